This design comes from an exercise in tuning for small area and a short achievable clock period on the open sky130 flow, not from production work. Where RTL was checked, it was by simulation tests only, not by an equivalence proof against the original. Order is by start time. A run may have started before the one above it ended, and the first run may already hold edits. Some runs may be left out. An edit can pass the tests and still lose a function that they never use. No functional check of the RTL was part of runs 19 and 24. No activity file was given, so power comes from the tool's default toggle rates.

[flow/design.v]
module DSP(A, B, C, D, clk, rst_n, P);
parameter OPERATION = "ADD";
input  [17:0] A, B, D;
input  [47:0] C;
input clk, rst_n;
output reg  [47:0] P;
reg  [17:0] A_reg_stg1, A_reg_stg2, B_reg, D_reg, adder_out_stg1, adder_out_stg2;
reg  [47:0] C_reg, mult_out;
always @(posedge clk or negedge rst_n) begin
	if (!rst_n) begin
		 A_reg_stg1 <= 0;
		 A_reg_stg2 <= 0;
		 B_reg <= 0;
		 C_reg <= 0;
		 D_reg <= 0;
		 adder_out_stg1 <= 0; 
		 adder_out_stg2 <= 0; 
		 mult_out <= 0;
		 P <= 0;
	end
	else begin
		A_reg_stg1 <= A;
		A_reg_stg2 <= A_reg_stg1;
		B_reg <= B;
		C_reg <= C;
		D_reg <= D; 
		adder_out_stg2 <= adder_out_stg1; 
		if (OPERATION == "ADD") begin
			adder_out_stg1 <= D_reg + B_reg;
			P <= mult_out + C_reg;
		end
		else if (OPERATION == "SUBTRACT") begin
			adder_out_stg1 <= D_reg - B_reg;
			P <= mult_out - C_reg;
		end
		mult_out <= A_reg_stg2 * adder_out_stg2;
	end
end
endmodule
[flow/run.sh]
#!/bin/bash
# synth_recipe.tcl (not shown) runs the flow's synth.tcl, then flattens the netlist and writes it again
# the make line also repeats each setting of config.mk as NAME=value (left out here)
make -C /OpenROAD-flow-scripts/flow DESIGN_CONFIG=/design/flow/config.mk WORK_HOME=/design/flow/orfs CLKGATE_MAP_FILE= SYNTH_SCRIPT=/design/flow/synth_recipe.tcl finish
[flow/config.mk]
export PLATFORM = sky130hd
export DESIGN_NAME = DSP
export DESIGN_NICKNAME = DSP
export VERILOG_FILES = /design/flow/design.v
export SDC_FILE = /design/flow/constraint.sdc
export NUM_CORES = 4
export LEC_CHECK = 0
export CAP_MARGIN = 20
export CORE_MARGIN = 2
export CORE_UTILIZATION = 40
export SLEW_MARGIN = 20
[flow/constraint.sdc]
create_clock -name core_clock -period 7.0 [get_ports {clk}]
set_input_delay 1.4000 -clock core_clock [delete_from_list [all_inputs] [get_ports {clk}]]
set_output_delay 1.4000 -clock core_clock [all_outputs]
set_load 0.01 [all_outputs]
==> results.txt, run 1 <==
The run finished with no timing, DRC or antenna violations. Static timing analysis puts the maximum clock frequency at 0.1583 GHz. The diode insertion count for antenna repair was 0; the global routing usage summed across all routing layers was 18.48%. The number of top-level pins was 152; the count of port buffers added during placement was 151.

The number of flops mapped to enable cells by yosys is 0. The H-tree depth was 1; the number of buffers between clock root and the deepest sink was 3. For this design, the sink count on the clock tree is 240. The maximum net fanout on the critical path was 18. The measured slew at the worst slew-check pin is 0.9940 ns.

The proportion of netlist area held by the largest area contributor was 30.89%; the width of the die was 224.5 um. The global-route wire length before repair is 73900 um. The cell area after synthesis is 19440 sq um.

Entering global routing, the biggest net connects 122 pins. The tools report the setup TNS as 0 ns. Counting both buffers and inverters, the worst setup path holds a total of 5. The floorplan step defined a die boundary enclosing 50390 sq um. The clock latency on the worst-skew pair is 0.57 ns. In this run the post-CTS setup repair buffer count came out at 0. The signal on the critical path passes through nand2_1 > fa_1 > inv_1 > fa_1 > inv_1 > fa_1 > inv_1 > fa_1 > fa_1 > inv_1 > fa_1 > inv_1 > ha_1 > nand2_1 > nor2_1 > nand3_1 > o32a_1 > a211o_1 > o21ai_1 > a21oi_1 > xnor2_1.

Dividing the synthesized area by the synthesized cell count gives 10.38 sq um. In the post-synthesis netlist, the biggest area contributors are dfrtp_1, fa_1, ha_1. The area growth from synthesis to layout is 15.37%. The number of endpoints with negative hold slack in the final report is 0. The dominant delay contributor by cell family on the critical path is adder cells. The clock period minus final worst setup slack is 6.319 ns, and the via density per instance is 4.937.

Setup repair after global routing left no endpoint under its margin. The initial antenna violation count was 0. The number of synthesis warnings was 1. The congestion estimate from routability-driven global placement came to 0.8958.

Total wire length: 44870 um. In this run the worst hold path is classified as register to register. In this run the number of cells on the critical path is 21. The worst relative slew slack was 33.74%. Of all cell types, the one taking the most synthesized area is dfrtp_1. The half-perimeter wire length after placement is 34580 um, and the core area is 47850 sq um. The via count of the first global-routing pass is 14090, and the height of the die is 224.5 um. The final critical path takes up 90.27% of the cycle.

The worst setup path category was register to register. The master of the slowest instance on the critical path was dfrtp_1. The tools report the total count of max-transition violations in the final report as 0. Cell at the root of the clock tree: clkbuf_16. The register clock-pin slew on the reported worst setup and hold paths works out to 0.06 ns. At the worst endpoint, the required time is 7.45 ns. The post-synthesis sequential element count was 240; the fraction of final layout cells sized beyond drive strength 1 was 3.182%.

Once detail routing completed, the nets flagged for antenna violations numbered 0. The number of DRC violations after detailed routing was 0. After clock tree synthesis, the flow added hold-fix buffers numbering 0. The post-synth net total is 2398, and the worst hold path stage count is 0. The floorplan has 80 rows.

Across all layers, the routed design uses 12970 vias. For this block, the initial DRC count from the detailed router was 790. The worst register-to-register path has a depth of 21.

In this run the register-to-register setup slack is 0.68 ns. In this design, the stage delay of the slowest critical-path cell is 0.84 ns. TritonCTS built the clock tree. Setup violations remaining at the end of the flow were counted as 0.

The tools report the post-CTS resize count as 0. The average wire length per cell after detail routing came out at 17.09 um. The cell that appears most often on the critical path is fa_1. Once the floorplan was initialized, standard cells occupied 40.64% of the core.

Buffers inserted during clock tree synthesis total 28. For this run, the post-layout net count is 2518. In this run, distinct cell masters in the synthesized netlist total 58. For this run, asynchronously set or reset flops after synthesis account for 100.0%.

The logs give 30.89% for the register area share after synthesis and 0.01564 ns for the final clock skew. The number of instances in the synthesized netlist is 1873, and the arrival time at the worst endpoint is 6.76 ns. The detailed-routing iteration count for the pre-antenna-repair pass was 7. The worst setup path is launched from a register. The worst setup path is captured at a register. The most used flip-flop cell after synthesis is dfrtp_1. The number of max-cap violations came out at 0. The total overflow left after global routing is 0.
cell usage after synthesis, types with 4 or more instances:
cell / n
inv_1: 312
fa_1: 258
dfrtp_1: 240
nand2_1: 237
ha_1: 163
and2_1: 137
a21oi_1: 68
xnor2_1: 63
clkbuf_1: 53
o21ai_0: 43
nor2_1: 40
a21o_1: 38
xor2_1: 27
nand3_1: 19
nor3_1: 19
o21a_1: 15
nand4_1: 13
a211oi_1: 11
and3_1: 11
o211ai_1: 10
buf_2: 8
o21bai_1: 8
o21ai_1: 7
or3_1: 7
nand2b_1: 6
nor2b_1: 6
a31oi_1: 5
or2_2: 4
kinds of logic (layout without fill, tap and decap cells):
group,Yosys count,after routing,synth area share (%)
compound gates,241,241,8.166
buf+inv,376,514,7.355
xor+xnor,90,90,4.054
flops,240,240,30.89
simple gates,505,505,12.48
fa+ha+maj,421,421,37.05
layout by cell type (no fill, tap or decap), types with 7 or more instances in the layout:
cell and instances:
clkbuf_16 28, o21bai_1 8, o21ai_0 43, o211ai_1 10, a21oi_1 68, fa_1 258
clkdlybuf4s50_1 150, nand2_1 237, o21ai_1 7, inv_1 312, ha_1 163, nand3_1 19
and2_1 137, a211oi_1 11, xnor2_1 63, nand4_1 13, xor2_1 27, o21a_1 15
nor2_1 40, and3_1 11, or3_1 7, dfrtp_1 240, a21o_1 38, nor3_1 19
final timing paths:
kind                                        start              to
min in group asynchronous                   rst_n  A_reg_stg1[12]
worst min-delay path                A_reg_stg1[1]   A_reg_stg2[1]
worst max register to register  adder_out_stg2[9]    mult_out[29]
worst min register to register      A_reg_stg1[1]   A_reg_stg2[1]
max in group asynchronous                   rst_n       D_reg[15]
worst max-delay path            adder_out_stg2[9]    mult_out[29]
through the flow:
step | hold WS (ns) | setup WS, ns | cell area, sq um | utilization (%) | cells
after floorplan | 0.3312 | 1.164 | 19440 | - | 1873
after global placement | 0.3315 | 0.7221 | 21510 | 44.95 | 2578
after detailed placement | 0.3347 | 0.7026 | 21510 | 44.95 | 2578
after CTS | 0.3464 | 0.7158 | 22430 | 46.89 | 2626
after global routing | 0.3506 | 0.3416 | 22430 | 46.89 | 2626
final | 0.3446 | 0.6811 | 22430 | 46.89 | 2626
layout make-up:
class                      count  area [sq um]
timing repair buffer         154          1551
fill                        4495         25410
sequential                   240          6006
inverter                     312          1171
clock inverter                 9         125.1
tap                          615         769.5
multi-input combinational   1257         12010
clock buffer                  39         802.0
metal layers:
layer | global-route usage, % | wire length, um | vias to the layer above
li1 | - | - | 6115
met1 | 25.31 | 20560 | 6415
met2 | 30.46 | 20460 | 361
met3 | 3.396 | 2749 | 74
met4 | 4.614 | 1095 | 0
met5 | 0 | 0 | -
worst register-to-register path, cell delays in order (launching register included):
cell,delay (ns)
dfrtp_1,0.84
nand2_1,0.18
fa_1,0.56
inv_1,0.05
fa_1,0.51
inv_1,0.06
fa_1,0.52
inv_1,0.05
fa_1,0.45
fa_1,0.49
inv_1,0.05
fa_1,0.47
inv_1,0.04
ha_1,0.38
nand2_1,0.12
nor2_1,0.19
nand3_1,0.14
o32a_1,0.40
a211o_1,0.31
o21ai_1,0.16
a21oi_1,0.10
xnor2_1,0.14
Power of run 1 is not shown: default switching activity piles up to over one toggle a cycle in this logic, so the estimate is an artifact.
==> run 2: changes to the inputs <==
==> flow/design.v (replaced) <==
module DSP(A, B, C, D, clk, rst_n, P);
input  [17:0] A, B, D;
input  [47:0] C;
input clk, rst_n;
output reg [47:0] P;
reg  [17:0] s1, s2, a1;
reg  [35:0] r0, r1;
reg  [47:0] sum;
wire pp1;
wire pp2;
wire pp3;
wire pp4;
wire pp5;
wire pp6;
wire pp7;
wire pp8;
wire pp9;
wire pp10;
wire pp11;
wire pp12;
wire pp13;
wire pp14;
wire pp15;
wire pp16;
wire pp17;
wire pp18;
wire pp19;
wire pp20;
wire pp21;
wire pp22;
wire pp23;
wire pp24;
wire pp25;
wire pp26;
wire pp27;
wire pp28;
wire pp29;
wire pp30;
wire pp31;
wire pp32;
wire pp33;
wire pp34;
wire pp35;
wire pp36;
wire pp37;
wire pp38;
wire pp39;
wire pp40;
wire pp41;
wire pp42;
wire pp43;
wire pp44;
wire pp45;
wire pp46;
wire pp47;
wire pp48;
wire pp49;
wire pp50;
wire pp51;
wire pp52;
wire pp53;
wire pp54;
wire pp55;
wire pp56;
wire pp57;
wire pp58;
wire pp59;
wire pp60;
wire pp61;
wire pp62;
wire pp63;
wire pp64;
wire pp65;
wire pp66;
wire pp67;
wire pp68;
wire pp69;
wire pp70;
wire pp71;
wire pp72;
wire pp73;
wire pp74;
wire pp75;
wire pp76;
wire pp77;
wire pp78;
wire pp79;
wire pp80;
wire pp81;
wire pp82;
wire pp83;
wire pp84;
wire pp85;
wire pp86;
wire pp87;
wire pp88;
wire pp89;
wire pp90;
wire pp91;
wire pp92;
wire pp93;
wire pp94;
wire pp95;
wire pp96;
wire pp97;
wire pp98;
wire pp99;
wire pp100;
wire pp101;
wire pp102;
wire pp103;
wire pp104;
wire pp105;
wire pp106;
wire pp107;
wire pp108;
wire pp109;
wire pp110;
wire pp111;
wire pp112;
wire pp113;
wire pp114;
wire pp115;
wire pp116;
wire pp117;
wire pp118;
wire pp119;
wire pp120;
wire pp121;
wire pp122;
wire pp123;
wire pp124;
wire pp125;
wire pp126;
wire pp127;
wire pp128;
wire pp129;
wire pp130;
wire pp131;
wire pp132;
wire pp133;
wire pp134;
wire pp135;
wire pp136;
wire pp137;
wire pp138;
wire pp139;
wire pp140;
wire pp141;
wire pp142;
wire pp143;
wire pp144;
wire pp145;
wire pp146;
wire pp147;
wire pp148;
wire pp149;
wire pp150;
wire pp151;
wire pp152;
wire pp153;
wire pp154;
wire pp155;
wire pp156;
wire pp157;
wire pp158;
wire pp159;
wire pp160;
wire pp161;
wire pp162;
wire pp163;
wire pp164;
wire pp165;
wire pp166;
wire pp167;
wire pp168;
wire pp169;
wire pp170;
wire pp171;
wire pp172;
wire pp173;
wire pp174;
wire pp175;
wire pp176;
wire pp177;
wire pp178;
wire pp179;
wire pp180;
wire pp181;
wire pp182;
wire pp183;
wire pp184;
wire pp185;
wire pp186;
wire pp187;
wire pp188;
wire pp189;
wire pp190;
wire pp191;
wire pp192;
wire pp193;
wire pp194;
wire pp195;
wire pp196;
wire pp197;
wire pp198;
wire pp199;
wire pp200;
wire pp201;
wire pp202;
wire pp203;
wire pp204;
wire pp205;
wire pp206;
wire pp207;
wire pp208;
wire pp209;
wire pp210;
wire pp211;
wire pp212;
wire pp213;
wire pp214;
wire pp215;
wire pp216;
wire pp217;
wire pp218;
wire pp219;
wire pp220;
wire pp221;
wire pp222;
wire pp223;
wire pp224;
wire pp225;
wire pp226;
wire pp227;
wire pp228;
wire pp229;
wire pp230;
wire pp231;
wire pp232;
wire pp233;
wire pp234;
wire pp235;
wire pp236;
wire pp237;
wire pp238;
wire pp239;
wire pp240;
wire pp241;
wire pp242;
wire pp243;
wire pp244;
wire pp245;
wire pp246;
wire pp247;
wire pp248;
wire pp249;
wire pp250;
wire pp251;
wire pp252;
wire pp253;
wire pp254;
wire pp255;
wire pp256;
wire pp257;
wire pp258;
wire pp259;
wire pp260;
wire pp261;
wire pp262;
wire pp263;
wire pp264;
wire pp265;
wire pp266;
wire pp267;
wire pp268;
wire pp269;
wire pp270;
wire pp271;
wire pp272;
wire pp273;
wire pp274;
wire pp275;
wire pp276;
wire pp277;
wire pp278;
wire pp279;
wire pp280;
wire pp281;
wire pp282;
wire pp283;
wire pp284;
wire pp285;
wire pp286;
wire pp287;
wire pp288;
wire pp289;
wire pp290;
wire pp291;
wire pp292;
wire pp293;
wire pp294;
wire pp295;
wire pp296;
wire pp297;
wire pp298;
wire pp299;
wire pp300;
wire pp301;
wire pp302;
wire pp303;
wire pp304;
wire pp305;
wire pp306;
wire pp307;
wire pp308;
wire pp309;
wire pp310;
wire pp311;
wire pp312;
wire pp313;
wire pp314;
wire pp315;
wire pp316;
wire pp317;
wire pp318;
wire pp319;
wire pp320;
wire pp321;
wire pp322;
wire pp323;
wire pp324;
wire hs325;
wire hc326;
wire fs327;
wire fc328;
wire hs329;
wire hc330;
wire fs331;
wire fc332;
wire fs333;
wire fc334;
wire hs335;
wire hc336;
wire fs337;
wire fc338;
wire fs339;
wire fc340;
wire fs341;
wire fc342;
wire hs343;
wire hc344;
wire fs345;
wire fc346;
wire fs347;
wire fc348;
wire fs349;
wire fc350;
wire fs351;
wire fc352;
wire hs353;
wire hc354;
wire fs355;
wire fc356;
wire fs357;
wire fc358;
wire fs359;
wire fc360;
wire fs361;
wire fc362;
wire hs363;
wire hc364;
wire fs365;
wire fc366;
wire fs367;
wire fc368;
wire fs369;
wire fc370;
wire fs371;
wire fc372;
wire fs373;
wire fc374;
wire fs375;
wire fc376;
wire fs377;
wire fc378;
wire fs379;
wire fc380;
wire fs381;
wire fc382;
wire fs383;
wire fc384;
wire hs385;
wire hc386;
wire fs387;
wire fc388;
wire hs389;
wire hc390;
wire fs391;
wire fc392;
wire fs393;
wire fc394;
wire hs395;
wire hc396;
wire fs397;
wire fc398;
wire fs399;
wire fc400;
wire fs401;
wire fc402;
wire hs403;
wire hc404;
wire fs405;
wire fc406;
wire fs407;
wire fc408;
wire fs409;
wire fc410;
wire fs411;
wire fc412;
wire fs413;
wire fc414;
wire fs415;
wire fc416;
wire fs417;
wire fc418;
wire fs419;
wire fc420;
wire fs421;
wire fc422;
wire fs423;
wire fc424;
wire fs425;
wire fc426;
wire fs427;
wire fc428;
wire fs429;
wire fc430;
wire fs431;
wire fc432;
wire fs433;
wire fc434;
wire fs435;
wire fc436;
wire fs437;
wire fc438;
wire fs439;
wire fc440;
wire fs441;
wire fc442;
wire fs443;
wire fc444;
wire fs445;
wire fc446;
wire fs447;
wire fc448;
wire fs449;
wire fc450;
wire fs451;
wire fc452;
wire fs453;
wire fc454;
wire fs455;
wire fc456;
wire fs457;
wire fc458;
wire fs459;
wire fc460;
wire fs461;
wire fc462;
wire fs463;
wire fc464;
wire fs465;
wire fc466;
wire fs467;
wire fc468;
wire fs469;
wire fc470;
wire fs471;
wire fc472;
wire fs473;
wire fc474;
wire fs475;
wire fc476;
wire fs477;
wire fc478;
wire fs479;
wire fc480;
wire fs481;
wire fc482;
wire fs483;
wire fc484;
wire fs485;
wire fc486;
wire fs487;
wire fc488;
wire fs489;
wire fc490;
wire fs491;
wire fc492;
wire fs493;
wire fc494;
wire fs495;
wire fc496;
wire fs497;
wire fc498;
wire fs499;
wire fc500;
wire fs501;
wire fc502;
wire fs503;
wire fc504;
wire hs505;
wire hc506;
wire fs507;
wire fc508;
wire hs509;
wire hc510;
wire fs511;
wire fc512;
wire fs513;
wire fc514;
wire hs515;
wire hc516;
wire fs517;
wire fc518;
wire fs519;
wire fc520;
wire fs521;
wire fc522;
wire fs523;
wire fc524;
wire fs525;
wire fc526;
wire fs527;
wire fc528;
wire fs529;
wire fc530;
wire fs531;
wire fc532;
wire fs533;
wire fc534;
wire fs535;
wire fc536;
wire fs537;
wire fc538;
wire fs539;
wire fc540;
wire fs541;
wire fc542;
wire fs543;
wire fc544;
wire fs545;
wire fc546;
wire fs547;
wire fc548;
wire fs549;
wire fc550;
wire fs551;
wire fc552;
wire fs553;
wire fc554;
wire fs555;
wire fc556;
wire fs557;
wire fc558;
wire fs559;
wire fc560;
wire fs561;
wire fc562;
wire fs563;
wire fc564;
wire fs565;
wire fc566;
wire fs567;
wire fc568;
wire fs569;
wire fc570;
wire fs571;
wire fc572;
wire fs573;
wire fc574;
wire fs575;
wire fc576;
wire fs577;
wire fc578;
wire fs579;
wire fc580;
wire fs581;
wire fc582;
wire fs583;
wire fc584;
wire fs585;
wire fc586;
wire fs587;
wire fc588;
wire fs589;
wire fc590;
wire fs591;
wire fc592;
wire fs593;
wire fc594;
wire fs595;
wire fc596;
wire fs597;
wire fc598;
wire fs599;
wire fc600;
wire fs601;
wire fc602;
wire fs603;
wire fc604;
wire fs605;
wire fc606;
wire fs607;
wire fc608;
wire fs609;
wire fc610;
wire fs611;
wire fc612;
wire fs613;
wire fc614;
wire fs615;
wire fc616;
wire fs617;
wire fc618;
wire fs619;
wire fc620;
wire fs621;
wire fc622;
wire fs623;
wire fc624;
wire fs625;
wire fc626;
wire fs627;
wire fc628;
wire fs629;
wire fc630;
wire fs631;
wire fc632;
wire fs633;
wire fc634;
wire fs635;
wire fc636;
wire hs637;
wire hc638;
wire fs639;
wire fc640;
wire hs641;
wire hc642;
wire fs643;
wire fc644;
wire fs645;
wire fc646;
wire fs647;
wire fc648;
wire fs649;
wire fc650;
wire fs651;
wire fc652;
wire fs653;
wire fc654;
wire fs655;
wire fc656;
wire fs657;
wire fc658;
wire fs659;
wire fc660;
wire fs661;
wire fc662;
wire fs663;
wire fc664;
wire fs665;
wire fc666;
wire fs667;
wire fc668;
wire fs669;
wire fc670;
wire fs671;
wire fc672;
wire fs673;
wire fc674;
wire fs675;
wire fc676;
wire fs677;
wire fc678;
wire fs679;
wire fc680;
wire fs681;
wire fc682;
wire fs683;
wire fc684;
wire fs685;
wire fc686;
wire fs687;
wire fc688;
wire fs689;
wire fc690;
wire fs691;
wire fc692;
wire fs693;
wire fc694;
wire fs695;
wire fc696;
wire fs697;
wire fc698;
wire fs699;
wire fc700;
wire fs701;
wire fc702;
wire fs703;
wire fc704;
wire fs705;
wire fc706;
wire fs707;
wire fc708;
wire fs709;
wire fc710;
wire fs711;
wire fc712;
wire fs713;
wire fc714;
wire fs715;
wire fc716;
wire fs717;
wire fc718;
wire fs719;
wire fc720;
wire fs721;
wire fc722;
wire fs723;
wire fc724;
wire fs725;
wire fc726;
wire fs727;
wire fc728;
wire fs729;
wire fc730;
wire fs731;
wire fc732;
wire fs733;
wire fc734;
wire fs735;
wire fc736;
wire fs737;
wire fc738;
wire fs739;
wire fc740;
wire fs741;
wire fc742;
wire fs743;
wire fc744;
wire hs745;
wire hc746;
wire fs747;
wire fc748;
wire fs749;
wire fc750;
wire fs751;
wire fc752;
wire fs753;
wire fc754;
wire fs755;
wire fc756;
wire fs757;
wire fc758;
wire fs759;
wire fc760;
wire fs761;
wire fc762;
wire fs763;
wire fc764;
wire fs765;
wire fc766;
wire fs767;
wire fc768;
wire fs769;
wire fc770;
wire fs771;
wire fc772;
wire fs773;
wire fc774;
wire fs775;
wire fc776;
wire fs777;
wire fc778;
wire fs779;
wire fc780;
wire fs781;
wire fc782;
wire fs783;
wire fc784;
wire fs785;
wire fc786;
wire fs787;
wire fc788;
wire fs789;
wire fc790;
wire fs791;
wire fc792;
wire fs793;
wire fc794;
wire fs795;
wire fc796;
wire fs797;
wire fc798;
wire fs799;
wire fc800;
wire fs801;
wire fc802;
wire fs803;
wire fc804;
wire hs805;
wire hc806;
wire fs807;
wire fc808;
wire fs809;
wire fc810;
wire fs811;
wire fc812;
wire fs813;
wire fc814;
wire fs815;
wire fc816;
wire fs817;
wire fc818;
wire fs819;
wire fc820;
wire fs821;
wire fc822;
wire fs823;
wire fc824;
wire fs825;
wire fc826;
wire fs827;
wire fc828;
wire fs829;
wire fc830;
wire fs831;
wire fc832;
wire fs833;
wire fc834;
wire fs835;
wire fc836;
wire fs837;
wire fc838;
wire fs839;
wire fc840;
wire fs841;
wire fc842;
wire fs843;
wire fc844;
wire fs845;
wire fc846;
wire fs847;
wire fc848;
wire fs849;
wire fc850;
wire fs851;
wire fc852;
wire fs853;
wire fc854;
wire fs855;
wire fc856;
wire fs857;
wire fc858;
wire fs859;
wire fc860;
wire fs861;
wire fc862;
wire fs863;
wire fc864;
wire fs865;
wire fc866;
wire fs867;
wire fc868;
assign pp1 = a1[0] & s2[0];
assign pp2 = a1[0] & s2[1];
assign pp3 = a1[0] & s2[2];
assign pp4 = a1[0] & s2[3];
assign pp5 = a1[0] & s2[4];
assign pp6 = a1[0] & s2[5];
assign pp7 = a1[0] & s2[6];
assign pp8 = a1[0] & s2[7];
assign pp9 = a1[0] & s2[8];
assign pp10 = a1[0] & s2[9];
assign pp11 = a1[0] & s2[10];
assign pp12 = a1[0] & s2[11];
assign pp13 = a1[0] & s2[12];
assign pp14 = a1[0] & s2[13];
assign pp15 = a1[0] & s2[14];
assign pp16 = a1[0] & s2[15];
assign pp17 = a1[0] & s2[16];
assign pp18 = a1[0] & s2[17];
assign pp19 = a1[1] & s2[0];
assign pp20 = a1[1] & s2[1];
assign pp21 = a1[1] & s2[2];
assign pp22 = a1[1] & s2[3];
assign pp23 = a1[1] & s2[4];
assign pp24 = a1[1] & s2[5];
assign pp25 = a1[1] & s2[6];
assign pp26 = a1[1] & s2[7];
assign pp27 = a1[1] & s2[8];
assign pp28 = a1[1] & s2[9];
assign pp29 = a1[1] & s2[10];
assign pp30 = a1[1] & s2[11];
assign pp31 = a1[1] & s2[12];
assign pp32 = a1[1] & s2[13];
assign pp33 = a1[1] & s2[14];
assign pp34 = a1[1] & s2[15];
assign pp35 = a1[1] & s2[16];
assign pp36 = a1[1] & s2[17];
assign pp37 = a1[2] & s2[0];
assign pp38 = a1[2] & s2[1];
assign pp39 = a1[2] & s2[2];
assign pp40 = a1[2] & s2[3];
assign pp41 = a1[2] & s2[4];
assign pp42 = a1[2] & s2[5];
assign pp43 = a1[2] & s2[6];
assign pp44 = a1[2] & s2[7];
assign pp45 = a1[2] & s2[8];
assign pp46 = a1[2] & s2[9];
assign pp47 = a1[2] & s2[10];
assign pp48 = a1[2] & s2[11];
assign pp49 = a1[2] & s2[12];
assign pp50 = a1[2] & s2[13];
assign pp51 = a1[2] & s2[14];
assign pp52 = a1[2] & s2[15];
assign pp53 = a1[2] & s2[16];
assign pp54 = a1[2] & s2[17];
assign pp55 = a1[3] & s2[0];
assign pp56 = a1[3] & s2[1];
assign pp57 = a1[3] & s2[2];
assign pp58 = a1[3] & s2[3];
assign pp59 = a1[3] & s2[4];
assign pp60 = a1[3] & s2[5];
assign pp61 = a1[3] & s2[6];
assign pp62 = a1[3] & s2[7];
assign pp63 = a1[3] & s2[8];
assign pp64 = a1[3] & s2[9];
assign pp65 = a1[3] & s2[10];
assign pp66 = a1[3] & s2[11];
assign pp67 = a1[3] & s2[12];
assign pp68 = a1[3] & s2[13];
assign pp69 = a1[3] & s2[14];
assign pp70 = a1[3] & s2[15];
assign pp71 = a1[3] & s2[16];
assign pp72 = a1[3] & s2[17];
assign pp73 = a1[4] & s2[0];
assign pp74 = a1[4] & s2[1];
assign pp75 = a1[4] & s2[2];
assign pp76 = a1[4] & s2[3];
assign pp77 = a1[4] & s2[4];
assign pp78 = a1[4] & s2[5];
assign pp79 = a1[4] & s2[6];
assign pp80 = a1[4] & s2[7];
assign pp81 = a1[4] & s2[8];
assign pp82 = a1[4] & s2[9];
assign pp83 = a1[4] & s2[10];
assign pp84 = a1[4] & s2[11];
assign pp85 = a1[4] & s2[12];
assign pp86 = a1[4] & s2[13];
assign pp87 = a1[4] & s2[14];
assign pp88 = a1[4] & s2[15];
assign pp89 = a1[4] & s2[16];
assign pp90 = a1[4] & s2[17];
assign pp91 = a1[5] & s2[0];
assign pp92 = a1[5] & s2[1];
assign pp93 = a1[5] & s2[2];
assign pp94 = a1[5] & s2[3];
assign pp95 = a1[5] & s2[4];
assign pp96 = a1[5] & s2[5];
assign pp97 = a1[5] & s2[6];
assign pp98 = a1[5] & s2[7];
assign pp99 = a1[5] & s2[8];
assign pp100 = a1[5] & s2[9];
assign pp101 = a1[5] & s2[10];
assign pp102 = a1[5] & s2[11];
assign pp103 = a1[5] & s2[12];
assign pp104 = a1[5] & s2[13];
assign pp105 = a1[5] & s2[14];
assign pp106 = a1[5] & s2[15];
assign pp107 = a1[5] & s2[16];
assign pp108 = a1[5] & s2[17];
assign pp109 = a1[6] & s2[0];
assign pp110 = a1[6] & s2[1];
assign pp111 = a1[6] & s2[2];
assign pp112 = a1[6] & s2[3];
assign pp113 = a1[6] & s2[4];
assign pp114 = a1[6] & s2[5];
assign pp115 = a1[6] & s2[6];
assign pp116 = a1[6] & s2[7];
assign pp117 = a1[6] & s2[8];
assign pp118 = a1[6] & s2[9];
assign pp119 = a1[6] & s2[10];
assign pp120 = a1[6] & s2[11];
assign pp121 = a1[6] & s2[12];
assign pp122 = a1[6] & s2[13];
assign pp123 = a1[6] & s2[14];
assign pp124 = a1[6] & s2[15];
assign pp125 = a1[6] & s2[16];
assign pp126 = a1[6] & s2[17];
assign pp127 = a1[7] & s2[0];
assign pp128 = a1[7] & s2[1];
assign pp129 = a1[7] & s2[2];
assign pp130 = a1[7] & s2[3];
assign pp131 = a1[7] & s2[4];
assign pp132 = a1[7] & s2[5];
assign pp133 = a1[7] & s2[6];
assign pp134 = a1[7] & s2[7];
assign pp135 = a1[7] & s2[8];
assign pp136 = a1[7] & s2[9];
assign pp137 = a1[7] & s2[10];
assign pp138 = a1[7] & s2[11];
assign pp139 = a1[7] & s2[12];
assign pp140 = a1[7] & s2[13];
assign pp141 = a1[7] & s2[14];
assign pp142 = a1[7] & s2[15];
assign pp143 = a1[7] & s2[16];
assign pp144 = a1[7] & s2[17];
assign pp145 = a1[8] & s2[0];
assign pp146 = a1[8] & s2[1];
assign pp147 = a1[8] & s2[2];
assign pp148 = a1[8] & s2[3];
assign pp149 = a1[8] & s2[4];
assign pp150 = a1[8] & s2[5];
assign pp151 = a1[8] & s2[6];
assign pp152 = a1[8] & s2[7];
assign pp153 = a1[8] & s2[8];
assign pp154 = a1[8] & s2[9];
assign pp155 = a1[8] & s2[10];
assign pp156 = a1[8] & s2[11];
assign pp157 = a1[8] & s2[12];
assign pp158 = a1[8] & s2[13];
assign pp159 = a1[8] & s2[14];
assign pp160 = a1[8] & s2[15];
assign pp161 = a1[8] & s2[16];
assign pp162 = a1[8] & s2[17];
assign pp163 = a1[9] & s2[0];
assign pp164 = a1[9] & s2[1];
assign pp165 = a1[9] & s2[2];
assign pp166 = a1[9] & s2[3];
assign pp167 = a1[9] & s2[4];
assign pp168 = a1[9] & s2[5];
assign pp169 = a1[9] & s2[6];
assign pp170 = a1[9] & s2[7];
assign pp171 = a1[9] & s2[8];
assign pp172 = a1[9] & s2[9];
assign pp173 = a1[9] & s2[10];
assign pp174 = a1[9] & s2[11];
assign pp175 = a1[9] & s2[12];
assign pp176 = a1[9] & s2[13];
assign pp177 = a1[9] & s2[14];
assign pp178 = a1[9] & s2[15];
assign pp179 = a1[9] & s2[16];
assign pp180 = a1[9] & s2[17];
assign pp181 = a1[10] & s2[0];
assign pp182 = a1[10] & s2[1];
assign pp183 = a1[10] & s2[2];
assign pp184 = a1[10] & s2[3];
assign pp185 = a1[10] & s2[4];
assign pp186 = a1[10] & s2[5];
assign pp187 = a1[10] & s2[6];
assign pp188 = a1[10] & s2[7];
assign pp189 = a1[10] & s2[8];
assign pp190 = a1[10] & s2[9];
assign pp191 = a1[10] & s2[10];
assign pp192 = a1[10] & s2[11];
assign pp193 = a1[10] & s2[12];
assign pp194 = a1[10] & s2[13];
assign pp195 = a1[10] & s2[14];
assign pp196 = a1[10] & s2[15];
assign pp197 = a1[10] & s2[16];
assign pp198 = a1[10] & s2[17];
assign pp199 = a1[11] & s2[0];
assign pp200 = a1[11] & s2[1];
assign pp201 = a1[11] & s2[2];
assign pp202 = a1[11] & s2[3];
assign pp203 = a1[11] & s2[4];
assign pp204 = a1[11] & s2[5];
assign pp205 = a1[11] & s2[6];
assign pp206 = a1[11] & s2[7];
assign pp207 = a1[11] & s2[8];
assign pp208 = a1[11] & s2[9];
assign pp209 = a1[11] & s2[10];
assign pp210 = a1[11] & s2[11];
assign pp211 = a1[11] & s2[12];
assign pp212 = a1[11] & s2[13];
assign pp213 = a1[11] & s2[14];
assign pp214 = a1[11] & s2[15];
assign pp215 = a1[11] & s2[16];
assign pp216 = a1[11] & s2[17];
assign pp217 = a1[12] & s2[0];
assign pp218 = a1[12] & s2[1];
assign pp219 = a1[12] & s2[2];
assign pp220 = a1[12] & s2[3];
assign pp221 = a1[12] & s2[4];
assign pp222 = a1[12] & s2[5];
assign pp223 = a1[12] & s2[6];
assign pp224 = a1[12] & s2[7];
assign pp225 = a1[12] & s2[8];
assign pp226 = a1[12] & s2[9];
assign pp227 = a1[12] & s2[10];
assign pp228 = a1[12] & s2[11];
assign pp229 = a1[12] & s2[12];
assign pp230 = a1[12] & s2[13];
assign pp231 = a1[12] & s2[14];
assign pp232 = a1[12] & s2[15];
assign pp233 = a1[12] & s2[16];
assign pp234 = a1[12] & s2[17];
assign pp235 = a1[13] & s2[0];
assign pp236 = a1[13] & s2[1];
assign pp237 = a1[13] & s2[2];
assign pp238 = a1[13] & s2[3];
assign pp239 = a1[13] & s2[4];
assign pp240 = a1[13] & s2[5];
assign pp241 = a1[13] & s2[6];
assign pp242 = a1[13] & s2[7];
assign pp243 = a1[13] & s2[8];
assign pp244 = a1[13] & s2[9];
assign pp245 = a1[13] & s2[10];
assign pp246 = a1[13] & s2[11];
assign pp247 = a1[13] & s2[12];
assign pp248 = a1[13] & s2[13];
assign pp249 = a1[13] & s2[14];
assign pp250 = a1[13] & s2[15];
assign pp251 = a1[13] & s2[16];
assign pp252 = a1[13] & s2[17];
assign pp253 = a1[14] & s2[0];
assign pp254 = a1[14] & s2[1];
assign pp255 = a1[14] & s2[2];
assign pp256 = a1[14] & s2[3];
assign pp257 = a1[14] & s2[4];
assign pp258 = a1[14] & s2[5];
assign pp259 = a1[14] & s2[6];
assign pp260 = a1[14] & s2[7];
assign pp261 = a1[14] & s2[8];
assign pp262 = a1[14] & s2[9];
assign pp263 = a1[14] & s2[10];
assign pp264 = a1[14] & s2[11];
assign pp265 = a1[14] & s2[12];
assign pp266 = a1[14] & s2[13];
assign pp267 = a1[14] & s2[14];
assign pp268 = a1[14] & s2[15];
assign pp269 = a1[14] & s2[16];
assign pp270 = a1[14] & s2[17];
assign pp271 = a1[15] & s2[0];
assign pp272 = a1[15] & s2[1];
assign pp273 = a1[15] & s2[2];
assign pp274 = a1[15] & s2[3];
assign pp275 = a1[15] & s2[4];
assign pp276 = a1[15] & s2[5];
assign pp277 = a1[15] & s2[6];
assign pp278 = a1[15] & s2[7];
assign pp279 = a1[15] & s2[8];
assign pp280 = a1[15] & s2[9];
assign pp281 = a1[15] & s2[10];
assign pp282 = a1[15] & s2[11];
assign pp283 = a1[15] & s2[12];
assign pp284 = a1[15] & s2[13];
assign pp285 = a1[15] & s2[14];
assign pp286 = a1[15] & s2[15];
assign pp287 = a1[15] & s2[16];
assign pp288 = a1[15] & s2[17];
assign pp289 = a1[16] & s2[0];
assign pp290 = a1[16] & s2[1];
assign pp291 = a1[16] & s2[2];
assign pp292 = a1[16] & s2[3];
assign pp293 = a1[16] & s2[4];
assign pp294 = a1[16] & s2[5];
assign pp295 = a1[16] & s2[6];
assign pp296 = a1[16] & s2[7];
assign pp297 = a1[16] & s2[8];
assign pp298 = a1[16] & s2[9];
assign pp299 = a1[16] & s2[10];
assign pp300 = a1[16] & s2[11];
assign pp301 = a1[16] & s2[12];
assign pp302 = a1[16] & s2[13];
assign pp303 = a1[16] & s2[14];
assign pp304 = a1[16] & s2[15];
assign pp305 = a1[16] & s2[16];
assign pp306 = a1[16] & s2[17];
assign pp307 = a1[17] & s2[0];
assign pp308 = a1[17] & s2[1];
assign pp309 = a1[17] & s2[2];
assign pp310 = a1[17] & s2[3];
assign pp311 = a1[17] & s2[4];
assign pp312 = a1[17] & s2[5];
assign pp313 = a1[17] & s2[6];
assign pp314 = a1[17] & s2[7];
assign pp315 = a1[17] & s2[8];
assign pp316 = a1[17] & s2[9];
assign pp317 = a1[17] & s2[10];
assign pp318 = a1[17] & s2[11];
assign pp319 = a1[17] & s2[12];
assign pp320 = a1[17] & s2[13];
assign pp321 = a1[17] & s2[14];
assign pp322 = a1[17] & s2[15];
assign pp323 = a1[17] & s2[16];
assign pp324 = a1[17] & s2[17];
assign hs325 = pp116 ^ pp133;
assign hc326 = pp116 & pp133;
assign fs327 = pp100 ^ pp117 ^ pp134;
assign fc328 = (pp100 & pp117) | (pp100 & pp134) | (pp117 & pp134);
assign hs329 = pp15 ^ pp151;
assign hc330 = pp15 & pp151;
assign fs331 = pp101 ^ pp118 ^ pp135;
assign fc332 = (pp101 & pp118) | (pp101 & pp135) | (pp118 & pp135);
assign fs333 = pp152 ^ pp16 ^ pp169;
assign fc334 = (pp152 & pp16) | (pp152 & pp169) | (pp16 & pp169);
assign hs335 = pp186 ^ pp203;
assign hc336 = pp186 & pp203;
assign fs337 = pp102 ^ pp119 ^ pp136;
assign fc338 = (pp102 & pp119) | (pp102 & pp136) | (pp119 & pp136);
assign fs339 = pp153 ^ pp17 ^ pp170;
assign fc340 = (pp153 & pp17) | (pp153 & pp170) | (pp17 & pp170);
assign fs341 = pp187 ^ pp204 ^ pp221;
assign fc342 = (pp187 & pp204) | (pp187 & pp221) | (pp204 & pp221);
assign hs343 = pp238 ^ pp255;
assign hc344 = pp238 & pp255;
assign fs345 = pp103 ^ pp120 ^ pp137;
assign fc346 = (pp103 & pp120) | (pp103 & pp137) | (pp120 & pp137);
assign fs347 = pp154 ^ pp171 ^ pp18;
assign fc348 = (pp154 & pp171) | (pp154 & pp18) | (pp171 & pp18);
assign fs349 = pp188 ^ pp205 ^ pp222;
assign fc350 = (pp188 & pp205) | (pp188 & pp222) | (pp205 & pp222);
assign fs351 = pp239 ^ pp256 ^ pp273;
assign fc352 = (pp239 & pp256) | (pp239 & pp273) | (pp256 & pp273);
assign hs353 = pp290 ^ pp307;
assign hc354 = pp290 & pp307;
assign fs355 = pp104 ^ pp121 ^ pp138;
assign fc356 = (pp104 & pp121) | (pp104 & pp138) | (pp121 & pp138);
assign fs357 = pp155 ^ pp172 ^ pp189;
assign fc358 = (pp155 & pp172) | (pp155 & pp189) | (pp172 & pp189);
assign fs359 = pp206 ^ pp223 ^ pp240;
assign fc360 = (pp206 & pp223) | (pp206 & pp240) | (pp223 & pp240);
assign fs361 = pp257 ^ pp274 ^ pp291;
assign fc362 = (pp257 & pp274) | (pp257 & pp291) | (pp274 & pp291);
assign hs363 = pp308 ^ pp36;
assign hc364 = pp308 & pp36;
assign fs365 = pp105 ^ pp122 ^ pp139;
assign fc366 = (pp105 & pp122) | (pp105 & pp139) | (pp122 & pp139);
assign fs367 = pp156 ^ pp173 ^ pp190;
assign fc368 = (pp156 & pp173) | (pp156 & pp190) | (pp173 & pp190);
assign fs369 = pp207 ^ pp224 ^ pp241;
assign fc370 = (pp207 & pp224) | (pp207 & pp241) | (pp224 & pp241);
assign fs371 = pp258 ^ pp275 ^ pp292;
assign fc372 = (pp258 & pp275) | (pp258 & pp292) | (pp275 & pp292);
assign fs373 = pp106 ^ pp123 ^ pp140;
assign fc374 = (pp106 & pp123) | (pp106 & pp140) | (pp123 & pp140);
assign fs375 = pp157 ^ pp174 ^ pp191;
assign fc376 = (pp157 & pp174) | (pp157 & pp191) | (pp174 & pp191);
assign fs377 = pp208 ^ pp225 ^ pp242;
assign fc378 = (pp208 & pp225) | (pp208 & pp242) | (pp225 & pp242);
assign fs379 = pp107 ^ pp124 ^ pp141;
assign fc380 = (pp107 & pp124) | (pp107 & pp141) | (pp124 & pp141);
assign fs381 = pp158 ^ pp175 ^ pp192;
assign fc382 = (pp158 & pp175) | (pp158 & pp192) | (pp175 & pp192);
assign fs383 = pp108 ^ pp125 ^ pp142;
assign fc384 = (pp108 & pp125) | (pp108 & pp142) | (pp125 & pp142);
assign hs385 = pp10 ^ pp112;
assign hc386 = pp10 & pp112;
assign fs387 = pp11 ^ pp113 ^ pp130;
assign fc388 = (pp11 & pp113) | (pp11 & pp130) | (pp113 & pp130);
assign hs389 = pp147 ^ pp164;
assign hc390 = pp147 & pp164;
assign fs391 = pp114 ^ pp12 ^ pp131;
assign fc392 = (pp114 & pp12) | (pp114 & pp131) | (pp12 & pp131);
assign fs393 = pp148 ^ pp165 ^ pp182;
assign fc394 = (pp148 & pp165) | (pp148 & pp182) | (pp165 & pp182);
assign hs395 = pp199 ^ pp29;
assign hc396 = pp199 & pp29;
assign fs397 = pp115 ^ pp13 ^ pp132;
assign fc398 = (pp115 & pp13) | (pp115 & pp132) | (pp13 & pp132);
assign fs399 = pp149 ^ pp166 ^ pp183;
assign fc400 = (pp149 & pp166) | (pp149 & pp183) | (pp166 & pp183);
assign fs401 = pp200 ^ pp217 ^ pp30;
assign fc402 = (pp200 & pp217) | (pp200 & pp30) | (pp217 & pp30);
assign hs403 = pp47 ^ pp64;
assign hc404 = pp47 & pp64;
assign fs405 = pp14 ^ pp150 ^ pp167;
assign fc406 = (pp14 & pp150) | (pp14 & pp167) | (pp150 & pp167);
assign fs407 = pp184 ^ pp201 ^ pp218;
assign fc408 = (pp184 & pp201) | (pp184 & pp218) | (pp201 & pp218);
assign fs409 = pp235 ^ pp31 ^ pp48;
assign fc410 = (pp235 & pp31) | (pp235 & pp48) | (pp31 & pp48);
assign fs411 = pp65 ^ pp82 ^ pp99;
assign fc412 = (pp65 & pp82) | (pp65 & pp99) | (pp82 & pp99);
assign fs413 = pp168 ^ pp185 ^ pp202;
assign fc414 = (pp168 & pp185) | (pp168 & pp202) | (pp185 & pp202);
assign fs415 = pp219 ^ pp236 ^ pp253;
assign fc416 = (pp219 & pp236) | (pp219 & pp253) | (pp236 & pp253);
assign fs417 = pp32 ^ pp49 ^ pp66;
assign fc418 = (pp32 & pp49) | (pp32 & pp66) | (pp49 & pp66);
assign fs419 = pp83 ^ hc326 ^ hs329;
assign fc420 = (pp83 & hc326) | (pp83 & hs329) | (hc326 & hs329);
assign fs421 = pp220 ^ pp237 ^ pp254;
assign fc422 = (pp220 & pp237) | (pp220 & pp254) | (pp237 & pp254);
assign fs423 = pp271 ^ pp33 ^ pp50;
assign fc424 = (pp271 & pp33) | (pp271 & pp50) | (pp33 & pp50);
assign fs425 = pp67 ^ pp84 ^ hc330;
assign fc426 = (pp67 & pp84) | (pp67 & hc330) | (pp84 & hc330);
assign fs427 = hs335 ^ fc328 ^ fc414;
assign fc428 = (hs335 & fc328) | (hs335 & fc414) | (fc328 & fc414);
assign fs429 = pp272 ^ pp289 ^ pp34;
assign fc430 = (pp272 & pp289) | (pp272 & pp34) | (pp289 & pp34);
assign fs431 = pp51 ^ pp68 ^ pp85;
assign fc432 = (pp51 & pp68) | (pp51 & pp85) | (pp68 & pp85);
assign fs433 = hc336 ^ hs343 ^ fc332;
assign fc434 = (hc336 & hs343) | (hc336 & fc332) | (hs343 & fc332);
assign fs435 = fc334 ^ fc422 ^ fc424;
assign fc436 = (fc334 & fc422) | (fc334 & fc424) | (fc422 & fc424);
assign fs437 = pp35 ^ pp52 ^ pp69;
assign fc438 = (pp35 & pp52) | (pp35 & pp69) | (pp52 & pp69);
assign fs439 = pp86 ^ hc344 ^ hs353;
assign fc440 = (pp86 & hc344) | (pp86 & hs353) | (hc344 & hs353);
assign fs441 = fc338 ^ fc340 ^ fc342;
assign fc442 = (fc338 & fc340) | (fc338 & fc342) | (fc340 & fc342);
assign fs443 = fc430 ^ fc432 ^ fs345;
assign fc444 = (fc430 & fc432) | (fc430 & fs345) | (fc432 & fs345);
assign fs445 = pp53 ^ pp70 ^ pp87;
assign fc446 = (pp53 & pp70) | (pp53 & pp87) | (pp70 & pp87);
assign fs447 = hc354 ^ hs363 ^ fc346;
assign fc448 = (hc354 & hs363) | (hc354 & fc346) | (hs363 & fc346);
assign fs449 = fc348 ^ fc350 ^ fc352;
assign fc450 = (fc348 & fc350) | (fc348 & fc352) | (fc350 & fc352);
assign fs451 = fc438 ^ fs355 ^ fs357;
assign fc452 = (fc438 & fs355) | (fc438 & fs357) | (fs355 & fs357);
assign fs453 = pp309 ^ pp54 ^ pp71;
assign fc454 = (pp309 & pp54) | (pp309 & pp71) | (pp54 & pp71);
assign fs455 = pp88 ^ hc364 ^ fc356;
assign fc456 = (pp88 & hc364) | (pp88 & fc356) | (hc364 & fc356);
assign fs457 = fc358 ^ fc360 ^ fc362;
assign fc458 = (fc358 & fc360) | (fc358 & fc362) | (fc360 & fc362);
assign fs459 = fc446 ^ fs365 ^ fs367;
assign fc460 = (fc446 & fs365) | (fc446 & fs367) | (fs365 & fs367);
assign fs461 = pp259 ^ pp276 ^ pp293;
assign fc462 = (pp259 & pp276) | (pp259 & pp293) | (pp276 & pp293);
assign fs463 = pp310 ^ pp72 ^ pp89;
assign fc464 = (pp310 & pp72) | (pp310 & pp89) | (pp72 & pp89);
assign fs465 = fc366 ^ fc368 ^ fc370;
assign fc466 = (fc366 & fc368) | (fc366 & fc370) | (fc368 & fc370);
assign fs467 = fc372 ^ fc454 ^ fs373;
assign fc468 = (fc372 & fc454) | (fc372 & fs373) | (fc454 & fs373);
assign fs469 = pp209 ^ pp226 ^ pp243;
assign fc470 = (pp209 & pp226) | (pp209 & pp243) | (pp226 & pp243);
assign fs471 = pp260 ^ pp277 ^ pp294;
assign fc472 = (pp260 & pp277) | (pp260 & pp294) | (pp277 & pp294);
assign fs473 = pp311 ^ pp90 ^ fc374;
assign fc474 = (pp311 & pp90) | (pp311 & fc374) | (pp90 & fc374);
assign fs475 = fc376 ^ fc378 ^ fc462;
assign fc476 = (fc376 & fc378) | (fc376 & fc462) | (fc378 & fc462);
assign fs477 = pp159 ^ pp176 ^ pp193;
assign fc478 = (pp159 & pp176) | (pp159 & pp193) | (pp176 & pp193);
assign fs479 = pp210 ^ pp227 ^ pp244;
assign fc480 = (pp210 & pp227) | (pp210 & pp244) | (pp227 & pp244);
assign fs481 = pp261 ^ pp278 ^ pp295;
assign fc482 = (pp261 & pp278) | (pp261 & pp295) | (pp278 & pp295);
assign fs483 = pp312 ^ fc380 ^ fc382;
assign fc484 = (pp312 & fc380) | (pp312 & fc382) | (fc380 & fc382);
assign fs485 = pp126 ^ pp143 ^ pp160;
assign fc486 = (pp126 & pp143) | (pp126 & pp160) | (pp143 & pp160);
assign fs487 = pp177 ^ pp194 ^ pp211;
assign fc488 = (pp177 & pp194) | (pp177 & pp211) | (pp194 & pp211);
assign fs489 = pp228 ^ pp245 ^ pp262;
assign fc490 = (pp228 & pp245) | (pp228 & pp262) | (pp245 & pp262);
assign fs491 = pp279 ^ pp296 ^ pp313;
assign fc492 = (pp279 & pp296) | (pp279 & pp313) | (pp296 & pp313);
assign fs493 = pp144 ^ pp161 ^ pp178;
assign fc494 = (pp144 & pp161) | (pp144 & pp178) | (pp161 & pp178);
assign fs495 = pp195 ^ pp212 ^ pp229;
assign fc496 = (pp195 & pp212) | (pp195 & pp229) | (pp212 & pp229);
assign fs497 = pp246 ^ pp263 ^ pp280;
assign fc498 = (pp246 & pp263) | (pp246 & pp280) | (pp263 & pp280);
assign fs499 = pp162 ^ pp179 ^ pp196;
assign fc500 = (pp162 & pp179) | (pp162 & pp196) | (pp179 & pp196);
assign fs501 = pp213 ^ pp230 ^ pp247;
assign fc502 = (pp213 & pp230) | (pp213 & pp247) | (pp230 & pp247);
assign fs503 = pp180 ^ pp197 ^ pp214;
assign fc504 = (pp180 & pp197) | (pp180 & pp214) | (pp197 & pp214);
assign hs505 = pp109 ^ pp24;
assign hc506 = pp109 & pp24;
assign fs507 = pp110 ^ pp127 ^ pp25;
assign fc508 = (pp110 & pp127) | (pp110 & pp25) | (pp127 & pp25);
assign hs509 = pp42 ^ pp59;
assign hc510 = pp42 & pp59;
assign fs511 = pp111 ^ pp128 ^ pp145;
assign fc512 = (pp111 & pp128) | (pp111 & pp145) | (pp128 & pp145);
assign fs513 = pp26 ^ pp43 ^ pp60;
assign fc514 = (pp26 & pp43) | (pp26 & pp60) | (pp43 & pp60);
assign hs515 = pp77 ^ pp9;
assign hc516 = pp77 & pp9;
assign fs517 = pp129 ^ pp146 ^ pp163;
assign fc518 = (pp129 & pp146) | (pp129 & pp163) | (pp146 & pp163);
assign fs519 = pp27 ^ pp44 ^ pp61;
assign fc520 = (pp27 & pp44) | (pp27 & pp61) | (pp44 & pp61);
assign fs521 = pp78 ^ pp95 ^ hc516;
assign fc522 = (pp78 & pp95) | (pp78 & hc516) | (pp95 & hc516);
assign fs523 = pp181 ^ pp28 ^ pp45;
assign fc524 = (pp181 & pp28) | (pp181 & pp45) | (pp28 & pp45);
assign fs525 = pp62 ^ pp79 ^ pp96;
assign fc526 = (pp62 & pp79) | (pp62 & pp96) | (pp79 & pp96);
assign fs527 = hc386 ^ hs389 ^ fc518;
assign fc528 = (hc386 & hs389) | (hc386 & fc518) | (hs389 & fc518);
assign fs529 = pp46 ^ pp63 ^ pp80;
assign fc530 = (pp46 & pp63) | (pp46 & pp80) | (pp63 & pp80);
assign fs531 = pp97 ^ hc390 ^ hs395;
assign fc532 = (pp97 & hc390) | (pp97 & hs395) | (hc390 & hs395);
assign fs533 = fc388 ^ fc524 ^ fc526;
assign fc534 = (fc388 & fc524) | (fc388 & fc526) | (fc524 & fc526);
assign fs535 = pp81 ^ pp98 ^ hc396;
assign fc536 = (pp81 & pp98) | (pp81 & hc396) | (pp98 & hc396);
assign fs537 = hs403 ^ fc392 ^ fc394;
assign fc538 = (hs403 & fc392) | (hs403 & fc394) | (fc392 & fc394);
assign fs539 = fc530 ^ fs397 ^ fs399;
assign fc540 = (fc530 & fs397) | (fc530 & fs399) | (fs397 & fs399);
assign fs541 = hc404 ^ hs325 ^ fc398;
assign fc542 = (hc404 & hs325) | (hc404 & fc398) | (hs325 & fc398);
assign fs543 = fc400 ^ fc402 ^ fs405;
assign fc544 = (fc400 & fc402) | (fc400 & fs405) | (fc402 & fs405);
assign fs545 = fs407 ^ fs409 ^ fs411;
assign fc546 = (fs407 & fs409) | (fs407 & fs411) | (fs409 & fs411);
assign fs547 = fc406 ^ fc408 ^ fc410;
assign fc548 = (fc406 & fc408) | (fc406 & fc410) | (fc408 & fc410);
assign fs549 = fc412 ^ fs327 ^ fs413;
assign fc550 = (fc412 & fs327) | (fc412 & fs413) | (fs327 & fs413);
assign fs551 = fs415 ^ fs417 ^ fc542;
assign fc552 = (fs415 & fs417) | (fs415 & fc542) | (fs417 & fc542);
assign fs553 = fc416 ^ fc418 ^ fs331;
assign fc554 = (fc416 & fc418) | (fc416 & fs331) | (fc418 & fs331);
assign fs555 = fs333 ^ fs421 ^ fs423;
assign fc556 = (fs333 & fs421) | (fs333 & fs423) | (fs421 & fs423);
assign fs557 = fc420 ^ fs425 ^ fc548;
assign fc558 = (fc420 & fs425) | (fc420 & fc548) | (fs425 & fc548);
assign fs559 = fs337 ^ fs339 ^ fs341;
assign fc560 = (fs337 & fs339) | (fs337 & fs341) | (fs339 & fs341);
assign fs561 = fs429 ^ fs431 ^ fc426;
assign fc562 = (fs429 & fs431) | (fs429 & fc426) | (fs431 & fc426);
assign fs563 = fc428 ^ fc554 ^ fc556;
assign fc564 = (fc428 & fc554) | (fc428 & fc556) | (fc554 & fc556);
assign fs565 = fs347 ^ fs349 ^ fs351;
assign fc566 = (fs347 & fs349) | (fs347 & fs351) | (fs349 & fs351);
assign fs567 = fs437 ^ fc434 ^ fc436;
assign fc568 = (fs437 & fc434) | (fs437 & fc436) | (fc434 & fc436);
assign fs569 = fs439 ^ fc560 ^ fs441;
assign fc570 = (fs439 & fc560) | (fs439 & fs441) | (fc560 & fs441);
assign fs571 = fs359 ^ fs361 ^ fs445;
assign fc572 = (fs359 & fs361) | (fs359 & fs445) | (fs361 & fs445);
assign fs573 = fc440 ^ fc442 ^ fc444;
assign fc574 = (fc440 & fc442) | (fc440 & fc444) | (fc442 & fc444);
assign fs575 = fc566 ^ fs447 ^ fs449;
assign fc576 = (fc566 & fs447) | (fc566 & fs449) | (fs447 & fs449);
assign fs577 = fs369 ^ fs371 ^ fs453;
assign fc578 = (fs369 & fs371) | (fs369 & fs453) | (fs371 & fs453);
assign fs579 = fc448 ^ fc450 ^ fc452;
assign fc580 = (fc448 & fc450) | (fc448 & fc452) | (fc450 & fc452);
assign fs581 = fc572 ^ fs455 ^ fs457;
assign fc582 = (fc572 & fs455) | (fc572 & fs457) | (fs455 & fs457);
assign fs583 = fs375 ^ fs377 ^ fs461;
assign fc584 = (fs375 & fs377) | (fs375 & fs461) | (fs377 & fs461);
assign fs585 = fs463 ^ fc456 ^ fc458;
assign fc586 = (fs463 & fc456) | (fs463 & fc458) | (fc456 & fc458);
assign fs587 = fc460 ^ fc578 ^ fs465;
assign fc588 = (fc460 & fc578) | (fc460 & fs465) | (fc578 & fs465);
assign fs589 = fc464 ^ fs379 ^ fs381;
assign fc590 = (fc464 & fs379) | (fc464 & fs381) | (fs379 & fs381);
assign fs591 = fs469 ^ fs471 ^ fc466;
assign fc592 = (fs469 & fs471) | (fs469 & fc466) | (fs471 & fc466);
assign fs593 = fc468 ^ fc584 ^ fs473;
assign fc594 = (fc468 & fc584) | (fc468 & fs473) | (fc584 & fs473);
assign fs595 = fc470 ^ fc472 ^ fs383;
assign fc596 = (fc470 & fc472) | (fc470 & fs383) | (fc472 & fs383);
assign fs597 = fs477 ^ fs479 ^ fs481;
assign fc598 = (fs477 & fs479) | (fs477 & fs481) | (fs479 & fs481);
assign fs599 = fc474 ^ fc476 ^ fc590;
assign fc600 = (fc474 & fc476) | (fc474 & fc590) | (fc476 & fc590);
assign fs601 = fc384 ^ fc478 ^ fc480;
assign fc602 = (fc384 & fc478) | (fc384 & fc480) | (fc478 & fc480);
assign fs603 = fc482 ^ fs485 ^ fs487;
assign fc604 = (fc482 & fs485) | (fc482 & fs487) | (fs485 & fs487);
assign fs605 = fs489 ^ fs491 ^ fc484;
assign fc606 = (fs489 & fs491) | (fs489 & fc484) | (fs491 & fc484);
assign fs607 = pp297 ^ pp314 ^ fc486;
assign fc608 = (pp297 & pp314) | (pp297 & fc486) | (pp314 & fc486);
assign fs609 = fc488 ^ fc490 ^ fc492;
assign fc610 = (fc488 & fc490) | (fc488 & fc492) | (fc490 & fc492);
assign fs611 = fs493 ^ fs495 ^ fs497;
assign fc612 = (fs493 & fs495) | (fs493 & fs497) | (fs495 & fs497);
assign fs613 = pp264 ^ pp281 ^ pp298;
assign fc614 = (pp264 & pp281) | (pp264 & pp298) | (pp281 & pp298);
assign fs615 = pp315 ^ fc494 ^ fc496;
assign fc616 = (pp315 & fc494) | (pp315 & fc496) | (fc494 & fc496);
assign fs617 = fc498 ^ fs499 ^ fs501;
assign fc618 = (fc498 & fs499) | (fc498 & fs501) | (fs499 & fs501);
assign fs619 = pp231 ^ pp248 ^ pp265;
assign fc620 = (pp231 & pp248) | (pp231 & pp265) | (pp248 & pp265);
assign fs621 = pp282 ^ pp299 ^ pp316;
assign fc622 = (pp282 & pp299) | (pp282 & pp316) | (pp299 & pp316);
assign fs623 = fc500 ^ fc502 ^ fc614;
assign fc624 = (fc500 & fc502) | (fc500 & fc614) | (fc502 & fc614);
assign fs625 = pp198 ^ pp215 ^ pp232;
assign fc626 = (pp198 & pp215) | (pp198 & pp232) | (pp215 & pp232);
assign fs627 = pp249 ^ pp266 ^ pp283;
assign fc628 = (pp249 & pp266) | (pp249 & pp283) | (pp266 & pp283);
assign fs629 = pp300 ^ pp317 ^ fc504;
assign fc630 = (pp300 & pp317) | (pp300 & fc504) | (pp317 & fc504);
assign fs631 = pp216 ^ pp233 ^ pp250;
assign fc632 = (pp216 & pp233) | (pp216 & pp250) | (pp233 & pp250);
assign fs633 = pp267 ^ pp284 ^ pp301;
assign fc634 = (pp267 & pp284) | (pp267 & pp301) | (pp284 & pp301);
assign fs635 = pp234 ^ pp251 ^ pp268;
assign fc636 = (pp234 & pp251) | (pp234 & pp268) | (pp251 & pp268);
assign hs637 = pp22 ^ pp39;
assign hc638 = pp22 & pp39;
assign fs639 = pp23 ^ pp40 ^ pp57;
assign fc640 = (pp23 & pp40) | (pp23 & pp57) | (pp40 & pp57);
assign hs641 = pp6 ^ pp74;
assign hc642 = pp6 & pp74;
assign fs643 = pp41 ^ pp58 ^ pp7;
assign fc644 = (pp41 & pp58) | (pp41 & pp7) | (pp58 & pp7);
assign fs645 = pp75 ^ pp92 ^ hc642;
assign fc646 = (pp75 & pp92) | (pp75 & hc642) | (pp92 & hc642);
assign fs647 = pp76 ^ pp8 ^ pp93;
assign fc648 = (pp76 & pp8) | (pp76 & pp93) | (pp8 & pp93);
assign fs649 = hc506 ^ hs509 ^ fc644;
assign fc650 = (hc506 & hs509) | (hc506 & fc644) | (hs509 & fc644);
assign fs651 = pp94 ^ hc510 ^ hs515;
assign fc652 = (pp94 & hc510) | (pp94 & hs515) | (hc510 & hs515);
assign fs653 = fc508 ^ fc648 ^ fs511;
assign fc654 = (fc508 & fc648) | (fc508 & fs511) | (fc648 & fs511);
assign fs655 = hs385 ^ fc512 ^ fc514;
assign fc656 = (hs385 & fc512) | (hs385 & fc514) | (fc512 & fc514);
assign fs657 = fs517 ^ fs519 ^ fc652;
assign fc658 = (fs517 & fs519) | (fs517 & fc652) | (fs519 & fc652);
assign fs659 = fc520 ^ fs387 ^ fs523;
assign fc660 = (fc520 & fs387) | (fc520 & fs523) | (fs387 & fs523);
assign fs661 = fs525 ^ fc522 ^ fc656;
assign fc662 = (fs525 & fc522) | (fs525 & fc656) | (fc522 & fc656);
assign fs663 = fs391 ^ fs393 ^ fs529;
assign fc664 = (fs391 & fs393) | (fs391 & fs529) | (fs393 & fs529);
assign fs665 = fc528 ^ fs531 ^ fc660;
assign fc666 = (fc528 & fs531) | (fc528 & fc660) | (fs531 & fc660);
assign fs667 = fs401 ^ fc532 ^ fs535;
assign fc668 = (fs401 & fc532) | (fs401 & fs535) | (fc532 & fs535);
assign fs669 = fc534 ^ fc664 ^ fs537;
assign fc670 = (fc534 & fc664) | (fc534 & fs537) | (fc664 & fs537);
assign fs671 = fc536 ^ fc538 ^ fc540;
assign fc672 = (fc536 & fc538) | (fc536 & fc540) | (fc538 & fc540);
assign fs673 = fs541 ^ fs543 ^ fs545;
assign fc674 = (fs541 & fs543) | (fs541 & fs545) | (fs543 & fs545);
assign fs675 = fs419 ^ fc544 ^ fc546;
assign fc676 = (fs419 & fc544) | (fs419 & fc546) | (fc544 & fc546);
assign fs677 = fs547 ^ fs549 ^ fc672;
assign fc678 = (fs547 & fs549) | (fs547 & fc672) | (fs549 & fc672);
assign fs679 = fc550 ^ fs427 ^ fs553;
assign fc680 = (fc550 & fs427) | (fc550 & fs553) | (fs427 & fs553);
assign fs681 = fs555 ^ fc552 ^ fc676;
assign fc682 = (fs555 & fc552) | (fs555 & fc676) | (fc552 & fc676);
assign fs683 = fs433 ^ fs435 ^ fs559;
assign fc684 = (fs433 & fs435) | (fs433 & fs559) | (fs435 & fs559);
assign fs685 = fc558 ^ fs561 ^ fc680;
assign fc686 = (fc558 & fs561) | (fc558 & fc680) | (fs561 & fc680);
assign fs687 = fs443 ^ fs565 ^ fc562;
assign fc688 = (fs443 & fs565) | (fs443 & fc562) | (fs565 & fc562);
assign fs689 = fc564 ^ fs567 ^ fc684;
assign fc690 = (fc564 & fs567) | (fc564 & fc684) | (fs567 & fc684);
assign fs691 = fs451 ^ fs571 ^ fc568;
assign fc692 = (fs451 & fs571) | (fs451 & fc568) | (fs571 & fc568);
assign fs693 = fc570 ^ fs573 ^ fs575;
assign fc694 = (fc570 & fs573) | (fc570 & fs575) | (fs573 & fs575);
assign fs695 = fs459 ^ fs577 ^ fc574;
assign fc696 = (fs459 & fs577) | (fs459 & fc574) | (fs577 & fc574);
assign fs697 = fc576 ^ fs579 ^ fs581;
assign fc698 = (fc576 & fs579) | (fc576 & fs581) | (fs579 & fs581);
assign fs699 = fs467 ^ fs583 ^ fc580;
assign fc700 = (fs467 & fs583) | (fs467 & fc580) | (fs583 & fc580);
assign fs701 = fc582 ^ fs585 ^ fs587;
assign fc702 = (fc582 & fs585) | (fc582 & fs587) | (fs585 & fs587);
assign fs703 = fs475 ^ fs589 ^ fc586;
assign fc704 = (fs475 & fs589) | (fs475 & fc586) | (fs589 & fc586);
assign fs705 = fc588 ^ fs591 ^ fs593;
assign fc706 = (fc588 & fs591) | (fc588 & fs593) | (fs591 & fs593);
assign fs707 = fs483 ^ fs595 ^ fs597;
assign fc708 = (fs483 & fs595) | (fs483 & fs597) | (fs595 & fs597);
assign fs709 = fc592 ^ fc594 ^ fs599;
assign fc710 = (fc592 & fc594) | (fc592 & fs599) | (fc594 & fs599);
assign fs711 = fc596 ^ fc598 ^ fs601;
assign fc712 = (fc596 & fc598) | (fc596 & fs601) | (fc598 & fs601);
assign fs713 = fs603 ^ fc600 ^ fs605;
assign fc714 = (fs603 & fc600) | (fs603 & fs605) | (fc600 & fs605);
assign fs715 = fc602 ^ fc604 ^ fs607;
assign fc716 = (fc602 & fc604) | (fc602 & fs607) | (fc604 & fs607);
assign fs717 = fs609 ^ fs611 ^ fc606;
assign fc718 = (fs609 & fs611) | (fs609 & fc606) | (fs611 & fc606);
assign fs719 = fs613 ^ fc608 ^ fc610;
assign fc720 = (fs613 & fc608) | (fs613 & fc610) | (fc608 & fc610);
assign fs721 = fc612 ^ fs615 ^ fs617;
assign fc722 = (fc612 & fs615) | (fc612 & fs617) | (fs615 & fs617);
assign fs723 = fs503 ^ fs619 ^ fs621;
assign fc724 = (fs503 & fs619) | (fs503 & fs621) | (fs619 & fs621);
assign fs725 = fc616 ^ fc618 ^ fs623;
assign fc726 = (fc616 & fc618) | (fc616 & fs623) | (fc618 & fs623);
assign fs727 = fc620 ^ fc622 ^ fs625;
assign fc728 = (fc620 & fc622) | (fc620 & fs625) | (fc622 & fs625);
assign fs729 = fs627 ^ fc624 ^ fc724;
assign fc730 = (fs627 & fc624) | (fs627 & fc724) | (fc624 & fc724);
assign fs731 = pp318 ^ fc626 ^ fc628;
assign fc732 = (pp318 & fc626) | (pp318 & fc628) | (fc626 & fc628);
assign fs733 = fs631 ^ fs633 ^ fc630;
assign fc734 = (fs631 & fs633) | (fs631 & fc630) | (fs633 & fc630);
assign fs735 = pp285 ^ pp302 ^ pp319;
assign fc736 = (pp285 & pp302) | (pp285 & pp319) | (pp302 & pp319);
assign fs737 = fc632 ^ fc634 ^ fs635;
assign fc738 = (fc632 & fc634) | (fc632 & fs635) | (fc634 & fs635);
assign fs739 = pp252 ^ pp269 ^ pp286;
assign fc740 = (pp252 & pp269) | (pp252 & pp286) | (pp269 & pp286);
assign fs741 = pp303 ^ pp320 ^ fc636;
assign fc742 = (pp303 & pp320) | (pp303 & fc636) | (pp320 & fc636);
assign fs743 = pp270 ^ pp287 ^ pp304;
assign fc744 = (pp270 & pp287) | (pp270 & pp304) | (pp287 & pp304);
assign hs745 = pp21 ^ pp38;
assign hc746 = pp21 & pp38;
assign fs747 = pp5 ^ pp56 ^ pp73;
assign fc748 = (pp5 & pp56) | (pp5 & pp73) | (pp56 & pp73);
assign fs749 = pp91 ^ hc638 ^ hs641;
assign fc750 = (pp91 & hc638) | (pp91 & hs641) | (hc638 & hs641);
assign fs751 = hs505 ^ fc640 ^ fs643;
assign fc752 = (hs505 & fc640) | (hs505 & fs643) | (fc640 & fs643);
assign fs753 = fs507 ^ fs647 ^ fc646;
assign fc754 = (fs507 & fs647) | (fs507 & fc646) | (fs647 & fc646);
assign fs755 = fs513 ^ fc650 ^ fs651;
assign fc756 = (fs513 & fc650) | (fs513 & fs651) | (fc650 & fs651);
assign fs757 = fs521 ^ fc654 ^ fs655;
assign fc758 = (fs521 & fc654) | (fs521 & fs655) | (fc654 & fs655);
assign fs759 = fs527 ^ fs659 ^ fc658;
assign fc760 = (fs527 & fs659) | (fs527 & fc658) | (fs659 & fc658);
assign fs761 = fs533 ^ fs663 ^ fc662;
assign fc762 = (fs533 & fs663) | (fs533 & fc662) | (fs663 & fc662);
assign fs763 = fs539 ^ fs667 ^ fc666;
assign fc764 = (fs539 & fs667) | (fs539 & fc666) | (fs667 & fc666);
assign fs765 = fc668 ^ fc670 ^ fs671;
assign fc766 = (fc668 & fc670) | (fc668 & fs671) | (fc670 & fs671);
assign fs767 = fs551 ^ fc674 ^ fs675;
assign fc768 = (fs551 & fc674) | (fs551 & fs675) | (fc674 & fs675);
assign fs769 = fs557 ^ fs679 ^ fc678;
assign fc770 = (fs557 & fs679) | (fs557 & fc678) | (fs679 & fc678);
assign fs771 = fs563 ^ fs683 ^ fc682;
assign fc772 = (fs563 & fs683) | (fs563 & fc682) | (fs683 & fc682);
assign fs773 = fs569 ^ fs687 ^ fc686;
assign fc774 = (fs569 & fs687) | (fs569 & fc686) | (fs687 & fc686);
assign fs775 = fc688 ^ fs691 ^ fc690;
assign fc776 = (fc688 & fs691) | (fc688 & fc690) | (fs691 & fc690);
assign fs777 = fc692 ^ fc694 ^ fs695;
assign fc778 = (fc692 & fc694) | (fc692 & fs695) | (fc694 & fs695);
assign fs779 = fc696 ^ fc698 ^ fs699;
assign fc780 = (fc696 & fc698) | (fc696 & fs699) | (fc698 & fs699);
assign fs781 = fc700 ^ fs703 ^ fc702;
assign fc782 = (fc700 & fs703) | (fc700 & fc702) | (fs703 & fc702);
assign fs783 = fs707 ^ fc704 ^ fc706;
assign fc784 = (fs707 & fc704) | (fs707 & fc706) | (fc704 & fc706);
assign fs785 = fc708 ^ fs711 ^ fc710;
assign fc786 = (fc708 & fs711) | (fc708 & fc710) | (fs711 & fc710);
assign fs787 = fc712 ^ fs715 ^ fc714;
assign fc788 = (fc712 & fs715) | (fc712 & fc714) | (fs715 & fc714);
assign fs789 = fc716 ^ fs719 ^ fs721;
assign fc790 = (fc716 & fs719) | (fc716 & fs721) | (fs719 & fs721);
assign fs791 = fs723 ^ fc720 ^ fc722;
assign fc792 = (fs723 & fc720) | (fs723 & fc722) | (fc720 & fc722);
assign fs793 = fs629 ^ fs727 ^ fc726;
assign fc794 = (fs629 & fs727) | (fs629 & fc726) | (fs727 & fc726);
assign fs795 = fc728 ^ fs731 ^ fc730;
assign fc796 = (fc728 & fs731) | (fc728 & fc730) | (fs731 & fc730);
assign fs797 = fs735 ^ fc732 ^ fs737;
assign fc798 = (fs735 & fc732) | (fs735 & fs737) | (fc732 & fs737);
assign fs799 = fc736 ^ fs739 ^ fc738;
assign fc800 = (fc736 & fs739) | (fc736 & fc738) | (fs739 & fc738);
assign fs801 = pp321 ^ fc740 ^ fs743;
assign fc802 = (pp321 & fc740) | (pp321 & fs743) | (fc740 & fs743);
assign fs803 = pp288 ^ pp305 ^ pp322;
assign fc804 = (pp288 & pp305) | (pp288 & pp322) | (pp305 & pp322);
assign hs805 = pp20 ^ pp3;
assign hc806 = pp20 & pp3;
assign fs807 = pp4 ^ pp55 ^ hc806;
assign fc808 = (pp4 & pp55) | (pp4 & hc806) | (pp55 & hc806);
assign fs809 = hc746 ^ hs637 ^ fs747;
assign fc810 = (hc746 & hs637) | (hc746 & fs747) | (hs637 & fs747);
assign fs811 = fc748 ^ fs639 ^ fs749;
assign fc812 = (fc748 & fs639) | (fc748 & fs749) | (fs639 & fs749);
assign fs813 = fc750 ^ fs645 ^ fs751;
assign fc814 = (fc750 & fs645) | (fc750 & fs751) | (fs645 & fs751);
assign fs815 = fc752 ^ fs649 ^ fs753;
assign fc816 = (fc752 & fs649) | (fc752 & fs753) | (fs649 & fs753);
assign fs817 = fs653 ^ fc754 ^ fs755;
assign fc818 = (fs653 & fc754) | (fs653 & fs755) | (fc754 & fs755);
assign fs819 = fc756 ^ fs657 ^ fs757;
assign fc820 = (fc756 & fs657) | (fc756 & fs757) | (fs657 & fs757);
assign fs821 = fc758 ^ fs661 ^ fs759;
assign fc822 = (fc758 & fs661) | (fc758 & fs759) | (fs661 & fs759);
assign fs823 = fs665 ^ fc760 ^ fs761;
assign fc824 = (fs665 & fc760) | (fs665 & fs761) | (fc760 & fs761);
assign fs825 = fs669 ^ fc762 ^ fs763;
assign fc826 = (fs669 & fc762) | (fs669 & fs763) | (fc762 & fs763);
assign fs827 = fs673 ^ fc764 ^ fs765;
assign fc828 = (fs673 & fc764) | (fs673 & fs765) | (fc764 & fs765);
assign fs829 = fc766 ^ fs677 ^ fs767;
assign fc830 = (fc766 & fs677) | (fc766 & fs767) | (fs677 & fs767);
assign fs831 = fc768 ^ fs681 ^ fs769;
assign fc832 = (fc768 & fs681) | (fc768 & fs769) | (fs681 & fs769);
assign fs833 = fs685 ^ fc770 ^ fs771;
assign fc834 = (fs685 & fc770) | (fs685 & fs771) | (fc770 & fs771);
assign fs835 = fs689 ^ fc772 ^ fs773;
assign fc836 = (fs689 & fc772) | (fs689 & fs773) | (fc772 & fs773);
assign fs837 = fs693 ^ fc774 ^ fs775;
assign fc838 = (fs693 & fc774) | (fs693 & fs775) | (fc774 & fs775);
assign fs839 = fs697 ^ fc776 ^ fs777;
assign fc840 = (fs697 & fc776) | (fs697 & fs777) | (fc776 & fs777);
assign fs841 = fs701 ^ fc778 ^ fs779;
assign fc842 = (fs701 & fc778) | (fs701 & fs779) | (fc778 & fs779);
assign fs843 = fs705 ^ fc780 ^ fs781;
assign fc844 = (fs705 & fc780) | (fs705 & fs781) | (fc780 & fs781);
assign fs845 = fs709 ^ fc782 ^ fs783;
assign fc846 = (fs709 & fc782) | (fs709 & fs783) | (fc782 & fs783);
assign fs847 = fs713 ^ fc784 ^ fs785;
assign fc848 = (fs713 & fc784) | (fs713 & fs785) | (fc784 & fs785);
assign fs849 = fs717 ^ fc786 ^ fs787;
assign fc850 = (fs717 & fc786) | (fs717 & fs787) | (fc786 & fs787);
assign fs851 = fc718 ^ fs789 ^ fc788;
assign fc852 = (fc718 & fs789) | (fc718 & fc788) | (fs789 & fc788);
assign fs853 = fs725 ^ fc790 ^ fs791;
assign fc854 = (fs725 & fc790) | (fs725 & fs791) | (fc790 & fs791);
assign fs855 = fs729 ^ fc792 ^ fs793;
assign fc856 = (fs729 & fc792) | (fs729 & fs793) | (fc792 & fs793);
assign fs857 = fs733 ^ fc794 ^ fs795;
assign fc858 = (fs733 & fc794) | (fs733 & fs795) | (fc794 & fs795);
assign fs859 = fc734 ^ fs797 ^ fc796;
assign fc860 = (fc734 & fs797) | (fc734 & fc796) | (fs797 & fc796);
assign fs861 = fs741 ^ fc798 ^ fs799;
assign fc862 = (fs741 & fc798) | (fs741 & fs799) | (fc798 & fs799);
assign fs863 = fc742 ^ fs801 ^ fc800;
assign fc864 = (fc742 & fs801) | (fc742 & fc800) | (fs801 & fc800);
assign fs865 = fc744 ^ fs803 ^ fc802;
assign fc866 = (fc744 & fs803) | (fc744 & fc802) | (fs803 & fc802);
assign fs867 = pp306 ^ pp323 ^ fc804;
assign fc868 = (pp306 & pp323) | (pp306 & fc804) | (pp323 & fc804);
wire [35:0] row0 = {1'b0, pp324, fs867, fs865, fc862, fs861, fc858, fc856, fc854, fs853, fc850, fc848, fc846, fc844, fc842, fc840, fc838, fc836, fc834, fc832, fc830, fc828, fc826, fc824, fc822, fc820, fc818, fc816, fc814, fc812, fc810, fc808, hs745, pp37, pp19, pp1};
wire [35:0] row1 = {1'b0, fc868, fc866, fc864, fs863, fc860, fs859, fs857, fs855, fc852, fs851, fs849, fs847, fs845, fs843, fs841, fs839, fs837, fs835, fs833, fs831, fs829, fs827, fs825, fs823, fs821, fs819, fs817, fs815, fs813, fs811, fs809, fs807, hs805, pp2, 1'b0};
always @(posedge clk or negedge rst_n) begin
  if (!rst_n) begin
    s1 <= 18'd0; s2 <= 18'd0; a1 <= 18'd0;
    r0 <= 0; r1 <= 0; sum <= 48'd0; P <= 48'd0;
  end else begin
    s1 <= B + D;
    s2 <= s1;
    a1 <= A;
    r0 <= row0;
    r1 <= row1;
    sum <= r0 + r1 + C;
    P <= sum;
  end
end
endmodule
==> run 2 against run 1 <==
Highest routed layer unchanged. Cell count decreased by 14%. Critical endpoint is now sum[45]. Die area decreased by 11%. Synthesized cell count fell by 17%. Worst hold slack got worse by 0.010 ns. Sequential share of layout area rose by 0.50 points. Global-route usage grew 0.52 points. Largest cell class unchanged. Critical path type is now input port to register.
==> results.txt, run 2 <==
The flow ran to the end and the layout has no timing, DRC or antenna violations. The run gives 76 as the number of core rows. The adder and majority gate portion of the synthesized area works out to 38.93%. For this design, the slowest cell found on the critical path is fa_1. Counting every instance in the synthesized netlist gives 1552. Global routing finished with a remaining overflow of 0. The number of buffers and inverters on the critical path is 2. Summed over all nets, the half-perimeter wirelength after detailed placement is 28800 um.

The smallest clock period supported by the final layout is computed as 4.803 ns. Measured slew at the worst slew-check pin: 0.9568 ns. The cell family contributing the most delay on the critical path is compound AO/OA/AOI/OAI gates. The startpoint identified for the worst register-to-register timing path is a1[9]. Summing the areas of all and, or, nand and nor instances in the mapped netlist gives 13.23% of the synthesized area. Number of CTS-inserted buffers: 25. The tools report the setup TNS as 0 ns.

The element type at the critical path start is an input port. The worst setup path startpoint is C[1]. The number of endpoints with negative hold slack in the final report came out at 0. By area, the combinational part of the netlist is dominated by adder cells.

The die covers 44710 sq um. The share of synthesized area in the top cell type comes to 33.84%. The clock latency on the worst-skew pair is 0.55 ns. Of the cells placed in the final design, the portion with a size suffix greater than 1 is 3.643%. The buffers inserted during post-CTS setup optimization is 0.

The initial antenna violation count is 0. The run gives 0.01359 ns as the final clock skew. The number of nets handed over by synthesis was 2017. The fraction of the mapped netlist area in compound gates is 6.157%. After clock tree synthesis, the clock-pin slew on the worst setup and hold paths is 0.06 ns. In the synthesized netlist the async set-or-reset flop fraction comes to 100.0%. Leaving out fill and tap cells, the most frequent cell in the layout is fa_1. Once the clock tree was built, the resizer swapped 0 gates to a different size. During placement, the flow inserted port buffers numbering 151. Data on the critical path is required at its endpoint by 7.43 ns. Global routing used 19.00% of the available tracks across all layers.

For this run, design rule violations remaining after detail routing come to 0. The tools report the total via count in the routed design as 11070. The tools report the number of synthesis warnings as 1.

The cell accounting for the most synthesized area is fa_1. 0 antenna diodes ended up in the layout. The highest achievable clock rate is 0.2082 GHz, and the average wire length per cell after detail routing is 17.69 um.

Worst setup path category: input port to register. The start point of the worst min-delay path is sum[1]. The total count of max-transition violations in the final report was 0. Routability-driven placement finished with a final weighted congestion of 0.8955. After floorplanning, the core was sized to cover 42790 sq um.

Clock tree synthesis selected as its root buffer the cell clkbuf_16. The portion of synthesized area spent on multiplexers is 0.05815%. The height of the die came out at 211.4 um.

Dividing the synthesized area by the synthesized cell count gives 11.09 sq um. For the setup-violating endpoint count in the final report, the log shows 0. STA puts the critical path data arrival time at 5.23 ns. The via count of the first global-routing pass came out at 12090. The synthesized design contains 0 enable-type register cells.

In this run the worst path has a maximum fanout of 7. Setup repair after global routing left no endpoint under its margin. Once detail routing completed, the nets flagged for antenna violations numbered 0. The largest net degree at the start of global routing was 158. The H-tree depth is 1, and the number of buffers between clock root and the deepest sink is 3. The share of the cycle needed by the critical path after routing was 68.61%.

TritonCTS built the clock tree. The post-synthesis sequential element count is 219. In the synthesized netlist the dominant register cell turns out to be dfrtp_1. The width of the die was 211.4 um. After the first detailed-routing iteration, the DRC count stood at 637. Among the stages of the critical path, the cell type that occurs most often is fa_1.

The cell area after synthesis is 17210 sq um. In the routed layout, each cell is associated on average with a via count of 4.924. The initial core utilization is 40.23%, and the area overhead of the layout relative to synthesis is 16.73%. Headroom to the max-slew limit came out at 36.21%.

After filler insertion, the fill cell instance count of the layout stands at 3950. Counting instances in the post-synthesis netlist gives the leading cell types as fa_1, inv_1, dfrtp_1. The tools report the count of cell types in the netlist as 56. fa_1 is the most common cell in the netlist. The first detailed-routing pass took 5 iterations.

The critical path goes through clkdlybuf4s50_1 > fa_1 > ha_1 > inv_1 > fa_1 > nor2b_1 > o21ai_0 > a21oi_1 > o2111ai_1 > a31oi_1 > o211ai_2 > a211oi_4 > o211ai_1 > xnor2_1. For this run, the register share of the synthesized area comes to 31.84%. The path class of the tightest hold or removal check is register to register.

Wires add up to 39760 um. Yosys attributes the largest share of cell area to fa_1, dfrtp_1, and2_1. The tools report the endpoint kind of the worst setup timing path as a register. On the worst path, the slowest cell contributes a delay of 0.55 ns. The logs give 65630 um for the global-route wire length before repair and 2148 for the final layout net count. The library cells used most frequently in the layout, excluding fill and tap cells, are fa_1, inv_1, dfrtp_1. The number of max-cap violations is 0, and the cell area after placement is 19260 sq um.

The tools report the final cell area excluding filler cells as 20090 sq um. The number of sinks on the clock net came out at 219. Hold repair after CTS inserted 0 buffers. The xor and xnor fraction of the mapped netlist area was 2.849%; the number of top-level pins was 152.
## run 2: cell count changes after synthesis, sizes merged, moves of 20 or more
cell,change
a21oi,-25
nand2,-60
xnor2,-20
fa,+33
and2,+49
ha,-93
o21ai,-25
dfrtp,-21
inv,-47
## run 2: worst reg2reg max path, delay by kind of cell (launching register included)
kind	cells	cell delay, ns
adders and majority gates	6	2.89
buffers and inverters	3	0.16
DFF	1	0.96
and+or+nand+nor	1	0.18
## run 2: final timing paths
kind / end / slack (ns) / cells after the start
worst max-delay path: sum[45] / 2.20 / 14
worst max register to register: r1[19] / 2.66 / 10
worst min-delay path: P[1] / 0.33 / 0
max in group asynchronous: P[20] / 4.95 / 2
min in group asynchronous: s1[0] / 0.78 / 1
worst min register to register: P[1] / 0.33 / 0
## run 2: cell type report
class	count	area (sq um)	area share, %
inverters	265	994.7	4.951
clock buffers	33	715.7	3.562
well taps	546	683.2	3.400
clock inverters	13	121.4	0.6040
repair buffers	155	1559	7.759
multi-input cells	1017	10540	52.45
flip-flops and latches	219	5480	27.27
## run 2: cell families after synthesis
logic type	after synthesis
AOI/OAI and AO/OA	152
xor gates and xnor gates	56
adders and majority gates	361
buffers and inverters	316
DFF	219
muxes	1
and+or+nand+nor	447
## run 2: stage by stage
stage | hold slack (ns) | worst slack (ns) | cells | util, %
floorplan | 0.3312 | 2.756 | 1552 | -
finish | 0.3346 | 2.197 | 2248 | 46.96
CTS | 0.3381 | 2.183 | 2248 | 46.96
global route | 0.3422 | 1.992 | 2248 | 46.96
detailed placement | 0.3347 | 1.616 | 2202 | 45.00
global placement | 0.3312 | 1.638 | 2202 | 45.00
## run 2: layer usage
layer  track usage, %  share of wire (%)
met1            26.59                 45
met2            30.67                 46
met3            3.264                6.8
met4            5.221                2.3
met5                0                  0
Power of run 2 is not shown: the default activity estimate is doubtful for this run.
--- run 3: outline of the changes from run 2 ---
flow/design.v: 1761 -> 2055 lines; modules unchanged: 0
  DSP: edited, 1761 -> 2055 lines, shown in part
==> module DSP, changes in run 3, first 131 of 3163 lines <==
@@ -4,7 +4,10 @@
 input clk, rst_n;
 output reg [47:0] P;
-reg  [17:0] s1, s2, a1;
-reg  [35:0] r0, r1;
-reg  [47:0] sum;
+reg  [17:0] s1, s2, s3, a1;
+reg  [8:0] ah;
+reg  [26:0] y0;
+reg  [47:0] z0;
+reg  [26:0] y1;
+reg  [47:0] z1;
 wire pp1;
 wire pp2;
@@ -169,710 +172,778 @@
 wire pp161;
 wire pp162;
-wire pp163;
-wire pp164;
-wire pp165;
-wire pp166;
-wire pp167;
-wire pp168;
-wire pp169;
-wire pp170;
-wire pp171;
-wire pp172;
-wire pp173;
-wire pp174;
-wire pp175;
-wire pp176;
-wire pp177;
-wire pp178;
-wire pp179;
-wire pp180;
-wire pp181;
-wire pp182;
-wire pp183;
-wire pp184;
-wire pp185;
-wire pp186;
-wire pp187;
-wire pp188;
-wire pp189;
-wire pp190;
-wire pp191;
-wire pp192;
-wire pp193;
-wire pp194;
-wire pp195;
-wire pp196;
-wire pp197;
-wire pp198;
-wire pp199;
-wire pp200;
-wire pp201;
-wire pp202;
-wire pp203;
-wire pp204;
-wire pp205;
-wire pp206;
-wire pp207;
-wire pp208;
-wire pp209;
-wire pp210;
-wire pp211;
-wire pp212;
-wire pp213;
-wire pp214;
-wire pp215;
-wire pp216;
-wire pp217;
-wire pp218;
-wire pp219;
-wire pp220;
-wire pp221;
-wire pp222;
-wire pp223;
-wire pp224;
-wire pp225;
-wire pp226;
-wire pp227;
-wire pp228;
-wire pp229;
-wire pp230;
-wire pp231;
-wire pp232;
-wire pp233;
-wire pp234;
-wire pp235;
-wire pp236;
-wire pp237;
-wire pp238;
-wire pp239;
-wire pp240;
-wire pp241;
-wire pp242;
-wire pp243;
-wire pp244;
-wire pp245;
-wire pp246;
-wire pp247;
-wire pp248;
-wire pp249;
-wire pp250;
-wire pp251;
-wire pp252;
-wire pp253;
-wire pp254;
-wire pp255;
-wire pp256;
-wire pp257;
-wire pp258;
-wire pp259;
-wire pp260;
-wire pp261;
-wire pp262;
-wire pp263;
-wire pp264;
-wire pp265;
-wire pp266;
-wire pp267;
-wire pp268;
-wire pp269;
-wire pp270;
-wire pp271;
-wire pp272;
-wire pp273;
-wire pp274;
-wire pp275;
-wire pp276;
==> run 3 against run 2 <==
Clock skew is 0.0019 ns higher. First-iteration DRC count is 11% lower. Synthesized area is 8.3% higher. Worst hold slack better by 0.0033 ns. Register-to-register slack better by 0.55 ns. Sequential cell count is 45 higher.
==> results.txt, run 3 <==
Worst setup path category: register to register. Once the clock tree was built, the setup fixing pass inserted 0 buffers. In this run, post-CTS repair resized a total of 0 instances. Tracing the worst setup path back leads to its startpoint at ah[0].

The measured slew at the worst slew-check pin works out to 0.8683 ns. The first global-routing pass estimated 65340 um of wire. The height of the die is 219.9 um.

TritonCTS built the clock tree. Most used flip-flop cell after synthesis: dfrtp_1. Of the post-synthesis cell area, the part taken by muxes is 0.1811%. The run gives 0.8635 as the final weighted congestion in routability-driven placement.

The diode insertion count for antenna repair was 0. The reg-to-reg critical path endpoint is z1[26]. The post-synthesis sequential element count works out to 264. Sorting the synthesized cells by how often they occur yields inv_1, fa_1, dfrtp_1. The run gives 0.3379 ns as the worst hold slack. The tools report the element type at the critical path start as a register. Data on the critical path arrives at its endpoint at 4.21 ns. The xor and xnor fraction of the mapped netlist area came out at 2.442%.

The biggest area contributor in the post-synthesis netlist is fa_1. Yosys attributes the largest share of cell area to fa_1, dfrtp_1, and2_1. In this run the remaining antenna-violating nets after routing total 0. Across all register-to-register paths, the minimum setup slack is 3.21 ns. Leaving out fill and tap cells, the most frequent cells in the layout are inv_1, fa_1, dfrtp_1. The via density per instance was 4.671; the mean post-synth cell area was 11.06 sq um. The H-tree depth is 1, and the share of the cycle needed by the critical path after routing is 54.07%. The run gives 0 as the initial antenna violation count. The width of the die works out to 219.9 um. For the cell leakage power, the log shows 10.07 nW. Power spread over the standard cell area amounts to 453.1 nW/um^2. For the number of synthesis warnings, the log shows 1. The launch instance of the worst register-to-register path is ah[0]. The final layout net count was 2292; the number of cell instances on the worst register-to-register path was 10. Clock period minus final worst setup slack: 3.785 ns. Between clock sinks in the finished design, the worst skew comes to 0.01549 ns.

No sink is reached through more buffers than the 3 on the longest clock path. The power consumption came out at 9.845 mW. Following the worst setup path forward leads to its endpoint at z1[26]. The share of synthesized area in the top cell type comes to 31.13%. The total grt overflow was 0; the cell area after synthesis was 18650 sq um.

Fill cells in the final layout number 4280. For the worst setup path, the data required time is 7.43 ns. The later pin in the worst-skew pair is clocked with a latency of 0.57 ns. During placement, the flow inserted port buffers numbering 151. After the first detailed-routing iteration, the DRC count stood at 565. Synthesis produced a netlist whose cell count is 1686.

The synthesized netlist devotes 5.964% of its cell area to compound gates. The final cell count without fillers is 2456. Endpoint kind of the worst setup timing path: a register.

The area growth from synthesis to layout is 16.51%. The async set-or-reset flop fraction in the synthesized netlist came out at 86.36%. Summing the areas of all fa, ha and maj instances in the mapped netlist gives 35.89% of the synthesized area. Static timing analysis puts the maximum clock frequency at 0.2642 GHz.

The tools report the worst relative slew slack as 42.12%. Setup repair after global routing left no endpoint under its margin. The total count of max-transition violations in the final report is 0, and the setup TNS is 0 ns.

Across the run, the number of max-cap violations was 0. The worst-case IR drop observed on VDD is 0.1991 mV. The average wire length per cell after detail routing was 15.78 um. The flow ran to the end and the layout has no timing, DRC or antenna violations. The run gives 0 as the cts-stage hold buffer count. The most common cell after layout, fill and taps aside was inv_1. The post-synth net total was 2151. The dominant cell by count in the synthesized netlist was inv_1. The number of DRC violations after detailed routing came out at 0. The run gives 38760 um as the total wire length. The tools report the setup-violating endpoint count in the final report as 0. The half-perimeter wire length after placement was 29550 um; the maximum net fanout on the critical path was 18. Counting flops with a built-in enable in the synthesized netlist gives 0. The tools report the number of top-level pins as 152.

Entering global routing, the biggest net connects 113 pins. The logs give 40.31% for the initial core utilization and 11470 for the total via count in the routed design. The register clock-pin slew on the reported worst setup and hold paths works out to 0.06 ns. The die covers 48370 sq um.

For this design, the sink count on the clock tree is 264. Yosys mapped the design onto 65 distinct sky130hd cell types. Before antenna repair, the detailed router went through 4 iterations. Of the synthesized area, sequential elements account for 34.46%. The number of placed instances, taps included, is 2403. The cell at the root of the clock tree is clkbuf_16. The type of the worst min-delay path is register to register. The tools report the via count of the first global-routing pass as 12530. Largest family of logic cells by synthesized area: adder cells. The logs give 0 for the number of endpoints with negative hold slack in the final report and 29 for the number of CTS-inserted buffers.

The worst hold path begins at s1[12]. The fraction of final layout cells sized beyond drive strength 1 is 3.894%, and the post-synthesis simple-gate area fraction is 13.43%. The number of core rows came out at 79. The region available for standard cell placement spans 46260 sq um.

The global routing usage summed across all routing layers was 16.97%.
[run 3: cell types whose count changed after synthesis, moves of 7 or more]
cell / before / now
inv_1: 265 / 330
nand2_1: 177 / 137
and2_1: 185 / 222
dfxtp_1: 0 / 36
a21oi_1: 42 / 55
a21o_1: 25 / 13
clkbuf_1: 45 / 34
dfrtp_1: 219 / 228
nor3_1: 7 / 14
[run 3: worst max-delay path: stages (launching register included)]
cell and delay, ns:
dfrtp_1 0.79, nand2_1 0.14, fa_1 0.42, fa_1 0.39, fa_1 0.49, inv_1 0.05
fa_1 0.35, inv_1 0.07, fa_1 0.44, inv_1 0.09, fa_1 0.40
[run 3: kinds of logic after synthesis]
kind of cell    after synthesis
compound gates              167
xor+xnor                     52
fa+ha+maj                   361
buf+inv                     373
flops                       264
mux                           3
simple gates                466
[run 3: worst min path at each step]
| stage | cells past startpoint | slack [ns] | to |
|---|---|---|---|
| floorplan | 0 | 0.32 | s2[0] |
| global route | 0 | 0.35 | s2[12] |
| detailed placement | 0 | 0.33 | s2[4] |
| finish | 0 | 0.34 | s2[12] |
| global placement | 0 | 0.33 | s2[12] |
| CTS | 0 | 0.34 | s2[12] |
[run 3: metrics by stage]
stage	utilization [%]	cell area (sq um)	setup WS, ns
6_report	46.97	21730	3.215
2_1_floorplan	-	18650	3.437
3_5_place_dp	44.87	20750	2.841
3_3_place_gp	44.87	20750	2.885
5_1_grt	46.97	21730	2.992
4_1_cts	46.97	21730	3.174
[run 3: cell type report]
cell class	count	area (sq um)	share of cell area, %
Multi-Input combinational cell	1049	10800	49.70
Tap cell	607	759.5	3.495
Sequential cell	264	6426	29.58
Clock buffer	39	845.8	3.893
Timing Repair Buffer	153	1531	7.048
Inverter	330	1239	5.701
Clock inverter	14	127.6	0.5874
[run 3: report_power, final]
group / internal, mW / switching, mW / total (mW)
Clock: 0.892 / 0.626 / 1.52
Combinational: 2.57 / 3.26 / 5.83
Sequential: 2.18 / 0.320 / 2.50
Total: 5.64 / 4.20 / 9.85
[run 3: routing by layer]
metal  vias to the layer above  wire, um  GRT usage [%]
met5                         -         0              0
met4                         0       971          5.101
met3                        63      1856          2.250
met2                       271     18410          28.30
met1                      5715     17530          23.19
li1                       5422         -              -
==> run 4: changes to the inputs <==
--- a/flow/config.mk
+++ b/flow/config.mk
@@ -9,3 +9,4 @@
 export CORE_MARGIN = 2
 export CORE_UTILIZATION = 40
+export SETUP_SLACK_MARGIN = 4.0
 export SLEW_MARGIN = 20
==> run 4 against run 3 <==
Still clean on timing, DRC and antenna. Design area rose by 6.8%. Register-to-register slack gained 0.49 ns. Via count is 4.4% higher. Sequential power is essentially flat. Global-route usage rose by 0.73 points. Count of clock-buffer cells in the layout increased by 3. Fmax grew 15%. Clock skew up 0.0098 ns. First-iteration DRC count is 8.0% higher.
==> results.txt, run 4 <==
The worst hold path stage count was 0; the number of buffer and inverter stages on the critical path was 3. The library cell used most frequently in the layout, excluding fill and tap cells, is inv_1. For the number of endpoints with negative hold slack in the final report, the log shows 0. Number of buffers between clock root and the deepest sink: 3. At the later pin of the worst-skew pair, clock insertion delay measures 0.57 ns.

Between clock sinks in the finished design, the worst skew comes to 0.02527 ns. The initial antenna violation count is 0. Before CTS, the worst setup slack after placement is 2.959 ns. For this configuration, the core starts out at a cell density of 40.31%. The post-route netlist has 20.56% of its cells at a drive strength greater than 1. The reg-to-reg critical path endpoint is z1[23]. Measured on the finished design, the core utilization comes to 50.14%. Count of cell types in the netlist: 65. Cell accounting for the most synthesized area: fa_1.

After layout, the worst setup slack is 3.701 ns. The synthesized netlist occupies a cell area of 18650 sq um. Global routing consumed, on the met1 layer, 23.55% of the routing resources. In this run the most used layer during global routing was met2. The tools report the H-tree depth as 1.

Traced cell by cell, the critical path runs through buf_6 > and2_4 > fa_2 > fa_1 > fa_2 > inv_2 > fa_1 > inv_1 > fa_2. The final layout net count is 2364. The number of CTS-inserted buffers is 28. Detailed placement finished with a half-perimeter wire length of 30310 um.

The synthesized design devotes to its leading area cell type 31.13% of total area. Global-route wire length before repair: 67790 um. The width of the die works out to 219.9 um. Leaving out fill and tap cells, the most frequent cells in the layout are inv_1, dfrtp_1, fa_1. After floorplanning, the core was divided into 79 placement rows. The logs give 17.70% for the global routing usage summed across all routing layers and 0.2319 mV for the worst-case vdd ir drop. Counting instances in the post-synthesis netlist gives the leading cell types as inv_1, fa_1, dfrtp_1.

The cell family contributing the most delay on the critical path is adder cells. The count of port buffers added during placement was 151. The run gives 1 as the number of synthesis warnings. The setup TNS was 0 ns; the height of the die was 219.9 um. Registers take 6506 sq um.

The cts-stage hold buffer count came out at 0. For this design the static power due to leakage is 10.48 nW. The detail route stage leaves a number of antenna-violating nets equal to 0. The async set-or-reset flop fraction in the synthesized netlist was 86.36%; the total wire length was 41620 um. Worst setup path category: register to register. Number of DRC violations after detailed routing: 0. For this run the aggregate overflow at the end of global routing stands at 0. Cell at the root of the clock tree: clkbuf_16. The startpoint identified for the worst register-to-register timing path is ah[6]. The run gives 3.72 ns as the arrival time at the worst endpoint.

The area overhead of the layout relative to synthesis is 24.38%. The number of flops mapped to enable cells by yosys was 0. Total count of max-transition violations in the final report: 0. After layout, the worst path uses 47.13% of the clock period. Core area: 46260 sq um. The cell depth of the worst setup path was 9; the clock period minus final worst setup slack was 3.299 ns. STA classifies the critical path endpoint as a register. The path with the worst hold slack has its endpoint at s2[16]. After detailed routing, the average wire length per cell comes to 16.46 um. The largest stage delay on the critical path came out at 0.57 ns.

The logs give 3.70 ns for the worst-case register-to-register setup slack and 7.42 ns for the data required time at the worst endpoint. Once placement completed, the tool counted placed cells totaling 2403. STA classifies the critical path startpoint as a register. In this run the worst path has a maximum fanout of 6. Counting every net in the synthesized netlist gives 2151.

Headroom to the max-slew limit came out at 45.33%. Global routing used 30.21% of the available met2 tracks. The cell count after synthesis came out at 1686.

The detailed router finished its first iteration with 610 violations. The run gives 13140 as the via count of the first global-routing pass. The most used flip-flop cell after synthesis is dfrtp_1. The start point of the worst min-delay path was s1[16]. Setup violations remaining at the end of the flow were counted as 0.

The final cell count without fillers was 2528; the register area share after synthesis was 34.46%. For this design the ratio of total power to cell area is 447.3 nW/um^2. The number of top-level pins was 152; the largest net degree at the start of global routing was 111. The detailed-routing iteration count for the pre-antenna-repair pass is 4. The worst hold slack was 0.3396 ns; the highest achievable clock rate was 0.3031 GHz. The tools report the area of the die as 48370 sq um.

In the global route stage, met3 resource usage came out at 2.181%. CTS saw 264 sinks. In the final layout, the multi-input gates occupy 11510 sq um.

TritonCTS built the clock tree. The measured slew at the worst slew-check pin was 0.8201 ns; the number of max-cap violations was 0. The via density per instance is 4.738, and the register clock-pin slew on the reported worst setup and hold paths is 0.06 ns. At the end of routability-driven placement, the weighted congestion stood at 0.8617. The post-synthesis sequential element count was 264; the number of cell instances on the worst register-to-register path was 9. The min-delay analysis places its worst path in the category register to register. The mean post-synth cell area is 11.06 sq um. The run finished with no timing, DRC or antenna violations. The largest individual stage delay along the critical path comes from the cell fa_2.

Setup repair after global routing could not meet its margin everywhere. The most numerous cell on the critical path is fa_2. By area the synthesized netlist is led by fa_1, dfrtp_1, and2_1. Number of inserted filler cells in the final layout: 4120. Among all cell types in the netlist, the one instantiated most often is inv_1. The final route contains 11980 vias. The run gives 0 as the diode insertion count for antenna repair.
run 4: changes by cell type in the layout (fill, tap and decap cells not counted), moves of 19 or more:
cell	delta
fa_2	+86
inv_2	+54
and2_4	+19
and2_1	-19
inv_1	-54
buf_4	+44
fa_1	-86
run 4: area by class of cell:
cell class | instances | area share (%)
Clock inverter | 10 | 0.4369
Inverter | 330 | 5.340
Clock buffer | 42 | 3.506
Timing Repair Buffer | 226 | 9.774
Tap cell | 607 | 3.274
Multi-Input combinational cell | 1049 | 49.62
Sequential cell | 264 | 28.05
run 4: cells by family (layout without fill, tap and decap cells):
| group | after synthesis | count (layout) | synth area share (%) |
|---|---|---|---|
| and+or+nand+nor | 466 | 466 | 13.43 |
| AOI/OAI and AO/OA | 167 | 167 | 5.965 |
| xor gates and xnor gates | 52 | 52 | 2.442 |
| DFF | 264 | 264 | 34.46 |
| muxes | 3 | 3 | 0.1811 |
| buffers and inverters | 373 | 608 | 7.635 |
| adders and majority gates | 361 | 361 | 35.89 |
run 4: per-layer routing:
metal / wire [um] / vias up
met5: 0 / -
li1: - / 5562
met2: 20200 / 313
met4: 1302 / 0
met1: 18070 / 6026
met3: 2048 / 76
run 4: worst max path at each step:
stage,from,endpoint,slack [ns]
final,ah[6],z1[23],3.70
after global routing,ah[0],z1[22],3.62
after CTS,ah[6],z1[26],3.70
after detailed placement,B[0],s1[16],2.96
after global placement,B[0],s1[16],3.00
after floorplan,ah[0],z1[26],3.76
run 4: stage by stage:
step / total power [mW] / cell area, sq um
final: 10.38 / 23200
after global placement: 8.331 / 20910
after CTS: 10.28 / 22660
after detailed placement: 8.536 / 20910
after floorplan: 6.715 / 18880
after global routing: 11.55 / 23200
run 4: what timing repair did:
item / 4_1_cts / 5_1_grt
buffers inserted: 56 / 17
pin swaps: 53 / 64
gates resized for setup: 146 / 144
endpoints found under the setup margin: 73 / 60
run 4: where the power goes:
part / internal (mW) / switching, mW / total (mW)
sequential: 2.19 / 0.314 / 2.50
combinational: 2.89 / 3.54 / 6.43
clock: 0.843 / 0.601 / 1.44
==> run 5: too many edits to list; what changed since run 4 <==
flow/design.v: 2055 -> 1757 lines; modules unchanged: 0
  DSP: edited, 2055 -> 1749 lines, shown in part
  dsp_fa: new, 4 lines
  dsp_ha: new, 4 lines
==> module DSP, changes in run 5, first 127 of 2795 lines <==
@@ -173,241 +173,360 @@
 wire pp162;
 wire yhs163;
-wire yhc164;
-wire yfs165;
+wire yhc163;
+wire yfs164;
+wire yfc164;
+wire yhs165;
+wire yhc165;
+wire yfs166;
 wire yfc166;
-wire yhs167;
+wire yfs167;
+wire yfc167;
+wire yhs168;
 wire yhc168;
 wire yfs169;
+wire yfc169;
+wire yfs170;
 wire yfc170;
 wire yfs171;
+wire yfc171;
+wire yfs172;
 wire yfc172;
-wire yhs173;
-wire yhc174;
+wire yfs173;
+wire yfc173;
+wire yfs174;
+wire yfc174;
 wire yfs175;
+wire yfc175;
+wire yfs176;
 wire yfc176;
 wire yfs177;
+wire yfc177;
+wire yfs178;
 wire yfc178;
 wire yfs179;
+wire yfc179;
+wire yfs180;
 wire yfc180;
 wire yfs181;
+wire yfc181;
+wire yfs182;
 wire yfc182;
 wire yfs183;
+wire yfc183;
+wire yfs184;
 wire yfc184;
 wire yfs185;
+wire yfc185;
+wire yfs186;
 wire yfc186;
 wire yfs187;
+wire yfc187;
+wire yfs188;
 wire yfc188;
 wire yfs189;
+wire yfc189;
+wire yfs190;
 wire yfc190;
 wire yfs191;
+wire yfc191;
+wire yfs192;
 wire yfc192;
 wire yfs193;
+wire yfc193;
+wire yfs194;
 wire yfc194;
 wire yfs195;
+wire yfc195;
+wire yfs196;
 wire yfc196;
 wire yfs197;
-wire yfc198;
+wire yfc197;
+wire yhs198;
+wire yhc198;
 wire yfs199;
+wire yfc199;
+wire yfs200;
 wire yfc200;
 wire yfs201;
-wire yfc202;
+wire yfc201;
+wire yhs202;
+wire yhc202;
 wire yfs203;
-wire yfc204;
+wire yfc203;
+wire yhs204;
+wire yhc204;
 wire yfs205;
+wire yfc205;
+wire yfs206;
 wire yfc206;
 wire yfs207;
+wire yfc207;
+wire yfs208;
 wire yfc208;
 wire yfs209;
+wire yfc209;
+wire yfs210;
 wire yfc210;
 wire yfs211;
+wire yfc211;
+wire yfs212;
 wire yfc212;
 wire yfs213;
+wire yfc213;
+wire yfs214;
 wire yfc214;
 wire yfs215;
+wire yfc215;
+wire yfs216;
 wire yfc216;
 wire yfs217;
+wire yfc217;
+wire yfs218;
 wire yfc218;
 wire yfs219;
+wire yfc219;
+wire yfs220;
 wire yfc220;
 wire yfs221;
==> module dsp_fa as of run 5 <==
module dsp_fa(input a, input b, input c, output s, output co);
assign s = a ^ b ^ c;
assign co = (a & b) | (a & c) | (b & c);
endmodule
==> module dsp_ha as of run 5 <==
module dsp_ha(input a, input b, output s, output co);
assign s = a ^ b;
assign co = a & b;
endmodule
--- a/flow/config.mk
+++ b/flow/config.mk
@@ -11,2 +11,3 @@
 export SETUP_SLACK_MARGIN = 4.0
 export SLEW_MARGIN = 20
+export SYNTH_HIERARCHICAL = 1
==> run 5 against run 4 <==
Still clean. Worst hold slack about the same. Clock power up 22%. Die area down 6.5%. Non-clock buffer count down 39. Highest routed layer unchanged.
==> results.txt, run 5 <==
The run finished with no timing, DRC or antenna violations. The total count of max-transition violations in the final report is 0, and the maximum net fanout on the critical path is 8. For this run, the leading register cell type out of synthesis is dfrtp_1. For this design the ratio of total power to cell area is 467.8 nW/um^2. The share of total power dissipated in the clock network is 17.4%.

The share of the cycle needed by the critical path after routing is 48.17%, and the final layout net count is 1968. Before CTS, the worst setup slack after placement is 3.061 ns. Counting the fill cells in the layout gives 3727. The later pin in the worst-skew pair is clocked with a latency of 0.57 ns.

The wire-length estimate of the detail-placed layout is 28400 um. The cell at the root of the clock tree was clkbuf_16. Subtracting the final worst setup slack from the clock period gives 3.372 ns. The portion of total power attributed to sequential cells came out at 24.9%.

The uppermost metal layer occupied by signal nets is met4. The worst setup path is captured at a register. Leaving out fill and tap cells, the most frequent cell in the layout is and2_1.

TritonCTS built the clock tree. The total grt overflow came out at 0. The dominant cell by count in the synthesized netlist is and2_1.

Together, buffers and inverters on the worst path number 0. For this run, the detailed router's first-pass iteration total came to 4. The tools report the initial core utilization as 40.44%. The clock passes through at most 3 buffers. The final clock skew was 0.01208 ns; the worst-case vdd ir drop was 0.2579 mV. The height of the die was 212.7 um. The measured slew at the worst slew-check pin was 0.9303 ns; the post-synthesis sequential element count was 264. The logs give 0 for the initial antenna violation count and 57.6% for the combinational share of power. Walking the worst path, the cells encountered are and2_4 > fa_1 > fa_2 > fa_1 > fa_2 > fa_2.

Net switching is 38.96% of the power. In this run, placement finished with an instance count of 2023. Worst setup path category: register to register.

Arrival time at the worst endpoint: 3.80 ns. The dominant delay contributor by cell family on the critical path is adder cells. The setup-violating endpoint count in the final report is 0, and the async set-or-reset flop fraction in the synthesized netlist is 86.36%. Cells with a size suffix above 1 make up 17.82% of the layout. 0 antenna diodes ended up in the layout. The tools report the total via count in the routed design as 10290. Counting stages on the worst path, the most repeated cell is fa_2. The width of the die was 212.7 um.

In the final routing, the length of wire on met1 measures 17060 um. 152 I/O pins were placed. In this run the cell area measured after placement is 19750 sq um.

Of all cell types, the one taking the most synthesized area is fa_1. The H-tree depth came out at 1. The largest net degree at the start of global routing came out at 81. The highest achievable clock rate was 0.2966 GHz; the proportion of netlist area held by the largest area contributor was 33.33%.

For this block, the initial DRC count from the detailed router was 456. The mean post-synth cell area works out to 13.28 sq um. The tools report the via count of the first global-routing pass as 11680. In the synthesized netlist, the cells that appear most often are and2_1, fa_1, dfrtp_1. The tools report the cell area after synthesis as 17420 sq um. For the final routed database, the setup TNS stands at 0 ns. The run gives 1677 um as the routed length on met3.

The slowest stage of the critical path belongs to the cell fa_1. After detailed routing, the average wire length per cell comes to 18.08 um. For the final weighted congestion in routability-driven placement, the log shows 0.8399. In this run the tightest slew margin relative to its limit is 37.98%.

The logs give 6.132 mW for the internal cell power and 36.89% for the register area share after synthesis. The number of core rows came out at 76. The netlist uses 58 different library cells. Setup repair after global routing could not meet its margin everywhere. The logs give 45230 sq um for the area of the die and 0 for the antenna violation net count after detailed routing. The final cell count without fillers was 2111. In the layout the commonest cells are and2_1, dfrtp_1, fa_1.

STA classifies the critical path startpoint as a register. The first global-routing pass estimated 62600 um of wire. On the worst path, the slowest cell contributes a delay of 0.57 ns. The number of endpoints with negative hold slack in the final report was 0; the number of max-cap violations was 0. The via density per instance is 4.873. After detailed routing, the met2 layer carries 18400 um of wire. The Yosys step of the flow raised 7 warnings. In the post-route analysis, the smallest setup slack over all paths is 3.628 ns. For this run, the total global-route usage over all layers was measured as 17.77%.

In this run the static leakage power is 9.175 nW. The area growth from synthesis to layout is 23.29%. The number of sinks on the clock net was 264; the number of instances in the synthesized netlist was 1312. Switching power: 3.914 mW. Yosys attributes the largest share of cell area to fa_1, dfrtp_1, and2_1. The type of the worst min-delay path was register to register. The number of flops mapped to enable cells by yosys works out to 0. Total power for the finished layout comes to 10.05 mW. The final cell area excluding filler cells is 21480 sq um, and the count of port buffers added during placement is 151.

Wires add up to 38170 um. Clock-pin slew was measured on the worst setup and hold paths at 0.06 ns. The tools report the core area as 43080 sq um. The logs give 1777 for the post-synth net total and 29 for the number of CTS-inserted buffers. The tools report the data required time at the worst endpoint as 7.43 ns. In the routed design, unresolved DRC markers number 0.
## run 5: cell families after synthesis
logic type,share of synthesized area (%)
buffers and inverters,0.6895
AO/OA/AOI/OAI,5.725
flip-flops,36.89
XOR/XNOR,3.168
AND/OR/NAND/NOR,15.10
adder cells (fa/ha/maj),38.43
## run 5: layout make-up
| cell class | count | area (sq um) | area share (%) |
|---|---|---|---|
| Clock buffer | 32 | 757.0 | 3.525 |
| Clock inverter | 22 | 365.4 | 1.701 |
| Inverter | 4 | 15.01 | 0.06991 |
| Multi-Input combinational cell | 1017 | 11310 | 52.66 |
| Sequential cell | 264 | 6464 | 30.10 |
| Tap cell | 585 | 732.0 | 3.408 |
| Timing Repair Buffer | 187 | 1833 | 8.535 |
## run 5: through the flow
step | utilization, % | hold WS, ns
5_1_grt | 49.85 | 0.3466
2_1_floorplan | - | 0.3242
6_report | 49.85 | 0.3401
3_3_place_gp | 45.85 | 0.3268
4_1_cts | 49.24 | 0.3410
3_5_place_dp | 45.85 | 0.3269
## run 5: final timing paths
kind                       start      to  slack (ns)  cells past startpoint
setup / recovery           ah[3]  z1[27]        3.63                      6
hold / removal             s1[0]   s2[0]        0.34                      0
setup reg to reg           ah[3]  z1[27]        3.63                      6
hold reg to reg            s1[0]   s2[0]        0.34                      0
max in group asynchronous  rst_n  z0[36]        4.85                      2
min in group asynchronous  rst_n   a1[1]        0.79                      1
## run 5: Yosys stat by module (local to each module, per instance)
module,flops+latches,cell area (sq um),times used,cells inside
dsp_ha,0,12.51,18,1
dsp_fa,0,20.02,288,1
DSP,264,11430,1,1006
## run 5: repair_timing
item / in CTS / in global routing
buffers inserted: 23 / 11
gates cloned: 0 / 0
hold buffers: 0 / 0
pin swaps: 34 / 42
endpoints found under the setup margin: 50 / 56
gates resized for setup: 75 / 70
## run 5: worst reg2reg max path: stages (launching register included)
cell and delay, ns:
dfrtp_4 0.54, and2_4 0.17, fa_1 0.57, fa_2 0.46
fa_1 0.52, fa_2 0.56, fa_2 0.42
## run 5: power by group through the flow
| stage | sequential (mW) | clock, mW | combinational [mW] |
|---|---|---|---|
| 2_1_floorplan | 2.46 | 0 | 4.02 |
| 6_report | 2.51 | 1.75 | 5.79 |
| 5_1_grt | 2.57 | 1.86 | 6.65 |
| 4_1_cts | 2.52 | 1.80 | 5.76 |
| 3_3_place_gp | 2.54 | 0 | 5.52 |
| 3_5_place_dp | 2.55 | 0 | 5.65 |
## run 5: metal layers
layer / vias up / global-route usage, %
met2: 233 / 29.15
li1: 4663 / -
met3: 68 / 2.236
met1: 5322 / 24.45
met4: 0 / 6.390
met5: - / 0
==> run 6: changes to the inputs <==
--- a/flow/design.v
+++ b/flow/design.v
@@ -7,6 +7,6 @@
 reg  [8:0] ah;
 reg  [26:0] y0;
-reg  [47:0] z0;
 reg  [26:0] y1;
+reg  [47:0] z0;
 reg  [47:0] z1;
 wire pp1;
@@ -1313,9 +1313,9 @@
 dsp_ha u_yha204 (.a(pp6), .b(pp74), .s(yhs204), .co(yhc204));
 dsp_fa u_yfa205 (.a(pp41), .b(pp58), .c(pp7), .s(yfs205), .co(yfc205));
-dsp_fa u_yfa206 (.a(pp75), .b(pp92), .c(yhc204), .s(yfs206), .co(yfc206));
+dsp_fa u_yfa206 (.a(pp75), .b(pp92), .c(yhs163), .s(yfs206), .co(yfc206));
 dsp_fa u_yfa207 (.a(pp76), .b(pp8), .c(pp93), .s(yfs207), .co(yfc207));
-dsp_fa u_yfa208 (.a(yhc163), .b(yhs165), .c(yfc205), .s(yfs208), .co(yfc208));
+dsp_fa u_yfa208 (.a(yhc163), .b(yhs165), .c(yfs164), .s(yfs208), .co(yfc208));
 dsp_fa u_yfa209 (.a(pp94), .b(yhc165), .c(yhs168), .s(yfs209), .co(yfc209));
-dsp_fa u_yfa210 (.a(yfc164), .b(yfc207), .c(yfs166), .s(yfs210), .co(yfc210));
+dsp_fa u_yfa210 (.a(yfc164), .b(yfs166), .c(yfs167), .s(yfs210), .co(yfc210));
 dsp_fa u_yfa211 (.a(yhc168), .b(yfc166), .c(yfc167), .s(yfs211), .co(yfc211));
 dsp_fa u_yfa212 (.a(yfs169), .b(yfs170), .c(yfs171), .s(yfs212), .co(yfc212));
@@ -1348,7 +1348,7 @@
 dsp_fa u_yfa239 (.a(pp5), .b(pp56), .c(pp73), .s(yfs239), .co(yfc239));
 dsp_fa u_yfa240 (.a(pp91), .b(yhc202), .c(yhs204), .s(yfs240), .co(yfc240));
-dsp_fa u_yfa241 (.a(yhs163), .b(yfc203), .c(yfs205), .s(yfs241), .co(yfc241));
-dsp_fa u_yfa242 (.a(yfs164), .b(yfs207), .c(yfc206), .s(yfs242), .co(yfc242));
-dsp_fa u_yfa243 (.a(yfs167), .b(yfc208), .c(yfs209), .s(yfs243), .co(yfc243));
+dsp_fa u_yfa241 (.a(yhc204), .b(yfc203), .c(yfs205), .s(yfs241), .co(yfc241));
+dsp_fa u_yfa242 (.a(yfc205), .b(yfs207), .c(yfc206), .s(yfs242), .co(yfc242));
+dsp_fa u_yfa243 (.a(yfc207), .b(yfs209), .c(yfc208), .s(yfs243), .co(yfc243));
 dsp_fa u_yfa244 (.a(yfc209), .b(yfc210), .c(yfs211), .s(yfs244), .co(yfc244));
 dsp_fa u_yfa245 (.a(yfc211), .b(yfc212), .c(yfs213), .s(yfs245), .co(yfc245));
@@ -1367,5 +1367,5 @@
 dsp_fa u_yfa258 (.a(pp126), .b(pp143), .c(pp160), .s(yfs258), .co(yfc258));
 dsp_ha u_yha259 (.a(pp20), .b(pp3), .s(yhs259), .co(yhc259));
-dsp_fa u_yfa260 (.a(pp4), .b(pp55), .c(yhc259), .s(yfs260), .co(yfc260));
+dsp_fa u_yfa260 (.a(pp4), .b(pp55), .c(yhs238), .s(yfs260), .co(yfc260));
 dsp_fa u_yfa261 (.a(yhc238), .b(yhs202), .c(yfs239), .s(yfs261), .co(yfc261));
 dsp_fa u_yfa262 (.a(yfc239), .b(yfs203), .c(yfs240), .s(yfs262), .co(yfc262));
@@ -1430,44 +1430,44 @@
 dsp_fa u_zfa483 (.a(pq288), .b(pq305), .c(pq322), .s(zfs483), .co(zfc483));
 dsp_fa u_zfa484 (.a(pq339), .b(pq356), .c(pq373), .s(zfs484), .co(zfc484));
-dsp_fa u_zfa485 (.a(pq390), .b(zhs444), .c(zhc482), .s(zfs485), .co(zfc485));
+dsp_fa u_zfa485 (.a(pq390), .b(zhs444), .c(C[15]), .s(zfs485), .co(zfc485));
 dsp_fa u_zfa486 (.a(pq340), .b(pq357), .c(pq374), .s(zfs486), .co(zfc486));
 dsp_fa u_zfa487 (.a(pq391), .b(pq408), .c(zhc444), .s(zfs487), .co(zfc487));
-dsp_fa u_zfa488 (.a(zhs446), .b(zfc483), .c(zfc484), .s(zfs488), .co(zfc488));
+dsp_fa u_zfa488 (.a(zhs446), .b(zfs445), .c(C[16]), .s(zfs488), .co(zfc488));
 dsp_fa u_zfa489 (.a(pq392), .b(pq409), .c(pq426), .s(zfs489), .co(zfc489));
 dsp_fa u_zfa490 (.a(zhc446), .b(zhs449), .c(zfc445), .s(zfs490), .co(zfc490));
-dsp_fa u_zfa491 (.a(zfc486), .b(zfs447), .c(zfs448), .s(zfs491), .co(zfc491));
+dsp_fa u_zfa491 (.a(zfs447), .b(zfs448), .c(C[17]), .s(zfs491), .co(zfc491));
 dsp_fa u_zfa492 (.a(pq410), .b(pq427), .c(zhc449), .s(zfs492), .co(zfc492));
-dsp_fa u_zfa493 (.a(zfc447), .b(zfc448), .c(zfc489), .s(zfs493), .co(zfc493));
-dsp_fa u_zfa494 (.a(zfs450), .b(zfs451), .c(zfs452), .s(zfs494), .co(zfc494));
+dsp_fa u_zfa493 (.a(zfc447), .b(zfc448), .c(zfs450), .s(zfs493), .co(zfc493));
+dsp_fa u_zfa494 (.a(zfs451), .b(zfs452), .c(C[18]), .s(zfs494), .co(zfc494));
 dsp_fa u_zfa495 (.a(pq411), .b(pq428), .c(zfc450), .s(zfs495), .co(zfc495));
 dsp_fa u_zfa496 (.a(zfc451), .b(zfc452), .c(zfs453), .s(zfs496), .co(zfc496));
-dsp_fa u_zfa497 (.a(zfs454), .b(zfs455), .c(zfc492), .s(zfs497), .co(zfc497));
+dsp_fa u_zfa497 (.a(zfs454), .b(zfs455), .c(C[19]), .s(zfs497), .co(zfc497));
 dsp_fa u_zfa498 (.a(pq412), .b(pq429), .c(zfc453), .s(zfs498), .co(zfc498));
 dsp_fa u_zfa499 (.a(zfc454), .b(zfc455), .c(zfs456), .s(zfs499), .co(zfc499));
-dsp_fa u_zfa500 (.a(zfs457), .b(zfs458), .c(zfc495), .s(zfs500), .co(zfc500));
+dsp_fa u_zfa500 (.a(zfs457), .b(zfs458), .c(C[20]), .s(zfs500), .co(zfc500));
 dsp_fa u_zfa501 (.a(pq413), .b(pq430), .c(zfc456), .s(zfs501), .co(zfc501));
 dsp_fa u_zfa502 (.a(zfc457), .b(zfc458), .c(zfs459), .s(zfs502), .co(zfc502));
-dsp_fa u_zfa503 (.a(zfs460), .b(zfs461), .c(zfc498), .s(zfs503), .co(zfc503));
+dsp_fa u_zfa503 (.a(zfs460), .b(zfs461), .c(C[21]), .s(zfs503), .co(zfc503));
 dsp_fa u_zfa504 (.a(pq414), .b(pq431), .c(zfc459), .s(zfs504), .co(zfc504));
 dsp_fa u_zfa505 (.a(zfc460), .b(zfc461), .c(zfs462), .s(zfs505), .co(zfc505));
-dsp_fa u_zfa506 (.a(zfs463), .b(zfs464), .c(zfc501), .s(zfs506), .co(zfc506));
+dsp_fa u_zfa506 (.a(zfs463), .b(zfs464), .c(C[22]), .s(zfs506), .co(zfc506));
 dsp_fa u_zfa507 (.a(pq415), .b(pq432), .c(zfc462), .s(zfs507), .co(zfc507));
 dsp_fa u_zfa508 (.a(zfc463), .b(zfc464), .c(zfs465), .s(zfs508), .co(zfc508));
-dsp_fa u_zfa509 (.a(zfs466), .b(zfs467), .c(zfc504), .s(zfs509), .co(zfc509));
+dsp_fa u_zfa509 (.a(zfs466), .b(zfs467), .c(C[23]), .s(zfs509), .co(zfc509));
 dsp_fa u_zfa510 (.a(pq416), .b(pq433), .c(zfc465), .s(zfs510), .co(zfc510));
 dsp_fa u_zfa511 (.a(zfc466), .b(zfc467), .c(zfs468), .s(zfs511), .co(zfc511));
-dsp_fa u_zfa512 (.a(zfs469), .b(zfs470), .c(zfc507), .s(zfs512), .co(zfc512));
+dsp_fa u_zfa512 (.a(zfs469), .b(zfs470), .c(C[24]), .s(zfs512), .co(zfc512));
 dsp_fa u_zfa513 (.a(pq417), .b(pq434), .c(zfc468), .s(zfs513), .co(zfc513));
 dsp_fa u_zfa514 (.a(zfc469), .b(zfc470), .c(zfs471), .s(zfs514), .co(zfc514));
-dsp_fa u_zfa515 (.a(zfs472), .b(zfs473), .c(zfc510), .s(zfs515), .co(zfc515));
+dsp_fa u_zfa515 (.a(zfs472), .b(zfs473), .c(C[25]), .s(zfs515), .co(zfc515));
 dsp_fa u_zfa516 (.a(pq401), .b(pq418), .c(pq435), .s(zfs516), .co(zfc516));
 dsp_fa u_zfa517 (.a(zfc471), .b(zfc472), .c(zfc473), .s(zfs517), .co(zfc517));
-dsp_fa u_zfa518 (.a(zfs474), .b(zfs475), .c(zfs516), .s(zfs518), .co(zfc518));
+dsp_fa u_zfa518 (.a(zfs474), .b(zfs475), .c(C[26]), .s(zfs518), .co(zfc518));
 dsp_fa u_zfa519 (.a(pq368), .b(pq385), .c(pq402), .s(zfs519), .co(zfc519));
 dsp_fa u_zfa520 (.a(pq419), .b(pq436), .c(zfc474), .s(zfs520), .co(zfc520));
-dsp_fa u_zfa521 (.a(zfc475), .b(zfc516), .c(zfs476), .s(zfs521), .co(zfc521));
+dsp_fa u_zfa521 (.a(zfc475), .b(zfs476), .c(C[27]), .s(zfs521), .co(zfc521));
 dsp_fa u_zfa522 (.a(pq335), .b(pq352), .c(pq369), .s(zfs522), .co(zfc522));
 dsp_fa u_zfa523 (.a(pq386), .b(pq403), .c(pq420), .s(zfs523), .co(zfc523));
-dsp_fa u_zfa524 (.a(pq437), .b(zfc476), .c(zfc519), .s(zfs524), .co(zfc524));
+dsp_fa u_zfa524 (.a(pq437), .b(zfc476), .c(C[28]), .s(zfs524), .co(zfc524));
 dsp_fa u_zfa525 (.a(pq353), .b(pq370), .c(pq387), .s(zfs525), .co(zfc525));
 dsp_fa u_zfa526 (.a(pq404), .b(pq421), .c(pq438), .s(zfs526), .co(zfc526));
@@ -1477,56 +1477,56 @@
 dsp_ha u_zha530 (.a(pq301), .b(pq318), .s(zhs530), .co(zhc530));
 dsp_fa u_zfa531 (.a(pq285), .b(pq302), .c(pq319), .s(zfs531), .co(zfc531));
-dsp_fa u_zfa532 (.a(pq336), .b(zhs477), .c(zhc530), .s(zfs532), .co(zfc532));
+dsp_fa u_zfa532 (.a(pq336), .b(zhs477), .c(C[12]), .s(zfs532), .co(zfc532));
 dsp_fa u_zfa533 (.a(pq337), .b(pq354), .c(zhc477), .s(zfs533), .co(zfc533));
-dsp_fa u_zfa534 (.a(zhs479), .b(zfc531), .c(zfs478), .s(zfs534), .co(zfc534));
+dsp_fa u_zfa534 (.a(zhs479), .b(zfs478), .c(C[13]), .s(zfs534), .co(zfc534));
 dsp_fa u_zfa535 (.a(zhc479), .b(zhs482), .c(zfc478), .s(zfs535), .co(zfc535));
-dsp_fa u_zfa536 (.a(zfs480), .b(zfs481), .c(zfc533), .s(zfs536), .co(zfc536));
-dsp_fa u_zfa537 (.a(zfc480), .b(zfc481), .c(zfs483), .s(zfs537), .co(zfc537));
-dsp_fa u_zfa538 (.a(zfs484), .b(zfs485), .c(zfc535), .s(zfs538), .co(zfc538));
-dsp_fa u_zfa539 (.a(zfs445), .b(zfs486), .c(zfs487), .s(zfs539), .co(zfc539));
-dsp_fa u_zfa540 (.a(zfc485), .b(zfc537), .c(zfs488), .s(zfs540), .co(zfc540));
-dsp_fa u_zfa541 (.a(zfs489), .b(zfc487), .c(zfc488), .s(zfs541), .co(zfc541));
-dsp_fa u_zfa542 (.a(zfs490), .b(C[17]), .c(zfs491), .s(zfs542), .co(zfc542));
-dsp_fa u_zfa543 (.a(zfs492), .b(zfc490), .c(zfc491), .s(zfs543), .co(zfc543));
-dsp_fa u_zfa544 (.a(zfs493), .b(C[18]), .c(zfs494), .s(zfs544), .co(zfc544));
-dsp_fa u_zfa545 (.a(zfc493), .b(zfc494), .c(zfs495), .s(zfs545), .co(zfc545));
-dsp_fa u_zfa546 (.a(C[19]), .b(zfs496), .c(zfs497), .s(zfs546), .co(zfc546));
-dsp_fa u_zfa547 (.a(zfc496), .b(zfs498), .c(C[20]), .s(zfs547), .co(zfc547));
-dsp_fa u_zfa548 (.a(zfs499), .b(zfc497), .c(zfc545), .s(zfs548), .co(zfc548));
-dsp_fa u_zfa549 (.a(zfc499), .b(zfs501), .c(C[21]), .s(zfs549), .co(zfc549));
+dsp_fa u_zfa536 (.a(zfs480), .b(zfs481), .c(C[14]), .s(zfs536), .co(zfc536));
+dsp_fa u_zfa537 (.a(zhc482), .b(zfc480), .c(zfc481), .s(zfs537), .co(zfc537));
+dsp_fa u_zfa538 (.a(zfs483), .b(zfs484), .c(zfs485), .s(zfs538), .co(zfc538));
+dsp_fa u_zfa539 (.a(zfc483), .b(zfc484), .c(zfs486), .s(zfs539), .co(zfc539));
+dsp_fa u_zfa540 (.a(zfs487), .b(zfc485), .c(zfs488), .s(zfs540), .co(zfc540));
+dsp_fa u_zfa541 (.a(zfc486), .b(zfs489), .c(zfc487), .s(zfs541), .co(zfc541));
+dsp_fa u_zfa542 (.a(zfs490), .b(zfc488), .c(zfs491), .s(zfs542), .co(zfc542));
+dsp_fa u_zfa543 (.a(zfc489), .b(zfs492), .c(zfc490), .s(zfs543), .co(zfc543));
+dsp_fa u_zfa544 (.a(zfs493), .b(zfc491), .c(zfs494), .s(zfs544), .co(zfc544));
+dsp_fa u_zfa545 (.a(zfc492), .b(zfc493), .c(zfs495), .s(zfs545), .co(zfc545));
+dsp_fa u_zfa546 (.a(zfs496), .b(zfc494), .c(zfs497), .s(zfs546), .co(zfc546));
+dsp_fa u_zfa547 (.a(zfc495), .b(zfc496), .c(zfs498), .s(zfs547), .co(zfc547));
+dsp_fa u_zfa548 (.a(zfs499), .b(zfc497), .c(zfs500), .s(zfs548), .co(zfc548));
+dsp_fa u_zfa549 (.a(zfc498), .b(zfc499), .c(zfs501), .s(zfs549), .co(zfc549));
 dsp_fa u_zfa550 (.a(zfs502), .b(zfc500), .c(zfs503), .s(zfs550), .co(zfc550));
-dsp_fa u_zfa551 (.a(zfc502), .b(zfs504), .c(C[22]), .s(zfs551), .co(zfc551));
+dsp_fa u_zfa551 (.a(zfc501), .b(zfc502), .c(zfs504), .s(zfs551), .co(zfc551));
 dsp_fa u_zfa552 (.a(zfs505), .b(zfc503), .c(zfs506), .s(zfs552), .co(zfc552));
-dsp_fa u_zfa553 (.a(zfc505), .b(zfs507), .c(C[23]), .s(zfs553), .co(zfc553));
+dsp_fa u_zfa553 (.a(zfc504), .b(zfc505), .c(zfs507), .s(zfs553), .co(zfc553));
 dsp_fa u_zfa554 (.a(zfs508), .b(zfc506), .c(zfs509), .s(zfs554), .co(zfc554));
-dsp_fa u_zfa555 (.a(zfc508), .b(zfs510), .c(C[24]), .s(zfs555), .co(zfc555));
+dsp_fa u_zfa555 (.a(zfc507), .b(zfc508), .c(zfs510), .s(zfs555), .co(zfc555));
 dsp_fa u_zfa556 (.a(zfs511), .b(zfc509), .c(zfs512), .s(zfs556), .co(zfc556));
-dsp_fa u_zfa557 (.a(zfc511), .b(zfs513), .c(C[25]), .s(zfs557), .co(zfc557));
+dsp_fa u_zfa557 (.a(zfc510), .b(zfc511), .c(zfs513), .s(zfs557), .co(zfc557));
 dsp_fa u_zfa558 (.a(zfs514), .b(zfc512), .c(zfs515), .s(zfs558), .co(zfc558));
-dsp_fa u_zfa559 (.a(zfc513), .b(zfc514), .c(zfs517), .s(zfs559), .co(zfc559));
-dsp_fa u_zfa560 (.a(C[26]), .b(zfs518), .c(zfc515), .s(zfs560), .co(zfc560));
-dsp_fa u_zfa561 (.a(zfs519), .b(zfc517), .c(zfc518), .s(zfs561), .co(zfc561));
-dsp_fa u_zfa562 (.a(zfs520), .b(C[27]), .c(zfs521), .s(zfs562), .co(zfc562));
-dsp_fa u_zfa563 (.a(zfs522), .b(zfs523), .c(zfc520), .s(zfs563), .co(zfc563));
-dsp_fa u_zfa564 (.a(zfc521), .b(zfs524), .c(C[28]), .s(zfs564), .co(zfc564));
+dsp_fa u_zfa559 (.a(zfs516), .b(zfc513), .c(zfc514), .s(zfs559), .co(zfc559));
+dsp_fa u_zfa560 (.a(zfs517), .b(zfc515), .c(zfs518), .s(zfs560), .co(zfc560));
+dsp_fa u_zfa561 (.a(zfc516), .b(zfs519), .c(zfc517), .s(zfs561), .co(zfc561));
+dsp_fa u_zfa562 (.a(zfs520), .b(zfc518), .c(zfs521), .s(zfs562), .co(zfc562));
+dsp_fa u_zfa563 (.a(zfc519), .b(zfs522), .c(zfs523), .s(zfs563), .co(zfc563));
+dsp_fa u_zfa564 (.a(zfc520), .b(zfc521), .c(zfs524), .s(zfs564), .co(zfc564));
 dsp_fa u_zfa565 (.a(zfc522), .b(zfc523), .c(zfs525), .s(zfs565), .co(zfc565));
-dsp_fa u_zfa566 (.a(zfs526), .b(zfc524), .c(C[29]), .s(zfs566), .co(zfc566));
+dsp_fa u_zfa566 (.a(zfs526), .b(C[29]), .c(zfc524), .s(zfs566), .co(zfc566));
 dsp_fa u_zfa567 (.a(pq422), .b(pq439), .c(zfc525), .s(zfs567), .co(zfc567));
-dsp_fa u_zfa568 (.a(zfc526), .b(zfs527), .c(zfc565), .s(zfs568), .co(zfc568));
+dsp_fa u_zfa568 (.a(zfc526), .b(zfs527), .c(C[30]), .s(zfs568), .co(zfc568));
 dsp_fa u_zfa569 (.a(pq389), .b(pq406), .c(pq423), .s(zfs569), .co(zfc569));
-dsp_fa u_zfa570 (.a(pq440), .b(zfc527), .c(zfs569), .s(zfs570), .co(zfc570));
+dsp_fa u_zfa570 (.a(pq440), .b(zfc527), .c(C[31]), .s(zfs570), .co(zfc570));
 dsp_fa u_zfa571 (.a(pq407), .b(pq424), .c(pq441), .s(zfs571), .co(zfc571));
 dsp_ha u_zha572 (.a(y0[9]), .b(y1[9]), .s(zhs572), .co(zhc572));
-dsp_fa u_zfa573 (.a(pq283), .b(pq300), .c(zhc572), .s(zfs573), .co(zfc573));
+dsp_fa u_zfa573 (.a(pq283), .b(pq300), .c(zhs528), .s(zfs573), .co(zfc573));
 dsp_fa u_zfa574 (.a(zhc528), .b(zhs530), .c(zfs529), .s(zfs574), .co(zfc574));
-dsp_fa u_zfa575 (.a(zfc529), .b(zfs531), .c(zfs532), .s(zfs575), .co(zfc575));
-dsp_fa u_zfa576 (.a(zfs533), .b(zfc532), .c(C[13]), .s(zfs576), .co(zfc576));
-dsp_fa u_zfa577 (.a(zfc534), .b(zfs535), .c(C[14]), .s(zfs577), .co(zfc577));
-dsp_fa u_zfa578 (.a(C[15]), .b(zfc536), .c(zfs537), .s(zfs578), .co(zfc578));
-dsp_fa u_zfa579 (.a(C[16]), .b(zfs539), .c(zfc538), .s(zfs579), .co(zfc579));
-dsp_fa u_zfa580 (.a(zfc539), .b(zfc540), .c(zfs541), .s(zfs580), .co(zfc580));
-dsp_fa u_zfa581 (.a(zfc541), .b(zfc542), .c(zfs543), .s(zfs581), .co(zfc581));
-dsp_fa u_zfa582 (.a(zfc543), .b(zfc544), .c(zfs545), .s(zfs582), .co(zfc582));
-dsp_fa u_zfa583 (.a(zfs500), .b(zfs547), .c(zfc546), .s(zfs583), .co(zfc583));
+dsp_fa u_zfa575 (.a(zhc530), .b(zfc529), .c(zfs531), .s(zfs575), .co(zfc575));
+dsp_fa u_zfa576 (.a(zfc531), .b(zfs533), .c(zfc532), .s(zfs576), .co(zfc576));
+dsp_fa u_zfa577 (.a(zfc533), .b(zfs535), .c(zfc534), .s(zfs577), .co(zfc577));
+dsp_fa u_zfa578 (.a(zfc535), .b(zfs537), .c(zfc536), .s(zfs578), .co(zfc578));
+dsp_fa u_zfa579 (.a(zfc537), .b(zfs539), .c(zfc538), .s(zfs579), .co(zfc579));
+dsp_fa u_zfa580 (.a(zfc539), .b(zfs541), .c(zfc540), .s(zfs580), .co(zfc580));
+dsp_fa u_zfa581 (.a(zfc541), .b(zfs543), .c(zfc542), .s(zfs581), .co(zfc581));
+dsp_fa u_zfa582 (.a(zfc543), .b(zfs545), .c(zfc544), .s(zfs582), .co(zfc582));
+dsp_fa u_zfa583 (.a(zfc545), .b(zfs547), .c(zfc546), .s(zfs583), .co(zfc583));
 dsp_fa u_zfa584 (.a(zfc547), .b(zfs549), .c(zfc548), .s(zfs584), .co(zfc584));
 dsp_fa u_zfa585 (.a(zfc549), .b(zfs551), .c(zfc550), .s(zfs585), .co(zfc585));
@@ -1535,14 +1535,14 @@
 dsp_fa u_zfa588 (.a(zfc555), .b(zfs557), .c(zfc556), .s(zfs588), .co(zfc588));
 dsp_fa u_zfa589 (.a(zfc557), .b(zfs559), .c(zfc558), .s(zfs589), .co(zfc589));
-dsp_fa u_zfa590 (.a(zfc559), .b(zfs561), .c(zfs562), .s(zfs590), .co(zfc590));
-dsp_fa u_zfa591 (.a(zfc561), .b(zfs563), .c(zfc562), .s(zfs591), .co(zfc591));
-dsp_fa u_zfa592 (.a(zfs565), .b(zfc563), .c(zfc564), .s(zfs592), .co(zfc592));
-dsp_fa u_zfa593 (.a(zfs567), .b(C[30]), .c(zfc566), .s(zfs593), .co(zfc593));
-dsp_fa u_zfa594 (.a(zfc567), .b(C[31]), .c(zfs570), .s(zfs594), .co(zfc594));
-dsp_fa u_zfa595 (.a(zfc569), .b(zfs571), .c(zfc570), .s(zfs595), .co(zfc595));
+dsp_fa u_zfa590 (.a(zfc559), .b(zfs561), .c(zfc560), .s(zfs590), .co(zfc590));
+dsp_fa u_zfa591 (.a(zfs563), .b(zfc561), .c(zfc562), .s(zfs591), .co(zfc591));
+dsp_fa u_zfa592 (.a(zfc563), .b(zfs565), .c(zfc564), .s(zfs592), .co(zfc592));
+dsp_fa u_zfa593 (.a(zfc565), .b(zfs567), .c(zfs568), .s(zfs593), .co(zfc593));
+dsp_fa u_zfa594 (.a(zfs569), .b(zfc567), .c(zfc568), .s(zfs594), .co(zfc594));
+dsp_fa u_zfa595 (.a(zfc569), .b(zfs571), .c(C[32]), .s(zfs595), .co(zfc595));
 dsp_fa u_zfa596 (.a(pq425), .b(pq442), .c(zfc571), .s(zfs596), .co(zfc596));
 dsp_ha u_zha597 (.a(y0[1]), .b(y1[1]), .s(zhs597), .co(zhc597));
-dsp_fa u_zfa598 (.a(y0[2]), .b(y1[2]), .c(zhc597), .s(zfs598), .co(zfc598));
-dsp_fa u_zfa599 (.a(y0[3]), .b(y1[3]), .c(zfc598), .s(zfs599), .co(zfc599));
+dsp_fa u_zfa598 (.a(y0[2]), .b(y1[2]), .c(C[2]), .s(zfs598), .co(zfc598));
+dsp_fa u_zfa599 (.a(y0[3]), .b(y1[3]), .c(C[3]), .s(zfs599), .co(zfc599));
 dsp_fa u_zfa600 (.a(y0[4]), .b(y1[4]), .c(C[4]), .s(zfs600), .co(zfc600));
 dsp_fa u_zfa601 (.a(y0[5]), .b(y1[5]), .c(C[5]), .s(zfs601), .co(zfc601));
@@ -1551,15 +1551,15 @@
 dsp_fa u_zfa604 (.a(y0[8]), .b(y1[8]), .c(C[8]), .s(zfs604), .co(zfc604));
 dsp_fa u_zfa605 (.a(pq282), .b(zhs572), .c(C[9]), .s(zfs605), .co(zfc605));
-dsp_fa u_zfa606 (.a(zhs528), .b(zfs573), .c(C[10]), .s(zfs606), .co(zfc606));
+dsp_fa u_zfa606 (.a(zhc572), .b(zfs573), .c(C[10]), .s(zfs606), .co(zfc606));
 dsp_fa u_zfa607 (.a(zfc573), .b(C[11]), .c(zfs574), .s(zfs607), .co(zfc607));
-dsp_fa u_zfa608 (.a(zfc574), .b(C[12]), .c(zfs575), .s(zfs608), .co(zfc608));
-dsp_fa u_zfa609 (.a(zfs534), .b(zfc575), .c(zfs576), .s(zfs609), .co(zfc609));
+dsp_fa u_zfa608 (.a(zfc574), .b(zfs575), .c(zfs532), .s(zfs608), .co(zfc608));
+dsp_fa u_zfa609 (.a(zfc575), .b(zfs534), .c(zfs576), .s(zfs609), .co(zfc609));
 dsp_fa u_zfa610 (.a(zfs536), .b(zfc576), .c(zfs577), .s(zfs610), .co(zfc610));
-dsp_fa u_zfa611 (.a(zfs538), .b(zfc577), .c(zfs578), .s(zfs611), .co(zfc611));
+dsp_fa u_zfa611 (.a(zfc577), .b(zfs578), .c(zfs538), .s(zfs611), .co(zfc611));
 dsp_fa u_zfa612 (.a(zfc578), .b(zfs540), .c(zfs579), .s(zfs612), .co(zfc612));
 dsp_fa u_zfa613 (.a(zfs542), .b(zfc579), .c(zfs580), .s(zfs613), .co(zfc613));
 dsp_fa u_zfa614 (.a(zfs544), .b(zfc580), .c(zfs581), .s(zfs614), .co(zfc614));
 dsp_fa u_zfa615 (.a(zfs546), .b(zfc581), .c(zfs582), .s(zfs615), .co(zfc615));
-dsp_fa u_zfa616 (.a(zfc582), .b(zfs548), .c(zfs583), .s(zfs616), .co(zfc616));
+dsp_fa u_zfa616 (.a(zfs548), .b(zfc582), .c(zfs583), .s(zfs616), .co(zfc616));
 dsp_fa u_zfa617 (.a(zfs550), .b(zfc583), .c(zfs584), .s(zfs617), .co(zfc617));
 dsp_fa u_zfa618 (.a(zfs552), .b(zfc584), .c(zfs585), .s(zfs618), .co(zfc618));
@@ -1568,10 +1568,10 @@
 dsp_fa u_zfa621 (.a(zfs558), .b(zfc587), .c(zfs588), .s(zfs621), .co(zfc621));
 dsp_fa u_zfa622 (.a(zfs560), .b(zfc588), .c(zfs589), .s(zfs622), .co(zfc622));
-dsp_fa u_zfa623 (.a(zfc560), .b(zfs590), .c(zfc589), .s(zfs623), .co(zfc623));
+dsp_fa u_zfa623 (.a(zfs562), .b(zfc589), .c(zfs590), .s(zfs623), .co(zfc623));
 dsp_fa u_zfa624 (.a(zfs564), .b(zfc590), .c(zfs591), .s(zfs624), .co(zfc624));
 dsp_fa u_zfa625 (.a(zfs566), .b(zfc591), .c(zfs592), .s(zfs625), .co(zfc625));
-dsp_fa u_zfa626 (.a(zfs568), .b(zfc592), .c(zfs593), .s(zfs626), .co(zfc626));
-dsp_fa u_zfa627 (.a(zfc568), .b(zfs594), .c(zfc593), .s(zfs627), .co(zfc627));
-dsp_fa u_zfa628 (.a(C[32]), .b(zfc594), .c(zfs595), .s(zfs628), .co(zfc628));
+dsp_fa u_zfa626 (.a(zfc566), .b(zfs593), .c(zfc592), .s(zfs626), .co(zfc626));
+dsp_fa u_zfa627 (.a(zfs570), .b(zfc593), .c(zfs594), .s(zfs627), .co(zfc627));
+dsp_fa u_zfa628 (.a(zfc570), .b(zfs595), .c(zfc594), .s(zfs628), .co(zfc628));
 dsp_fa u_zfa629 (.a(zfs596), .b(C[33]), .c(zfc595), .s(zfs629), .co(zfc629));
 dsp_fa u_zfa630 (.a(pq443), .b(zfc596), .c(C[34]), .s(zfs630), .co(zfc630));
@@ -1593,5 +1593,5 @@
     y0[1] <= pp19;
     y0[2] <= pp37;
-    y0[3] <= yhs238;
+    y0[3] <= yhc259;
     y0[4] <= yfc260;
     y0[5] <= yfc261;
@@ -1643,6 +1643,6 @@
     z0[0] <= y0[0];
     z0[1] <= zhs597;
-    z0[2] <= zfs598;
-    z0[3] <= C[3];
+    z0[2] <= zhc597;
+    z0[3] <= zfc598;
     z0[4] <= zfc599;
     z0[5] <= zfc600;
@@ -1669,10 +1669,10 @@
     z0[26] <= zfc621;
     z0[27] <= zfc622;
-    z0[28] <= zfs624;
+    z0[28] <= zfc623;
     z0[29] <= zfc624;
     z0[30] <= zfc625;
-    z0[31] <= zfc626;
-    z0[32] <= zfs628;
-    z0[33] <= zfc628;
+    z0[31] <= zfs627;
+    z0[32] <= zfc627;
+    z0[33] <= zfs629;
     z0[34] <= zfs630;
     z0[35] <= C[35];
@@ -1691,5 +1691,5 @@
     z1[0] <= C[0];
     z1[1] <= C[1];
-    z1[2] <= C[2];
+    z1[2] <= zfs598;
     z1[3] <= zfs599;
     z1[4] <= zfs600;
@@ -1717,10 +1717,10 @@
     z1[26] <= zfs622;
     z1[27] <= zfs623;
-    z1[28] <= zfc623;
+    z1[28] <= zfs624;
     z1[29] <= zfs625;
     z1[30] <= zfs626;
-    z1[31] <= zfs627;
-    z1[32] <= zfc627;
-    z1[33] <= zfs629;
+    z1[31] <= zfc626;
+    z1[32] <= zfs628;
+    z1[33] <= zfc628;
     z1[34] <= zfc629;
     z1[35] <= zfc630;
--- a/flow/config.mk
+++ b/flow/config.mk
@@ -9,5 +9,5 @@
 export CORE_MARGIN = 2
 export CORE_UTILIZATION = 40
-export SETUP_SLACK_MARGIN = 4.0
+export SETUP_SLACK_MARGIN = 4.2
 export SLEW_MARGIN = 20
 export SYNTH_HIERARCHICAL = 1
==> run 6 against run 5 <==
Largest cell class unchanged. Synthesized cell count unchanged. Combinational power decreased by 3%. Design area increased by 1.6%. Sequential power about the same. Critical endpoint is now z1[24]. Clock skew decreased by 0.0015 ns. Worst hold slack got worse by 0.00071 ns. Global-route usage about the same. Sequential cell count unchanged. Die area unchanged. Setup slack improved by 0.084 ns.
==> results.txt, run 6 <==
The endpoint kind of the worst setup timing path is a register. Synthesis inferred 264 register bits. The area overhead of the layout relative to synthesis was 25.32%. Leaving out fill and tap cells, the most frequent cells in the layout are and2_1, dfrtp_1, fa_1. The count of cell types in the netlist is 58.

Among all flip-flop cells after synthesis, the most frequent one is dfrtp_1. The number of DRC violations after detailed routing came out at 0. The worst setup path is launched from an input port. During I/O placement, the number of pins put on the boundary was 152. During synthesis, Yosys emitted a total of 7 warnings. The detailed router finished its first iteration with 560 violations.

The tools report the initial core utilization as 40.44%. After the last flow step, the layout net total stands at 1990. Data arrives at the worst endpoint at 3.73 ns. At the end of routability-driven placement, the weighted congestion stood at 0.8252. The number of sinks on the clock net was 264; the worst relative slew slack was 44.28%.

At the pin with the least slew margin, the transition time is 0.8358 ns. The worst hold slack is 0.3393 ns, and the proportion of netlist area held by the largest area contributor is 33.33%. Power spread over the standard cell area amounts to 457.2 nW/um^2. For the number of endpoints with negative hold slack in the final report, the log shows 0.

The number of hold buffers added after CTS was 0. Area of the die: 45230 sq um. The height of the die was 212.7 um; the highest achievable clock rate was 0.3041 GHz.

The floorplan step set the die width to 212.7 um. The via count of the first global-routing pass was 11520; the power consumption was 9.981 mW. STA puts the critical path data required time at 7.44 ns. In this run the static leakage power is 9.463 nW. Of all cell types, the one taking the most synthesized area is fa_1. Cells with a size suffix above 1 make up 19.17% of the layout. The total count of max-transition violations in the final report was 0; the mean post-synth cell area was 13.28 sq um. The average wire length per cell after detail routing was 18.60 um. Counting flops with an async set or reset pin after synthesis yields a share of 86.36%. The worst hold path begins at s1[8]. The number of antenna diodes in the final layout is 0.

The run gives 17420 sq um as the cell area after synthesis. The startpoint identified for the worst register-to-register timing path is ah[1]. The detailed-routing iteration count for the pre-antenna-repair pass is 4, and the H-tree depth is 1. The tools report the post-synth net total as 1777.

The via density per instance is 4.861, and the number of CTS-inserted buffers is 31. The logs give 62400 um for the global-route wire length before repair and 0.01055 ns for the final clock skew. Counting along the longest clock path gives a buffer depth of 3.

The path class of the tightest hold or removal check is register to register. The tools report the global routing usage summed across all routing layers as 17.79%. The critical path starts at C[23].

The worst path uses 46.98% of the clock period. The clock reaches the later pin of the worst-skew pair after 0.56 ns. Yosys instantiated no cell more often than and2_1. The total wire length is 39700 um. Register area share after synthesis: 36.89%.

The number of flops mapped to enable cells by yosys works out to 0. The commonest cells after synthesis are and2_1, fa_1, dfrtp_1. TritonCTS built the clock tree.

IR analysis of the VDD net gives a maximum drop of 0.2781 mV. Fill cells in the final layout number 3725. The maximum net fanout on the critical path works out to 1. The initial antenna violation count was 0. The largest net degree at the start of global routing was 127; the total via count in the routed design was 10370. The antenna violation net count after detailed routing was 0. Setup repair after global routing could not meet its margin everywhere.

The register clock-pin slew on the reported worst setup and hold paths is 0.06 ns. By startpoint and endpoint, the worst setup path is classified as input port to register. The library cell used most frequently in the layout, excluding fill and tap cells, is and2_1.

The tool flagged a number of max-cap violations equal to 0. The flow ran to the end and the layout has no timing, DRC or antenna violations. The tools report the cell at the root of the clock tree as clkbuf_16. Once detailed placement completed, the half-perimeter wirelength came to 28380 um. Summed over all failing endpoints, the final setup total negative slack is 0 ns. Synthesis handed over a netlist of 1312 instances. The number of core rows is 76, and the clock period minus final worst setup slack is 3.288 ns. Yosys attributes the largest share of cell area to fa_1, dfrtp_1, and2_1.

The run gives 43080 sq um as the core area. After global routing the overflow that remains totals 0. Buffers placed on the I/O ports in this run total 151. Setup violations remaining at the end of the flow were counted as 0.
run 6: cell types whose count changed in the layout (fill, tap and decap cells not counted), sizes merged:
cell / previous run / this run
clkdlybuf4s50: 144 / 86
clkinv: 8 / 5
clkinvlp: 3 / 4
clkdlybuf4s15: 0 / 1
bufinv: 9 / 10
buf: 39 / 57
dlymetal6s2s: 0 / 6
clkbuf: 33 / 39
dlygate4sd2: 3 / 54
run 6: worst max-delay path, stage by stage:
cell and delay [ns]:
clkdlybuf4s50_1 0.53, fa_1 0.48, fa_2 0.37, fa_1 0.51, fa_2 0.43
run 6: final timing paths:
kind                       depth (start not counted)  endpoint  slack, ns
max                                                5    z1[24]       3.71
min                                                0     s2[8]       0.34
max reg2reg                                        7    z1[18]       3.73
min reg2reg                                        0     s2[8]       0.34
max in group asynchronous                          2     P[26]       5.08
min in group asynchronous                          1     s1[4]       0.82
run 6: metal layers:
layer / track usage [%] / up-vias / part of all wire [%]
met1: 24.51 / 5361 / 44
li1: - / 4702 / -
met3: 2.368 / 74 / 4.1
met5: 0 / - / 0
met4: 5.281 / 0 / 2.7
met2: 29.58 / 237 / 49
run 6: power by group:
part | total (mW) | internal, mW | leakage (nW) | switching (mW)
Combinational | 5.64 | 2.70 | 5.88 | 2.94
Clock | 1.84 | 1.20 | 0.571 | 0.644
Sequential | 2.50 | 2.18 | 3.01 | 0.318
Total | 9.98 | 6.08 | 9.46 | 3.90
run 6: Yosys stat by module (local to each module, per instance):
module	times used	flip-flops and latches	cells inside
dsp_fa	288	0	1
dsp_ha	18	0	1
DSP	1	264	1006
run 6: cell type report:
type,count,area [sq um],area share (%)
clock buffers,36,814.5,3.731
clock inverters,21,376.6,1.725
inverters,4,15.01,0.06878
multi-input cells,1017,11360,52.05
flip-flops and latches,264,6477,29.67
well taps,585,732.0,3.353
repair buffers,207,2052,9.400
run 6: cell families (layout without fill, tap and decap cells):
kind of cell | after synthesis | after routing | synth area share (%)
and+or+nand+nor | 443 | 443 | 15.10
buffers and inverters | 31 | 268 | 0.6895
DFF | 264 | 264 | 36.89
AOI/OAI and AO/OA | 150 | 150 | 5.725
adders and majority gates | 361 | 361 | 38.43
xor gates and xnor gates | 63 | 63 | 3.168
run 6: repair_timing:
item	in CTS	in global routing
cloned	0	2
gates resized for setup	169	82
buffers inserted	28	25
setup endpoints to repair	133	73
pin swaps	47	79
run 6: through the flow:
| stage | worst slack [ns] | cell area, sq um | cells | util, % |
|---|---|---|---|---|
| final | 3.712 | 21830 | 2134 | 50.68 |
| after detailed placement | 3.061 | 19690 | 2022 | 45.72 |
| after CTS | 3.745 | 21340 | 2107 | 49.53 |
| after global placement | 3.071 | 19690 | 2022 | 45.72 |
| after floorplan | 3.784 | 17530 | 1312 | - |
| after global routing | 3.678 | 21830 | 2134 | 50.68 |
==> run 7: changes to the inputs <==
==> flow/flow/run.sh (new file) <==
#!/bin/bash
# The standard layout, with two changes to how it is made:
#  - the port buffers are plain sky130 buf_1 cells (the default pick is a slow delay cell),
#  - timing repair may swap cells across footprints (so it can resize those buffers).
set -euo pipefail
bash standard.sh "BUFFER_PORTS_ARGS=-buffer_cell sky130_fd_sc_hd__buf_1" MATCH_CELL_FOOTPRINT=0 finish > standard.log 2>&1
==> flow/standard.sh (new file) <==
#!/bin/bash
# synth_recipe.tcl (not shown) runs the flow's synth.tcl, then flattens the netlist and writes it again
# the make line also repeats each setting of config.mk as NAME=value (left out here)
make -C /OpenROAD-flow-scripts/flow DESIGN_CONFIG=/design/flow/config.mk WORK_HOME=/design/flow/orfs CLKGATE_MAP_FILE= SYNTH_SCRIPT=/design/flow/synth_recipe.tcl "${@:-finish}"
removed: flow/run.sh
==> run 7 against run 6 <==
Clock power is 6% lower. Fmax shrank 0.62%. Global-route usage fell by 0.090 points. Sequential power hardly changed. Utilization is 2.3 points lower. Routed wire length down 2.1%. Combinational power is 1% higher. Worst hold slack got worse by 0.0084 ns. First-iteration DRC count down 24%. Critical endpoint is now z1[27]. Largest cell class unchanged. Largest power group unchanged.
==> results.txt, run 7 <==
For this run, the top clock speed supported by timing is 0.3022 GHz. The clock period minus final worst setup slack was 3.309 ns. The half-perimeter wire length after placement was 28140 um.

The tree is rooted in a clkbuf_16. Setup violations remaining at the end of the flow were counted as 0. The run gives 20830 sq um as the final cell area excluding filler cells. The worst relative slew slack was 42.01%. The number of antenna diodes in the final layout is 0.

For the via count of the first global-routing pass, the log shows 11570. The most used flip-flop cell after synthesis was dfrtp_1. For this run, design rule violations remaining after detail routing come to 0. The data required time at the worst endpoint came out at 7.43 ns. The worst setup path is captured at a register.

The detail route stage leaves a number of antenna-violating nets equal to 0. The synthesized design contains 0 enable-type register cells. For the final routed database, the setup TNS stands at 0 ns.

Yosys instantiated no cell more often than and2_1. The total via count in the routed design is 10400, and the number of sinks on the clock net is 264. Along the worst hold path, the cell count comes to 0. Dividing the detail-routed via count by the number of cells gives 4.891. The floorplan step defined a core boundary enclosing 43080 sq um. Most numerous cell on the critical path: fa_2. The run gives 4 as the detailed-routing iteration count for the pre-antenna-repair pass.

The area of the die is 45230 sq um. The path class of the tightest hold or removal check is register to register. STA classifies the critical path startpoint as a register. Setup repair after global routing could not meet its margin everywhere. After floorplanning, the core was divided into 76 placement rows. The tools report the start point of the worst min-delay path as s1[14]. The master of the slowest instance on the critical path is fa_2. No sink is reached through more buffers than the 3 on the longest clock path. The library cell used most frequently in the layout, excluding fill and tap cells, is and2_1.

Across the VDD grid, the largest voltage drop is 0.2765 mV. The logs give 1 for the H-tree depth and 1984 for the final layout net count. The cell accounting for the most synthesized area is fa_1. The run gives 48.36% as the share of the core filled with cells.

The tools report the terminating pin of the worst hold path as s2[14]. For this block, the routed nets add up to 38880 um of wire. TritonCTS built the clock tree. The kind of cell with the highest combined delay along the critical path is adder cells. The commonest cells after synthesis are and2_1, fa_1, dfrtp_1. The logs give 0.01090 ns for the final clock skew and 1312 for the number of instances in the synthesized netlist. For this run, the register share of the synthesized area comes to 36.89%. Of all nets on the critical path, the largest fanout is 7.

Initial core utilization: 40.44%. The flow ran to the end and the layout has no timing, DRC or antenna violations. At the pin with the least slew margin, the transition time is 0.8698 ns. The count of port buffers added during placement is 151.

The setup path with the least slack is of type register to register. The power density over the cells was 476.1 nW/um^2; the clock latency on the worst-skew pair was 0.56 ns. The tools report the number of violations reported at the end of detailed-routing iteration 0 as 426.

The width of the die works out to 212.7 um. The first global-routing pass estimated 62180 um of wire. The signal on the critical path passes through buf_12 > and2_1 > fa_1 > fa_1 > fa_2 > fa_2 > fa_2. For the initial antenna violation count, the log shows 0. The fraction of final layout cells sized beyond drive strength 1 is 20.04%. The logs give 17.70% for the global routing usage summed across all routing layers and 3.691 ns for the slack of the critical path. The async set-or-reset flop fraction in the synthesized netlist was 86.36%. Global routing finished with a remaining overflow of 0. In this run the static leakage power is 8.812 nW. Counting the buffers created by CTS gives 30. The number of cell instances on the worst register-to-register path was 7. The worst register-to-register path begins at ah[2]. The largest single stage delay on the critical path is 0.57 ns. Data arrives at the worst endpoint at 3.74 ns. The total count of max-transition violations in the final report was 0. Relative to the synthesized area, the layout overhead comes to 19.58%. From bottom edge to top edge, the die measures 212.7 um.

When the netlist entered floorplanning its net count stood at 1777. After layout, the worst path uses 47.27% of the clock period. In this run the count of I/O pins placed on the die edge is 152. The cell area that synthesis handed to floorplanning was 17420 sq um.

Entering global routing, the biggest net connects 119 pins. The cell area after placement was 18760 sq um. Counting flops and latches in the post-synthesis netlist gives 264. The synthesized design devotes to its leading area cell type 33.33% of total area. The worst register-to-register path ends at z1[27]. Average wire length per cell after detail routing: 18.28 um.

Max-cap violations in this run came to 0. The top cell types in the final layout, fill and taps aside, are and2_1, dfrtp_1, fa_1. The logs give 0.8277 for the final weighted congestion in routability-driven placement and 3.451 ns for the pre-CTS setup slack. The critical path runs through a total of 7 cells. The number of buffer and inverter stages on the critical path was 1; the number of synthesis warnings was 7. After filler insertion, the fill cell instance count of the layout stands at 3770. The count of cell types in the netlist was 58. Ranked by total cell area, the synthesized netlist is headed by fa_1, dfrtp_1, and2_1. Clock-pin slew was measured on the worst setup and hold paths at 0.06 ns. The worst register-to-register path has a setup slack of 3.69 ns. The run gives 0 as the number of endpoints with negative hold slack in the final report. Dividing the synthesized area by the synthesized cell count gives 13.28 sq um.
## run 7: cell counts after synthesis
Identical to the previous run, type by type.
## run 7: worst max-delay path by stage
stage,startpoint,to,slack [ns]
3_3_place_gp,B[0],s1[16],3.45
3_5_place_dp,B[0],s1[16],3.45
5_1_grt,ah[1],z1[19],3.65
2_1_floorplan,C[16],z1[17],3.78
6_report,ah[2],z1[27],3.69
4_1_cts,ah[1],z1[27],3.73
## run 7: layout make-up
type	instances	area [sq um]	area share, %
clock buffer	42	857.1	4.115
clock inverter	13	254.0	1.219
inverter	4	15.01	0.07208
multi-input combinational	1017	11370	54.60
sequential	264	6485	31.13
tap	585	732.0	3.514
timing repair buffer	202	1115	5.352
## run 7: stage by stage
step	power, mW	hold WS [ns]	std cells
4_1_cts	9.871	0.3337	2107
5_1_grt	10.95	0.3452	2127
6_report	9.918	0.3309	2127
2_1_floorplan	6.348	0.3242	1312
3_5_place_dp	7.928	0.3269	2023
3_3_place_gp	7.765	0.3264	2023
## run 7: cells by family after synthesis
family          after synthesis  synth area share, %
compound gates              150                5.725
xor+xnor                     63                3.168
flops                       264                36.89
fa+ha+maj                   361                38.43
simple gates                443                15.10
buf+inv                      31               0.6895
## run 7: timing repair
action                     4_1_cts  5_1_grt
resized for setup              126       74
pin swaps                       45       38
buffers inserted                29       20
hold buffers                     0        0
setup endpoints to repair       76       71
## run 7: report_power, final
group,switching [mW],internal (mW)
sequential,0.316,2.18
combinational,3.01,2.69
clock,0.616,1.11
total,3.94,5.98
## run 7: per-layer routing
layer | routed length [um] | share of wire, % | global-route usage (%)
met1 | 17120 | 44 | 23.69
met2 | 18870 | 49 | 29.83
met3 | 1792 | 4.6 | 2.589
met4 | 1099 | 2.8 | 5.715
met5 | 0 | 0 | 0
## run 7: per-module statistics from Yosys (local to each module, per instance)
module / flops+latches / cells
DSP: 264 / 1006
dsp_ha: 0 / 1
dsp_fa: 0 / 1
==> run 8: changes to the inputs <==
==> flow/run.sh (new file) <==
#!/bin/bash
# synth_recipe.tcl (not shown) runs the flow's synth.tcl, then flattens the netlist and writes it again
# the make line also repeats each setting of config.mk as NAME=value (left out here)
make -C /OpenROAD-flow-scripts/flow DESIGN_CONFIG=/design/flow/config.mk WORK_HOME=/design/flow/orfs CLKGATE_MAP_FILE= SYNTH_SCRIPT=/design/flow/synth_recipe.tcl finish
--- a/flow/config.mk
+++ b/flow/config.mk
@@ -8,5 +8,5 @@
 export CAP_MARGIN = 20
 export CORE_MARGIN = 2
-export CORE_UTILIZATION = 40
+export CORE_UTILIZATION = 65
 export SETUP_SLACK_MARGIN = 4.2
 export SLEW_MARGIN = 20
removed: flow/flow/run.sh
removed: flow/standard.sh
==> run 8 against run 7 <==
Still clean on timing, DRC and antenna. Worst hold slack better by 0.0081 ns. Die area fell by 38%. Via count up 4.6%. Non-clock buffer count up 18. Synthesized area is the same. Critical endpoint is now z1[26]. Largest power group unchanged.
==> results.txt, run 8 <==
Leaving out fill and tap cells, the most frequent cells in the layout are and2_1, dfrtp_1, fa_1. The run gives 264 as the number of sinks on the clock net. The logs give 3 for the number of buffers between clock root and the deepest sink and 0.3148 mV for the worst-case vdd ir drop. The number of top-level pins came out at 152.

Timing would allow up to 0.3062 GHz. Max-cap violations in this run came to 0. For the clock power share, the log shows 15.2%. Global routing used 28.53% of the available tracks. Along the worst path, the maximum fanout reaches 5. In the final layout, the share of cells above drive strength 1 is 20.36%. The number of violations reported at the end of detailed-routing iteration 0 is 858, and the diode insertion count for antenna repair is 0. Cell at the root of the clock tree: clkbuf_16. In the final routed layout, each cell accounts on average for 20.82 um. The initial utilization of the core area, before any placement, comes to 66.47%. The total via count in the routed design is 10880, and the via density per instance is 5.752. Clock latency on the worst-skew pair, taken at its later pin, is 0.56 ns. The commonest cells after synthesis are and2_1, fa_1, dfrtp_1. The worst setup path startpoint was ah[0].

The internal portion of the total power is 5.793 mW. The total grt overflow was 0. The number of DRC violations after detailed routing came out at 0. Synthesis produced a netlist whose cell count is 1312. TritonCTS built the clock tree.

The first global-routing pass estimated 62540 um of wire. The power consumption is 9.702 mW. The switching power was 3.909 mW; the number of core rows was 59.

Summed over all layers, the routed wires come to 39390 um. Most common cell after layout, fill and taps aside: and2_1. The number of nets in the synthesized netlist is 1777.

Cell accounting for the most synthesized area: fa_1. The area of the die is 28130 sq um, and the cell area after placement is 19380 sq um. The tools report the initial antenna violation count as 0. The run gives 1773 as the cell count after placement.

Switching part of the total power: 40.29%. The height of the die works out to 167.7 um. The count of cell types in the netlist is 58. Data arrives at the worst endpoint at 3.69 ns. The total count of max-transition violations in the final report is 0.

The clock arrives with 0.02698 ns of skew. For this design the ratio of total power to cell area is 452.9 nW/um^2. The worst setup path category is register to register.

The mapped netlist covers 17420 sq um. In this run, synthesis produced a sequential element count of 264. The type of the worst min-delay path was register to register. In this run, post-CTS hold repair placed 0 buffers.

For this design the static power due to leakage is 9.402 nW. The run gives 7.43 ns as the data required time at the worst endpoint. In the synthesized netlist the async set-or-reset flop fraction comes to 86.36%. The proportion of netlist area held by the largest area contributor works out to 33.33%. The antenna violation net count after detailed routing is 0, and the number of synthesis warnings is 7. The register area share after synthesis is 36.89%, and the width of the die is 167.7 um.

The area overhead of the layout relative to synthesis was 22.99%. At the pin with the least slew margin, the transition time is 0.8348 ns. Setup total negative slack on the finished layout was measured at 0 ns. Once detailed placement completed, the half-perimeter wirelength came to 27230 um.

Measured against its own limit, the worst slew margin works out to 44.34%. After clock tree synthesis, the clock-pin slew on the worst setup and hold paths is 0.06 ns. Counting the buffers created by CTS gives 28. The clock period could shrink to 3.266 ns. Number of endpoints with negative hold slack in the final report: 0. STA classifies the critical path startpoint as a register. Setup violations remaining at the end of the flow were counted as 0.

Buffers placed on the I/O ports in this run total 151. In this run the critical register-to-register path is launched from ah[0]. Per report_power, the combinational group accounts for 58.8% of the total. The final layout net count came out at 2000. STA classifies the critical path endpoint as a register.

Ranked by total cell area, the synthesized netlist is headed by fa_1, dfrtp_1, and2_1. Setup repair after global routing could not meet its margin everywhere. The tools report the final cell count without fillers as 1892.

The flow ran to the end and the layout has no timing, DRC or antenna violations. Core area: 26210 sq um. Per report_power, the sequential group accounts for 26.0% of the total. The synthesized design contains 0 enable-type register cells.

Dominant cell by count in the synthesized netlist: and2_1. The worst hold path begins at s1[6]. The congestion estimate from routability-driven global placement came to 0.8862. Of the available clock period, the critical path in the final layout requires 46.66%.

The most used flip-flop cell after synthesis is dfrtp_1. The logs give 109 for the largest net degree at the start of global routing and 1 for the H-tree depth. Averaged over all synthesized cells, the footprint is 13.28 sq um. The via count of the first global-routing pass was 11890; the final cell area excluding filler cells was 21420 sq um.

Detailed-routing iteration count for the pre-antenna-repair pass: 5.
## run 8: cell counts after synthesis
No cell type changed its count.
## run 8: kinds of logic (layout without fill, tap and decap cells)
kind of cell | after synthesis | in the layout | synth area share [%]
AND/OR/NAND/NOR | 443 | 443 | 15.10
adder cells (fa/ha/maj) | 361 | 361 | 38.43
flip-flops | 264 | 264 | 36.89
AO/OA/AOI/OAI | 150 | 150 | 5.725
XOR/XNOR | 63 | 63 | 3.168
buffers and inverters | 31 | 276 | 0.6895
## run 8: worst paths after layout
| path | endpoint | slack, ns | cells past startpoint |
|---|---|---|---|
| max | z1[26] | 3.73 | 7 |
| min | s2[6] | 0.34 | 0 |
| max reg2reg | z1[26] | 3.73 | 7 |
| min reg2reg | s2[6] | 0.34 | 0 |
| max in group asynchronous | ah[6] | 4.85 | 2 |
| min in group asynchronous | z0[5] | 0.84 | 1 |
## run 8: final cells by class
cell class                 count  area (sq um)
inverter                       4         15.01
multi-input combinational   1017         11470
clock inverter                11         132.6
fill                        1451          4782
clock buffer                  41         809.5
tap                          335         419.2
timing repair buffer         220          2113
sequential                   264          6467
## run 8: repair_timing
action	CTS	global route
setup endpoints to repair	131	72
resized for setup	162	116
setup buffers	49	18
pin swaps	57	77
## run 8: layer usage
layer / wire [um] / vias up / global-route usage [%]
met2: 19190 / 443 / 46.69
met3: 2828 / 83 / 6.098
met4: 913 / 0 / 7.146
met5: 0 / - / 0
met1: 16470 / 5625 / 39.90
li1: - / 4731 / -
## run 8: Yosys stat by module (local to each module, per instance)
module  flip-flops and latches  cells inside
dsp_ha                       0             1
dsp_fa                       0             1
DSP                        264          1006
## run 8: per-stage QoR
| stage | util, % | setup slack (ns) | hold slack, ns |
|---|---|---|---|
| 2_1_floorplan | - | 3.784 | 0.3242 |
| 3_3_place_gp | 73.94 | 3.115 | 0.3242 |
| 3_5_place_dp | 73.94 | 3.095 | 0.3269 |
| 4_1_cts | 79.77 | 3.793 | 0.3383 |
| 5_1_grt | 81.75 | 3.714 | 0.3470 |
| 6_report | 81.75 | 3.734 | 0.3390 |
## run 8: power groups by stage
| stage | Sequential, mW | Combinational (mW) | Clock, mW |
|---|---|---|---|
| floorplan | 2.45 | 3.90 | 0 |
| global placement | 2.54 | 5.16 | 0 |
| detailed placement | 2.55 | 5.46 | 0 |
| CTS | 2.52 | 5.54 | 1.50 |
| global route | 2.57 | 6.44 | 1.58 |
| finish | 2.52 | 5.71 | 1.48 |
## run 8: worst max-delay path: stages (launching register included)
cell and delay, ns:
dfrtp_2 0.44, buf_6 0.14, and2_1 0.14, fa_1 0.57, fa_2 0.48, fa_2 0.41, fa_1 0.53, fa_2 0.43
--- run 9: outline of the changes from run 8 ---
flow/design.v: 1757 -> 1933 lines; modules unchanged: 2
  DSP: edited, 1749 -> 1797 lines, shown in part
  dsp_add18: new, 128 lines, not shown
==> module DSP, changes in run 9, first 124 of 1949 lines <==
@@ -5,7 +5,8 @@
 output reg [47:0] P;
 reg  [17:0] s1, s2, s3, a1;
-reg  [8:0] ah;
-reg  [26:0] y0;
-reg  [26:0] y1;
+reg  [4:0] ah;
+reg  [30:0] y0;
+reg  [30:0] y1;
+reg  [30:0] y2;
 reg  [47:0] z0;
 reg  [47:0] z1;
@@ -172,160 +173,88 @@
 wire pp161;
 wire pp162;
-wire yhs163;
-wire yhc163;
-wire yfs164;
-wire yfc164;
-wire yhs165;
-wire yhc165;
-wire yfs166;
-wire yfc166;
-wire yfs167;
-wire yfc167;
-wire yhs168;
-wire yhc168;
-wire yfs169;
-wire yfc169;
-wire yfs170;
-wire yfc170;
-wire yfs171;
-wire yfc171;
-wire yfs172;
-wire yfc172;
-wire yfs173;
-wire yfc173;
-wire yfs174;
-wire yfc174;
-wire yfs175;
-wire yfc175;
-wire yfs176;
-wire yfc176;
-wire yfs177;
-wire yfc177;
-wire yfs178;
-wire yfc178;
-wire yfs179;
-wire yfc179;
-wire yfs180;
-wire yfc180;
-wire yfs181;
-wire yfc181;
-wire yfs182;
-wire yfc182;
-wire yfs183;
-wire yfc183;
-wire yfs184;
-wire yfc184;
-wire yfs185;
-wire yfc185;
-wire yfs186;
-wire yfc186;
-wire yfs187;
-wire yfc187;
-wire yfs188;
-wire yfc188;
-wire yfs189;
-wire yfc189;
-wire yfs190;
-wire yfc190;
-wire yfs191;
-wire yfc191;
-wire yfs192;
-wire yfc192;
-wire yfs193;
-wire yfc193;
-wire yfs194;
-wire yfc194;
-wire yfs195;
-wire yfc195;
-wire yfs196;
-wire yfc196;
-wire yfs197;
-wire yfc197;
-wire yhs198;
-wire yhc198;
-wire yfs199;
-wire yfc199;
-wire yfs200;
-wire yfc200;
-wire yfs201;
-wire yfc201;
-wire yhs202;
-wire yhc202;
-wire yfs203;
-wire yfc203;
-wire yhs204;
-wire yhc204;
-wire yfs205;
-wire yfc205;
-wire yfs206;
-wire yfc206;
-wire yfs207;
-wire yfc207;
-wire yfs208;
-wire yfc208;
-wire yfs209;
-wire yfc209;
-wire yfs210;
-wire yfc210;
-wire yfs211;
-wire yfc211;
-wire yfs212;
-wire yfc212;
-wire yfs213;
-wire yfc213;
-wire yfs214;
-wire yfc214;
-wire yfs215;
-wire yfc215;
-wire yfs216;
-wire yfc216;
-wire yfs217;
removed: flow/run.sh
==> flow/flow/run.sh (new file) <==
#!/bin/bash
# The standard layout, with two changes to how it is made:
#  - the port buffers are plain sky130 buf_1 cells (the default pick is a slow delay cell),
#  - timing repair may swap cells across footprints (so it can resize those buffers).
set -euo pipefail
bash standard.sh "BUFFER_PORTS_ARGS=-buffer_cell sky130_fd_sc_hd__buf_1" MATCH_CELL_FOOTPRINT=0 finish > standard.log 2>&1
==> flow/standard.sh (new file) <==
#!/bin/bash
# synth_recipe.tcl (not shown) runs the flow's synth.tcl, then flattens the netlist and writes it again
# the make line also repeats each setting of config.mk as NAME=value (left out here)
make -C /OpenROAD-flow-scripts/flow DESIGN_CONFIG=/design/flow/config.mk WORK_HOME=/design/flow/orfs CLKGATE_MAP_FILE= SYNTH_SCRIPT=/design/flow/synth_recipe.tcl "${@:-finish}"
--- a/flow/config.mk
+++ b/flow/config.mk
@@ -8,6 +8,6 @@
 export CAP_MARGIN = 20
 export CORE_MARGIN = 2
-export CORE_UTILIZATION = 65
-export SETUP_SLACK_MARGIN = 4.2
+export CORE_UTILIZATION = 40
+export SETUP_SLACK_MARGIN = 4.3
 export SLEW_MARGIN = 20
 export SYNTH_HIERARCHICAL = 1
==> run 9 against run 8 <==
Synthesized area increased by 5.3%. Cell count increased by 18%. Non-clock buffer count increased by 20. Critical path depth increased by 3. Largest cell class unchanged. Routed wire length increased by 6.9%. Highest routed layer unchanged. Still clean. Register-to-register slack improved by 0.39 ns.
==> results.txt, run 9 <==
The run finished with no timing, DRC or antenna violations. Setup repair after global routing could not meet its margin everywhere. The tools report the cts-stage hold buffer count as 0.

The setup-violating endpoint count in the final report was 0. Data on the critical path arrives at its endpoint at 3.41 ns. Summing all non-filler instances in the final layout gives an area of 22180 sq um. Based on the critical path, the design can be clocked at up to 0.3372 GHz.

Leaving out fill and tap cells, the most frequent cell in the layout is and2_1. For this run, asynchronously set or reset flops after synthesis account for 87.76%. The run gives 1 as the H-tree depth. The mapped netlist covers 18350 sq um.

On the final layout, the worst clock skew is 0.01312 ns. Endpoint kind of the worst setup timing path: a register. Per report_power, the combinational group accounts for 56.3% of the total. Sorting the synthesized cells by how often they occur yields and2_1, fa_1, dfrtp_1. The first global-routing pass estimated 67550 um of wire.

The proportion of netlist area held by the largest area contributor came out at 35.19%. TritonCTS built the clock tree. The run gives 2069 as the final layout net count. The logs give 3.260 ns for the pre-CTS setup slack and 9.566 nW for the cell leakage power. The slack of the critical path was 4.034 ns. The tools report the via count of the first global-routing pass as 12220.

The tools report the number of inserted filler cells in the final layout as 3974. The tree is rooted in a clkbuf_16. The critical path is of the input port to register type. The initial antenna violation count came out at 0. In this run the core area contains 78 standard-cell rows. The number of DRC violations after detailed routing is 0, and the clock latency on the worst-skew pair is 0.58 ns. Setup TNS: 0 ns.

From bottom edge to top edge, the die measures 218.2 um. Of all cell types, the one taking the most synthesized area is dfrtp_1. The share of the Yosys chip area taken by registers is 39.12%. The tool flagged a number of max-cap violations equal to 0. Count of port buffers added during placement: 151. The tightest min-delay check is of the register to register type. The completed layout was analyzed and its total power is 10.07 mW. The largest stage delay on the critical path was 0.42 ns; the average wire length per cell after detail routing was 18.91 um. The signal on the critical path passes through buf_6 > ha_4 > inv_2 > fa_2 > nand2b_4 > a211oi_4 > nor2_4 > o311ai_4 > a21o_1 > fa_2. The internal portion of the total power is 6.031 mW.

The tools report the total via count in the routed design as 10850. For the area of the die, the log shows 47590 sq um. After clock tree synthesis, the clock-pin slew on the worst setup and hold paths is 0.05 ns. For the data required time at the worst endpoint, the log shows 7.45 ns. TritonCTS created 31 clock buffers.

The share of the cycle needed by the critical path after routing was 42.37%; the number of endpoints with negative hold slack in the final report was 0. Registers are responsible for 27.5% of the overall power. Counting every instance in the synthesized netlist gives 1375. In this run the power spent charging and discharging nets is 4.043 mW. In this run, synthesis inferred 0 flip-flops with an integrated enable. The area overhead of the layout relative to synthesis was 20.90%; the post-synth net total was 1842. The count of cell types in the netlist is 64. After synthesis, the cell types taking the most area are dfrtp_1, fa_1, and2_1.

Global routing consumed, over all layers together, 18.33% of the routing resources. In this run the worst path has a maximum fanout of 3. Dividing total power by cell area gives a power density of 454.2 nW/um^2.

The clock drives 294 sinks. The detail route stage leaves a number of antenna-violating nets equal to 0. Summed over all layers, the global routing overflow is 0. Dividing the synthesized area by the synthesized cell count gives 13.34 sq um. STA classifies the critical path startpoint as an input port. In this run, the clock network consumes 16.2% of the power. After legalization and detailed placement, the total HPWL measured 29150 um.

The smallest clock period supported by the final layout is computed as 2.966 ns. The width of the die works out to 218.2 um. The tools report the number of violations reported at the end of detailed-routing iteration 0 as 482.

For the worst relative slew slack, the log shows 39.86%. The largest net degree at the start of global routing came out at 139. The total count of max-transition violations in the final report is 0, and the post-synthesis sequential element count is 294.

The longest clock path from root to sink contains 3 buffers. The top cell types in the final layout, fill and taps aside, are and2_1, dfrtp_1, fa_1. The cell area after placement was 19630 sq um.

For this design the top-level I/O count stands at 152. The repair_antennas step left the layout with diodes totalling 0. Yosys instantiated no cell more often than and2_1. The detailed-routing iteration count for the pre-antenna-repair pass was 4. For this design, the slowest cell found on the critical path is fa_2. Summed over all layers, the routed wires come to 42110 um.

For the core area, the log shows 45280 sq um. The run gives 40.51% as the initial core utilization. Dividing the detail-routed via count by the number of cells gives 4.872. In the final layout, the share of cells above drive strength 1 is 24.15%.

VDD sags by at most 0.1960 mV. The measured slew at the worst slew-check pin is 0.9020 ns. The congestion estimate from routability-driven global placement came to 0.8452.

The run gives 7 as the number of synthesis warnings. The most numerous cell on the critical path was fa_2. The switching part of the total power came out at 40.14%. In the synthesized netlist the dominant register cell turns out to be dfrtp_1.
[run 9: changes by cell type in the layout (fill, tap and decap cells not counted), sizes merged, moves of 6 or more]
cell,change
buf,+161
clkdlybuf4s50,-79
dlygate4sd2,-61
inv,+31
dfrtp,+30
nand3,+10
a21o,-9
nand2b,+8
o21ai,-7
dlymetal6s2s,-6
nor2,-6
[run 9: critical path, delay by kind of cell]
| family | cells | cell delay (ns) |
|---|---|---|
| AOI/OAI and AO/OA | 3 | 0.77 |
| adders and majority gates | 3 | 0.88 |
| and+or+nand+nor | 2 | 0.24 |
| buffers and inverters | 2 | 0.10 |
[run 9: power by group through the flow]
stage | clock network (mW) | logic, mW | registers, mW
floorplan | 0 | 3.74 | 2.68
global placement | 0 | 4.99 | 2.81
detailed placement | 0 | 5.19 | 2.81
CTS | 1.68 | 5.45 | 2.77
global route | 1.76 | 6.42 | 2.84
finish | 1.64 | 5.67 | 2.77
[run 9: logic make-up (layout without fill, tap and decap cells)]
| group | Yosys count | in the layout | share of synthesized area, % |
|---|---|---|---|
| flip-flops | 294 | 294 | 39.12 |
| AO/OA/AOI/OAI | 140 | 140 | 5.334 |
| adder cells (fa/ha/maj) | 363 | 363 | 36.79 |
| AND/OR/NAND/NOR | 442 | 442 | 14.34 |
| XOR/XNOR | 57 | 57 | 2.762 |
| buffers and inverters | 79 | 331 | 1.651 |
[run 9: final cells by class]
class	instances	area [sq um]	area share, %
Inverter	33	123.9	0.5585
Tap cell	600	750.7	3.385
Multi-Input combinational cell	1002	11500	51.83
Clock buffer	40	839.6	3.785
Timing Repair Buffer	240	1516	6.837
Clock inverter	18	188.9	0.8519
Sequential cell	294	7263	32.75
[run 9: path summary, 6_finish.rpt]
path | startpoint | slack [ns] | endpoint | cells past startpoint
max reg2reg | z0[0] | 4.12 | P[44] | 11
min in group asynchronous | rst_n | 0.97 | y1[5] | 1
max in group asynchronous | rst_n | 4.71 | a1[11] | 2
min | s1[15] | 0.34 | s2[15] | 0
max | B[0] | 4.03 | s1[16] | 10
min reg2reg | s1[15] | 0.34 | s2[15] | 0
[run 9: metal layers]
metal | part of all wire, % | routed length (um) | vias up | track usage, %
li1 | - | - | 4878 | -
met1 | 44 | 18460 | 5652 | 24.47
met2 | 49 | 20770 | 243 | 31.38
met3 | 4.2 | 1773 | 77 | 2.366
met4 | 2.6 | 1113 | 0 | 5.397
met5 | 0 | 0 | - | 0
[run 9: what timing repair did]
action,CTS,global route
hold endpoints to repair,0,0
resized for setup,170,106
buffers inserted,69,17
cloned,1,0
setup endpoints to repair,83,77
pin swaps,63,58
[run 9: Yosys stat by module (local to each module, per instance)]
| module | times used | cells |
|---|---|---|
| DSP | 1 | 976 |
| dsp_add18 | 1 | 93 |
| dsp_fa | 288 | 1 |
| dsp_ha | 18 | 1 |
[run 9: metrics by stage]
step | instances | hold slack [ns] | util [%]
after floorplan | 1375 | 0.3242 | -
after global placement | 2082 | 0.3251 | 43.34
after detailed placement | 2082 | 0.3269 | 43.34
after CTS | 2210 | 0.3384 | 47.97
after global routing | 2227 | 0.3441 | 48.98
final | 2227 | 0.3388 | 48.98
==> run 10: changes to the inputs <==
--- a/flow/config.mk
+++ b/flow/config.mk
@@ -9,4 +9,6 @@
 export CORE_MARGIN = 2
 export CORE_UTILIZATION = 40
+export CTS_BUF_LIST = sky130_fd_sc_hd__clkbuf_8
+export CTS_CLUSTER_SIZE = 20
 export SETUP_SLACK_MARGIN = 4.3
 export SLEW_MARGIN = 20
==> run 10 against run 9 <==
Still clean. Critical path depth unchanged. Sequential cell count is the same. Register-to-register slack is essentially flat. Synthesized area stayed put. Design area up 0.51%. Count of clock-buffer cells in the layout grew 24. Total power is 1.8% higher. Routed wire length rose by 1.9%.
==> results.txt, run 10 <==
Counting every instance in the synthesized netlist gives 1375. Most numerous cell on the critical path: fa_2. TritonCTS built the clock tree. The post-synth net total was 1842.

Each instance of the synthesized netlist takes up on average 13.34 sq um. The tools report the number of synthesis warnings as 7. Setup repair after global routing could not meet its margin everywhere. The final cell area excluding filler cells was 22290 sq um. Data arrives at the worst endpoint at 3.40 ns.

The total wire length is 42920 um, and the worst hold path stage count is 0. The critical path is of the input port to register type. Excluding fillers, the count of instances in the completed layout stands at 2267.

The H-tree was split into 2 levels. In this run the register-to-register setup slack is 4.11 ns. For the pin with the worst max-slew slack, the measured transition is 0.8972 ns. The endpoint kind of the worst setup timing path was a register. For this run, the leading register cell type out of synthesis is dfrtp_1. Summed over all instances, the cell type with the most area after synthesis is dfrtp_1.

The clock drives 294 sinks. The initial utilization of the core area, before any placement, comes to 40.51%. The highest achievable clock rate came out at 0.3459 GHz.

Buffers inserted during clock tree synthesis total 49. The min-delay analysis places its worst path in the category register to register. The logs give 0 for the cts-stage hold buffer count and 0 for the antenna violation net count after detailed routing. The tools report the cell area after synthesis as 18350 sq um.

The most common cell after layout, fill and taps aside is and2_1. Global routing finished with a remaining overflow of 0. Detailed placement finished with a half-perimeter wire length of 29150 um. The first global-routing pass estimated 68340 um of wire. Entering global routing, the biggest net connects 139 pins.

The logs give 11030 for the total via count in the routed design and 3 for the number of buffers between clock root and the deepest sink. The core area was 45280 sq um; the width of the die was 218.2 um. For the register area share after synthesis, the log shows 39.12%. After synthesis, the netlist uses 64 different library cells. Ranked by total cell area, the synthesized netlist is headed by dfrtp_1, fa_1, and2_1.

By area, the combinational part of the netlist is dominated by adder cells. The count of buffers added on input and output ports is 151. For this run, the slowest stage of the critical path takes 0.42 ns. The cell area after placement is 19630 sq um. After clock tree synthesis, the clock-pin slew on the worst setup and hold paths is 0.06 ns.

Setup violations remaining at the end of the flow were counted as 0. Of the post-synthesis cell area, the part taken by muxes is 0%. Dominant cell by count in the synthesized netlist: and2_1. The total count of max-transition violations in the final report was 0. The area overhead of the layout relative to synthesis works out to 21.51%.

The cell leakage power came out at 9.701 nW. Start point of the worst min-delay path: s1[11]. The power density over the cells was 460.0 nW/um^2. The via count of the first global-routing pass is 12410, and the post-synthesis simple-gate area fraction is 14.34%. At the end of the flow, the number of nets in the layout was 2093. Reg-to-reg critical path endpoint: P[44]. In the routed design, unresolved DRC markers number 0.

The library cells used most frequently in the layout, excluding fill and tap cells, are and2_1, dfrtp_1, fa_1. For the worst-case vdd ir drop, the log shows 0.1761 mV. The run finished with no timing, DRC or antenna violations. Global routing used 18.76% of the available tracks across all layers.

The element type at the critical path start is an input port. For the number of max-cap violations, the log shows 0. Summed over its instances, the top area cell type makes up 35.19% of the synthesized netlist area. The path with the worst hold slack has its endpoint at s2[11]. The first detailed-routing pass took 4 iterations. Using the TritonRoute via totals, the vias-per-cell ratio works out to 4.864. The fraction of final layout cells sized beyond drive strength 1 is 24.61%.

In this run the critical register-to-register path is launched from z0[0]. The final clock skew is 0.02455 ns. CTS placed an instance of clkbuf_8 at the clock tree root. The clock latency on the worst-skew pair is 0.64 ns, and the average wire length per cell after detail routing is 18.93 um. Number of cell instances on the worst register-to-register path: 11. The die is 218.2 um tall. Number of flops mapped to enable cells by yosys: 0. The run gives 78 as the number of core rows. For the number of endpoints with negative hold slack in the final report, the log shows 0. The maximum net fanout on the critical path works out to 3.

Ranked by instance count, the synthesized netlist is headed by and2_1, fa_1, dfrtp_1. The clock period minus final worst setup slack was 2.891 ns; the fraction of the mapped netlist area in compound gates was 5.334%. The share of the cycle needed by the critical path after routing was 41.30%. The run gives 492 as the number of violations reported at the end of detailed-routing iteration 0. Of all flip-flops after synthesis, the portion carrying an async set or reset was 87.76%.

The cell count after placement is 2082, and the adder and majority gate portion of the synthesized area is 36.79%. The signal on the critical path passes through buf_6 > ha_4 > inv_2 > fa_2 > nand2b_4 > a211oi_4 > nor2_4 > o311ai_4 > a21o_1 > fa_2. The area of the die came out at 47590 sq um. Headroom to the max-slew limit came out at 40.19%.

The post-synthesis sequential element count is 294. After routing, the total negative slack on setup checks comes to 0 ns. The tools report the worst setup path startpoint as B[0]. At the end of routability-driven placement, the weighted congestion stood at 0.8452. The initial antenna violation count was 2; the number of top-level pins was 152. At the worst endpoint, the required time is 7.51 ns. The xor and xnor fraction of the mapped netlist area came out at 2.762%. For this design, the slowest cell found on the critical path is fa_2.
run 10: cell count changes in the layout (fill, tap and decap cells not counted), moves of 8 or more:
cell and delta:
inv_1 +11, buf_4 +9, ha_2 -8, clkbuf_8 +61, buf_6 -8, clkbuf_16 -32
run 10: worst max-delay path by stage:
stage / end / slack [ns] / cells past startpoint
6_report: s1[16] / 4.11 / 10
2_1_floorplan: s1[16] / 3.70 / 9
3_5_place_dp: s1[16] / 3.26 / 10
4_1_cts: P[44] / 4.05 / 11
3_3_place_gp: s1[16] / 3.29 / 10
5_1_grt: P[44] / 3.97 / 11
run 10: layer usage:
layer | wire (um) | track usage, %
met5 | 10 | 0
met4 | 1708 | 7.574
met3 | 1974 | 3.744
met2 | 20840 | 31.11
met1 | 18390 | 24.23
run 10: per-stage QoR:
step	util, %	power, mW	hold slack [ns]	setup WS [ns]
final	49.23	10.25	0.3336	4.109
after global routing	49.23	11.23	0.3438	3.965
after CTS	48.03	9.975	0.3362	4.052
after detailed placement	43.34	8.001	0.3269	3.260
after global placement	43.34	7.801	0.3251	3.289
after floorplan	-	6.424	0.3242	3.697
run 10: per-module statistics from Yosys, one instance, submodules excluded:
module     times used  flip-flops and latches
dsp_ha             18                       0
dsp_fa            288                       0
DSP                 1                     294
dsp_add18           1                       0
run 10: timing repair:
item,4_1_cts,5_1_grt
endpoints found under the setup margin,82,67
gates resized for setup,163,81
buffers inserted,63,30
pin swaps,63,72
run 10: logic make-up after synthesis:
logic type,count (synthesis)
and+or+nand+nor,442
adders and majority gates,363
buffers and inverters,79
AOI/OAI and AO/OA,140
xor gates and xnor gates,57
DFF,294
run 10: area by class of cell:
cell class,instances,area [sq um]
Multi-Input combinational cell,1002,11500
Fill cell,3952,22990
Tap cell,600,750.7
Timing Repair Buffer,246,1536
Inverter,33,123.9
Sequential cell,294,7254
Clock inverter,27,240.2
Clock buffer,64,880.8
Antenna cell,1,2.502
run 10: where the power goes:
group / switching (mW) / internal [mW] / total (mW)
registers: 0.370 / 2.41 / 2.78
clock network: 0.712 / 0.974 / 1.69
logic: 3.05 / 2.74 / 5.79
total: 4.13 / 6.12 / 10.3
run 10: critical path, delay by kind of cell:
family	cells	cell delay (ns)
AOI/OAI and AO/OA	3	0.77
buffers and inverters	2	0.10
and+or+nand+nor	2	0.24
adders and majority gates	3	0.88
==> run 11: changes to the inputs <==
--- a/flow/config.mk
+++ b/flow/config.mk
@@ -11,5 +11,5 @@
 export CTS_BUF_LIST = sky130_fd_sc_hd__clkbuf_8
 export CTS_CLUSTER_SIZE = 20
-export SETUP_SLACK_MARGIN = 4.3
+export SETUP_SLACK_MARGIN = 4.6
 export SLEW_MARGIN = 20
 export SYNTH_HIERARCHICAL = 1
==> run 11 against run 10 <==
Clock power decreased by 6%. Via count increased by 0.83%. Worst hold slack got worse by 0.0053 ns. First-iteration DRC count decreased by 12%. Clock skew increased by 0.0011 ns. Fmax decreased by 2.1%. Die area unchanged. Count of clock-buffer cells in the layout unchanged. Critical path depth increased by 1. Cell count increased by 0.75%. Sequential share of layout area decreased by 1.1 points. Register-to-register slack got worse by 0.06 ns. Critical endpoint is now P[44]. Largest power group unchanged.
==> results.txt, run 11 <==
The logs give 0 for the initial antenna violation count and 1375 for the number of instances in the synthesized netlist. The cell accounting for the most synthesized area is dfrtp_1. 152 I/O pins were placed. The logs give 0.02565 ns for the final clock skew and 0 for the number of endpoints with negative hold slack in the final report.

Clock tree synthesis inserted a total of 51 buffers. Initial core utilization: 40.51%. The worst setup path is of the register to register kind. For this design the ratio of total power to cell area is 459.6 nW/um^2. The tools report the final cell count without fillers as 2284.

The logs give 32.62% for the routing usage on met2 and 3.270 ns for the pre-CTS setup slack. The highest achievable clock rate is 0.3387 GHz, and the number of flops mapped to enable cells by yosys is 0. In the layout the commonest cells are and2_1, dfrtp_1, fa_2. The repair_antennas step left the layout with diodes totalling 0.

The floorplan step defined a die boundary enclosing 47590 sq um. The run gives 0 as the cts-stage hold buffer count. In this run the worst hold path is classified as register to register. The cell area after synthesis came out at 18350 sq um. Register clock-pin slew on the reported worst setup and hold paths: 0.06 ns.

The cell count after placement was 2082; the area of combinational cells with multiple inputs was 12060 sq um. Most common cell after layout, fill and taps aside: and2_1. In this run the standard cell core region covers 45280 sq um. Number of inserted filler cells in the final layout: 3913. The pre-antenna-repair detailed-routing pass consisted of 4 iterations. The cell at the root of the clock tree is clkbuf_8. After the first detailed-routing iteration, the DRC count stood at 432. Cells with a size suffix above 1 make up 36.05% of the layout. The async set-or-reset flop fraction in the synthesized netlist is 87.76%. The tools report the setup-violating endpoint count in the final report as 0.

Most used flip-flop cell after synthesis: dfrtp_1. Traced cell by cell, the critical path runs through ha_2 > inv_2 > fa_2 > nand2b_4 > a21oi_4 > o2111ai_4 > a2111oi_4 > o2111ai_2 > o31a_1 > nand2b_4 > xnor2_2. TritonCTS built the clock tree. The largest stage delay on the critical path was 0.53 ns. The maximum net fanout on the critical path was 5.

Counting I/O delays and the setup requirement, the final critical path takes 2.952 ns. The longest clock path from root to sink contains 3 buffers. Global routing consumed, over all layers together, 19.22% of the routing resources. Sorting the synthesized cells by how often they occur yields and2_1, fa_1, dfrtp_1. The run gives 4.048 ns as the slack of the critical path. The sequential cells in the finished layout cover a total of 7254 sq um.

The final critical path takes up 42.18% of the cycle. The final layout net count was 2108; the half-perimeter wire length after placement was 29770 um. The run gives 24.92% as the fraction of met1 tracks used by global routing. Data on the critical path is required at its endpoint by 7.50 ns.

After detailed routing, the average wire length per cell comes to 19.25 um. Overall power consumption after layout is estimated at 10.61 mW. The dominant delay contributor by cell family on the critical path was compound AO/OA/AOI/OAI gates. The area overhead of the layout relative to synthesis was 25.86%; the number of sinks on the clock net was 294. For the cell leakage power, the log shows 10.03 nW. The via count of the first global-routing pass came out at 12810. The post-synthesis sequential element count is 294, and the total via count in the routed design is 11120.

Synthesis produced a netlist with a net count of 1842. The largest net degree at the start of global routing was 141; the number of max-cap violations was 0. The endpoint kind of the worst setup timing path was a register.

The number of core rows was 78; the proportion of netlist area held by the largest area contributor was 35.19%. Worst relative slew slack: 49.10%. In this run the number of H-tree levels came out at 2. Width of the die: 218.2 um.

The run gives 0.64 ns as the clock latency on the worst-skew pair. The global-route wire length before repair is 70100 um, and the number of DRC violations after detailed routing is 0. Setup repair after global routing could not meet its margin everywhere. The via density per instance was 4.868; the total grt overflow was 0.

The run finished with no timing, DRC or antenna violations. The run gives 0.8265 as the final weighted congestion in routability-driven placement. The run gives 7 as the number of synthesis warnings.

In the post-synthesis netlist, the biggest area contributors are dfrtp_1, fa_1, and2_1. The register area share after synthesis is 39.12%. For the antenna violation net count after detailed routing, the log shows 0. The layer with the highest usage after global routing is met2. The count of buffers added on input and output ports is 151. The number of buffer and inverter stages on the critical path is 1. The total count of max-transition violations in the final report is 0, and the worst-case vdd ir drop is 0.1810 mV. Element type at the critical path start: a register. Measured along the y axis, the die boundary spans 218.2 um. At the pin with the least slew margin, the transition time is 0.7635 ns.

The dominant cell by count in the synthesized netlist was and2_1. The tools report the setup TNS as 0 ns. Master of the slowest instance on the critical path: a2111oi_4. Total wire length: 43960 um. The arrival time at the worst endpoint is 3.45 ns, and the count of cell types in the netlist is 64.

The met3 demand-to-capacity share in global routing came out at 3.312%. The cell that appears most often on the critical path is nand2b_4. Each instance of the synthesized netlist takes up on average 13.34 sq um.
[run 11: cell counts after synthesis]
No cell type changed its count.
[run 11: cell families after synthesis]
family / Yosys count / synth area share, %
adders and majority gates: 363 / 36.79
AOI/OAI and AO/OA: 140 / 5.334
DFF: 294 / 39.12
buffers and inverters: 79 / 1.651
xor gates and xnor gates: 57 / 2.762
and+or+nand+nor: 442 / 14.34
[run 11: Yosys stat by module (local to each module, per instance)]
module | flops+latches | copies in the design | area, sq um | cells
DSP | 294 | 1 | 11620 | 976
dsp_add18 | 0 | 1 | 733.2 | 93
dsp_fa | 0 | 288 | 20.02 | 1
dsp_ha | 0 | 18 | 12.51 | 1
[run 11: per-layer routing]
layer	part of all wire [%]	up-vias
met1	43	5789
met5	0	-
met2	50	278
li1	-	4968
met3	4.6	83
met4	3.4	0
[run 11: final cells by class]
class	instances	share of cell area, %
Clock inverter	32	0.8183
Tap cell	600	3.251
Sequential cell	294	31.42
Timing Repair Buffer	259	7.933
Inverter	33	0.5365
Multi-Input combinational cell	1002	52.23
Clock buffer	64	3.815
[run 11: where the power goes]
group,total (mW),switching [mW],internal (mW)
Combinational,6.20,3.16,3.05
Clock,1.59,0.717,0.870
Sequential,2.82,0.412,2.41
Total,10.6,4.28,6.33
[run 11: through the flow]
step                      area [sq um]  hold WS (ns)  utilization (%)
after CTS                        22480        0.3277            49.65
final                            23090        0.3283            50.99
after global placement           19810        0.3244            43.74
after global routing             23090        0.3372            50.99
after floorplan                  18730        0.3242                -
after detailed placement         19810        0.3269            43.74
[run 11: worst paths after layout]
kind                              from  endpoint  slack, ns  cells past startpoint
max in group asynchronous        rst_n     a1[1]       4.99                      2
worst min-delay path            s1[16]    s2[16]       0.33                      0
worst max register to register   z0[0]     P[44]       4.05                     11
min in group asynchronous        rst_n     s1[9]       0.81                      1
worst min register to register  s1[16]    s2[16]       0.33                      0
worst max-delay path             z0[0]     P[44]       4.05                     11
[run 11: what timing repair did]
action | 4_1_cts | 5_1_grt
gates resized for setup | 294 | 118
setup endpoints to repair | 168 | 167
cloned | 0 | 0
pin swaps | 95 | 88
buffers inserted | 81 | 24
endpoints found under the hold margin | 0 | 0
==> run 12: changes to the inputs <==
--- a/flow/config.mk
+++ b/flow/config.mk
@@ -11,5 +11,5 @@
 export CTS_BUF_LIST = sky130_fd_sc_hd__clkbuf_8
 export CTS_CLUSTER_SIZE = 20
-export SETUP_SLACK_MARGIN = 4.6
+export SETUP_SLACK_MARGIN = 3.9
 export SLEW_MARGIN = 20
 export SYNTH_HIERARCHICAL = 1
==> run 12 against run 11 <==
Still clean on timing, DRC and antenna. Via count decreased by 5.6%. Sequential share of layout area is 3.4 points higher. Combinational power fell by 17%. Global-route usage is 1.6 points lower. Utilization decreased by 5.4 points. Critical path type unchanged. Critical endpoint is now y2[15]. Largest cell class unchanged.
==> results.txt, run 12 <==
The run finished with no timing, DRC or antenna violations. The tools report the detailed-routing iteration count for the pre-antenna-repair pass as 7. By count the netlist is led by and2_1, fa_1, dfrtp_1. The min-delay analysis places its worst path in the category register to register.

The via density per instance is 4.821, and the post-synthesis sequential element count is 294. Sequential elements use 39.12% of the synthesized area. The post-synth net total came out at 1842. The global routing usage summed across all routing layers is 17.65%. The number of DRC violations after detailed routing came out at 0. The critical path starts at s2[4]. The most used flip-flop cell after synthesis is dfrtp_1.

STA classifies the critical path endpoint as a register. The cell at the root of the clock tree was clkbuf_8. The worst relative slew slack was 46.20%.

Of the post-synthesis cell area, the dominant cell type holds 35.19%. 152 I/O pins were placed. The initial core utilization was 40.51%; the share of the cycle needed by the critical path after routing was 43.23%. The run gives 11900 as the via count of the first global-routing pass. The congestion estimate from routability-driven global placement came to 0.8721. Number of flops mapped to enable cells by yosys: 0. In this run, post-CTS hold repair placed 0 buffers.

After synthesis, the mean cell area works out to 13.34 sq um. In this run the vertical extent of the chip is 218.2 um. Setup violations remaining at the end of the flow were counted as 0. For this run, the post-layout net count is 2005. Final hold analysis gives a worst-case slack of 0.3391 ns. In this run the core area contains 78 standard-cell rows. In this run the power density over the cells is 454.4 nW/um^2. The startpoint identified for the worst register-to-register timing path is s2[4].

The pre-CTS setup slack was 3.259 ns. For this block, the via count after detailed routing is 10490. Entering global routing, the biggest net connects 69 pins.

The logs give 9.134 nW for the cell leakage power and 2 for the H-tree depth. The startpoint identified for the worst hold timing path is s1[4]. The area of the die is 47590 sq um. For the pin with the worst max-slew slack, the measured transition is 0.8070 ns. Synthesis handed over a netlist of 1375 instances. The global-route wire length before repair came out at 64830 um. The clock drives 294 sinks. Worst-case vdd ir drop: 0.1497 mV.

The run gives 39250 um as the total wire length. The logs give 0 for the total count of max-transition violations in the final report and 0 for the total grt overflow. The async set-or-reset flop fraction in the synthesized netlist came out at 87.76%. The number of buffers between clock root and the deepest sink is 3, and the initial antenna violation count is 0. Based on the critical path, the design can be clocked at up to 0.3304 GHz. Reg-to-reg critical path endpoint: y2[15]. The tools report the number of max-cap violations as 0.

The smallest clock period supported by the final layout is computed as 3.026 ns. By instance count, the leading cell after synthesis is and2_1. The half-perimeter wire length after placement is 29290 um.

TritonCTS built the clock tree. The repair_antennas step left the layout with diodes totalling 0. Summing all non-filler instances in the final layout gives an area of 20660 sq um.

Including well taps, the total number of placed cells is 2084. Slack of the critical path: 3.974 ns. The count of port buffers added during placement came out at 151. The core area is 45280 sq um, and the width of the die is 218.2 um. The setup check on the worst reg-to-reg path leaves a slack of 3.97 ns. The terminating pin of the worst hold path is s2[4]. For this run, the number of standard cells in the final layout without fillers is 2176. Most common cell after layout, fill and taps aside: and2_1.

The worst setup path is launched from a register. The area overhead of the layout relative to synthesis was 12.64%. Cell area after synthesis: 18350 sq um. For the final clock skew, the log shows 0.03018 ns.

The number of violations reported at the end of detailed-routing iteration 0 is 451. The number of cells on the worst reg-to-reg path is 5. The fraction of final layout cells sized beyond drive strength 1 was 9.137%; the antenna violation net count after detailed routing was 0. Yosys printed 7 warnings. Clock tree synthesis inserted a total of 48 buffers. The maximum net fanout on the critical path is 14.

The worst hold path was traced through 0 stages. The setup TNS came out at 0 ns. In this run the cell area measured after placement is 19600 sq um. Worst setup path category: register to register. The count of cell types in the netlist came out at 64.

The average wire length per cell after detail routing is 18.04 um, and the arrival time at the worst endpoint is 3.50 ns. Sorting the synthesized cells by area gives the leading types as dfrtp_1, fa_1, and2_1. After clock tree synthesis, the clock-pin slew on the worst setup and hold paths is 0.06 ns. Setup repair after global routing could not meet its margin everywhere. The library cells used most frequently in the layout, excluding fill and tap cells, are and2_1, fa_1, dfrtp_1. Cell accounting for the most synthesized area: dfrtp_1.

The tools report the number of endpoints with negative hold slack in the final report as 0. The later pin in the worst-skew pair is clocked with a latency of 0.63 ns. The data required time at the worst endpoint is 7.48 ns.
-- run 12: cell counts after synthesis --
No cell type changed its count.
-- run 12: metrics by stage --
| stage | total power, mW | utilization, % |
|---|---|---|
| finish | 9.389 | 45.63 |
| global route | 10.39 | 45.63 |
| CTS | 9.525 | 45.52 |
| detailed placement | 7.978 | 43.29 |
| global placement | 7.782 | 43.29 |
| floorplan | 6.408 | - |
-- run 12: layer usage --
layer,vias to the layer above,part of all wire (%),GRT usage [%]
met5,-,0,0
met4,0,2.6,5.782
met3,74,4.5,3.605
met2,224,48,29.03
met1,5427,45,23.50
li1,4765,-,-
-- run 12: how the worst max path moves through the flow --
stage | endpoint | slack [ns]
after floorplan | s1[16] | 3.70
after global placement | s1[16] | 3.29
after detailed placement | s1[16] | 3.26
after CTS | y2[18] | 3.92
after global routing | y2[18] | 3.89
final | y2[15] | 3.97
-- run 12: logic make-up after synthesis --
kind of cell | synth area share, %
fa+ha+maj | 36.79
compound gates | 5.334
buf+inv | 1.651
xor+xnor | 2.762
flops | 39.12
simple gates | 14.34
-- run 12: timing repair --
action,4_1_cts,5_1_grt
endpoints found under the hold margin,0,0
buffers inserted,2,2
endpoints found under the setup margin,6,19
pin swaps,3,4
resized for setup,5,17
-- run 12: layout make-up --
cell class	count	area [sq um]
fillers	4172	24620
inverters	33	123.9
clock inverters	33	224.0
flip-flops and latches	294	7197
multi-input cells	1002	10980
clock buffers	55	757.0
repair buffers	159	630.6
well taps	600	750.7
-- run 12: per-module statistics from Yosys, one instance, submodules excluded --
module     cells inside  copies in the design
DSP                 976                     1
dsp_add18            93                     1
dsp_fa                1                   288
dsp_ha                1                    18
-- run 12: where the power goes --
part	total [mW]	switching [mW]	internal, mW
Combinational	5.12	2.79	2.33
Sequential	2.77	0.364	2.40
Clock	1.50	0.700	0.804
Total	9.39	3.85	5.53
-- run 12: critical path, stage by stage (launching register included) --
cell and delay [ns]:
dfxtp_1 0.76, and2_1 0.26, fa_1 0.42, fa_1 0.44, fa_1 0.53, fa_1 0.46
==> run 13: changes to the inputs <==
--- a/flow/config.mk
+++ b/flow/config.mk
@@ -11,5 +11,5 @@
 export CTS_BUF_LIST = sky130_fd_sc_hd__clkbuf_8
 export CTS_CLUSTER_SIZE = 20
-export SETUP_SLACK_MARGIN = 3.9
+export SETUP_SLACK_MARGIN = 3.5
 export SLEW_MARGIN = 20
 export SYNTH_HIERARCHICAL = 1
==> run 13 against run 12 <==
Via count rose by 1.1%. Largest cell class unchanged. Register-to-register slack got worse by 0.14 ns. Fmax fell by 6.1%. Routed wire length rose by 1.1%. Sequential cell count did not move. Utilization fell by 0.22 points. Largest power group unchanged. Synthesized cell count did not move. Clock skew rose by 0.0056 ns.
==> results.txt, run 13 <==
The detailed router put a total of 17330 um of wire on met1. Counting flops and latches in the post-synthesis netlist gives 294. The average wire length per cell after detail routing came out at 18.29 um.

Setup repair after global routing left no endpoint under its margin. The dominant delay contributor by cell family on the critical path is adder cells. For this run, the slowest stage of the critical path takes 0.41 ns. During placement, the flow inserted port buffers numbering 151. In the post-synthesis netlist, the biggest area contributors are dfrtp_1, fa_1, and2_1. The run gives 49 as the number of CTS-inserted buffers. The register area share after synthesis is 39.12%.

The area of the die came out at 47590 sq um. The number of buffers between clock root and the deepest sink is 3, and the register clock-pin slew on the reported worst setup and hold paths is 0.05 ns. Global routing used 17.72% of the available tracks across all layers.

Leaving out fill and tap cells, the most frequent cells in the layout are and2_1, fa_1, dfrtp_1. The number of antenna diodes in the final layout is 0. Adding up every negative setup slack in the final design gives 0 ns.

The via count of the first global-routing pass is 12080, and the worst-case vdd ir drop is 0.1700 mV. The signal on the critical path passes through buf_1 > ha_1 > inv_1 > fa_1 > nand2b_1 > a211oi_1 > nor2_1 > o311ai_2 > a21o_1 > fa_1. The total grt overflow was 0; the core area was 45280 sq um. Power spread over the standard cell area amounts to 457.4 nW/um^2. Detailed-routed wire length on met2: 19140 um. For the setup-violating endpoint count in the final report, the log shows 0. The height of the die is 218.2 um. Among all flip-flop cells after synthesis, the most frequent one is dfrtp_1. The number of sinks on the clock net is 294. The worst path uses 46.06% of the clock period. The number of core rows came out at 78. In this run the worst path has a maximum fanout of 3. Routed signal wires occupy layers up through met4.

The area overhead of the layout relative to synthesis is 12.10%. The initial antenna violation count is 0. The run finished with no timing, DRC or antenna violations.

The H-tree was split into 2 levels. The number of buffer and inverter stages on the critical path works out to 2. For this block, the initial DRC count from the detailed router was 388.

STA classifies the critical path endpoint as a register. The data required time at the worst endpoint was 7.48 ns. The run gives 65270 um as the global-route wire length before repair. Half-perimeter wire length after placement: 29540 um. Clock skew on the completed layout was measured at 0.03576 ns.

The master of the slowest instance on the critical path is fa_1. The tools report the element type at the critical path start as an input port. The cell area after synthesis was 18350 sq um; the final weighted congestion in routability-driven placement was 0.8446.

Antenna violation net count after detailed routing: 0. The arrival time at the worst endpoint is 3.71 ns. Using the TritonRoute via totals, the vias-per-cell ratio works out to 4.886.

The clock period minus final worst setup slack was 3.225 ns. In this run, post-CTS hold repair placed 0 buffers. During I/O placement, the number of pins put on the boundary was 152. For this run, design rule violations remaining after detail routing come to 0. The routed length on met3 was 2034 um. For the total wire length, the log shows 39690 um.

The initial core utilization is 40.51%. The synthesized design contains 0 enable-type register cells. The mean post-synth cell area came out at 13.34 sq um. For the number of instances in the synthesized netlist, the log shows 1375.

The total count of max-transition violations in the final report is 0. Measured along the x axis, the die boundary spans 218.2 um. In this run the tightest slew margin relative to its limit is 43.18%. The net count of the finished layout is 2000. Summing over every cut layer, the via total after detailed routing is 10600. Once placement finished, the instance area stood at 19520 sq um.

Before antenna repair, the detailed router went through 5 iterations. The logs give 9.140 nW for the cell leakage power and 0 for the number of endpoints with negative hold slack in the final report. The most common cell after layout, fill and taps aside was and2_1. Counting flops with an async set or reset pin after synthesis yields a share of 87.76%. The finished cells cover 20560 sq um. TritonCTS built the clock tree. For the largest net degree at the start of global routing, the log shows 142. For the pin with the worst max-slew slack, the measured transition is 0.8308 ns. The post-synth net total was 1842; the share of the core filled with cells was 45.41%. Of all cell types, the one taking the most synthesized area is dfrtp_1.

Across the run, the number of max-cap violations was 0. The fraction of final layout cells sized beyond drive strength 1 works out to 5.860%. By count the netlist is led by and2_1, fa_1, dfrtp_1. Dominant cell by count in the synthesized netlist: and2_1. The proportion of netlist area held by the largest area contributor is 35.19%, and the post-CTS resize count is 0. Buffers added to address setup during post-CTS repair amount to 0.

The run gives 7 as the number of synthesis warnings. The count of cell types in the netlist came out at 64. The tightest min-delay check is of the register to register type. In this design, the critical path's most frequently occurring cell is fa_1.

For the highest achievable clock rate, the log shows 0.3101 GHz. For the clock latency on the worst-skew pair, the log shows 0.64 ns. The critical path is of the input port to register type. CTS placed an instance of clkbuf_8 at the clock tree root.
## run 13: modules after synthesis (local to each module, per instance)
module	area, sq um	flops+latches
dsp_ha	12.51	0
dsp_fa	20.02	0
DSP	11620	294
dsp_add18	733.2	0
## run 13: cell type report
type / instances / area, sq um
Fill cell: 4142 / 24720
Tap cell: 600 / 750.7
Timing Repair Buffer: 153 / 601.8
Multi-Input combinational cell: 1002 / 10870
Clock inverter: 27 / 206.4
Sequential cell: 294 / 7177
Inverter: 33 / 123.9
Clock buffer: 61 / 839.6
## run 13: kinds of logic (layout without fill, tap and decap cells)
| group | after synthesis | after routing | synth area share, % |
|---|---|---|---|
| AND/OR/NAND/NOR | 442 | 442 | 14.34 |
| adder cells (fa/ha/maj) | 363 | 363 | 36.79 |
| flip-flops | 294 | 294 | 39.12 |
| AO/OA/AOI/OAI | 140 | 140 | 5.334 |
| buffers and inverters | 79 | 274 | 1.651 |
| XOR/XNOR | 57 | 57 | 2.762 |
## run 13: through the flow
step	total power, mW	instances	setup WS (ns)	hold slack [ns]
after floorplan	6.344	1375	3.575	0.3242
after global placement	7.694	2082	3.126	0.3264
after detailed placement	7.930	2082	3.112	0.3269
after CTS	9.548	2170	3.770	0.3394
after global routing	10.35	2170	3.641	0.3452
final	9.406	2170	3.775	0.3398
## run 13: layer usage
layer,GRT usage [%],up-vias
li1,-,4743
met5,0,-
met1,23.54,5494
met3,3.312,80
met4,6.009,0
met2,29.34,286
## run 13: final timing paths
check                      slack, ns     end  cells past startpoint  start
setup / recovery                3.78  s1[16]                     10   B[0]
hold / removal                  0.34   s2[1]                      0  s1[1]
setup reg to reg                3.83  y2[15]                      5  s2[6]
hold reg to reg                 0.34   s2[1]                      0  s1[1]
max in group asynchronous       5.06   P[44]                      2  rst_n
min in group asynchronous       0.77   s1[6]                      1  rst_n
## run 13: power by group
| group | total, mW | internal (mW) | switching [mW] |
|---|---|---|---|
| clock network | 1.59 | 0.898 | 0.692 |
| registers | 2.77 | 2.40 | 0.368 |
| logic | 5.05 | 2.27 | 2.77 |
| total | 9.41 | 5.57 | 3.84 |
==> run 14: changes to the inputs <==
--- a/flow/config.mk
+++ b/flow/config.mk
@@ -11,5 +11,5 @@
 export CTS_BUF_LIST = sky130_fd_sc_hd__clkbuf_8
 export CTS_CLUSTER_SIZE = 20
-export SETUP_SLACK_MARGIN = 3.5
+export SETUP_SLACK_MARGIN = 3.7
 export SLEW_MARGIN = 20
 export SYNTH_HIERARCHICAL = 1
==> run 14 against run 13 <==
Still clean on timing, DRC and antenna. Worst hold slack lost 0.00051 ns. Fmax rose by 2.4%. Via count down 0.18%. Design area is 0.51% higher. Critical path type is now register to register. Largest power group unchanged.
==> results.txt, run 14 <==
The run finished with no timing, DRC or antenna violations. The number of sinks on the clock net was 294; the worst-case vdd ir drop was 0.1785 mV. The reg-to-reg critical path endpoint was y2[18]. In this run the number of H-tree levels came out at 2.

The final cell area excluding filler cells was 20670 sq um; the total count of max-transition violations in the final report was 0. Type of the worst min-delay path: register to register. Wires add up to 39680 um.

Once detail routing completed, the nets flagged for antenna violations numbered 0. The multi-input combinational cells in the finished layout cover a total of 10880 sq um. At the worst endpoint, the arrival time is 3.62 ns. The tools report the post-CTS resize count as 0. The number of endpoints with negative hold slack in the final report is 0, and the measured slew at the worst slew-check pin is 0.8831 ns. Averaged over all synthesized cells, the footprint is 13.34 sq um.

Most used flip-flop cell after synthesis: dfrtp_1. The initial antenna violation count came out at 1. In the post-synthesis netlist, the biggest area contributors are dfrtp_1, fa_1, and2_1. Summed over its instances, the top area cell type makes up 35.19% of the synthesized netlist area. The library cell used most frequently in the layout, excluding fill and tap cells, is and2_1.

The run gives 7.47 ns as the data required time at the worst endpoint. The count of cells in the finished layout, fillers not included, comes to 2175. The area of the die was 47590 sq um. In the synthesized netlist, the number of instances is 1375.

After floorplanning, the core was sized to cover 45280 sq um. Summed over all instances, the cell type with the most area after synthesis is dfrtp_1. The number of cell instances on the worst register-to-register path was 5; the fraction of final layout cells sized beyond drive strength 1 was 6.226%. The worst path needs 3.149 ns of the cycle, external delays included. The worst relative slew slack is 41.13%. The root buffer cell chosen for the clock tree is clkbuf_8.

The synthesized design contains 0 enable-type register cells. Worst setup path category: register to register. Cell count after placement: 2082. The average wire length per cell after detail routing was 18.25 um; the height of the die was 218.2 um. By count the netlist is led by and2_1, fa_1, dfrtp_1. The first routing iteration left 412 violations. The power consumption was 9.513 mW. TritonCTS built the clock tree. The floorplan has 78 rows. Fill cells in the final layout number 4126.

The share of the cycle needed by the critical path after routing came out at 44.98%. For this run, the number of Yosys warnings is 7. The power density over the cells came out at 460.3 nW/um^2.

The worst setup path endpoint is y2[18]. Before antenna repair, the detailed router went through 4 iterations. During I/O placement, the number of pins put on the boundary was 152. The worst setup path is captured at a register.

Cells fill 45.65% of the core in the end. Buffers inserted during clock tree synthesis total 49. The via count of the first global-routing pass came out at 12080.

The async set-or-reset flop fraction in the synthesized netlist is 87.76%. Setup total negative slack on the finished layout was measured at 0 ns. After clock tree synthesis, the clock-pin slew on the worst setup and hold paths is 0.06 ns. Across every metal layer, demand over resource in global routing totals 17.76%. The logs give 65510 um for the global-route wire length before repair and 0 for the number of DRC violations after detailed routing.

Number of buffers between clock root and the deepest sink: 3. The setup-violating endpoint count in the final report came out at 0. For this run, the post-layout net count is 2000. The worst register-to-register path begins at a1[9].

The area growth from synthesis to layout is 12.67%. Of all nets on the critical path, the largest fanout is 18. The register area share after synthesis is 39.12%, and the cell area after placement is 19530 sq um. The tools report the final weighted congestion in routability-driven placement as 0.8536. Yosys instantiated no cell more often than and2_1. The via density per instance is 4.866, and the total grt overflow is 0. Leaving out fill and tap cells, the most frequent cells in the layout are and2_1, fa_1, dfrtp_1. The buffers inserted during post-CTS setup optimization was 0; the count of cell types in the netlist was 64. STA classifies the critical path startpoint as a register. The worst-case register-to-register setup slack is 3.85 ns.

Entering global routing, the biggest net connects 153 pins. Timing would allow up to 0.3176 GHz. In this run the horizontal extent of the chip is 218.2 um. The count of port buffers added during placement was 151; the total via count in the routed design was 10580. Across the routed clock network, the largest skew measured is 0.03214 ns. Once the floorplan was initialized, standard cells occupied 40.51% of the core.

The number of max-cap violations was 0. The area used by sequential logic in the layout came out at 7177 sq um. The post-synth net total was 1842; the half-perimeter wire length after placement was 29230 um. The cts-stage hold buffer count came out at 0. Summing every instance area after synthesis gives 18350 sq um. The critical path starts at a1[9]. At the later pin of the worst-skew pair, clock insertion delay measures 0.62 ns.

Setup repair after global routing left no endpoint under its margin. The post-synthesis sequential element count was 294; the cell leakage power was 9.197 nW.
run 14: modules after synthesis, one instance, submodules excluded:
module     copies in the design  cells inside  cell area [sq um]
DSP                           1           976              11620
dsp_add18                     1            93              733.2
dsp_fa                      288             1              20.02
dsp_ha                       18             1              12.51
run 14: final cells by class:
cell class / count / area share (%)
clock inverters: 31 / 1.441
clock buffers: 61 / 4.062
multi-input cells: 1002 / 52.64
well taps: 600 / 3.632
flip-flops and latches: 294 / 34.72
diodes: 1 / 0.01211
inverters: 33 / 0.5993
repair buffers: 153 / 2.893
run 14: metal layers:
metal	GRT usage, %	routed length [um]	share of wire [%]	vias up
met5	0	0	0	-
met4	6.281	1094	2.8	0
met3	3.744	1814	4.6	75
met2	29.40	19190	48	251
met1	23.21	17590	44	5508
li1	-	-	-	4750
run 14: power breakdown:
group	internal (mW)	leakage (nW)	total [mW]	switching [mW]
Sequential	2.40	3.40	2.77	0.372
Combinational	2.27	5.16	5.04	2.76
Clock	1.01	0.638	1.70	0.691
Total	5.69	9.20	9.51	3.83
run 14: cell families (layout without fill, tap and decap cells):
group,count (synthesis),count (layout),share of synthesized area (%)
AND/OR/NAND/NOR,442,442,14.34
adder cells (fa/ha/maj),363,363,36.79
flip-flops,294,294,39.12
AO/OA/AOI/OAI,140,140,5.334
buffers and inverters,79,278,1.651
XOR/XNOR,57,57,2.762
other,0,1,0
run 14: through the flow:
| stage | setup WS [ns] | hold WS [ns] |
|---|---|---|
| 2_1_floorplan | 3.690 | 0.3242 |
| 3_3_place_gp | 3.342 | 0.3251 |
| 3_5_place_dp | 3.302 | 0.3269 |
| 4_1_cts | 3.810 | 0.3408 |
| 5_1_grt | 3.720 | 0.3430 |
| 6_report | 3.851 | 0.3393 |
run 14: worst max-delay path, stage by stage, from the launching register on:
cell     delay (ns)
dfrtp_1        0.87
and2_1         0.25
fa_1           0.45
fa_1           0.51
fa_1           0.40
fa_1           0.52
run 14: worst min path at each step:
| stage | startpoint | to | slack (ns) | depth (start not counted) |
|---|---|---|---|---|
| 6_report | s1[10] | s2[10] | 0.34 | 0 |
| 3_3_place_gp | s1[1] | s2[1] | 0.33 | 0 |
| 3_5_place_dp | s1[10] | s2[10] | 0.33 | 0 |
| 4_1_cts | s1[10] | s2[10] | 0.34 | 0 |
| 5_1_grt | s1[17] | s2[17] | 0.34 | 0 |
| 2_1_floorplan | s1[0] | s2[0] | 0.32 | 0 |
==> run 15: changes to the inputs <==
--- a/flow/config.mk
+++ b/flow/config.mk
@@ -9,7 +9,8 @@
 export CORE_MARGIN = 2
 export CORE_UTILIZATION = 40
-export CTS_BUF_LIST = sky130_fd_sc_hd__clkbuf_8
-export CTS_CLUSTER_SIZE = 20
-export SETUP_SLACK_MARGIN = 3.7
+export CTS_BUF_LIST = sky130_fd_sc_hd__clkbuf_16
+export CTS_CLUSTER_DIAMETER = 200
+export CTS_CLUSTER_SIZE = 24
+export SETUP_SLACK_MARGIN = 3.9
 export SLEW_MARGIN = 20
 export SYNTH_HIERARCHICAL = 1
==> run 15 against run 14 <==
Largest power group unchanged. Count of clock-buffer cells in the layout down 44. Sequential power about the same. Worst hold slack worse by 0.016 ns. Fmax up 2.6%. Still clean on timing, DRC and antenna. First-iteration DRC count grew 11%.
==> results.txt, run 15 <==
IR analysis of the VDD net gives a maximum drop of 0.1558 mV. The detailed-routing iteration count for the pre-antenna-repair pass was 4. The via count of the first global-routing pass is 11500. The top cell types in the final layout, fill and taps aside, are and2_1, fa_1, dfrtp_1. H-tree depth: 1. The clock arrives with 0.01941 ns of skew.

The most used flip-flop cell after synthesis is dfrtp_1. The critical path in this run is classified as input port to register. Summing every instance area after synthesis gives 18350 sq um. Global routing consumed, over all layers together, 17.19% of the routing resources. The run gives 3.718 mW as the switching power. In this run the deepest clock path goes through 3 buffers. Measured slew at the worst slew-check pin: 0.8139 ns. The run gives 5.176 mW as the internal cell power.

The tightest min-delay check is of the register to register type. The mean post-synth cell area was 13.34 sq um; the average wire length per cell after detail routing was 18.29 um. The final layout contains 1975 nets. For met2 alone, demand over resource in global routing was 28.77%.

Setup repair after global routing could not meet its margin everywhere. TritonCTS built the clock tree. In this run, synthesis inferred 0 flip-flops with an integrated enable. The number of violations reported at the end of detailed-routing iteration 0 came out at 457.

The element type at the critical path start was an input port. For the setup TNS, the log shows 0 ns. The global-route wire length before repair is 63810 um, and the maximum net fanout on the critical path is 3. For the number of CTS-inserted buffers, the log shows 16. Summed over all nets, the half-perimeter wirelength after detailed placement is 29290 um. Clock tree synthesis selected as its root buffer the cell clkbuf_16.

Fraction of final layout cells sized beyond drive strength 1: 6.324%. Row generation in the floorplan step produced 78 rows. In this run the static leakage power is 8.844 nW. Power density over the cells: 440.5 nW/um^2.

The combinational share of power is 57.6%. The post-synthesis sequential element count was 294; the total count of max-transition violations in the final report was 0. The tools report the number of inserted filler cells in the final layout as 4176. The detail route stage leaves a number of antenna-violating nets equal to 0. The diode insertion count for antenna repair was 0; the clock period minus final worst setup slack was 3.069 ns. The number of synthesis warnings is 7, and the number of max-cap violations is 0.

The logs give 38730 um for the total wire length and 0 for the setup-violating endpoint count in the final report. In the final layout, the multi-input gates occupy 10990 sq um. In this run the tightest slew margin relative to its limit is 45.74%.

Initial antenna violation count: 0. Cell accounting for the most synthesized area: dfrtp_1. After clock tree synthesis, the clock-pin slew on the worst setup and hold paths is 0.09 ns. In this run the horizontal extent of the chip is 218.2 um. The core region is 45280 sq um. The number of hold buffers added after CTS was 0. Of the total power, registers draw 31.0%.

In the global route stage, met3 resource usage came out at 2.046%. The run gives 0.3237 ns as the worst hold slack. The most common cell after layout, fill and taps aside was and2_1. The number of endpoints with negative hold slack in the final report was 0; the area used by sequential logic in the layout was 7198 sq um. The area of the die was 47590 sq um. The count of cell types in the netlist is 64. The logs give 0.52 ns for the clock latency on the worst-skew pair and 1842 for the post-synth net total. 152 I/O pins were placed. Once the floorplan was initialized, standard cells occupied 40.51% of the core. Dividing the detail-routed via count by the number of cells gives 4.850. Endpoint kind of the worst setup timing path: a register. The number of instances in the synthesized netlist was 1375; the fraction of met1 tracks used by global routing was 23.94%.

The dominant cell by count in the synthesized netlist was and2_1. The async set-or-reset flop fraction in the synthesized netlist was 87.76%; the area overhead of the layout relative to synthesis was 10.05%. The largest net degree at the start of global routing was 69. Of the total power, the share spent switching nets is 41.81%. After global routing, the most crowded layer is met2. For this run, the top clock speed supported by timing is 0.3259 GHz. The synthesized design devotes to its leading area cell type 35.19% of total area. Summed over all layers, the global routing overflow is 0. The count of port buffers added during placement came out at 151. The flow ran to the end and the layout has no timing, DRC or antenna violations. For this run, the register share of the synthesized area comes to 39.12%. Counting every sink on the clock net gives 294. The routed layout has 10270 vias. By area the synthesized netlist is led by dfrtp_1, fa_1, and2_1. Of the available clock period, the critical path in the final layout requires 43.84%. For the worst setup path, the data required time is 7.40 ns. The run gives 3.47 ns as the arrival time at the worst endpoint. Of the total power, the clock network draws 11.3%. After synthesis, the most frequently instantiated cells are and2_1, fa_1, dfrtp_1. The congestion estimate from routability-driven global placement came to 0.8721. From bottom edge to top edge, the die measures 218.2 um. In the routed design, unresolved DRC markers number 0.
==> run 15: area by class of cell <==
class,instances,share of cell area (%)
timing repair buffer,161,3.210
clock inverter,11,0.2851
sequential,294,35.65
tap,600,3.718
clock buffer,17,2.107
multi-input combinational,1002,54.41
inverter,33,0.6135
==> run 15: power groups by stage <==
stage	logic [mW]	clock network, mW	registers [mW]
after floorplan	3.72	0	2.68
after global placement	4.98	0	2.80
after detailed placement	5.17	0	2.81
after CTS	5.17	1.06	2.77
after global routing	5.91	1.12	2.83
final	5.13	1.01	2.76
==> run 15: Yosys stat by module (local to each module, per instance) <==
| module | flip-flops and latches | cells inside | times used |
|---|---|---|---|
| dsp_add18 | 0 | 93 | 1 |
| DSP | 294 | 976 | 1 |
| dsp_fa | 0 | 1 | 288 |
| dsp_ha | 0 | 1 | 18 |
==> run 15: worst max-delay path, stage by stage <==
cell and delay, ns:
clkbuf_2 0.10, ha_4 0.13, inv_2 0.03, fa_2 0.36, nand2b_4 0.18, a211oi_4 0.27
nor2_2 0.08, o311ai_2 0.21, buf_4 0.17, a21o_1 0.12, fa_2 0.42
==> run 15: final timing paths <==
| check | start | to | slack, ns | cells past startpoint |
|---|---|---|---|---|
| hold / removal | s1[8] | s2[8] | 0.32 | 0 |
| setup reg to reg | a1[4] | y2[14] | 3.99 | 5 |
| hold reg to reg | s1[8] | s2[8] | 0.32 | 0 |
| setup / recovery | B[0] | s1[16] | 3.93 | 11 |
| min in group asynchronous | rst_n | a1[3] | 0.98 | 1 |
| max in group asynchronous | rst_n | z1[26] | 4.70 | 2 |
==> run 15: per-stage QoR <==
| stage | total power, mW | setup slack (ns) | util, % | instances | area [sq um] |
|---|---|---|---|---|---|
| 2_1_floorplan | 6.408 | 3.696 | - | 1375 | 18430 |
| 3_3_place_gp | 7.782 | 3.287 | 43.29 | 2084 | 19600 |
| 3_5_place_dp | 7.978 | 3.259 | 43.29 | 2084 | 19600 |
| 4_1_cts | 8.999 | 3.903 | 44.42 | 2114 | 20120 |
| 5_1_grt | 9.858 | 3.858 | 44.58 | 2118 | 20190 |
| 6_report | 8.894 | 3.931 | 44.58 | 2118 | 20190 |
==> run 15: logic make-up after synthesis <==
| group | count (synthesis) | synth area share, % |
|---|---|---|
| AO/OA/AOI/OAI | 140 | 5.334 |
| AND/OR/NAND/NOR | 442 | 14.34 |
| XOR/XNOR | 57 | 2.762 |
| buffers and inverters | 79 | 1.651 |
| flip-flops | 294 | 39.12 |
| adder cells (fa/ha/maj) | 363 | 36.79 |
==> run 15: timing repair <==
action	4_1_cts	5_1_grt
gates resized for setup	7	19
gates cloned	0	0
pin swaps	4	5
endpoints found under the setup margin	8	19
buffers inserted	2	4
==> run 15: routing by layer <==
| metal | vias up | part of all wire (%) |
|---|---|---|
| met5 | - | 0 |
| met1 | 5356 | 46 |
| met2 | 197 | 48 |
| met3 | 48 | 3.5 |
| li1 | 4672 | - |
| met4 | 0 | 2.0 |
==> run 16: changes to the inputs <==
--- a/flow/config.mk
+++ b/flow/config.mk
@@ -6,4 +6,5 @@
 export NUM_CORES = 4
 export LEC_CHECK = 0
+export ABC_AREA = 1
 export CAP_MARGIN = 20
 export CORE_MARGIN = 2
@@ -11,5 +12,5 @@
 export CTS_BUF_LIST = sky130_fd_sc_hd__clkbuf_16
 export CTS_CLUSTER_DIAMETER = 200
-export CTS_CLUSTER_SIZE = 24
+export CTS_CLUSTER_SIZE = 30
 export SETUP_SLACK_MARGIN = 3.9
 export SLEW_MARGIN = 20
==> run 16 against run 15 <==
Still clean. Fmax rose by 1.6%. Count of clock-buffer cells in the layout fell by 4. Critical path depth down 5. Synthesized area rose by 11%. Global-route usage increased by 1.3 points. Critical path type is now register to register. Critical endpoint is now y2[13].
==> results.txt, run 16 <==
The run finished with no timing, DRC or antenna violations. The mean post-synth cell area is 9.193 sq um, and the via density per instance is 4.523. The routed design could run at a clock period as short as 3.022 ns. TritonCTS created 13 clock buffers. The number of nets handed over by synthesis was 2691. Setup violations remaining at the end of the flow were counted as 0.

The diode insertion count for antenna repair was 0. Of the synthesized area, sequential elements account for 35.10%. For the number of instances in the synthesized netlist, the log shows 2224.

The detailed-routing iteration count for the pre-antenna-repair pass was 7. The number of hold buffers added after CTS was 0. The highest achievable clock rate is 0.3310 GHz, and the height of the die is 230.1 um. On the critical path, the stage with the largest delay is an instance of dfxtp_1. The area of combinational cells with multiple inputs was 11050 sq um; the initial antenna violation count was 0. TritonCTS built the clock tree. Across the VDD grid, the largest voltage drop is 0.2003 mV. Global routing finished with a remaining overflow of 0.

Sorting the synthesized cells by area gives the leading types as dfrtp_1, fa_1, nand2_1. Entering global routing, the biggest net connects 155 pins. The switching power is 4.268 mW.

In the synthesized netlist the dominant register cell turns out to be dfrtp_1. The detail route stage leaves a number of antenna-violating nets equal to 0. The largest total area in the synthesized netlist belongs to dfrtp_1.

The run gives 0 ns as the setup TNS. The signal on the critical path passes through nand2_1 > inv_1 > fa_1 > fa_1 > fa_1 > fa_1. Clock-pin slew was measured on the worst setup and hold paths at 0.12 ns. The total count of max-transition violations in the final report was 0. For the clock latency on the worst-skew pair, the log shows 0.51 ns. The die covers 52940 sq um. The cell at the root of the clock tree was clkbuf_16.

The routed design has 47140 um of wire. Setup repair after global routing could not meet its margin everywhere. Net switching is 46.40% of the power.

The cell area after placement was 21710 sq um; the post-synthesis sequential element count was 294. The measured slew at the worst slew-check pin was 0.7979 ns; the number of max-cap violations was 0. For the cell area after synthesis, the log shows 20440 sq um. Among all cell types in the netlist, the one instantiated most often is nand2_1. In the final layout, the share of cells above drive strength 1 is 6.101%.

Combinational share of power: 60.5%. The final cell count without fillers was 3016; the internal cell power was 4.931 mW. The tools report the final clock skew as 0.01910 ns. The area growth from synthesis to layout is 8.084%. The worst setup path is captured at a register.

The number of sinks on the clock net came out at 294. In this run the tool buffered the top-level ports with 151 buffer cells. Most numerous cell on the critical path: fa_1. For this design the ratio of total power to cell area is 416.3 nW/um^2. Worst hold path stage count: 0. The library cells used most frequently in the layout, excluding fill and tap cells, are nand2_1, inv_1, fa_1. The min-delay analysis places its worst path in the category register to register. Via count of the first global-routing pass: 14720.

Largest stage delay on the critical path: 0.83 ns. The region available for standard cell placement spans 50270 sq um. Final hold analysis gives a worst-case slack of 0.3370 ns. The logs give 12.80 nW for the cell leakage power and 77050 um for the global-route wire length before repair. The worst setup path category is register to register. Along the worst path, the maximum fanout reaches 14. Detailed placement finished with a half-perimeter wire length of 38150 um.

The average wire length per cell after detail routing is 15.63 um. Once the floorplan was initialized, standard cells occupied 40.67% of the core. Width of the die: 230.1 um.

Leaving out fill and tap cells, the most frequent cell in the layout is nand2_1. For the worst flop-to-flop path, the logic depth is 6. The detailed router finished its first iteration with 787 violations. In this run the count of I/O pins placed on the die edge is 152. Summing all flip-flop and latch instances after layout gives 7206 sq um.

The final cell area excluding filler cells is 22100 sq um. The run gives 13640 as the total via count in the routed design. The proportion of netlist area held by the largest area contributor works out to 31.58%. The setup check on the worst reg-to-reg path leaves a slack of 3.98 ns.

Counting flops with a built-in enable in the synthesized netlist gives 0. At the worst endpoint, the arrival time is 3.40 ns. The commonest cells after synthesis are nand2_1, inv_1, fa_1.

The H-tree depth was 1; the number of buffers between clock root and the deepest sink was 3. Data on the critical path is required at its endpoint by 7.38 ns. In this run, the clock network consumes 9.5% of the power. The net count of the finished layout is 2805.

Sequential cells burn 30.0% of the power. Overall power consumption after layout is estimated at 9.198 mW. Final weighted congestion in routability-driven placement: 0.8974. The worst pin sits at a relative slew slack of 46.81%.

For this run, asynchronously set or reset flops after synthesis account for 87.76%. Number of synthesis warnings: 7. The element type at the critical path start was a register. Yosys mapped the design onto 35 distinct sky130hd cell types.

After detailed placement, the design holds a cell count of 2995. In this run the core area contains 82 standard-cell rows. Global routing consumed, over all layers together, 18.49% of the routing resources. The logs give 0 for the number of endpoints with negative hold slack in the final report and 4916 for the number of inserted filler cells in the final layout. The worst path uses 43.16% of the clock period. The number of DRC violations after detailed routing was 0.
-- run 16: worst paths after layout --
kind,from,to
max,s2[12],y2[13]
min,s1[17],s2[17]
max reg2reg,s2[12],y2[13]
min reg2reg,s1[17],s2[17]
max in group asynchronous,rst_n,z0[43]
min in group asynchronous,rst_n,a1[2]
-- run 16: cell type report --
cell class,count,area share [%]
clock buffer,13,1.472
clock inverter,8,0.1585
inverter,543,9.224
multi-input combinational,1333,50.03
sequential,294,32.61
tap,672,3.805
timing repair buffer,153,2.707
-- run 16: kinds of logic after synthesis --
family                     count (synthesis)  synth area share [%]
buffers and inverters                    597                 10.96
DFF                                      294                 35.10
and+or+nand+nor                          898                 18.50
xor gates and xnor gates                  32                 1.371
adders and majority gates                363                 33.01
AOI/OAI and AO/OA                         40                 1.053
-- run 16: per-module statistics from Yosys (local to each module, per instance) --
module / copies in the design / cells inside
dsp_ha: 18 / 1
dsp_fa: 288 / 1
DSP: 1 / 1782
dsp_add18: 1 / 136
-- run 16: critical path, delay by kind of cell, from the launching register on --
kind                     cells  cell delay [ns]
adder cells (fa/ha/maj)      4             1.84
buffers and inverters        1             0.11
flip-flops                   1             0.83
AND/OR/NAND/NOR              1             0.11
-- run 16: what timing repair did --
item,in CTS,in global routing
gates resized for setup,4,19
setup endpoints to repair,2,29
buffers inserted,0,0
-- run 16: metal layers --
layer	up-vias	share of wire, %	global-route usage [%]
met5	-	0	0
met4	0	2.4	4.395
met3	66	4.0	1.823
met2	305	51	33.59
met1	6722	42	23.73
li1	6547	-	-
-- run 16: stage by stage --
step	setup slack, ns	utilization [%]
after floorplan	3.785	-
after global placement	3.548	43.18
after detailed placement	3.488	43.18
after CTS	3.900	43.91
after global routing	3.882	43.95
final	3.978	43.95
-- run 16: power groups by stage --
stage	clock network (mW)	logic (mW)	registers [mW]
2_1_floorplan	0	4.01	2.67
3_3_place_gp	0	5.45	2.79
3_5_place_dp	0	5.68	2.80
4_1_cts	0.919	5.67	2.76
5_1_grt	0.969	6.42	2.83
6_report	0.870	5.57	2.76
==> run 17: changes to the inputs <==
--- a/flow/config.mk
+++ b/flow/config.mk
@@ -6,5 +6,4 @@
 export NUM_CORES = 4
 export LEC_CHECK = 0
-export ABC_AREA = 1
 export CAP_MARGIN = 20
 export CORE_MARGIN = 2
==> run 17 against run 16 <==
Via count is 25% lower. Sequential cell count stayed put. Non-clock buffer count is 6 higher. Sequential power hardly changed. Synthesized cell count is 38% lower. Combinational power is 8.1% lower. Design area is 9.2% lower. Clock skew is 0.0077 ns higher. Sequential share of layout area is 3.3 points higher. Critical path type is now input port to register.
==> results.txt, run 17 <==
The flow ran to the end and the layout has no timing, DRC or antenna violations. The tools report the launch instance of the worst register-to-register path as a1[4]. The average wire length per cell after detail routing is 18.30 um, and the height of the die is 218.2 um. The via count of the first global-routing pass was 11490. The global routing usage summed across all routing layers is 17.08%, and the async set-or-reset flop fraction in the synthesized netlist is 87.76%. The detailed-routing iteration count for the pre-antenna-repair pass came out at 4. After synthesis the netlist holds a flip-flop and latch count of 294. The logs give 7 for the number of synthesis warnings and 40.51% for the initial core utilization. The reg-to-reg critical path endpoint was y2[14]. Data on the critical path arrives at its endpoint at 3.49 ns.

On the critical path the largest part of the delay comes from adder cells. The type of the worst min-delay path was register to register. The run gives 38620 um as the total wire length.

The dominant cell by count in the synthesized netlist is and2_1. Detailed placement ended at an HPWL of 29290 um. For this run the aggregate overflow at the end of global routing stands at 0. Of the post-synthesis cell area, the dominant cell type holds 35.19%. The measured slew at the worst slew-check pin works out to 0.8143 ns. The tools report the share of the core filled with cells as 44.29%.

The master of the slowest instance on the critical path is fa_2. A synthesized cell averages 13.34 sq um. The mapped netlist covers 18350 sq um.

The number of instances in the synthesized netlist came out at 1375. The number of sinks on the clock net is 294, and the power density over the cells is 436.7 nW/um^2. The number of inserted filler cells in the final layout is 4193. Cell at the root of the clock tree: clkbuf_16. The run gives 3 as the number of buffers between clock root and the deepest sink. The final cell count without fillers is 2110. The region available for standard cell placement spans 45280 sq um. Leaving out fill and tap cells, the most frequent cell in the layout is and2_1.

Total count of max-transition violations in the final report: 0. Worst setup path category: input port to register. The logs give 45.71% for the worst relative slew slack and 0 for the diode insertion count for antenna repair. The run gives 0.1658 mV as the worst-case vdd ir drop.

The number of endpoints with negative hold slack in the final report is 0. For the largest net degree at the start of global routing, the log shows 69. The clock period minus final worst setup slack came out at 3.081 ns.

The data required time at the worst endpoint came out at 7.41 ns. The cell that appears most often on the critical path is fa_2. For the count of cell types in the netlist, the log shows 64. The most used flip-flop cell after synthesis is dfrtp_1.

The register area share after synthesis was 39.12%; the number of top-level pins was 152. The worst setup path startpoint was B[0]. The cell count after placement is 2084.

The element type at the critical path start was an input port. Leaving out fill and tap cells, the most frequent cells in the layout are and2_1, fa_1, dfrtp_1. For the H-tree depth, the log shows 1. For this design the static power due to leakage is 8.761 nW. The setup-violating endpoint count in the final report came out at 0. Cell accounting for the most synthesized area: dfrtp_1. The count of port buffers added during placement was 151; the final weighted congestion in routability-driven placement was 0.8721.

The post-synthesis simple-gate area fraction is 14.34%, and the via density per instance is 4.871. The final route contains 10280 vias. The critical path goes through buf_1 > ha_4 > inv_2 > fa_2 > nand2b_4 > a211oi_4 > nor2_1 > o311ai_2 > buf_4 > a21o_1 > fa_2. The fraction of final layout cells sized beyond drive strength 1 was 5.960%; the post-synth net total was 1842. By count the netlist is led by and2_1, fa_1, dfrtp_1. From left edge to right edge, the die measures 218.2 um. Number of violations reported at the end of detailed-routing iteration 0: 476. The first global-routing pass estimated 63600 um of wire. TritonCTS built the clock tree. The register clock-pin slew on the reported worst setup and hold paths is 0.12 ns. Ranked by total cell area, the synthesized netlist is headed by dfrtp_1, fa_1, and2_1.

For the antenna violation net count after detailed routing, the log shows 0. The critical path ends at s1[16]. The multiplexer share of the synthesized area was 0%; the number of flops mapped to enable cells by yosys was 0. The critical path runs through a total of 11 cells. The setup TNS is 0 ns. The clock latency on the worst-skew pair is 0.52 ns, and the number of buffer and inverter stages on the critical path is 3. After floorplanning, the core was divided into 78 placement rows.

The run gives 1970 as the final layout net count. The final clock skew came out at 0.02685 ns. The endpoint kind of the worst setup timing path is a register.

Based on the critical path, the design can be clocked at up to 0.3246 GHz. The maximum net fanout on the critical path was 3. The tools report the number of DRC violations after detailed routing as 0.

Buffers inserted during clock tree synthesis total 13. The largest stage delay on the critical path was 0.42 ns; the fraction of the mapped netlist area in compound gates was 5.334%. Of the total synthesized cell area, the portion taken by full adders, half adders and majority gates is 36.79%.

Summing the areas of all xor and xnor instances in the mapped netlist gives 2.762% of the synthesized area. The area overhead of the layout relative to synthesis works out to 9.337%. The floorplan step defined a die boundary enclosing 47590 sq um. The tool flagged a number of max-cap violations equal to 0. The worst path uses 44.01% of the clock period. For the worst flop-to-flop path, the logic depth is 5.

Across all register-to-register paths, the minimum setup slack is 3.97 ns. After synthesis, the largest family of logic cells by area is adder cells. Setup repair after global routing could not meet its margin everywhere.

The initial antenna violation count is 0.
[run 17: cell count changes after synthesis, moves of 27 or more]
cell	change
inv_1	-494
nand2_1	-659
nor2_1	-43
nand2_2	-27
xnor2_1	+28
and2_1	+328
nand3_1	-32
[run 17: how the worst min path moves through the flow]
stage | startpoint | to | slack (ns) | cells after the start
after floorplan | s1[0] | s2[0] | 0.32 | 0
final | s1[8] | s2[8] | 0.34 | 0
after CTS | s1[8] | s2[8] | 0.34 | 0
after global routing | s1[7] | s2[7] | 0.35 | 0
after detailed placement | s1[11] | s2[11] | 0.33 | 0
after global placement | s1[1] | s2[1] | 0.32 | 0
[run 17: area by class of cell]
| class | count | area (sq um) | share of cell area (%) |
|---|---|---|---|
| Sequential cell | 294 | 7201 | 35.90 |
| Inverter | 33 | 123.9 | 0.6176 |
| Clock buffer | 13 | 325.3 | 1.622 |
| Timing Repair Buffer | 159 | 630.6 | 3.144 |
| Clock inverter | 9 | 43.79 | 0.2183 |
| Tap cell | 600 | 750.7 | 3.743 |
| Multi-Input combinational cell | 1002 | 10980 | 54.76 |
[run 17: modules after synthesis (local to each module, per instance)]
module,copies in the design,area [sq um]
dsp_fa,288,20.02
DSP,1,11620
dsp_ha,18,12.51
dsp_add18,1,733.2
[run 17: stage by stage]
stage	power [mW]	setup slack, ns	hold slack, ns	cell area, sq um
global route	9.717	3.823	0.3497	20060
detailed placement	7.978	3.259	0.3269	19600
floorplan	6.408	3.696	0.3242	18430
global placement	7.782	3.287	0.3249	19600
finish	8.760	3.919	0.3361	20060
CTS	8.857	3.895	0.3411	20000
[run 17: kinds of logic after synthesis]
| kind of cell | after synthesis |
|---|---|
| and+or+nand+nor | 442 |
| adders and majority gates | 363 |
| DFF | 294 |
| AOI/OAI and AO/OA | 140 |
| buffers and inverters | 79 |
| xor gates and xnor gates | 57 |
[run 17: layer usage]
layer  part of all wire, %  GRT usage (%)  wire length, um  vias to the layer above
li1                      -              -                -                     4661
met1                    46          23.98            17860                     5365
met2                    48          28.73            18670                      199
met3                   3.3          1.879             1289                       53
met4                   2.1          3.810              800                        0
met5                     0              0                0                        -
[run 17: timing repair]
action | 4_1_cts | 5_1_grt
hold buffers | 0 | 0
gates resized for setup | 5 | 20
setup endpoints to repair | 8 | 19
setup buffers | 2 | 2
pin swaps | 4 | 3
[run 17: where the power goes]
part	total, mW	internal (mW)	switching, mW
Combinational	5.12	2.33	2.80
Clock	0.875	0.349	0.526
Sequential	2.76	2.39	0.366
Total	8.76	5.07	3.69
==> run 18: changes to the inputs <==
--- a/flow/config.mk
+++ b/flow/config.mk
@@ -12,5 +12,5 @@
 export CTS_CLUSTER_DIAMETER = 200
 export CTS_CLUSTER_SIZE = 30
-export SETUP_SLACK_MARGIN = 3.9
+export SETUP_SLACK_MARGIN = 4.05
 export SLEW_MARGIN = 20
 export SYNTH_HIERARCHICAL = 1
==> run 18 against run 17 <==
Largest cell class unchanged. Critical path depth unchanged. Utilization grew 0.78 points. Combinational power grew 3%. Clock power decreased by 0.6%. Count of clock-buffer cells in the layout unchanged. Sequential cell count unchanged. Sequential share of layout area decreased by 0.42 points. Clock skew rose by 0.0065 ns. Sequential power barely moved. Routed wire length increased by 4.2%.
==> results.txt, run 18 <==
The flow ran to the end and the layout has no timing, DRC or antenna violations. The terminating pin of the worst hold path is s2[11]. The area overhead of the layout relative to synthesis came out at 11.26%. Summed over all instances, the cell type with the most area after synthesis is dfrtp_1. For the number of violations reported at the end of detailed-routing iteration 0, the log shows 434. The proportion of netlist area held by the largest area contributor was 35.19%; the total count of max-transition violations in the final report was 0. The post-synthesis sequential element count came out at 294.

The total grt overflow was 0. The setup-violating endpoint count in the final report was 0. For the worst-skew pair, the clock arrives at the later sink with an insertion delay of 0.53 ns. Synthesis produced 1375 cells. The register area share after synthesis came out at 39.12%. The clock period minus final worst setup slack is 2.998 ns, and the fraction of final layout cells sized beyond drive strength 1 is 10.14%. The count of cell types in the netlist came out at 64. Entering global routing, the biggest net connects 164 pins. The data required time at the worst endpoint came out at 7.42 ns. The tree is rooted in a clkbuf_16. In this run the tool buffered the top-level ports with 151 buffer cells.

The tools report the H-tree depth as 1. Among all cell types in the netlist, the one instantiated most often is and2_1. The initial antenna violation count is 0, and the global-route wire length before repair is 64720 um.

The congestion estimate from routability-driven global placement came to 0.8687. At the placement stage, the worst setup path has a slack of 3.241 ns. Once layout is complete, the utilization of the core stands at 45.07%. The worst hold path begins at s1[11]. Summing over every cut layer, the via total after detailed routing is 10440. Averaged over all synthesized cells, the footprint is 13.34 sq um. The via count of the first global-routing pass was 11720.

For this design the ratio of total power to cell area is 435.8 nW/um^2. The tools report the cell leakage power as 8.934 nW. STA classifies the critical path endpoint as a register.

Across the VDD grid, the largest voltage drop is 0.2004 mV. In this run, post-CTS hold repair placed 0 buffers. In this run the vertical extent of the chip is 218.2 um. Setup repair after global routing could not meet its margin everywhere. The final cell area excluding filler cells came out at 20410 sq um. The number of core rows was 78. The tools report the number of endpoints with negative hold slack in the final report as 0. For the initial core utilization, the log shows 40.51%.

After synthesis, the share of flip-flops with an asynchronous set or reset is 87.76%. Timing would allow up to 0.3335 GHz. The logs give 4.02 ns for the worst-case register-to-register setup slack and 3 for the number of buffers between clock root and the deepest sink. In this run the horizontal extent of the chip is 218.2 um. The total wire length was 40230 um.

Among all flip-flop cells after synthesis, the most frequent one is dfrtp_1. The setup TNS was 0 ns. Counting every net in the synthesized netlist gives 1842. Ranked by total cell area, the synthesized netlist is headed by dfrtp_1, fa_1, and2_1. 0 antenna diodes ended up in the layout. The run gives 2139 as the final cell count without fillers. Clock-pin slew was measured on the worst setup and hold paths at 0.12 ns. In this run the standard cell core region covers 45280 sq um. The half-perimeter wire length after placement came out at 29380 um.

The logs give 13 for the number of CTS-inserted buffers and 17.37% for the global routing usage summed across all routing layers. At the pin with the least slew margin, the transition time is 0.8821 ns. In this run the critical register-to-register path is launched from a1[6].

Type of the worst min-delay path: register to register. The number of sinks on the clock net was 294; the slack of the critical path was 4.002 ns. The antenna violation net count after detailed routing came out at 0. The endpoint identified for the worst register-to-register timing path is y2[18]. The logs give 0 for the number of DRC violations after detailed routing and 2082 for the cell count after placement. The logs give 0 for the number of max-cap violations and 7 for the number of synthesis warnings. Between clock sinks in the finished design, the worst skew comes to 0.03334 ns.

The die covers 47590 sq um. The library cell used most frequently in the layout, excluding fill and tap cells, is and2_1. 152 I/O pins were placed. The worst hold path stage count is 0.

The worst pin sits at a relative slew slack of 41.19%. The arrival time at the worst endpoint was 3.42 ns; the number of cell instances on the worst register-to-register path was 6. In the layout the commonest cells are and2_1, fa_1, dfrtp_1. The critical path is of the input port to register type.

The cell area after placement is 19610 sq um. The final layout net count came out at 1999. By count the netlist is led by and2_1, fa_1, dfrtp_1.

Element type at the critical path start: an input port. After detailed routing, the average wire length per cell comes to 18.81 um. In this run the cell area of the synthesized design comes to 18350 sq um. Counting flops with a built-in enable in the synthesized netlist gives 0. The maximum net fanout on the critical path is 3.

The share of the cycle needed by the critical path after routing is 42.84%, and the detailed-routing iteration count for the pre-antenna-repair pass is 5. Dividing the detail-routed via count by the number of cells gives 4.882. TritonCTS built the clock tree.
[run 18: cell counts after synthesis]
No cell type changed its count.
[run 18: per-layer routing]
metal	share of wire, %	track usage, %
met5	0	0
met4	2.5	4.966
met3	3.5	1.907
met2	48	28.90
met1	46	24.23
[run 18: power by group]
part           switching (mW)  leakage (nW)  internal (mW)  total (mW)
combinational            2.87          5.35           2.40        5.27
clock                   0.521         0.206          0.349       0.870
sequential              0.358          3.38           2.40        2.76
total                    3.74          8.93           5.15        8.89
[run 18: worst max-delay path by stage]
| stage | startpoint | endpoint | slack, ns | cells past startpoint |
|---|---|---|---|---|
| global placement | B[0] | s1[16] | 3.29 | 10 |
| detailed placement | B[0] | s1[16] | 3.24 | 10 |
| finish | D[0] | s1[16] | 4.00 | 11 |
| CTS | D[0] | s1[16] | 3.98 | 11 |
| floorplan | B[0] | s1[16] | 3.70 | 9 |
| global route | D[0] | s1[16] | 3.91 | 11 |
[run 18: repair_timing]
action,in CTS,in global routing
cloned,0,0
endpoints found under the setup margin,38,37
setup buffers,8,27
pin swaps,14,10
resized for setup,42,30
[run 18: kinds of logic after synthesis]
group	share of synthesized area (%)
AOI/OAI and AO/OA	5.334
xor gates and xnor gates	2.762
adders and majority gates	36.79
buffers and inverters	1.651
DFF	39.12
and+or+nand+nor	14.34
[run 18: layout make-up]
class / count / area, sq um
Clock inverter: 9 / 43.79
Timing Repair Buffer: 188 / 877.1
Sequential cell: 294 / 7241
Clock buffer: 13 / 325.3
Fill cell: 4201 / 24870
Tap cell: 600 / 750.7
Inverter: 33 / 123.9
Multi-Input combinational cell: 1002 / 11050
[run 18: per-stage QoR]
stage                     hold WS, ns  power [mW]
after detailed placement       0.3269       8.006
after floorplan                0.3242       6.413
after global placement         0.3265       7.786
after global routing           0.3517       9.863
after CTS                      0.3328       8.916
final                          0.3309       8.894
[run 18: Yosys stat by module, one instance, submodules excluded]
module,cells,times used,flops+latches
DSP,976,1,294
dsp_add18,93,1,0
dsp_fa,1,288,0
dsp_ha,1,18,0
[run 18: worst max-delay path, stage by stage]
cell,delay (ns)
buf_6,0.08
ha_4,0.12
inv_2,0.03
fa_2,0.34
nand2b_4,0.17
a211oi_4,0.24
nor2_2,0.08
o311ai_2,0.25
buf_4,0.16
a21o_1,0.12
fa_2,0.42
==> run 19: changes to the inputs <==
--- a/flow/design.v
+++ b/flow/design.v
@@ -4,6 +4,6 @@
 input clk, rst_n;
 output reg [47:0] P;
-reg  [17:0] s1, s2, s3, a1;
-reg  [4:0] ah;
+reg  [17:0] s1n, s2n, s3n, a1n;
+reg  [4:0] ahn;
 reg  [30:0] y0;
 reg  [30:0] y1;
@@ -947,328 +947,328 @@
 wire zfs630;
 wire zfc630;
-assign pp1 = a1[0] & s2[0];
-assign pp2 = a1[0] & s2[1];
-assign pp3 = a1[0] & s2[2];
-assign pp4 = a1[0] & s2[3];
-assign pp5 = a1[0] & s2[4];
-assign pp6 = a1[0] & s2[5];
-assign pp7 = a1[0] & s2[6];
-assign pp8 = a1[0] & s2[7];
-assign pp9 = a1[0] & s2[8];
-assign pp10 = a1[0] & s2[9];
-assign pp11 = a1[0] & s2[10];
-assign pp12 = a1[0] & s2[11];
-assign pp13 = a1[0] & s2[12];
-assign pp14 = a1[0] & s2[13];
-assign pp15 = a1[0] & s2[14];
-assign pp16 = a1[0] & s2[15];
-assign pp17 = a1[0] & s2[16];
-assign pp18 = a1[0] & s2[17];
-assign pp19 = a1[1] & s2[0];
-assign pp20 = a1[1] & s2[1];
-assign pp21 = a1[1] & s2[2];
-assign pp22 = a1[1] & s2[3];
-assign pp23 = a1[1] & s2[4];
-assign pp24 = a1[1] & s2[5];
-assign pp25 = a1[1] & s2[6];
-assign pp26 = a1[1] & s2[7];
-assign pp27 = a1[1] & s2[8];
-assign pp28 = a1[1] & s2[9];
-assign pp29 = a1[1] & s2[10];
-assign pp30 = a1[1] & s2[11];
-assign pp31 = a1[1] & s2[12];
-assign pp32 = a1[1] & s2[13];
-assign pp33 = a1[1] & s2[14];
-assign pp34 = a1[1] & s2[15];
-assign pp35 = a1[1] & s2[16];
-assign pp36 = a1[1] & s2[17];
-assign pp37 = a1[2] & s2[0];
-assign pp38 = a1[2] & s2[1];
-assign pp39 = a1[2] & s2[2];
-assign pp40 = a1[2] & s2[3];
-assign pp41 = a1[2] & s2[4];
-assign pp42 = a1[2] & s2[5];
-assign pp43 = a1[2] & s2[6];
-assign pp44 = a1[2] & s2[7];
-assign pp45 = a1[2] & s2[8];
-assign pp46 = a1[2] & s2[9];
-assign pp47 = a1[2] & s2[10];
-assign pp48 = a1[2] & s2[11];
-assign pp49 = a1[2] & s2[12];
-assign pp50 = a1[2] & s2[13];
-assign pp51 = a1[2] & s2[14];
-assign pp52 = a1[2] & s2[15];
-assign pp53 = a1[2] & s2[16];
-assign pp54 = a1[2] & s2[17];
-assign pp55 = a1[3] & s2[0];
-assign pp56 = a1[3] & s2[1];
-assign pp57 = a1[3] & s2[2];
-assign pp58 = a1[3] & s2[3];
-assign pp59 = a1[3] & s2[4];
-assign pp60 = a1[3] & s2[5];
-assign pp61 = a1[3] & s2[6];
-assign pp62 = a1[3] & s2[7];
-assign pp63 = a1[3] & s2[8];
-assign pp64 = a1[3] & s2[9];
-assign pp65 = a1[3] & s2[10];
-assign pp66 = a1[3] & s2[11];
-assign pp67 = a1[3] & s2[12];
-assign pp68 = a1[3] & s2[13];
-assign pp69 = a1[3] & s2[14];
-assign pp70 = a1[3] & s2[15];
-assign pp71 = a1[3] & s2[16];
-assign pp72 = a1[3] & s2[17];
-assign pp73 = a1[4] & s2[0];
-assign pp74 = a1[4] & s2[1];
-assign pp75 = a1[4] & s2[2];
-assign pp76 = a1[4] & s2[3];
-assign pp77 = a1[4] & s2[4];
-assign pp78 = a1[4] & s2[5];
-assign pp79 = a1[4] & s2[6];
-assign pp80 = a1[4] & s2[7];
-assign pp81 = a1[4] & s2[8];
-assign pp82 = a1[4] & s2[9];
-assign pp83 = a1[4] & s2[10];
-assign pp84 = a1[4] & s2[11];
-assign pp85 = a1[4] & s2[12];
-assign pp86 = a1[4] & s2[13];
-assign pp87 = a1[4] & s2[14];
-assign pp88 = a1[4] & s2[15];
-assign pp89 = a1[4] & s2[16];
-assign pp90 = a1[4] & s2[17];
-assign pp91 = a1[5] & s2[0];
-assign pp92 = a1[5] & s2[1];
-assign pp93 = a1[5] & s2[2];
-assign pp94 = a1[5] & s2[3];
-assign pp95 = a1[5] & s2[4];
-assign pp96 = a1[5] & s2[5];
-assign pp97 = a1[5] & s2[6];
-assign pp98 = a1[5] & s2[7];
-assign pp99 = a1[5] & s2[8];
-assign pp100 = a1[5] & s2[9];
-assign pp101 = a1[5] & s2[10];
-assign pp102 = a1[5] & s2[11];
-assign pp103 = a1[5] & s2[12];
-assign pp104 = a1[5] & s2[13];
-assign pp105 = a1[5] & s2[14];
-assign pp106 = a1[5] & s2[15];
-assign pp107 = a1[5] & s2[16];
-assign pp108 = a1[5] & s2[17];
-assign pp109 = a1[6] & s2[0];
-assign pp110 = a1[6] & s2[1];
-assign pp111 = a1[6] & s2[2];
-assign pp112 = a1[6] & s2[3];
-assign pp113 = a1[6] & s2[4];
-assign pp114 = a1[6] & s2[5];
-assign pp115 = a1[6] & s2[6];
-assign pp116 = a1[6] & s2[7];
-assign pp117 = a1[6] & s2[8];
-assign pp118 = a1[6] & s2[9];
-assign pp119 = a1[6] & s2[10];
-assign pp120 = a1[6] & s2[11];
-assign pp121 = a1[6] & s2[12];
-assign pp122 = a1[6] & s2[13];
-assign pp123 = a1[6] & s2[14];
-assign pp124 = a1[6] & s2[15];
-assign pp125 = a1[6] & s2[16];
-assign pp126 = a1[6] & s2[17];
-assign pp127 = a1[7] & s2[0];
-assign pp128 = a1[7] & s2[1];
-assign pp129 = a1[7] & s2[2];
-assign pp130 = a1[7] & s2[3];
-assign pp131 = a1[7] & s2[4];
-assign pp132 = a1[7] & s2[5];
-assign pp133 = a1[7] & s2[6];
-assign pp134 = a1[7] & s2[7];
-assign pp135 = a1[7] & s2[8];
-assign pp136 = a1[7] & s2[9];
-assign pp137 = a1[7] & s2[10];
-assign pp138 = a1[7] & s2[11];
-assign pp139 = a1[7] & s2[12];
-assign pp140 = a1[7] & s2[13];
-assign pp141 = a1[7] & s2[14];
-assign pp142 = a1[7] & s2[15];
-assign pp143 = a1[7] & s2[16];
-assign pp144 = a1[7] & s2[17];
-assign pp145 = a1[8] & s2[0];
-assign pp146 = a1[8] & s2[1];
-assign pp147 = a1[8] & s2[2];
-assign pp148 = a1[8] & s2[3];
-assign pp149 = a1[8] & s2[4];
-assign pp150 = a1[8] & s2[5];
-assign pp151 = a1[8] & s2[6];
-assign pp152 = a1[8] & s2[7];
-assign pp153 = a1[8] & s2[8];
-assign pp154 = a1[8] & s2[9];
-assign pp155 = a1[8] & s2[10];
-assign pp156 = a1[8] & s2[11];
-assign pp157 = a1[8] & s2[12];
-assign pp158 = a1[8] & s2[13];
-assign pp159 = a1[8] & s2[14];
-assign pp160 = a1[8] & s2[15];
-assign pp161 = a1[8] & s2[16];
-assign pp162 = a1[8] & s2[17];
-assign pp163 = a1[9] & s2[0];
-assign pp164 = a1[9] & s2[1];
-assign pp165 = a1[9] & s2[2];
-assign pp166 = a1[9] & s2[3];
-assign pp167 = a1[9] & s2[4];
-assign pp168 = a1[9] & s2[5];
-assign pp169 = a1[9] & s2[6];
-assign pp170 = a1[9] & s2[7];
-assign pp171 = a1[9] & s2[8];
-assign pp172 = a1[9] & s2[9];
-assign pp173 = a1[9] & s2[10];
-assign pp174 = a1[9] & s2[11];
-assign pp175 = a1[9] & s2[12];
-assign pp176 = a1[9] & s2[13];
-assign pp177 = a1[9] & s2[14];
-assign pp178 = a1[9] & s2[15];
-assign pp179 = a1[9] & s2[16];
-assign pp180 = a1[9] & s2[17];
-assign pp181 = a1[10] & s2[0];
-assign pp182 = a1[10] & s2[1];
-assign pp183 = a1[10] & s2[2];
-assign pp184 = a1[10] & s2[3];
-assign pp185 = a1[10] & s2[4];
-assign pp186 = a1[10] & s2[5];
-assign pp187 = a1[10] & s2[6];
-assign pp188 = a1[10] & s2[7];
-assign pp189 = a1[10] & s2[8];
-assign pp190 = a1[10] & s2[9];
-assign pp191 = a1[10] & s2[10];
-assign pp192 = a1[10] & s2[11];
-assign pp193 = a1[10] & s2[12];
-assign pp194 = a1[10] & s2[13];
-assign pp195 = a1[10] & s2[14];
-assign pp196 = a1[10] & s2[15];
-assign pp197 = a1[10] & s2[16];
-assign pp198 = a1[10] & s2[17];
-assign pp199 = a1[11] & s2[0];
-assign pp200 = a1[11] & s2[1];
-assign pp201 = a1[11] & s2[2];
-assign pp202 = a1[11] & s2[3];
-assign pp203 = a1[11] & s2[4];
-assign pp204 = a1[11] & s2[5];
-assign pp205 = a1[11] & s2[6];
-assign pp206 = a1[11] & s2[7];
-assign pp207 = a1[11] & s2[8];
-assign pp208 = a1[11] & s2[9];
-assign pp209 = a1[11] & s2[10];
-assign pp210 = a1[11] & s2[11];
-assign pp211 = a1[11] & s2[12];
-assign pp212 = a1[11] & s2[13];
-assign pp213 = a1[11] & s2[14];
-assign pp214 = a1[11] & s2[15];
-assign pp215 = a1[11] & s2[16];
-assign pp216 = a1[11] & s2[17];
-assign pp217 = a1[12] & s2[0];
-assign pp218 = a1[12] & s2[1];
-assign pp219 = a1[12] & s2[2];
-assign pp220 = a1[12] & s2[3];
-assign pp221 = a1[12] & s2[4];
-assign pp222 = a1[12] & s2[5];
-assign pp223 = a1[12] & s2[6];
-assign pp224 = a1[12] & s2[7];
-assign pp225 = a1[12] & s2[8];
-assign pp226 = a1[12] & s2[9];
-assign pp227 = a1[12] & s2[10];
-assign pp228 = a1[12] & s2[11];
-assign pp229 = a1[12] & s2[12];
-assign pp230 = a1[12] & s2[13];
-assign pp231 = a1[12] & s2[14];
-assign pp232 = a1[12] & s2[15];
-assign pp233 = a1[12] & s2[16];
-assign pp234 = a1[12] & s2[17];
-assign pq395 = ah[0] & s3[0];
-assign pq396 = ah[0] & s3[1];
-assign pq397 = ah[0] & s3[2];
-assign pq398 = ah[0] & s3[3];
-assign pq399 = ah[0] & s3[4];
-assign pq400 = ah[0] & s3[5];
-assign pq401 = ah[0] & s3[6];
-assign pq402 = ah[0] & s3[7];
-assign pq403 = ah[0] & s3[8];
-assign pq404 = ah[0] & s3[9];
-assign pq405 = ah[0] & s3[10];
-assign pq406 = ah[0] & s3[11];
-assign pq407 = ah[0] & s3[12];
-assign pq408 = ah[0] & s3[13];
-assign pq409 = ah[0] & s3[14];
-assign pq410 = ah[0] & s3[15];
-assign pq411 = ah[0] & s3[16];
-assign pq412 = ah[0] & s3[17];
-assign pq413 = ah[1] & s3[0];
-assign pq414 = ah[1] & s3[1];
-assign pq415 = ah[1] & s3[2];
-assign pq416 = ah[1] & s3[3];
-assign pq417 = ah[1] & s3[4];
-assign pq418 = ah[1] & s3[5];
-assign pq419 = ah[1] & s3[6];
-assign pq420 = ah[1] & s3[7];
-assign pq421 = ah[1] & s3[8];
-assign pq422 = ah[1] & s3[9];
-assign pq423 = ah[1] & s3[10];
-assign pq424 = ah[1] & s3[11];
-assign pq425 = ah[1] & s3[12];
-assign pq426 = ah[1] & s3[13];
-assign pq427 = ah[1] & s3[14];
-assign pq428 = ah[1] & s3[15];
-assign pq429 = ah[1] & s3[16];
-assign pq430 = ah[1] & s3[17];
-assign pq431 = ah[2] & s3[0];
-assign pq432 = ah[2] & s3[1];
-assign pq433 = ah[2] & s3[2];
-assign pq434 = ah[2] & s3[3];
-assign pq435 = ah[2] & s3[4];
-assign pq436 = ah[2] & s3[5];
-assign pq437 = ah[2] & s3[6];
-assign pq438 = ah[2] & s3[7];
-assign pq439 = ah[2] & s3[8];
-assign pq440 = ah[2] & s3[9];
-assign pq441 = ah[2] & s3[10];
-assign pq442 = ah[2] & s3[11];
-assign pq443 = ah[2] & s3[12];
-assign pq444 = ah[2] & s3[13];
-assign pq445 = ah[2] & s3[14];
-assign pq446 = ah[2] & s3[15];
-assign pq447 = ah[2] & s3[16];
-assign pq448 = ah[2] & s3[17];
-assign pq449 = ah[3] & s3[0];
-assign pq450 = ah[3] & s3[1];
-assign pq451 = ah[3] & s3[2];
-assign pq452 = ah[3] & s3[3];
-assign pq453 = ah[3] & s3[4];
-assign pq454 = ah[3] & s3[5];
-assign pq455 = ah[3] & s3[6];
-assign pq456 = ah[3] & s3[7];
-assign pq457 = ah[3] & s3[8];
-assign pq458 = ah[3] & s3[9];
-assign pq459 = ah[3] & s3[10];
-assign pq460 = ah[3] & s3[11];
-assign pq461 = ah[3] & s3[12];
-assign pq462 = ah[3] & s3[13];
-assign pq463 = ah[3] & s3[14];
-assign pq464 = ah[3] & s3[15];
-assign pq465 = ah[3] & s3[16];
-assign pq466 = ah[3] & s3[17];
-assign pq467 = ah[4] & s3[0];
-assign pq468 = ah[4] & s3[1];
-assign pq469 = ah[4] & s3[2];
-assign pq470 = ah[4] & s3[3];
-assign pq471 = ah[4] & s3[4];
-assign pq472 = ah[4] & s3[5];
-assign pq473 = ah[4] & s3[6];
-assign pq474 = ah[4] & s3[7];
-assign pq475 = ah[4] & s3[8];
-assign pq476 = ah[4] & s3[9];
-assign pq477 = ah[4] & s3[10];
-assign pq478 = ah[4] & s3[11];
-assign pq479 = ah[4] & s3[12];
-assign pq480 = ah[4] & s3[13];
-assign pq481 = ah[4] & s3[14];
-assign pq482 = ah[4] & s3[15];
-assign pq483 = ah[4] & s3[16];
-assign pq484 = ah[4] & s3[17];
+assign pp1 = ~(a1n[0] | s2n[0]);
+assign pp2 = ~(a1n[0] | s2n[1]);
+assign pp3 = ~(a1n[0] | s2n[2]);
+assign pp4 = ~(a1n[0] | s2n[3]);
+assign pp5 = ~(a1n[0] | s2n[4]);
+assign pp6 = ~(a1n[0] | s2n[5]);
+assign pp7 = ~(a1n[0] | s2n[6]);
+assign pp8 = ~(a1n[0] | s2n[7]);
+assign pp9 = ~(a1n[0] | s2n[8]);
+assign pp10 = ~(a1n[0] | s2n[9]);
+assign pp11 = ~(a1n[0] | s2n[10]);
+assign pp12 = ~(a1n[0] | s2n[11]);
+assign pp13 = ~(a1n[0] | s2n[12]);
+assign pp14 = ~(a1n[0] | s2n[13]);
+assign pp15 = ~(a1n[0] | s2n[14]);
+assign pp16 = ~(a1n[0] | s2n[15]);
+assign pp17 = ~(a1n[0] | s2n[16]);
+assign pp18 = ~(a1n[0] | s2n[17]);
+assign pp19 = ~(a1n[1] | s2n[0]);
+assign pp20 = ~(a1n[1] | s2n[1]);
+assign pp21 = ~(a1n[1] | s2n[2]);
+assign pp22 = ~(a1n[1] | s2n[3]);
+assign pp23 = ~(a1n[1] | s2n[4]);
+assign pp24 = ~(a1n[1] | s2n[5]);
+assign pp25 = ~(a1n[1] | s2n[6]);
+assign pp26 = ~(a1n[1] | s2n[7]);
+assign pp27 = ~(a1n[1] | s2n[8]);
+assign pp28 = ~(a1n[1] | s2n[9]);
+assign pp29 = ~(a1n[1] | s2n[10]);
+assign pp30 = ~(a1n[1] | s2n[11]);
+assign pp31 = ~(a1n[1] | s2n[12]);
+assign pp32 = ~(a1n[1] | s2n[13]);
+assign pp33 = ~(a1n[1] | s2n[14]);
+assign pp34 = ~(a1n[1] | s2n[15]);
+assign pp35 = ~(a1n[1] | s2n[16]);
+assign pp36 = ~(a1n[1] | s2n[17]);
+assign pp37 = ~(a1n[2] | s2n[0]);
+assign pp38 = ~(a1n[2] | s2n[1]);
+assign pp39 = ~(a1n[2] | s2n[2]);
+assign pp40 = ~(a1n[2] | s2n[3]);
+assign pp41 = ~(a1n[2] | s2n[4]);
+assign pp42 = ~(a1n[2] | s2n[5]);
+assign pp43 = ~(a1n[2] | s2n[6]);
+assign pp44 = ~(a1n[2] | s2n[7]);
+assign pp45 = ~(a1n[2] | s2n[8]);
+assign pp46 = ~(a1n[2] | s2n[9]);
+assign pp47 = ~(a1n[2] | s2n[10]);
+assign pp48 = ~(a1n[2] | s2n[11]);
+assign pp49 = ~(a1n[2] | s2n[12]);
+assign pp50 = ~(a1n[2] | s2n[13]);
+assign pp51 = ~(a1n[2] | s2n[14]);
+assign pp52 = ~(a1n[2] | s2n[15]);
+assign pp53 = ~(a1n[2] | s2n[16]);
+assign pp54 = ~(a1n[2] | s2n[17]);
+assign pp55 = ~(a1n[3] | s2n[0]);
+assign pp56 = ~(a1n[3] | s2n[1]);
+assign pp57 = ~(a1n[3] | s2n[2]);
+assign pp58 = ~(a1n[3] | s2n[3]);
+assign pp59 = ~(a1n[3] | s2n[4]);
+assign pp60 = ~(a1n[3] | s2n[5]);
+assign pp61 = ~(a1n[3] | s2n[6]);
+assign pp62 = ~(a1n[3] | s2n[7]);
+assign pp63 = ~(a1n[3] | s2n[8]);
+assign pp64 = ~(a1n[3] | s2n[9]);
+assign pp65 = ~(a1n[3] | s2n[10]);
+assign pp66 = ~(a1n[3] | s2n[11]);
+assign pp67 = ~(a1n[3] | s2n[12]);
+assign pp68 = ~(a1n[3] | s2n[13]);
+assign pp69 = ~(a1n[3] | s2n[14]);
+assign pp70 = ~(a1n[3] | s2n[15]);
+assign pp71 = ~(a1n[3] | s2n[16]);
+assign pp72 = ~(a1n[3] | s2n[17]);
+assign pp73 = ~(a1n[4] | s2n[0]);
+assign pp74 = ~(a1n[4] | s2n[1]);
+assign pp75 = ~(a1n[4] | s2n[2]);
+assign pp76 = ~(a1n[4] | s2n[3]);
+assign pp77 = ~(a1n[4] | s2n[4]);
+assign pp78 = ~(a1n[4] | s2n[5]);
+assign pp79 = ~(a1n[4] | s2n[6]);
+assign pp80 = ~(a1n[4] | s2n[7]);
+assign pp81 = ~(a1n[4] | s2n[8]);
+assign pp82 = ~(a1n[4] | s2n[9]);
+assign pp83 = ~(a1n[4] | s2n[10]);
+assign pp84 = ~(a1n[4] | s2n[11]);
+assign pp85 = ~(a1n[4] | s2n[12]);
+assign pp86 = ~(a1n[4] | s2n[13]);
+assign pp87 = ~(a1n[4] | s2n[14]);
+assign pp88 = ~(a1n[4] | s2n[15]);
+assign pp89 = ~(a1n[4] | s2n[16]);
+assign pp90 = ~(a1n[4] | s2n[17]);
+assign pp91 = ~(a1n[5] | s2n[0]);
+assign pp92 = ~(a1n[5] | s2n[1]);
+assign pp93 = ~(a1n[5] | s2n[2]);
+assign pp94 = ~(a1n[5] | s2n[3]);
+assign pp95 = ~(a1n[5] | s2n[4]);
+assign pp96 = ~(a1n[5] | s2n[5]);
+assign pp97 = ~(a1n[5] | s2n[6]);
+assign pp98 = ~(a1n[5] | s2n[7]);
+assign pp99 = ~(a1n[5] | s2n[8]);
+assign pp100 = ~(a1n[5] | s2n[9]);
+assign pp101 = ~(a1n[5] | s2n[10]);
+assign pp102 = ~(a1n[5] | s2n[11]);
+assign pp103 = ~(a1n[5] | s2n[12]);
+assign pp104 = ~(a1n[5] | s2n[13]);
+assign pp105 = ~(a1n[5] | s2n[14]);
+assign pp106 = ~(a1n[5] | s2n[15]);
+assign pp107 = ~(a1n[5] | s2n[16]);
+assign pp108 = ~(a1n[5] | s2n[17]);
+assign pp109 = ~(a1n[6] | s2n[0]);
+assign pp110 = ~(a1n[6] | s2n[1]);
+assign pp111 = ~(a1n[6] | s2n[2]);
+assign pp112 = ~(a1n[6] | s2n[3]);
+assign pp113 = ~(a1n[6] | s2n[4]);
+assign pp114 = ~(a1n[6] | s2n[5]);
+assign pp115 = ~(a1n[6] | s2n[6]);
+assign pp116 = ~(a1n[6] | s2n[7]);
+assign pp117 = ~(a1n[6] | s2n[8]);
+assign pp118 = ~(a1n[6] | s2n[9]);
+assign pp119 = ~(a1n[6] | s2n[10]);
+assign pp120 = ~(a1n[6] | s2n[11]);
+assign pp121 = ~(a1n[6] | s2n[12]);
+assign pp122 = ~(a1n[6] | s2n[13]);
+assign pp123 = ~(a1n[6] | s2n[14]);
+assign pp124 = ~(a1n[6] | s2n[15]);
+assign pp125 = ~(a1n[6] | s2n[16]);
+assign pp126 = ~(a1n[6] | s2n[17]);
+assign pp127 = ~(a1n[7] | s2n[0]);
+assign pp128 = ~(a1n[7] | s2n[1]);
+assign pp129 = ~(a1n[7] | s2n[2]);
+assign pp130 = ~(a1n[7] | s2n[3]);
+assign pp131 = ~(a1n[7] | s2n[4]);
+assign pp132 = ~(a1n[7] | s2n[5]);
+assign pp133 = ~(a1n[7] | s2n[6]);
+assign pp134 = ~(a1n[7] | s2n[7]);
+assign pp135 = ~(a1n[7] | s2n[8]);
+assign pp136 = ~(a1n[7] | s2n[9]);
+assign pp137 = ~(a1n[7] | s2n[10]);
+assign pp138 = ~(a1n[7] | s2n[11]);
+assign pp139 = ~(a1n[7] | s2n[12]);
+assign pp140 = ~(a1n[7] | s2n[13]);
+assign pp141 = ~(a1n[7] | s2n[14]);
+assign pp142 = ~(a1n[7] | s2n[15]);
+assign pp143 = ~(a1n[7] | s2n[16]);
+assign pp144 = ~(a1n[7] | s2n[17]);
+assign pp145 = ~(a1n[8] | s2n[0]);
+assign pp146 = ~(a1n[8] | s2n[1]);
+assign pp147 = ~(a1n[8] | s2n[2]);
+assign pp148 = ~(a1n[8] | s2n[3]);
+assign pp149 = ~(a1n[8] | s2n[4]);
+assign pp150 = ~(a1n[8] | s2n[5]);
+assign pp151 = ~(a1n[8] | s2n[6]);
+assign pp152 = ~(a1n[8] | s2n[7]);
+assign pp153 = ~(a1n[8] | s2n[8]);
+assign pp154 = ~(a1n[8] | s2n[9]);
+assign pp155 = ~(a1n[8] | s2n[10]);
+assign pp156 = ~(a1n[8] | s2n[11]);
+assign pp157 = ~(a1n[8] | s2n[12]);
+assign pp158 = ~(a1n[8] | s2n[13]);
+assign pp159 = ~(a1n[8] | s2n[14]);
+assign pp160 = ~(a1n[8] | s2n[15]);
+assign pp161 = ~(a1n[8] | s2n[16]);
+assign pp162 = ~(a1n[8] | s2n[17]);
+assign pp163 = ~(a1n[9] | s2n[0]);
+assign pp164 = ~(a1n[9] | s2n[1]);
+assign pp165 = ~(a1n[9] | s2n[2]);
+assign pp166 = ~(a1n[9] | s2n[3]);
+assign pp167 = ~(a1n[9] | s2n[4]);
+assign pp168 = ~(a1n[9] | s2n[5]);
+assign pp169 = ~(a1n[9] | s2n[6]);
+assign pp170 = ~(a1n[9] | s2n[7]);
+assign pp171 = ~(a1n[9] | s2n[8]);
+assign pp172 = ~(a1n[9] | s2n[9]);
+assign pp173 = ~(a1n[9] | s2n[10]);
+assign pp174 = ~(a1n[9] | s2n[11]);
+assign pp175 = ~(a1n[9] | s2n[12]);
+assign pp176 = ~(a1n[9] | s2n[13]);
+assign pp177 = ~(a1n[9] | s2n[14]);
+assign pp178 = ~(a1n[9] | s2n[15]);
+assign pp179 = ~(a1n[9] | s2n[16]);
+assign pp180 = ~(a1n[9] | s2n[17]);
+assign pp181 = ~(a1n[10] | s2n[0]);
+assign pp182 = ~(a1n[10] | s2n[1]);
+assign pp183 = ~(a1n[10] | s2n[2]);
+assign pp184 = ~(a1n[10] | s2n[3]);
+assign pp185 = ~(a1n[10] | s2n[4]);
+assign pp186 = ~(a1n[10] | s2n[5]);
+assign pp187 = ~(a1n[10] | s2n[6]);
+assign pp188 = ~(a1n[10] | s2n[7]);
+assign pp189 = ~(a1n[10] | s2n[8]);
+assign pp190 = ~(a1n[10] | s2n[9]);
+assign pp191 = ~(a1n[10] | s2n[10]);
+assign pp192 = ~(a1n[10] | s2n[11]);
+assign pp193 = ~(a1n[10] | s2n[12]);
+assign pp194 = ~(a1n[10] | s2n[13]);
+assign pp195 = ~(a1n[10] | s2n[14]);
+assign pp196 = ~(a1n[10] | s2n[15]);
+assign pp197 = ~(a1n[10] | s2n[16]);
+assign pp198 = ~(a1n[10] | s2n[17]);
+assign pp199 = ~(a1n[11] | s2n[0]);
+assign pp200 = ~(a1n[11] | s2n[1]);
+assign pp201 = ~(a1n[11] | s2n[2]);
+assign pp202 = ~(a1n[11] | s2n[3]);
+assign pp203 = ~(a1n[11] | s2n[4]);
+assign pp204 = ~(a1n[11] | s2n[5]);
+assign pp205 = ~(a1n[11] | s2n[6]);
+assign pp206 = ~(a1n[11] | s2n[7]);
+assign pp207 = ~(a1n[11] | s2n[8]);
+assign pp208 = ~(a1n[11] | s2n[9]);
+assign pp209 = ~(a1n[11] | s2n[10]);
+assign pp210 = ~(a1n[11] | s2n[11]);
+assign pp211 = ~(a1n[11] | s2n[12]);
+assign pp212 = ~(a1n[11] | s2n[13]);
+assign pp213 = ~(a1n[11] | s2n[14]);
+assign pp214 = ~(a1n[11] | s2n[15]);
+assign pp215 = ~(a1n[11] | s2n[16]);
+assign pp216 = ~(a1n[11] | s2n[17]);
+assign pp217 = ~(a1n[12] | s2n[0]);
+assign pp218 = ~(a1n[12] | s2n[1]);
+assign pp219 = ~(a1n[12] | s2n[2]);
+assign pp220 = ~(a1n[12] | s2n[3]);
+assign pp221 = ~(a1n[12] | s2n[4]);
+assign pp222 = ~(a1n[12] | s2n[5]);
+assign pp223 = ~(a1n[12] | s2n[6]);
+assign pp224 = ~(a1n[12] | s2n[7]);
+assign pp225 = ~(a1n[12] | s2n[8]);
+assign pp226 = ~(a1n[12] | s2n[9]);
+assign pp227 = ~(a1n[12] | s2n[10]);
+assign pp228 = ~(a1n[12] | s2n[11]);
+assign pp229 = ~(a1n[12] | s2n[12]);
+assign pp230 = ~(a1n[12] | s2n[13]);
+assign pp231 = ~(a1n[12] | s2n[14]);
+assign pp232 = ~(a1n[12] | s2n[15]);
+assign pp233 = ~(a1n[12] | s2n[16]);
+assign pp234 = ~(a1n[12] | s2n[17]);
+assign pq395 = ~(ahn[0] | s3n[0]);
+assign pq396 = ~(ahn[0] | s3n[1]);
+assign pq397 = ~(ahn[0] | s3n[2]);
+assign pq398 = ~(ahn[0] | s3n[3]);
+assign pq399 = ~(ahn[0] | s3n[4]);
+assign pq400 = ~(ahn[0] | s3n[5]);
+assign pq401 = ~(ahn[0] | s3n[6]);
+assign pq402 = ~(ahn[0] | s3n[7]);
+assign pq403 = ~(ahn[0] | s3n[8]);
+assign pq404 = ~(ahn[0] | s3n[9]);
+assign pq405 = ~(ahn[0] | s3n[10]);
+assign pq406 = ~(ahn[0] | s3n[11]);
+assign pq407 = ~(ahn[0] | s3n[12]);
+assign pq408 = ~(ahn[0] | s3n[13]);
+assign pq409 = ~(ahn[0] | s3n[14]);
+assign pq410 = ~(ahn[0] | s3n[15]);
+assign pq411 = ~(ahn[0] | s3n[16]);
+assign pq412 = ~(ahn[0] | s3n[17]);
+assign pq413 = ~(ahn[1] | s3n[0]);
+assign pq414 = ~(ahn[1] | s3n[1]);
+assign pq415 = ~(ahn[1] | s3n[2]);
+assign pq416 = ~(ahn[1] | s3n[3]);
+assign pq417 = ~(ahn[1] | s3n[4]);
+assign pq418 = ~(ahn[1] | s3n[5]);
+assign pq419 = ~(ahn[1] | s3n[6]);
+assign pq420 = ~(ahn[1] | s3n[7]);
+assign pq421 = ~(ahn[1] | s3n[8]);
+assign pq422 = ~(ahn[1] | s3n[9]);
+assign pq423 = ~(ahn[1] | s3n[10]);
+assign pq424 = ~(ahn[1] | s3n[11]);
+assign pq425 = ~(ahn[1] | s3n[12]);
+assign pq426 = ~(ahn[1] | s3n[13]);
+assign pq427 = ~(ahn[1] | s3n[14]);
+assign pq428 = ~(ahn[1] | s3n[15]);
+assign pq429 = ~(ahn[1] | s3n[16]);
+assign pq430 = ~(ahn[1] | s3n[17]);
+assign pq431 = ~(ahn[2] | s3n[0]);
+assign pq432 = ~(ahn[2] | s3n[1]);
+assign pq433 = ~(ahn[2] | s3n[2]);
+assign pq434 = ~(ahn[2] | s3n[3]);
+assign pq435 = ~(ahn[2] | s3n[4]);
+assign pq436 = ~(ahn[2] | s3n[5]);
+assign pq437 = ~(ahn[2] | s3n[6]);
+assign pq438 = ~(ahn[2] | s3n[7]);
+assign pq439 = ~(ahn[2] | s3n[8]);
+assign pq440 = ~(ahn[2] | s3n[9]);
+assign pq441 = ~(ahn[2] | s3n[10]);
+assign pq442 = ~(ahn[2] | s3n[11]);
+assign pq443 = ~(ahn[2] | s3n[12]);
+assign pq444 = ~(ahn[2] | s3n[13]);
+assign pq445 = ~(ahn[2] | s3n[14]);
+assign pq446 = ~(ahn[2] | s3n[15]);
+assign pq447 = ~(ahn[2] | s3n[16]);
+assign pq448 = ~(ahn[2] | s3n[17]);
+assign pq449 = ~(ahn[3] | s3n[0]);
+assign pq450 = ~(ahn[3] | s3n[1]);
+assign pq451 = ~(ahn[3] | s3n[2]);
+assign pq452 = ~(ahn[3] | s3n[3]);
+assign pq453 = ~(ahn[3] | s3n[4]);
+assign pq454 = ~(ahn[3] | s3n[5]);
+assign pq455 = ~(ahn[3] | s3n[6]);
+assign pq456 = ~(ahn[3] | s3n[7]);
+assign pq457 = ~(ahn[3] | s3n[8]);
+assign pq458 = ~(ahn[3] | s3n[9]);
+assign pq459 = ~(ahn[3] | s3n[10]);
+assign pq460 = ~(ahn[3] | s3n[11]);
+assign pq461 = ~(ahn[3] | s3n[12]);
+assign pq462 = ~(ahn[3] | s3n[13]);
+assign pq463 = ~(ahn[3] | s3n[14]);
+assign pq464 = ~(ahn[3] | s3n[15]);
+assign pq465 = ~(ahn[3] | s3n[16]);
+assign pq466 = ~(ahn[3] | s3n[17]);
+assign pq467 = ~(ahn[4] | s3n[0]);
+assign pq468 = ~(ahn[4] | s3n[1]);
+assign pq469 = ~(ahn[4] | s3n[2]);
+assign pq470 = ~(ahn[4] | s3n[3]);
+assign pq471 = ~(ahn[4] | s3n[4]);
+assign pq472 = ~(ahn[4] | s3n[5]);
+assign pq473 = ~(ahn[4] | s3n[6]);
+assign pq474 = ~(ahn[4] | s3n[7]);
+assign pq475 = ~(ahn[4] | s3n[8]);
+assign pq476 = ~(ahn[4] | s3n[9]);
+assign pq477 = ~(ahn[4] | s3n[10]);
+assign pq478 = ~(ahn[4] | s3n[11]);
+assign pq479 = ~(ahn[4] | s3n[12]);
+assign pq480 = ~(ahn[4] | s3n[13]);
+assign pq481 = ~(ahn[4] | s3n[14]);
+assign pq482 = ~(ahn[4] | s3n[15]);
+assign pq483 = ~(ahn[4] | s3n[16]);
+assign pq484 = ~(ahn[4] | s3n[17]);
 dsp_ha u_yha235 (.a(pp10), .b(pp112), .s(yhs235), .co(yhc235));
 dsp_fa u_yfa236 (.a(pp11), .b(pp113), .c(pp130), .s(yfs236), .co(yfc236));
@@ -1782,16 +1782,16 @@
 always @(posedge clk or negedge rst_n) begin
   if (!rst_n) begin
-    s1 <= 0;
-    a1 <= 0;
-    ah <= 0;
+    s1n <= {18{1'b1}};
+    a1n <= {18{1'b1}};
+    ahn <= {18{1'b1}};
   end else begin
-    s1 <= sbd;
-    a1 <= A;
-    ah <= a1[17:13];
+    s1n <= ~(sbd);
+    a1n <= ~A;
+    ahn <= a1n[17:13];
   end
 end
 always @(posedge clk) begin
-  s2 <= s1;
-  s3 <= s2;
+  s2n <= s1n;
+  s3n <= s2n;
 end
 endmodule
@@ -1805,6 +1805,6 @@
 endmodule
 module dsp_add18(input [17:0] a, input [17:0] b, output [17:0] s);
-wire [17:0] p0 = a ^ b;
-wire [17:0] g0 = a & b;
+wire [17:0] p0, g0;
+dsp_add18_pg u_pg (.a(a), .b(b), .p(p0), .g(g0));
 wire G1;
 wire G2;
@@ -1825,5 +1825,7 @@
 wire P9;
 wire G10;
+wire P10;
 wire G11;
+wire P11;
 wire G12;
 wire P12;
@@ -1841,5 +1843,7 @@
 wire G19;
 wire G20;
+wire P20;
 wire G21;
+wire P21;
 wire G22;
 wire P22;
@@ -1851,83 +1855,179 @@
 wire P25;
 wire G26;
+wire P26;
 wire G27;
+wire P27;
 wire G28;
+wire P28;
 wire G29;
+wire P29;
 wire G30;
+wire P30;
 wire G31;
+wire P31;
 wire G32;
+wire P32;
 wire G33;
+wire P33;
 wire G34;
 wire G35;
+wire G36;
+wire G37;
+wire G38;
+wire P38;
+wire G39;
+wire P39;
+wire G40;
+wire P40;
+wire G41;
+wire P41;
+wire G42;
+wire P42;
+wire G43;
+wire P43;
+wire G44;
+wire P44;
+wire G45;
+wire P45;
+wire G46;
+wire P46;
+wire G47;
+wire P47;
+wire G48;
+wire G49;
+wire G50;
+wire G51;
+wire G52;
+wire G53;
+wire G54;
+wire G55;
+wire G56;
+wire P56;
+wire G57;
+wire P57;
+wire G58;
+wire G59;
 assign G1 = g0[1] | (p0[1] & g0[0]);
-assign G2 = g0[3] | (p0[3] & g0[2]);
-assign P2 = p0[3] & p0[2];
-assign G3 = g0[5] | (p0[5] & g0[4]);
-assign P3 = p0[5] & p0[4];
-assign G4 = g0[7] | (p0[7] & g0[6]);
-assign P4 = p0[7] & p0[6];
-assign G5 = g0[9] | (p0[9] & g0[8]);
-assign P5 = p0[9] & p0[8];
-assign G6 = g0[11] | (p0[11] & g0[10]);
-assign P6 = p0[11] & p0[10];
-assign G7 = g0[13] | (p0[13] & g0[12]);
-assign P7 = p0[13] & p0[12];
-assign G8 = g0[15] | (p0[15] & g0[14]);
-assign P8 = p0[15] & p0[14];
-assign G9 = g0[17] | (p0[17] & g0[16]);
-assign P9 = p0[17] & p0[16];
-assign G10 = g0[2] | (p0[2] & G1);
-assign G11 = G2 | (P2 & G1);
-assign G12 = g0[6] | (p0[6] & G3);
-assign P12 = p0[6] & P3;
-assign G13 = G4 | (P4 & G3);
-assign P13 = P4 & P3;
-assign G14 = g0[10] | (p0[10] & G5);
-assign P14 = p0[10] & P5;
-assign G15 = G6 | (P6 & G5);
-assign P15 = P6 & P5;
-assign G16 = g0[14] | (p0[14] & G7);
-assign P16 = p0[14] & P7;
-assign G17 = G8 | (P8 & G7);
-assign P17 = P8 & P7;
-assign G18 = g0[4] | (p0[4] & G11);
-assign G19 = G3 | (P3 & G11);
-assign G20 = G12 | (P12 & G11);
-assign G21 = G13 | (P13 & G11);
-assign G22 = g0[12] | (p0[12] & G15);
-assign P22 = p0[12] & P15;
-assign G23 = G7 | (P7 & G15);
-assign P23 = P7 & P15;
-assign G24 = G16 | (P16 & G15);
-assign P24 = P16 & P15;
-assign G25 = G17 | (P17 & G15);
-assign P25 = P17 & P15;
-assign G26 = g0[8] | (p0[8] & G21);
-assign G27 = G5 | (P5 & G21);
-assign G28 = G14 | (P14 & G21);
-assign G29 = G15 | (P15 & G21);
-assign G30 = G22 | (P22 & G21);
-assign G31 = G23 | (P23 & G21);
-assign G32 = G24 | (P24 & G21);
-assign G33 = G25 | (P25 & G21);
-assign G34 = g0[16] | (p0[16] & G33);
-assign G35 = G9 | (P9 & G33);
+assign G2 = g0[2] | (p0[2] & g0[1]);
+assign P2 = p0[2] & p0[1];
+assign G3 = g0[3] | (p0[3] & g0[2]);
+assign P3 = p0[3] & p0[2];
+assign G4 = g0[4] | (p0[4] & g0[3]);
+assign P4 = p0[4] & p0[3];
+assign G5 = g0[5] | (p0[5] & g0[4]);
+assign P5 = p0[5] & p0[4];
+assign G6 = g0[6] | (p0[6] & g0[5]);
+assign P6 = p0[6] & p0[5];
+assign G7 = g0[7] | (p0[7] & g0[6]);
+assign P7 = p0[7] & p0[6];
+assign G8 = g0[8] | (p0[8] & g0[7]);
+assign P8 = p0[8] & p0[7];
+assign G9 = g0[9] | (p0[9] & g0[8]);
+assign P9 = p0[9] & p0[8];
+assign G10 = g0[10] | (p0[10] & g0[9]);
+assign P10 = p0[10] & p0[9];
+assign G11 = g0[11] | (p0[11] & g0[10]);
+assign P11 = p0[11] & p0[10];
+assign G12 = g0[12] | (p0[12] & g0[11]);
+assign P12 = p0[12] & p0[11];
+assign G13 = g0[13] | (p0[13] & g0[12]);
+assign P13 = p0[13] & p0[12];
+assign G14 = g0[14] | (p0[14] & g0[13]);
+assign P14 = p0[14] & p0[13];
+assign G15 = g0[15] | (p0[15] & g0[14]);
+assign P15 = p0[15] & p0[14];
+assign G16 = g0[16] | (p0[16] & g0[15]);
+assign P16 = p0[16] & p0[15];
+assign G17 = g0[17] | (p0[17] & g0[16]);
+assign P17 = p0[17] & p0[16];
+assign G18 = G2 | (P2 & g0[0]);
+assign G19 = G3 | (P3 & G1);
+assign G20 = G4 | (P4 & G2);
+assign P20 = P4 & P2;
+assign G21 = G5 | (P5 & G3);
+assign P21 = P5 & P3;
+assign G22 = G6 | (P6 & G4);
+assign P22 = P6 & P4;
+assign G23 = G7 | (P7 & G5);
+assign P23 = P7 & P5;
+assign G24 = G8 | (P8 & G6);
+assign P24 = P8 & P6;
+assign G25 = G9 | (P9 & G7);
+assign P25 = P9 & P7;
+assign G26 = G10 | (P10 & G8);
+assign P26 = P10 & P8;
+assign G27 = G11 | (P11 & G9);
+assign P27 = P11 & P9;
+assign G28 = G12 | (P12 & G10);
+assign P28 = P12 & P10;
+assign G29 = G13 | (P13 & G11);
+assign P29 = P13 & P11;
+assign G30 = G14 | (P14 & G12);
+assign P30 = P14 & P12;
+assign G31 = G15 | (P15 & G13);
+assign P31 = P15 & P13;
+assign G32 = G16 | (P16 & G14);
+assign P32 = P16 & P14;
+assign G33 = G17 | (P17 & G15);
+assign P33 = P17 & P15;
+assign G34 = G20 | (P20 & g0[0]);
+assign G35 = G21 | (P21 & G1);
+assign G36 = G22 | (P22 & G18);
+assign G37 = G23 | (P23 & G19);
+assign G38 = G24 | (P24 & G20);
+assign P38 = P24 & P20;
+assign G39 = G25 | (P25 & G21);
+assign P39 = P25 & P21;
+assign G40 = G26 | (P26 & G22);
+assign P40 = P26 & P22;
+assign G41 = G27 | (P27 & G23);
+assign P41 = P27 & P23;
+assign G42 = G28 | (P28 & G24);
+assign P42 = P28 & P24;
+assign G43 = G29 | (P29 & G25);
+assign P43 = P29 & P25;
+assign G44 = G30 | (P30 & G26);
+assign P44 = P30 & P26;
+assign G45 = G31 | (P31 & G27);
+assign P45 = P31 & P27;
+assign G46 = G32 | (P32 & G28);
+assign P46 = P32 & P28;
+assign G47 = G33 | (P33 & G29);
+assign P47 = P33 & P29;
+assign G48 = G38 | (P38 & g0[0]);
+assign G49 = G39 | (P39 & G1);
+assign G50 = G40 | (P40 & G18);
+assign G51 = G41 | (P41 & G19);
+assign G52 = G42 | (P42 & G34);
+assign G53 = G43 | (P43 & G35);
+assign G54 = G44 | (P44 & G36);
+assign G55 = G45 | (P45 & G37);
+assign G56 = G46 | (P46 & G38);
+assign P56 = P46 & P38;
+assign G57 = G47 | (P47 & G39);
+assign P57 = P47 & P39;
+assign G58 = G56 | (P56 & g0[0]);
+assign G59 = G57 | (P57 & G1);
 assign s[0] = p0[0];
 assign s[1] = p0[1] ^ g0[0];
 assign s[2] = p0[2] ^ G1;
-assign s[3] = p0[3] ^ G10;
-assign s[4] = p0[4] ^ G11;
-assign s[5] = p0[5] ^ G18;
-assign s[6] = p0[6] ^ G19;
-assign s[7] = p0[7] ^ G20;
-assign s[8] = p0[8] ^ G21;
-assign s[9] = p0[9] ^ G26;
-assign s[10] = p0[10] ^ G27;
-assign s[11] = p0[11] ^ G28;
-assign s[12] = p0[12] ^ G29;
-assign s[13] = p0[13] ^ G30;
-assign s[14] = p0[14] ^ G31;
-assign s[15] = p0[15] ^ G32;
-assign s[16] = p0[16] ^ G33;
-assign s[17] = p0[17] ^ G34;
+assign s[3] = p0[3] ^ G18;
+assign s[4] = p0[4] ^ G19;
+assign s[5] = p0[5] ^ G34;
+assign s[6] = p0[6] ^ G35;
+assign s[7] = p0[7] ^ G36;
+assign s[8] = p0[8] ^ G37;
+assign s[9] = p0[9] ^ G48;
+assign s[10] = p0[10] ^ G49;
+assign s[11] = p0[11] ^ G50;
+assign s[12] = p0[12] ^ G51;
+assign s[13] = p0[13] ^ G52;
+assign s[14] = p0[14] ^ G53;
+assign s[15] = p0[15] ^ G54;
+assign s[16] = p0[16] ^ G55;
+assign s[17] = p0[17] ^ G58;
+endmodule
+module dsp_add18_pg(input [17:0] a, input [17:0] b, output [17:0] p, output [17:0] g);
+assign p = a ^ b;
+assign g = a & b;
 endmodule
--- a/flow/config.mk
+++ b/flow/config.mk
@@ -12,5 +12,5 @@
 export CTS_CLUSTER_DIAMETER = 200
 export CTS_CLUSTER_SIZE = 30
-export SETUP_SLACK_MARGIN = 4.05
+export SETUP_SLACK_MARGIN = 4.0
 export SLEW_MARGIN = 20
 export SYNTH_HIERARCHICAL = 1
==> run 19 against run 18 <==
Sequential share of layout area is 1.4 points higher. Non-clock buffer count fell by 16. Synthesized cell count grew 6.9%. Worst hold slack better by 0.025 ns. Cell count increased by 2.3%. Via count is 4.7% higher. Clock power decreased by 0.7%. Register-to-register slack is essentially flat. Critical endpoint is now y2[19]. Routed wire length fell by 1.6%. Total power hardly changed. Clock skew down 0.010 ns. Combinational power shrank 1%.
==> results.txt, run 19 <==
0 antenna diodes ended up in the layout. For the highest achievable clock rate, the log shows 0.3363 GHz. Endpoint kind of the worst setup timing path: a register. In the synthesized netlist the async set-or-reset flop fraction comes to 87.76%. After detailed routing, the number of vias per cell comes to 4.997. For the cell count after placement, the log shows 2149. Core area: 45090 sq um. Dominant cell by count in the synthesized netlist: nor2_1.

The detail route stage leaves a number of antenna-violating nets equal to 0. The signal on the critical path passes through nor2_1 > fa_1 > fa_1 > fa_1 > fa_1. 152 I/O pins were placed. After clock tree synthesis, the flow added hold-fix buffers numbering 0.

The flow ran to the end and the layout has no timing, DRC or antenna violations. Sorting the synthesized cells by how often they occur yields nor2_1, fa_1, dfrtp_1. The die is 217.1 um wide. The routing usage on met2 is 28.96%, and the final layout net count is 2049. The clock passes through at most 3 buffers.

In the layout the commonest cells are nor2_1, fa_1, dfrtp_1. Measured along the y axis, the die boundary spans 217.1 um. The first routing iteration left 466 violations.

Across the run, the number of max-cap violations was 0. For the final clock skew, the log shows 0.02301 ns. The logs give 0 ns for the setup TNS and 0 for the number of DRC violations after detailed routing. For the pin with the worst max-slew slack, the measured transition is 0.8331 ns.

The critical path is of the register to register type. The clock period minus final worst setup slack was 2.974 ns; the largest net degree at the start of global routing was 145. Before antenna repair, the detailed router went through 5 iterations. The logs give 17.30% for the global routing usage summed across all routing layers and 294 for the number of sinks on the clock net. The tightest min-delay check is of the register to register type.

In this run the worst setup path terminates at y2[19]. Average wire length per cell after detail routing: 18.08 um. Headroom to the max-slew limit came out at 44.12%.

The final cell area excluding filler cells is 19820 sq um. After layout, the design draws a total of 8.896 mW. The number of cell instances on the worst register-to-register path is 5. STA classifies the critical path startpoint as a register.

For this run, global-route usage on met3 was measured as 2.096%. Among all flip-flop cells after synthesis, the most frequent one is dfrtp_1. Power spread over the standard cell area amounts to 448.7 nW/um^2. The analysis attributes to cell leakage a power of 8.873 nW. The logs give 18160 sq um for the cell area after synthesis and 7 for the number of synthesis warnings.

The count of port buffers added during placement was 151. The fraction of final layout cells sized beyond drive strength 1 came out at 8.559%. The congestion estimate from routability-driven global placement came to 0.8604. The total count of max-transition violations in the final report came out at 0. Detailed routing inserted a total of 10940 vias.

Yosys mapped a number of flops with a built-in enable equal to 0. The run gives 47130 sq um as the area of the die. After synthesis, flip-flops and latches occupy 39.79% of the total area.

The tree is rooted in a clkbuf_16. Setup violations remaining at the end of the flow were counted as 0. Data arrives at the worst endpoint at 3.36 ns.

Once detailed placement completed, the half-perimeter wirelength came to 29740 um. The synthesized design contains 294 register bits. In this run the critical register-to-register path is launched from s2n[17]. The run gives 1 as the H-tree depth. The run gives 7.38 ns as the data required time at the worst endpoint. The cell area after placement is 19140 sq um, and the worst-case vdd ir drop is 0.1884 mV. The run gives 1 as the initial antenna violation count. After global routing, the most crowded layer is met2. Setup repair after global routing could not meet its margin everywhere. The fraction of met1 tracks used by global routing was 24.14%; the share of the cycle needed by the critical path after routing was 42.48%. fa_1 takes more of the synthesized area than any other cell. The worst-case register-to-register setup slack is 4.03 ns, and the number of instances in the synthesized netlist is 1470. The total grt overflow is 0, and the number of core rows is 78. The clock latency on the worst-skew pair came out at 0.51 ns. In the post-synthesis netlist, the biggest area contributors are fa_1, dfrtp_1, nor2_1. Each instance of the synthesized netlist takes up on average 12.36 sq um. Area overhead of the layout relative to synthesis: 9.141%.

Area used by sequential logic in the layout: 7313 sq um. Tracing the worst setup path back leads to its startpoint at s2n[17]. After clock tree synthesis, the clock-pin slew on the worst setup and hold paths is 0.12 ns.

TritonCTS built the clock tree. Leaving out fill and tap cells, the most frequent cell in the layout is nor2_1. The number of CTS-inserted buffers is 13, and the number of endpoints with negative hold slack in the final report is 0. The area of combinational cells with multiple inputs is 10390 sq um, and the global-route wire length before repair is 64670 um.

In this design, the stage delay of the slowest critical-path cell is 0.78 ns. The initial utilization of the core area, before any placement, comes to 40.28%. The logs give 4194 for the number of inserted filler cells in the final layout and 11990 for the via count of the first global-routing pass. The proportion of netlist area held by the largest area contributor was 31.85%. The reg-to-reg critical path endpoint was y2[19].

The post-synth net total is 1936, and the maximum net fanout on the critical path is 14. After detailed routing, the total wire length is 39580 um. The final cell count without fillers was 2189. Among all stages on the critical path, the largest delay is contributed by dfxtp_1.

Yosys mapped the design onto 75 distinct sky130hd cell types. The most numerous cell type found on the critical path is fa_1.
run 19: repair_timing:
action | CTS | global route
endpoints found under the setup margin | 18 | 24
setup buffers | 0 | 19
endpoints found under the hold margin | 0 | 0
gates resized for setup | 21 | 19
pin swaps | 0 | 1
run 19: logic make-up after synthesis:
| logic type | Yosys count | share of synthesized area [%] |
|---|---|---|
| and+or+nand+nor | 461 | 10.56 |
| buffers and inverters | 125 | 3.279 |
| AOI/OAI and AO/OA | 172 | 6.785 |
| xor gates and xnor gates | 56 | 2.700 |
| adders and majority gates | 362 | 36.88 |
| DFF | 294 | 39.79 |
run 19: area by class of cell:
class	count	area share (%)
inverter	51	0.9657
multi-input combinational	1051	52.42
sequential	294	36.89
tap	600	3.787
clock inverter	8	0.1767
timing repair buffer	172	4.115
clock buffer	13	1.641
run 19: worst max-delay path, delay by kind of cell, from the launching register on:
family	cells	cell delay [ns]
flops	1	0.78
simple gates	1	0.14
fa+ha+maj	4	1.93
run 19: worst min path at each step:
stage | slack, ns | cells past startpoint | start | endpoint
floorplan | 0.33 | 0 | y0[0] | z0[0]
global placement | 0.34 | 0 | y0[0] | z0[0]
detailed placement | 0.34 | 0 | y0[0] | z0[0]
CTS | 0.36 | 0 | a1n[17] | ahn[4]
global route | 0.37 | 0 | a1n[17] | ahn[4]
finish | 0.36 | 0 | a1n[17] | ahn[4]
run 19: stage by stage:
| stage | setup WS, ns | hold slack, ns | util, % |
|---|---|---|---|
| 6_report | 4.026 | 0.3559 | 43.97 |
| 2_1_floorplan | 3.784 | 0.3312 | - |
| 5_1_grt | 3.971 | 0.3665 | 43.97 |
| 4_1_cts | 3.980 | 0.3566 | 43.36 |
| 3_5_place_dp | 3.519 | 0.3386 | 42.44 |
| 3_3_place_gp | 3.565 | 0.3384 | 42.44 |
run 19: layer usage:
metal | part of all wire [%] | vias up
li1 | - | 4914
met1 | 45 | 5663
met2 | 48 | 302
met3 | 5.0 | 58
met4 | 2.0 | 2
met5 | 0.030 | -
run 19: modules after synthesis (local to each module, per instance):
module / copies in the design / cell area (sq um) / flops+latches
dsp_ha: 18 / 12.51 / 0
dsp_add18: 1 / 600.6 / 0
dsp_fa: 288 / 20.02 / 0
DSP: 1 / 11350 / 294
dsp_add18_pg: 1 / 225.2 / 0
run 19: power by group:
| group | internal [mW] | switching [mW] |
|---|---|---|
| Combinational | 2.31 | 2.90 |
| Sequential | 2.43 | 0.400 |
| Clock | 0.346 | 0.517 |
| Total | 5.08 | 3.81 |
==> run 20: changes to the inputs <==
--- a/flow/design.v
+++ b/flow/design.v
@@ -4,6 +4,6 @@
 input clk, rst_n;
 output reg [47:0] P;
-reg  [17:0] s1n, s2n, s3n, a1n;
-reg  [4:0] ahn;
+reg  [17:0] s1, s2, s3, a1;
+reg  [4:0] ah;
 reg  [30:0] y0;
 reg  [30:0] y1;
@@ -947,328 +947,328 @@
 wire zfs630;
 wire zfc630;
-assign pp1 = ~(a1n[0] | s2n[0]);
-assign pp2 = ~(a1n[0] | s2n[1]);
-assign pp3 = ~(a1n[0] | s2n[2]);
-assign pp4 = ~(a1n[0] | s2n[3]);
-assign pp5 = ~(a1n[0] | s2n[4]);
-assign pp6 = ~(a1n[0] | s2n[5]);
-assign pp7 = ~(a1n[0] | s2n[6]);
-assign pp8 = ~(a1n[0] | s2n[7]);
-assign pp9 = ~(a1n[0] | s2n[8]);
-assign pp10 = ~(a1n[0] | s2n[9]);
-assign pp11 = ~(a1n[0] | s2n[10]);
-assign pp12 = ~(a1n[0] | s2n[11]);
-assign pp13 = ~(a1n[0] | s2n[12]);
-assign pp14 = ~(a1n[0] | s2n[13]);
-assign pp15 = ~(a1n[0] | s2n[14]);
-assign pp16 = ~(a1n[0] | s2n[15]);
-assign pp17 = ~(a1n[0] | s2n[16]);
-assign pp18 = ~(a1n[0] | s2n[17]);
-assign pp19 = ~(a1n[1] | s2n[0]);
-assign pp20 = ~(a1n[1] | s2n[1]);
-assign pp21 = ~(a1n[1] | s2n[2]);
-assign pp22 = ~(a1n[1] | s2n[3]);
-assign pp23 = ~(a1n[1] | s2n[4]);
-assign pp24 = ~(a1n[1] | s2n[5]);
-assign pp25 = ~(a1n[1] | s2n[6]);
-assign pp26 = ~(a1n[1] | s2n[7]);
-assign pp27 = ~(a1n[1] | s2n[8]);
-assign pp28 = ~(a1n[1] | s2n[9]);
-assign pp29 = ~(a1n[1] | s2n[10]);
-assign pp30 = ~(a1n[1] | s2n[11]);
-assign pp31 = ~(a1n[1] | s2n[12]);
-assign pp32 = ~(a1n[1] | s2n[13]);
-assign pp33 = ~(a1n[1] | s2n[14]);
-assign pp34 = ~(a1n[1] | s2n[15]);
-assign pp35 = ~(a1n[1] | s2n[16]);
-assign pp36 = ~(a1n[1] | s2n[17]);
-assign pp37 = ~(a1n[2] | s2n[0]);
-assign pp38 = ~(a1n[2] | s2n[1]);
-assign pp39 = ~(a1n[2] | s2n[2]);
-assign pp40 = ~(a1n[2] | s2n[3]);
-assign pp41 = ~(a1n[2] | s2n[4]);
-assign pp42 = ~(a1n[2] | s2n[5]);
-assign pp43 = ~(a1n[2] | s2n[6]);
-assign pp44 = ~(a1n[2] | s2n[7]);
-assign pp45 = ~(a1n[2] | s2n[8]);
-assign pp46 = ~(a1n[2] | s2n[9]);
-assign pp47 = ~(a1n[2] | s2n[10]);
-assign pp48 = ~(a1n[2] | s2n[11]);
-assign pp49 = ~(a1n[2] | s2n[12]);
-assign pp50 = ~(a1n[2] | s2n[13]);
-assign pp51 = ~(a1n[2] | s2n[14]);
-assign pp52 = ~(a1n[2] | s2n[15]);
-assign pp53 = ~(a1n[2] | s2n[16]);
-assign pp54 = ~(a1n[2] | s2n[17]);
-assign pp55 = ~(a1n[3] | s2n[0]);
-assign pp56 = ~(a1n[3] | s2n[1]);
-assign pp57 = ~(a1n[3] | s2n[2]);
-assign pp58 = ~(a1n[3] | s2n[3]);
-assign pp59 = ~(a1n[3] | s2n[4]);
-assign pp60 = ~(a1n[3] | s2n[5]);
-assign pp61 = ~(a1n[3] | s2n[6]);
-assign pp62 = ~(a1n[3] | s2n[7]);
-assign pp63 = ~(a1n[3] | s2n[8]);
-assign pp64 = ~(a1n[3] | s2n[9]);
-assign pp65 = ~(a1n[3] | s2n[10]);
-assign pp66 = ~(a1n[3] | s2n[11]);
-assign pp67 = ~(a1n[3] | s2n[12]);
-assign pp68 = ~(a1n[3] | s2n[13]);
-assign pp69 = ~(a1n[3] | s2n[14]);
-assign pp70 = ~(a1n[3] | s2n[15]);
-assign pp71 = ~(a1n[3] | s2n[16]);
-assign pp72 = ~(a1n[3] | s2n[17]);
-assign pp73 = ~(a1n[4] | s2n[0]);
-assign pp74 = ~(a1n[4] | s2n[1]);
-assign pp75 = ~(a1n[4] | s2n[2]);
-assign pp76 = ~(a1n[4] | s2n[3]);
-assign pp77 = ~(a1n[4] | s2n[4]);
-assign pp78 = ~(a1n[4] | s2n[5]);
-assign pp79 = ~(a1n[4] | s2n[6]);
-assign pp80 = ~(a1n[4] | s2n[7]);
-assign pp81 = ~(a1n[4] | s2n[8]);
-assign pp82 = ~(a1n[4] | s2n[9]);
-assign pp83 = ~(a1n[4] | s2n[10]);
-assign pp84 = ~(a1n[4] | s2n[11]);
-assign pp85 = ~(a1n[4] | s2n[12]);
-assign pp86 = ~(a1n[4] | s2n[13]);
-assign pp87 = ~(a1n[4] | s2n[14]);
-assign pp88 = ~(a1n[4] | s2n[15]);
-assign pp89 = ~(a1n[4] | s2n[16]);
-assign pp90 = ~(a1n[4] | s2n[17]);
-assign pp91 = ~(a1n[5] | s2n[0]);
-assign pp92 = ~(a1n[5] | s2n[1]);
-assign pp93 = ~(a1n[5] | s2n[2]);
-assign pp94 = ~(a1n[5] | s2n[3]);
-assign pp95 = ~(a1n[5] | s2n[4]);
-assign pp96 = ~(a1n[5] | s2n[5]);
-assign pp97 = ~(a1n[5] | s2n[6]);
-assign pp98 = ~(a1n[5] | s2n[7]);
-assign pp99 = ~(a1n[5] | s2n[8]);
-assign pp100 = ~(a1n[5] | s2n[9]);
-assign pp101 = ~(a1n[5] | s2n[10]);
-assign pp102 = ~(a1n[5] | s2n[11]);
-assign pp103 = ~(a1n[5] | s2n[12]);
-assign pp104 = ~(a1n[5] | s2n[13]);
-assign pp105 = ~(a1n[5] | s2n[14]);
-assign pp106 = ~(a1n[5] | s2n[15]);
-assign pp107 = ~(a1n[5] | s2n[16]);
-assign pp108 = ~(a1n[5] | s2n[17]);
-assign pp109 = ~(a1n[6] | s2n[0]);
-assign pp110 = ~(a1n[6] | s2n[1]);
-assign pp111 = ~(a1n[6] | s2n[2]);
-assign pp112 = ~(a1n[6] | s2n[3]);
-assign pp113 = ~(a1n[6] | s2n[4]);
-assign pp114 = ~(a1n[6] | s2n[5]);
-assign pp115 = ~(a1n[6] | s2n[6]);
-assign pp116 = ~(a1n[6] | s2n[7]);
-assign pp117 = ~(a1n[6] | s2n[8]);
-assign pp118 = ~(a1n[6] | s2n[9]);
-assign pp119 = ~(a1n[6] | s2n[10]);
-assign pp120 = ~(a1n[6] | s2n[11]);
-assign pp121 = ~(a1n[6] | s2n[12]);
-assign pp122 = ~(a1n[6] | s2n[13]);
-assign pp123 = ~(a1n[6] | s2n[14]);
-assign pp124 = ~(a1n[6] | s2n[15]);
-assign pp125 = ~(a1n[6] | s2n[16]);
-assign pp126 = ~(a1n[6] | s2n[17]);
-assign pp127 = ~(a1n[7] | s2n[0]);
-assign pp128 = ~(a1n[7] | s2n[1]);
-assign pp129 = ~(a1n[7] | s2n[2]);
-assign pp130 = ~(a1n[7] | s2n[3]);
-assign pp131 = ~(a1n[7] | s2n[4]);
-assign pp132 = ~(a1n[7] | s2n[5]);
-assign pp133 = ~(a1n[7] | s2n[6]);
-assign pp134 = ~(a1n[7] | s2n[7]);
-assign pp135 = ~(a1n[7] | s2n[8]);
-assign pp136 = ~(a1n[7] | s2n[9]);
-assign pp137 = ~(a1n[7] | s2n[10]);
-assign pp138 = ~(a1n[7] | s2n[11]);
-assign pp139 = ~(a1n[7] | s2n[12]);
-assign pp140 = ~(a1n[7] | s2n[13]);
-assign pp141 = ~(a1n[7] | s2n[14]);
-assign pp142 = ~(a1n[7] | s2n[15]);
-assign pp143 = ~(a1n[7] | s2n[16]);
-assign pp144 = ~(a1n[7] | s2n[17]);
-assign pp145 = ~(a1n[8] | s2n[0]);
-assign pp146 = ~(a1n[8] | s2n[1]);
-assign pp147 = ~(a1n[8] | s2n[2]);
-assign pp148 = ~(a1n[8] | s2n[3]);
-assign pp149 = ~(a1n[8] | s2n[4]);
-assign pp150 = ~(a1n[8] | s2n[5]);
-assign pp151 = ~(a1n[8] | s2n[6]);
-assign pp152 = ~(a1n[8] | s2n[7]);
-assign pp153 = ~(a1n[8] | s2n[8]);
-assign pp154 = ~(a1n[8] | s2n[9]);
-assign pp155 = ~(a1n[8] | s2n[10]);
-assign pp156 = ~(a1n[8] | s2n[11]);
-assign pp157 = ~(a1n[8] | s2n[12]);
-assign pp158 = ~(a1n[8] | s2n[13]);
-assign pp159 = ~(a1n[8] | s2n[14]);
-assign pp160 = ~(a1n[8] | s2n[15]);
-assign pp161 = ~(a1n[8] | s2n[16]);
-assign pp162 = ~(a1n[8] | s2n[17]);
-assign pp163 = ~(a1n[9] | s2n[0]);
-assign pp164 = ~(a1n[9] | s2n[1]);
-assign pp165 = ~(a1n[9] | s2n[2]);
-assign pp166 = ~(a1n[9] | s2n[3]);
-assign pp167 = ~(a1n[9] | s2n[4]);
-assign pp168 = ~(a1n[9] | s2n[5]);
-assign pp169 = ~(a1n[9] | s2n[6]);
-assign pp170 = ~(a1n[9] | s2n[7]);
-assign pp171 = ~(a1n[9] | s2n[8]);
-assign pp172 = ~(a1n[9] | s2n[9]);
-assign pp173 = ~(a1n[9] | s2n[10]);
-assign pp174 = ~(a1n[9] | s2n[11]);
-assign pp175 = ~(a1n[9] | s2n[12]);
-assign pp176 = ~(a1n[9] | s2n[13]);
-assign pp177 = ~(a1n[9] | s2n[14]);
-assign pp178 = ~(a1n[9] | s2n[15]);
-assign pp179 = ~(a1n[9] | s2n[16]);
-assign pp180 = ~(a1n[9] | s2n[17]);
-assign pp181 = ~(a1n[10] | s2n[0]);
-assign pp182 = ~(a1n[10] | s2n[1]);
-assign pp183 = ~(a1n[10] | s2n[2]);
-assign pp184 = ~(a1n[10] | s2n[3]);
-assign pp185 = ~(a1n[10] | s2n[4]);
-assign pp186 = ~(a1n[10] | s2n[5]);
-assign pp187 = ~(a1n[10] | s2n[6]);
-assign pp188 = ~(a1n[10] | s2n[7]);
-assign pp189 = ~(a1n[10] | s2n[8]);
-assign pp190 = ~(a1n[10] | s2n[9]);
-assign pp191 = ~(a1n[10] | s2n[10]);
-assign pp192 = ~(a1n[10] | s2n[11]);
-assign pp193 = ~(a1n[10] | s2n[12]);
-assign pp194 = ~(a1n[10] | s2n[13]);
-assign pp195 = ~(a1n[10] | s2n[14]);
-assign pp196 = ~(a1n[10] | s2n[15]);
-assign pp197 = ~(a1n[10] | s2n[16]);
-assign pp198 = ~(a1n[10] | s2n[17]);
-assign pp199 = ~(a1n[11] | s2n[0]);
-assign pp200 = ~(a1n[11] | s2n[1]);
-assign pp201 = ~(a1n[11] | s2n[2]);
-assign pp202 = ~(a1n[11] | s2n[3]);
-assign pp203 = ~(a1n[11] | s2n[4]);
-assign pp204 = ~(a1n[11] | s2n[5]);
-assign pp205 = ~(a1n[11] | s2n[6]);
-assign pp206 = ~(a1n[11] | s2n[7]);
-assign pp207 = ~(a1n[11] | s2n[8]);
-assign pp208 = ~(a1n[11] | s2n[9]);
-assign pp209 = ~(a1n[11] | s2n[10]);
-assign pp210 = ~(a1n[11] | s2n[11]);
-assign pp211 = ~(a1n[11] | s2n[12]);
-assign pp212 = ~(a1n[11] | s2n[13]);
-assign pp213 = ~(a1n[11] | s2n[14]);
-assign pp214 = ~(a1n[11] | s2n[15]);
-assign pp215 = ~(a1n[11] | s2n[16]);
-assign pp216 = ~(a1n[11] | s2n[17]);
-assign pp217 = ~(a1n[12] | s2n[0]);
-assign pp218 = ~(a1n[12] | s2n[1]);
-assign pp219 = ~(a1n[12] | s2n[2]);
-assign pp220 = ~(a1n[12] | s2n[3]);
-assign pp221 = ~(a1n[12] | s2n[4]);
-assign pp222 = ~(a1n[12] | s2n[5]);
-assign pp223 = ~(a1n[12] | s2n[6]);
-assign pp224 = ~(a1n[12] | s2n[7]);
-assign pp225 = ~(a1n[12] | s2n[8]);
-assign pp226 = ~(a1n[12] | s2n[9]);
-assign pp227 = ~(a1n[12] | s2n[10]);
-assign pp228 = ~(a1n[12] | s2n[11]);
-assign pp229 = ~(a1n[12] | s2n[12]);
-assign pp230 = ~(a1n[12] | s2n[13]);
-assign pp231 = ~(a1n[12] | s2n[14]);
-assign pp232 = ~(a1n[12] | s2n[15]);
-assign pp233 = ~(a1n[12] | s2n[16]);
-assign pp234 = ~(a1n[12] | s2n[17]);
-assign pq395 = ~(ahn[0] | s3n[0]);
-assign pq396 = ~(ahn[0] | s3n[1]);
-assign pq397 = ~(ahn[0] | s3n[2]);
-assign pq398 = ~(ahn[0] | s3n[3]);
-assign pq399 = ~(ahn[0] | s3n[4]);
-assign pq400 = ~(ahn[0] | s3n[5]);
-assign pq401 = ~(ahn[0] | s3n[6]);
-assign pq402 = ~(ahn[0] | s3n[7]);
-assign pq403 = ~(ahn[0] | s3n[8]);
-assign pq404 = ~(ahn[0] | s3n[9]);
-assign pq405 = ~(ahn[0] | s3n[10]);
-assign pq406 = ~(ahn[0] | s3n[11]);
-assign pq407 = ~(ahn[0] | s3n[12]);
-assign pq408 = ~(ahn[0] | s3n[13]);
-assign pq409 = ~(ahn[0] | s3n[14]);
-assign pq410 = ~(ahn[0] | s3n[15]);
-assign pq411 = ~(ahn[0] | s3n[16]);
-assign pq412 = ~(ahn[0] | s3n[17]);
-assign pq413 = ~(ahn[1] | s3n[0]);
-assign pq414 = ~(ahn[1] | s3n[1]);
-assign pq415 = ~(ahn[1] | s3n[2]);
-assign pq416 = ~(ahn[1] | s3n[3]);
-assign pq417 = ~(ahn[1] | s3n[4]);
-assign pq418 = ~(ahn[1] | s3n[5]);
-assign pq419 = ~(ahn[1] | s3n[6]);
-assign pq420 = ~(ahn[1] | s3n[7]);
-assign pq421 = ~(ahn[1] | s3n[8]);
-assign pq422 = ~(ahn[1] | s3n[9]);
-assign pq423 = ~(ahn[1] | s3n[10]);
-assign pq424 = ~(ahn[1] | s3n[11]);
-assign pq425 = ~(ahn[1] | s3n[12]);
-assign pq426 = ~(ahn[1] | s3n[13]);
-assign pq427 = ~(ahn[1] | s3n[14]);
-assign pq428 = ~(ahn[1] | s3n[15]);
-assign pq429 = ~(ahn[1] | s3n[16]);
-assign pq430 = ~(ahn[1] | s3n[17]);
-assign pq431 = ~(ahn[2] | s3n[0]);
-assign pq432 = ~(ahn[2] | s3n[1]);
-assign pq433 = ~(ahn[2] | s3n[2]);
-assign pq434 = ~(ahn[2] | s3n[3]);
-assign pq435 = ~(ahn[2] | s3n[4]);
-assign pq436 = ~(ahn[2] | s3n[5]);
-assign pq437 = ~(ahn[2] | s3n[6]);
-assign pq438 = ~(ahn[2] | s3n[7]);
-assign pq439 = ~(ahn[2] | s3n[8]);
-assign pq440 = ~(ahn[2] | s3n[9]);
-assign pq441 = ~(ahn[2] | s3n[10]);
-assign pq442 = ~(ahn[2] | s3n[11]);
-assign pq443 = ~(ahn[2] | s3n[12]);
-assign pq444 = ~(ahn[2] | s3n[13]);
-assign pq445 = ~(ahn[2] | s3n[14]);
-assign pq446 = ~(ahn[2] | s3n[15]);
-assign pq447 = ~(ahn[2] | s3n[16]);
-assign pq448 = ~(ahn[2] | s3n[17]);
-assign pq449 = ~(ahn[3] | s3n[0]);
-assign pq450 = ~(ahn[3] | s3n[1]);
-assign pq451 = ~(ahn[3] | s3n[2]);
-assign pq452 = ~(ahn[3] | s3n[3]);
-assign pq453 = ~(ahn[3] | s3n[4]);
-assign pq454 = ~(ahn[3] | s3n[5]);
-assign pq455 = ~(ahn[3] | s3n[6]);
-assign pq456 = ~(ahn[3] | s3n[7]);
-assign pq457 = ~(ahn[3] | s3n[8]);
-assign pq458 = ~(ahn[3] | s3n[9]);
-assign pq459 = ~(ahn[3] | s3n[10]);
-assign pq460 = ~(ahn[3] | s3n[11]);
-assign pq461 = ~(ahn[3] | s3n[12]);
-assign pq462 = ~(ahn[3] | s3n[13]);
-assign pq463 = ~(ahn[3] | s3n[14]);
-assign pq464 = ~(ahn[3] | s3n[15]);
-assign pq465 = ~(ahn[3] | s3n[16]);
-assign pq466 = ~(ahn[3] | s3n[17]);
-assign pq467 = ~(ahn[4] | s3n[0]);
-assign pq468 = ~(ahn[4] | s3n[1]);
-assign pq469 = ~(ahn[4] | s3n[2]);
-assign pq470 = ~(ahn[4] | s3n[3]);
-assign pq471 = ~(ahn[4] | s3n[4]);
-assign pq472 = ~(ahn[4] | s3n[5]);
-assign pq473 = ~(ahn[4] | s3n[6]);
-assign pq474 = ~(ahn[4] | s3n[7]);
-assign pq475 = ~(ahn[4] | s3n[8]);
-assign pq476 = ~(ahn[4] | s3n[9]);
-assign pq477 = ~(ahn[4] | s3n[10]);
-assign pq478 = ~(ahn[4] | s3n[11]);
-assign pq479 = ~(ahn[4] | s3n[12]);
-assign pq480 = ~(ahn[4] | s3n[13]);
-assign pq481 = ~(ahn[4] | s3n[14]);
-assign pq482 = ~(ahn[4] | s3n[15]);
-assign pq483 = ~(ahn[4] | s3n[16]);
-assign pq484 = ~(ahn[4] | s3n[17]);
+assign pp1 = a1[0] & s2[0];
+assign pp2 = a1[0] & s2[1];
+assign pp3 = a1[0] & s2[2];
+assign pp4 = a1[0] & s2[3];
+assign pp5 = a1[0] & s2[4];
+assign pp6 = a1[0] & s2[5];
+assign pp7 = a1[0] & s2[6];
+assign pp8 = a1[0] & s2[7];
+assign pp9 = a1[0] & s2[8];
+assign pp10 = a1[0] & s2[9];
+assign pp11 = a1[0] & s2[10];
+assign pp12 = a1[0] & s2[11];
+assign pp13 = a1[0] & s2[12];
+assign pp14 = a1[0] & s2[13];
+assign pp15 = a1[0] & s2[14];
+assign pp16 = a1[0] & s2[15];
+assign pp17 = a1[0] & s2[16];
+assign pp18 = a1[0] & s2[17];
+assign pp19 = a1[1] & s2[0];
+assign pp20 = a1[1] & s2[1];
+assign pp21 = a1[1] & s2[2];
+assign pp22 = a1[1] & s2[3];
+assign pp23 = a1[1] & s2[4];
+assign pp24 = a1[1] & s2[5];
+assign pp25 = a1[1] & s2[6];
+assign pp26 = a1[1] & s2[7];
+assign pp27 = a1[1] & s2[8];
+assign pp28 = a1[1] & s2[9];
+assign pp29 = a1[1] & s2[10];
+assign pp30 = a1[1] & s2[11];
+assign pp31 = a1[1] & s2[12];
+assign pp32 = a1[1] & s2[13];
+assign pp33 = a1[1] & s2[14];
+assign pp34 = a1[1] & s2[15];
+assign pp35 = a1[1] & s2[16];
+assign pp36 = a1[1] & s2[17];
+assign pp37 = a1[2] & s2[0];
+assign pp38 = a1[2] & s2[1];
+assign pp39 = a1[2] & s2[2];
+assign pp40 = a1[2] & s2[3];
+assign pp41 = a1[2] & s2[4];
+assign pp42 = a1[2] & s2[5];
+assign pp43 = a1[2] & s2[6];
+assign pp44 = a1[2] & s2[7];
+assign pp45 = a1[2] & s2[8];
+assign pp46 = a1[2] & s2[9];
+assign pp47 = a1[2] & s2[10];
+assign pp48 = a1[2] & s2[11];
+assign pp49 = a1[2] & s2[12];
+assign pp50 = a1[2] & s2[13];
+assign pp51 = a1[2] & s2[14];
+assign pp52 = a1[2] & s2[15];
+assign pp53 = a1[2] & s2[16];
+assign pp54 = a1[2] & s2[17];
+assign pp55 = a1[3] & s2[0];
+assign pp56 = a1[3] & s2[1];
+assign pp57 = a1[3] & s2[2];
+assign pp58 = a1[3] & s2[3];
+assign pp59 = a1[3] & s2[4];
+assign pp60 = a1[3] & s2[5];
+assign pp61 = a1[3] & s2[6];
+assign pp62 = a1[3] & s2[7];
+assign pp63 = a1[3] & s2[8];
+assign pp64 = a1[3] & s2[9];
+assign pp65 = a1[3] & s2[10];
+assign pp66 = a1[3] & s2[11];
+assign pp67 = a1[3] & s2[12];
+assign pp68 = a1[3] & s2[13];
+assign pp69 = a1[3] & s2[14];
+assign pp70 = a1[3] & s2[15];
+assign pp71 = a1[3] & s2[16];
+assign pp72 = a1[3] & s2[17];
+assign pp73 = a1[4] & s2[0];
+assign pp74 = a1[4] & s2[1];
+assign pp75 = a1[4] & s2[2];
+assign pp76 = a1[4] & s2[3];
+assign pp77 = a1[4] & s2[4];
+assign pp78 = a1[4] & s2[5];
+assign pp79 = a1[4] & s2[6];
+assign pp80 = a1[4] & s2[7];
+assign pp81 = a1[4] & s2[8];
+assign pp82 = a1[4] & s2[9];
+assign pp83 = a1[4] & s2[10];
+assign pp84 = a1[4] & s2[11];
+assign pp85 = a1[4] & s2[12];
+assign pp86 = a1[4] & s2[13];
+assign pp87 = a1[4] & s2[14];
+assign pp88 = a1[4] & s2[15];
+assign pp89 = a1[4] & s2[16];
+assign pp90 = a1[4] & s2[17];
+assign pp91 = a1[5] & s2[0];
+assign pp92 = a1[5] & s2[1];
+assign pp93 = a1[5] & s2[2];
+assign pp94 = a1[5] & s2[3];
+assign pp95 = a1[5] & s2[4];
+assign pp96 = a1[5] & s2[5];
+assign pp97 = a1[5] & s2[6];
+assign pp98 = a1[5] & s2[7];
+assign pp99 = a1[5] & s2[8];
+assign pp100 = a1[5] & s2[9];
+assign pp101 = a1[5] & s2[10];
+assign pp102 = a1[5] & s2[11];
+assign pp103 = a1[5] & s2[12];
+assign pp104 = a1[5] & s2[13];
+assign pp105 = a1[5] & s2[14];
+assign pp106 = a1[5] & s2[15];
+assign pp107 = a1[5] & s2[16];
+assign pp108 = a1[5] & s2[17];
+assign pp109 = a1[6] & s2[0];
+assign pp110 = a1[6] & s2[1];
+assign pp111 = a1[6] & s2[2];
+assign pp112 = a1[6] & s2[3];
+assign pp113 = a1[6] & s2[4];
+assign pp114 = a1[6] & s2[5];
+assign pp115 = a1[6] & s2[6];
+assign pp116 = a1[6] & s2[7];
+assign pp117 = a1[6] & s2[8];
+assign pp118 = a1[6] & s2[9];
+assign pp119 = a1[6] & s2[10];
+assign pp120 = a1[6] & s2[11];
+assign pp121 = a1[6] & s2[12];
+assign pp122 = a1[6] & s2[13];
+assign pp123 = a1[6] & s2[14];
+assign pp124 = a1[6] & s2[15];
+assign pp125 = a1[6] & s2[16];
+assign pp126 = a1[6] & s2[17];
+assign pp127 = a1[7] & s2[0];
+assign pp128 = a1[7] & s2[1];
+assign pp129 = a1[7] & s2[2];
+assign pp130 = a1[7] & s2[3];
+assign pp131 = a1[7] & s2[4];
+assign pp132 = a1[7] & s2[5];
+assign pp133 = a1[7] & s2[6];
+assign pp134 = a1[7] & s2[7];
+assign pp135 = a1[7] & s2[8];
+assign pp136 = a1[7] & s2[9];
+assign pp137 = a1[7] & s2[10];
+assign pp138 = a1[7] & s2[11];
+assign pp139 = a1[7] & s2[12];
+assign pp140 = a1[7] & s2[13];
+assign pp141 = a1[7] & s2[14];
+assign pp142 = a1[7] & s2[15];
+assign pp143 = a1[7] & s2[16];
+assign pp144 = a1[7] & s2[17];
+assign pp145 = a1[8] & s2[0];
+assign pp146 = a1[8] & s2[1];
+assign pp147 = a1[8] & s2[2];
+assign pp148 = a1[8] & s2[3];
+assign pp149 = a1[8] & s2[4];
+assign pp150 = a1[8] & s2[5];
+assign pp151 = a1[8] & s2[6];
+assign pp152 = a1[8] & s2[7];
+assign pp153 = a1[8] & s2[8];
+assign pp154 = a1[8] & s2[9];
+assign pp155 = a1[8] & s2[10];
+assign pp156 = a1[8] & s2[11];
+assign pp157 = a1[8] & s2[12];
+assign pp158 = a1[8] & s2[13];
+assign pp159 = a1[8] & s2[14];
+assign pp160 = a1[8] & s2[15];
+assign pp161 = a1[8] & s2[16];
+assign pp162 = a1[8] & s2[17];
+assign pp163 = a1[9] & s2[0];
+assign pp164 = a1[9] & s2[1];
+assign pp165 = a1[9] & s2[2];
+assign pp166 = a1[9] & s2[3];
+assign pp167 = a1[9] & s2[4];
+assign pp168 = a1[9] & s2[5];
+assign pp169 = a1[9] & s2[6];
+assign pp170 = a1[9] & s2[7];
+assign pp171 = a1[9] & s2[8];
+assign pp172 = a1[9] & s2[9];
+assign pp173 = a1[9] & s2[10];
+assign pp174 = a1[9] & s2[11];
+assign pp175 = a1[9] & s2[12];
+assign pp176 = a1[9] & s2[13];
+assign pp177 = a1[9] & s2[14];
+assign pp178 = a1[9] & s2[15];
+assign pp179 = a1[9] & s2[16];
+assign pp180 = a1[9] & s2[17];
+assign pp181 = a1[10] & s2[0];
+assign pp182 = a1[10] & s2[1];
+assign pp183 = a1[10] & s2[2];
+assign pp184 = a1[10] & s2[3];
+assign pp185 = a1[10] & s2[4];
+assign pp186 = a1[10] & s2[5];
+assign pp187 = a1[10] & s2[6];
+assign pp188 = a1[10] & s2[7];
+assign pp189 = a1[10] & s2[8];
+assign pp190 = a1[10] & s2[9];
+assign pp191 = a1[10] & s2[10];
+assign pp192 = a1[10] & s2[11];
+assign pp193 = a1[10] & s2[12];
+assign pp194 = a1[10] & s2[13];
+assign pp195 = a1[10] & s2[14];
+assign pp196 = a1[10] & s2[15];
+assign pp197 = a1[10] & s2[16];
+assign pp198 = a1[10] & s2[17];
+assign pp199 = a1[11] & s2[0];
+assign pp200 = a1[11] & s2[1];
+assign pp201 = a1[11] & s2[2];
+assign pp202 = a1[11] & s2[3];
+assign pp203 = a1[11] & s2[4];
+assign pp204 = a1[11] & s2[5];
+assign pp205 = a1[11] & s2[6];
+assign pp206 = a1[11] & s2[7];
+assign pp207 = a1[11] & s2[8];
+assign pp208 = a1[11] & s2[9];
+assign pp209 = a1[11] & s2[10];
+assign pp210 = a1[11] & s2[11];
+assign pp211 = a1[11] & s2[12];
+assign pp212 = a1[11] & s2[13];
+assign pp213 = a1[11] & s2[14];
+assign pp214 = a1[11] & s2[15];
+assign pp215 = a1[11] & s2[16];
+assign pp216 = a1[11] & s2[17];
+assign pp217 = a1[12] & s2[0];
+assign pp218 = a1[12] & s2[1];
+assign pp219 = a1[12] & s2[2];
+assign pp220 = a1[12] & s2[3];
+assign pp221 = a1[12] & s2[4];
+assign pp222 = a1[12] & s2[5];
+assign pp223 = a1[12] & s2[6];
+assign pp224 = a1[12] & s2[7];
+assign pp225 = a1[12] & s2[8];
+assign pp226 = a1[12] & s2[9];
+assign pp227 = a1[12] & s2[10];
+assign pp228 = a1[12] & s2[11];
+assign pp229 = a1[12] & s2[12];
+assign pp230 = a1[12] & s2[13];
+assign pp231 = a1[12] & s2[14];
+assign pp232 = a1[12] & s2[15];
+assign pp233 = a1[12] & s2[16];
+assign pp234 = a1[12] & s2[17];
+assign pq395 = ah[0] & s3[0];
+assign pq396 = ah[0] & s3[1];
+assign pq397 = ah[0] & s3[2];
+assign pq398 = ah[0] & s3[3];
+assign pq399 = ah[0] & s3[4];
+assign pq400 = ah[0] & s3[5];
+assign pq401 = ah[0] & s3[6];
+assign pq402 = ah[0] & s3[7];
+assign pq403 = ah[0] & s3[8];
+assign pq404 = ah[0] & s3[9];
+assign pq405 = ah[0] & s3[10];
+assign pq406 = ah[0] & s3[11];
+assign pq407 = ah[0] & s3[12];
+assign pq408 = ah[0] & s3[13];
+assign pq409 = ah[0] & s3[14];
+assign pq410 = ah[0] & s3[15];
+assign pq411 = ah[0] & s3[16];
+assign pq412 = ah[0] & s3[17];
+assign pq413 = ah[1] & s3[0];
+assign pq414 = ah[1] & s3[1];
+assign pq415 = ah[1] & s3[2];
+assign pq416 = ah[1] & s3[3];
+assign pq417 = ah[1] & s3[4];
+assign pq418 = ah[1] & s3[5];
+assign pq419 = ah[1] & s3[6];
+assign pq420 = ah[1] & s3[7];
+assign pq421 = ah[1] & s3[8];
+assign pq422 = ah[1] & s3[9];
+assign pq423 = ah[1] & s3[10];
+assign pq424 = ah[1] & s3[11];
+assign pq425 = ah[1] & s3[12];
+assign pq426 = ah[1] & s3[13];
+assign pq427 = ah[1] & s3[14];
+assign pq428 = ah[1] & s3[15];
+assign pq429 = ah[1] & s3[16];
+assign pq430 = ah[1] & s3[17];
+assign pq431 = ah[2] & s3[0];
+assign pq432 = ah[2] & s3[1];
+assign pq433 = ah[2] & s3[2];
+assign pq434 = ah[2] & s3[3];
+assign pq435 = ah[2] & s3[4];
+assign pq436 = ah[2] & s3[5];
+assign pq437 = ah[2] & s3[6];
+assign pq438 = ah[2] & s3[7];
+assign pq439 = ah[2] & s3[8];
+assign pq440 = ah[2] & s3[9];
+assign pq441 = ah[2] & s3[10];
+assign pq442 = ah[2] & s3[11];
+assign pq443 = ah[2] & s3[12];
+assign pq444 = ah[2] & s3[13];
+assign pq445 = ah[2] & s3[14];
+assign pq446 = ah[2] & s3[15];
+assign pq447 = ah[2] & s3[16];
+assign pq448 = ah[2] & s3[17];
+assign pq449 = ah[3] & s3[0];
+assign pq450 = ah[3] & s3[1];
+assign pq451 = ah[3] & s3[2];
+assign pq452 = ah[3] & s3[3];
+assign pq453 = ah[3] & s3[4];
+assign pq454 = ah[3] & s3[5];
+assign pq455 = ah[3] & s3[6];
+assign pq456 = ah[3] & s3[7];
+assign pq457 = ah[3] & s3[8];
+assign pq458 = ah[3] & s3[9];
+assign pq459 = ah[3] & s3[10];
+assign pq460 = ah[3] & s3[11];
+assign pq461 = ah[3] & s3[12];
+assign pq462 = ah[3] & s3[13];
+assign pq463 = ah[3] & s3[14];
+assign pq464 = ah[3] & s3[15];
+assign pq465 = ah[3] & s3[16];
+assign pq466 = ah[3] & s3[17];
+assign pq467 = ah[4] & s3[0];
+assign pq468 = ah[4] & s3[1];
+assign pq469 = ah[4] & s3[2];
+assign pq470 = ah[4] & s3[3];
+assign pq471 = ah[4] & s3[4];
+assign pq472 = ah[4] & s3[5];
+assign pq473 = ah[4] & s3[6];
+assign pq474 = ah[4] & s3[7];
+assign pq475 = ah[4] & s3[8];
+assign pq476 = ah[4] & s3[9];
+assign pq477 = ah[4] & s3[10];
+assign pq478 = ah[4] & s3[11];
+assign pq479 = ah[4] & s3[12];
+assign pq480 = ah[4] & s3[13];
+assign pq481 = ah[4] & s3[14];
+assign pq482 = ah[4] & s3[15];
+assign pq483 = ah[4] & s3[16];
+assign pq484 = ah[4] & s3[17];
 dsp_ha u_yha235 (.a(pp10), .b(pp112), .s(yhs235), .co(yhc235));
 dsp_fa u_yfa236 (.a(pp11), .b(pp113), .c(pp130), .s(yfs236), .co(yfc236));
@@ -1782,16 +1782,16 @@
 always @(posedge clk or negedge rst_n) begin
   if (!rst_n) begin
-    s1n <= {18{1'b1}};
-    a1n <= {18{1'b1}};
-    ahn <= {18{1'b1}};
+    s1 <= 0;
+    a1 <= 0;
+    ah <= 0;
   end else begin
-    s1n <= ~(sbd);
-    a1n <= ~A;
-    ahn <= a1n[17:13];
+    s1 <= sbd;
+    a1 <= A;
+    ah <= a1[17:13];
   end
 end
 always @(posedge clk) begin
-  s2n <= s1n;
-  s3n <= s2n;
+  s2 <= s1;
+  s3 <= s2;
 end
 endmodule
--- a/flow/config.mk
+++ b/flow/config.mk
@@ -12,5 +12,5 @@
 export CTS_CLUSTER_DIAMETER = 200
 export CTS_CLUSTER_SIZE = 30
-export SETUP_SLACK_MARGIN = 4.0
+export SETUP_SLACK_MARGIN = 4.1
 export SLEW_MARGIN = 20
 export SYNTH_HIERARCHICAL = 1
==> run 20 against run 19 <==
Non-clock buffer count grew 44. Clock skew grew 0.0095 ns. Synthesized cell count shrank 5.6%. Critical endpoint is now z1[20]. Largest power group unchanged.
==> results.txt, run 20 <==
The measured slew at the worst slew-check pin came out at 0.9851 ns. The final weighted congestion in routability-driven placement was 0.8396. In the post-synthesis netlist, the biggest area contributors are dfrtp_1, fa_1, and2_1. Counting flops with a built-in enable in the synthesized netlist gives 0. The tools report the setup-violating endpoint count in the final report as 0.

CTS placed an instance of clkbuf_16 at the clock tree root. In the layout the commonest cells are and2_1, dfrtp_1, fa_1. The via density per instance is 4.889. Across the run, the number of max-cap violations was 0.

The element type at the critical path start was an input port. Once layout is complete, the utilization of the core stands at 46.03%. Counting flops and latches in the post-synthesis netlist gives 294. The master of the slowest instance on the critical path is fa_1. The clock latency on the worst-skew pair came out at 0.52 ns. The critical path is of the input port to register type.

The run gives 17.57% as the global routing usage summed across all routing layers. The share of synthesized area in the top cell type comes to 35.02%. Share of the cycle needed by the critical path after routing: 41.38%. The tools report the number of core rows as 78. Of the cells placed in the final design, the portion with a size suffix greater than 1 is 13.30%. Post-synthesis simple-gate area fraction: 14.39%. After synthesis, flip-flops and latches occupy 38.93% of the total area. The number of sinks on the clock net is 294. The maximum net fanout on the critical path works out to 1. The first detailed-routing pass took 5 iterations. The most common cell after layout, fill and taps aside is and2_1. The routing usage on met2 came out at 28.98%. Clock skew on the completed layout was measured at 0.03255 ns.

For this run, asynchronously set or reset flops after synthesis account for 87.76%. The tools report the total grt overflow as 0. The logs give 0 for the antenna violation net count after detailed routing and 7 for the number of synthesis warnings.

The synthesized netlist devotes 6.162% of its cell area to compound gates. Yosys mapped the design onto 70 distinct sky130hd cell types. The first global-routing pass estimated 65520 um of wire. On the final layout, the worst hold slack is 0.3499 ns. The half-perimeter wire length after placement was 29690 um. The count of port buffers added during placement works out to 151.

0 antenna diodes ended up in the layout. The width of the die is 218.7 um, and the final layout net count is 2039. The adder and majority gate portion of the synthesized area came out at 36.33%. The xor and xnor fraction of the mapped netlist area came out at 2.796%. The run gives 0 as the number of endpoints with negative hold slack in the final report. For the core area, the log shows 45480 sq um. In this run the static leakage power is 9.065 nW. IR analysis of the VDD net gives a maximum drop of 0.2117 mV. Cell accounting for the most synthesized area: dfrtp_1. The multiplexer share of the synthesized area came out at 0%.

The number of buffers between clock root and the deepest sink was 3; the mean post-synth cell area was 13.28 sq um. The power density over the cells was 427.8 nW/um^2. The worst setup path is captured at a register. Layer with the highest usage after global routing: met2. In this run the worst hold path is classified as register to register. The tools report the H-tree depth as 1. The tools report the via count of the first global-routing pass as 11810. The die covers 47830 sq um. The cell that appears most often on the critical path is fa_1. Pin placement for this block handled 152 I/O pins. The number of instances in the synthesized netlist is 1388, and the highest achievable clock rate is 0.3453 GHz.

The area overhead of the layout relative to synthesis came out at 13.55%. Setup repair after global routing could not meet its margin everywhere. Ranked by instance count, the synthesized netlist is headed by and2_1, fa_1, dfrtp_1. The dominant cell by count in the synthesized netlist was and2_1. STA puts the critical path data required time at 7.40 ns. In this run the cell area of the synthesized design comes to 18440 sq um. For the setup TNS, the log shows 0 ns. The total count of max-transition violations in the final report is 0. The critical path goes through buf_1 > fa_1 > fa_2 > fa_1 > fa_1. The worst pin sits at a relative slew slack of 34.33%. For met3 alone, demand over resource in global routing was 1.587%. The run gives 3.30 ns as the arrival time at the worst endpoint. TritonCTS built the clock tree. The flow ran to the end and the layout has no timing, DRC or antenna violations. Detailed routing inserted a total of 10650 vias. For this run, the slowest stage of the critical path takes 0.50 ns.

In this run the vertical extent of the chip is 218.7 um. Dividing the detail-routed wire length by the instance count gives 18.92 um. The routed design could run at a clock period as short as 2.896 ns. Summed over all layers, the routed wires come to 41230 um. The number of CTS-inserted buffers was 13; the fraction of met1 tracks used by global routing was 24.90%. For this configuration, the core starts out at a cell density of 40.54%.

The register clock-pin slew on the reported worst setup and hold paths was 0.11 ns; the post-synth net total was 1854. After synthesis, the largest family of logic cells by area is adder cells. The most used flip-flop cell after synthesis is dfrtp_1. The number of DRC violations after detailed routing is 0. The run gives 0 as the initial antenna violation count. Entering global routing, the biggest net connects 177 pins.

The number of violations reported at the end of detailed-routing iteration 0 was 493.
## run 20: kinds of logic (layout without fill, tap and decap cells)
group	count (synthesis)	count (layout)
compound gates	161	161
xor+xnor	58	58
buf+inv	67	258
fa+ha+maj	362	362
simple gates	446	446
flops	294	294
## run 20: repair_timing
item                       in CTS  in global routing
gates resized for setup        45                 74
pin swaps                       8                 38
setup endpoints to repair      41                 36
setup buffers                  10                 52
cloned                          0                  1
hold buffers                    0                  0
## run 20: layout make-up
type | count | area [sq um]
sequential | 294 | 7267
inverter | 21 | 78.83
clock buffer | 13 | 325.3
multi-input combinational | 1027 | 11240
clock inverter | 8 | 40.04
timing repair buffer | 216 | 1231
tap | 600 | 750.7
fill | 4153 | 24540
## run 20: modules after synthesis, one instance, submodules excluded
| module | times used | flops+latches | cells | area, sq um |
|---|---|---|---|---|
| dsp_add18_pg | 1 | 0 | 18 | 225.2 |
| dsp_fa | 288 | 0 | 1 | 20.02 |
| dsp_ha | 18 | 0 | 1 | 12.51 |
| DSP | 1 | 294 | 976 | 11620 |
| dsp_add18 | 1 | 0 | 88 | 600.6 |
## run 20: through the flow
| step | std cells | power [mW] | instance area [sq um] | setup WS (ns) |
|---|---|---|---|---|
| after floorplan | 1388 | 6.404 | 18500 | 3.784 |
| after global placement | 2095 | 7.761 | 19670 | 3.572 |
| after detailed placement | 2095 | 7.982 | 19670 | 3.533 |
| after CTS | 2126 | 8.889 | 20190 | 4.014 |
| after global routing | 2179 | 9.891 | 20940 | 3.975 |
| final | 2179 | 8.957 | 20940 | 4.104 |
## run 20: path summary, 6_finish.rpt
check	startpoint	end	slack (ns)	cells after the start
min in group asynchronous	rst_n	y1[4]	0.78	1
hold reg to reg	s1[3]	s2[3]	0.35	0
max in group asynchronous	rst_n	z0[23]	4.98	2
setup reg to reg	a1[10]	y2[19]	4.10	6
setup / recovery	C[19]	z1[20]	4.10	5
hold / removal	s1[3]	s2[3]	0.35	0
## run 20: routing by layer
metal / part of all wire (%) / up-vias
met5: 0 / -
met3: 3.2 / 55
met1: 46 / 5550
met4: 2.4 / 0
met2: 49 / 204
li1: - / 4845
## run 20: worst max-delay path, delay by kind of cell
kind,cells,cell delay [ns]
fa+ha+maj,4,1.73
buf+inv,1,0.17
## run 20: where the power goes
group          internal (mW)  switching [mW]
Clock                  0.349           0.524
Sequential              2.40           0.357
Combinational           2.44            2.88
==> run 21: changes to the inputs <==
--- a/flow/config.mk
+++ b/flow/config.mk
@@ -12,5 +12,5 @@
 export CTS_CLUSTER_DIAMETER = 200
 export CTS_CLUSTER_SIZE = 30
-export SETUP_SLACK_MARGIN = 4.1
+export SETUP_SLACK_MARGIN = 4.0
 export SLEW_MARGIN = 20
 export SYNTH_HIERARCHICAL = 1
==> run 21 against run 20 <==
Synthesized cell count stayed put. Count of clock-buffer cells in the layout stayed put. First-iteration DRC count is 7.1% lower. Largest cell class unchanged. Largest power group unchanged. Highest routed layer unchanged.
==> results.txt, run 21 <==
The tools report the number of sinks on the clock net as 294. Buffers inserted during clock tree synthesis total 13. The dominant cell by count in the synthesized netlist is and2_1.

The register clock-pin slew on the reported worst setup and hold paths was 0.12 ns; the adder and majority gate portion of the synthesized area was 36.33%. After legalization and detailed placement, the total HPWL measured 29850 um. The min-delay analysis places its worst path in the category register to register.

The initial core utilization is 40.54%. Leaving out fill and tap cells, the most frequent cell in the layout is and2_1. The post-synthesis simple-gate area fraction is 14.39%, and the fraction of final layout cells sized beyond drive strength 1 is 6.483%.

Static timing analysis puts the maximum clock frequency at 0.3370 GHz. TritonCTS built the clock tree. The cell at the root of the clock tree is clkbuf_16.

For the number of max-cap violations, the log shows 0. The most used flip-flop cell after synthesis is dfrtp_1. The share of the cycle needed by the critical path after routing was 42.39%.

In the synthesized netlist the async set-or-reset flop fraction comes to 87.76%. The worst path in the final design needs a cycle of 2.967 ns, including I/O delays and setup. Final hold analysis gives a worst-case slack of 0.3507 ns. Power spread over the standard cell area amounts to 437.3 nW/um^2. The setup TNS is 0 ns, and the final layout net count is 1986. Yosys printed 7 warnings. In this run the horizontal extent of the chip is 218.7 um.

The post-synth net total came out at 1854. The endpoint kind of the worst setup timing path was a register. The total grt overflow was 0; the initial antenna violation count was 0.

The number of antenna diodes in the final layout is 0. The logs give 9.9% for the clock power share and 152 for the number of top-level pins. For the core area, the log shows 45480 sq um.

Setup violations remaining at the end of the flow were counted as 0. After synthesis, the share of cell area in mux cells is 0%. The xor and xnor fraction of the mapped netlist area came out at 2.796%. In the synthesized netlist, the cells that appear most often are and2_1, fa_1, dfrtp_1. By area, the combinational part of the netlist is dominated by adder cells.

The flow ran to the end and the layout has no timing, DRC or antenna violations. The pre-CTS setup slack is 3.533 ns. Internal power comes to 5.083 mW.

Counting flops with a built-in enable in the synthesized netlist gives 0. In this run, placement finished with an instance count of 2095. The global routing usage summed across all routing layers was 17.40%; the via density per instance was 4.926.

The worst relative slew slack was 40.57%. The cell count after synthesis came out at 1388. Setup repair after global routing could not meet its margin everywhere. The worst-case IR drop observed on VDD is 0.1934 mV. The slack of the critical path was 4.033 ns; the routing usage on met2 was 29.06%.

The register area share after synthesis is 38.93%, and the largest stage delay on the critical path is 0.60 ns. Average wire length per cell after detail routing: 18.72 um. The layer with the highest usage after global routing is met2.

The synthesized netlist contains 70 unique library cells. Per report_power, the combinational group accounts for 58.7% of the total. The run gives 0.52 ns as the clock latency on the worst-skew pair.

The tools report the H-tree depth as 1. The cell accounting for the most synthesized area is dfrtp_1. Summed over its instances, the top area cell type makes up 35.02% of the synthesized netlist area.

The slowest stage of the critical path belongs to the cell dfrtp_4. The first detailed-routing pass took 5 iterations. The run gives 8.819 mW as the power consumption. Across all layers, the routed design uses 10480 vias.

The logs give 0 for the total count of max-transition violations in the final report and 458 for the number of violations reported at the end of detailed-routing iteration 0. The floorplan step defined a die boundary enclosing 47830 sq um. The worst setup path category is register to register. The logs give 39820 um for the total wire length and 78 for the number of core rows.

For this run, design rule violations remaining after detail routing come to 0. The final clock skew was 0.03373 ns; the largest net degree at the start of global routing was 131. The finished cells cover 20170 sq um. After synthesis, the cell types taking the most area are dfrtp_1, fa_1, and2_1. The area overhead of the layout relative to synthesis was 9.378%; the met3 demand-to-capacity share in global routing was 2.060%.

After synthesis the cells add up to 18440 sq um. Global routing used 24.05% of the available met1 tracks. The post-synthesis sequential element count came out at 294.

Of the total power, registers draw 31.4%. At the worst endpoint, the arrival time is 3.36 ns. STA classifies the critical path startpoint as a register. The via count of the first global-routing pass was 11850. STA puts the critical path data required time at 7.40 ns. Summing the areas of all compound-gate instances in the mapped netlist gives 6.162% of the synthesized area. The analysis attributes to cell leakage a power of 8.789 nW.

The signal on the critical path passes through buf_4 > and2_1 > fa_1 > fa_1 > fa_1 > fa_1. Hold repair after CTS inserted 0 buffers. The top cell types in the final layout, fill and taps aside, are and2_1, fa_1, dfrtp_1. Once layout is complete, the cells apart from fillers number 2127. For the final weighted congestion in routability-driven placement, the log shows 0.8490. Along the worst path, the maximum fanout reaches 16. Counting stages on the worst path, the most repeated cell is fa_1. After filler insertion, the fill cell instance count of the layout stands at 4214. For the number of endpoints with negative hold slack in the final report, the log shows 0. The clock passes through at most 3 buffers. The share of the core filled with cells was 44.34%; the measured slew at the worst slew-check pin was 0.8914 ns. Summed over all nets, the switching power comes to 3.736 mW. The average instance in the mapped netlist occupies 13.28 sq um. In this run switching power makes up 42.36% of total power. Once detail routing completed, the nets flagged for antenna violations numbered 0. After detailed placement, the total cell area comes to 19640 sq um. Measured along the y axis, the die boundary spans 218.7 um. The first global-routing pass estimated 64620 um of wire. Count of port buffers added during placement: 151.
[run 21: cell counts after synthesis]
Identical to the previous run, type by type.
[run 21: worst paths after layout]
kind / slack [ns] / from / depth (start not counted) / end
min in group asynchronous: 0.99 / rst_n / 1 / s1[9]
max in group asynchronous: 4.59 / rst_n / 2 / y1[28]
max: 4.03 / a1[8] / 6 / y2[13]
min: 0.35 / s1[1] / 0 / s2[1]
max reg2reg: 4.03 / a1[8] / 6 / y2[13]
min reg2reg: 0.35 / s1[1] / 0 / s2[1]
[run 21: timing repair]
item                       CTS  global route
resized for setup           26            18
pin swaps                    4             6
setup buffers                3             7
setup endpoints to repair   32            35
[run 21: cell type report]
class	instances	area, sq um	share of cell area (%)
multi-input cells	1027	11070	54.91
flip-flops and latches	294	7224	35.82
well taps	600	750.7	3.723
repair buffers	163	670.6	3.325
clock buffers	13	325.3	1.613
inverters	21	78.83	0.3909
clock inverters	9	43.79	0.2171
[run 21: per-module statistics from Yosys, one instance, submodules excluded]
module        flip-flops and latches  copies in the design  cells  area (sq um)
dsp_add18_pg                       0                     1     18         225.2
DSP                              294                     1    976         11620
dsp_fa                             0                   288      1         20.02
dsp_add18                          0                     1     88         600.6
dsp_ha                             0                    18      1         12.51
[run 21: power groups by stage]
| stage | clock, mW | combinational, mW | sequential [mW] |
|---|---|---|---|
| 2_1_floorplan | 0 | 3.71 | 2.69 |
| 3_3_place_gp | 0 | 4.96 | 2.81 |
| 3_5_place_dp | 0 | 5.19 | 2.81 |
| 4_1_cts | 0.927 | 5.20 | 2.78 |
| 5_1_grt | 0.972 | 5.94 | 2.84 |
| 6_report | 0.875 | 5.18 | 2.77 |
[run 21: critical path: cells and delay by family, from the launching register on]
kind | cells | cell delay (ns)
AND/OR/NAND/NOR | 1 | 0.16
flip-flops | 1 | 0.60
adder cells (fa/ha/maj) | 4 | 1.88
buffers and inverters | 1 | 0.18
[run 21: per-layer routing]
layer | share of wire (%) | vias up
li1 | - | 4741
met1 | 45 | 5473
met2 | 48 | 214
met3 | 4.0 | 50
met4 | 2.3 | 0
met5 | 0 | -
[run 21: kinds of logic (layout without fill, tap and decap cells)]
kind of cell | Yosys count | count (layout)
XOR/XNOR | 58 | 58
flip-flops | 294 | 294
AND/OR/NAND/NOR | 446 | 446
buffers and inverters | 67 | 206
adder cells (fa/ha/maj) | 362 | 362
AO/OA/AOI/OAI | 161 | 161
==> run 22: changes to the inputs <==
--- a/flow/design.v
+++ b/flow/design.v
@@ -11,4 +11,5 @@
 reg  [47:0] z0;
 reg  [47:0] z1;
+reg  [9:0] zl;
 wire pp1;
 wire pp2;
@@ -1587,4 +1588,5 @@
     z0 <= 0;
     z1 <= 0;
+    zl <= 0;
   end else begin
     y0[0] <= pp1;
@@ -1673,13 +1675,4 @@
     y2[27] <= yfc393;
     y2[28] <= yfc394;
-    z0[0] <= y0[0];
-    z0[1] <= zhs597;
-    z0[2] <= zhc597;
-    z0[3] <= zfc598;
-    z0[4] <= zfc599;
-    z0[5] <= zfc600;
-    z0[6] <= zfc601;
-    z0[7] <= zfc602;
-    z0[8] <= zfc603;
     z0[9] <= zfc604;
     z0[10] <= zfc605;
@@ -1721,13 +1714,4 @@
     z0[46] <= C[46];
     z0[47] <= C[47];
-    z1[0] <= C[0];
-    z1[1] <= C[1];
-    z1[2] <= zfs598;
-    z1[3] <= zfs599;
-    z1[4] <= zfs600;
-    z1[5] <= zfs601;
-    z1[6] <= zfs602;
-    z1[7] <= zfs603;
-    z1[8] <= zfs604;
     z1[9] <= zfs605;
     z1[10] <= zfs606;
@@ -1757,5 +1741,6 @@
     z1[34] <= zfc629;
     z1[35] <= zfc630;
-    P <= z0 + z1;
+    zl <= {1'b0, {zfc603, zfc602, zfc601, zfc600, zfc599, zfc598, zhc597, zhs597, y0[0]}} + {1'b0, {zfs604, zfs603, zfs602, zfs601, zfs600, zfs599, zfs598, C[1], C[0]}};
+    P <= {z0[47:9] + z1[47:9] + zl[9], zl[8:0]};
     y0[30] <= 1'b0;
     y1[0] <= 1'b0;
@@ -1766,4 +1751,22 @@
     y2[29] <= 1'b0;
     y2[30] <= 1'b0;
+    z0[0] <= 1'b0;
+    z0[1] <= 1'b0;
+    z0[2] <= 1'b0;
+    z0[3] <= 1'b0;
+    z0[4] <= 1'b0;
+    z0[5] <= 1'b0;
+    z0[6] <= 1'b0;
+    z0[7] <= 1'b0;
+    z0[8] <= 1'b0;
+    z1[0] <= 1'b0;
+    z1[1] <= 1'b0;
+    z1[2] <= 1'b0;
+    z1[3] <= 1'b0;
+    z1[4] <= 1'b0;
+    z1[5] <= 1'b0;
+    z1[6] <= 1'b0;
+    z1[7] <= 1'b0;
+    z1[8] <= 1'b0;
     z1[36] <= 1'b0;
     z1[37] <= 1'b0;
==> run 22 against run 21 <==
Global-route usage is 0.21 points lower. Critical path depth is 1 lower. Combinational power is 1% lower. Sequential cell count is 8 lower. Setup slack better by 0.026 ns. Utilization hardly changed. Synthesized area is 2.0% lower. Die area is 2.0% lower. Total power is 1.2% lower. Synthesized cell count is 1.9% lower. Critical path type unchanged. Critical endpoint is now y2[15].
==> results.txt, run 22 <==
The flow ran to the end and the layout has no timing, DRC or antenna violations. The register with the most flip-flops in the final layout is P. For this design the static power due to leakage is 8.582 nW.

For the worst-skew pair, the clock arrives at the later sink with an insertion delay of 0.52 ns. The flip-flop count of the largest register, all copies and words added is 48, and the number of synthesis warnings is 7. Entering global routing, the biggest net connects 56 pins. The root buffer cell chosen for the clock tree is clkbuf_16. TritonCTS built the clock tree. The count of buffers added on input and output ports is 151. The netlist uses 60 different library cells. The worst pin sits at a relative slew slack of 49.22%. The detailed-routing iteration count for the pre-antenna-repair pass came out at 5. The run gives 0 as the number of DRC violations after detailed routing.

The via density per instance was 4.886; the number of buffers between clock root and the deepest sink was 3. The element type at the critical path start is a register. The power density over the cells came out at 442.4 nW/um^2.

Endpoint kind of the worst setup timing path: a register. Counting flops with a built-in enable in the synthesized netlist gives 0. Total power for the finished layout comes to 8.714 mW. The slack of the critical path is 4.059 ns. The most used flip-flop cell after synthesis was dfrtp_1. Of the cells placed in the final design, the portion with a size suffix greater than 1 is 5.481%. On the final layout, the worst clock skew is 0.02743 ns. The logs give 0 for the antenna violation net count after detailed routing and 0 for the number of max-cap violations. The die is 216.5 um wide.

The first routing iteration left 443 violations. Summing all flip-flop and latch instances after layout gives 7018 sq um. The H-tree depth is 1. The first global-routing pass estimated 63470 um of wire. Cell count after placement: 2067. The average wire length per cell after detail routing is 18.43 um. The tools report the share of the core filled with cells as 44.35%. For this configuration, the core starts out at a cell density of 40.68%. The tightest min-delay check is of the register to register type.

The total via count in the routed design is 10200. The library cells used most frequently in the layout, excluding fill and tap cells, are and2_1, fa_1, dfrtp_1. The xor and xnor fraction of the mapped netlist area was 2.569%; the final weighted congestion in routability-driven placement was 0.8530.

The run gives 46890 sq um as the area of the die. The tools report the arrival time at the worst endpoint as 3.34 ns. For the final layout net count, the log shows 1957.

The data required time at the worst endpoint is 7.40 ns, and the number of instances in the synthesized netlist is 1362. The proportion of netlist area held by the largest area contributor is 34.63%. The worst setup path is of the register to register kind. Along the worst path, the maximum fanout reaches 18. The tools report the total grt overflow as 0. In the final layout, the multi-input gates occupy 10900 sq um. The post-CTS resize count was 19; the number of CTS-inserted buffers was 13. The via count of the first global-routing pass was 11540; the core area was 44410 sq um. In the synthesized netlist, the cells that appear most often are and2_1, fa_1, dfrtp_1. Measured along the y axis, the die boundary spans 216.5 um. Cts-stage hold buffer count: 0. The synthesized design contains 286 register bits. Leaving out fill and tap cells, the most frequent cell in the layout is and2_1.

After synthesis, the cell types taking the most area are dfrtp_1, fa_1, and2_1. The final cell count without fillers was 2088; the register clock-pin slew on the reported worst setup and hold paths was 0.12 ns. In the final timing run, aggregate negative setup slack is 0 ns.

The tools report the buffers inserted during post-CTS setup optimization as 0. The run gives 0 as the number of endpoints with negative hold slack in the final report. The area overhead of the layout relative to synthesis is 9.023%, and the post-synthesis simple-gate area fraction is 14.43%. 152 I/O pins were placed. Row generation in the floorplan step produced 77 rows. The repair_antennas step left the layout with diodes totalling 0. The tools report the number of inserted filler cells in the final layout as 4046.

The tools report the total count of max-transition violations in the final report as 0. The measured slew at the worst slew-check pin was 0.7511 ns. For this run, the register share of the synthesized area comes to 38.61%. The final layout contains routed wiring with a total length of 38490 um. Yosys instantiated no cell more often than and2_1. Setup repair after global routing could not meet its margin everywhere.

Measured against the total synthesized area, the mux share comes to 0%. The cell area that synthesis handed to floorplanning was 18070 sq um. The share of the cycle needed by the critical path after routing came out at 42.02%. After Yosys synthesis, full adders, half adders and majority gates account for 37.23% of the synthesized area. Across the VDD grid, the largest voltage drop is 0.2454 mV. The fraction of the mapped netlist area in compound gates is 5.859%. At the placement stage, the worst setup path has a slack of 3.525 ns. The run gives 0 as the initial antenna violation count. The largest family of logic cells by synthesized area is adder cells. Clock tree synthesis found a total of 286 sinks.

For the highest achievable clock rate, the log shows 0.3400 GHz. The number of nets in the synthesized netlist is 1829. Cell accounting for the most synthesized area: dfrtp_1. Half-perimeter wire length after placement: 29160 um.

The clock period minus final worst setup slack was 2.941 ns. Dividing the synthesized area by the synthesized cell count gives 13.27 sq um. For this run, the total global-route usage over all layers was measured as 17.19%.

For this run, asynchronously set or reset flops after synthesis account for 87.41%. The run gives 0 as the setup-violating endpoint count in the final report.
[run 22: cell types whose count changed after synthesis, sizes merged, moves of 3 or more]
cell    before  now
nand3       18    9
o21a         3   12
dfrtp      258  250
a21oi       54   60
xnor2       38   32
nand2b       9    4
nor2        18   22
inv         21   18
o211ai       7    4
o21ai       33   30
or2          1    4
[run 22: critical path, stage by stage (launching register included)]
cell     delay [ns]
dfrtp_4        0.61
and2_1         0.22
fa_1           0.58
fa_1           0.46
fa_1           0.44
fa_1           0.49
[run 22: through the flow]
step           cell area, sq um  hold slack, ns
5_1_grt                   19700          0.3565
2_1_floorplan             18110          0.3242
4_1_cts                   19680          0.3480
6_report                  19700          0.3475
3_5_place_dp              19290          0.3269
3_3_place_gp              19290          0.3250
[run 22: layout make-up]
| cell class | count | area share [%] |
|---|---|---|
| well taps | 592 | 3.760 |
| inverters | 18 | 0.3430 |
| multi-input cells | 1016 | 55.35 |
| clock inverters | 8 | 0.2160 |
| flip-flops and latches | 286 | 35.63 |
| repair buffers | 155 | 3.049 |
| clock buffers | 13 | 1.652 |
[run 22: metal layers]
metal	GRT usage (%)	vias to the layer above	wire [um]	share of wire [%]
met5	0	-	0	0
met4	4.087	0	670	1.7
met3	1.670	35	1260	3.3
li1	-	4627	-	-
met1	25.30	5352	18510	48
met2	27.64	188	18050	47
[run 22: kinds of logic (layout without fill, tap and decap cells)]
kind of cell             count (synthesis)  in the layout
buffers and inverters                   60            194
AO/OA/AOI/OAI                          160            160
adder cells (fa/ha/maj)                363            363
AND/OR/NAND/NOR                        440            440
flip-flops                             286            286
XOR/XNOR                                53             53
[run 22: final timing paths]
check	from	endpoint	slack [ns]	cells after the start
setup / recovery	a1[5]	y2[15]	4.06	5
hold / removal	s1[10]	s2[10]	0.35	0
setup reg to reg	a1[5]	y2[15]	4.06	5
hold reg to reg	s1[10]	s2[10]	0.35	0
max in group asynchronous	rst_n	ah[0]	4.90	2
min in group asynchronous	rst_n	P[2]	0.92	1
[run 22: Yosys stat by module (local to each module, per instance)]
module	copies in the design	cell area, sq um
DSP	1	11250
dsp_ha	18	12.51
dsp_fa	288	20.02
dsp_add18	1	600.6
dsp_add18_pg	1	225.2
[run 22: power breakdown]
part           leakage [nW]  total, mW  switching (mW)  internal (mW)
clock network         0.205      0.873           0.523          0.350
registers              3.28       2.73           0.381           2.35
logic                  5.10       5.11            2.77           2.34
total                  8.58       8.71            3.67           5.04
==> run 23: changes to the inputs <==
--- a/flow/design.v
+++ b/flow/design.v
@@ -11,5 +11,5 @@
 reg  [47:0] z0;
 reg  [47:0] z1;
-reg  [9:0] zl;
+reg  [13:0] zl;
 wire pp1;
 wire pp2;
@@ -1675,8 +1675,4 @@
     y2[27] <= yfc393;
     y2[28] <= yfc394;
-    z0[9] <= zfc604;
-    z0[10] <= zfc605;
-    z0[11] <= zfc606;
-    z0[12] <= zfc607;
     z0[13] <= zfc608;
     z0[14] <= zfc609;
@@ -1714,8 +1710,4 @@
     z0[46] <= C[46];
     z0[47] <= C[47];
-    z1[9] <= zfs605;
-    z1[10] <= zfs606;
-    z1[11] <= zfs607;
-    z1[12] <= zfs608;
     z1[13] <= zfs609;
     z1[14] <= zfs610;
@@ -1741,6 +1733,6 @@
     z1[34] <= zfc629;
     z1[35] <= zfc630;
-    zl <= {1'b0, {zfc603, zfc602, zfc601, zfc600, zfc599, zfc598, zhc597, zhs597, y0[0]}} + {1'b0, {zfs604, zfs603, zfs602, zfs601, zfs600, zfs599, zfs598, C[1], C[0]}};
-    P <= {z0[47:9] + z1[47:9] + zl[9], zl[8:0]};
+    zl <= {1'b0, {zfc607, zfc606, zfc605, zfc604, zfc603, zfc602, zfc601, zfc600, zfc599, zfc598, zhc597, zhs597, y0[0]}} + {1'b0, {zfs608, zfs607, zfs606, zfs605, zfs604, zfs603, zfs602, zfs601, zfs600, zfs599, zfs598, C[1], C[0]}};
+    P <= {z0[47:13] + z1[47:13] + zl[13], zl[12:0]};
     y0[30] <= 1'b0;
     y1[0] <= 1'b0;
@@ -1760,4 +1752,8 @@
     z0[7] <= 1'b0;
     z0[8] <= 1'b0;
+    z0[9] <= 1'b0;
+    z0[10] <= 1'b0;
+    z0[11] <= 1'b0;
+    z0[12] <= 1'b0;
     z1[0] <= 1'b0;
     z1[1] <= 1'b0;
@@ -1769,4 +1765,8 @@
     z1[7] <= 1'b0;
     z1[8] <= 1'b0;
+    z1[9] <= 1'b0;
+    z1[10] <= 1'b0;
+    z1[11] <= 1'b0;
+    z1[12] <= 1'b0;
     z1[36] <= 1'b0;
     z1[37] <= 1'b0;
==> run 23 against run 22 <==
Total power increased by 1.6%. Sequential power shrank 2%. Register-to-register slack got worse by 0.02 ns. Sequential share of layout area down 0.24 points. Routed wire length down 3.6%. Sequential cell count decreased by 4. Critical endpoint is now y2[18]. Largest cell class unchanged.
==> results.txt, run 23 <==
On the final layout, the worst clock skew is 0.03648 ns. The die covers 46270 sq um. Of the total synthesized cell area, the portion taken by XOR and XNOR cells is 2.408%. Setup total negative slack on the finished layout was measured at 0 ns. The most numerous cell type found on the critical path is fa_1. The synthesized netlist contains 58 unique library cells. In the final layout, the multi-input gates occupy 10800 sq um.

The mean post-synth cell area works out to 13.42 sq um. Of the total synthesized cell area, the portion taken by full adders, half adders and majority gates is 37.73%. The worst hold path belongs to the class register to register. Entering global routing, the biggest net connects 142 pins. Final weighted congestion in routability-driven placement: 0.8147. The largest total area in the synthesized netlist belongs to dfrtp_1. Summing all flip-flop and latch instances after layout gives 6928 sq um. The total area inside the core boundary comes to 44120 sq um. The die is 215.1 um tall. The most used flip-flop cell after synthesis is dfrtp_1.

Counting flops with an async set or reset pin after synthesis yields a share of 87.23%. The number of nets handed over by synthesis was 1795. The run gives 0.3376 GHz as the highest achievable clock rate. Across all register-to-register paths, the minimum setup slack is 4.04 ns. Data on the critical path is required at its endpoint by 7.37 ns. The diode insertion count for antenna repair came out at 0. The cell depth of the worst setup path works out to 5. Setup repair after global routing could not meet its margin everywhere. The largest stage delay on the critical path was 0.59 ns; the detailed-routing iteration count for the pre-antenna-repair pass was 5. The first global-routing pass estimated 61640 um of wire.

After synthesis, the share of cell area in mux cells is 0%. For this configuration, the core starts out at a cell density of 40.40%. For this run the aggregate overflow at the end of global routing stands at 0.

For this design the static power due to leakage is 8.513 nW. Counting I/O delays and the setup requirement, the final critical path takes 2.962 ns. Setup-violating endpoint count in the final report: 0. The worst setup path endpoint is y2[18]. The antenna violation net count after detailed routing is 0. The synthesized netlist devotes 14.20% of its cell area to simple gates.

P holds more flip-flops than any other register. The number of flops mapped to enable cells by yosys is 0. The logs give 1 for the H-tree depth and 0 for the total count of max-transition violations in the final report.

Clock-pin slew was measured on the worst setup and hold paths at 0.12 ns. The share of the cycle needed by the critical path after routing was 42.31%. The worst relative slew slack came out at 46.68%. In the layout the commonest cells are and2_1, fa_1, dfrtp_1. Synthesis produced 1328 cells.

Including well taps, the total number of placed cells is 2033. The number of max-cap violations is 0, and the maximum net fanout on the critical path is 18. The initial antenna violation count is 0.

The startpoint identified for the worst register-to-register timing path is a1[10]. The worst hold slack was 0.3470 ns. The cell at the root of the clock tree was clkbuf_16. For this design, the sink count on the clock tree is 282. In this run the critical register-to-register path is captured at y2[18]. The number of synthesis warnings was 7; the arrival time at the worst endpoint was 3.33 ns.

The number of buffers between clock root and the deepest sink came out at 3. On the critical path, the stage with the largest delay is an instance of dfrtp_2. The most critical setup path has its startpoint at a1[10].

The power density over the cells is 452.3 nW/um^2, and the number of violations reported at the end of detailed-routing iteration 0 is 438. The count of port buffers added during placement was 151; the proportion of netlist area held by the largest area contributor was 34.53%. The worst setup path is launched from a register. The half-perimeter wire length after placement is 27790 um, and the post-synthesis sequential element count is 282.

For this block, the routed nets add up to 37110 um of wire. The run gives 9937 as the total via count in the routed design. After synthesis, the largest family of logic cells by area is adder cells.

TritonCTS built the clock tree. The flip-flop count of the largest register, all copies and words added was 48. Using the TritonRoute via totals, the vias-per-cell ratio works out to 4.828.

In the global route stage, overall resource usage came out at 16.77%. The setup path with the least slack is of type register to register. Compared with the post-synthesis result, the final layout area differs by 9.812%.

The via count of the first global-routing pass came out at 11160. The fraction of the mapped netlist area in compound gates was 5.735%. The most common cell after layout, fill and taps aside is and2_1. The net count of the finished layout is 1929. In the synthesized netlist, the cells that appear most often are and2_1, fa_1, dfrtp_1. The number of cell instances on the worst register-to-register path was 5. On the critical path the largest part of the delay comes from adder cells. For this run, design rule violations remaining after detail routing come to 0. The die is 215.1 um wide. After synthesis, the cell types taking the most area are dfrtp_1, fa_1, and2_1. Excluding fillers, the count of instances in the completed layout stands at 2058. The register area share after synthesis is 38.58%, and the measured slew at the worst slew-check pin is 0.7998 ns. After filler insertion, the fill cell instance count of the layout stands at 4101. Summing every instance area after synthesis gives 17830 sq um. The clock latency on the worst-skew pair was 0.51 ns. Number of buffer and inverter stages on the critical path: 0. The worst-case vdd ir drop is 0.1937 mV, and the average wire length per cell after detail routing is 18.03 um. 152 I/O pins were placed.

Of the cells placed in the final design, the portion with a size suffix greater than 1 is 6.276%. The number of CTS-inserted buffers is 13. The run finished with no timing, DRC or antenna violations. Number of endpoints with negative hold slack in the final report: 0.

The floorplan has 77 rows. Walking the worst path, the cells encountered are and2_1 > fa_1 > fa_1 > fa_1 > fa_1. By instance count, the leading cell after synthesis is and2_1. STA classifies the critical path endpoint as a register.
run 23: stage by stage:
stage                     power, mW  area (sq um)  worst slack (ns)  util (%)
after detailed placement      8.069         19100             3.535     43.28
after global routing          9.843         19580             3.967     44.36
final                         8.854         19580             4.038     44.36
after global placement        7.847         19100             3.541     43.28
after floorplan               6.536         17910             3.768         -
after CTS                     8.953         19480             3.994     44.16
run 23: worst register-to-register path: stages (launching register included):
cell and delay (ns):
dfrtp_2 0.59, and2_1 0.27, fa_1 0.57, fa_1 0.45, fa_1 0.41, fa_1 0.52
run 23: metal layers:
metal	GRT usage (%)	routed length [um]
met5	0	0
met4	3.241	440
met3	1.727	1385
met2	27.13	17170
met1	24.87	18110
run 23: Yosys stat by module, one instance, submodules excluded:
module        area (sq um)  cells inside  times used  flip-flops and latches
DSP                  11010           916           1                     282
dsp_add18            600.6            88           1                       0
dsp_add18_pg         225.2            18           1                       0
dsp_fa               20.02             1         288                       0
dsp_ha               12.51             1          18                       0
run 23: cell families (layout without fill, tap and decap cells):
logic type,Yosys count,in the layout
buffers and inverters,63,201
adder cells (fa/ha/maj),363,363
flip-flops,282,282
AND/OR/NAND/NOR,428,428
AO/OA/AOI/OAI,143,143
XOR/XNOR,49,49
run 23: layout make-up:
class                   instances  share of cell area [%]
clock buffers                  13                   1.662
clock inverters                 6                  0.1981
inverters                      23                  0.4410
multi-input cells             983                   55.17
flip-flops and latches        282                   35.39
well taps                     592                   3.784
repair buffers                159                   3.349
run 23: worst min-delay path by stage:
| stage | end | start | cells after the start |
|---|---|---|---|
| finish | s2[11] | s1[11] | 0 |
| global placement | s2[3] | s1[3] | 0 |
| global route | s2[11] | s1[11] | 0 |
| detailed placement | s2[1] | s1[1] | 0 |
| floorplan | s2[0] | s1[0] | 0 |
| CTS | s2[11] | s1[11] | 0 |
run 23: timing repair:
| action | in CTS | in global routing |
|---|---|---|
| resized for setup | 19 | 19 |
| gates cloned | 0 | 0 |
| hold buffers | 0 | 0 |
| endpoints found under the setup margin | 18 | 17 |
| buffers inserted | 0 | 6 |
run 23: where the power goes:
group / switching (mW) / total (mW) / internal, mW
clock: 0.513 / 0.863 / 0.350
sequential: 0.361 / 2.68 / 2.32
combinational: 2.82 / 5.31 / 2.50
==> run 24: changes to the inputs <==
--- a/flow/design.v
+++ b/flow/design.v
@@ -4,6 +4,6 @@
 input clk, rst_n;
 output reg [47:0] P;
-reg  [17:0] s1, s2, s3, a1;
-reg  [4:0] ah;
+reg  [17:0] s1n, s2n, s3n, a1n;
+reg  [4:0] ahn;
 reg  [30:0] y0;
 reg  [30:0] y1;
@@ -11,5 +11,5 @@
 reg  [47:0] z0;
 reg  [47:0] z1;
-reg  [13:0] zl;
+reg  [9:0] zl;
 wire pp1;
 wire pp2;
@@ -948,328 +948,328 @@
 wire zfs630;
 wire zfc630;
-assign pp1 = a1[0] & s2[0];
-assign pp2 = a1[0] & s2[1];
-assign pp3 = a1[0] & s2[2];
-assign pp4 = a1[0] & s2[3];
-assign pp5 = a1[0] & s2[4];
-assign pp6 = a1[0] & s2[5];
-assign pp7 = a1[0] & s2[6];
-assign pp8 = a1[0] & s2[7];
-assign pp9 = a1[0] & s2[8];
-assign pp10 = a1[0] & s2[9];
-assign pp11 = a1[0] & s2[10];
-assign pp12 = a1[0] & s2[11];
-assign pp13 = a1[0] & s2[12];
-assign pp14 = a1[0] & s2[13];
-assign pp15 = a1[0] & s2[14];
-assign pp16 = a1[0] & s2[15];
-assign pp17 = a1[0] & s2[16];
-assign pp18 = a1[0] & s2[17];
-assign pp19 = a1[1] & s2[0];
-assign pp20 = a1[1] & s2[1];
-assign pp21 = a1[1] & s2[2];
-assign pp22 = a1[1] & s2[3];
-assign pp23 = a1[1] & s2[4];
-assign pp24 = a1[1] & s2[5];
-assign pp25 = a1[1] & s2[6];
-assign pp26 = a1[1] & s2[7];
-assign pp27 = a1[1] & s2[8];
-assign pp28 = a1[1] & s2[9];
-assign pp29 = a1[1] & s2[10];
-assign pp30 = a1[1] & s2[11];
-assign pp31 = a1[1] & s2[12];
-assign pp32 = a1[1] & s2[13];
-assign pp33 = a1[1] & s2[14];
-assign pp34 = a1[1] & s2[15];
-assign pp35 = a1[1] & s2[16];
-assign pp36 = a1[1] & s2[17];
-assign pp37 = a1[2] & s2[0];
-assign pp38 = a1[2] & s2[1];
-assign pp39 = a1[2] & s2[2];
-assign pp40 = a1[2] & s2[3];
-assign pp41 = a1[2] & s2[4];
-assign pp42 = a1[2] & s2[5];
-assign pp43 = a1[2] & s2[6];
-assign pp44 = a1[2] & s2[7];
-assign pp45 = a1[2] & s2[8];
-assign pp46 = a1[2] & s2[9];
-assign pp47 = a1[2] & s2[10];
-assign pp48 = a1[2] & s2[11];
-assign pp49 = a1[2] & s2[12];
-assign pp50 = a1[2] & s2[13];
-assign pp51 = a1[2] & s2[14];
-assign pp52 = a1[2] & s2[15];
-assign pp53 = a1[2] & s2[16];
-assign pp54 = a1[2] & s2[17];
-assign pp55 = a1[3] & s2[0];
-assign pp56 = a1[3] & s2[1];
-assign pp57 = a1[3] & s2[2];
-assign pp58 = a1[3] & s2[3];
-assign pp59 = a1[3] & s2[4];
-assign pp60 = a1[3] & s2[5];
-assign pp61 = a1[3] & s2[6];
-assign pp62 = a1[3] & s2[7];
-assign pp63 = a1[3] & s2[8];
-assign pp64 = a1[3] & s2[9];
-assign pp65 = a1[3] & s2[10];
-assign pp66 = a1[3] & s2[11];
-assign pp67 = a1[3] & s2[12];
-assign pp68 = a1[3] & s2[13];
-assign pp69 = a1[3] & s2[14];
-assign pp70 = a1[3] & s2[15];
-assign pp71 = a1[3] & s2[16];
-assign pp72 = a1[3] & s2[17];
-assign pp73 = a1[4] & s2[0];
-assign pp74 = a1[4] & s2[1];
-assign pp75 = a1[4] & s2[2];
-assign pp76 = a1[4] & s2[3];
-assign pp77 = a1[4] & s2[4];
-assign pp78 = a1[4] & s2[5];
-assign pp79 = a1[4] & s2[6];
-assign pp80 = a1[4] & s2[7];
-assign pp81 = a1[4] & s2[8];
-assign pp82 = a1[4] & s2[9];
-assign pp83 = a1[4] & s2[10];
-assign pp84 = a1[4] & s2[11];
-assign pp85 = a1[4] & s2[12];
-assign pp86 = a1[4] & s2[13];
-assign pp87 = a1[4] & s2[14];
-assign pp88 = a1[4] & s2[15];
-assign pp89 = a1[4] & s2[16];
-assign pp90 = a1[4] & s2[17];
-assign pp91 = a1[5] & s2[0];
-assign pp92 = a1[5] & s2[1];
-assign pp93 = a1[5] & s2[2];
-assign pp94 = a1[5] & s2[3];
-assign pp95 = a1[5] & s2[4];
-assign pp96 = a1[5] & s2[5];
-assign pp97 = a1[5] & s2[6];
-assign pp98 = a1[5] & s2[7];
-assign pp99 = a1[5] & s2[8];
-assign pp100 = a1[5] & s2[9];
-assign pp101 = a1[5] & s2[10];
-assign pp102 = a1[5] & s2[11];
-assign pp103 = a1[5] & s2[12];
-assign pp104 = a1[5] & s2[13];
-assign pp105 = a1[5] & s2[14];
-assign pp106 = a1[5] & s2[15];
-assign pp107 = a1[5] & s2[16];
-assign pp108 = a1[5] & s2[17];
-assign pp109 = a1[6] & s2[0];
-assign pp110 = a1[6] & s2[1];
-assign pp111 = a1[6] & s2[2];
-assign pp112 = a1[6] & s2[3];
-assign pp113 = a1[6] & s2[4];
-assign pp114 = a1[6] & s2[5];
-assign pp115 = a1[6] & s2[6];
-assign pp116 = a1[6] & s2[7];
-assign pp117 = a1[6] & s2[8];
-assign pp118 = a1[6] & s2[9];
-assign pp119 = a1[6] & s2[10];
-assign pp120 = a1[6] & s2[11];
-assign pp121 = a1[6] & s2[12];
-assign pp122 = a1[6] & s2[13];
-assign pp123 = a1[6] & s2[14];
-assign pp124 = a1[6] & s2[15];
-assign pp125 = a1[6] & s2[16];
-assign pp126 = a1[6] & s2[17];
-assign pp127 = a1[7] & s2[0];
-assign pp128 = a1[7] & s2[1];
-assign pp129 = a1[7] & s2[2];
-assign pp130 = a1[7] & s2[3];
-assign pp131 = a1[7] & s2[4];
-assign pp132 = a1[7] & s2[5];
-assign pp133 = a1[7] & s2[6];
-assign pp134 = a1[7] & s2[7];
-assign pp135 = a1[7] & s2[8];
-assign pp136 = a1[7] & s2[9];
-assign pp137 = a1[7] & s2[10];
-assign pp138 = a1[7] & s2[11];
-assign pp139 = a1[7] & s2[12];
-assign pp140 = a1[7] & s2[13];
-assign pp141 = a1[7] & s2[14];
-assign pp142 = a1[7] & s2[15];
-assign pp143 = a1[7] & s2[16];
-assign pp144 = a1[7] & s2[17];
-assign pp145 = a1[8] & s2[0];
-assign pp146 = a1[8] & s2[1];
-assign pp147 = a1[8] & s2[2];
-assign pp148 = a1[8] & s2[3];
-assign pp149 = a1[8] & s2[4];
-assign pp150 = a1[8] & s2[5];
-assign pp151 = a1[8] & s2[6];
-assign pp152 = a1[8] & s2[7];
-assign pp153 = a1[8] & s2[8];
-assign pp154 = a1[8] & s2[9];
-assign pp155 = a1[8] & s2[10];
-assign pp156 = a1[8] & s2[11];
-assign pp157 = a1[8] & s2[12];
-assign pp158 = a1[8] & s2[13];
-assign pp159 = a1[8] & s2[14];
-assign pp160 = a1[8] & s2[15];
-assign pp161 = a1[8] & s2[16];
-assign pp162 = a1[8] & s2[17];
-assign pp163 = a1[9] & s2[0];
-assign pp164 = a1[9] & s2[1];
-assign pp165 = a1[9] & s2[2];
-assign pp166 = a1[9] & s2[3];
-assign pp167 = a1[9] & s2[4];
-assign pp168 = a1[9] & s2[5];
-assign pp169 = a1[9] & s2[6];
-assign pp170 = a1[9] & s2[7];
-assign pp171 = a1[9] & s2[8];
-assign pp172 = a1[9] & s2[9];
-assign pp173 = a1[9] & s2[10];
-assign pp174 = a1[9] & s2[11];
-assign pp175 = a1[9] & s2[12];
-assign pp176 = a1[9] & s2[13];
-assign pp177 = a1[9] & s2[14];
-assign pp178 = a1[9] & s2[15];
-assign pp179 = a1[9] & s2[16];
-assign pp180 = a1[9] & s2[17];
-assign pp181 = a1[10] & s2[0];
-assign pp182 = a1[10] & s2[1];
-assign pp183 = a1[10] & s2[2];
-assign pp184 = a1[10] & s2[3];
-assign pp185 = a1[10] & s2[4];
-assign pp186 = a1[10] & s2[5];
-assign pp187 = a1[10] & s2[6];
-assign pp188 = a1[10] & s2[7];
-assign pp189 = a1[10] & s2[8];
-assign pp190 = a1[10] & s2[9];
-assign pp191 = a1[10] & s2[10];
-assign pp192 = a1[10] & s2[11];
-assign pp193 = a1[10] & s2[12];
-assign pp194 = a1[10] & s2[13];
-assign pp195 = a1[10] & s2[14];
-assign pp196 = a1[10] & s2[15];
-assign pp197 = a1[10] & s2[16];
-assign pp198 = a1[10] & s2[17];
-assign pp199 = a1[11] & s2[0];
-assign pp200 = a1[11] & s2[1];
-assign pp201 = a1[11] & s2[2];
-assign pp202 = a1[11] & s2[3];
-assign pp203 = a1[11] & s2[4];
-assign pp204 = a1[11] & s2[5];
-assign pp205 = a1[11] & s2[6];
-assign pp206 = a1[11] & s2[7];
-assign pp207 = a1[11] & s2[8];
-assign pp208 = a1[11] & s2[9];
-assign pp209 = a1[11] & s2[10];
-assign pp210 = a1[11] & s2[11];
-assign pp211 = a1[11] & s2[12];
-assign pp212 = a1[11] & s2[13];
-assign pp213 = a1[11] & s2[14];
-assign pp214 = a1[11] & s2[15];
-assign pp215 = a1[11] & s2[16];
-assign pp216 = a1[11] & s2[17];
-assign pp217 = a1[12] & s2[0];
-assign pp218 = a1[12] & s2[1];
-assign pp219 = a1[12] & s2[2];
-assign pp220 = a1[12] & s2[3];
-assign pp221 = a1[12] & s2[4];
-assign pp222 = a1[12] & s2[5];
-assign pp223 = a1[12] & s2[6];
-assign pp224 = a1[12] & s2[7];
-assign pp225 = a1[12] & s2[8];
-assign pp226 = a1[12] & s2[9];
-assign pp227 = a1[12] & s2[10];
-assign pp228 = a1[12] & s2[11];
-assign pp229 = a1[12] & s2[12];
-assign pp230 = a1[12] & s2[13];
-assign pp231 = a1[12] & s2[14];
-assign pp232 = a1[12] & s2[15];
-assign pp233 = a1[12] & s2[16];
-assign pp234 = a1[12] & s2[17];
-assign pq395 = ah[0] & s3[0];
-assign pq396 = ah[0] & s3[1];
-assign pq397 = ah[0] & s3[2];
-assign pq398 = ah[0] & s3[3];
-assign pq399 = ah[0] & s3[4];
-assign pq400 = ah[0] & s3[5];
-assign pq401 = ah[0] & s3[6];
-assign pq402 = ah[0] & s3[7];
-assign pq403 = ah[0] & s3[8];
-assign pq404 = ah[0] & s3[9];
-assign pq405 = ah[0] & s3[10];
-assign pq406 = ah[0] & s3[11];
-assign pq407 = ah[0] & s3[12];
-assign pq408 = ah[0] & s3[13];
-assign pq409 = ah[0] & s3[14];
-assign pq410 = ah[0] & s3[15];
-assign pq411 = ah[0] & s3[16];
-assign pq412 = ah[0] & s3[17];
-assign pq413 = ah[1] & s3[0];
-assign pq414 = ah[1] & s3[1];
-assign pq415 = ah[1] & s3[2];
-assign pq416 = ah[1] & s3[3];
-assign pq417 = ah[1] & s3[4];
-assign pq418 = ah[1] & s3[5];
-assign pq419 = ah[1] & s3[6];
-assign pq420 = ah[1] & s3[7];
-assign pq421 = ah[1] & s3[8];
-assign pq422 = ah[1] & s3[9];
-assign pq423 = ah[1] & s3[10];
-assign pq424 = ah[1] & s3[11];
-assign pq425 = ah[1] & s3[12];
-assign pq426 = ah[1] & s3[13];
-assign pq427 = ah[1] & s3[14];
-assign pq428 = ah[1] & s3[15];
-assign pq429 = ah[1] & s3[16];
-assign pq430 = ah[1] & s3[17];
-assign pq431 = ah[2] & s3[0];
-assign pq432 = ah[2] & s3[1];
-assign pq433 = ah[2] & s3[2];
-assign pq434 = ah[2] & s3[3];
-assign pq435 = ah[2] & s3[4];
-assign pq436 = ah[2] & s3[5];
-assign pq437 = ah[2] & s3[6];
-assign pq438 = ah[2] & s3[7];
-assign pq439 = ah[2] & s3[8];
-assign pq440 = ah[2] & s3[9];
-assign pq441 = ah[2] & s3[10];
-assign pq442 = ah[2] & s3[11];
-assign pq443 = ah[2] & s3[12];
-assign pq444 = ah[2] & s3[13];
-assign pq445 = ah[2] & s3[14];
-assign pq446 = ah[2] & s3[15];
-assign pq447 = ah[2] & s3[16];
-assign pq448 = ah[2] & s3[17];
-assign pq449 = ah[3] & s3[0];
-assign pq450 = ah[3] & s3[1];
-assign pq451 = ah[3] & s3[2];
-assign pq452 = ah[3] & s3[3];
-assign pq453 = ah[3] & s3[4];
-assign pq454 = ah[3] & s3[5];
-assign pq455 = ah[3] & s3[6];
-assign pq456 = ah[3] & s3[7];
-assign pq457 = ah[3] & s3[8];
-assign pq458 = ah[3] & s3[9];
-assign pq459 = ah[3] & s3[10];
-assign pq460 = ah[3] & s3[11];
-assign pq461 = ah[3] & s3[12];
-assign pq462 = ah[3] & s3[13];
-assign pq463 = ah[3] & s3[14];
-assign pq464 = ah[3] & s3[15];
-assign pq465 = ah[3] & s3[16];
-assign pq466 = ah[3] & s3[17];
-assign pq467 = ah[4] & s3[0];
-assign pq468 = ah[4] & s3[1];
-assign pq469 = ah[4] & s3[2];
-assign pq470 = ah[4] & s3[3];
-assign pq471 = ah[4] & s3[4];
-assign pq472 = ah[4] & s3[5];
-assign pq473 = ah[4] & s3[6];
-assign pq474 = ah[4] & s3[7];
-assign pq475 = ah[4] & s3[8];
-assign pq476 = ah[4] & s3[9];
-assign pq477 = ah[4] & s3[10];
-assign pq478 = ah[4] & s3[11];
-assign pq479 = ah[4] & s3[12];
-assign pq480 = ah[4] & s3[13];
-assign pq481 = ah[4] & s3[14];
-assign pq482 = ah[4] & s3[15];
-assign pq483 = ah[4] & s3[16];
-assign pq484 = ah[4] & s3[17];
+assign pp1 = ~(a1n[0] | s2n[0]);
+assign pp2 = ~(a1n[0] | s2n[1]);
+assign pp3 = ~(a1n[0] | s2n[2]);
+assign pp4 = ~(a1n[0] | s2n[3]);
+assign pp5 = ~(a1n[0] | s2n[4]);
+assign pp6 = ~(a1n[0] | s2n[5]);
+assign pp7 = ~(a1n[0] | s2n[6]);
+assign pp8 = ~(a1n[0] | s2n[7]);
+assign pp9 = ~(a1n[0] | s2n[8]);
+assign pp10 = ~(a1n[0] | s2n[9]);
+assign pp11 = ~(a1n[0] | s2n[10]);
+assign pp12 = ~(a1n[0] | s2n[11]);
+assign pp13 = ~(a1n[0] | s2n[12]);
+assign pp14 = ~(a1n[0] | s2n[13]);
+assign pp15 = ~(a1n[0] | s2n[14]);
+assign pp16 = ~(a1n[0] | s2n[15]);
+assign pp17 = ~(a1n[0] | s2n[16]);
+assign pp18 = ~(a1n[0] | s2n[17]);
+assign pp19 = ~(a1n[1] | s2n[0]);
+assign pp20 = ~(a1n[1] | s2n[1]);
+assign pp21 = ~(a1n[1] | s2n[2]);
+assign pp22 = ~(a1n[1] | s2n[3]);
+assign pp23 = ~(a1n[1] | s2n[4]);
+assign pp24 = ~(a1n[1] | s2n[5]);
+assign pp25 = ~(a1n[1] | s2n[6]);
+assign pp26 = ~(a1n[1] | s2n[7]);
+assign pp27 = ~(a1n[1] | s2n[8]);
+assign pp28 = ~(a1n[1] | s2n[9]);
+assign pp29 = ~(a1n[1] | s2n[10]);
+assign pp30 = ~(a1n[1] | s2n[11]);
+assign pp31 = ~(a1n[1] | s2n[12]);
+assign pp32 = ~(a1n[1] | s2n[13]);
+assign pp33 = ~(a1n[1] | s2n[14]);
+assign pp34 = ~(a1n[1] | s2n[15]);
+assign pp35 = ~(a1n[1] | s2n[16]);
+assign pp36 = ~(a1n[1] | s2n[17]);
+assign pp37 = ~(a1n[2] | s2n[0]);
+assign pp38 = ~(a1n[2] | s2n[1]);
+assign pp39 = ~(a1n[2] | s2n[2]);
+assign pp40 = ~(a1n[2] | s2n[3]);
+assign pp41 = ~(a1n[2] | s2n[4]);
+assign pp42 = ~(a1n[2] | s2n[5]);
+assign pp43 = ~(a1n[2] | s2n[6]);
+assign pp44 = ~(a1n[2] | s2n[7]);
+assign pp45 = ~(a1n[2] | s2n[8]);
+assign pp46 = ~(a1n[2] | s2n[9]);
+assign pp47 = ~(a1n[2] | s2n[10]);
+assign pp48 = ~(a1n[2] | s2n[11]);
+assign pp49 = ~(a1n[2] | s2n[12]);
+assign pp50 = ~(a1n[2] | s2n[13]);
+assign pp51 = ~(a1n[2] | s2n[14]);
+assign pp52 = ~(a1n[2] | s2n[15]);
+assign pp53 = ~(a1n[2] | s2n[16]);
+assign pp54 = ~(a1n[2] | s2n[17]);
+assign pp55 = ~(a1n[3] | s2n[0]);
+assign pp56 = ~(a1n[3] | s2n[1]);
+assign pp57 = ~(a1n[3] | s2n[2]);
+assign pp58 = ~(a1n[3] | s2n[3]);
+assign pp59 = ~(a1n[3] | s2n[4]);
+assign pp60 = ~(a1n[3] | s2n[5]);
+assign pp61 = ~(a1n[3] | s2n[6]);
+assign pp62 = ~(a1n[3] | s2n[7]);
+assign pp63 = ~(a1n[3] | s2n[8]);
+assign pp64 = ~(a1n[3] | s2n[9]);
+assign pp65 = ~(a1n[3] | s2n[10]);
+assign pp66 = ~(a1n[3] | s2n[11]);
+assign pp67 = ~(a1n[3] | s2n[12]);
+assign pp68 = ~(a1n[3] | s2n[13]);
+assign pp69 = ~(a1n[3] | s2n[14]);
+assign pp70 = ~(a1n[3] | s2n[15]);
+assign pp71 = ~(a1n[3] | s2n[16]);
+assign pp72 = ~(a1n[3] | s2n[17]);
+assign pp73 = ~(a1n[4] | s2n[0]);
+assign pp74 = ~(a1n[4] | s2n[1]);
+assign pp75 = ~(a1n[4] | s2n[2]);
+assign pp76 = ~(a1n[4] | s2n[3]);
+assign pp77 = ~(a1n[4] | s2n[4]);
+assign pp78 = ~(a1n[4] | s2n[5]);
+assign pp79 = ~(a1n[4] | s2n[6]);
+assign pp80 = ~(a1n[4] | s2n[7]);
+assign pp81 = ~(a1n[4] | s2n[8]);
+assign pp82 = ~(a1n[4] | s2n[9]);
+assign pp83 = ~(a1n[4] | s2n[10]);
+assign pp84 = ~(a1n[4] | s2n[11]);
+assign pp85 = ~(a1n[4] | s2n[12]);
+assign pp86 = ~(a1n[4] | s2n[13]);
+assign pp87 = ~(a1n[4] | s2n[14]);
+assign pp88 = ~(a1n[4] | s2n[15]);
+assign pp89 = ~(a1n[4] | s2n[16]);
+assign pp90 = ~(a1n[4] | s2n[17]);
+assign pp91 = ~(a1n[5] | s2n[0]);
+assign pp92 = ~(a1n[5] | s2n[1]);
+assign pp93 = ~(a1n[5] | s2n[2]);
+assign pp94 = ~(a1n[5] | s2n[3]);
+assign pp95 = ~(a1n[5] | s2n[4]);
+assign pp96 = ~(a1n[5] | s2n[5]);
+assign pp97 = ~(a1n[5] | s2n[6]);
+assign pp98 = ~(a1n[5] | s2n[7]);
+assign pp99 = ~(a1n[5] | s2n[8]);
+assign pp100 = ~(a1n[5] | s2n[9]);
+assign pp101 = ~(a1n[5] | s2n[10]);
+assign pp102 = ~(a1n[5] | s2n[11]);
+assign pp103 = ~(a1n[5] | s2n[12]);
+assign pp104 = ~(a1n[5] | s2n[13]);
+assign pp105 = ~(a1n[5] | s2n[14]);
+assign pp106 = ~(a1n[5] | s2n[15]);
+assign pp107 = ~(a1n[5] | s2n[16]);
+assign pp108 = ~(a1n[5] | s2n[17]);
+assign pp109 = ~(a1n[6] | s2n[0]);
+assign pp110 = ~(a1n[6] | s2n[1]);
+assign pp111 = ~(a1n[6] | s2n[2]);
+assign pp112 = ~(a1n[6] | s2n[3]);
+assign pp113 = ~(a1n[6] | s2n[4]);
+assign pp114 = ~(a1n[6] | s2n[5]);
+assign pp115 = ~(a1n[6] | s2n[6]);
+assign pp116 = ~(a1n[6] | s2n[7]);
+assign pp117 = ~(a1n[6] | s2n[8]);
+assign pp118 = ~(a1n[6] | s2n[9]);
+assign pp119 = ~(a1n[6] | s2n[10]);
+assign pp120 = ~(a1n[6] | s2n[11]);
+assign pp121 = ~(a1n[6] | s2n[12]);
+assign pp122 = ~(a1n[6] | s2n[13]);
+assign pp123 = ~(a1n[6] | s2n[14]);
+assign pp124 = ~(a1n[6] | s2n[15]);
+assign pp125 = ~(a1n[6] | s2n[16]);
+assign pp126 = ~(a1n[6] | s2n[17]);
+assign pp127 = ~(a1n[7] | s2n[0]);
+assign pp128 = ~(a1n[7] | s2n[1]);
+assign pp129 = ~(a1n[7] | s2n[2]);
+assign pp130 = ~(a1n[7] | s2n[3]);
+assign pp131 = ~(a1n[7] | s2n[4]);
+assign pp132 = ~(a1n[7] | s2n[5]);
+assign pp133 = ~(a1n[7] | s2n[6]);
+assign pp134 = ~(a1n[7] | s2n[7]);
+assign pp135 = ~(a1n[7] | s2n[8]);
+assign pp136 = ~(a1n[7] | s2n[9]);
+assign pp137 = ~(a1n[7] | s2n[10]);
+assign pp138 = ~(a1n[7] | s2n[11]);
+assign pp139 = ~(a1n[7] | s2n[12]);
+assign pp140 = ~(a1n[7] | s2n[13]);
+assign pp141 = ~(a1n[7] | s2n[14]);
+assign pp142 = ~(a1n[7] | s2n[15]);
+assign pp143 = ~(a1n[7] | s2n[16]);
+assign pp144 = ~(a1n[7] | s2n[17]);
+assign pp145 = ~(a1n[8] | s2n[0]);
+assign pp146 = ~(a1n[8] | s2n[1]);
+assign pp147 = ~(a1n[8] | s2n[2]);
+assign pp148 = ~(a1n[8] | s2n[3]);
+assign pp149 = ~(a1n[8] | s2n[4]);
+assign pp150 = ~(a1n[8] | s2n[5]);
+assign pp151 = ~(a1n[8] | s2n[6]);
+assign pp152 = ~(a1n[8] | s2n[7]);
+assign pp153 = ~(a1n[8] | s2n[8]);
+assign pp154 = ~(a1n[8] | s2n[9]);
+assign pp155 = ~(a1n[8] | s2n[10]);
+assign pp156 = ~(a1n[8] | s2n[11]);
+assign pp157 = ~(a1n[8] | s2n[12]);
+assign pp158 = ~(a1n[8] | s2n[13]);
+assign pp159 = ~(a1n[8] | s2n[14]);
+assign pp160 = ~(a1n[8] | s2n[15]);
+assign pp161 = ~(a1n[8] | s2n[16]);
+assign pp162 = ~(a1n[8] | s2n[17]);
+assign pp163 = ~(a1n[9] | s2n[0]);
+assign pp164 = ~(a1n[9] | s2n[1]);
+assign pp165 = ~(a1n[9] | s2n[2]);
+assign pp166 = ~(a1n[9] | s2n[3]);
+assign pp167 = ~(a1n[9] | s2n[4]);
+assign pp168 = ~(a1n[9] | s2n[5]);
+assign pp169 = ~(a1n[9] | s2n[6]);
+assign pp170 = ~(a1n[9] | s2n[7]);
+assign pp171 = ~(a1n[9] | s2n[8]);
+assign pp172 = ~(a1n[9] | s2n[9]);
+assign pp173 = ~(a1n[9] | s2n[10]);
+assign pp174 = ~(a1n[9] | s2n[11]);
+assign pp175 = ~(a1n[9] | s2n[12]);
+assign pp176 = ~(a1n[9] | s2n[13]);
+assign pp177 = ~(a1n[9] | s2n[14]);
+assign pp178 = ~(a1n[9] | s2n[15]);
+assign pp179 = ~(a1n[9] | s2n[16]);
+assign pp180 = ~(a1n[9] | s2n[17]);
+assign pp181 = ~(a1n[10] | s2n[0]);
+assign pp182 = ~(a1n[10] | s2n[1]);
+assign pp183 = ~(a1n[10] | s2n[2]);
+assign pp184 = ~(a1n[10] | s2n[3]);
+assign pp185 = ~(a1n[10] | s2n[4]);
+assign pp186 = ~(a1n[10] | s2n[5]);
+assign pp187 = ~(a1n[10] | s2n[6]);
+assign pp188 = ~(a1n[10] | s2n[7]);
+assign pp189 = ~(a1n[10] | s2n[8]);
+assign pp190 = ~(a1n[10] | s2n[9]);
+assign pp191 = ~(a1n[10] | s2n[10]);
+assign pp192 = ~(a1n[10] | s2n[11]);
+assign pp193 = ~(a1n[10] | s2n[12]);
+assign pp194 = ~(a1n[10] | s2n[13]);
+assign pp195 = ~(a1n[10] | s2n[14]);
+assign pp196 = ~(a1n[10] | s2n[15]);
+assign pp197 = ~(a1n[10] | s2n[16]);
+assign pp198 = ~(a1n[10] | s2n[17]);
+assign pp199 = ~(a1n[11] | s2n[0]);
+assign pp200 = ~(a1n[11] | s2n[1]);
+assign pp201 = ~(a1n[11] | s2n[2]);
+assign pp202 = ~(a1n[11] | s2n[3]);
+assign pp203 = ~(a1n[11] | s2n[4]);
+assign pp204 = ~(a1n[11] | s2n[5]);
+assign pp205 = ~(a1n[11] | s2n[6]);
+assign pp206 = ~(a1n[11] | s2n[7]);
+assign pp207 = ~(a1n[11] | s2n[8]);
+assign pp208 = ~(a1n[11] | s2n[9]);
+assign pp209 = ~(a1n[11] | s2n[10]);
+assign pp210 = ~(a1n[11] | s2n[11]);
+assign pp211 = ~(a1n[11] | s2n[12]);
+assign pp212 = ~(a1n[11] | s2n[13]);
+assign pp213 = ~(a1n[11] | s2n[14]);
+assign pp214 = ~(a1n[11] | s2n[15]);
+assign pp215 = ~(a1n[11] | s2n[16]);
+assign pp216 = ~(a1n[11] | s2n[17]);
+assign pp217 = ~(a1n[12] | s2n[0]);
+assign pp218 = ~(a1n[12] | s2n[1]);
+assign pp219 = ~(a1n[12] | s2n[2]);
+assign pp220 = ~(a1n[12] | s2n[3]);
+assign pp221 = ~(a1n[12] | s2n[4]);
+assign pp222 = ~(a1n[12] | s2n[5]);
+assign pp223 = ~(a1n[12] | s2n[6]);
+assign pp224 = ~(a1n[12] | s2n[7]);
+assign pp225 = ~(a1n[12] | s2n[8]);
+assign pp226 = ~(a1n[12] | s2n[9]);
+assign pp227 = ~(a1n[12] | s2n[10]);
+assign pp228 = ~(a1n[12] | s2n[11]);
+assign pp229 = ~(a1n[12] | s2n[12]);
+assign pp230 = ~(a1n[12] | s2n[13]);
+assign pp231 = ~(a1n[12] | s2n[14]);
+assign pp232 = ~(a1n[12] | s2n[15]);
+assign pp233 = ~(a1n[12] | s2n[16]);
+assign pp234 = ~(a1n[12] | s2n[17]);
+assign pq395 = ~(ahn[0] | s3n[0]);
+assign pq396 = ~(ahn[0] | s3n[1]);
+assign pq397 = ~(ahn[0] | s3n[2]);
+assign pq398 = ~(ahn[0] | s3n[3]);
+assign pq399 = ~(ahn[0] | s3n[4]);
+assign pq400 = ~(ahn[0] | s3n[5]);
+assign pq401 = ~(ahn[0] | s3n[6]);
+assign pq402 = ~(ahn[0] | s3n[7]);
+assign pq403 = ~(ahn[0] | s3n[8]);
+assign pq404 = ~(ahn[0] | s3n[9]);
+assign pq405 = ~(ahn[0] | s3n[10]);
+assign pq406 = ~(ahn[0] | s3n[11]);
+assign pq407 = ~(ahn[0] | s3n[12]);
+assign pq408 = ~(ahn[0] | s3n[13]);
+assign pq409 = ~(ahn[0] | s3n[14]);
+assign pq410 = ~(ahn[0] | s3n[15]);
+assign pq411 = ~(ahn[0] | s3n[16]);
+assign pq412 = ~(ahn[0] | s3n[17]);
+assign pq413 = ~(ahn[1] | s3n[0]);
+assign pq414 = ~(ahn[1] | s3n[1]);
+assign pq415 = ~(ahn[1] | s3n[2]);
+assign pq416 = ~(ahn[1] | s3n[3]);
+assign pq417 = ~(ahn[1] | s3n[4]);
+assign pq418 = ~(ahn[1] | s3n[5]);
+assign pq419 = ~(ahn[1] | s3n[6]);
+assign pq420 = ~(ahn[1] | s3n[7]);
+assign pq421 = ~(ahn[1] | s3n[8]);
+assign pq422 = ~(ahn[1] | s3n[9]);
+assign pq423 = ~(ahn[1] | s3n[10]);
+assign pq424 = ~(ahn[1] | s3n[11]);
+assign pq425 = ~(ahn[1] | s3n[12]);
+assign pq426 = ~(ahn[1] | s3n[13]);
+assign pq427 = ~(ahn[1] | s3n[14]);
+assign pq428 = ~(ahn[1] | s3n[15]);
+assign pq429 = ~(ahn[1] | s3n[16]);
+assign pq430 = ~(ahn[1] | s3n[17]);
+assign pq431 = ~(ahn[2] | s3n[0]);
+assign pq432 = ~(ahn[2] | s3n[1]);
+assign pq433 = ~(ahn[2] | s3n[2]);
+assign pq434 = ~(ahn[2] | s3n[3]);
+assign pq435 = ~(ahn[2] | s3n[4]);
+assign pq436 = ~(ahn[2] | s3n[5]);
+assign pq437 = ~(ahn[2] | s3n[6]);
+assign pq438 = ~(ahn[2] | s3n[7]);
+assign pq439 = ~(ahn[2] | s3n[8]);
+assign pq440 = ~(ahn[2] | s3n[9]);
+assign pq441 = ~(ahn[2] | s3n[10]);
+assign pq442 = ~(ahn[2] | s3n[11]);
+assign pq443 = ~(ahn[2] | s3n[12]);
+assign pq444 = ~(ahn[2] | s3n[13]);
+assign pq445 = ~(ahn[2] | s3n[14]);
+assign pq446 = ~(ahn[2] | s3n[15]);
+assign pq447 = ~(ahn[2] | s3n[16]);
+assign pq448 = ~(ahn[2] | s3n[17]);
+assign pq449 = ~(ahn[3] | s3n[0]);
+assign pq450 = ~(ahn[3] | s3n[1]);
+assign pq451 = ~(ahn[3] | s3n[2]);
+assign pq452 = ~(ahn[3] | s3n[3]);
+assign pq453 = ~(ahn[3] | s3n[4]);
+assign pq454 = ~(ahn[3] | s3n[5]);
+assign pq455 = ~(ahn[3] | s3n[6]);
+assign pq456 = ~(ahn[3] | s3n[7]);
+assign pq457 = ~(ahn[3] | s3n[8]);
+assign pq458 = ~(ahn[3] | s3n[9]);
+assign pq459 = ~(ahn[3] | s3n[10]);
+assign pq460 = ~(ahn[3] | s3n[11]);
+assign pq461 = ~(ahn[3] | s3n[12]);
+assign pq462 = ~(ahn[3] | s3n[13]);
+assign pq463 = ~(ahn[3] | s3n[14]);
+assign pq464 = ~(ahn[3] | s3n[15]);
+assign pq465 = ~(ahn[3] | s3n[16]);
+assign pq466 = ~(ahn[3] | s3n[17]);
+assign pq467 = ~(ahn[4] | s3n[0]);
+assign pq468 = ~(ahn[4] | s3n[1]);
+assign pq469 = ~(ahn[4] | s3n[2]);
+assign pq470 = ~(ahn[4] | s3n[3]);
+assign pq471 = ~(ahn[4] | s3n[4]);
+assign pq472 = ~(ahn[4] | s3n[5]);
+assign pq473 = ~(ahn[4] | s3n[6]);
+assign pq474 = ~(ahn[4] | s3n[7]);
+assign pq475 = ~(ahn[4] | s3n[8]);
+assign pq476 = ~(ahn[4] | s3n[9]);
+assign pq477 = ~(ahn[4] | s3n[10]);
+assign pq478 = ~(ahn[4] | s3n[11]);
+assign pq479 = ~(ahn[4] | s3n[12]);
+assign pq480 = ~(ahn[4] | s3n[13]);
+assign pq481 = ~(ahn[4] | s3n[14]);
+assign pq482 = ~(ahn[4] | s3n[15]);
+assign pq483 = ~(ahn[4] | s3n[16]);
+assign pq484 = ~(ahn[4] | s3n[17]);
 dsp_ha u_yha235 (.a(pp10), .b(pp112), .s(yhs235), .co(yhc235));
 dsp_fa u_yfa236 (.a(pp11), .b(pp113), .c(pp130), .s(yfs236), .co(yfc236));
@@ -1675,4 +1675,8 @@
     y2[27] <= yfc393;
     y2[28] <= yfc394;
+    z0[9] <= zfc604;
+    z0[10] <= zfc605;
+    z0[11] <= zfc606;
+    z0[12] <= zfc607;
     z0[13] <= zfc608;
     z0[14] <= zfc609;
@@ -1710,4 +1714,8 @@
     z0[46] <= C[46];
     z0[47] <= C[47];
+    z1[9] <= zfs605;
+    z1[10] <= zfs606;
+    z1[11] <= zfs607;
+    z1[12] <= zfs608;
     z1[13] <= zfs609;
     z1[14] <= zfs610;
@@ -1733,6 +1741,6 @@
     z1[34] <= zfc629;
     z1[35] <= zfc630;
-    zl <= {1'b0, {zfc607, zfc606, zfc605, zfc604, zfc603, zfc602, zfc601, zfc600, zfc599, zfc598, zhc597, zhs597, y0[0]}} + {1'b0, {zfs608, zfs607, zfs606, zfs605, zfs604, zfs603, zfs602, zfs601, zfs600, zfs599, zfs598, C[1], C[0]}};
-    P <= {z0[47:13] + z1[47:13] + zl[13], zl[12:0]};
+    zl <= {1'b0, {zfc603, zfc602, zfc601, zfc600, zfc599, zfc598, zhc597, zhs597, y0[0]}} + {1'b0, {zfs604, zfs603, zfs602, zfs601, zfs600, zfs599, zfs598, C[1], C[0]}};
+    P <= {z0[47:9] + z1[47:9] + zl[9], zl[8:0]};
     y0[30] <= 1'b0;
     y1[0] <= 1'b0;
@@ -1752,8 +1760,4 @@
     z0[7] <= 1'b0;
     z0[8] <= 1'b0;
-    z0[9] <= 1'b0;
-    z0[10] <= 1'b0;
-    z0[11] <= 1'b0;
-    z0[12] <= 1'b0;
     z1[0] <= 1'b0;
     z1[1] <= 1'b0;
@@ -1765,8 +1769,4 @@
     z1[7] <= 1'b0;
     z1[8] <= 1'b0;
-    z1[9] <= 1'b0;
-    z1[10] <= 1'b0;
-    z1[11] <= 1'b0;
-    z1[12] <= 1'b0;
     z1[36] <= 1'b0;
     z1[37] <= 1'b0;
@@ -1785,16 +1785,16 @@
 always @(posedge clk or negedge rst_n) begin
   if (!rst_n) begin
-    s1 <= 0;
-    a1 <= 0;
-    ah <= 0;
+    s1n <= {18{1'b1}};
+    a1n <= {18{1'b1}};
+    ahn <= {18{1'b1}};
   end else begin
-    s1 <= sbd;
-    a1 <= A;
-    ah <= a1[17:13];
+    s1n <= ~(sbd);
+    a1n <= ~A;
+    ahn <= a1n[17:13];
   end
 end
 always @(posedge clk) begin
-  s2 <= s1;
-  s3 <= s2;
+  s2n <= s1n;
+  s3n <= s2n;
 end
 endmodule
==> run 24 against run 23 <==
Non-clock buffer count rose by 15. Via count up 7.6%. Design area is 0.85% lower. Die area down 1.4%. Clock power rose by 1%. Largest power group unchanged. Highest routed layer unchanged.
==> results.txt, run 24 <==
The startpoint identified for the worst hold timing path is s1n[12]. The share of the cycle needed by the critical path after routing is 43.10%, and the number of sinks on the clock net is 286. Adding up every negative setup slack in the final design gives 0 ns. The final clock skew was 0.03437 ns. The tools report the core area as 43270 sq um. The number of endpoints with negative hold slack in the final report is 0. The cell accounting for the most synthesized area is fa_1. Counting I/O delays and the setup requirement, the final critical path takes 3.017 ns.

The via density per instance was 5.012. The register area share after synthesis was 39.98%; the total grt overflow was 0. Counting instances in the post-synthesis netlist gives the leading cell types as nor2_1, fa_1, dfrtp_1. Across the run, the number of max-cap violations was 0.

The routing usage on met2 was 28.50%; the H-tree depth was 1. The logs give 3 for the number of buffers between clock root and the deepest sink and 3.561 ns for the pre-CTS setup slack. The library cell used most frequently in the layout, excluding fill and tap cells, is nor2_1.

The mapped netlist covers 17580 sq um. The worst setup path category was register to register. The tools report the share of the core filled with cells as 44.86%.

The clock latency on the worst-skew pair is 0.52 ns. The tools report the half-perimeter wire length after placement as 28500 um. Before antenna repair, the detailed router went through 5 iterations.

For this run, asynchronously set or reset flops after synthesis account for 87.41%. The logs give 0.8213 for the final weighted congestion in routability-driven placement and 1881 for the post-synth net total. Worst-case vdd ir drop: 0.1622 mV. The number of synthesis warnings is 7.

The average wire length per cell after detail routing is 17.86 um. The run gives 2009 as the final layout net count. In the global route stage, met1 resource usage came out at 24.36%. Detailed routing inserted a total of 10690 vias.

The width of the die is 213.6 um. The worst register-to-register path ends at y2[19]. Yosys instantiated no cell more often than nor2_1.

The total wire length is 38100 um, and the arrival time at the worst endpoint is 3.39 ns. The global-route wire length before repair was 61870 um. Each instance of the synthesized netlist takes up on average 12.43 sq um.

The layer with the highest usage after global routing was met2. The repair_antennas step left the layout with diodes totalling 0. Of the cells placed in the final design, the portion with a size suffix greater than 1 is 8.592%. In the synthesized netlist the dominant register cell turns out to be dfrtp_1.

The startpoint identified for the worst register-to-register timing path is a1n[9]. Yosys attributes the largest share of cell area to fa_1, dfrtp_1, nor2_1. For this design the static power due to leakage is 8.668 nW. The run finished with no timing, DRC or antenna violations.

The flip-flop count of the largest register, all copies and words added is 48. Across every metal layer, demand over resource in global routing totals 17.38%. Setup repair after global routing could not meet its margin everywhere. The met3 demand-to-capacity share in global routing was 2.373%. The first routing iteration left 707 violations. The maximum net fanout on the critical path came out at 17. TritonCTS built the clock tree. Synthesis handed over a netlist of 1414 instances.

For the largest net degree at the start of global routing, the log shows 139. The proportion of netlist area held by the largest area contributor is 33.14%, and the setup-violating endpoint count in the final report is 0. For the worst setup path, the data required time is 7.37 ns. Yosys mapped the design onto 70 distinct sky130hd cell types. The logs give 11610 for the via count of the first global-routing pass and 3.983 ns for the slack of the critical path. Number of cell instances on the worst register-to-register path: 5. The run gives 13 as the number of CTS-inserted buffers.

In this run the count of I/O pins placed on the die edge is 152. For the number of DRC violations after detailed routing, the log shows 0. From synthesis to final layout, the design area changed by 10.40%. Synthesis inferred 286 register bits.

The power density over the cells came out at 449.0 nW/um^2. In this run the tool buffered the top-level ports with 151 buffer cells. The floorplan step set the die height to 213.6 um.

The initialized floorplan defines 76 standard-cell rows. Yosys mapped a number of flops with a built-in enable equal to 0. The terminating pin of the worst hold path was s2n[12]. Static timing analysis puts the maximum clock frequency at 0.3315 GHz. Clock-pin slew was measured on the worst setup and hold paths at 0.12 ns.

The tools report the initial antenna violation count as 0. Measured against its own limit, the worst slew margin works out to 46.33%. The top cell types in the final layout, fill and taps aside, are nor2_1, fa_1, dfrtp_1. In this run the remaining antenna-violating nets after routing total 0.

Along the worst hold path, the cell count comes to 0. The cts-stage hold buffer count is 0, and the measured slew at the worst slew-check pin is 0.7983 ns. Register bank with the most flops: P. The worst hold slack is 0.3520 ns.

The tree is rooted in a clkbuf_16. In this run the worst hold path is classified as register to register. Endpoint kind of the worst setup timing path: a register. The initial utilization of the core area, before any placement, comes to 40.63%. The tools report the total count of max-transition violations in the final report as 0. The tools report the element type at the critical path start as a register. The setup check on the worst reg-to-reg path leaves a slack of 3.98 ns. For the area of the die, the log shows 45640 sq um.
-- run 24: cell types whose count changed after synthesis, sizes merged, moves of 6 or more --
cell and change:
nand3 +6, inv +34, nand2 +8, o211ai -6
a31oi +9, nor2 +317, dfrtp -37, clkbuf +16
and2 -324, o311ai +6, dfstp +41
-- run 24: worst max-delay path by stage --
stage	startpoint	end	slack, ns	cells past startpoint
2_1_floorplan	C[18]	z1[19]	3.78	4
3_3_place_gp	C[21]	z1[22]	3.59	5
3_5_place_dp	C[21]	z1[22]	3.56	5
4_1_cts	a1n[0]	y2[15]	4.00	5
5_1_grt	a1n[9]	y2[19]	3.95	5
6_report	a1n[9]	y2[19]	3.98	5
-- run 24: critical path, stage by stage (launching register included) --
cell	delay, ns
dfstp_4	0.79
nor2_1	0.10
fa_1	0.50
fa_1	0.47
fa_1	0.45
fa_1	0.55
-- run 24: through the flow --
step	instance area (sq um)	total power, mW	cells
floorplan	17650	6.423	1414
global placement	18730	7.674	2091
detailed placement	18730	7.915	2091
CTS	19220	8.822	2120
global route	19410	9.620	2133
finish	19410	8.715	2133
-- run 24: layout make-up --
class | count | area [sq um]
fill | 3995 | 23860
multi-input combinational | 1010 | 10160
sequential | 286 | 7114
timing repair buffer | 174 | 818.3
tap | 585 | 732.0
clock buffer | 13 | 325.3
inverter | 57 | 214.0
clock inverter | 8 | 42.54
-- run 24: repair_timing --
item                       in CTS  in global routing
setup endpoints to repair      22                 26
gates cloned                    0                  0
hold endpoints to repair        0                  0
buffers inserted                8                 13
pin swaps                       1                  1
gates resized for setup        25                 11
-- run 24: cell families after synthesis --
group	count (synthesis)	share of synthesized area (%)
adders and majority gates	363	38.26
DFF	286	39.98
and+or+nand+nor	444	10.43
xor gates and xnor gates	49	2.441
muxes	1	0.06405
AOI/OAI and AO/OA	153	6.299
buffers and inverters	118	2.534
-- run 24: report_power, final --
part	internal [mW]	switching, mW
clock	0.350	0.523
combinational	2.30	2.77
sequential	2.37	0.399
total	5.03	3.69
-- run 24: modules after synthesis (local to each module, per instance) --
module | flip-flops and latches | cells | cell area, sq um
dsp_ha | 0 | 1 | 12.51
DSP | 286 | 1002 | 10760
dsp_fa | 0 | 1 | 20.02
dsp_add18 | 0 | 88 | 600.6
dsp_add18_pg | 0 | 18 | 225.2
-- run 24: routing by layer --
layer  part of all wire [%]  vias to the layer above
li1                       -                     4763
met1                     44                     5541
met2                     48                      335
met3                    6.1                       51
met4                    1.9                        0
met5                      0                        -
==> run 25: changes to the inputs <==
==> flow/design.v: back to that of run 22 <==
--- a/flow/config.mk
+++ b/flow/config.mk
@@ -12,4 +12,5 @@
 export CTS_CLUSTER_DIAMETER = 200
 export CTS_CLUSTER_SIZE = 30
+export PLACE_DENSITY = 0.8
 export SETUP_SLACK_MARGIN = 4.0
 export SLEW_MARGIN = 20
==> run 25 against run 24 <==
Still clean on timing, DRC and antenna. Setup slack better by 0.062 ns. Clock power down 0.9%. First-iteration DRC count down 22%. Critical path type unchanged. Largest cell class unchanged.
==> results.txt, run 25 <==
The first global-routing pass estimated 63630 um of wire. TritonCTS built the clock tree. The global routing usage summed across all routing layers came out at 17.05%. The clock period minus final worst setup slack is 2.954 ns. The most numerous cell type found on the critical path is fa_1.

For this design, the CTS-stage hold fixing added 0 buffers. In this run the worst path has a maximum fanout of 14. Global routing finished with a remaining overflow of 0. The number of synthesis warnings came out at 7. Among all flip-flop cells after synthesis, the most frequent one is dfrtp_1. The worst hold path stage count is 0. Setup repair after global routing could not meet its margin everywhere. The share of the cycle needed by the critical path after routing was 42.20%; the detailed-routing iteration count for the pre-antenna-repair pass was 5.

The number of sinks on the clock net is 286, and the routing usage on met2 is 29.79%. For this block, the via count after detailed routing is 10540. The register with the most flip-flops in the layout has 48 of them. The die covers 46890 sq um. Across the run, the number of max-cap violations was 0. Pin placement for this block handled 152 I/O pins.

The area overhead of the layout relative to synthesis was 9.169%. Register bank with the most flops: P. Once the floorplan was initialized, standard cells occupied 40.68% of the core. Row generation in the floorplan step produced 77 rows. The tools report the reg-to-reg critical path endpoint as y2[14]. STA puts the critical path data required time at 7.37 ns.

The tools report the number of endpoints with negative hold slack in the final report as 0. The synthesized netlist occupies a cell area of 18070 sq um. Most common cell after layout, fill and taps aside: and2_1. The type of the worst min-delay path is register to register. The largest stage delay on the critical path was 0.69 ns. The width of the die works out to 216.5 um. Wires add up to 38890 um.

At the end of the flow the core is filled with cells to 44.41%. Counting instances in the post-synthesis netlist gives the leading cell types as and2_1, fa_1, dfrtp_1. Synthesis produced 1362 cells. Counting flops and latches in the post-synthesis netlist gives 286.

The number of CTS-inserted buffers is 13, and the final clock skew is 0.03189 ns. The run gives 38.61% as the register area share after synthesis. Yosys attributes the largest share of cell area to dfrtp_1, fa_1, and2_1. The cell count after placement is 2065. Buffers added to address setup during post-CTS repair amount to 0. In this run, synthesis inferred 0 flip-flops with an integrated enable.

Worst-case vdd ir drop: 0.2241 mV. For the met3 demand-to-capacity share in global routing, the log shows 2.063%. The launch instance of the worst register-to-register path was s2[1]. For hold timing, the worst endpoint is s2[12].

The flow ran to the end and the layout has no timing, DRC or antenna violations. In the layout the commonest cells are and2_1, fa_1, dfrtp_1. The run gives 2088 as the final cell count without fillers. Cell leakage power: 8.588 nW. Summed over all instances, the cell type with the most area after synthesis is dfrtp_1.

H-tree depth: 1. STA puts the critical path data arrival time at 3.33 ns. STA classifies the critical path startpoint as a register. After synthesis, the largest area contributor takes up 34.63% of total cell area. The first routing iteration left 551 violations. In the routed layout, each cell is associated on average with a via count of 5.046. The tools report the fraction of met1 tracks used by global routing as 22.16%. In this run the standard cell core region covers 44410 sq um. Clock-pin slew was measured on the worst setup and hold paths at 0.12 ns. The highest achievable clock rate is 0.3385 GHz, and the number of DRC violations after detailed routing is 0. Counting cells, the worst reg-to-reg path comes to 5. The total count of max-transition violations in the final report came out at 0. Walking the worst path, the cells encountered are and2_1 > fa_1 > fa_1 > fa_1 > fa_1. The height of the die was 216.5 um; the async set-or-reset flop fraction in the synthesized netlist was 87.41%.

For the pin with the worst max-slew slack, the measured transition is 0.8600 ns. The clock reaches the later pin of the worst-skew pair after 0.51 ns. Buffers placed on the I/O ports in this run total 151.

Mean post-synth cell area: 13.27 sq um. The worst setup path is captured at a register. The largest individual stage delay along the critical path comes from the cell dfxtp_1.

The number of different library cells used by synthesis comes to 60. Setup violations remaining at the end of the flow were counted as 0. The logs give 12190 for the via count of the first global-routing pass and 0 ns for the setup TNS. No sink is reached through more buffers than the 3 on the longest clock path.

The fraction of final layout cells sized beyond drive strength 1 works out to 5.485%. At the end of routability-driven placement, the weighted congestion stood at 0.8670. In this run the tightest slew margin relative to its limit is 41.86%.

The power density over the cells was 442.3 nW/um^2. Clock tree synthesis selected as its root buffer the cell clkbuf_16. In this run the most critical hold path is launched from s1[12].

The worst-case register-to-register setup slack is 4.05 ns. In this run the remaining antenna-violating nets after routing total 0. Detailed placement ended at an HPWL of 29350 um.

The initial antenna violation count is 1. By startpoint and endpoint, the worst setup path is classified as register to register. Entering global routing, the biggest net connects 184 pins. The global routing stage identified its most utilized layer as met2. After detailed routing, the average wire length per cell comes to 18.62 um.

The most common cell in the synthesized netlist is and2_1. Synthesis produced a netlist with a net count of 1829. The final layout contains 1956 nets.
run 25: changes by cell type in the layout (fill, tap and decap cells not counted), sizes merged, moves of 7 or more:
cell	change
a31oi	-8
and2	+325
dfrtp	+41
o21a	+9
inv	-39
o311ai	-7
nor2	-321
a21oi	+18
buf	-20
dfstp	-41
run 25: report_power, final:
part	internal [mW]	total [mW]	switching (mW)
combinational	2.35	5.14	2.79
clock	0.350	0.866	0.516
sequential	2.35	2.72	0.374
run 25: what timing repair did:
| action | CTS | global route |
|---|---|---|
| endpoints found under the setup margin | 13 | 13 |
| gates resized for setup | 15 | 17 |
| pin swaps | 0 | 0 |
run 25: Yosys stat by module (local to each module, per instance):
module | flip-flops and latches | cells inside | times used
DSP | 286 | 950 | 1
dsp_fa | 0 | 1 | 288
dsp_ha | 0 | 1 | 18
dsp_add18_pg | 0 | 18 | 1
dsp_add18 | 0 | 88 | 1
run 25: how the worst max path moves through the flow:
stage,start,end,slack (ns),cells after the start
floorplan,C[18],z1[19],3.78,4
global placement,C[21],z1[22],3.59,5
detailed placement,C[20],z1[21],3.54,5
CTS,a1[2],y2[15],4.00,5
global route,a1[10],y2[16],4.00,5
finish,s2[1],y2[14],4.05,5
run 25: logic make-up after synthesis:
logic type      count (synthesis)  share of synthesized area [%]
fa+ha+maj                     363                          37.23
simple gates                  440                          14.43
xor+xnor                       53                          2.569
compound gates                160                          5.859
buf+inv                        60                          1.302
flops                         286                          38.61
run 25: layer usage:
layer	vias to the layer above	wire length, um
met2	360	19540
met1	5464	16460
met4	0	1010
met3	75	1869
met5	-	0
li1	4637	-
run 25: cell type report:
| type | instances | area [sq um] |
|---|---|---|
| Multi-Input combinational cell | 1016 | 10900 |
| Antenna cell | 1 | 2.502 |
| Tap cell | 592 | 740.7 |
| Inverter | 18 | 67.56 |
| Sequential cell | 286 | 7017 |
| Fill cell | 3923 | 24690 |
| Timing Repair Buffer | 154 | 625.6 |
| Clock buffer | 13 | 325.3 |
| Clock inverter | 8 | 42.54 |
run 25: critical path, delay by kind of cell (launching register included):
family	cells	cell delay [ns]
flip-flops	1	0.69
adder cells (fa/ha/maj)	4	1.88
AND/OR/NAND/NOR	1	0.26
run 25: per-stage QoR:
stage	total power, mW	area (sq um)	setup WS [ns]	hold WS, ns
floorplan	6.361	18110	3.784	0.3242
global placement	7.494	19290	3.589	0.3265
detailed placement	7.852	19290	3.542	0.3269
CTS	8.762	19670	3.997	0.3179
global route	9.579	19720	3.997	0.3334
finish	8.723	19720	4.046	0.3205
==> run 26: changes to the inputs <==
--- a/flow/config.mk
+++ b/flow/config.mk
@@ -11,6 +11,5 @@
 export CTS_BUF_LIST = sky130_fd_sc_hd__clkbuf_16
 export CTS_CLUSTER_DIAMETER = 200
-export CTS_CLUSTER_SIZE = 30
-export PLACE_DENSITY = 0.8
+export CTS_CLUSTER_SIZE = 24
 export SETUP_SLACK_MARGIN = 4.0
 export SLEW_MARGIN = 20
==> run 26 against run 25 <==
Combinational power decreased by 1%. Highest routed layer unchanged. Fmax increased by 0.77%. Die area unchanged. Count of clock-buffer cells in the layout increased by 2. Largest cell class unchanged. Utilization about the same.
==> results.txt, run 26 <==
The largest stage delay on the critical path is 0.61 ns. Master of the slowest instance on the critical path: dfrtp_4. After detailed routing, the total wire length is 38630 um. Among all flip-flop cells after synthesis, the most frequent one is dfrtp_1. The number of flops mapped to enable cells by yosys is 0. The netlist uses 60 different library cells. The wire-length estimate of the detail-placed layout is 29160 um. The run gives 15 as the number of CTS-inserted buffers. The initial antenna violation count is 0. For this run, the number of Yosys warnings is 7.

The total count of max-transition violations in the final report was 0. For the final routed database, the setup TNS stands at 0 ns. The first global-routing pass estimated 63580 um of wire. The congestion estimate from routability-driven global placement came to 0.8530. The height of the die works out to 216.5 um.

Between clock sinks in the finished design, the worst skew comes to 0.02483 ns. Entering global routing, the biggest net connects 56 pins. The mean post-synth cell area was 13.27 sq um. The die is 216.5 um wide. Traced cell by cell, the critical path runs through and2_1 > fa_1 > fa_1 > fa_1 > fa_1.

The first TritonRoute pass finished after 4 iterations. Using the TritonRoute via totals, the vias-per-cell ratio works out to 4.888. Setup violations remaining at the end of the flow were counted as 0.

Most common cell after layout, fill and taps aside: and2_1. The run gives 0.2251 mV as the worst-case vdd ir drop. By count the netlist is led by and2_1, fa_1, dfrtp_1. Setup repair after global routing left no endpoint under its margin.

For the pin with the worst max-slew slack, the measured transition is 0.7468 ns. Once placement completed, the tool counted placed cells totaling 2067. Data on the critical path is required at its endpoint by 7.40 ns.

Counting flops with an async set or reset pin after synthesis yields a share of 87.41%. The critical path in this run is classified as register to register. Detailed routing inserted a total of 10230 vias. In this run the worst path has a maximum fanout of 18.

The highest achievable clock rate is 0.3411 GHz, and the number of DRC violations after detailed routing is 0. The flow ran to the end and the layout has no timing, DRC or antenna violations. The fraction of final layout cells sized beyond drive strength 1 came out at 5.600%. The average wire length per cell after detail routing is 18.47 um. TritonCTS built the clock tree.

Dominant cell by count in the synthesized netlist: and2_1. The count of port buffers added during placement came out at 151. The tools report the H-tree depth as 1. The run gives 3.34 ns as the arrival time at the worst endpoint.

The cell at the root of the clock tree is clkbuf_16. 152 I/O pins were placed. Counting every sink on the clock net gives 286. More flip-flops sit in one register than any other, and that register is P.

The number of endpoints with negative hold slack in the final report was 0; the post-synthesis sequential element count was 286. The top cell types in the final layout, fill and taps aside, are and2_1, fa_1, dfrtp_1. Type of the worst min-delay path: register to register. After floorplanning, the core was divided into 77 placement rows.

Power spread over the standard cell area amounts to 442.6 nW/um^2. The clock period minus final worst setup slack was 2.932 ns. Once detail routing completed, the nets flagged for antenna violations numbered 0. Once the floorplan was initialized, standard cells occupied 40.68% of the core.

After floorplanning, the core was sized to cover 44410 sq um. The first routing iteration left 464 violations. Sequential elements use 38.61% of the synthesized area. The cell that appears most often on the critical path is fa_1. In the global route stage, overall resource usage came out at 17.23%. Compared with the post-synthesis result, the final layout area differs by 9.280%. The final layout net count was 1959; the flip-flop count of the largest register, all copies and words added was 48. Synthesis handed over a netlist of 1362 instances. Sorting the synthesized cells by area gives the leading types as dfrtp_1, fa_1, and2_1. STA classifies the critical path endpoint as a register. The tools report the via count of the first global-routing pass as 11530. The repair_antennas step left the layout with diodes totalling 0. The post-synth net total came out at 1829.

Once layout is complete, the cells apart from fillers number 2092. The proportion of netlist area held by the largest area contributor was 34.63%. The cell leakage power came out at 8.611 nW. Worst relative slew slack: 49.51%. At the later pin of the worst-skew pair, clock insertion delay measures 0.53 ns. The worst path uses 41.88% of the clock period.

Element type at the critical path start: a register. Area of the die: 46890 sq um. Global routing finished with a remaining overflow of 0. The number of buffers between clock root and the deepest sink came out at 3. The number of max-cap violations is 0. The register clock-pin slew on the reported worst setup and hold paths is 0.11 ns. The cell accounting for the most synthesized area was dfrtp_1.

The cell area after synthesis came out at 18070 sq um.
run 26: worst paths after layout:
path                       startpoint     end  slack, ns  cells past startpoint
setup / recovery                a1[5]  y2[15]       4.07                      5
min in group asynchronous       rst_n    P[2]       0.94                      1
hold reg to reg                s1[16]  s2[16]       0.32                      0
setup reg to reg                a1[5]  y2[15]       4.07                      5
hold / removal                 s1[16]  s2[16]       0.32                      0
max in group asynchronous       rst_n   ah[1]       4.90                      2
run 26: what timing repair did:
action / in CTS / in global routing
endpoints found under the setup margin: 15 / 16
hold buffers: 0 / 0
resized for setup: 15 / 18
setup buffers: 0 / 0
run 26: cells by family after synthesis:
logic type / after synthesis / share of synthesized area, %
AND/OR/NAND/NOR: 440 / 14.43
flip-flops: 286 / 38.61
XOR/XNOR: 53 / 2.569
buffers and inverters: 60 / 1.302
AO/OA/AOI/OAI: 160 / 5.859
adder cells (fa/ha/maj): 363 / 37.23
run 26: per-stage QoR:
step / instance area [sq um] / setup WS [ns] / util, % / hold WS [ns] / total power [mW]
final: 19740 / 4.068 / 44.45 / 0.3220 / 8.738
after floorplan: 18110 / 3.784 / - / 0.3242 / 6.361
after global placement: 19290 / 3.577 / 43.43 / 0.3250 / 7.694
after detailed placement: 19290 / 3.525 / 43.43 / 0.3269 / 7.934
after global routing: 19740 / 4.003 / 44.45 / 0.3550 / 9.697
after CTS: 19720 / 3.996 / 44.40 / 0.3224 / 8.885
run 26: critical path, delay by kind of cell, from the launching register on:
kind | cells | cell delay [ns]
fa+ha+maj | 4 | 1.96
flops | 1 | 0.61
simple gates | 1 | 0.22
run 26: report_power, final:
group          switching (mW)  internal (mW)
logic                    2.75           2.33
clock network           0.533          0.394
registers               0.380           2.35
total                    3.66           5.08
run 26: area by class of cell:
| class | instances | area, sq um |
|---|---|---|
| Inverter | 18 | 67.56 |
| Tap cell | 592 | 740.7 |
| Sequential cell | 286 | 7019 |
| Clock buffer | 15 | 375.4 |
| Clock inverter | 10 | 37.54 |
| Multi-Input combinational cell | 1016 | 10900 |
| Timing Repair Buffer | 155 | 600.6 |
| Fill cell | 4046 | 24670 |
run 26: metal layers:
layer / part of all wire [%] / vias up / global-route usage (%)
met5: 0 / - / 0
met4: 1.9 / 0 / 4.269
met3: 3.9 / 40 / 1.881
met2: 47 / 204 / 27.78
met1: 48 / 5351 / 25.10
li1: - / 4631 / -
run 26: Yosys stat by module, one instance, submodules excluded:
| module | area (sq um) | cells | times used |
|---|---|---|---|
| DSP | 11250 | 950 | 1 |
| dsp_add18 | 600.6 | 88 | 1 |
| dsp_add18_pg | 225.2 | 18 | 1 |
| dsp_fa | 20.02 | 1 | 288 |
| dsp_ha | 12.51 | 1 | 18 |
==> run 27: changes to the inputs <==
--- a/flow/design.v
+++ b/flow/design.v
@@ -11,5 +11,5 @@
 reg  [47:0] z0;
 reg  [47:0] z1;
-reg  [9:0] zl;
+reg  [13:0] zl;
 wire pp1;
 wire pp2;
@@ -1675,8 +1675,4 @@
     y2[27] <= yfc393;
     y2[28] <= yfc394;
-    z0[9] <= zfc604;
-    z0[10] <= zfc605;
-    z0[11] <= zfc606;
-    z0[12] <= zfc607;
     z0[13] <= zfc608;
     z0[14] <= zfc609;
@@ -1714,8 +1710,4 @@
     z0[46] <= C[46];
     z0[47] <= C[47];
-    z1[9] <= zfs605;
-    z1[10] <= zfs606;
-    z1[11] <= zfs607;
-    z1[12] <= zfs608;
     z1[13] <= zfs609;
     z1[14] <= zfs610;
@@ -1741,6 +1733,6 @@
     z1[34] <= zfc629;
     z1[35] <= zfc630;
-    zl <= {1'b0, {zfc603, zfc602, zfc601, zfc600, zfc599, zfc598, zhc597, zhs597, y0[0]}} + {1'b0, {zfs604, zfs603, zfs602, zfs601, zfs600, zfs599, zfs598, C[1], C[0]}};
-    P <= {z0[47:9] + z1[47:9] + zl[9], zl[8:0]};
+    zl <= {1'b0, {zfc607, zfc606, zfc605, zfc604, zfc603, zfc602, zfc601, zfc600, zfc599, zfc598, zhc597, zhs597, y0[0]}} + {1'b0, {zfs608, zfs607, zfs606, zfs605, zfs604, zfs603, zfs602, zfs601, zfs600, zfs599, zfs598, C[1], C[0]}};
+    P <= {z0[47:13] + z1[47:13] + zl[13], zl[12:0]};
     y0[30] <= 1'b0;
     y1[0] <= 1'b0;
@@ -1760,4 +1752,8 @@
     z0[7] <= 1'b0;
     z0[8] <= 1'b0;
+    z0[9] <= 1'b0;
+    z0[10] <= 1'b0;
+    z0[11] <= 1'b0;
+    z0[12] <= 1'b0;
     z1[0] <= 1'b0;
     z1[1] <= 1'b0;
@@ -1769,4 +1765,8 @@
     z1[7] <= 1'b0;
     z1[8] <= 1'b0;
+    z1[9] <= 1'b0;
+    z1[10] <= 1'b0;
+    z1[11] <= 1'b0;
+    z1[12] <= 1'b0;
     z1[36] <= 1'b0;
     z1[37] <= 1'b0;
==> run 27 against run 26 <==
Still clean on timing, DRC and antenna. Worst hold slack better by 0.014 ns. Synthesized area down 1.3%. Via count down 3.2%. Combinational power up 4.1%. Sequential cell count down 4. Design area down 0.79%. Clock power down 2%. Utilization down 0.061 points. Synthesized cell count down 2.5%. Cell count down 1.5%. Register-to-register slack worse by 0.02 ns. Sequential power down 2%. Critical endpoint is now zl[12]. Highest routed layer unchanged.
==> results.txt, run 27 <==
The register with the most flip-flops in the layout has 48 of them. In this run, distinct cell masters in the synthesized netlist total 58. After technology mapping, the gate count stands at 1328.

For the area of the die, the log shows 46270 sq um. Dividing the detail-routed wire length by the instance count gives 17.98 um. The filler cells instantiated in the layout total 4105. The clock period minus final worst setup slack works out to 2.950 ns. At the end of routability-driven placement, the weighted congestion stood at 0.8147. OpenSTA, run right after detailed placement, puts the worst setup slack at 3.535 ns.

The launch instance of the worst register-to-register path is a1[8]. Net switching is 41.39% of the power. After detailed routing, the total wire length is 37060 um. The via count of the first global-routing pass came out at 11140. By count the netlist is led by and2_1, fa_1, dfrtp_1. The reg-to-reg critical path endpoint is y2[19].

STA classifies the critical path endpoint as a register. The tools report the global-route wire length before repair as 61700 um. The critical path in this run is classified as input port to register.

Summing the areas of all xor and xnor instances in the mapped netlist gives 2.408% of the synthesized area. Setup slack on the worst reg-to-reg path comes out at 4.05 ns. The number of endpoints with negative hold slack in the final report came out at 0.

The number of core rows came out at 77. The internal power of the cells totals 5.206 mW. In this design, the stage delay of the slowest critical-path cell is 0.52 ns.

Entering global routing, the biggest net connects 142 pins. The synthesized netlist devotes 5.735% of its cell area to compound gates. In the final layout, the share of cells above drive strength 1 is 6.195%.

In this run, post-CTS hold repair placed 0 buffers. Per report_power, the combinational group accounts for 59.6% of the total. The cell sitting at the root of the clock tree is a clkbuf_16. The run gives 15 as the number of CTS-inserted buffers. The element type at the critical path start was an input port. and2_1 is the most common cell in the netlist. The post-synthesis simple-gate area fraction was 14.20%; the worst relative slew slack was 46.82%. The tools report the final clock skew as 0.01480 ns.

The logs give 1795 for the post-synth net total and 30.2% for the portion of total power attributed to sequential cells. The total via count in the routed design is 9896. TritonCTS built the clock tree. The final critical path takes up 42.14% of the cycle. The initial antenna violation count is 0, and the async set-or-reset flop fraction in the synthesized netlist is 87.23%. The maximum net fanout on the critical path came out at 3. For this run the aggregate overflow at the end of global routing stands at 0. Summed over all nets, the half-perimeter wirelength after detailed placement is 27790 um. VDD sags by at most 0.2172 mV. In this run, the number of DRC markers left after iteration 0 of detailed routing was 470. The clock power share came out at 10.2%. The number of synthesis warnings is 7, and the number of top-level pins is 152.

Measured slew at the worst slew-check pin: 0.7977 ns. The switching power is 3.677 mW. The clock passes through at most 3 buffers. The data required time at the worst endpoint is 7.43 ns.

The multiplexer share of the synthesized area came out at 0%. After detailed routing, the number of vias per cell comes to 4.802. In the post-synthesis netlist, the biggest area contributors are dfrtp_1, fa_1, and2_1. After the flow finishes, the layout carries non-filler instances totaling 2061. The total count of max-transition violations in the final report is 0, and the post-synthesis sequential element count is 282. Among all flip-flop cells after synthesis, the most frequent one is dfrtp_1. Compared with the post-synthesis result, the final layout area differs by 9.890%. The largest total area in the synthesized netlist belongs to dfrtp_1. Setup repair after global routing could not meet its margin everywhere.

Dividing total power by cell area gives a power density of 453.4 nW/um^2. The slack of the critical path is 4.050 ns, and the adder and majority gate portion of the synthesized area is 37.73%. For this design, the sink count on the clock tree is 282.

The initial utilization of the core area, before any placement, comes to 40.40%. Clock latency on the worst-skew pair: 0.50 ns. The number of DRC violations after detailed routing is 0.

The cell count after placement is 2033, and the proportion of netlist area held by the largest area contributor is 34.53%. The number of flops mapped to enable cells by yosys was 0. For the final routed database, the setup TNS stands at 0 ns. In the layout the commonest cells are and2_1, fa_1, dfrtp_1. Ranked by flip-flop count, first place goes to P. The average instance in the mapped netlist occupies 13.42 sq um.

The most numerous cell on the critical path was o211ai_1. The run finished with no timing, DRC or antenna violations. Hold timing on the final database bottoms out at a slack of 0.3357 ns.

Across the run, the number of max-cap violations was 0. The dominant delay contributor by cell family on the critical path was adder cells. The terminating pin of the worst hold path was s2[1]. The count of nets left with antenna violations once routing finished came out at 0.

Walking the worst path, the cells encountered are buf_1 > fa_1 > ha_4 > nor2b_1 > o21ai_1 > nand2b_1 > a2111oi_4 > o211ai_1 > o211ai_1 > xnor2_1. The final layout net count is 1928, and the width of the die is 215.1 um. The analysis attributes to cell leakage a power of 8.534 nW.

In this run the worst hold path is classified as register to register. The register clock-pin slew on the reported worst setup and hold paths came out at 0.09 ns. The number of buffer and inverter stages on the critical path is 1. H-tree depth: 1. After layout, the design draws a total of 8.883 mW.

The slowest stage of the critical path is the fa_1 cell. Leaving out fill and tap cells, the most frequent cell in the layout is and2_1. The number of antenna diodes in the final layout is 0.

The detailed-routing iteration count for the pre-antenna-repair pass was 5; the global routing usage summed across all routing layers was 16.77%. The number of cell instances on the worst register-to-register path was 5; the setup-violating endpoint count in the final report was 0. The total area inside the core boundary comes to 44120 sq um. In this run the number of cells on the critical path is 10. For the worst setup path, the data arrival time is 3.38 ns. From bottom edge to top edge, the die measures 215.1 um. The register area share after synthesis came out at 38.58%. Largest family of logic cells by synthesized area: adder cells. The worst hold path begins at s1[1]. During placement, the flow inserted port buffers numbering 151. The logs give 0.3390 GHz for the highest achievable clock rate and 17830 sq um for the cell area after synthesis. The worst hold path stage count works out to 0.
[run 27: changes by cell type after synthesis, moves of 3 or more]
cell | before | now
o2111ai_1 | 0 | 3
nand2_1 | 38 | 28
inv_1 | 18 | 23
o211ai_1 | 4 | 10
nor2_1 | 22 | 26
nor3_1 | 6 | 9
a21oi_1 | 57 | 39
a21oi_2 | 3 | 0
o21bai_1 | 8 | 4
o21a_1 | 11 | 7
xor2_1 | 21 | 16
dfrtp_1 | 250 | 246
o21ai_1 | 10 | 5
[run 27: power by group through the flow]
stage	logic, mW	clock network [mW]	registers (mW)
finish	5.29	0.907	2.68
global route	6.11	1.02	2.75
CTS	5.36	0.961	2.69
detailed placement	5.35	0	2.72
global placement	5.13	0	2.71
floorplan	3.94	0	2.60
[run 27: worst max path at each step]
stage | slack, ns | to | from
after floorplan | 3.77 | zl[12] | C[2]
after global placement | 3.54 | zl[12] | C[2]
after detailed placement | 3.53 | zl[12] | C[2]
after CTS | 4.00 | y2[18] | s2[17]
after global routing | 3.97 | zl[12] | C[2]
final | 4.05 | zl[12] | C[2]
[run 27: layer usage]
layer / wire (um) / global-route usage (%) / share of wire [%] / vias to the layer above
met2: 17240 / 27.27 / 47 / 185
met5: 0 / 0 / 0 / -
met4: 508 / 3.126 / 1.4 / 0
li1: - / - / - / 4528
met1: 17880 / 24.77 / 48 / 5151
met3: 1426 / 1.727 / 3.8 / 32
[run 27: final cells by class]
type / count / area [sq um] / share of cell area (%)
Multi-Input combinational cell: 983 / 10800 / 55.14
Sequential cell: 282 / 6923 / 35.34
Tap cell: 592 / 740.7 / 3.781
Timing Repair Buffer: 156 / 620.6 / 3.168
Clock buffer: 15 / 375.4 / 1.916
Inverter: 23 / 86.33 / 0.4407
Clock inverter: 10 / 42.54 / 0.2172
[run 27: logic make-up after synthesis]
family | after synthesis
xor+xnor | 49
buf+inv | 63
flops | 282
fa+ha+maj | 363
simple gates | 428
compound gates | 143
[run 27: metrics by stage]
stage / utilization, % / cell area, sq um
after floorplan: - / 17910
after global placement: 43.28 / 19100
after detailed placement: 43.28 / 19100
after CTS: 44.28 / 19540
after global routing: 44.39 / 19590
final: 44.39 / 19590
[run 27: timing repair]
action | in CTS | in global routing
setup buffers | 0 | 3
resized for setup | 21 | 15
endpoints found under the setup margin | 15 | 17
endpoints found under the hold margin | 0 | 0
[run 27: Yosys stat by module, one instance, submodules excluded]
module,area (sq um),flops+latches,cells inside
DSP,11010,282,916
dsp_fa,20.02,0,1
dsp_ha,12.51,0,1
dsp_add18_pg,225.2,0,18
dsp_add18,600.6,0,88
[run 27: worst register-to-register path, delay by kind of cell (launching register included)]
kind	cells	cell delay, ns
flops	1	0.60
fa+ha+maj	4	1.99
simple gates	1	0.22
==> run 28: changes to the inputs <==
--- a/flow/design.v
+++ b/flow/design.v
@@ -4,6 +4,6 @@
 input clk, rst_n;
 output reg [47:0] P;
-reg  [17:0] s1, s2, s3, a1;
-reg  [4:0] ah;
+reg  [17:0] s1n, s2n, s3n, a1n;
+reg  [4:0] ahn;
 reg  [30:0] y0;
 reg  [30:0] y1;
@@ -11,5 +11,5 @@
 reg  [47:0] z0;
 reg  [47:0] z1;
-reg  [13:0] zl;
+reg  [9:0] zl;
 wire pp1;
 wire pp2;
@@ -948,328 +948,328 @@
 wire zfs630;
 wire zfc630;
-assign pp1 = a1[0] & s2[0];
-assign pp2 = a1[0] & s2[1];
-assign pp3 = a1[0] & s2[2];
-assign pp4 = a1[0] & s2[3];
-assign pp5 = a1[0] & s2[4];
-assign pp6 = a1[0] & s2[5];
-assign pp7 = a1[0] & s2[6];
-assign pp8 = a1[0] & s2[7];
-assign pp9 = a1[0] & s2[8];
-assign pp10 = a1[0] & s2[9];
-assign pp11 = a1[0] & s2[10];
-assign pp12 = a1[0] & s2[11];
-assign pp13 = a1[0] & s2[12];
-assign pp14 = a1[0] & s2[13];
-assign pp15 = a1[0] & s2[14];
-assign pp16 = a1[0] & s2[15];
-assign pp17 = a1[0] & s2[16];
-assign pp18 = a1[0] & s2[17];
-assign pp19 = a1[1] & s2[0];
-assign pp20 = a1[1] & s2[1];
-assign pp21 = a1[1] & s2[2];
-assign pp22 = a1[1] & s2[3];
-assign pp23 = a1[1] & s2[4];
-assign pp24 = a1[1] & s2[5];
-assign pp25 = a1[1] & s2[6];
-assign pp26 = a1[1] & s2[7];
-assign pp27 = a1[1] & s2[8];
-assign pp28 = a1[1] & s2[9];
-assign pp29 = a1[1] & s2[10];
-assign pp30 = a1[1] & s2[11];
-assign pp31 = a1[1] & s2[12];
-assign pp32 = a1[1] & s2[13];
-assign pp33 = a1[1] & s2[14];
-assign pp34 = a1[1] & s2[15];
-assign pp35 = a1[1] & s2[16];
-assign pp36 = a1[1] & s2[17];
-assign pp37 = a1[2] & s2[0];
-assign pp38 = a1[2] & s2[1];
-assign pp39 = a1[2] & s2[2];
-assign pp40 = a1[2] & s2[3];
-assign pp41 = a1[2] & s2[4];
-assign pp42 = a1[2] & s2[5];
-assign pp43 = a1[2] & s2[6];
-assign pp44 = a1[2] & s2[7];
-assign pp45 = a1[2] & s2[8];
-assign pp46 = a1[2] & s2[9];
-assign pp47 = a1[2] & s2[10];
-assign pp48 = a1[2] & s2[11];
-assign pp49 = a1[2] & s2[12];
-assign pp50 = a1[2] & s2[13];
-assign pp51 = a1[2] & s2[14];
-assign pp52 = a1[2] & s2[15];
-assign pp53 = a1[2] & s2[16];
-assign pp54 = a1[2] & s2[17];
-assign pp55 = a1[3] & s2[0];
-assign pp56 = a1[3] & s2[1];
-assign pp57 = a1[3] & s2[2];
-assign pp58 = a1[3] & s2[3];
-assign pp59 = a1[3] & s2[4];
-assign pp60 = a1[3] & s2[5];
-assign pp61 = a1[3] & s2[6];
-assign pp62 = a1[3] & s2[7];
-assign pp63 = a1[3] & s2[8];
-assign pp64 = a1[3] & s2[9];
-assign pp65 = a1[3] & s2[10];
-assign pp66 = a1[3] & s2[11];
-assign pp67 = a1[3] & s2[12];
-assign pp68 = a1[3] & s2[13];
-assign pp69 = a1[3] & s2[14];
-assign pp70 = a1[3] & s2[15];
-assign pp71 = a1[3] & s2[16];
-assign pp72 = a1[3] & s2[17];
-assign pp73 = a1[4] & s2[0];
-assign pp74 = a1[4] & s2[1];
-assign pp75 = a1[4] & s2[2];
-assign pp76 = a1[4] & s2[3];
-assign pp77 = a1[4] & s2[4];
-assign pp78 = a1[4] & s2[5];
-assign pp79 = a1[4] & s2[6];
-assign pp80 = a1[4] & s2[7];
-assign pp81 = a1[4] & s2[8];
-assign pp82 = a1[4] & s2[9];
-assign pp83 = a1[4] & s2[10];
-assign pp84 = a1[4] & s2[11];
-assign pp85 = a1[4] & s2[12];
-assign pp86 = a1[4] & s2[13];
-assign pp87 = a1[4] & s2[14];
-assign pp88 = a1[4] & s2[15];
-assign pp89 = a1[4] & s2[16];
-assign pp90 = a1[4] & s2[17];
-assign pp91 = a1[5] & s2[0];
-assign pp92 = a1[5] & s2[1];
-assign pp93 = a1[5] & s2[2];
-assign pp94 = a1[5] & s2[3];
-assign pp95 = a1[5] & s2[4];
-assign pp96 = a1[5] & s2[5];
-assign pp97 = a1[5] & s2[6];
-assign pp98 = a1[5] & s2[7];
-assign pp99 = a1[5] & s2[8];
-assign pp100 = a1[5] & s2[9];
-assign pp101 = a1[5] & s2[10];
-assign pp102 = a1[5] & s2[11];
-assign pp103 = a1[5] & s2[12];
-assign pp104 = a1[5] & s2[13];
-assign pp105 = a1[5] & s2[14];
-assign pp106 = a1[5] & s2[15];
-assign pp107 = a1[5] & s2[16];
-assign pp108 = a1[5] & s2[17];
-assign pp109 = a1[6] & s2[0];
-assign pp110 = a1[6] & s2[1];
-assign pp111 = a1[6] & s2[2];
-assign pp112 = a1[6] & s2[3];
-assign pp113 = a1[6] & s2[4];
-assign pp114 = a1[6] & s2[5];
-assign pp115 = a1[6] & s2[6];
-assign pp116 = a1[6] & s2[7];
-assign pp117 = a1[6] & s2[8];
-assign pp118 = a1[6] & s2[9];
-assign pp119 = a1[6] & s2[10];
-assign pp120 = a1[6] & s2[11];
-assign pp121 = a1[6] & s2[12];
-assign pp122 = a1[6] & s2[13];
-assign pp123 = a1[6] & s2[14];
-assign pp124 = a1[6] & s2[15];
-assign pp125 = a1[6] & s2[16];
-assign pp126 = a1[6] & s2[17];
-assign pp127 = a1[7] & s2[0];
-assign pp128 = a1[7] & s2[1];
-assign pp129 = a1[7] & s2[2];
-assign pp130 = a1[7] & s2[3];
-assign pp131 = a1[7] & s2[4];
-assign pp132 = a1[7] & s2[5];
-assign pp133 = a1[7] & s2[6];
-assign pp134 = a1[7] & s2[7];
-assign pp135 = a1[7] & s2[8];
-assign pp136 = a1[7] & s2[9];
-assign pp137 = a1[7] & s2[10];
-assign pp138 = a1[7] & s2[11];
-assign pp139 = a1[7] & s2[12];
-assign pp140 = a1[7] & s2[13];
-assign pp141 = a1[7] & s2[14];
-assign pp142 = a1[7] & s2[15];
-assign pp143 = a1[7] & s2[16];
-assign pp144 = a1[7] & s2[17];
-assign pp145 = a1[8] & s2[0];
-assign pp146 = a1[8] & s2[1];
-assign pp147 = a1[8] & s2[2];
-assign pp148 = a1[8] & s2[3];
-assign pp149 = a1[8] & s2[4];
-assign pp150 = a1[8] & s2[5];
-assign pp151 = a1[8] & s2[6];
-assign pp152 = a1[8] & s2[7];
-assign pp153 = a1[8] & s2[8];
-assign pp154 = a1[8] & s2[9];
-assign pp155 = a1[8] & s2[10];
-assign pp156 = a1[8] & s2[11];
-assign pp157 = a1[8] & s2[12];
-assign pp158 = a1[8] & s2[13];
-assign pp159 = a1[8] & s2[14];
-assign pp160 = a1[8] & s2[15];
-assign pp161 = a1[8] & s2[16];
-assign pp162 = a1[8] & s2[17];
-assign pp163 = a1[9] & s2[0];
-assign pp164 = a1[9] & s2[1];
-assign pp165 = a1[9] & s2[2];
-assign pp166 = a1[9] & s2[3];
-assign pp167 = a1[9] & s2[4];
-assign pp168 = a1[9] & s2[5];
-assign pp169 = a1[9] & s2[6];
-assign pp170 = a1[9] & s2[7];
-assign pp171 = a1[9] & s2[8];
-assign pp172 = a1[9] & s2[9];
-assign pp173 = a1[9] & s2[10];
-assign pp174 = a1[9] & s2[11];
-assign pp175 = a1[9] & s2[12];
-assign pp176 = a1[9] & s2[13];
-assign pp177 = a1[9] & s2[14];
-assign pp178 = a1[9] & s2[15];
-assign pp179 = a1[9] & s2[16];
-assign pp180 = a1[9] & s2[17];
-assign pp181 = a1[10] & s2[0];
-assign pp182 = a1[10] & s2[1];
-assign pp183 = a1[10] & s2[2];
-assign pp184 = a1[10] & s2[3];
-assign pp185 = a1[10] & s2[4];
-assign pp186 = a1[10] & s2[5];
-assign pp187 = a1[10] & s2[6];
-assign pp188 = a1[10] & s2[7];
-assign pp189 = a1[10] & s2[8];
-assign pp190 = a1[10] & s2[9];
-assign pp191 = a1[10] & s2[10];
-assign pp192 = a1[10] & s2[11];
-assign pp193 = a1[10] & s2[12];
-assign pp194 = a1[10] & s2[13];
-assign pp195 = a1[10] & s2[14];
-assign pp196 = a1[10] & s2[15];
-assign pp197 = a1[10] & s2[16];
-assign pp198 = a1[10] & s2[17];
-assign pp199 = a1[11] & s2[0];
-assign pp200 = a1[11] & s2[1];
-assign pp201 = a1[11] & s2[2];
-assign pp202 = a1[11] & s2[3];
-assign pp203 = a1[11] & s2[4];
-assign pp204 = a1[11] & s2[5];
-assign pp205 = a1[11] & s2[6];
-assign pp206 = a1[11] & s2[7];
-assign pp207 = a1[11] & s2[8];
-assign pp208 = a1[11] & s2[9];
-assign pp209 = a1[11] & s2[10];
-assign pp210 = a1[11] & s2[11];
-assign pp211 = a1[11] & s2[12];
-assign pp212 = a1[11] & s2[13];
-assign pp213 = a1[11] & s2[14];
-assign pp214 = a1[11] & s2[15];
-assign pp215 = a1[11] & s2[16];
-assign pp216 = a1[11] & s2[17];
-assign pp217 = a1[12] & s2[0];
-assign pp218 = a1[12] & s2[1];
-assign pp219 = a1[12] & s2[2];
-assign pp220 = a1[12] & s2[3];
-assign pp221 = a1[12] & s2[4];
-assign pp222 = a1[12] & s2[5];
-assign pp223 = a1[12] & s2[6];
-assign pp224 = a1[12] & s2[7];
-assign pp225 = a1[12] & s2[8];
-assign pp226 = a1[12] & s2[9];
-assign pp227 = a1[12] & s2[10];
-assign pp228 = a1[12] & s2[11];
-assign pp229 = a1[12] & s2[12];
-assign pp230 = a1[12] & s2[13];
-assign pp231 = a1[12] & s2[14];
-assign pp232 = a1[12] & s2[15];
-assign pp233 = a1[12] & s2[16];
-assign pp234 = a1[12] & s2[17];
-assign pq395 = ah[0] & s3[0];
-assign pq396 = ah[0] & s3[1];
-assign pq397 = ah[0] & s3[2];
-assign pq398 = ah[0] & s3[3];
-assign pq399 = ah[0] & s3[4];
-assign pq400 = ah[0] & s3[5];
-assign pq401 = ah[0] & s3[6];
-assign pq402 = ah[0] & s3[7];
-assign pq403 = ah[0] & s3[8];
-assign pq404 = ah[0] & s3[9];
-assign pq405 = ah[0] & s3[10];
-assign pq406 = ah[0] & s3[11];
-assign pq407 = ah[0] & s3[12];
-assign pq408 = ah[0] & s3[13];
-assign pq409 = ah[0] & s3[14];
-assign pq410 = ah[0] & s3[15];
-assign pq411 = ah[0] & s3[16];
-assign pq412 = ah[0] & s3[17];
-assign pq413 = ah[1] & s3[0];
-assign pq414 = ah[1] & s3[1];
-assign pq415 = ah[1] & s3[2];
-assign pq416 = ah[1] & s3[3];
-assign pq417 = ah[1] & s3[4];
-assign pq418 = ah[1] & s3[5];
-assign pq419 = ah[1] & s3[6];
-assign pq420 = ah[1] & s3[7];
-assign pq421 = ah[1] & s3[8];
-assign pq422 = ah[1] & s3[9];
-assign pq423 = ah[1] & s3[10];
-assign pq424 = ah[1] & s3[11];
-assign pq425 = ah[1] & s3[12];
-assign pq426 = ah[1] & s3[13];
-assign pq427 = ah[1] & s3[14];
-assign pq428 = ah[1] & s3[15];
-assign pq429 = ah[1] & s3[16];
-assign pq430 = ah[1] & s3[17];
-assign pq431 = ah[2] & s3[0];
-assign pq432 = ah[2] & s3[1];
-assign pq433 = ah[2] & s3[2];
-assign pq434 = ah[2] & s3[3];
-assign pq435 = ah[2] & s3[4];
-assign pq436 = ah[2] & s3[5];
-assign pq437 = ah[2] & s3[6];
-assign pq438 = ah[2] & s3[7];
-assign pq439 = ah[2] & s3[8];
-assign pq440 = ah[2] & s3[9];
-assign pq441 = ah[2] & s3[10];
-assign pq442 = ah[2] & s3[11];
-assign pq443 = ah[2] & s3[12];
-assign pq444 = ah[2] & s3[13];
-assign pq445 = ah[2] & s3[14];
-assign pq446 = ah[2] & s3[15];
-assign pq447 = ah[2] & s3[16];
-assign pq448 = ah[2] & s3[17];
-assign pq449 = ah[3] & s3[0];
-assign pq450 = ah[3] & s3[1];
-assign pq451 = ah[3] & s3[2];
-assign pq452 = ah[3] & s3[3];
-assign pq453 = ah[3] & s3[4];
-assign pq454 = ah[3] & s3[5];
-assign pq455 = ah[3] & s3[6];
-assign pq456 = ah[3] & s3[7];
-assign pq457 = ah[3] & s3[8];
-assign pq458 = ah[3] & s3[9];
-assign pq459 = ah[3] & s3[10];
-assign pq460 = ah[3] & s3[11];
-assign pq461 = ah[3] & s3[12];
-assign pq462 = ah[3] & s3[13];
-assign pq463 = ah[3] & s3[14];
-assign pq464 = ah[3] & s3[15];
-assign pq465 = ah[3] & s3[16];
-assign pq466 = ah[3] & s3[17];
-assign pq467 = ah[4] & s3[0];
-assign pq468 = ah[4] & s3[1];
-assign pq469 = ah[4] & s3[2];
-assign pq470 = ah[4] & s3[3];
-assign pq471 = ah[4] & s3[4];
-assign pq472 = ah[4] & s3[5];
-assign pq473 = ah[4] & s3[6];
-assign pq474 = ah[4] & s3[7];
-assign pq475 = ah[4] & s3[8];
-assign pq476 = ah[4] & s3[9];
-assign pq477 = ah[4] & s3[10];
-assign pq478 = ah[4] & s3[11];
-assign pq479 = ah[4] & s3[12];
-assign pq480 = ah[4] & s3[13];
-assign pq481 = ah[4] & s3[14];
-assign pq482 = ah[4] & s3[15];
-assign pq483 = ah[4] & s3[16];
-assign pq484 = ah[4] & s3[17];
+assign pp1 = ~(a1n[0] | s2n[0]);
+assign pp2 = ~(a1n[0] | s2n[1]);
+assign pp3 = ~(a1n[0] | s2n[2]);
+assign pp4 = ~(a1n[0] | s2n[3]);
+assign pp5 = ~(a1n[0] | s2n[4]);
+assign pp6 = ~(a1n[0] | s2n[5]);
+assign pp7 = ~(a1n[0] | s2n[6]);
+assign pp8 = ~(a1n[0] | s2n[7]);
+assign pp9 = ~(a1n[0] | s2n[8]);
+assign pp10 = ~(a1n[0] | s2n[9]);
+assign pp11 = ~(a1n[0] | s2n[10]);
+assign pp12 = ~(a1n[0] | s2n[11]);
+assign pp13 = ~(a1n[0] | s2n[12]);
+assign pp14 = ~(a1n[0] | s2n[13]);
+assign pp15 = ~(a1n[0] | s2n[14]);
+assign pp16 = ~(a1n[0] | s2n[15]);
+assign pp17 = ~(a1n[0] | s2n[16]);
+assign pp18 = ~(a1n[0] | s2n[17]);
+assign pp19 = ~(a1n[1] | s2n[0]);
+assign pp20 = ~(a1n[1] | s2n[1]);
+assign pp21 = ~(a1n[1] | s2n[2]);
+assign pp22 = ~(a1n[1] | s2n[3]);
+assign pp23 = ~(a1n[1] | s2n[4]);
+assign pp24 = ~(a1n[1] | s2n[5]);
+assign pp25 = ~(a1n[1] | s2n[6]);
+assign pp26 = ~(a1n[1] | s2n[7]);
+assign pp27 = ~(a1n[1] | s2n[8]);
+assign pp28 = ~(a1n[1] | s2n[9]);
+assign pp29 = ~(a1n[1] | s2n[10]);
+assign pp30 = ~(a1n[1] | s2n[11]);
+assign pp31 = ~(a1n[1] | s2n[12]);
+assign pp32 = ~(a1n[1] | s2n[13]);
+assign pp33 = ~(a1n[1] | s2n[14]);
+assign pp34 = ~(a1n[1] | s2n[15]);
+assign pp35 = ~(a1n[1] | s2n[16]);
+assign pp36 = ~(a1n[1] | s2n[17]);
+assign pp37 = ~(a1n[2] | s2n[0]);
+assign pp38 = ~(a1n[2] | s2n[1]);
+assign pp39 = ~(a1n[2] | s2n[2]);
+assign pp40 = ~(a1n[2] | s2n[3]);
+assign pp41 = ~(a1n[2] | s2n[4]);
+assign pp42 = ~(a1n[2] | s2n[5]);
+assign pp43 = ~(a1n[2] | s2n[6]);
+assign pp44 = ~(a1n[2] | s2n[7]);
+assign pp45 = ~(a1n[2] | s2n[8]);
+assign pp46 = ~(a1n[2] | s2n[9]);
+assign pp47 = ~(a1n[2] | s2n[10]);
+assign pp48 = ~(a1n[2] | s2n[11]);
+assign pp49 = ~(a1n[2] | s2n[12]);
+assign pp50 = ~(a1n[2] | s2n[13]);
+assign pp51 = ~(a1n[2] | s2n[14]);
+assign pp52 = ~(a1n[2] | s2n[15]);
+assign pp53 = ~(a1n[2] | s2n[16]);
+assign pp54 = ~(a1n[2] | s2n[17]);
+assign pp55 = ~(a1n[3] | s2n[0]);
+assign pp56 = ~(a1n[3] | s2n[1]);
+assign pp57 = ~(a1n[3] | s2n[2]);
+assign pp58 = ~(a1n[3] | s2n[3]);
+assign pp59 = ~(a1n[3] | s2n[4]);
+assign pp60 = ~(a1n[3] | s2n[5]);
+assign pp61 = ~(a1n[3] | s2n[6]);
+assign pp62 = ~(a1n[3] | s2n[7]);
+assign pp63 = ~(a1n[3] | s2n[8]);
+assign pp64 = ~(a1n[3] | s2n[9]);
+assign pp65 = ~(a1n[3] | s2n[10]);
+assign pp66 = ~(a1n[3] | s2n[11]);
+assign pp67 = ~(a1n[3] | s2n[12]);
+assign pp68 = ~(a1n[3] | s2n[13]);
+assign pp69 = ~(a1n[3] | s2n[14]);
+assign pp70 = ~(a1n[3] | s2n[15]);
+assign pp71 = ~(a1n[3] | s2n[16]);
+assign pp72 = ~(a1n[3] | s2n[17]);
+assign pp73 = ~(a1n[4] | s2n[0]);
+assign pp74 = ~(a1n[4] | s2n[1]);
+assign pp75 = ~(a1n[4] | s2n[2]);
+assign pp76 = ~(a1n[4] | s2n[3]);
+assign pp77 = ~(a1n[4] | s2n[4]);
+assign pp78 = ~(a1n[4] | s2n[5]);
+assign pp79 = ~(a1n[4] | s2n[6]);
+assign pp80 = ~(a1n[4] | s2n[7]);
+assign pp81 = ~(a1n[4] | s2n[8]);
+assign pp82 = ~(a1n[4] | s2n[9]);
+assign pp83 = ~(a1n[4] | s2n[10]);
+assign pp84 = ~(a1n[4] | s2n[11]);
+assign pp85 = ~(a1n[4] | s2n[12]);
+assign pp86 = ~(a1n[4] | s2n[13]);
+assign pp87 = ~(a1n[4] | s2n[14]);
+assign pp88 = ~(a1n[4] | s2n[15]);
+assign pp89 = ~(a1n[4] | s2n[16]);
+assign pp90 = ~(a1n[4] | s2n[17]);
+assign pp91 = ~(a1n[5] | s2n[0]);
+assign pp92 = ~(a1n[5] | s2n[1]);
+assign pp93 = ~(a1n[5] | s2n[2]);
+assign pp94 = ~(a1n[5] | s2n[3]);
+assign pp95 = ~(a1n[5] | s2n[4]);
+assign pp96 = ~(a1n[5] | s2n[5]);
+assign pp97 = ~(a1n[5] | s2n[6]);
+assign pp98 = ~(a1n[5] | s2n[7]);
+assign pp99 = ~(a1n[5] | s2n[8]);
+assign pp100 = ~(a1n[5] | s2n[9]);
+assign pp101 = ~(a1n[5] | s2n[10]);
+assign pp102 = ~(a1n[5] | s2n[11]);
+assign pp103 = ~(a1n[5] | s2n[12]);
+assign pp104 = ~(a1n[5] | s2n[13]);
+assign pp105 = ~(a1n[5] | s2n[14]);
+assign pp106 = ~(a1n[5] | s2n[15]);
+assign pp107 = ~(a1n[5] | s2n[16]);
+assign pp108 = ~(a1n[5] | s2n[17]);
+assign pp109 = ~(a1n[6] | s2n[0]);
+assign pp110 = ~(a1n[6] | s2n[1]);
+assign pp111 = ~(a1n[6] | s2n[2]);
+assign pp112 = ~(a1n[6] | s2n[3]);
+assign pp113 = ~(a1n[6] | s2n[4]);
+assign pp114 = ~(a1n[6] | s2n[5]);
+assign pp115 = ~(a1n[6] | s2n[6]);
+assign pp116 = ~(a1n[6] | s2n[7]);
+assign pp117 = ~(a1n[6] | s2n[8]);
+assign pp118 = ~(a1n[6] | s2n[9]);
+assign pp119 = ~(a1n[6] | s2n[10]);
+assign pp120 = ~(a1n[6] | s2n[11]);
+assign pp121 = ~(a1n[6] | s2n[12]);
+assign pp122 = ~(a1n[6] | s2n[13]);
+assign pp123 = ~(a1n[6] | s2n[14]);
+assign pp124 = ~(a1n[6] | s2n[15]);
+assign pp125 = ~(a1n[6] | s2n[16]);
+assign pp126 = ~(a1n[6] | s2n[17]);
+assign pp127 = ~(a1n[7] | s2n[0]);
+assign pp128 = ~(a1n[7] | s2n[1]);
+assign pp129 = ~(a1n[7] | s2n[2]);
+assign pp130 = ~(a1n[7] | s2n[3]);
+assign pp131 = ~(a1n[7] | s2n[4]);
+assign pp132 = ~(a1n[7] | s2n[5]);
+assign pp133 = ~(a1n[7] | s2n[6]);
+assign pp134 = ~(a1n[7] | s2n[7]);
+assign pp135 = ~(a1n[7] | s2n[8]);
+assign pp136 = ~(a1n[7] | s2n[9]);
+assign pp137 = ~(a1n[7] | s2n[10]);
+assign pp138 = ~(a1n[7] | s2n[11]);
+assign pp139 = ~(a1n[7] | s2n[12]);
+assign pp140 = ~(a1n[7] | s2n[13]);
+assign pp141 = ~(a1n[7] | s2n[14]);
+assign pp142 = ~(a1n[7] | s2n[15]);
+assign pp143 = ~(a1n[7] | s2n[16]);
+assign pp144 = ~(a1n[7] | s2n[17]);
+assign pp145 = ~(a1n[8] | s2n[0]);
+assign pp146 = ~(a1n[8] | s2n[1]);
+assign pp147 = ~(a1n[8] | s2n[2]);
+assign pp148 = ~(a1n[8] | s2n[3]);
+assign pp149 = ~(a1n[8] | s2n[4]);
+assign pp150 = ~(a1n[8] | s2n[5]);
+assign pp151 = ~(a1n[8] | s2n[6]);
+assign pp152 = ~(a1n[8] | s2n[7]);
+assign pp153 = ~(a1n[8] | s2n[8]);
+assign pp154 = ~(a1n[8] | s2n[9]);
+assign pp155 = ~(a1n[8] | s2n[10]);
+assign pp156 = ~(a1n[8] | s2n[11]);
+assign pp157 = ~(a1n[8] | s2n[12]);
+assign pp158 = ~(a1n[8] | s2n[13]);
+assign pp159 = ~(a1n[8] | s2n[14]);
+assign pp160 = ~(a1n[8] | s2n[15]);
+assign pp161 = ~(a1n[8] | s2n[16]);
+assign pp162 = ~(a1n[8] | s2n[17]);
+assign pp163 = ~(a1n[9] | s2n[0]);
+assign pp164 = ~(a1n[9] | s2n[1]);
+assign pp165 = ~(a1n[9] | s2n[2]);
+assign pp166 = ~(a1n[9] | s2n[3]);
+assign pp167 = ~(a1n[9] | s2n[4]);
+assign pp168 = ~(a1n[9] | s2n[5]);
+assign pp169 = ~(a1n[9] | s2n[6]);
+assign pp170 = ~(a1n[9] | s2n[7]);
+assign pp171 = ~(a1n[9] | s2n[8]);
+assign pp172 = ~(a1n[9] | s2n[9]);
+assign pp173 = ~(a1n[9] | s2n[10]);
+assign pp174 = ~(a1n[9] | s2n[11]);
+assign pp175 = ~(a1n[9] | s2n[12]);
+assign pp176 = ~(a1n[9] | s2n[13]);
+assign pp177 = ~(a1n[9] | s2n[14]);
+assign pp178 = ~(a1n[9] | s2n[15]);
+assign pp179 = ~(a1n[9] | s2n[16]);
+assign pp180 = ~(a1n[9] | s2n[17]);
+assign pp181 = ~(a1n[10] | s2n[0]);
+assign pp182 = ~(a1n[10] | s2n[1]);
+assign pp183 = ~(a1n[10] | s2n[2]);
+assign pp184 = ~(a1n[10] | s2n[3]);
+assign pp185 = ~(a1n[10] | s2n[4]);
+assign pp186 = ~(a1n[10] | s2n[5]);
+assign pp187 = ~(a1n[10] | s2n[6]);
+assign pp188 = ~(a1n[10] | s2n[7]);
+assign pp189 = ~(a1n[10] | s2n[8]);
+assign pp190 = ~(a1n[10] | s2n[9]);
+assign pp191 = ~(a1n[10] | s2n[10]);
+assign pp192 = ~(a1n[10] | s2n[11]);
+assign pp193 = ~(a1n[10] | s2n[12]);
+assign pp194 = ~(a1n[10] | s2n[13]);
+assign pp195 = ~(a1n[10] | s2n[14]);
+assign pp196 = ~(a1n[10] | s2n[15]);
+assign pp197 = ~(a1n[10] | s2n[16]);
+assign pp198 = ~(a1n[10] | s2n[17]);
+assign pp199 = ~(a1n[11] | s2n[0]);
+assign pp200 = ~(a1n[11] | s2n[1]);
+assign pp201 = ~(a1n[11] | s2n[2]);
+assign pp202 = ~(a1n[11] | s2n[3]);
+assign pp203 = ~(a1n[11] | s2n[4]);
+assign pp204 = ~(a1n[11] | s2n[5]);
+assign pp205 = ~(a1n[11] | s2n[6]);
+assign pp206 = ~(a1n[11] | s2n[7]);
+assign pp207 = ~(a1n[11] | s2n[8]);
+assign pp208 = ~(a1n[11] | s2n[9]);
+assign pp209 = ~(a1n[11] | s2n[10]);
+assign pp210 = ~(a1n[11] | s2n[11]);
+assign pp211 = ~(a1n[11] | s2n[12]);
+assign pp212 = ~(a1n[11] | s2n[13]);
+assign pp213 = ~(a1n[11] | s2n[14]);
+assign pp214 = ~(a1n[11] | s2n[15]);
+assign pp215 = ~(a1n[11] | s2n[16]);
+assign pp216 = ~(a1n[11] | s2n[17]);
+assign pp217 = ~(a1n[12] | s2n[0]);
+assign pp218 = ~(a1n[12] | s2n[1]);
+assign pp219 = ~(a1n[12] | s2n[2]);
+assign pp220 = ~(a1n[12] | s2n[3]);
+assign pp221 = ~(a1n[12] | s2n[4]);
+assign pp222 = ~(a1n[12] | s2n[5]);
+assign pp223 = ~(a1n[12] | s2n[6]);
+assign pp224 = ~(a1n[12] | s2n[7]);
+assign pp225 = ~(a1n[12] | s2n[8]);
+assign pp226 = ~(a1n[12] | s2n[9]);
+assign pp227 = ~(a1n[12] | s2n[10]);
+assign pp228 = ~(a1n[12] | s2n[11]);
+assign pp229 = ~(a1n[12] | s2n[12]);
+assign pp230 = ~(a1n[12] | s2n[13]);
+assign pp231 = ~(a1n[12] | s2n[14]);
+assign pp232 = ~(a1n[12] | s2n[15]);
+assign pp233 = ~(a1n[12] | s2n[16]);
+assign pp234 = ~(a1n[12] | s2n[17]);
+assign pq395 = ~(ahn[0] | s3n[0]);
+assign pq396 = ~(ahn[0] | s3n[1]);
+assign pq397 = ~(ahn[0] | s3n[2]);
+assign pq398 = ~(ahn[0] | s3n[3]);
+assign pq399 = ~(ahn[0] | s3n[4]);
+assign pq400 = ~(ahn[0] | s3n[5]);
+assign pq401 = ~(ahn[0] | s3n[6]);
+assign pq402 = ~(ahn[0] | s3n[7]);
+assign pq403 = ~(ahn[0] | s3n[8]);
+assign pq404 = ~(ahn[0] | s3n[9]);
+assign pq405 = ~(ahn[0] | s3n[10]);
+assign pq406 = ~(ahn[0] | s3n[11]);
+assign pq407 = ~(ahn[0] | s3n[12]);
+assign pq408 = ~(ahn[0] | s3n[13]);
+assign pq409 = ~(ahn[0] | s3n[14]);
+assign pq410 = ~(ahn[0] | s3n[15]);
+assign pq411 = ~(ahn[0] | s3n[16]);
+assign pq412 = ~(ahn[0] | s3n[17]);
+assign pq413 = ~(ahn[1] | s3n[0]);
+assign pq414 = ~(ahn[1] | s3n[1]);
+assign pq415 = ~(ahn[1] | s3n[2]);
+assign pq416 = ~(ahn[1] | s3n[3]);
+assign pq417 = ~(ahn[1] | s3n[4]);
+assign pq418 = ~(ahn[1] | s3n[5]);
+assign pq419 = ~(ahn[1] | s3n[6]);
+assign pq420 = ~(ahn[1] | s3n[7]);
+assign pq421 = ~(ahn[1] | s3n[8]);
+assign pq422 = ~(ahn[1] | s3n[9]);
+assign pq423 = ~(ahn[1] | s3n[10]);
+assign pq424 = ~(ahn[1] | s3n[11]);
+assign pq425 = ~(ahn[1] | s3n[12]);
+assign pq426 = ~(ahn[1] | s3n[13]);
+assign pq427 = ~(ahn[1] | s3n[14]);
+assign pq428 = ~(ahn[1] | s3n[15]);
+assign pq429 = ~(ahn[1] | s3n[16]);
+assign pq430 = ~(ahn[1] | s3n[17]);
+assign pq431 = ~(ahn[2] | s3n[0]);
+assign pq432 = ~(ahn[2] | s3n[1]);
+assign pq433 = ~(ahn[2] | s3n[2]);
+assign pq434 = ~(ahn[2] | s3n[3]);
+assign pq435 = ~(ahn[2] | s3n[4]);
+assign pq436 = ~(ahn[2] | s3n[5]);
+assign pq437 = ~(ahn[2] | s3n[6]);
+assign pq438 = ~(ahn[2] | s3n[7]);
+assign pq439 = ~(ahn[2] | s3n[8]);
+assign pq440 = ~(ahn[2] | s3n[9]);
+assign pq441 = ~(ahn[2] | s3n[10]);
+assign pq442 = ~(ahn[2] | s3n[11]);
+assign pq443 = ~(ahn[2] | s3n[12]);
+assign pq444 = ~(ahn[2] | s3n[13]);
+assign pq445 = ~(ahn[2] | s3n[14]);
+assign pq446 = ~(ahn[2] | s3n[15]);
+assign pq447 = ~(ahn[2] | s3n[16]);
+assign pq448 = ~(ahn[2] | s3n[17]);
+assign pq449 = ~(ahn[3] | s3n[0]);
+assign pq450 = ~(ahn[3] | s3n[1]);
+assign pq451 = ~(ahn[3] | s3n[2]);
+assign pq452 = ~(ahn[3] | s3n[3]);
+assign pq453 = ~(ahn[3] | s3n[4]);
+assign pq454 = ~(ahn[3] | s3n[5]);
+assign pq455 = ~(ahn[3] | s3n[6]);
+assign pq456 = ~(ahn[3] | s3n[7]);
+assign pq457 = ~(ahn[3] | s3n[8]);
+assign pq458 = ~(ahn[3] | s3n[9]);
+assign pq459 = ~(ahn[3] | s3n[10]);
+assign pq460 = ~(ahn[3] | s3n[11]);
+assign pq461 = ~(ahn[3] | s3n[12]);
+assign pq462 = ~(ahn[3] | s3n[13]);
+assign pq463 = ~(ahn[3] | s3n[14]);
+assign pq464 = ~(ahn[3] | s3n[15]);
+assign pq465 = ~(ahn[3] | s3n[16]);
+assign pq466 = ~(ahn[3] | s3n[17]);
+assign pq467 = ~(ahn[4] | s3n[0]);
+assign pq468 = ~(ahn[4] | s3n[1]);
+assign pq469 = ~(ahn[4] | s3n[2]);
+assign pq470 = ~(ahn[4] | s3n[3]);
+assign pq471 = ~(ahn[4] | s3n[4]);
+assign pq472 = ~(ahn[4] | s3n[5]);
+assign pq473 = ~(ahn[4] | s3n[6]);
+assign pq474 = ~(ahn[4] | s3n[7]);
+assign pq475 = ~(ahn[4] | s3n[8]);
+assign pq476 = ~(ahn[4] | s3n[9]);
+assign pq477 = ~(ahn[4] | s3n[10]);
+assign pq478 = ~(ahn[4] | s3n[11]);
+assign pq479 = ~(ahn[4] | s3n[12]);
+assign pq480 = ~(ahn[4] | s3n[13]);
+assign pq481 = ~(ahn[4] | s3n[14]);
+assign pq482 = ~(ahn[4] | s3n[15]);
+assign pq483 = ~(ahn[4] | s3n[16]);
+assign pq484 = ~(ahn[4] | s3n[17]);
 dsp_ha u_yha235 (.a(pp10), .b(pp112), .s(yhs235), .co(yhc235));
 dsp_fa u_yfa236 (.a(pp11), .b(pp113), .c(pp130), .s(yfs236), .co(yfc236));
@@ -1675,4 +1675,8 @@
     y2[27] <= yfc393;
     y2[28] <= yfc394;
+    z0[9] <= zfc604;
+    z0[10] <= zfc605;
+    z0[11] <= zfc606;
+    z0[12] <= zfc607;
     z0[13] <= zfc608;
     z0[14] <= zfc609;
@@ -1710,4 +1714,8 @@
     z0[46] <= C[46];
     z0[47] <= C[47];
+    z1[9] <= zfs605;
+    z1[10] <= zfs606;
+    z1[11] <= zfs607;
+    z1[12] <= zfs608;
     z1[13] <= zfs609;
     z1[14] <= zfs610;
@@ -1733,6 +1741,6 @@
     z1[34] <= zfc629;
     z1[35] <= zfc630;
-    zl <= {1'b0, {zfc607, zfc606, zfc605, zfc604, zfc603, zfc602, zfc601, zfc600, zfc599, zfc598, zhc597, zhs597, y0[0]}} + {1'b0, {zfs608, zfs607, zfs606, zfs605, zfs604, zfs603, zfs602, zfs601, zfs600, zfs599, zfs598, C[1], C[0]}};
-    P <= {z0[47:13] + z1[47:13] + zl[13], zl[12:0]};
+    zl <= {1'b0, {zfc603, zfc602, zfc601, zfc600, zfc599, zfc598, zhc597, zhs597, y0[0]}} + {1'b0, {zfs604, zfs603, zfs602, zfs601, zfs600, zfs599, zfs598, C[1], C[0]}};
+    P <= {z0[47:9] + z1[47:9] + zl[9], zl[8:0]};
     y0[30] <= 1'b0;
     y1[0] <= 1'b0;
@@ -1752,8 +1760,4 @@
     z0[7] <= 1'b0;
     z0[8] <= 1'b0;
-    z0[9] <= 1'b0;
-    z0[10] <= 1'b0;
-    z0[11] <= 1'b0;
-    z0[12] <= 1'b0;
     z1[0] <= 1'b0;
     z1[1] <= 1'b0;
@@ -1765,8 +1769,4 @@
     z1[7] <= 1'b0;
     z1[8] <= 1'b0;
-    z1[9] <= 1'b0;
-    z1[10] <= 1'b0;
-    z1[11] <= 1'b0;
-    z1[12] <= 1'b0;
     z1[36] <= 1'b0;
     z1[37] <= 1'b0;
@@ -1785,16 +1785,16 @@
 always @(posedge clk or negedge rst_n) begin
   if (!rst_n) begin
-    s1 <= 0;
-    a1 <= 0;
-    ah <= 0;
+    s1n <= {18{1'b1}};
+    s2n <= {18{1'b1}};
+    s3n <= {18{1'b1}};
   end else begin
-    s1 <= sbd;
-    a1 <= A;
-    ah <= a1[17:13];
+    s1n <= ~(sbd);
+    s2n <= s1n;
+    s3n <= s2n;
   end
 end
 always @(posedge clk) begin
-  s2 <= s1;
-  s3 <= s2;
+  a1n <= ~A;
+  ahn <= a1n[17:13];
 end
 endmodule
==> run 28 against run 27 <==
Still clean. Synthesized cell count increased by 6.5%. Global-route usage increased by 0.45 points. Design area decreased by 0.57%. Synthesized area decreased by 0.92%. First-iteration DRC count increased by 19%. Cell count increased by 3.7%. Sequential share of layout area increased by 1.5 points. Sequential cell count increased by 4. Clock power about the same. Count of clock-buffer cells in the layout unchanged. Sequential power increased by 4%. Via count increased by 7.2%. Largest cell class unchanged.
==> results.txt, run 28 <==
After synthesis the netlist holds a flip-flop and latch count of 286. The clock drives 286 sinks. The largest stage delay on the critical path works out to 0.77 ns. Of the total synthesized cell area, the portion taken by XOR and XNOR cells is 2.430%. The clock reaches the later pin of the worst-skew pair after 0.51 ns. Flip-flop count of the largest register, all copies and words added: 48. The count of cell types in the netlist was 70; the count of port buffers added during placement was 151. The proportion of netlist area held by the largest area contributor was 32.98%; the cts-stage hold buffer count was 0.

On the critical path, the stage with the largest delay is an instance of dfstp_4. The HPWL after detailed placement is 28580 um. The clock network accounts for 10.3% of the total power. The average wire length per cell after detail routing is 17.84 um.

The data required time at the worst endpoint was 7.37 ns; the async set-or-reset flop fraction in the synthesized netlist was 91.96%. Yosys instantiated no cell more often than nor2_1. The number of inserted filler cells in the final layout was 4047; the register area share after synthesis was 40.25%. For the final database, setup skew stands at 0.01888 ns. The most used flip-flop cell after synthesis is dfrtp_1.

The maximum net fanout on the critical path came out at 14. The run gives 0 as the total count of max-transition violations in the final report. In this run switching power makes up 41.93% of total power. The fraction of the mapped netlist area in compound gates was 6.269%. In this design, the critical path's most frequently occurring cell is fa_1.

The floorplan has 76 rows. The cell accounting for the most synthesized area is fa_1. The area overhead of the layout relative to synthesis was 10.28%.

Setup repair after global routing left no endpoint under its margin. The post-route netlist has 9.343% of its cells at a drive strength greater than 1. In this run the tightest slew margin relative to its limit is 42.44%.

The number of CTS-inserted buffers was 15; the power density over the cells was 453.5 nW/um^2. The logs give 0 for the antenna violation net count after detailed routing and 0 for the diode insertion count for antenna repair. The run gives 43360 sq um as the core area. The measured slew at the worst slew-check pin works out to 0.8561 ns. Entering global routing, the biggest net connects 91 pins. 152 I/O pins were placed.

The run gives 3.33 ns as the arrival time at the worst endpoint. The tools report the endpoint kind of the worst setup timing path as a register. In this run the static leakage power is 8.710 nW. The run gives 0.8219 as the final weighted congestion in routability-driven placement. In the layout the commonest cells are nor2_1, fa_1, dfrtp_1. For this configuration, the core starts out at a cell density of 40.73%. The adder and majority gate portion of the synthesized area works out to 38.08%. Most common cell after layout, fill and taps aside: nor2_1.

The final layout contains 2011 nets. The share of the cycle needed by the critical path after routing came out at 42.35%. Total wire length: 38130 um. The cell at the root of the clock tree was clkbuf_16. Counting I/O delays and the setup requirement, the final critical path takes 2.965 ns. The total via count in the routed design is 10610.

The detailed router finished its first iteration with 561 violations. The internal cell power was 5.129 mW. The worst hold path belongs to the class register to register. The via density per instance came out at 4.963. The H-tree depth was 1; the area of the die was 45850 sq um. The highest achievable clock rate is 0.3373 GHz. The number of max-cap violations is 0. The detailed-routing iteration count for the pre-antenna-repair pass came out at 4.

Worst hold slack: 0.3224 ns. In this run, flip-flops and latches consume 31.6% of the power. STA classifies the critical path startpoint as a register.

Setup violations remaining at the end of the flow were counted as 0. After detailed routing, the number of remaining DRC violations is 0. After synthesis, the mean cell area works out to 12.49 sq um. The flow ran to the end and the layout has no timing, DRC or antenna violations.

The number of nets in the synthesized netlist is 1881. In this run, synthesis inferred 0 flip-flops with an integrated enable. The number of buffers between clock root and the deepest sink was 3; the slack of the critical path was 4.035 ns. The number of instances in the synthesized netlist was 1414. TritonCTS built the clock tree. The worst setup path category is register to register.

The logs give 0 for the initial antenna violation count and 58.1% for the combinational share of power. For the final routed database, the setup TNS stands at 0 ns. The cell area that synthesis handed to floorplanning was 17660 sq um.

Counting instances in the post-synthesis netlist gives the leading cell types as nor2_1, fa_1, dfrtp_1. The first global-routing pass estimated 63560 um of wire. The number of endpoints with negative hold slack in the final report is 0. Height of the die: 214.1 um. The portion of synthesized area spent on multiplexers is 0.06376%. The register with the most flip-flops in the final layout is P. The register clock-pin slew on the reported worst setup and hold paths is 0.10 ns, and the pre-CTS setup slack is 3.546 ns.

The post-synthesis simple-gate area fraction was 10.38%. By area the synthesized netlist is led by fa_1, dfrtp_1, dfstp_2. After global routing the overflow that remains totals 0. The signal on the critical path passes through nor2_1 > fa_1 > fa_1 > fa_1 > fa_1. The via count of the first global-routing pass is 11870. Worst-case vdd ir drop: 0.2069 mV. The tools report the switching power as 3.704 mW.

By area, the combinational part of the netlist is dominated by adder cells. For the number of synthesis warnings, the log shows 7. Global routing consumed, over all layers together, 17.22% of the routing resources.

The die is 214.1 um wide.
-- run 28: changes by cell type in the layout (fill, tap and decap cells not counted), sizes merged, moves of 8 or more --
cell and change:
nor2 +317, dfxtp -13, inv +34, nand2 +8, a31oi +9, buf +18
and2 -324, dfstp +54, dfrtp -37
-- run 28: repair_timing --
action,CTS,global route
setup buffers,3,16
endpoints found under the hold margin,0,0
gates resized for setup,22,8
setup endpoints to repair,34,12
pin swaps,1,0
-- run 28: Yosys stat by module, one instance, submodules excluded --
module        cells inside  times used
DSP                   1002           1
dsp_fa                   1         288
dsp_add18_pg            18           1
dsp_add18               88           1
dsp_ha                   1          18
-- run 28: layout make-up --
type | count | area [sq um] | share of cell area, %
well taps | 585 | 732.0 | 3.758
clock buffers | 15 | 375.4 | 1.927
multi-input cells | 1010 | 10160 | 52.16
inverters | 57 | 214.0 | 1.098
repair buffers | 174 | 780.7 | 4.008
flip-flops and latches | 286 | 7179 | 36.86
clock inverters | 10 | 37.54 | 0.1927
-- run 28: kinds of logic (layout without fill, tap and decap cells) --
| family | Yosys count | count (layout) |
|---|---|---|
| mux | 1 | 1 |
| compound gates | 153 | 153 |
| fa+ha+maj | 363 | 363 |
| simple gates | 444 | 444 |
| buf+inv | 118 | 256 |
| xor+xnor | 49 | 49 |
| flops | 286 | 286 |
-- run 28: worst paths after layout --
kind	startpoint	to	slack (ns)	cells past startpoint
worst max-delay path	s2n[8]	y2[19]	4.04	5
worst min-delay path	a1n[15]	ahn[2]	0.32	0
worst max register to register	s2n[8]	y2[19]	4.04	5
worst min register to register	a1n[15]	ahn[2]	0.32	0
max in group asynchronous	rst_n	y0[0]	4.65	2
min in group asynchronous	rst_n	P[12]	0.98	1
-- run 28: critical path: cells and delay by family, from the launching register on --
kind / cells / cell delay [ns]
flops: 1 / 0.77
simple gates: 1 / 0.11
fa+ha+maj: 4 / 1.96
-- run 28: stage by stage --
step                      instance area [sq um]  utilization (%)  power [mW]  std cells
final                                     19480            44.92       8.833       2137
after global routing                      19480            44.92       9.821       2137
after CTS                                 19300            44.51       8.916       2121
after detailed placement                  18830            43.42       7.978       2093
after floorplan                           17710                -       6.450       1414
after global placement                    18830            43.42       7.723       2093
-- run 28: power groups by stage --
stage          combinational [mW]  sequential [mW]  clock (mW)
2_1_floorplan                3.76             2.69           0
3_3_place_gp                 4.89             2.84           0
3_5_place_dp                 5.13             2.85           0
4_1_cts                      5.13             2.82       0.965
5_1_grt                      5.94             2.86        1.02
6_report                     5.13             2.79       0.910
-- run 28: routing by layer --
metal / up-vias / part of all wire, % / wire length [um] / global-route usage (%)
met5: - / 0 / 0 / 0
met2: 292 / 48 / 18180 / 28.30
met1: 5480 / 45 / 17240 / 24.22
met3: 53 / 5.2 / 1998 / 2.511
li1: 4781 / - / - / -
met4: 0 / 1.9 / 713 / 4.329

==> static timing again, ports no longer ideal <==
How much do the figures lean on ideal ports? The routed layouts below were timed once more, with nothing changed but the port constraints. Step 1, drivers: a clkbuf_16 drives clk and a buf_2 each remaining input, both assumed. Step 2, shift: input delay + t, output delay - t, t = (earliest + latest rising clock arrival at the registers) / 2. This alone moves slack from input paths to output paths. Slacks: no drivers / after step 1 / after step 2; pairs: no drivers / after step 1.
| run | shift t [ns] | setup slack, ns | worst hold slack (ns) | latest minus earliest clock arrival (ns) | slew at the worst register clock pin (ns) |
|---|---|---|---|---|---|
| run 1 | 0.615 | 0.681 / 0.681 / 0.681 | 0.345 / 0.345 / 0.345 | 0.017 / 0.017 | 0.06 / 0.06 |
| run 2 | 0.594 | 2.197 / 2.228 / 1.634 | 0.335 / 0.335 / 0.335 | 0.016 / 0.016 | 0.07 / 0.07 |
| run 3 | 0.615 | 3.215 / 3.215 / 2.816 | 0.338 / 0.338 / 0.338 | 0.017 / 0.017 | 0.07 / 0.07 |
| run 4 | 0.608 | 3.701 / 3.701 / 3.345 | 0.340 / 0.340 / 0.340 | 0.026 / 0.026 | 0.06 / 0.06 |
| run 5 | 0.613 | 3.628 / 3.628 / 3.459 | 0.340 / 0.340 / 0.340 | 0.012 / 0.013 | 0.07 / 0.07 |
| run 6 | 0.610 | 3.712 / 3.730 / 3.128 | 0.339 / 0.339 / 0.339 | 0.012 / 0.012 | 0.07 / 0.07 |
| run 7 | 0.609 | 3.691 / 3.691 / 3.401 | 0.331 / 0.331 / 0.331 | 0.012 / 0.011 | 0.06 / 0.06 |
| run 8 | 0.599 | 3.734 / 3.734 / 3.171 | 0.339 / 0.339 / 0.339 | 0.027 / 0.027 | 0.07 / 0.07 |
| run 9 | 0.629 | 4.034 / 4.054 / 3.424 | 0.339 / 0.339 / 0.339 | 0.014 / 0.013 | 0.07 / 0.07 |
| run 10 | 0.678 | 4.109 / 4.111 / 3.445 | 0.334 / 0.334 / 0.334 | 0.029 / 0.029 | 0.07 / 0.07 |
| run 11 | 0.676 | 4.048 / 4.048 / 3.446 | 0.328 / 0.328 / 0.328 | 0.025 / 0.026 | 0.06 / 0.06 |
| run 12 | 0.661 | 3.974 / 3.974 / 3.362 | 0.339 / 0.339 / 0.339 | 0.031 / 0.031 | 0.07 / 0.07 |
| run 13 | 0.669 | 3.775 / 3.799 / 3.130 | 0.340 / 0.340 / 0.340 | 0.040 / 0.040 | 0.07 / 0.07 |
| run 14 | 0.658 | 3.851 / 3.851 / 3.327 | 0.339 / 0.339 / 0.339 | 0.032 / 0.032 | 0.06 / 0.06 |
| run 15 | 0.562 | 3.931 / 3.956 / 3.394 | 0.324 / 0.324 / 0.324 | 0.028 / 0.028 | 0.11 / 0.11 |
| run 16 | 0.555 | 3.978 / 3.978 / 3.512 | 0.337 / 0.337 / 0.337 | 0.021 / 0.020 | 0.12 / 0.12 |
| run 17 | 0.557 | 3.919 / 3.949 / 3.392 | 0.336 / 0.336 / 0.336 | 0.035 / 0.035 | 0.12 / 0.12 |
| run 18 | 0.563 | 4.002 / 4.014 / 3.451 | 0.331 / 0.331 / 0.331 | 0.036 / 0.036 | 0.12 / 0.12 |
| run 19 | 0.544 | 4.026 / 4.026 / 3.556 | 0.356 / 0.356 / 0.356 | 0.024 / 0.023 | 0.12 / 0.12 |
| run 20 | 0.558 | 4.104 / 4.104 / 3.575 | 0.350 / 0.350 / 0.350 | 0.035 / 0.035 | 0.12 / 0.12 |
| run 21 | 0.556 | 4.033 / 4.033 / 3.556 | 0.351 / 0.351 / 0.351 | 0.034 / 0.034 | 0.12 / 0.12 |
| run 22 | 0.555 | 4.059 / 4.059 / 3.570 | 0.348 / 0.348 / 0.348 | 0.028 / 0.028 | 0.12 / 0.12 |
| run 23 | 0.543 | 4.038 / 4.038 / 3.534 | 0.347 / 0.347 / 0.347 | 0.036 / 0.036 | 0.12 / 0.12 |
| run 24 | 0.549 | 3.983 / 3.983 / 3.609 | 0.352 / 0.352 / 0.352 | 0.037 / 0.037 | 0.12 / 0.12 |
| run 25 | 0.549 | 4.046 / 4.046 / 3.547 | 0.321 / 0.321 / 0.321 | 0.033 / 0.032 | 0.12 / 0.12 |
| run 26 | 0.566 | 4.068 / 4.068 / 3.556 | 0.322 / 0.322 / 0.322 | 0.025 / 0.025 | 0.11 / 0.11 |
| run 27 | 0.540 | 4.050 / 4.055 / 3.536 | 0.336 / 0.336 / 0.336 | 0.016 / 0.017 | 0.10 / 0.10 |
| run 28 | 0.548 | 4.035 / 4.035 / 3.563 | 0.322 / 0.322 / 0.322 | 0.018 / 0.019 | 0.10 / 0.10 |
After both steps every run listed still meets setup and hold. For run 10, which loses most, drivers alone change the setup slack by +0.002 ns; drivers and shift together by -0.664 ns.
